From an optimization exercise on the open Yosys and OpenROAD flow, aimed at small area, a short achievable clock period and few clock cycles per item; shortcuts taken in it are not production practice. RTL that was checked went through simulation tests only; none was proved equivalent to the original. Runs are listed by start time; runs that overlapped did not see each other's results, and the first one shown may already differ from the original design. Some runs may be left out. An edit can pass the tests and still lose a function that they never use. The RTL of runs 1 to 6, 8 to 10, 12, 13, 17 to 19, 27 to 29 and 31 was laid out without a check of its function.

### flow/run.sh
#!/bin/bash
# synth_recipe.tcl (not shown) runs the flow's synth.tcl, then flattens the netlist and writes it again
# the make line also repeats each setting of config.mk as NAME=value (left out here)
make -C /OpenROAD-flow-scripts/flow DESIGN_CONFIG=/design/flow/config.mk WORK_HOME=/design/flow/orfs CLKGATE_MAP_FILE= SYNTH_SCRIPT=/design/flow/synth_recipe.tcl finish
### flow/config.mk
export PLATFORM = sky130hd
export DESIGN_NAME = alu
export DESIGN_NICKNAME = alu
export VERILOG_FILES = /design/flow/design.v
export SDC_FILE = /design/flow/constraint.sdc
export NUM_CORES = 4
export LEC_CHECK = 0
export CAP_MARGIN = 20
export CORE_MARGIN = 2
export CORE_UTILIZATION = 40
export SLEW_MARGIN = 20
### flow/constraint.sdc
create_clock -name core_clock -period 5.0 [get_ports {clk}]
set_input_delay 1.0000 -clock core_clock [delete_from_list [all_inputs] [get_ports {clk}]]
set_output_delay 1.0000 -clock core_clock [all_outputs]
set_load 0.01 [all_outputs]
### flow/design.v
module alu(
	output reg[16 - 1:0] 		data_out,
	output reg 						  		valid_out,
	output reg							  		cmd_out,
	input [16 - 1:0] 			data_in,
	input 							  			valid_in,
	input 							  			cmd_in,
	output reg 									 	amm_read,
	output reg[8 - 1:0] 		amm_address,
	input [8 - 1:0] 			amm_readdata,
	input 									 			amm_waitrequest,
	input[1:0] 							 			amm_response,
	input clk,
	input rst_n
	);
	localparam ST_READ_HEAD = 3'h0, ST_READ_PAYLOAD = 3'h1, ST_DECODE = 3'h2, ST_OP_CODE = 3'h3,
	           ST_ERROR = 3'h4, ST_SEND = 3'h5, ST_SEND2 = 3'h6;
	reg[7:0] date[63:0];
	reg      is_addr[63:0];
	reg[5:0] numar_val;
	reg[5:0] i;
	reg[3:0] operatie;
	reg[2:0] state;
	reg[11:0] rez;
	reg       err;
	wire[5:0] last = numar_val - 6'd1;
	wire[7:0] cur  = date[i];
	reg[11:0] rez_next;
	reg       op_err;
	always @(*) begin
		rez_next = rez;
		op_err   = 1'b0;
		case(operatie)
			4'd0: rez_next = rez + {4'h0, cur};
			4'd1: rez_next = (i == 6'd0) ? {4'h0, cur} : (rez & {4'h0, cur});
			4'd2: rez_next = rez | {4'h0, cur};
			4'd3: rez_next = rez ^ {4'h0, cur};
			4'd4: if(numar_val == 6'd1) rez_next = {4'h0, ~cur}; else op_err = 1'b1;
			4'd5: if(numar_val == 6'd1) rez_next = {4'h0, cur} + 12'd1; else op_err = 1'b1;
			4'd6: if(numar_val == 6'd1) rez_next = {4'h0, cur} - 12'd1; else op_err = 1'b1;
			4'd7: if(numar_val == 6'd1) rez_next = {4'h0, 8'd0 - cur}; else op_err = 1'b1;
			4'd8: if(numar_val == 6'd2) rez_next = {4'h0, date[0] >> date[1]}; else op_err = 1'b1;
			4'd9: if(numar_val == 6'd2) rez_next = {4'h0, date[0] << date[1]}; else op_err = 1'b1;
			default: op_err = 1'b1;
		endcase
	end
	always @(posedge clk) begin
		if(!rst_n) begin
			state     <= ST_READ_HEAD;
			valid_out <= 1'b0;
			cmd_out   <= 1'b0;
			data_out  <= 0;
			amm_read  <= 1'b0;
			amm_address <= 0;
			i         <= 0;
			numar_val <= 0;
			operatie  <= 0;
			rez       <= 0;
			err       <= 1'b0;
		end
		else begin
			case(state)
				ST_READ_HEAD: begin
					valid_out <= 1'b0;
					cmd_out   <= 1'b0;
					i         <= 0;
					err       <= 1'b0;
					if(valid_in && cmd_in) begin
						numar_val <= data_in[5:0];
						operatie  <= data_in[11:8];
						if(data_in[5:0] == 6'd0)
							state <= ST_ERROR;
						else
							state <= ST_READ_PAYLOAD;
					end
				end
				ST_READ_PAYLOAD: begin
					if(valid_in) begin
						date[i]    <= data_in[7:0];
						is_addr[i] <= data_in[8];
						i <= i + 6'd1;
						if(i == last) begin
							i     <= 0;
							state <= ST_DECODE;
						end
					end
				end
				ST_DECODE: begin  
					if(is_addr[i]) begin
						if(!amm_read) begin
							amm_read    <= 1'b1;
							amm_address <= cur;
						end
						else if(!amm_waitrequest) begin
							amm_read <= 1'b0;
							if(amm_response != 2'b00)
								state <= ST_ERROR;
							else begin
								date[i]    <= amm_readdata;
								is_addr[i] <= 1'b0;
								i <= i + 6'd1;
								if(i == last) begin
									i     <= 0;
									rez   <= 0;
									state <= ST_OP_CODE;
								end
							end
						end
					end
					else begin
						i <= i + 6'd1;
						if(i == last) begin
							i     <= 0;
							rez   <= 0;
							state <= ST_OP_CODE;
						end
					end
				end
				ST_OP_CODE: begin  
					rez <= rez_next;
					i   <= i + 6'd1;
					if(op_err)
						state <= ST_ERROR;
					else if(i == last)
						state <= ST_SEND;
				end
				ST_ERROR: begin
					rez   <= 12'hbad;
					err   <= 1'b1;
					state <= ST_SEND;
				end
				ST_SEND: begin
					data_out  <= {11'h0, err, operatie};
					valid_out <= 1'b1;
					cmd_out   <= 1'b1;
					state     <= ST_SEND2;
				end
				ST_SEND2: begin
					data_out <= {4'h0, rez};
					cmd_out  <= 1'b0;
					state    <= ST_READ_HEAD;
				end
				default: state <= ST_READ_HEAD;
			endcase
		end
	end
endmodule
==> flow_summary.html, run 1 <==
<table>
<tr><th>Metric</th><th>Value</th></tr>
<tr><th colspan="2">Synthesis</th></tr>
<tr><td>Cell taking the most area after synthesis</td><td>sky130_fd_sc_hd__edfxtp_1</td></tr>
<tr><td>Register bit total from synthesis</td><td>637</td></tr>
<tr><td>Cell Area, Synth</td><td>27200 um^2</td></tr>
<tr><td>Sequential-to-total area share from yosys stat</td><td>68.2%</td></tr>
<tr><td>Cell types with the largest area share after synthesis</td><td>sky130_fd_sc_hd__edfxtp_1, sky130_fd_sc_hd__mux4_2, sky130_fd_sc_hd__dfxtp_1</td></tr>
<tr><td>Count of cell types in the netlist</td><td>78</td></tr>
<tr><td>Prevailing post-synth register cell</td><td>sky130_fd_sc_hd__edfxtp_1</td></tr>
<tr><td>Proportion of synthesized flip-flops having asynchronous set or reset</td><td>0%</td></tr>
<tr><td>Mean area per synthesized cell</td><td>16.8 um^2</td></tr>
<tr><td>Portion of synthesized cell area occupied by the leading cell type</td><td>63.7%</td></tr>
<tr><td>Post-Syn Instances</td><td>1612</td></tr>
<tr><td>EDFF count, synth</td><td>576</td></tr>
<tr><td>YS warnings</td><td>1</td></tr>
<tr><th colspan="2">Clocking</th></tr>
<tr><td>Latest clock arrival within the worst-skew pair</td><td>0.62 ns</td></tr>
<tr><td># Post-CTS Setup Buffers</td><td>0</td></tr>
<tr><td>Worst-path clk slew</td><td>0.06 ns</td></tr>
<tr><td>Maximum buffer depth of the clock tree</td><td>3</td></tr>
<tr><td>CTS H-Tree Depth</td><td>3</td></tr>
<tr><td>Post-CTS sizing</td><td>0</td></tr>
<tr><td>Clock tree from TritonCTS</td><td>done</td></tr>
<tr><td>Buffer type at the clock tree root</td><td>sky130_fd_sc_hd__clkbuf_16</td></tr>
<tr><td>Total clock buffers created by CTS</td><td>68</td></tr>
<tr><td>Quantity of hold-fixing buffers added after cts</td><td>0</td></tr>
<tr><td>Number of clock sinks seen by CTS</td><td>637</td></tr>
<tr><th colspan="2">STA</th></tr>
<tr><td>Clock period minus final worst setup slack</td><td>4.46 ns</td></tr>
<tr><td>RSZ-0062 raised after global routing</td><td>no</td></tr>
<tr><td>Final worst path period share</td><td>89.2%</td></tr>
<tr><td>Final number of setup-violating endpoints</td><td>0</td></tr>
<tr><td>Highest clock rate</td><td>224 MHz</td></tr>
<tr><td>Hold Violations, Final</td><td>0</td></tr>
<tr><td>Pins Over Slew Limit</td><td>0</td></tr>
<tr><td>Least-Margin Pin Slew</td><td>1.11 ns</td></tr>
<tr><td>Headroom to the max-slew limit</td><td>25.8%</td></tr>
<tr><td>Final total negative setup slack</td><td>0 ns</td></tr>
<tr><td>Skew final</td><td>0.0375 ns</td></tr>
<tr><th colspan="2">Floorplanning</th></tr>
<tr><td>Site row count</td><td>95</td></tr>
<tr><td>Die extent in y</td><td>265 um</td></tr>
<tr><td>Top-Level Pins</td><td>58</td></tr>
<tr><td>Horizontal die dimension</td><td>265 um</td></tr>
<tr><td>Total core area</td><td>67200 um^2</td></tr>
<tr><td>Die Footprint</td><td>70000 um^2</td></tr>
<tr><td>Initial core utilization</td><td>40.4%</td></tr>
<tr><th colspan="2">Routing</th></tr>
<tr><td>DRC violation total after the first TritonRoute iteration</td><td>1441</td></tr>
<tr><td>Final wirelength</td><td>69.7 mm</td></tr>
<tr><td>Count of vias placed by the detailed router</td><td>15500</td></tr>
<tr><td>Mean routed wirelength per cell</td><td>25.9 um</td></tr>
<tr><td>Number of design rule violations left after detail routing</td><td>0</td></tr>
<tr><td>Router iterations before antenna repair</td><td>5</td></tr>
<tr><td>Number of vias per cell after detailed routing</td><td>5.75</td></tr>
<tr><td>ANT nets after route</td><td>0</td></tr>
<tr><th colspan="2">Setup path</th></tr>
<tr><td>Critical Path Fanout Max</td><td>37</td></tr>
<tr><td>Startpoint-to-endpoint class of the critical path</td><td>reg2reg</td></tr>
<tr><td>WP data required</td><td>5.24 ns</td></tr>
<tr><td>Critical Path Source Type</td><td>flip-flop</td></tr>
<tr><td>Number of cells on the worst reg-to-reg path</td><td>13</td></tr>
<tr><td>Endpoint type of the worst setup path</td><td>flip-flop</td></tr>
<tr><td>CP arrival</td><td>4.70 ns</td></tr>
<tr><th colspan="2">Run status</th></tr>
<tr><td>Result of the run</td><td>no timing/DRC/antenna violations</td></tr>
<tr><th colspan="2">Global route</th></tr>
<tr><td>Maximum number of pins on one net before global-route repair</td><td>65</td></tr>
<tr><td>Combined global-route utilization of all metal layers</td><td>20.1%</td></tr>
<tr><td>Wire length of the first global-routing pass</td><td>104 mm</td></tr>
<tr><td>Overflow left after global routing</td><td>0</td></tr>
<tr><td>Number of antenna violations at the first check in global routing</td><td>0</td></tr>
<tr><td>Number of global-route vias before repair</td><td>15400</td></tr>
<tr><th colspan="2">Job</th></tr>
<tr><td>Number of max-capacitance violations reported</td><td>0</td></tr>
<tr><th colspan="2">Place</th></tr>
<tr><td>DP HPWL</td><td>44.8 mm</td></tr>
<tr><td>Count of buffers from port buffering</td><td>49</td></tr>
<tr><td>Weighted congestion reported at the end of routability-driven placement</td><td>0.868</td></tr>
<tr><th colspan="2">Layout</th></tr>
<tr><td>Diode count</td><td>0</td></tr>
<tr><td>Fraction of final layout cells with drive strength greater than 1</td><td>23.4%</td></tr>
<tr><td>Commonest cells after routing, fill and taps aside</td><td>sky130_fd_sc_hd__edfxtp_1, sky130_fd_sc_hd__mux4_2, sky130_fd_sc_hd__nor2_1, sky130_fd_sc_hd__buf_4</td></tr>
<tr><td>Final-layout fill cell count</td><td>5663</td></tr>
<tr><td>Final layout net count</td><td>1823</td></tr>
<tr><td>Leading cell type in the layout, fill and taps excluded</td><td>sky130_fd_sc_hd__edfxtp_1</td></tr>
<tr><td>Area growth, synth to finish</td><td>16.1%</td></tr>
<tr><th colspan="2">Worst hold path</th></tr>
<tr><td>Class of the tightest hold or removal check</td><td>reg2reg</td></tr>
<tr><td>Worst Hold Depth</td><td>2</td></tr>
</table>
[state kept, by name, indices dropped and copies added (netlist names), named ones only]
signal	count
date	512
is_addr	64
data_out	12
rez	12
amm_address	8
i	6
numar_val	6
operatie	4
state	3
amm_read	1
cmd_out	1
err	1
valid_out	1
[final cells by class]
type / count / area, um^2 / share of cell area [%]
sequential: 637 / 18500 / 58.8
multi-input combinational: 843 / 8000 / 25.4
clock buffer: 87 / 1840 / 5.82
timing repair buffer: 179 / 1620 / 5.13
tap: 873 / 1090 / 3.47
clock inverter: 33 / 307 / 0.972
inverter: 39 / 146 / 0.464
[worst max-delay path: stages, from the launching register on]
cell and delay [ns]:
sky130_fd_sc_hd__dfxtp_4 0.57, sky130_fd_sc_hd__buf_12 0.30, sky130_fd_sc_hd__buf_4 0.20, sky130_fd_sc_hd__mux4_2 0.20, sky130_fd_sc_hd__mux4_2 0.23, sky130_fd_sc_hd__mux2i_1 0.14, sky130_fd_sc_hd__mux2_2 0.39, sky130_fd_sc_hd__nor4_4 0.27
sky130_fd_sc_hd__a31oi_1 0.16, sky130_fd_sc_hd__nor2_1 0.35, sky130_fd_sc_hd__nand3_1 0.12, sky130_fd_sc_hd__buf_4 0.24, sky130_fd_sc_hd__buf_4 0.15, sky130_fd_sc_hd__nor2_1 0.68
[path summary, 6_finish.rpt]
| kind | startpoint | slack, ns | end |
|---|---|---|---|
| max | flip-flop | 0.54 | date[54][5]$_DFFE_PP_ |
| min | data_out[1]$_SDFFE_PN0P_ | 0.45 | data_out[1]$_SDFFE_PN0P_ |
| max reg2reg | flip-flop | 0.54 | date[54][5]$_DFFE_PP_ |
| min reg2reg | data_out[1]$_SDFFE_PN0P_ | 0.45 | data_out[1]$_SDFFE_PN0P_ |
[layer usage]
metal	GRT usage, %	wire length (um)
met1	28.2	30000
met2	32.6	33800
met3	3.31	4090
met4	5.74	1830
met5	0	0
[cells by family (layout without fill, tap and decap cells)]
logic type | after synthesis | count (layout) | share of synthesized area [%]
and+or+nand+nor | 337 | 337 | 5.82
adders and majority gates | 24 | 24 | 1.13
AOI/OAI and AO/OA | 230 | 230 | 6.11
muxes | 219 | 219 | 15.3
other | 1 | 4 | 0.0138
DFF | 637 | 637 | 68.2
xor gates and xnor gates | 29 | 29 | 0.935
buffers and inverters | 135 | 338 | 2.53
[stage by stage]
stage	hold WS (ns)	instance area [um^2]	cells	setup WS, ns	util (%)
after floorplan	0.454	27200	1615	0.760	-
after global routing	0.482	31500	2691	0.296	46.9
after CTS	0.456	31500	2691	0.479	46.9
final	0.452	31500	2691	0.538	46.9
after detailed placement	0.448	29400	2571	0.508	43.7
after global placement	0.444	29400	2571	0.590	43.7
[Yosys cell counts (all sizes together), types with 5 or more instances]
library cell  instances
xnor2                22
a2111oi               6
edfxtp              576
ha                   23
mux2                 11
a221oi               14
a21oi                34
nor3b                 5
nand3                25
o22ai                12
dfxtp                61
nand2                70
buf                  46
a31oi                13
nor2                141
nand4                 5
mux4                155
o31ai                 5
nand2b               13
clkbuf               50
mux2i                53
and3                  5
a211oi               16
a21boi                5
a32oi                 6
nand3b                5
nor2b                14
a21o                  5
o21ai                38
or3                   6
inv                  39
a22oi                29
o211ai                5
nor4                  8
nor3                 23
and2                 10
xor2                  7
Power of run 1 is not shown: the default activity estimate is doubtful for this run.
==> run 2: changes to the inputs <==
==> flow/design.v (replaced) <==
module alu(
	output reg[15:0] data_out,
	output reg       valid_out,
	output reg       cmd_out,
	input [15:0]     data_in,
	input            valid_in,
	input            cmd_in,
	output reg       amm_read,
	output reg[7:0]  amm_address,
	input [7:0]      amm_readdata,
	input            amm_waitrequest,
	input [1:0]      amm_response,
	input clk,
	input rst_n
	);
	localparam D = 62;               
	reg        busy;                 
	reg        rx;                   
	reg        last;                 
	reg [5:0]  rem;                  
	reg        idx0, idx1;           
	reg [3:0]  op;
	reg        ee;                   
	reg        err;                  
	reg        b_v;                  
	reg        b_mem;                
	reg        b_iss;                
	reg        b_i1;                 
	reg [7:0]  b_val;
	reg [7:0]  stk [0:D-1];
	reg [5:0]  cnt;
	reg        pop;                  
	reg        infl_i1;              
	reg        rd_v;                 
	reg        rd_i1;
	reg [7:0]  rd_q;
	reg [11:0] acc;
	reg [7:0]  s1;
	wire hdr_in  = !busy && !(valid_out && cmd_out) && valid_in && cmd_in;
	wire beat_in = busy && rx && valid_in;
	wire [3:0] h_op = data_in[11:8];
	wire [5:0] h_n  = data_in[5:0];
	wire h_ee = (h_n == 6'd0) || (h_op >= 4'd10) ||
	            (h_op[3:2] == 2'b01 && h_n != 6'd1) ||
	            (h_op[3:1] == 3'b100 && h_n != 6'd2);
	wire done_rd  = amm_read && !amm_waitrequest;
	wire rsp_err  = done_rd && (amm_response != 2'b00);
	wire err_n    = err || rsp_err;
	wire push     = b_mem && !b_iss && !err;
	wire head_ok  = (cnt != 6'd0) && !pop;
	wire new_mem  = beat_in && data_in[8] && !ee;
	wire port_free = !amm_read || !amm_waitrequest;
	wire can_iss   = busy && port_free && !err_n;
	wire src_b     = push;
	wire src_e     = !push && head_ok;
	wire src_d     = !push && !head_ok && new_mem;
	wire issue     = can_iss && (src_b || src_e || src_d);
	wire waiting   = push || head_ok || new_mem;
	wire reads_done = err_n || (!(amm_read && amm_waitrequest) && !waiting);
	wire beats_done = !rx || (last && valid_in);
	wire respond    = (busy && beats_done && reads_done) ||
	                  (hdr_in && h_n == 6'd0);
	wire [7:0] vb  = b_v  ? b_val : 8'h00;
	wire [7:0] vr  = rd_v ? rd_q  : 8'h00;
	wire [7:0] vb0 = (b_v  && !b_i1)  ? b_val : 8'h00;
	wire [7:0] vr0 = (rd_v && !rd_i1) ? rd_q  : 8'h00;
	wire [7:0] vb1 = (b_v  && b_i1)   ? b_val : 8'h00;
	wire [7:0] vr1 = (rd_v && rd_i1)  ? rd_q  : 8'h00;
	wire [7:0] ab  = b_v  ? b_val : 8'hff;
	wire [7:0] ar  = rd_v ? rd_q  : 8'hff;
	reg [11:0] acc_n;
	always @(*) begin
		case (op)
			4'd0:    acc_n = acc + {4'h0, vb} + {4'h0, vr};
			4'd1:    acc_n = {4'h0, acc[7:0] & ab & ar};
			4'd3:    acc_n = {4'h0, acc[7:0] ^ vb ^ vr};
			4'd2:    acc_n = {4'h0, acc[7:0] | vb | vr};
			default: acc_n = {4'h0, acc[7:0] | vb0 | vr0};
		endcase
	end
	wire [7:0] s1_n = s1 | vb1 | vr1;
	wire [7:0] a0 = acc_n[7:0];
	reg [11:0] res;
	always @(*) begin
		case (op)
			4'd4:    res = {4'h0, ~a0};
			4'd5:    res = {4'h0, a0} + 12'd1;
			4'd6:    res = {4'h0, a0} - 12'd1;
			4'd7:    res = {4'h0, 8'd0 - a0};
			4'd8:    res = {4'h0, a0 >> s1_n};
			4'd9:    res = {4'h0, a0 << s1_n};
			default: res = acc_n;
		endcase
	end
	integer k;
	always @(posedge clk) begin
		if (push) begin
			stk[0] <= b_val;
			if (!pop)
				for (k = 1; k < D; k = k + 1) stk[k] <= stk[k-1];
		end
		else if (pop) begin
			for (k = 0; k < D-1; k = k + 1) stk[k] <= stk[k+1];
		end
		b_val <= data_in[7:0];
		b_i1  <= idx1;
		rd_q  <= amm_readdata;
		rd_i1 <= infl_i1;
		data_out <= respond ? {11'h0, (hdr_in ? 1'b1 : err_n), (hdr_in ? h_op : op)}
		                    : (err ? 16'h0bad : {4'h0, res});
		if (issue) begin
			amm_address <= src_b ? b_val : (src_e ? stk[0] : data_in[7:0]);
			infl_i1     <= src_b ? b_i1 : (src_e ? 1'b1 : idx1);
		end
		if (!rst_n) begin
			busy      <= 1'b0;
			rx        <= 1'b0;
			last      <= 1'b0;
			rem       <= 6'd0;
			idx0      <= 1'b0;
			idx1      <= 1'b0;
			op        <= 4'd0;
			ee        <= 1'b0;
			err       <= 1'b0;
			b_v       <= 1'b0;
			b_mem     <= 1'b0;
			b_iss     <= 1'b0;
			cnt       <= 6'd0;
			pop       <= 1'b0;
			rd_v      <= 1'b0;
			acc       <= 12'd0;
			s1        <= 8'd0;
			amm_read  <= 1'b0;
			valid_out <= 1'b0;
			cmd_out   <= 1'b0;
		end
		else begin
			if (hdr_in) begin
				busy <= 1'b1;
				rx   <= (h_n != 6'd0);
				last <= (h_n == 6'd1);
				rem  <= h_n;
				idx0 <= 1'b1;
				idx1 <= 1'b0;
				op   <= h_op;
				ee   <= h_ee;
				err  <= h_ee;
				acc  <= (h_op == 4'd1) ? 12'h0ff : 12'h000;
				s1   <= 8'd0;
			end
			else begin
				acc <= acc_n;
				s1  <= s1_n;
				err <= err_n;
			end
			if (beat_in) begin
				rem  <= rem - 6'd1;
				last <= (rem == 6'd2);
				rx   <= !last;
				idx0 <= 1'b0;
				idx1 <= idx0;
			end
			b_v   <= beat_in && !(data_in[8] && !ee);
			b_mem <= new_mem;
			b_iss <= issue && src_d;
			cnt <= err ? 6'd0 : cnt + {5'd0, push} - {5'd0, pop};
			pop <= issue && !src_d;
			amm_read <= (amm_read && amm_waitrequest) || issue;
			rd_v     <= done_rd;
			if (respond) busy <= 1'b0;
			valid_out <= respond || (valid_out && cmd_out);
			cmd_out   <= respond;
		end
	end
endmodule
==> run 2 against run 1 <==
  * Still clean
  * Synthesized area fell by 2.2%
  * Wire length fell by 24%
  * Final cell count rose by 22%
  * Global-route usage fell by 4.7 points
  * Hold slack got worse by 0.11 ns
  * Setup slack improved by 0.18 ns
  * Fmax rose by 4.2%
==> flow_summary.html, run 2 <==
<table>
<tr><th>Metric</th><th>Value</th></tr>
<tr><th colspan="2">STA</th></tr>
<tr><td>Highest clock rate</td><td>234 MHz (was 224 MHz)</td></tr>
<tr><td>Clock period minus final worst setup slack</td><td>4.28 ns (was 4.46 ns)</td></tr>
<tr><td>Final worst path period share</td><td>85.6% (was 89.2%)</td></tr>
<tr><td>Final number of setup-violating endpoints</td><td>0 (unchanged)</td></tr>
<tr><td>Skew final</td><td>0.0177 ns (was 0.0375 ns)</td></tr>
<tr><td>RSZ-0062 raised after global routing</td><td>no (unchanged)</td></tr>
<tr><td>Headroom to the max-slew limit</td><td>26.0% (was 25.8%)</td></tr>
<tr><td>Pins Over Slew Limit</td><td>0 (unchanged)</td></tr>
<tr><td>Least-Margin Pin Slew</td><td>1.11 ns (about the same)</td></tr>
<tr><td>Final total negative setup slack</td><td>0 ns (unchanged)</td></tr>
<tr><td>Hold Violations, Final</td><td>0 (unchanged)</td></tr>
<tr><th colspan="2">Global route</th></tr>
<tr><td>Combined global-route utilization of all metal layers</td><td>15.4% (was 20.1%)</td></tr>
<tr><td>Most Used Layer, Global Route</td><td>met2 (unchanged)</td></tr>
<tr><td>Wire length of the first global-routing pass</td><td>87.2 mm (was 104 mm)</td></tr>
<tr><td>Number of global-route vias before repair</td><td>16900 (was 15400)</td></tr>
<tr><td>Maximum number of pins on one net before global-route repair</td><td>163 (was 65)</td></tr>
<tr><td>Met3 track utilization from global routing</td><td>3.23% (was 3.31%)</td></tr>
<tr><td>Overflow left after global routing</td><td>0 (unchanged)</td></tr>
<tr><td>Number of antenna violations at the first check in global routing</td><td>0 (unchanged)</td></tr>
<tr><td>Met2 Use GR</td><td>23.5% (was 32.6%)</td></tr>
<tr><td>Met1 Track Usage GR</td><td>21.7% (was 28.2%)</td></tr>
<tr><th colspan="2">Setup path</th></tr>
<tr><td>Critical Path Fanout Max</td><td>20 (was 37)</td></tr>
<tr><td>Startpoint-to-endpoint class of the critical path</td><td>reg2reg (unchanged)</td></tr>
<tr><td>R2R Path End</td><td>data_out[4]$_DFF_P_ (was date[54][5]$_DFFE_PP_)</td></tr>
<tr><td>WP data required</td><td>5.49 ns (was 5.24 ns)</td></tr>
<tr><td>Setup slack of the worst register-to-register path</td><td>0.72 ns (was 0.54 ns)</td></tr>
<tr><td>CP arrival</td><td>4.77 ns (was 4.70 ns)</td></tr>
<tr><td>Endpoint type of the worst setup path</td><td>flip-flop (unchanged)</td></tr>
<tr><td>Critical Path Source Type</td><td>flip-flop (unchanged)</td></tr>
<tr><td>Timing startpoint of the critical path</td><td>b_v$_SDFF_PN0_</td></tr>
<tr><td>Number of cells on the worst reg-to-reg path</td><td>14 (was 13)</td></tr>
<tr><td>Reg2reg start</td><td>b_v$_SDFF_PN0_</td></tr>
<tr><th colspan="2">Floorplanning</th></tr>
<tr><td>Site row count</td><td>94 (was 95)</td></tr>
<tr><td>Die extent in y</td><td>262 um (was 265 um)</td></tr>
<tr><td>Top-Level Pins</td><td>58 (unchanged)</td></tr>
<tr><td>Horizontal die dimension</td><td>262 um (was 265 um)</td></tr>
<tr><td>Total core area</td><td>65700 um^2 (was 67200 um^2)</td></tr>
<tr><td>Die Footprint</td><td>68500 um^2 (was 70000 um^2)</td></tr>
<tr><td>Initial core utilization</td><td>40.4% (about the same)</td></tr>
<tr><th colspan="2">Clocking</th></tr>
<tr><td>Quantity of hold-fixing buffers added after cts</td><td>0 (unchanged)</td></tr>
<tr><td>Maximum buffer depth of the clock tree</td><td>3 (unchanged)</td></tr>
<tr><td>Worst-path clk slew</td><td>0.06 ns (about the same)</td></tr>
<tr><td>Latest clock arrival within the worst-skew pair</td><td>0.61 ns (was 0.62 ns)</td></tr>
<tr><td>Buffer type at the clock tree root</td><td>sky130_fd_sc_hd__clkbuf_16 (unchanged)</td></tr>
<tr><td>Number of clock sinks seen by CTS</td><td>586 (was 637)</td></tr>
<tr><td>CTS H-Tree Depth</td><td>3 (unchanged)</td></tr>
<tr><td>Clock tree from TritonCTS</td><td>done (unchanged)</td></tr>
<tr><td>Total clock buffers created by CTS</td><td>68 (unchanged)</td></tr>
<tr><td>Post-CTS sizing</td><td>0 (unchanged)</td></tr>
<tr><td># Post-CTS Setup Buffers</td><td>0 (unchanged)</td></tr>
<tr><th colspan="2">Synthesis</th></tr>
<tr><td>Cell types with the largest area share after synthesis</td><td>sky130_fd_sc_hd__dfxtp_1, sky130_fd_sc_hd__mux2i_1, sky130_fd_sc_hd__edfxtp_1 (was sky130_fd_sc_hd__edfxtp_1, sky130_fd_sc_hd__mux4_2, sky130_fd_sc_hd__dfxtp_1)</td></tr>
<tr><td>Cell Area, Synth</td><td>26600 um^2 (was 27200 um^2)</td></tr>
<tr><td>Most frequent cell after synthesis</td><td>sky130_fd_sc_hd__mux2i_1 (was sky130_fd_sc_hd__edfxtp_1)</td></tr>
<tr><td>Cell taking the most area after synthesis</td><td>sky130_fd_sc_hd__dfxtp_1 (was sky130_fd_sc_hd__edfxtp_1)</td></tr>
<tr><td>Sequential-to-total area share from yosys stat</td><td>44.8% (was 68.2%)</td></tr>
<tr><td>Portion of synthesized cell area occupied by the leading cell type</td><td>42.9% (was 63.7%)</td></tr>
<tr><td>Most frequent cells after synthesis</td><td>sky130_fd_sc_hd__mux2i_1, sky130_fd_sc_hd__dfxtp_1, sky130_fd_sc_hd__clkbuf_1 (was sky130_fd_sc_hd__edfxtp_1, sky130_fd_sc_hd__mux4_2, sky130_fd_sc_hd__nor2_1)</td></tr>
<tr><td>EDFF count, synth</td><td>17 (was 576)</td></tr>
<tr><td>Mean area per synthesized cell</td><td>11.2 um^2 (was 16.8 um^2)</td></tr>
<tr><td>Prevailing post-synth register cell</td><td>sky130_fd_sc_hd__dfxtp_1 (was sky130_fd_sc_hd__edfxtp_1)</td></tr>
<tr><td>Register bit total from synthesis</td><td>586 (was 637)</td></tr>
<tr><td>YS warnings</td><td>2 (was 1)</td></tr>
<tr><td>Proportion of synthesized flip-flops having asynchronous set or reset</td><td>0% (unchanged)</td></tr>
<tr><td>Post-Syn Instances</td><td>2373 (was 1612)</td></tr>
<tr><td>Count of cell types in the netlist</td><td>92 (was 78)</td></tr>
<tr><th colspan="2">Routing</th></tr>
<tr><td>Number of vias per cell after detailed routing</td><td>5.26 (was 5.75)</td></tr>
<tr><td>DRC violation total after the first TritonRoute iteration</td><td>791 (was 1441)</td></tr>
<tr><td>Final wirelength</td><td>53.2 mm (was 69.7 mm)</td></tr>
<tr><td>Router iterations before antenna repair</td><td>5 (unchanged)</td></tr>
<tr><td>Count of vias placed by the detailed router</td><td>17300 (was 15500)</td></tr>
<tr><td>Number of design rule violations left after detail routing</td><td>0 (unchanged)</td></tr>
<tr><td>Mean routed wirelength per cell</td><td>16.2 um (was 25.9 um)</td></tr>
<tr><td>ANT nets after route</td><td>0 (unchanged)</td></tr>
<tr><th colspan="2">Worst hold path</th></tr>
<tr><td>Class of the tightest hold or removal check</td><td>reg2reg (unchanged)</td></tr>
<tr><td>Hold Path End</td><td>rd_i1$_DFF_P_ (was data_out[1]$_SDFFE_PN0P_)</td></tr>
<tr><td>Hold Crit Start</td><td>infl_i1$_DFFE_PP_ (was data_out[1]$_SDFFE_PN0P_)</td></tr>
<tr><td>Worst Hold Depth</td><td>0 (was 2)</td></tr>
<tr><th colspan="2">Place</th></tr>
<tr><td>Weighted congestion reported at the end of routability-driven placement</td><td>0.851 (was 0.868)</td></tr>
<tr><td>Instance area at placement</td><td>27800 um^2 (was 29400 um^2)</td></tr>
<tr><td>DP HPWL</td><td>35.2 mm (was 44.8 mm)</td></tr>
<tr><td>Count of buffers from port buffering</td><td>49 (unchanged)</td></tr>
<tr><th colspan="2">Layout</th></tr>
<tr><td>Final layout net count</td><td>2443 (was 1823)</td></tr>
<tr><td>Flip-flop count of the largest register after layout</td><td>496 (was 512)</td></tr>
<tr><td>Leading cell type in the layout, fill and taps excluded</td><td>sky130_fd_sc_hd__mux2i_1 (was sky130_fd_sc_hd__edfxtp_1)</td></tr>
<tr><td>Regs by FF count</td><td>stk (496), acc (12), data_out (12) (was date (512), is_addr (64))</td></tr>
<tr><td>Post-route cell area</td><td>30100 um^2 (was 31500 um^2)</td></tr>
<tr><td>Top register by number of flip-flops</td><td>stk (was date)</td></tr>
<tr><td>Fraction of final layout cells with drive strength greater than 1</td><td>7.96% (was 23.4%)</td></tr>
<tr><td>Diode count</td><td>0 (unchanged)</td></tr>
<tr><td>Commonest cells after routing, fill and taps aside</td><td>sky130_fd_sc_hd__mux2i_1, sky130_fd_sc_hd__dfxtp_1, sky130_fd_sc_hd__nor2_1, sky130_fd_sc_hd__a21oi_1, sky130_fd_sc_hd__nand2_1 (was sky130_fd_sc_hd__edfxtp_1, sky130_fd_sc_hd__mux4_2, sky130_fd_sc_hd__nor2_1, sky130_fd_sc_hd__buf_4)</td></tr>
<tr><td>Area growth, synth to finish</td><td>13.3% (was 16.1%)</td></tr>
<tr><th colspan="2">Job</th></tr>
<tr><td>Number of max-capacitance violations reported</td><td>0 (unchanged)</td></tr>
<tr><th colspan="2">Run status</th></tr>
<tr><td>Result of the run</td><td>no timing/DRC/antenna violations (unchanged)</td></tr>
</table>
-- run 2: worst max path at each step --
stage / endpoint / slack (ns)
CTS: data_out[4]$_DFF_P_ / 0.74
floorplan: data_out[4]$_DFF_P_ / 1.18
detailed placement: data_out[4]$_DFF_P_ / 0.77
finish: data_out[4]$_DFF_P_ / 0.72
global placement: data_out[7]$_SDFF_PP0_ / 0.70
global route: data_out[7]$_SDFF_PP0_ / 0.52
-- run 2: logic make-up after synthesis --
family / synth area share, %
mux: 36.8
flops: 44.8
simple gates: 6.06
compound gates: 6.34
buf+inv: 3.29
fa+ha+maj: 2.07
xor+xnor: 0.593
other cells: 0.0141
-- run 2: final cells by class --
cell class	count	area [um^2]
fillers	6047	35700
multi-input cells	1585	13800
flip-flops and latches	586	11900
clock buffers	97	1920
well taps	864	1080
repair buffers	87	846
clock inverters	23	352
inverters	46	175
-- run 2: worst max-delay path, stage by stage (launching register included) --
cell                       delay (ns)
sky130_fd_sc_hd__dfxtp_1         0.31
sky130_fd_sc_hd__buf_4           0.22
sky130_fd_sc_hd__nand2_1         0.13
sky130_fd_sc_hd__inv_1           0.11
sky130_fd_sc_hd__fa_1            0.37
sky130_fd_sc_hd__ha_1            0.28
sky130_fd_sc_hd__fa_1            0.49
sky130_fd_sc_hd__a211oi_2        0.38
sky130_fd_sc_hd__nor3_1          0.10
sky130_fd_sc_hd__or3_1           0.44
sky130_fd_sc_hd__o21ai_2         0.34
sky130_fd_sc_hd__inv_1           0.16
sky130_fd_sc_hd__a211oi_1        0.31
sky130_fd_sc_hd__o21ai_0         0.17
sky130_fd_sc_hd__a211o_1         0.32
-- run 2: per-layer routing --
layer | up-vias | share of wire [%]
li1 | 8662 | -
met1 | 8308 | 50
met2 | 250 | 43
met3 | 77 | 4.9
met4 | 0 | 2.3
met5 | - | 0
-- run 2: per-stage QoR --
step / utilization [%] / std cells / hold WS [ns] / setup slack [ns]
floorplan: - / 2376 / 0.323 / 1.18
global placement: 42.3 / 3167 / 0.330 / 0.699
detailed placement: 42.3 / 3167 / 0.338 / 0.770
CTS: 45.7 / 3287 / 0.351 / 0.735
global route: 45.8 / 3288 / 0.351 / 0.520
finish: 45.8 / 3288 / 0.347 / 0.719
Power of run 2 is not shown: the default activity estimate is doubtful for this run.
==> run 3: changes to the inputs <==
--- a/flow/config.mk
+++ b/flow/config.mk
@@ -5,7 +5,9 @@
 export SDC_FILE = /design/flow/constraint.sdc
 export NUM_CORES = 4
 export LEC_CHECK = 0
+export ABC_CLOCK_PERIOD_IN_PS = 1800
 export CAP_MARGIN = 20
 export CORE_MARGIN = 2
 export CORE_UTILIZATION = 40
+export SETUP_SLACK_MARGIN = 3.0
 export SLEW_MARGIN = 20
==> run 3 against run 2 <==
  * Final cell count up 2.7%
  * Still clean on timing, DRC and antenna
  * Synthesized area did not move
  * Count of clock-buffer cells in the layout rose by 5
  * Largest cell class unchanged
  * Global-route usage rose by 0.72 points
  * Critical endpoint is now data_out[8]$_SDFF_PP0_
==> flow_summary.html, run 3 <==
<table>
<tr><th>Metric</th><th>Value</th></tr>
<tr><th colspan="2">Routing</th></tr>
<tr><td>Count of vias placed by the detailed router</td><td>17900 (was 17300)</td></tr>
<tr><td>ANT nets after route</td><td>0 (unchanged)</td></tr>
<tr><td>DRC violation total after the first TritonRoute iteration</td><td>849 (was 791)</td></tr>
<tr><td>Final wirelength</td><td>58.8 mm (was 53.2 mm)</td></tr>
<tr><td>Number of design rule violations left after detail routing</td><td>0 (unchanged)</td></tr>
<tr><td>Router iterations before antenna repair</td><td>5 (unchanged)</td></tr>
<tr><td>Mean routed wirelength per cell</td><td>17.4 um (was 16.2 um)</td></tr>
<tr><td>Number of vias per cell after detailed routing</td><td>5.30 (was 5.26)</td></tr>
<tr><th colspan="2">Global route</th></tr>
<tr><td>Overflow left after global routing</td><td>0 (unchanged)</td></tr>
<tr><td>Combined global-route utilization of all metal layers</td><td>16.2% (was 15.4%)</td></tr>
<tr><td>Maximum number of pins on one net before global-route repair</td><td>123 (was 163)</td></tr>
<tr><td>Number of global-route vias before repair</td><td>17500 (was 16900)</td></tr>
<tr><td>Number of antenna violations at the first check in global routing</td><td>0 (unchanged)</td></tr>
<tr><td>Wire length of the first global-routing pass</td><td>90.4 mm (was 87.2 mm)</td></tr>
<tr><th colspan="2">Synthesis</th></tr>
<tr><td>Multiplexer area fraction after synthesis</td><td>36.8% (unchanged)</td></tr>
<tr><td>Register bit total from synthesis</td><td>586 (unchanged)</td></tr>
<tr><td>Portion of synthesized cell area occupied by the leading cell type</td><td>42.9% (unchanged)</td></tr>
<tr><td>Area fraction in and, or, nand and nor cells after synthesis</td><td>6.06% (unchanged)</td></tr>
<tr><td>Post-synthesis compound-gate area fraction</td><td>6.34% (unchanged)</td></tr>
<tr><td>Sequential-to-total area share from yosys stat</td><td>44.8% (unchanged)</td></tr>
<tr><td>Prevailing post-synth register cell</td><td>sky130_fd_sc_hd__dfxtp_1 (unchanged)</td></tr>
<tr><td>Cell types with the largest area share after synthesis</td><td>sky130_fd_sc_hd__dfxtp_1, sky130_fd_sc_hd__mux2i_1, sky130_fd_sc_hd__edfxtp_1 (unchanged)</td></tr>
<tr><td>Cell Area, Synth</td><td>26600 um^2 (unchanged)</td></tr>
<tr><td>YS warnings</td><td>2 (unchanged)</td></tr>
<tr><td>Adder-cell share of the synthesized area</td><td>2.07% (unchanged)</td></tr>
<tr><td>EDFF count, synth</td><td>17 (unchanged)</td></tr>
<tr><td>Most frequent cell after synthesis</td><td>sky130_fd_sc_hd__mux2i_1 (unchanged)</td></tr>
<tr><td>Dominant combinational cell family by area after synthesis</td><td>multiplexers (unchanged)</td></tr>
<tr><td>Post-Syn Instances</td><td>2373 (unchanged)</td></tr>
<tr><td>Cell taking the most area after synthesis</td><td>sky130_fd_sc_hd__dfxtp_1 (unchanged)</td></tr>
<tr><td>Mean area per synthesized cell</td><td>11.2 um^2 (unchanged)</td></tr>
<tr><td>Proportion of synthesized flip-flops having asynchronous set or reset</td><td>0% (unchanged)</td></tr>
<tr><td>XOR/XNOR Fraction of Synth Area</td><td>0.593% (unchanged)</td></tr>
<tr><td>Most frequent cells after synthesis</td><td>sky130_fd_sc_hd__mux2i_1, sky130_fd_sc_hd__dfxtp_1, sky130_fd_sc_hd__clkbuf_1 (unchanged)</td></tr>
<tr><td>Count of cell types in the netlist</td><td>92 (unchanged)</td></tr>
<tr><th colspan="2">Clocking</th></tr>
<tr><td>Latest clock arrival within the worst-skew pair</td><td>0.58 ns (was 0.61 ns)</td></tr>
<tr><td>Clock tree from TritonCTS</td><td>done (unchanged)</td></tr>
<tr><td>Total clock buffers created by CTS</td><td>66 (was 68)</td></tr>
<tr><td>Maximum buffer depth of the clock tree</td><td>3 (unchanged)</td></tr>
<tr><td>Number of clock sinks seen by CTS</td><td>586 (unchanged)</td></tr>
<tr><td>Buffer type at the clock tree root</td><td>sky130_fd_sc_hd__clkbuf_16 (unchanged)</td></tr>
<tr><td>Worst-path clk slew</td><td>0.06 ns (about the same)</td></tr>
<tr><td>CTS H-Tree Depth</td><td>3 (unchanged)</td></tr>
<tr><th colspan="2">Layout</th></tr>
<tr><td>Final layout net count</td><td>2539 (was 2443)</td></tr>
<tr><td>Fraction of final layout cells with drive strength greater than 1</td><td>17.2% (was 7.96%)</td></tr>
<tr><td>Commonest cells after routing, fill and taps aside</td><td>sky130_fd_sc_hd__mux2i_1, sky130_fd_sc_hd__dfxtp_1, sky130_fd_sc_hd__nor2_1, sky130_fd_sc_hd__clkbuf_16 (was sky130_fd_sc_hd__mux2i_1, sky130_fd_sc_hd__dfxtp_1, sky130_fd_sc_hd__nor2_1, sky130_fd_sc_hd__a21oi_1, sky130_fd_sc_hd__nand2_1)</td></tr>
<tr><td>Flip-flop count of the largest register after layout</td><td>496 (unchanged)</td></tr>
<tr><td>Top register by number of flip-flops</td><td>stk (unchanged)</td></tr>
<tr><td>Regs by FF count</td><td>stk (496), acc (12), data_out (12) (unchanged)</td></tr>
<tr><td>Diode count</td><td>0 (unchanged)</td></tr>
<tr><td>Area growth, synth to finish</td><td>20.2% (was 13.3%)</td></tr>
<tr><td>Leading cell type in the layout, fill and taps excluded</td><td>sky130_fd_sc_hd__mux2i_1 (unchanged)</td></tr>
<tr><td>Post-route cell area</td><td>31900 um^2 (was 30100 um^2)</td></tr>
<tr><th colspan="2">STA</th></tr>
<tr><td>Hold Violations, Final</td><td>0 (unchanged)</td></tr>
<tr><td>Skew final</td><td>0.0155 ns (was 0.0177 ns)</td></tr>
<tr><td>Headroom to the max-slew limit</td><td>10.7% (was 26.0%)</td></tr>
<tr><td>Final number of setup-violating endpoints</td><td>0 (unchanged)</td></tr>
<tr><td>Post-Route Hold Slack</td><td>0.344 ns (was 0.347 ns)</td></tr>
<tr><td>Final total negative setup slack</td><td>0 ns (unchanged)</td></tr>
<tr><td>Final worst path period share</td><td>72.8% (was 85.6%)</td></tr>
<tr><td>Least-Margin Pin Slew</td><td>1.33 ns (was 1.11 ns)</td></tr>
<tr><td>Clock period minus final worst setup slack</td><td>3.64 ns (was 4.28 ns)</td></tr>
<tr><td>Pins Over Slew Limit</td><td>0 (unchanged)</td></tr>
<tr><td>RSZ-0062 raised after global routing</td><td>yes (was no)</td></tr>
<tr><td>Highest clock rate</td><td>275 MHz (was 234 MHz)</td></tr>
<tr><th colspan="2">Run status</th></tr>
<tr><td>Result of the run</td><td>no timing/DRC/antenna violations (unchanged)</td></tr>
<tr><th colspan="2">Setup path</th></tr>
<tr><td>Buffer and inverter count on the worst path</td><td>3 (unchanged)</td></tr>
<tr><td>Critical Path Fanout Max</td><td>5 (was 20)</td></tr>
<tr><td>Endpoint type of the worst setup path</td><td>flip-flop (unchanged)</td></tr>
<tr><td>WP data required</td><td>5.51 ns (was 5.49 ns)</td></tr>
<tr><td>Cell-by-cell trace of the critical path</td><td>buf_4 &gt; and2_4 &gt; fa_2 &gt; fa_2 &gt; a211oi_4 &gt; buf_4 &gt; buf_6 &gt; o2111a_1 &gt; or3_4 &gt; o21ai_4 &gt; nand2_1 &gt; or4_4 &gt; nor2b_4 &gt; a31oi_1 (was buf_4 &gt; nand2_1 &gt; inv_1 &gt; fa_1 &gt; ha_1 &gt; fa_1 &gt; a211oi_2 &gt; nor3_1 &gt; or3_1 &gt; o21ai_2 &gt; inv_1 &gt; a211oi_1 &gt; o21ai_0 &gt; a211o_1)</td></tr>
<tr><td>CP arrival</td><td>4.15 ns (was 4.77 ns)</td></tr>
<tr><td>Number of cells on the worst reg-to-reg path</td><td>14 (unchanged)</td></tr>
<tr><td>Timing startpoint of the critical path</td><td>rd_v$_SDFF_PN0_ (was b_v$_SDFF_PN0_)</td></tr>
<tr><td>Critical Path Source Type</td><td>flip-flop (unchanged)</td></tr>
<tr><td>Reg2reg start</td><td>rd_v$_SDFF_PN0_ (was b_v$_SDFF_PN0_)</td></tr>
<tr><td>CP max stage delay</td><td>0.58 ns (was 0.49 ns)</td></tr>
<tr><td>Cell with the largest stage delay on the worst path</td><td>sky130_fd_sc_hd__fa_2 (was sky130_fd_sc_hd__fa_1)</td></tr>
<tr><td>Startpoint-to-endpoint class of the critical path</td><td>reg2reg (unchanged)</td></tr>
<tr><td>Logic depth of the worst setup path including buffers</td><td>14 (unchanged)</td></tr>
<tr><td>Top Family by Delay on Critical Path</td><td>simple AND/OR/NAND/NOR gates (was compound AO/OA/AOI/OAI gates)</td></tr>
<tr><th colspan="2">Floorplanning</th></tr>
<tr><td>Horizontal die dimension</td><td>262 um (unchanged)</td></tr>
<tr><td>Initial core utilization</td><td>40.4% (unchanged)</td></tr>
<tr><td>Total core area</td><td>65700 um^2 (unchanged)</td></tr>
<tr><td>Die extent in y</td><td>262 um (unchanged)</td></tr>
<tr><td>Top-Level Pins</td><td>58 (unchanged)</td></tr>
<tr><td>Site row count</td><td>94 (unchanged)</td></tr>
<tr><td>Die Footprint</td><td>68500 um^2 (unchanged)</td></tr>
<tr><th colspan="2">Place</th></tr>
<tr><td>DP HPWL</td><td>34.9 mm (was 35.2 mm)</td></tr>
<tr><td>Instance area at placement</td><td>27900 um^2 (was 27800 um^2)</td></tr>
<tr><td>Count of buffers from port buffering</td><td>49 (unchanged)</td></tr>
<tr><td>Weighted congestion reported at the end of routability-driven placement</td><td>0.849 (was 0.851)</td></tr>
<tr><th colspan="2">Worst hold path</th></tr>
<tr><td>Worst Hold Depth</td><td>0 (unchanged)</td></tr>
<tr><td>Hold Crit Start</td><td>infl_i1$_DFFE_PP_ (unchanged)</td></tr>
<tr><td>Class of the tightest hold or removal check</td><td>reg2reg (unchanged)</td></tr>
<tr><th colspan="2">Job</th></tr>
<tr><td>Number of max-capacitance violations reported</td><td>0 (unchanged)</td></tr>
</table>
[run 3: cell types whose count changed in the layout (fill, tap and decap cells not counted), moves of 10 or more]
| cell | delta |
|---|---|
| sky130_fd_sc_hd__clkdlybuf4s50_1 | -34 |
| sky130_fd_sc_hd__dfxtp_2 | +15 |
| sky130_fd_sc_hd__buf_4 | +33 |
| sky130_fd_sc_hd__clkbuf_16 | +10 |
| sky130_fd_sc_hd__o21ai_0 | -15 |
| sky130_fd_sc_hd__buf_2 | +14 |
| sky130_fd_sc_hd__buf_6 | +40 |
| sky130_fd_sc_hd__buf_16 | +11 |
| sky130_fd_sc_hd__inv_1 | -12 |
| sky130_fd_sc_hd__dfxtp_1 | -19 |
[run 3: kinds of logic (layout without fill, tap and decap cells)]
| logic type | after synthesis | count (layout) |
|---|---|---|
| mux | 976 | 976 |
| flops | 586 | 586 |
| simple gates | 304 | 307 |
| compound gates | 245 | 245 |
| buf+inv | 205 | 340 |
| fa+ha+maj | 38 | 38 |
| xor+xnor | 18 | 18 |
| other cells | 1 | 4 |
[run 3: path summary, 6_finish.rpt]
check	end	slack, ns
setup / recovery	data_out[8]$_SDFF_PP0_	1.36
hold / removal	rd_i1$_DFF_P_	0.34
setup reg to reg	data_out[8]$_SDFF_PP0_	1.36
hold reg to reg	rd_i1$_DFF_P_	0.34
[run 3: worst reg2reg max path, delay by kind of cell (launching register included)]
kind	cells	cell delay, ns
buf+inv	3	0.41
simple gates	5	1.23
fa+ha+maj	2	0.85
compound gates	4	0.72
flops	1	0.37
[run 3: metrics by stage]
stage                     cells  worst slack (ns)  utilization [%]
after floorplan            2376              1.53                -
after global routing       3378              1.24             48.6
after global placement     3163             0.907             42.5
after CTS                  3338              1.43             47.2
final                      3378              1.36             48.6
after detailed placement   3163             0.959             42.5
[run 3: what timing repair did]
action / CTS / global route
gates resized for setup: 266 / 91
buffers inserted: 55 / 23
hold buffers: 0 / 0
pin swaps: 44 / 50
endpoints found under the hold margin: 0 / 0
setup endpoints to repair: 539 / 274
gates cloned: 8 / 17
[run 3: layout make-up]
| type | instances | area (um^2) |
|---|---|---|
| Inverter | 46 | 205 |
| Timing Repair inverter | 2 | 16.3 |
| Clock buffer | 102 | 1960 |
| Tap cell | 864 | 1080 |
| Sequential cell | 586 | 11900 |
| Timing Repair Buffer | 180 | 2140 |
| Multi-Input combinational cell | 1588 | 14500 |
| Fill cell | 5836 | 33800 |
| Clock inverter | 10 | 98.8 |
[run 3: metal layers]
metal / vias to the layer above / global-route usage, % / routed length (um)
li1: 8864 / - / -
met1: 8662 / 21.0 / 27300
met2: 287 / 25.8 / 27000
met3: 99 / 3.70 / 2870
met4: 0 / 6.87 / 1640
met5: - / 0 / 0
Power of run 3 is not shown: the default activity estimate is doubtful for this run.
==> run 4: changes to the inputs <==
--- a/flow/design.v
+++ b/flow/design.v
@@ -58,8 +58,7 @@
 	wire waiting   = push || head_ok || new_mem;
 	wire reads_done = err_n || (!(amm_read && amm_waitrequest) && !waiting);
 	wire beats_done = !rx || (last && valid_in);
-	wire respond    = (busy && beats_done && reads_done) ||
-	                  (hdr_in && h_n == 6'd0);
+	wire respond    = busy && beats_done && reads_done;
 	wire [7:0] vb  = b_v  ? b_val : 8'h00;
 	wire [7:0] vr  = rd_v ? rd_q  : 8'h00;
 	wire [7:0] vb0 = (b_v  && !b_i1)  ? b_val : 8'h00;
@@ -80,13 +79,14 @@
 	end
 	wire [7:0] s1_n = s1 | vb1 | vr1;
 	wire [7:0] a0 = acc_n[7:0];
+	wire [7:0] u0 = b_v ? b_val : rd_q;    
 	reg [11:0] res;
 	always @(*) begin
 		case (op)
-			4'd4:    res = {4'h0, ~a0};
-			4'd5:    res = {4'h0, a0} + 12'd1;
-			4'd6:    res = {4'h0, a0} - 12'd1;
-			4'd7:    res = {4'h0, 8'd0 - a0};
+			4'd4:    res = {4'h0, ~u0};
+			4'd5:    res = {4'h0, u0} + 12'd1;
+			4'd6:    res = {4'h0, u0} - 12'd1;
+			4'd7:    res = {4'h0, 8'd0 - u0};
 			4'd8:    res = {4'h0, a0 >> s1_n};
 			4'd9:    res = {4'h0, a0 << s1_n};
 			default: res = acc_n;
@@ -106,9 +106,9 @@
 		b_i1  <= idx1;
 		rd_q  <= amm_readdata;
 		rd_i1 <= infl_i1;
-		data_out <= respond ? {11'h0, (hdr_in ? 1'b1 : err_n), (hdr_in ? h_op : op)}
-		                    : (err ? 16'h0bad : {4'h0, res});
-		if (issue) begin
+		data_out <= (valid_out && cmd_out) ? (err ? 16'h0bad : {4'h0, res})
+		                                   : {11'h0, err_n, op};
+		if (!(amm_read && amm_waitrequest)) begin
 			amm_address <= src_b ? b_val : (src_e ? stk[0] : data_in[7:0]);
 			infl_i1     <= src_b ? b_i1 : (src_e ? 1'b1 : idx1);
 		end
==> run 4 against run 3 <==
  * Still clean on timing, DRC and antenna
  * Die area decreased by 0.31%
  * First-iteration DRC count is 14% lower
  * Synthesized cell count fell by 0.59%
  * Critical path type unchanged
  * Largest cell class unchanged
==> flow_summary.html, run 4 <==
<table>
<tr><th>Metric</th><th>Value</th></tr>
<tr><th colspan="2">Run status</th></tr>
<tr><td>Result of the run</td><td>no timing/DRC/antenna violations (unchanged)</td></tr>
<tr><th colspan="2">Floorplanning</th></tr>
<tr><td>Die extent in y</td><td>261 um (was 262 um)</td></tr>
<tr><td>Top-Level Pins</td><td>58 (unchanged)</td></tr>
<tr><td>Site row count</td><td>94 (unchanged)</td></tr>
<tr><td>Die Footprint</td><td>68300 um^2 (was 68500 um^2)</td></tr>
<tr><td>Horizontal die dimension</td><td>261 um (was 262 um)</td></tr>
<tr><td>Initial core utilization</td><td>40.3% (was 40.4%)</td></tr>
<tr><td>Total core area</td><td>65600 um^2 (was 65700 um^2)</td></tr>
<tr><th colspan="2">Global route</th></tr>
<tr><td>Number of antenna violations at the first check in global routing</td><td>0 (unchanged)</td></tr>
<tr><td>Number of global-route vias before repair</td><td>17700 (was 17500)</td></tr>
<tr><td>Wire length of the first global-routing pass</td><td>87.3 mm (was 90.4 mm)</td></tr>
<tr><td>Overflow left after global routing</td><td>0 (unchanged)</td></tr>
<tr><td>Combined global-route utilization of all metal layers</td><td>15.3% (was 16.2%)</td></tr>
<tr><td>Maximum number of pins on one net before global-route repair</td><td>119 (was 123)</td></tr>
<tr><th colspan="2">Synthesis</th></tr>
<tr><td>Post-synthesis compound-gate area fraction</td><td>6.14% (was 6.34%)</td></tr>
<tr><td>Portion of synthesized cell area occupied by the leading cell type</td><td>43.0% (was 42.9%)</td></tr>
<tr><td>Cell types with the largest area share after synthesis</td><td>sky130_fd_sc_hd__dfxtp_1, sky130_fd_sc_hd__mux2i_1, sky130_fd_sc_hd__edfxtp_1 (unchanged)</td></tr>
<tr><td>Sequential-to-total area share from yosys stat</td><td>44.9% (was 44.8%)</td></tr>
<tr><td>Prevailing post-synth register cell</td><td>sky130_fd_sc_hd__dfxtp_1 (unchanged)</td></tr>
<tr><td>XOR/XNOR Fraction of Synth Area</td><td>0.761% (was 0.593%)</td></tr>
<tr><td>YS warnings</td><td>2 (unchanged)</td></tr>
<tr><td>Register bit total from synthesis</td><td>586 (unchanged)</td></tr>
<tr><td>Most frequent cell after synthesis</td><td>sky130_fd_sc_hd__mux2i_1 (unchanged)</td></tr>
<tr><td>Post-Syn Instances</td><td>2359 (was 2373)</td></tr>
<tr><td>Most frequent cells after synthesis</td><td>sky130_fd_sc_hd__mux2i_1, sky130_fd_sc_hd__dfxtp_1, sky130_fd_sc_hd__nand2_1 (was sky130_fd_sc_hd__mux2i_1, sky130_fd_sc_hd__dfxtp_1, sky130_fd_sc_hd__clkbuf_1)</td></tr>
<tr><td>Dominant combinational cell family by area after synthesis</td><td>multiplexers (unchanged)</td></tr>
<tr><td>Proportion of synthesized flip-flops having asynchronous set or reset</td><td>0% (unchanged)</td></tr>
<tr><td>Cell Area, Synth</td><td>26500 um^2 (was 26600 um^2)</td></tr>
<tr><td>Multiplexer area fraction after synthesis</td><td>37.2% (was 36.8%)</td></tr>
<tr><td>Adder-cell share of the synthesized area</td><td>2.08% (was 2.07%)</td></tr>
<tr><td>Area fraction in and, or, nand and nor cells after synthesis</td><td>5.57% (was 6.06%)</td></tr>
<tr><td>Cell taking the most area after synthesis</td><td>sky130_fd_sc_hd__dfxtp_1 (unchanged)</td></tr>
<tr><td>Mean area per synthesized cell</td><td>11.2 um^2 (about the same)</td></tr>
<tr><td>EDFF count, synth</td><td>17 (unchanged)</td></tr>
<tr><td>Count of cell types in the netlist</td><td>86 (was 92)</td></tr>
<tr><th colspan="2">Worst hold path</th></tr>
<tr><td>Worst Hold Depth</td><td>0 (unchanged)</td></tr>
<tr><td>Hold Path End</td><td>rd_i1$_DFF_P_ (unchanged)</td></tr>
<tr><td>Hold Crit Start</td><td>infl_i1$_DFFE_PN_ (was infl_i1$_DFFE_PP_)</td></tr>
<tr><td>Class of the tightest hold or removal check</td><td>reg2reg (unchanged)</td></tr>
<tr><th colspan="2">Place</th></tr>
<tr><td>Count of buffers from port buffering</td><td>49 (unchanged)</td></tr>
<tr><td>Instance area at placement</td><td>27800 um^2 (was 27900 um^2)</td></tr>
<tr><td>DP HPWL</td><td>32.2 mm (was 34.9 mm)</td></tr>
<tr><td>Weighted congestion reported at the end of routability-driven placement</td><td>0.863 (was 0.849)</td></tr>
<tr><th colspan="2">STA</th></tr>
<tr><td>Highest clock rate</td><td>286 MHz (was 275 MHz)</td></tr>
<tr><td>Pins Over Slew Limit</td><td>0 (unchanged)</td></tr>
<tr><td>Hold Violations, Final</td><td>0 (unchanged)</td></tr>
<tr><td>Final number of setup-violating endpoints</td><td>0 (unchanged)</td></tr>
<tr><td>Clock period minus final worst setup slack</td><td>3.50 ns (was 3.64 ns)</td></tr>
<tr><td>RSZ-0062 raised after global routing</td><td>yes (unchanged)</td></tr>
<tr><td>Final total negative setup slack</td><td>0 ns (unchanged)</td></tr>
<tr><td>Least-Margin Pin Slew</td><td>1.03 ns (was 1.33 ns)</td></tr>
<tr><td>Final worst path period share</td><td>70.0% (was 72.8%)</td></tr>
<tr><td>Skew final</td><td>0.0201 ns (was 0.0155 ns)</td></tr>
<tr><td>Headroom to the max-slew limit</td><td>31.3% (was 10.7%)</td></tr>
<tr><th colspan="2">Clocking</th></tr>
<tr><td>Number of clock sinks seen by CTS</td><td>586 (unchanged)</td></tr>
<tr><td>Latest clock arrival within the worst-skew pair</td><td>0.59 ns (was 0.58 ns)</td></tr>
<tr><td>Maximum buffer depth of the clock tree</td><td>3 (unchanged)</td></tr>
<tr><td>Worst-path clk slew</td><td>0.06 ns (about the same)</td></tr>
<tr><td>CTS H-Tree Depth</td><td>3 (unchanged)</td></tr>
<tr><td>Clock tree from TritonCTS</td><td>done (unchanged)</td></tr>
<tr><td>Buffer type at the clock tree root</td><td>sky130_fd_sc_hd__clkbuf_16 (unchanged)</td></tr>
<tr><td>Total clock buffers created by CTS</td><td>66 (unchanged)</td></tr>
<tr><td>Quantity of hold-fixing buffers added after cts</td><td>0 (unchanged)</td></tr>
<tr><th colspan="2">Layout</th></tr>
<tr><td>Commonest cells after routing, fill and taps aside</td><td>sky130_fd_sc_hd__mux2i_1, sky130_fd_sc_hd__dfxtp_1, sky130_fd_sc_hd__nor2_1, sky130_fd_sc_hd__nand2_1, sky130_fd_sc_hd__clkbuf_16 (was sky130_fd_sc_hd__mux2i_1, sky130_fd_sc_hd__dfxtp_1, sky130_fd_sc_hd__nor2_1, sky130_fd_sc_hd__clkbuf_16)</td></tr>
<tr><td>Diode count</td><td>0 (unchanged)</td></tr>
<tr><td>Top register by number of flip-flops</td><td>stk (unchanged)</td></tr>
<tr><td>Final layout net count</td><td>2489 (was 2539)</td></tr>
<tr><td>Area growth, synth to finish</td><td>17.4% (was 20.2%)</td></tr>
<tr><td>Regs by FF count</td><td>stk (496), acc (12), data_out (12) (unchanged)</td></tr>
<tr><td>Leading cell type in the layout, fill and taps excluded</td><td>sky130_fd_sc_hd__mux2i_1 (unchanged)</td></tr>
<tr><td>Fraction of final layout cells with drive strength greater than 1</td><td>14.8% (was 17.2%)</td></tr>
<tr><td>Post-route cell area</td><td>31100 um^2 (was 31900 um^2)</td></tr>
<tr><td>Flip-flop count of the largest register after layout</td><td>496 (unchanged)</td></tr>
<tr><th colspan="2">Setup path</th></tr>
<tr><td>WP data required</td><td>5.47 ns (was 5.51 ns)</td></tr>
<tr><td>Startpoint-to-endpoint class of the critical path</td><td>reg2reg (unchanged)</td></tr>
<tr><td>Critical Path Source Type</td><td>flip-flop (unchanged)</td></tr>
<tr><td>CP arrival</td><td>3.97 ns (was 4.15 ns)</td></tr>
<tr><td>Number of cells on the worst reg-to-reg path</td><td>13 (was 14)</td></tr>
<tr><td>Critical Path Fanout Max</td><td>7 (was 5)</td></tr>
<tr><td>R2R Path End</td><td>data_out[4]$_DFF_P_ (was data_out[8]$_SDFF_PP0_)</td></tr>
<tr><td>Endpoint type of the worst setup path</td><td>flip-flop (unchanged)</td></tr>
<tr><td>Setup slack of the worst register-to-register path</td><td>1.50 ns (was 1.36 ns)</td></tr>
<tr><td>Reg2reg start</td><td>b_v$_SDFF_PN0_ (was rd_v$_SDFF_PN0_)</td></tr>
<tr><th colspan="2">Routing</th></tr>
<tr><td>ANT nets after route</td><td>0 (unchanged)</td></tr>
<tr><td>Mean routed wirelength per cell</td><td>15.8 um (was 17.4 um)</td></tr>
<tr><td>Number of design rule violations left after detail routing</td><td>0 (unchanged)</td></tr>
<tr><td>Router iterations before antenna repair</td><td>5 (unchanged)</td></tr>
<tr><td>Final wirelength</td><td>52.8 mm (was 58.8 mm)</td></tr>
<tr><td>Count of vias placed by the detailed router</td><td>17700 (was 17900)</td></tr>
<tr><td>DRC violation total after the first TritonRoute iteration</td><td>726 (was 849)</td></tr>
<tr><td>Number of vias per cell after detailed routing</td><td>5.31 (was 5.30)</td></tr>
<tr><th colspan="2">Job</th></tr>
<tr><td>Number of max-capacitance violations reported</td><td>0 (unchanged)</td></tr>
</table>
-- run 4: changes by cell type in the layout (fill, tap and decap cells not counted), sizes merged, moves of 7 or more --
cell    delta
a211oi     -7
a21oi      -7
buf       -32
clkbuf    -14
nand2     +12
nand3     +10
nor2      -11
nor3      -10
nor4       -7
o21ai     -10
o22ai     +14
xnor2     +10
-- run 4: cells by family after synthesis --
| group | count (synthesis) |
|---|---|
| multiplexers | 982 |
| buffers and inverters | 202 |
| AND/OR/NAND/NOR | 290 |
| other | 1 |
| XOR/XNOR | 23 |
| adder cells (fa/ha/maj) | 38 |
| AO/OA/AOI/OAI | 237 |
| flip-flops | 586 |
-- run 4: worst max path at each step --
stage / from / endpoint / slack (ns)
2_1_floorplan: b_v$_SDFF_PN0_ / data_out[4]$_DFF_P_ / 1.61
3_3_place_gp: b_v$_SDFF_PN0_ / data_out[4]$_DFF_P_ / 0.89
3_5_place_dp: b_v$_SDFF_PN0_ / data_out[4]$_DFF_P_ / 0.81
4_1_cts: b_v$_SDFF_PN0_ / data_out[4]$_DFF_P_ / 1.55
5_1_grt: b_v$_SDFF_PN0_ / data_out[4]$_DFF_P_ / 1.43
6_report: b_v$_SDFF_PN0_ / data_out[4]$_DFF_P_ / 1.50
-- run 4: through the flow --
| stage | setup slack [ns] | utilization [%] | std cells | hold slack (ns) |
|---|---|---|---|---|
| final | 1.50 | 47.4 | 3331 | 0.344 |
| after global routing | 1.43 | 47.4 | 3331 | 0.346 |
| after global placement | 0.892 | 42.3 | 3142 | 0.325 |
| after detailed placement | 0.806 | 42.3 | 3142 | 0.333 |
| after floorplan | 1.61 | - | 2362 | 0.323 |
| after CTS | 1.55 | 46.8 | 3311 | 0.345 |
-- run 4: routing by layer --
metal	part of all wire, %	vias up	GRT usage (%)
met1	44	8480	18.9
met4	3.0	0	6.39
met3	4.5	111	2.60
li1	-	8747	-
met2	48	345	26.4
met5	0	-	0
-- run 4: final cells by class --
class / count / area [um^2]
tap: 864 / 1080
timing repair inverter: 1 / 8.76
inverter: 47 / 204
timing repair buffer: 141 / 1370
fill: 5962 / 34500
clock buffer: 99 / 1990
clock inverter: 16 / 188
sequential: 586 / 11900
multi-input combinational: 1577 / 14300
-- run 4: worst max-delay path, stage by stage, from the launching register on --
cell	delay, ns
sky130_fd_sc_hd__dfxtp_4	0.44
sky130_fd_sc_hd__nand2_4	0.08
sky130_fd_sc_hd__inv_4	0.06
sky130_fd_sc_hd__fa_2	0.46
sky130_fd_sc_hd__ha_4	0.19
sky130_fd_sc_hd__fa_2	0.37
sky130_fd_sc_hd__a211oi_4	0.29
sky130_fd_sc_hd__nor4b_2	0.08
sky130_fd_sc_hd__o31a_1	0.32
sky130_fd_sc_hd__nor3_4	0.26
sky130_fd_sc_hd__mux2_4	0.20
sky130_fd_sc_hd__o31a_1	0.21
sky130_fd_sc_hd__nand3_2	0.10
sky130_fd_sc_hd__a221o_1	0.32
-- run 4: timing repair --
action                     in CTS  in global routing
cloned                          4                  1
buffers inserted               50                 19
setup endpoints to repair     522                206
pin swaps                      55                 36
resized for setup             201                 45
Power of run 4 is not shown: the default activity estimate is doubtful for this run.
==> run 5: changes to the inputs <==
--- a/flow/design.v
+++ b/flow/design.v
@@ -67,10 +67,33 @@
 	wire [7:0] vr1 = (rd_v && rd_i1)  ? rd_q  : 8'h00;
 	wire [7:0] ab  = b_v  ? b_val : 8'hff;
 	wire [7:0] ar  = rd_v ? rd_q  : 8'hff;
+	function [11:0] ks_add;
+		input [11:0] x, y;
+		reg [11:0] g, p, gn, pn;
+		integer i, d;
+		begin
+			g = x & y;
+			p = x ^ y;
+			for (d = 1; d < 12; d = d * 2) begin
+				gn = g;
+				pn = p;
+				for (i = d; i < 12; i = i + 1) begin
+					gn[i] = g[i] | (p[i] & g[i-d]);
+					pn[i] = p[i] & p[i-d];
+				end
+				g = gn;
+				p = pn;
+			end
+			ks_add = x ^ y ^ {g[10:0], 1'b0};
+		end
+	endfunction
+	wire [11:0] cs_s = acc ^ {4'h0, vb ^ vr};
+	wire [11:0] cs_c = {acc[10:0] & {3'h0, vb | vr} | {3'h0, vb & vr}, 1'b0};
+	wire [11:0] sum  = ks_add(cs_s, cs_c);
 	reg [11:0] acc_n;
 	always @(*) begin
 		case (op)
-			4'd0:    acc_n = acc + {4'h0, vb} + {4'h0, vr};
+			4'd0:    acc_n = sum;
 			4'd1:    acc_n = {4'h0, acc[7:0] & ab & ar};
 			4'd3:    acc_n = {4'h0, acc[7:0] ^ vb ^ vr};
 			4'd2:    acc_n = {4'h0, acc[7:0] | vb | vr};
@@ -80,13 +103,26 @@
 	wire [7:0] s1_n = s1 | vb1 | vr1;
 	wire [7:0] a0 = acc_n[7:0];
 	wire [7:0] u0 = b_v ? b_val : rd_q;    
+	reg  [7:0] u_all1, u_any1;             
+	integer j;
+	always @(*) begin
+		u_all1[0] = 1'b1;
+		u_any1[0] = 1'b0;
+		for (j = 1; j < 8; j = j + 1) begin
+			u_all1[j] = u_all1[j-1] & u0[j-1];
+			u_any1[j] = u_any1[j-1] | u0[j-1];
+		end
+	end
+	wire [11:0] u_inc = {3'h0, u_all1[7] & u0[7], u0 ^ u_all1};
+	wire [11:0] u_dec = {{4{!(u_any1[7] | u0[7])}}, u0 ^ ~u_any1};
+	wire [7:0]  u_neg = u0 ^ u_any1;
 	reg [11:0] res;
 	always @(*) begin
 		case (op)
 			4'd4:    res = {4'h0, ~u0};
-			4'd5:    res = {4'h0, u0} + 12'd1;
-			4'd6:    res = {4'h0, u0} - 12'd1;
-			4'd7:    res = {4'h0, 8'd0 - u0};
+			4'd5:    res = u_inc;
+			4'd6:    res = u_dec;
+			4'd7:    res = {4'h0, u_neg};
 			4'd8:    res = {4'h0, a0 >> s1_n};
 			4'd9:    res = {4'h0, a0 << s1_n};
 			default: res = acc_n;
==> run 5 against run 4 <==
  * Clock skew rose by 0.0058 ns
  * Sequential share of layout area down 0.30 points
  * Critical path depth rose by 2
  * Utilization is 0.46 points higher
  * Count of clock-buffer cells in the layout fell by 2
  * Global-route usage is 1.7 points higher
  * Flip-flop and latch count unchanged
==> flow_summary.html, run 5 <==
<table>
<tr><th>Metric</th><th>Value</th></tr>
<tr><th colspan="2">Synthesis</th></tr>
<tr><td>Proportion of synthesized flip-flops having asynchronous set or reset</td><td>0% (unchanged)</td></tr>
<tr><td>Cell types with the largest area share after synthesis</td><td>sky130_fd_sc_hd__dfxtp_1, sky130_fd_sc_hd__mux2i_1, sky130_fd_sc_hd__edfxtp_1 (unchanged)</td></tr>
<tr><td>Prevailing post-synth register cell</td><td>sky130_fd_sc_hd__dfxtp_1 (unchanged)</td></tr>
<tr><td>Count of cell types in the netlist</td><td>85 (was 86)</td></tr>
<tr><td>Cell taking the most area after synthesis</td><td>sky130_fd_sc_hd__dfxtp_1 (unchanged)</td></tr>
<tr><td>EDFF count, synth</td><td>17 (unchanged)</td></tr>
<tr><td>Portion of synthesized cell area occupied by the leading cell type</td><td>43.1% (was 43.0%)</td></tr>
<tr><td>Register bit total from synthesis</td><td>586 (unchanged)</td></tr>
<tr><td>Cell Area, Synth</td><td>26400 um^2 (was 26500 um^2)</td></tr>
<tr><td>Most frequent cells after synthesis</td><td>sky130_fd_sc_hd__mux2i_1, sky130_fd_sc_hd__dfxtp_1, sky130_fd_sc_hd__nand2_1 (unchanged)</td></tr>
<tr><td>Post-Syn Instances</td><td>2401 (was 2359)</td></tr>
<tr><td>Most frequent cell after synthesis</td><td>sky130_fd_sc_hd__mux2i_1 (unchanged)</td></tr>
<tr><td>Mean area per synthesized cell</td><td>11.0 um^2 (was 11.2 um^2)</td></tr>
<tr><td>YS warnings</td><td>2 (unchanged)</td></tr>
<tr><td>Sequential-to-total area share from yosys stat</td><td>45.0% (was 44.9%)</td></tr>
<tr><th colspan="2">Routing</th></tr>
<tr><td>Mean routed wirelength per cell</td><td>17.6 um (was 15.8 um)</td></tr>
<tr><td>DRC violation total after the first TritonRoute iteration</td><td>927 (was 726)</td></tr>
<tr><td>Final wirelength</td><td>59.3 mm (was 52.8 mm)</td></tr>
<tr><td>Number of design rule violations left after detail routing</td><td>0 (unchanged)</td></tr>
<tr><td>Routed met2 length</td><td>26.3 mm (was 25.5 mm)</td></tr>
<tr><td>Router iterations before antenna repair</td><td>5 (unchanged)</td></tr>
<tr><td>Count of vias placed by the detailed router</td><td>18000 (was 17700)</td></tr>
<tr><td>Number of vias per cell after detailed routing</td><td>5.35 (was 5.31)</td></tr>
<tr><td>ANT nets after route</td><td>0 (unchanged)</td></tr>
<tr><td>Met3 routed WL</td><td>2.35 mm (was 2.37 mm)</td></tr>
<tr><td>Highest metal used</td><td>met4 (unchanged)</td></tr>
<tr><td>Met1 Wirelength</td><td>29.6 mm (was 23.3 mm)</td></tr>
<tr><th colspan="2">Layout</th></tr>
<tr><td>Fraction of final layout cells with drive strength greater than 1</td><td>15.1% (was 14.8%)</td></tr>
<tr><td>Top register by number of flip-flops</td><td>stk (unchanged)</td></tr>
<tr><td>Commonest cells after routing, fill and taps aside</td><td>sky130_fd_sc_hd__mux2i_1, sky130_fd_sc_hd__dfxtp_1, sky130_fd_sc_hd__nand2_1, sky130_fd_sc_hd__nor2_1, sky130_fd_sc_hd__clkbuf_16 (was sky130_fd_sc_hd__mux2i_1, sky130_fd_sc_hd__dfxtp_1, sky130_fd_sc_hd__nor2_1, sky130_fd_sc_hd__nand2_1, sky130_fd_sc_hd__clkbuf_16)</td></tr>
<tr><td>Final core utilization</td><td>47.8% (was 47.4%)</td></tr>
<tr><td>Diode count</td><td>0 (unchanged)</td></tr>
<tr><td>Final-layout fill cell count</td><td>6032 (was 5962)</td></tr>
<tr><td>Leading cell type in the layout, fill and taps excluded</td><td>sky130_fd_sc_hd__mux2i_1 (unchanged)</td></tr>
<tr><td>Final layout net count</td><td>2517 (was 2489)</td></tr>
<tr><td>Flip-flop count of the largest register after layout</td><td>496 (unchanged)</td></tr>
<tr><td>Regs by FF count</td><td>stk (496), acc (12), data_out (12) (unchanged)</td></tr>
<tr><td>Area growth, synth to finish</td><td>18.7% (was 17.4%)</td></tr>
<tr><th colspan="2">STA</th></tr>
<tr><td>Final total negative setup slack</td><td>0 ns (unchanged)</td></tr>
<tr><td>Highest clock rate</td><td>291 MHz (was 286 MHz)</td></tr>
<tr><td>Final number of setup-violating endpoints</td><td>0 (unchanged)</td></tr>
<tr><td>Final worst path period share</td><td>68.6% (was 70.0%)</td></tr>
<tr><td>Skew final</td><td>0.0260 ns (was 0.0201 ns)</td></tr>
<tr><td>Hold Violations, Final</td><td>0 (unchanged)</td></tr>
<tr><td>Clock period minus final worst setup slack</td><td>3.43 ns (was 3.50 ns)</td></tr>
<tr><td>Least-Margin Pin Slew</td><td>0.997 ns (was 1.03 ns)</td></tr>
<tr><td>RSZ-0062 raised after global routing</td><td>yes (unchanged)</td></tr>
<tr><td>Pins Over Slew Limit</td><td>0 (unchanged)</td></tr>
<tr><td>Headroom to the max-slew limit</td><td>33.1% (was 31.3%)</td></tr>
<tr><th colspan="2">Global route</th></tr>
<tr><td>Overflow left after global routing</td><td>0 (unchanged)</td></tr>
<tr><td>Number of antenna violations at the first check in global routing</td><td>0 (unchanged)</td></tr>
<tr><td>Maximum number of pins on one net before global-route repair</td><td>132 (was 119)</td></tr>
<tr><td>Number of global-route vias before repair</td><td>17600 (was 17700)</td></tr>
<tr><td>Wire length of the first global-routing pass</td><td>94.1 mm (was 87.3 mm)</td></tr>
<tr><td>Combined global-route utilization of all metal layers</td><td>17.0% (was 15.3%)</td></tr>
<tr><th colspan="2">Clocking</th></tr>
<tr><td>Quantity of hold-fixing buffers added after cts</td><td>0 (unchanged)</td></tr>
<tr><td>Number of clock sinks seen by CTS</td><td>586 (unchanged)</td></tr>
<tr><td>Buffer type at the clock tree root</td><td>sky130_fd_sc_hd__clkbuf_16 (unchanged)</td></tr>
<tr><td>Maximum buffer depth of the clock tree</td><td>3 (unchanged)</td></tr>
<tr><td>Total clock buffers created by CTS</td><td>66 (unchanged)</td></tr>
<tr><td>Latest clock arrival within the worst-skew pair</td><td>0.59 ns (about the same)</td></tr>
<tr><td>Worst-path clk slew</td><td>0.06 ns (about the same)</td></tr>
<tr><td>CTS H-Tree Depth</td><td>3 (unchanged)</td></tr>
<tr><td>Clock tree from TritonCTS</td><td>done (unchanged)</td></tr>
<tr><th colspan="2">Job</th></tr>
<tr><td>Number of max-capacitance violations reported</td><td>0 (unchanged)</td></tr>
<tr><th colspan="2">Floorplanning</th></tr>
<tr><td>Die extent in y</td><td>261 um (about the same)</td></tr>
<tr><td>Site row count</td><td>94 (unchanged)</td></tr>
<tr><td>Horizontal die dimension</td><td>261 um (about the same)</td></tr>
<tr><td>Initial core utilization</td><td>40.3% (about the same)</td></tr>
<tr><td>Top-Level Pins</td><td>58 (unchanged)</td></tr>
<tr><td>Die Footprint</td><td>68200 um^2 (was 68300 um^2)</td></tr>
<tr><td>Total core area</td><td>65600 um^2 (unchanged)</td></tr>
<tr><th colspan="2">Setup path</th></tr>
<tr><td>Critical Path Source Type</td><td>flip-flop (unchanged)</td></tr>
<tr><td>CP arrival</td><td>3.94 ns (was 3.97 ns)</td></tr>
<tr><td>Endpoint type of the worst setup path</td><td>flip-flop (unchanged)</td></tr>
<tr><td>Critical Path Fanout Max</td><td>5 (was 7)</td></tr>
<tr><td>Startpoint-to-endpoint class of the critical path</td><td>reg2reg (unchanged)</td></tr>
<tr><td>WP data required</td><td>5.50 ns (was 5.47 ns)</td></tr>
<tr><th colspan="2">Place</th></tr>
<tr><td>Count of buffers from port buffering</td><td>49 (unchanged)</td></tr>
<tr><td>DP HPWL</td><td>36.2 mm (was 32.2 mm)</td></tr>
<tr><td>Weighted congestion reported at the end of routability-driven placement</td><td>0.842 (was 0.863)</td></tr>
<tr><th colspan="2">Worst hold path</th></tr>
<tr><td>Class of the tightest hold or removal check</td><td>reg2reg (unchanged)</td></tr>
<tr><th colspan="2">Run status</th></tr>
<tr><td>Result of the run</td><td>no timing/DRC/antenna violations (unchanged)</td></tr>
</table>
## run 5: changes by cell type in the layout (fill, tap and decap cells not counted), sizes merged, moves of 7 or more
cell	previous run	this run
o31ai	1	10
o22ai	19	12
o21ai	37	53
nand2	88	103
buf	114	107
o2111ai	3	11
mux2i	971	959
## run 5: worst paths after layout
check	from	to	slack (ns)	cells after the start
max	rd_v$_SDFF_PN0_	data_out[7]$_SDFF_PN0_	1.57	15
min reg2reg	infl_i1$_DFFE_PN_	rd_i1$_DFF_P_	0.34	0
max reg2reg	rd_v$_SDFF_PN0_	data_out[7]$_SDFF_PN0_	1.57	15
min	infl_i1$_DFFE_PN_	rd_i1$_DFF_P_	0.34	0
## run 5: area by class of cell
type                            count  area, um^2  share of cell area (%)
Timing Repair inverter              1        8.76                  0.0279
Inverter                           52         234                   0.745
Multi-Input combinational cell   1607       14400                    46.0
Sequential cell                   586       12000                    38.1
Clock inverter                     18         226                   0.722
Clock buffer                       97        1920                    6.12
Tap cell                          864        1080                    3.44
Timing Repair Buffer              136        1520                    4.84
## run 5: cell families (layout without fill, tap and decap cells)
kind of cell,count (synthesis),count (layout),synth area share [%]
adders and majority gates,36,36,1.90
xor gates and xnor gates,20,20,0.663
muxes,968,968,36.7
other,1,4,0.0142
and+or+nand+nor,298,301,5.38
DFF,586,586,45.0
buffers and inverters,214,304,3.20
AOI/OAI and AO/OA,278,278,7.12
## run 5: metal layers
layer	up-vias	GRT usage, %
met5	-	0
met4	0	4.45
met3	79	3.18
met2	318	26.6
met1	8680	24.1
li1	8903	-
## run 5: critical path, cell delays in order, from the launching register on
cell and delay (ns):
sky130_fd_sc_hd__dfxtp_4 0.39, sky130_fd_sc_hd__and2_4 0.17, sky130_fd_sc_hd__inv_4 0.04, sky130_fd_sc_hd__ha_4 0.28
sky130_fd_sc_hd__xor2_4 0.17, sky130_fd_sc_hd__ha_4 0.17, sky130_fd_sc_hd__inv_2 0.04, sky130_fd_sc_hd__fa_2 0.41
sky130_fd_sc_hd__o21ba_4 0.20, sky130_fd_sc_hd__a32o_1 0.19, sky130_fd_sc_hd__o31a_1 0.37, sky130_fd_sc_hd__mux2i_2 0.21
sky130_fd_sc_hd__nand2_1 0.07, sky130_fd_sc_hd__a21o_1 0.22, sky130_fd_sc_hd__a211o_1 0.28, sky130_fd_sc_hd__o22ai_2 0.12
## run 5: what timing repair did
action | in CTS | in global routing
resized for setup | 237 | 79
endpoints found under the setup margin | 594 | 323
gates cloned | 9 | 2
pin swaps | 30 | 43
setup buffers | 40 | 15
## run 5: stage by stage
stage / hold slack [ns] / std cells / setup WS, ns / area [um^2]
after global placement: 0.326 / 3180 / 1.05 / 27800
after global routing: 0.349 / 3361 / 1.44 / 31400
after CTS: 0.343 / 3344 / 1.54 / 30900
final: 0.342 / 3361 / 1.57 / 31400
after detailed placement: 0.328 / 3180 / 1.06 / 27800
after floorplan: 0.323 / 2404 / 1.76 / 26700
Power of run 5 is not shown: the default activity estimate is doubtful for this run.
==> run 6: changes to the inputs <==
--- a/flow/design.v
+++ b/flow/design.v
@@ -34,6 +34,7 @@
 	reg        rd_v;                 
 	reg        rd_i1;
 	reg [7:0]  rd_q;
+	reg [8:0]  bsum;                 
 	reg [11:0] acc;
 	reg [7:0]  s1;
 	wire hdr_in  = !busy && !(valid_out && cmd_out) && valid_in && cmd_in;
@@ -67,41 +68,48 @@
 	wire [7:0] vr1 = (rd_v && rd_i1)  ? rd_q  : 8'h00;
 	wire [7:0] ab  = b_v  ? b_val : 8'hff;
 	wire [7:0] ar  = rd_v ? rd_q  : 8'hff;
-	function [11:0] ks_add;
+	function [11:0] pf_add;
 		input [11:0] x, y;
-		reg [11:0] g, p, gn, pn;
+		reg [11:0] g, t, gn, tn;
 		integer i, d;
 		begin
 			g = x & y;
-			p = x ^ y;
+			t = x | y;
 			for (d = 1; d < 12; d = d * 2) begin
 				gn = g;
-				pn = p;
+				tn = t;
 				for (i = d; i < 12; i = i + 1) begin
-					gn[i] = g[i] | (p[i] & g[i-d]);
-					pn[i] = p[i] & p[i-d];
+					gn[i] = g[i] | (t[i] & g[i-d]);
+					tn[i] = t[i] & t[i-d];
 				end
 				g = gn;
-				p = pn;
-			end
-			ks_add = x ^ y ^ {g[10:0], 1'b0};
+				t = tn;
+			end
+			pf_add = (x ^ {g[10:0], 1'b0}) ^ y;
 		end
 	endfunction
-	wire [11:0] cs_s = acc ^ {4'h0, vb ^ vr};
-	wire [11:0] cs_c = {acc[10:0] & {3'h0, vb | vr} | {3'h0, vb & vr}, 1'b0};
-	wire [11:0] sum  = ks_add(cs_s, cs_c);
-	reg [11:0] acc_n;
-	always @(*) begin
-		case (op)
-			4'd0:    acc_n = sum;
-			4'd1:    acc_n = {4'h0, acc[7:0] & ab & ar};
-			4'd3:    acc_n = {4'h0, acc[7:0] ^ vb ^ vr};
-			4'd2:    acc_n = {4'h0, acc[7:0] | vb | vr};
-			default: acc_n = {4'h0, acc[7:0] | vb0 | vr0};
-		endcase
-	end
-	wire [7:0] s1_n = s1 | vb1 | vr1;
-	wire [7:0] a0 = acc_n[7:0];
+	wire [11:0] bsum_n = pf_add({4'h0, (beat_in && !new_mem) ? data_in[7:0] : 8'h00},
+	                            {4'h0, done_rd ? amm_readdata : 8'h00});
+	wire [11:0] sum = pf_add(acc, {3'h0, bsum});
+	wire o_add = (op == 4'd0);
+	wire o_and = (op == 4'd1);
+	wire o_or  = (op == 4'd2);
+	wire o_xor = (op == 4'd3);
+	wire o_not = (op == 4'd4);
+	wire o_inc = (op == 4'd5);
+	wire o_dec = (op == 4'd6);
+	wire o_neg = (op == 4'd7);
+	wire o_shr = (op == 4'd8);
+	wire o_shl = (op == 4'd9);
+	wire [7:0] a_and = acc[7:0] & ab & ar;
+	wire [7:0] a_or  = acc[7:0] | vb | vr;
+	wire [7:0] a_xor = acc[7:0] ^ vb ^ vr;
+	wire [7:0] a0    = acc[7:0] | vb0 | vr0;     
+	wire [7:0] s1_n  = s1 | vb1 | vr1;           
+	wire [11:0] acc_n = o_add ? sum :
+	                    {4'h0, ({8{o_and}} & a_and) | ({8{o_or}} & a_or) |
+	                           ({8{o_xor}} & a_xor) | ({8{!op[3] && op[2]}} & a0) |
+	                           ({8{op[3]}} & a0)};
 	wire [7:0] u0 = b_v ? b_val : rd_q;    
 	reg  [7:0] u_all1, u_any1;             
 	integer j;
@@ -116,18 +124,13 @@
 	wire [11:0] u_inc = {3'h0, u_all1[7] & u0[7], u0 ^ u_all1};
 	wire [11:0] u_dec = {{4{!(u_any1[7] | u0[7])}}, u0 ^ ~u_any1};
 	wire [7:0]  u_neg = u0 ^ u_any1;
-	reg [11:0] res;
-	always @(*) begin
-		case (op)
-			4'd4:    res = {4'h0, ~u0};
-			4'd5:    res = u_inc;
-			4'd6:    res = u_dec;
-			4'd7:    res = {4'h0, u_neg};
-			4'd8:    res = {4'h0, a0 >> s1_n};
-			4'd9:    res = {4'h0, a0 << s1_n};
-			default: res = acc_n;
-		endcase
-	end
+	wire [7:0]  u_shr = a0 >> s1_n;
+	wire [7:0]  u_shl = a0 << s1_n;
+	wire [11:0] res = ({12{o_add}} & sum) |
+	                  {4'h0, ({8{o_and}} & a_and) | ({8{o_or}} & a_or) | ({8{o_xor}} & a_xor) |
+	                         ({8{o_not}} & ~u0) | ({8{o_neg}} & u_neg) |
+	                         ({8{o_shr}} & u_shr) | ({8{o_shl}} & u_shl)} |
+	                  ({12{o_inc}} & u_inc) | ({12{o_dec}} & u_dec);
 	integer k;
 	always @(posedge clk) begin
 		if (push) begin
@@ -141,6 +144,7 @@
 		b_val <= data_in[7:0];
 		b_i1  <= idx1;
 		rd_q  <= amm_readdata;
+		bsum  <= bsum_n[8:0];
 		rd_i1 <= infl_i1;
 		data_out <= (valid_out && cmd_out) ? (err ? 16'h0bad : {4'h0, res})
 		                                   : {11'h0, err_n, op};
==> run 6 against run 5 <==
  * Via count is 1.6% higher
  * Count of clock-buffer cells in the layout stayed put
  * Hold slack worse by 0.0041 ns
  * Critical path type is now in2reg
  * Fmax is 23% higher
  * Synthesized area is 1.7% higher
  * Register-to-register slack better by 0.70 ns
  * Critical endpoint is now bsum[6]$_DFF_P_
  * Global-route usage is 1.3 points lower
  * Highest routed layer unchanged
==> flow_summary.html, run 6 <==
<table>
<tr><th>Metric</th><th>Value</th></tr>
<tr><th colspan="2">Setup path</th></tr>
<tr><td>Number of cells on the worst reg-to-reg path</td><td>14 (was 15)</td></tr>
<tr><td>Capturing element of the worst setup path</td><td>bsum[6]$_DFF_P_ (was data_out[7]$_SDFF_PN0_)</td></tr>
<tr><td>Setup slack of the worst register-to-register path</td><td>2.27 ns (was 1.57 ns)</td></tr>
<tr><td>R2R Path End</td><td>bsum[6]$_DFF_P_ (was data_out[7]$_SDFF_PN0_)</td></tr>
<tr><td>Critical Path Fanout Max</td><td>4 (was 5)</td></tr>
<tr><td>CP arrival</td><td>3.26 ns (was 3.94 ns)</td></tr>
<tr><td>Startpoint-to-endpoint class of the critical path</td><td>in2reg (was reg2reg)</td></tr>
<tr><td>Timing startpoint of the critical path</td><td>data_in[8] (was rd_v$_SDFF_PN0_)</td></tr>
<tr><td>Reg2reg start</td><td>busy$_SDFFE_PP0P_ (was rd_v$_SDFF_PN0_)</td></tr>
<tr><td>Critical Path Source Type</td><td>input pin (was flip-flop)</td></tr>
<tr><td>WP data required</td><td>5.47 ns (was 5.50 ns)</td></tr>
<tr><td>Endpoint type of the worst setup path</td><td>flip-flop (unchanged)</td></tr>
<tr><th colspan="2">Floorplanning</th></tr>
<tr><td>Initial core utilization</td><td>40.2% (was 40.3%)</td></tr>
<tr><td>Die extent in y</td><td>263 um (was 261 um)</td></tr>
<tr><td>Total core area</td><td>66900 um^2 (was 65600 um^2)</td></tr>
<tr><td>Top-Level Pins</td><td>58 (unchanged)</td></tr>
<tr><td>Horizontal die dimension</td><td>263 um (was 261 um)</td></tr>
<tr><td>Site row count</td><td>95 (was 94)</td></tr>
<tr><td>Die Footprint</td><td>69300 um^2 (was 68200 um^2)</td></tr>
<tr><th colspan="2">Clocking</th></tr>
<tr><td>Maximum buffer depth of the clock tree</td><td>3 (unchanged)</td></tr>
<tr><td>Worst-path clk slew</td><td>0.06 ns (about the same)</td></tr>
<tr><td>Buffer type at the clock tree root</td><td>sky130_fd_sc_hd__clkbuf_16 (unchanged)</td></tr>
<tr><td>Clock tree from TritonCTS</td><td>done (unchanged)</td></tr>
<tr><td>Quantity of hold-fixing buffers added after cts</td><td>0 (unchanged)</td></tr>
<tr><td>Latest clock arrival within the worst-skew pair</td><td>0.60 ns (was 0.59 ns)</td></tr>
<tr><td>CTS H-Tree Depth</td><td>3 (unchanged)</td></tr>
<tr><td>Total clock buffers created by CTS</td><td>66 (unchanged)</td></tr>
<tr><td>Number of clock sinks seen by CTS</td><td>595 (was 586)</td></tr>
<tr><th colspan="2">Synthesis</th></tr>
<tr><td>Prevailing post-synth register cell</td><td>sky130_fd_sc_hd__dfxtp_1 (unchanged)</td></tr>
<tr><td>Most frequent cell after synthesis</td><td>sky130_fd_sc_hd__mux2i_1 (unchanged)</td></tr>
<tr><td>Cell Area, Synth</td><td>26900 um^2 (was 26400 um^2)</td></tr>
<tr><td>EDFF count, synth</td><td>17 (unchanged)</td></tr>
<tr><td>Post-Syn Instances</td><td>2454 (was 2401)</td></tr>
<tr><td>Cell taking the most area after synthesis</td><td>sky130_fd_sc_hd__dfxtp_1 (unchanged)</td></tr>
<tr><td>Mean area per synthesized cell</td><td>11.0 um^2 (about the same)</td></tr>
<tr><td>Proportion of synthesized flip-flops having asynchronous set or reset</td><td>0% (unchanged)</td></tr>
<tr><td>YS warnings</td><td>2 (unchanged)</td></tr>
<tr><td>Register bit total from synthesis</td><td>595 (was 586)</td></tr>
<tr><td>Cell types with the largest area share after synthesis</td><td>sky130_fd_sc_hd__dfxtp_1, sky130_fd_sc_hd__mux2i_1, sky130_fd_sc_hd__edfxtp_1 (unchanged)</td></tr>
<tr><td>Count of cell types in the netlist</td><td>80 (was 85)</td></tr>
<tr><td>Sequential-to-total area share from yosys stat</td><td>44.9% (was 45.0%)</td></tr>
<tr><td>Most frequent cells after synthesis</td><td>sky130_fd_sc_hd__mux2i_1, sky130_fd_sc_hd__dfxtp_1, sky130_fd_sc_hd__nand2_1 (unchanged)</td></tr>
<tr><td>Portion of synthesized cell area occupied by the leading cell type</td><td>43.0% (was 43.1%)</td></tr>
<tr><th colspan="2">Place</th></tr>
<tr><td>Count of buffers from port buffering</td><td>49 (unchanged)</td></tr>
<tr><td>DP HPWL</td><td>33.6 mm (was 36.2 mm)</td></tr>
<tr><td>Total instance count after detailed placement</td><td>3230 (was 3180)</td></tr>
<tr><td>Weighted congestion reported at the end of routability-driven placement</td><td>0.827 (was 0.842)</td></tr>
<tr><th colspan="2">Routing</th></tr>
<tr><td>DRC violation total after the first TritonRoute iteration</td><td>961 (was 927)</td></tr>
<tr><td>Final wirelength</td><td>55.4 mm (was 59.3 mm)</td></tr>
<tr><td>Mean routed wirelength per cell</td><td>16.2 um (was 17.6 um)</td></tr>
<tr><td>Number of vias per cell after detailed routing</td><td>5.32 (was 5.35)</td></tr>
<tr><td>Router iterations before antenna repair</td><td>7 (was 5)</td></tr>
<tr><td>Number of design rule violations left after detail routing</td><td>0 (unchanged)</td></tr>
<tr><td>Count of vias placed by the detailed router</td><td>18300 (was 18000)</td></tr>
<tr><td>ANT nets after route</td><td>0 (unchanged)</td></tr>
<tr><th colspan="2">STA</th></tr>
<tr><td>Final total negative setup slack</td><td>0 ns (unchanged)</td></tr>
<tr><td>Final worst path period share</td><td>55.8% (was 68.6%)</td></tr>
<tr><td>RSZ-0062 raised after global routing</td><td>yes (unchanged)</td></tr>
<tr><td>Clock period minus final worst setup slack</td><td>2.79 ns (was 3.43 ns)</td></tr>
<tr><td>Headroom to the max-slew limit</td><td>36.6% (was 33.1%)</td></tr>
<tr><td>Highest clock rate</td><td>359 MHz (was 291 MHz)</td></tr>
<tr><td>Pins Over Slew Limit</td><td>0 (unchanged)</td></tr>
<tr><td>Hold Violations, Final</td><td>0 (unchanged)</td></tr>
<tr><td>Skew final</td><td>0.0198 ns (was 0.0260 ns)</td></tr>
<tr><td>Final number of setup-violating endpoints</td><td>0 (unchanged)</td></tr>
<tr><td>Least-Margin Pin Slew</td><td>0.951 ns (was 0.997 ns)</td></tr>
<tr><th colspan="2">Layout</th></tr>
<tr><td>Flip-flop count of the largest register after layout</td><td>496 (unchanged)</td></tr>
<tr><td>Area growth, synth to finish</td><td>18.6% (was 18.7%)</td></tr>
<tr><td>Top register by number of flip-flops</td><td>stk (unchanged)</td></tr>
<tr><td>Diode count</td><td>0 (unchanged)</td></tr>
<tr><td>Fraction of final layout cells with drive strength greater than 1</td><td>16.5% (was 15.1%)</td></tr>
<tr><td>Commonest cells after routing, fill and taps aside</td><td>sky130_fd_sc_hd__mux2i_1, sky130_fd_sc_hd__dfxtp_1, sky130_fd_sc_hd__nand2_1, sky130_fd_sc_hd__nor2_1, sky130_fd_sc_hd__a21oi_1 (was sky130_fd_sc_hd__mux2i_1, sky130_fd_sc_hd__dfxtp_1, sky130_fd_sc_hd__nand2_1, sky130_fd_sc_hd__nor2_1, sky130_fd_sc_hd__clkbuf_16)</td></tr>
<tr><td>Regs by FF count</td><td>stk (496), acc (12), data_out (12) (unchanged)</td></tr>
<tr><td>Final layout net count</td><td>2578 (was 2517)</td></tr>
<tr><td>Leading cell type in the layout, fill and taps excluded</td><td>sky130_fd_sc_hd__mux2i_1 (unchanged)</td></tr>
<tr><td>Number of non-filler instances in the completed layout</td><td>3430 (was 3361)</td></tr>
<tr><th colspan="2">Global route</th></tr>
<tr><td>Combined global-route utilization of all metal layers</td><td>15.7% (was 17.0%)</td></tr>
<tr><td>Number of antenna violations at the first check in global routing</td><td>1 (was 0)</td></tr>
<tr><td>Wire length of the first global-routing pass</td><td>91.4 mm (was 94.1 mm)</td></tr>
<tr><td>Overflow left after global routing</td><td>0 (unchanged)</td></tr>
<tr><td>Maximum number of pins on one net before global-route repair</td><td>125 (was 132)</td></tr>
<tr><td>Number of global-route vias before repair</td><td>18500 (was 17600)</td></tr>
<tr><th colspan="2">Worst hold path</th></tr>
<tr><td>Worst Hold Depth</td><td>0 (unchanged)</td></tr>
<tr><td>Class of the tightest hold or removal check</td><td>reg2reg (unchanged)</td></tr>
<tr><th colspan="2">Job</th></tr>
<tr><td>Number of max-capacitance violations reported</td><td>0 (unchanged)</td></tr>
<tr><th colspan="2">Run status</th></tr>
<tr><td>Result of the run</td><td>no timing/DRC/antenna violations (unchanged)</td></tr>
</table>
==> run 6: changes by cell type after synthesis, sizes merged, moves of 10 or more <==
| cell | previous run | this run |
|---|---|---|
| buf | 64 | 88 |
| nand3 | 23 | 37 |
| a21boi | 2 | 12 |
| xnor2 | 12 | 24 |
| clkbuf | 98 | 80 |
| mux2i | 959 | 977 |
==> run 6: metal layers <==
metal  global-route usage (%)  wire length [um]  vias up
met1                     19.5             25000     8858
met5                        0                 0        -
met4                     5.54              1280        0
li1                         -                 -     9043
met3                     2.53              2070       80
met2                     27.3             27000      281
==> run 6: layout make-up <==
cell class | instances | area, um^2
inverter | 47 | 186
clock inverter | 18 | 180
sequential | 595 | 12100
timing repair buffer | 150 | 1570
fill | 6130 | 35000
multi-input combinational | 1650 | 14800
tap | 873 | 1090
clock buffer | 97 | 1890
==> run 6: timing repair <==
action / 4_1_cts / 5_1_grt
setup buffers: 60 / 18
pin swaps: 71 / 54
hold endpoints to repair: 0 / 0
cloned: 5 / 2
setup endpoints to repair: 573 / 116
resized for setup: 283 / 78
==> run 6: worst max-delay path: stages <==
cell and delay [ns]:
sky130_fd_sc_hd__buf_8 0.10, sky130_fd_sc_hd__nor2b_4 0.13, sky130_fd_sc_hd__nor2_4 0.12, sky130_fd_sc_hd__and2_4 0.16
sky130_fd_sc_hd__ha_4 0.13, sky130_fd_sc_hd__inv_2 0.04, sky130_fd_sc_hd__fa_2 0.38, sky130_fd_sc_hd__a21oi_2 0.16
sky130_fd_sc_hd__o21ai_1 0.10, sky130_fd_sc_hd__a21oi_2 0.21, sky130_fd_sc_hd__nor4_2 0.08, sky130_fd_sc_hd__nor4_2 0.28
sky130_fd_sc_hd__buf_4 0.18, sky130_fd_sc_hd__a21o_1 0.08, sky130_fd_sc_hd__nand3_1 0.09
==> run 6: kinds of logic after synthesis <==
| group | after synthesis | synth area share [%] |
|---|---|---|
| AO/OA/AOI/OAI | 252 | 6.05 |
| XOR/XNOR | 40 | 1.30 |
| adder cells (fa/ha/maj) | 40 | 1.93 |
| buffers and inverters | 215 | 3.16 |
| flip-flops | 595 | 44.9 |
| multiplexers | 989 | 36.9 |
| other | 1 | 0.0139 |
| AND/OR/NAND/NOR | 322 | 5.72 |
==> run 6: through the flow <==
step	area, um^2	util [%]	setup slack, ns	hold slack (ns)
floorplan	27300	-	1.59	0.323
global placement	28400	42.4	0.601	0.327
detailed placement	28400	42.4	0.607	0.327
CTS	31500	47.0	2.24	0.339
global route	31900	47.7	2.10	0.360
finish	31900	47.7	2.21	0.338
==> run 6: worst min-delay path by stage <==
| stage | startpoint | end | slack, ns |
|---|---|---|---|
| 3_5_place_dp | infl_i1$_DFFE_PN_ | rd_i1$_DFF_P_ | 0.33 |
| 2_1_floorplan | infl_i1$_DFFE_PN_ | rd_i1$_DFF_P_ | 0.32 |
| 6_report | infl_i1$_DFFE_PN_ | rd_i1$_DFF_P_ | 0.34 |
| 4_1_cts | infl_i1$_DFFE_PN_ | rd_i1$_DFF_P_ | 0.34 |
| 5_1_grt | infl_i1$_DFFE_PN_ | rd_i1$_DFF_P_ | 0.36 |
| 3_3_place_gp | infl_i1$_DFFE_PN_ | rd_i1$_DFF_P_ | 0.33 |
Power of run 6 is not shown: the default activity estimate is doubtful for this run.
==> run 7: changes to the inputs <==
--- a/flow/design.v
+++ b/flow/design.v
@@ -22,6 +22,7 @@
 	reg [3:0]  op;
 	reg        ee;                   
 	reg        err;                  
+	reg        dly;                  
 	reg        b_v;                  
 	reg        b_mem;                
 	reg        b_iss;                
@@ -37,7 +38,7 @@
 	reg [8:0]  bsum;                 
 	reg [11:0] acc;
 	reg [7:0]  s1;
-	wire hdr_in  = !busy && !(valid_out && cmd_out) && valid_in && cmd_in;
+	wire hdr_in  = !busy && !dly && !(valid_out && cmd_out) && valid_in && cmd_in;
 	wire beat_in = busy && rx && valid_in;
 	wire [3:0] h_op = data_in[11:8];
 	wire [5:0] h_n  = data_in[5:0];
@@ -60,6 +61,7 @@
 	wire reads_done = err_n || (!(amm_read && amm_waitrequest) && !waiting);
 	wire beats_done = !rx || (last && valid_in);
 	wire respond    = busy && beats_done && reads_done;
+	wire hdr_go     = (respond && !o_add) || dly;
 	wire [7:0] vb  = b_v  ? b_val : 8'h00;
 	wire [7:0] vr  = rd_v ? rd_q  : 8'h00;
 	wire [7:0] vb0 = (b_v  && !b_i1)  ? b_val : 8'h00;
@@ -126,7 +128,7 @@
 	wire [7:0]  u_neg = u0 ^ u_any1;
 	wire [7:0]  u_shr = a0 >> s1_n;
 	wire [7:0]  u_shl = a0 << s1_n;
-	wire [11:0] res = ({12{o_add}} & sum) |
+	wire [11:0] res = ({12{o_add}} & acc) |
 	                  {4'h0, ({8{o_and}} & a_and) | ({8{o_or}} & a_or) | ({8{o_xor}} & a_xor) |
 	                         ({8{o_not}} & ~u0) | ({8{o_neg}} & u_neg) |
 	                         ({8{o_shr}} & u_shr) | ({8{o_shl}} & u_shl)} |
@@ -173,6 +175,7 @@
 			amm_read  <= 1'b0;
 			valid_out <= 1'b0;
 			cmd_out   <= 1'b0;
+			dly       <= 1'b0;
 		end
 		else begin
 			if (hdr_in) begin
@@ -208,8 +211,9 @@
 			amm_read <= (amm_read && amm_waitrequest) || issue;
 			rd_v     <= done_rd;
 			if (respond) busy <= 1'b0;
-			valid_out <= respond || (valid_out && cmd_out);
-			cmd_out   <= respond;
+			dly       <= respond && o_add;
+			valid_out <= hdr_go || (valid_out && cmd_out);
+			cmd_out   <= hdr_go;
 		end
 	end
 endmodule
==> run 7 against run 6 <==
  * Synthesized area grew 1.0%
  * Final cell count increased by 1.9%
  * Synthesized cell count grew 0.33%
  * Hold slack gained 0.019 ns
==> flow_summary.html, run 7 <==
<table>
<tr><th>Metric</th><th>Value</th></tr>
<tr><th colspan="2">Layout</th></tr>
<tr><td>Area growth, synth to finish</td><td>21.1% (was 18.6%)</td></tr>
<tr><td>Regs by FF count</td><td>stk (496), acc (12), data_out (12) (unchanged)</td></tr>
<tr><td>Leading cell type in the layout, fill and taps excluded</td><td>sky130_fd_sc_hd__mux2i_1 (unchanged)</td></tr>
<tr><td>Fraction of final layout cells with drive strength greater than 1</td><td>20.0% (was 16.5%)</td></tr>
<tr><td>Commonest cells after routing, fill and taps aside</td><td>sky130_fd_sc_hd__mux2i_1, sky130_fd_sc_hd__dfxtp_1, sky130_fd_sc_hd__buf_4, sky130_fd_sc_hd__nand2_1, sky130_fd_sc_hd__nor2_1 (was sky130_fd_sc_hd__mux2i_1, sky130_fd_sc_hd__dfxtp_1, sky130_fd_sc_hd__nand2_1, sky130_fd_sc_hd__nor2_1, sky130_fd_sc_hd__a21oi_1)</td></tr>
<tr><td>Final layout net count</td><td>2637 (was 2578)</td></tr>
<tr><td>Top register by number of flip-flops</td><td>stk (unchanged)</td></tr>
<tr><td>Flip-flop count of the largest register after layout</td><td>496 (unchanged)</td></tr>
<tr><th colspan="2">STA</th></tr>
<tr><td>Highest clock rate</td><td>370 MHz (was 359 MHz)</td></tr>
<tr><td>RSZ-0062 raised after global routing</td><td>yes (unchanged)</td></tr>
<tr><td>Final worst path period share</td><td>54.0% (was 55.8%)</td></tr>
<tr><td>Pins Over Slew Limit</td><td>0 (unchanged)</td></tr>
<tr><td>Clock period minus final worst setup slack</td><td>2.70 ns (was 2.79 ns)</td></tr>
<tr><td>Headroom to the max-slew limit</td><td>34.0% (was 36.6%)</td></tr>
<tr><td>Skew final</td><td>0.0231 ns (was 0.0198 ns)</td></tr>
<tr><td>Final total negative setup slack</td><td>0 ns (unchanged)</td></tr>
<tr><td>Final number of setup-violating endpoints</td><td>0 (unchanged)</td></tr>
<tr><td>Hold Violations, Final</td><td>0 (unchanged)</td></tr>
<tr><td>Least-Margin Pin Slew</td><td>0.989 ns (was 0.951 ns)</td></tr>
<tr><th colspan="2">Worst hold path</th></tr>
<tr><td>Hold Crit Start</td><td>infl_i1$_DFFE_PN_ (unchanged)</td></tr>
<tr><td>Class of the tightest hold or removal check</td><td>reg2reg (unchanged)</td></tr>
<tr><th colspan="2">Routing</th></tr>
<tr><td>Final wirelength</td><td>58.1 mm (was 55.4 mm)</td></tr>
<tr><td>Number of design rule violations left after detail routing</td><td>0 (unchanged)</td></tr>
<tr><td>DRC violation total after the first TritonRoute iteration</td><td>785 (was 961)</td></tr>
<tr><td>ANT nets after route</td><td>0 (unchanged)</td></tr>
<tr><td>Router iterations before antenna repair</td><td>5 (was 7)</td></tr>
<tr><td>Mean routed wirelength per cell</td><td>16.6 um (was 16.2 um)</td></tr>
<tr><td>Number of vias per cell after detailed routing</td><td>5.29 (was 5.32)</td></tr>
<tr><td>Count of vias placed by the detailed router</td><td>18500 (was 18300)</td></tr>
<tr><th colspan="2">Floorplanning</th></tr>
<tr><td>Top-Level Pins</td><td>58 (unchanged)</td></tr>
<tr><td>Die extent in y</td><td>265 um (was 263 um)</td></tr>
<tr><td>Total core area</td><td>67200 um^2 (was 66900 um^2)</td></tr>
<tr><td>Initial core utilization</td><td>40.5% (was 40.2%)</td></tr>
<tr><td>Site row count</td><td>95 (unchanged)</td></tr>
<tr><td>Die Footprint</td><td>70000 um^2 (was 69300 um^2)</td></tr>
<tr><td>Horizontal die dimension</td><td>265 um (was 263 um)</td></tr>
<tr><th colspan="2">Clocking</th></tr>
<tr><td>Quantity of hold-fixing buffers added after cts</td><td>0 (unchanged)</td></tr>
<tr><td>Number of clock sinks seen by CTS</td><td>596 (was 595)</td></tr>
<tr><td>Latest clock arrival within the worst-skew pair</td><td>0.60 ns (about the same)</td></tr>
<tr><td>Total clock buffers created by CTS</td><td>68 (was 66)</td></tr>
<tr><td>Worst-path clk slew</td><td>0.07 ns (was 0.06 ns)</td></tr>
<tr><td>Clock tree from TritonCTS</td><td>done (unchanged)</td></tr>
<tr><td>CTS H-Tree Depth</td><td>3 (unchanged)</td></tr>
<tr><td>Buffer type at the clock tree root</td><td>sky130_fd_sc_hd__clkbuf_16 (unchanged)</td></tr>
<tr><td>Maximum buffer depth of the clock tree</td><td>3 (unchanged)</td></tr>
<tr><th colspan="2">Global route</th></tr>
<tr><td>Met3 track utilization from global routing</td><td>2.96% (was 2.53%)</td></tr>
<tr><td>Wire length of the first global-routing pass</td><td>92.6 mm (was 91.4 mm)</td></tr>
<tr><td>Number of global-route vias before repair</td><td>18200 (was 18500)</td></tr>
<tr><td>Met2 Use GR</td><td>26.3% (was 27.3%)</td></tr>
<tr><td>Met1 Track Usage GR</td><td>21.1% (was 19.5%)</td></tr>
<tr><td>Overflow left after global routing</td><td>0 (unchanged)</td></tr>
<tr><td>Number of antenna violations at the first check in global routing</td><td>0 (was 1)</td></tr>
<tr><td>Most Used Layer, Global Route</td><td>met2 (unchanged)</td></tr>
<tr><td>Combined global-route utilization of all metal layers</td><td>16.0% (was 15.7%)</td></tr>
<tr><td>Maximum number of pins on one net before global-route repair</td><td>146 (was 125)</td></tr>
<tr><th colspan="2">Run status</th></tr>
<tr><td>Result of the run</td><td>no timing/DRC/antenna violations (unchanged)</td></tr>
<tr><th colspan="2">Synthesis</th></tr>
<tr><td>Sequential-to-total area share from yosys stat</td><td>44.5% (was 44.9%)</td></tr>
<tr><td>Cell taking the most area after synthesis</td><td>sky130_fd_sc_hd__dfxtp_1 (unchanged)</td></tr>
<tr><td>Proportion of synthesized flip-flops having asynchronous set or reset</td><td>0% (unchanged)</td></tr>
<tr><td>Post-Syn Instances</td><td>2462 (was 2454)</td></tr>
<tr><td>Cell Area, Synth</td><td>27200 um^2 (was 26900 um^2)</td></tr>
<tr><td>Cell types with the largest area share after synthesis</td><td>sky130_fd_sc_hd__dfxtp_1, sky130_fd_sc_hd__mux2i_1, sky130_fd_sc_hd__edfxtp_1 (unchanged)</td></tr>
<tr><td>Mean area per synthesized cell</td><td>11.0 um^2 (about the same)</td></tr>
<tr><td>Most frequent cells after synthesis</td><td>sky130_fd_sc_hd__mux2i_1, sky130_fd_sc_hd__dfxtp_1, sky130_fd_sc_hd__nand2_1 (unchanged)</td></tr>
<tr><td>Prevailing post-synth register cell</td><td>sky130_fd_sc_hd__dfxtp_1 (unchanged)</td></tr>
<tr><td>Most frequent cell after synthesis</td><td>sky130_fd_sc_hd__mux2i_1 (unchanged)</td></tr>
<tr><td>YS warnings</td><td>2 (unchanged)</td></tr>
<tr><td>Register bit total from synthesis</td><td>596 (was 595)</td></tr>
<tr><td>EDFF count, synth</td><td>17 (unchanged)</td></tr>
<tr><td>Portion of synthesized cell area occupied by the leading cell type</td><td>42.7% (was 43.0%)</td></tr>
<tr><td>Count of cell types in the netlist</td><td>89 (was 80)</td></tr>
<tr><th colspan="2">Setup path</th></tr>
<tr><td>CP arrival</td><td>3.22 ns (was 3.26 ns)</td></tr>
<tr><td>WP data required</td><td>5.52 ns (was 5.47 ns)</td></tr>
<tr><td>Critical Path Source Type</td><td>input pin (unchanged)</td></tr>
<tr><td>Reg2reg start</td><td>busy$_SDFFE_PP0P_ (unchanged)</td></tr>
<tr><td>Endpoint type of the worst setup path</td><td>flip-flop (unchanged)</td></tr>
<tr><td>Critical Path Fanout Max</td><td>4 (unchanged)</td></tr>
<tr><td>Startpoint-to-endpoint class of the critical path</td><td>in2reg (unchanged)</td></tr>
<tr><td>Timing startpoint of the critical path</td><td>valid_in (was data_in[8])</td></tr>
<tr><th colspan="2">Place</th></tr>
<tr><td>DP HPWL</td><td>35.4 mm (was 33.6 mm)</td></tr>
<tr><td>Weighted congestion reported at the end of routability-driven placement</td><td>0.885 (was 0.827)</td></tr>
<tr><td>Count of buffers from port buffering</td><td>49 (unchanged)</td></tr>
<tr><th colspan="2">Job</th></tr>
<tr><td>Number of max-capacitance violations reported</td><td>0 (unchanged)</td></tr>
</table>
[run 7: final cells by class]
class	instances	area [um^2]
well taps	873	1090
clock inverters	28	322
diodes	1	2.50
inverters	54	219
fillers	6071	34300
clock buffers	94	1960
repair buffers	194	1900
flip-flops and latches	596	12200
multi-input cells	1655	15200
[run 7: cell families (layout without fill, tap and decap cells)]
| logic type | Yosys count | count (layout) | synth area share, % |
|---|---|---|---|
| other | 1 | 5 | 0.0138 |
| AO/OA/AOI/OAI | 261 | 263 | 6.62 |
| adder cells (fa/ha/maj) | 41 | 41 | 1.94 |
| buffers and inverters | 220 | 370 | 3.53 |
| XOR/XNOR | 40 | 40 | 1.29 |
| multiplexers | 982 | 982 | 36.2 |
| AND/OR/NAND/NOR | 321 | 325 | 5.84 |
| flip-flops | 596 | 596 | 44.5 |
[run 7: path summary, 6_finish.rpt]
check / end / slack (ns) / depth (start not counted)
setup / recovery: bsum[8]$_DFF_P_ / 2.30 / 15
hold / removal: rd_i1$_DFF_P_ / 0.36 / 0
setup reg to reg: bsum[8]$_DFF_P_ / 2.36 / 14
hold reg to reg: rd_i1$_DFF_P_ / 0.36 / 0
[run 7: metrics by stage]
stage | setup WS [ns] | instance area, um^2 | instances | hold slack, ns | utilization (%)
2_1_floorplan | 1.90 | 27600 | 2465 | 0.323 | -
4_1_cts | 2.26 | 32200 | 3457 | 0.348 | 48.0
3_3_place_gp | 0.837 | 28600 | 3240 | 0.338 | 42.6
6_report | 2.30 | 32900 | 3495 | 0.357 | 49.0
3_5_place_dp | 0.837 | 28600 | 3240 | 0.335 | 42.6
5_1_grt | 2.25 | 32900 | 3494 | 0.378 | 49.0
[run 7: worst max-delay path: stages]
cell and delay, ns:
sky130_fd_sc_hd__buf_8 0.07, sky130_fd_sc_hd__and3_4 0.18, sky130_fd_sc_hd__and3_4 0.19, sky130_fd_sc_hd__ha_4 0.15
sky130_fd_sc_hd__inv_4 0.03, sky130_fd_sc_hd__fa_2 0.38, sky130_fd_sc_hd__nor3_4 0.27, sky130_fd_sc_hd__nor3_2 0.06
sky130_fd_sc_hd__o22ai_1 0.13, sky130_fd_sc_hd__o211ai_1 0.11, sky130_fd_sc_hd__buf_4 0.16, sky130_fd_sc_hd__buf_6 0.11
sky130_fd_sc_hd__a211oi_2 0.20, sky130_fd_sc_hd__o21ai_1 0.10, sky130_fd_sc_hd__o31ai_1 0.07
[run 7: what timing repair did]
item | 4_1_cts | 5_1_grt
endpoints found under the hold margin | 0 | 0
gates cloned | 7 | 4
setup endpoints to repair | 600 | 342
setup buffers | 88 | 33
pin swaps | 88 | 70
gates resized for setup | 313 | 79
[run 7: metal layers]
layer	share of wire, %	vias up
met5	0	-
met4	2.9	0
met3	3.7	120
met2	46	258
met1	47	8901
li1	-	9194
Testbench counts for the RTL of run 7, summed over its fixed seeds: cycles 33,362, items 2,000.
Power of run 7 is not shown: the default activity estimate is doubtful for this run.
==> run 8: changes to the inputs <==
--- a/flow/design.v
+++ b/flow/design.v
@@ -33,11 +33,11 @@
 	reg        pop;                  
 	reg        infl_i1;              
 	reg        rd_v;                 
-	reg        rd_i1;
 	reg [7:0]  rd_q;
 	reg [8:0]  bsum;                 
+	reg [7:0]  v0r, v1r;             
+	reg [11:0] ures;                 
 	reg [11:0] acc;
-	reg [7:0]  s1;
 	wire hdr_in  = !busy && !dly && !(valid_out && cmd_out) && valid_in && cmd_in;
 	wire beat_in = busy && rx && valid_in;
 	wire [3:0] h_op = data_in[11:8];
@@ -62,14 +62,9 @@
 	wire beats_done = !rx || (last && valid_in);
 	wire respond    = busy && beats_done && reads_done;
 	wire hdr_go     = (respond && !o_add) || dly;
-	wire [7:0] vb  = b_v  ? b_val : 8'h00;
-	wire [7:0] vr  = rd_v ? rd_q  : 8'h00;
-	wire [7:0] vb0 = (b_v  && !b_i1)  ? b_val : 8'h00;
-	wire [7:0] vr0 = (rd_v && !rd_i1) ? rd_q  : 8'h00;
-	wire [7:0] vb1 = (b_v  && b_i1)   ? b_val : 8'h00;
-	wire [7:0] vr1 = (rd_v && rd_i1)  ? rd_q  : 8'h00;
-	wire [7:0] ab  = b_v  ? b_val : 8'hff;
-	wire [7:0] ar  = rd_v ? rd_q  : 8'hff;
+	wire       imm_now = beat_in && !new_mem;
+	wire [7:0] d_in    = data_in[7:0];
+	wire [7:0] r_in    = amm_readdata;
 	function [11:0] pf_add;
 		input [11:0] x, y;
 		reg [11:0] g, t, gn, tn;
@@ -90,9 +85,11 @@
 			pf_add = (x ^ {g[10:0], 1'b0}) ^ y;
 		end
 	endfunction
-	wire [11:0] bsum_n = pf_add({4'h0, (beat_in && !new_mem) ? data_in[7:0] : 8'h00},
-	                            {4'h0, done_rd ? amm_readdata : 8'h00});
-	wire [11:0] sum = pf_add(acc, {3'h0, bsum});
+	wire [11:0] dr_sum = pf_add({4'h0, d_in}, {4'h0, r_in});
+	wire [8:0]  bsum_n = (imm_now && done_rd) ? dr_sum[8:0] :
+	                     imm_now ? {1'b0, d_in} : done_rd ? {1'b0, r_in} : 9'd0;
+	wire [7:0] x0 = (done_rd && !infl_i1) ? r_in : (imm_now && idx0) ? d_in : v0r;
+	wire [7:0] x1 = (done_rd &&  infl_i1) ? r_in : (imm_now && idx1) ? d_in : v1r;
 	wire o_add = (op == 4'd0);
 	wire o_and = (op == 4'd1);
 	wire o_or  = (op == 4'd2);
@@ -103,36 +100,37 @@
 	wire o_neg = (op == 4'd7);
 	wire o_shr = (op == 4'd8);
 	wire o_shl = (op == 4'd9);
-	wire [7:0] a_and = acc[7:0] & ab & ar;
-	wire [7:0] a_or  = acc[7:0] | vb | vr;
-	wire [7:0] a_xor = acc[7:0] ^ vb ^ vr;
-	wire [7:0] a0    = acc[7:0] | vb0 | vr0;     
-	wire [7:0] s1_n  = s1 | vb1 | vr1;           
-	wire [11:0] acc_n = o_add ? sum :
-	                    {4'h0, ({8{o_and}} & a_and) | ({8{o_or}} & a_or) |
-	                           ({8{o_xor}} & a_xor) | ({8{!op[3] && op[2]}} & a0) |
-	                           ({8{op[3]}} & a0)};
-	wire [7:0] u0 = b_v ? b_val : rd_q;    
-	reg  [7:0] u_all1, u_any1;             
+	reg  [7:0] x_all1, x_any1;             
 	integer j;
 	always @(*) begin
-		u_all1[0] = 1'b1;
-		u_any1[0] = 1'b0;
+		x_all1[0] = 1'b1;
+		x_any1[0] = 1'b0;
 		for (j = 1; j < 8; j = j + 1) begin
-			u_all1[j] = u_all1[j-1] & u0[j-1];
-			u_any1[j] = u_any1[j-1] | u0[j-1];
+			x_all1[j] = x_all1[j-1] & x0[j-1];
+			x_any1[j] = x_any1[j-1] | x0[j-1];
 		end
 	end
-	wire [11:0] u_inc = {3'h0, u_all1[7] & u0[7], u0 ^ u_all1};
-	wire [11:0] u_dec = {{4{!(u_any1[7] | u0[7])}}, u0 ^ ~u_any1};
-	wire [7:0]  u_neg = u0 ^ u_any1;
-	wire [7:0]  u_shr = a0 >> s1_n;
-	wire [7:0]  u_shl = a0 << s1_n;
+	wire [11:0] x_inc = {3'h0, x_all1[7] & x0[7], x0 ^ x_all1};
+	wire [11:0] x_dec = {{4{!(x_any1[7] | x0[7])}}, x0 ^ ~x_any1};
+	wire [7:0]  x_neg = x0 ^ x_any1;
+	wire [7:0]  x_shr = x0 >> x1;
+	wire [7:0]  x_shl = x0 << x1;
+	wire [11:0] ures_n = {4'h0, ({8{o_not}} & ~x0) | ({8{o_neg}} & x_neg) |
+	                            ({8{o_shr}} & x_shr) | ({8{o_shl}} & x_shl)} |
+	                     ({12{o_inc}} & x_inc) | ({12{o_dec}} & x_dec);
+	wire [7:0] vb  = b_v  ? b_val : 8'h00;
+	wire [7:0] vr  = rd_v ? rd_q  : 8'h00;
+	wire [7:0] ab  = b_v  ? b_val : 8'hff;
+	wire [7:0] ar  = rd_v ? rd_q  : 8'hff;
+	wire [11:0] sum   = pf_add(acc, {3'h0, bsum});
+	wire [7:0]  a_and = acc[7:0] & ab & ar;
+	wire [7:0]  a_or  = acc[7:0] | vb | vr;
+	wire [7:0]  a_xor = acc[7:0] ^ vb ^ vr;
+	wire [11:0] acc_n = o_add ? sum :
+	                    {4'h0, ({8{o_and}} & a_and) | ({8{o_or}} & a_or) | ({8{o_xor}} & a_xor)};
 	wire [11:0] res = ({12{o_add}} & acc) |
-	                  {4'h0, ({8{o_and}} & a_and) | ({8{o_or}} & a_or) | ({8{o_xor}} & a_xor) |
-	                         ({8{o_not}} & ~u0) | ({8{o_neg}} & u_neg) |
-	                         ({8{o_shr}} & u_shr) | ({8{o_shl}} & u_shl)} |
-	                  ({12{o_inc}} & u_inc) | ({12{o_dec}} & u_dec);
+	                  {4'h0, ({8{o_and}} & a_and) | ({8{o_or}} & a_or) | ({8{o_xor}} & a_xor)} |
+	                  ({12{op[3] || op[2]}} & ures);
 	integer k;
 	always @(posedge clk) begin
 		if (push) begin
@@ -146,8 +144,10 @@
 		b_val <= data_in[7:0];
 		b_i1  <= idx1;
 		rd_q  <= amm_readdata;
-		bsum  <= bsum_n[8:0];
-		rd_i1 <= infl_i1;
+		bsum  <= bsum_n;
+		v0r   <= x0;
+		v1r   <= x1;
+		ures  <= ures_n;
 		data_out <= (valid_out && cmd_out) ? (err ? 16'h0bad : {4'h0, res})
 		                                   : {11'h0, err_n, op};
 		if (!(amm_read && amm_waitrequest)) begin
@@ -171,7 +171,6 @@
 			pop       <= 1'b0;
 			rd_v      <= 1'b0;
 			acc       <= 12'd0;
-			s1        <= 8'd0;
 			amm_read  <= 1'b0;
 			valid_out <= 1'b0;
 			cmd_out   <= 1'b0;
@@ -189,11 +188,9 @@
 				ee   <= h_ee;
 				err  <= h_ee;
 				acc  <= (h_op == 4'd1) ? 12'h0ff : 12'h000;
-				s1   <= 8'd0;
 			end
 			else begin
 				acc <= acc_n;
-				s1  <= s1_n;
 				err <= err_n;
 			end
 			if (beat_in) begin
==> flow/flow/run.sh (new file) <==
#!/bin/bash
# The standard layout (standard.sh), with synthesis changed in two ways:
# adders are left to ABC as plain logic (no full/half-adder cells, ADDER_MAP_FILE
# empty), and ABC maps with a delay target (flow/synth.tcl). Registers and their
# names are those of the standard synthesis.
set -euo pipefail
here=$(pwd)
export MY_ABC_D=1200
bash standard.sh synth SYNTH_SCRIPT="$here/flow/synth.tcl" ADDER_MAP_FILE= > "$here/synth.log" 2>&1
bash standard.sh finish SYNTH_SCRIPT="$here/flow/synth.tcl" ADDER_MAP_FILE= > "$here/layout.log" 2>&1
test -f "$here/out/final.def"
==> flow/flow/synth.tcl (new file) <==
# The standard flow's synthesis script (synth_recipe.tcl), with one change: ABC maps with a
# delay target (the flow's speed script, -D on the mapper and the sizers).
proc synth {args} { yosys synth -nofsm -noshare {*}$args }
if {![info exists ::env(MY_ABC_D)]} { set ::env(MY_ABC_D) 1200 }
proc abc {args} {
  set i [lsearch -exact $args -script]
  if {$i >= 0} {
    set d $::env(MY_ABC_D)
    set s "+&get -n;&st;&dch;&nf -D $d;&st;&syn2;&if -g -K 6;&synch2;&nf -D $d;&st;&syn2;&if -g -K 6;&synch2;&nf -D $d;&put;buffer -c;topo;stime -c;upsize -c -D $d;dnsize -c -D $d"
    set args [lreplace $args $i [expr {$i + 1}] -script $s]
  }
  yosys abc {*}$args
}
source $::env(SCRIPTS_DIR)/synth.tcl
# left out here: clear keep_hierarchy, flatten, clean up, hide names made inside functions, write 1_2_yosys.v
==> flow/standard.sh (new file) <==
#!/bin/bash
# synth_recipe.tcl (not shown) runs the flow's synth.tcl, then flattens the netlist and writes it again
# the make line also repeats each setting of config.mk as NAME=value (left out here)
make -C /OpenROAD-flow-scripts/flow DESIGN_CONFIG=/design/flow/config.mk WORK_HOME=/design/flow/orfs CLKGATE_MAP_FILE= SYNTH_SCRIPT=/design/flow/synth_recipe.tcl "${@:-finish}"
removed: flow/run.sh
==> run 8 against run 7 <==
  * Synthesized cell count is 2.6% higher
  * Synthesized area is 1.2% higher
  * Clock skew hardly changed
  * Fmax is 0.47% higher
  * Die area is 1.2% higher
  * Wire length is 4.7% higher
  * Count of clock-buffer cells in the layout stayed put
  * Flip-flop and latch count is 17 higher
  * First-iteration DRC count is 31% higher
  * Setup slack better by 0.013 ns
  * Register-to-register slack better by 0.05 ns
  * Critical endpoint is now ures[6]$_DFF_P_
  * Largest cell class unchanged
==> flow_summary.html, run 8 <==
<table>
<tr><th>Metric</th><th>Value</th></tr>
<tr><th colspan="2">Run status</th></tr>
<tr><td>Result of the run</td><td>no timing/DRC/antenna violations (unchanged)</td></tr>
<tr><th colspan="2">Global route</th></tr>
<tr><td>Overflow left after global routing</td><td>0 (unchanged)</td></tr>
<tr><td>Number of antenna violations at the first check in global routing</td><td>1 (was 0)</td></tr>
<tr><td>Combined global-route utilization of all metal layers</td><td>16.6% (was 16.0%)</td></tr>
<tr><td>Wire length of the first global-routing pass</td><td>97.3 mm (was 92.6 mm)</td></tr>
<tr><td>Number of global-route vias before repair</td><td>19000 (was 18200)</td></tr>
<tr><td>Maximum number of pins on one net before global-route repair</td><td>68 (was 146)</td></tr>
<tr><th colspan="2">STA</th></tr>
<tr><td>Final worst path period share</td><td>53.8% (was 54.0%)</td></tr>
<tr><td>Clock period minus final worst setup slack</td><td>2.69 ns (was 2.70 ns)</td></tr>
<tr><td>Pins Over Slew Limit</td><td>0 (unchanged)</td></tr>
<tr><td>RSZ-0062 raised after global routing</td><td>yes (unchanged)</td></tr>
<tr><td>Final number of setup-violating endpoints</td><td>0 (unchanged)</td></tr>
<tr><td>Post-Route Hold Slack</td><td>0.466 ns (was 0.357 ns)</td></tr>
<tr><td>Skew final</td><td>0.0233 ns (was 0.0231 ns)</td></tr>
<tr><td>Hold Violations, Final</td><td>0 (unchanged)</td></tr>
<tr><td>Highest clock rate</td><td>372 MHz (was 370 MHz)</td></tr>
<tr><td>Post-route setup slack</td><td>2.31 ns (was 2.30 ns)</td></tr>
<tr><td>Least-Margin Pin Slew</td><td>0.799 ns (was 0.989 ns)</td></tr>
<tr><td>Headroom to the max-slew limit</td><td>46.7% (was 34.0%)</td></tr>
<tr><td>Final total negative setup slack</td><td>0 ns (unchanged)</td></tr>
<tr><th colspan="2">Synthesis</th></tr>
<tr><td>Cell taking the most area after synthesis</td><td>sky130_fd_sc_hd__dfxtp_1 (unchanged)</td></tr>
<tr><td>Cell types with the largest area share after synthesis</td><td>sky130_fd_sc_hd__dfxtp_1, sky130_fd_sc_hd__mux2i_1, sky130_fd_sc_hd__edfxtp_1 (unchanged)</td></tr>
<tr><td>Portion of synthesized cell area occupied by the leading cell type</td><td>43.4% (was 42.7%)</td></tr>
<tr><td>EDFF count, synth</td><td>17 (unchanged)</td></tr>
<tr><td>Sequential-to-total area share from yosys stat</td><td>45.2% (was 44.5%)</td></tr>
<tr><td>Proportion of synthesized flip-flops having asynchronous set or reset</td><td>0% (unchanged)</td></tr>
<tr><td>Most frequent cells after synthesis</td><td>sky130_fd_sc_hd__mux2i_1, sky130_fd_sc_hd__dfxtp_1, sky130_fd_sc_hd__clkbuf_1 (was sky130_fd_sc_hd__mux2i_1, sky130_fd_sc_hd__dfxtp_1, sky130_fd_sc_hd__nand2_1)</td></tr>
<tr><td>Prevailing post-synth register cell</td><td>sky130_fd_sc_hd__dfxtp_1 (unchanged)</td></tr>
<tr><td>Count of cell types in the netlist</td><td>87 (was 89)</td></tr>
<tr><td>Cell Area, Synth</td><td>27500 um^2 (was 27200 um^2)</td></tr>
<tr><td>YS warnings</td><td>2 (unchanged)</td></tr>
<tr><td>Post-Syn Instances</td><td>2527 (was 2462)</td></tr>
<tr><td>Mean area per synthesized cell</td><td>10.9 um^2 (was 11.0 um^2)</td></tr>
<tr><td>Most frequent cell after synthesis</td><td>sky130_fd_sc_hd__mux2i_1 (unchanged)</td></tr>
<tr><td>Register bit total from synthesis</td><td>613 (was 596)</td></tr>
<tr><th colspan="2">Layout</th></tr>
<tr><td>Reg area</td><td>12500 um^2 (was 12200 um^2)</td></tr>
<tr><td>Fraction of final layout cells with drive strength greater than 1</td><td>17.9% (was 20.0%)</td></tr>
<tr><td>Combined area of the multi-input logic cells</td><td>15200 um^2 (about the same)</td></tr>
<tr><td>Number of non-filler instances in the completed layout</td><td>3524 (was 3495)</td></tr>
<tr><td>Commonest cells after routing, fill and taps aside</td><td>sky130_fd_sc_hd__mux2i_1, sky130_fd_sc_hd__dfxtp_1, sky130_fd_sc_hd__nor2_1, sky130_fd_sc_hd__nand2_1 (was sky130_fd_sc_hd__mux2i_1, sky130_fd_sc_hd__dfxtp_1, sky130_fd_sc_hd__buf_4, sky130_fd_sc_hd__nand2_1, sky130_fd_sc_hd__nor2_1)</td></tr>
<tr><td>Area growth, synth to finish</td><td>20.8% (was 21.1%)</td></tr>
<tr><td>Final layout net count</td><td>2622 (was 2637)</td></tr>
<tr><td>Top register by number of flip-flops</td><td>stk (unchanged)</td></tr>
<tr><td>Regs by FF count</td><td>stk (496), acc (12), data_out (12) (unchanged)</td></tr>
<tr><td>Leading cell type in the layout, fill and taps excluded</td><td>sky130_fd_sc_hd__mux2i_1 (unchanged)</td></tr>
<tr><td>Flip-flop count of the largest register after layout</td><td>496 (unchanged)</td></tr>
<tr><td>Final-layout fill cell count</td><td>6089 (was 6071)</td></tr>
<tr><th colspan="2">Setup path</th></tr>
<tr><td>WP data required</td><td>5.45 ns (was 5.52 ns)</td></tr>
<tr><td>Startpoint-to-endpoint class of the critical path</td><td>in2reg (unchanged)</td></tr>
<tr><td>CP max stage delay</td><td>0.46 ns (was 0.38 ns)</td></tr>
<tr><td>Critical Path Fanout Max</td><td>6 (was 4)</td></tr>
<tr><td>CP arrival</td><td>3.14 ns (was 3.22 ns)</td></tr>
<tr><td>Buffer and inverter count on the worst path</td><td>5 (was 4)</td></tr>
<tr><td>Endpoint type of the worst setup path</td><td>flip-flop (unchanged)</td></tr>
<tr><td>Critical Path Source Type</td><td>input pin (unchanged)</td></tr>
<tr><td>Cell with the largest stage delay on the worst path</td><td>sky130_fd_sc_hd__or3b_4 (was sky130_fd_sc_hd__fa_2)</td></tr>
<tr><td>Cell-by-cell trace of the critical path</td><td>buf_8 &gt; or3b_4 &gt; buf_4 &gt; buf_4 &gt; nor2_4 &gt; a31oi_4 &gt; buf_6 &gt; buf_4 &gt; mux2i_1 &gt; o22ai_1 &gt; and3_1 &gt; o22ai_1 &gt; o22ai_1 (was buf_8 &gt; and3_4 &gt; and3_4 &gt; ha_4 &gt; inv_4 &gt; fa_2 &gt; nor3_4 &gt; nor3_2 &gt; o22ai_1 &gt; o211ai_1 &gt; buf_4 &gt; buf_6 &gt; a211oi_2 &gt; o21ai_1 &gt; o31ai_1)</td></tr>
<tr><td>Top Family by Delay on Critical Path</td><td>simple AND/OR/NAND/NOR gates (unchanged)</td></tr>
<tr><th colspan="2">Routing</th></tr>
<tr><td>Mean routed wirelength per cell</td><td>17.3 um (was 16.6 um)</td></tr>
<tr><td>Count of vias placed by the detailed router</td><td>19300 (was 18500)</td></tr>
<tr><td>Final wirelength</td><td>60.9 mm (was 58.1 mm)</td></tr>
<tr><td>Number of vias per cell after detailed routing</td><td>5.46 (was 5.29)</td></tr>
<tr><td>ANT nets after route</td><td>0 (unchanged)</td></tr>
<tr><td>Router iterations before antenna repair</td><td>5 (unchanged)</td></tr>
<tr><td>DRC violation total after the first TritonRoute iteration</td><td>1029 (was 785)</td></tr>
<tr><td>Number of design rule violations left after detail routing</td><td>0 (unchanged)</td></tr>
<tr><th colspan="2">Floorplanning</th></tr>
<tr><td>Horizontal die dimension</td><td>266 um (was 265 um)</td></tr>
<tr><td>Die extent in y</td><td>266 um (was 265 um)</td></tr>
<tr><td>Initial core utilization</td><td>40.2% (was 40.5%)</td></tr>
<tr><td>Total core area</td><td>68300 um^2 (was 67200 um^2)</td></tr>
<tr><td>Die Footprint</td><td>70900 um^2 (was 70000 um^2)</td></tr>
<tr><td>Site row count</td><td>96 (was 95)</td></tr>
<tr><td>Top-Level Pins</td><td>58 (unchanged)</td></tr>
<tr><th colspan="2">Clocking</th></tr>
<tr><td>Latest clock arrival within the worst-skew pair</td><td>0.60 ns (about the same)</td></tr>
<tr><td>Total clock buffers created by CTS</td><td>68 (unchanged)</td></tr>
<tr><td>Buffer type at the clock tree root</td><td>sky130_fd_sc_hd__clkbuf_16 (unchanged)</td></tr>
<tr><td>Clock tree from TritonCTS</td><td>done (unchanged)</td></tr>
<tr><td>Worst-path clk slew</td><td>0.06 ns (was 0.07 ns)</td></tr>
<tr><td>Number of clock sinks seen by CTS</td><td>613 (was 596)</td></tr>
<tr><td>Quantity of hold-fixing buffers added after cts</td><td>0 (unchanged)</td></tr>
<tr><td>CTS H-Tree Depth</td><td>3 (unchanged)</td></tr>
<tr><td>Maximum buffer depth of the clock tree</td><td>3 (unchanged)</td></tr>
<tr><th colspan="2">Worst hold path</th></tr>
<tr><td>Class of the tightest hold or removal check</td><td>reg2reg (unchanged)</td></tr>
<tr><th colspan="2">Place</th></tr>
<tr><td>DP HPWL</td><td>36.0 mm (was 35.4 mm)</td></tr>
<tr><td>Count of buffers from port buffering</td><td>49 (unchanged)</td></tr>
<tr><td>Placement Setup Slack</td><td>0.813 ns (was 0.837 ns)</td></tr>
<tr><td>Weighted congestion reported at the end of routability-driven placement</td><td>0.859 (was 0.885)</td></tr>
<tr><td>Total instance count after detailed placement</td><td>3296 (was 3240)</td></tr>
<tr><th colspan="2">Job</th></tr>
<tr><td>Number of max-capacitance violations reported</td><td>0 (unchanged)</td></tr>
</table>
run 8: changes by cell type after synthesis, sizes merged, moves of 10 or more:
cell    change
clkbuf     +55
inv        -37
ha         -34
nor2       +25
buf        -24
dfxtp      +17
nand4      +17
o31ai      +17
o21ai      +11
a21oi      +10
run 8: final timing paths:
check	end	cells past startpoint	startpoint	slack [ns]
max	ures[6]$_DFF_P_	13	amm_waitrequest	2.31
min	b_i1$_DFF_P_	0	idx1$_SDFFE_PN0P_	0.47
max reg2reg	ures[6]$_DFF_P_	11	idx1$_SDFFE_PN0P_	2.41
min reg2reg	b_i1$_DFF_P_	0	idx1$_SDFFE_PN0P_	0.47
run 8: cell type report:
type,count,area share [%]
Multi-Input combinational cell,1709,45.6
Sequential cell,613,37.6
Timing Repair Buffer,180,6.39
Clock buffer,94,5.88
Tap cell,882,3.32
Clock inverter,26,0.851
Inverter,17,0.264
Timing Repair inverter,2,0.0527
Antenna cell,1,0.00753
run 8: per-stage QoR:
| step | area [um^2] | utilization (%) |
|---|---|---|
| 6_report | 33200 | 48.6 |
| 5_1_grt | 33200 | 48.6 |
| 4_1_cts | 32500 | 47.6 |
| 3_5_place_dp | 28800 | 42.1 |
| 3_3_place_gp | 28800 | 42.1 |
| 2_1_floorplan | 27800 | - |
run 8: repair_timing:
action,4_1_cts,5_1_grt
pin swaps,50,42
resized for setup,348,99
endpoints found under the hold margin,0,0
buffers inserted,59,25
cloned,20,3
endpoints found under the setup margin,568,216
run 8: worst register-to-register path, cell delays in order, from the launching register on:
cell and delay, ns:
sky130_fd_sc_hd__dfxtp_2 0.46, sky130_fd_sc_hd__inv_1 0.24, sky130_fd_sc_hd__o31ai_4 0.35, sky130_fd_sc_hd__a31oi_4 0.13, sky130_fd_sc_hd__nor4_4 0.27, sky130_fd_sc_hd__buf_4 0.19, sky130_fd_sc_hd__buf_6 0.13, sky130_fd_sc_hd__bufbuf_16 0.26
sky130_fd_sc_hd__nand3_1 0.08, sky130_fd_sc_hd__o21ai_0 0.10, sky130_fd_sc_hd__o22ai_1 0.14, sky130_fd_sc_hd__o22ai_1 0.18
run 8: routing by layer:
layer | wire, um | global-route usage [%]
met2 | 28100 | 27.5
met5 | 0 | 0
met3 | 2830 | 3.28
met1 | 28400 | 21.5
met4 | 1550 | 5.92
run 8: logic make-up after synthesis:
kind of cell,Yosys count,synth area share [%]
other,1,0.0136
muxes,982,35.8
DFF,613,45.2
xor gates and xnor gates,41,1.31
and+or+nand+nor,362,6.56
adders and majority gates,2,0.0728
AOI/OAI and AO/OA,313,7.84
buffers and inverters,213,3.16
Power of run 8 is not shown: the default activity estimate is doubtful for this run.
==> run 9: changes to the inputs <==
--- a/flow/config.mk
+++ b/flow/config.mk
@@ -9,5 +9,7 @@
 export CAP_MARGIN = 20
 export CORE_MARGIN = 2
 export CORE_UTILIZATION = 40
+export CTS_CLUSTER_DIAMETER = 60
+export CTS_CLUSTER_SIZE = 24
 export SETUP_SLACK_MARGIN = 3.0
 export SLEW_MARGIN = 20
==> run 9 against run 8 <==
  * Critical path depth is the same
  * Global-route usage down 0.20 points
  * Count of clock-buffer cells in the layout shrank 45
  * Design area fell by 2.0%
  * Sequential share of layout area grew 0.77 points
  * Setup slack gained 0.054 ns
  * Non-clock buffer count decreased by 9
  * Die area unchanged
  * Utilization down 0.98 points
  * Clock skew grew 0.020 ns
  * Final cell count fell by 1.1%
  * Synthesized area is the same
==> flow_summary.html, run 9 <==
<table>
<tr><th>Metric</th><th>Value</th></tr>
<tr><th colspan="2">Floorplanning</th></tr>
<tr><td>Die Footprint</td><td>70900 um^2 (unchanged)</td></tr>
<tr><td>Die extent in y</td><td>266 um (unchanged)</td></tr>
<tr><td>Total core area</td><td>68300 um^2 (unchanged)</td></tr>
<tr><td>Top-Level Pins</td><td>58 (unchanged)</td></tr>
<tr><td>Horizontal die dimension</td><td>266 um (unchanged)</td></tr>
<tr><td>Site row count</td><td>96 (unchanged)</td></tr>
<tr><td>Initial core utilization</td><td>40.2% (unchanged)</td></tr>
<tr><th colspan="2">Setup path</th></tr>
<tr><td>R2R Path End</td><td>ures[6]$_DFF_P_ (unchanged)</td></tr>
<tr><td>CP max stage delay</td><td>0.29 ns (was 0.46 ns)</td></tr>
<tr><td>Cell-by-cell trace of the critical path</td><td>buf_8 &gt; and2b_4 &gt; buf_8 &gt; o31ai_4 &gt; a31oi_4 &gt; nor4_4 &gt; buf_4 &gt; buf_6 &gt; bufbuf_16 &gt; nand3_1 &gt; o21ai_0 &gt; o22ai_1 &gt; o22ai_1 (was buf_8 &gt; or3b_4 &gt; buf_4 &gt; buf_4 &gt; nor2_4 &gt; a31oi_4 &gt; buf_6 &gt; buf_4 &gt; mux2i_1 &gt; o22ai_1 &gt; and3_1 &gt; o22ai_1 &gt; o22ai_1)</td></tr>
<tr><td>Startpoint-to-endpoint class of the critical path</td><td>in2reg (unchanged)</td></tr>
<tr><td>Critical Path Fanout Max</td><td>7 (was 6)</td></tr>
<tr><td>Cell with the largest stage delay on the worst path</td><td>sky130_fd_sc_hd__nor4_4 (was sky130_fd_sc_hd__or3b_4)</td></tr>
<tr><td>Number of cells on the worst reg-to-reg path</td><td>10 (was 11)</td></tr>
<tr><td>Critical Path Source Type</td><td>input pin (unchanged)</td></tr>
<tr><td>CP arrival</td><td>3.17 ns (was 3.14 ns)</td></tr>
<tr><td>WP data required</td><td>5.53 ns (was 5.45 ns)</td></tr>
<tr><td>Reg2reg start</td><td>infl_i1$_DFFE_PN_ (was idx1$_SDFFE_PN0P_)</td></tr>
<tr><td>Endpoint type of the worst setup path</td><td>flip-flop (unchanged)</td></tr>
<tr><td>Setup slack of the worst register-to-register path</td><td>2.43 ns (was 2.41 ns)</td></tr>
<tr><th colspan="2">Clocking</th></tr>
<tr><td>Clock tree from TritonCTS</td><td>done (unchanged)</td></tr>
<tr><td>CTS H-Tree Depth</td><td>2 (was 3)</td></tr>
<tr><td>Number of clock sinks seen by CTS</td><td>613 (unchanged)</td></tr>
<tr><td>Latest clock arrival within the worst-skew pair</td><td>0.63 ns (was 0.60 ns)</td></tr>
<tr><td>Buffer type at the clock tree root</td><td>sky130_fd_sc_hd__clkbuf_16 (unchanged)</td></tr>
<tr><td>Quantity of hold-fixing buffers added after cts</td><td>0 (unchanged)</td></tr>
<tr><td>Maximum buffer depth of the clock tree</td><td>3 (unchanged)</td></tr>
<tr><td>Total clock buffers created by CTS</td><td>48 (was 68)</td></tr>
<tr><td>Worst-path clk slew</td><td>0.08 ns (was 0.06 ns)</td></tr>
<tr><th colspan="2">Worst hold path</th></tr>
<tr><td>Hold Path End</td><td>data_out[11]$_SDFF_PN0_ (was b_i1$_DFF_P_)</td></tr>
<tr><td>Class of the tightest hold or removal check</td><td>reg2reg (unchanged)</td></tr>
<tr><td>Worst Hold Depth</td><td>2 (was 0)</td></tr>
<tr><td>Hold Crit Start</td><td>acc[11]$_SDFF_PP0_ (was idx1$_SDFFE_PN0P_)</td></tr>
<tr><th colspan="2">Synthesis</th></tr>
<tr><td>Portion of synthesized cell area occupied by the leading cell type</td><td>43.4% (unchanged)</td></tr>
<tr><td>Cell taking the most area after synthesis</td><td>sky130_fd_sc_hd__dfxtp_1 (unchanged)</td></tr>
<tr><td>YS warnings</td><td>2 (unchanged)</td></tr>
<tr><td>Count of cell types in the netlist</td><td>87 (unchanged)</td></tr>
<tr><td>Prevailing post-synth register cell</td><td>sky130_fd_sc_hd__dfxtp_1 (unchanged)</td></tr>
<tr><td>Sequential-to-total area share from yosys stat</td><td>45.2% (unchanged)</td></tr>
<tr><td>Cell types with the largest area share after synthesis</td><td>sky130_fd_sc_hd__dfxtp_1, sky130_fd_sc_hd__mux2i_1, sky130_fd_sc_hd__edfxtp_1 (unchanged)</td></tr>
<tr><td>Proportion of synthesized flip-flops having asynchronous set or reset</td><td>0% (unchanged)</td></tr>
<tr><td>Post-Syn Instances</td><td>2527 (unchanged)</td></tr>
<tr><td>Most frequent cells after synthesis</td><td>sky130_fd_sc_hd__mux2i_1, sky130_fd_sc_hd__dfxtp_1, sky130_fd_sc_hd__clkbuf_1 (unchanged)</td></tr>
<tr><td>Mean area per synthesized cell</td><td>10.9 um^2 (unchanged)</td></tr>
<tr><td>Most frequent cell after synthesis</td><td>sky130_fd_sc_hd__mux2i_1 (unchanged)</td></tr>
<tr><td>EDFF count, synth</td><td>17 (unchanged)</td></tr>
<tr><td>Register bit total from synthesis</td><td>613 (unchanged)</td></tr>
<tr><td>Cell Area, Synth</td><td>27500 um^2 (unchanged)</td></tr>
<tr><th colspan="2">Routing</th></tr>
<tr><td>Mean routed wirelength per cell</td><td>17.0 um (was 17.3 um)</td></tr>
<tr><td>DRC violation total after the first TritonRoute iteration</td><td>1101 (was 1029)</td></tr>
<tr><td>Number of vias per cell after detailed routing</td><td>5.45 (was 5.46)</td></tr>
<tr><td>ANT nets after route</td><td>0 (unchanged)</td></tr>
<tr><td>Router iterations before antenna repair</td><td>5 (unchanged)</td></tr>
<tr><td>Met3 routed WL</td><td>2.27 mm (was 2.83 mm)</td></tr>
<tr><td>Met1 Wirelength</td><td>28.2 mm (was 28.4 mm)</td></tr>
<tr><td>Count of vias placed by the detailed router</td><td>19000 (was 19300)</td></tr>
<tr><td>Routed met2 length</td><td>27.5 mm (was 28.1 mm)</td></tr>
<tr><td>Number of design rule violations left after detail routing</td><td>0 (unchanged)</td></tr>
<tr><td>Final wirelength</td><td>59.3 mm (was 60.9 mm)</td></tr>
<tr><td>Highest metal used</td><td>met4 (unchanged)</td></tr>
<tr><th colspan="2">STA</th></tr>
<tr><td>Headroom to the max-slew limit</td><td>46.8% (was 46.7%)</td></tr>
<tr><td>Final total negative setup slack</td><td>0 ns (unchanged)</td></tr>
<tr><td>Clock period minus final worst setup slack</td><td>2.64 ns (was 2.69 ns)</td></tr>
<tr><td>Final worst path period share</td><td>52.7% (was 53.8%)</td></tr>
<tr><td>Pins Over Slew Limit</td><td>0 (unchanged)</td></tr>
<tr><td>Least-Margin Pin Slew</td><td>0.799 ns (about the same)</td></tr>
<tr><td>RSZ-0062 raised after global routing</td><td>yes (unchanged)</td></tr>
<tr><td>Highest clock rate</td><td>379 MHz (was 372 MHz)</td></tr>
<tr><td>Skew final</td><td>0.0430 ns (was 0.0233 ns)</td></tr>
<tr><td>Hold Violations, Final</td><td>0 (unchanged)</td></tr>
<tr><td>Final number of setup-violating endpoints</td><td>0 (unchanged)</td></tr>
<tr><th colspan="2">Layout</th></tr>
<tr><td>Fraction of final layout cells with drive strength greater than 1</td><td>16.8% (was 17.9%)</td></tr>
<tr><td>Flip-flop count of the largest register after layout</td><td>496 (unchanged)</td></tr>
<tr><td>Commonest cells after routing, fill and taps aside</td><td>sky130_fd_sc_hd__mux2i_1, sky130_fd_sc_hd__dfxtp_1, sky130_fd_sc_hd__nor2_1, sky130_fd_sc_hd__nand2_1, sky130_fd_sc_hd__buf_4 (was sky130_fd_sc_hd__mux2i_1, sky130_fd_sc_hd__dfxtp_1, sky130_fd_sc_hd__nor2_1, sky130_fd_sc_hd__nand2_1)</td></tr>
<tr><td>Area growth, synth to finish</td><td>18.4% (was 20.8%)</td></tr>
<tr><td>Leading cell type in the layout, fill and taps excluded</td><td>sky130_fd_sc_hd__mux2i_1 (unchanged)</td></tr>
<tr><td>Top register by number of flip-flops</td><td>stk (unchanged)</td></tr>
<tr><td>Final core utilization</td><td>47.6% (was 48.6%)</td></tr>
<tr><td>Regs by FF count</td><td>stk (496), acc (12), data_out (12) (unchanged)</td></tr>
<tr><td>Final-layout fill cell count</td><td>6131 (was 6089)</td></tr>
<tr><td>Final layout net count</td><td>2594 (was 2622)</td></tr>
<tr><th colspan="2">Global route</th></tr>
<tr><td>Wire length of the first global-routing pass</td><td>96.8 mm (was 97.3 mm)</td></tr>
<tr><td>Maximum number of pins on one net before global-route repair</td><td>81 (was 68)</td></tr>
<tr><td>Overflow left after global routing</td><td>0 (unchanged)</td></tr>
<tr><td>Number of antenna violations at the first check in global routing</td><td>0 (was 1)</td></tr>
<tr><td>Number of global-route vias before repair</td><td>18800 (was 19000)</td></tr>
<tr><td>Combined global-route utilization of all metal layers</td><td>16.4% (was 16.6%)</td></tr>
<tr><th colspan="2">Place</th></tr>
<tr><td>DP HPWL</td><td>36.0 mm (unchanged)</td></tr>
<tr><td>Weighted congestion reported at the end of routability-driven placement</td><td>0.859 (unchanged)</td></tr>
<tr><td>Count of buffers from port buffering</td><td>49 (unchanged)</td></tr>
<tr><th colspan="2">Job</th></tr>
<tr><td>Number of max-capacitance violations reported</td><td>0 (unchanged)</td></tr>
<tr><th colspan="2">Run status</th></tr>
<tr><td>Result of the run</td><td>no timing/DRC/antenna violations (unchanged)</td></tr>
</table>
-- run 9: cell counts after synthesis --
Identical to the previous run, type by type.
-- run 9: cell type report --
type,instances,area (um^2),area share (%)
multi-input cells,1710,15100,46.4
flip-flops and latches,613,12500,38.4
repair buffers,171,1960,6.02
clock buffers,49,1210,3.73
well taps,882,1100,3.39
clock inverters,41,563,1.73
inverters,17,91.3,0.281
repair inverters,2,17.5,0.0538
diodes,1,2.50,0.00769
-- run 9: kinds of logic (layout without fill, tap and decap cells) --
kind of cell	after synthesis	after routing	share of synthesized area, %
buf+inv	213	280	3.16
mux	982	982	35.8
other cells	1	5	0.0136
fa+ha+maj	2	2	0.0728
compound gates	313	314	7.84
flops	613	613	45.2
xor+xnor	41	41	1.31
simple gates	362	367	6.56
-- run 9: worst max-delay path by stage --
stage | from | to | slack, ns | cells after the start
floorplan | amm_waitrequest | ures[5]$_DFF_P_ | 2.06 | 9
global placement | data_in[8] | ures[5]$_DFF_P_ | 0.87 | 11
detailed placement | amm_waitrequest | ures[1]$_DFF_P_ | 0.81 | 9
CTS | data_in[0] | bsum[7]$_DFF_P_ | 2.43 | 10
global route | data_in[8] | ures[0]$_DFF_P_ | 2.32 | 13
finish | data_in[8] | ures[6]$_DFF_P_ | 2.36 | 13
-- run 9: per-layer routing --
| metal | up-vias | GRT usage (%) |
|---|---|---|
| met1 | 9253 | 21.8 |
| li1 | 9366 | - |
| met2 | 270 | 27.4 |
| met5 | - | 0 |
| met3 | 96 | 2.92 |
| met4 | 0 | 4.46 |
-- run 9: worst max-delay path: cells and delay by family --
kind | cells | cell delay, ns
buf+inv | 5 | 0.85
simple gates | 3 | 0.55
compound gates | 5 | 0.76
-- run 9: stage by stage --
stage                     cell area [um^2]  hold slack (ns)  instances  setup slack [ns]
after global routing                 32500            0.473       3485              2.32
final                                32500            0.484       3486              2.36
after CTS                            32100            0.450       3467              2.43
after global placement               28800            0.468       3296             0.869
after floorplan                      27800            0.326       2530              2.06
after detailed placement             28800            0.476       3296             0.813
-- run 9: timing repair --
action / 4_1_cts / 5_1_grt
buffers inserted: 59 / 18
resized for setup: 354 / 68
setup endpoints to repair: 568 / 201
pin swaps: 49 / 37
cloned: 22 / 0
Power of run 9 is not shown: the default activity estimate is doubtful for this run.
==> run 10: changes to the inputs <==
--- a/flow/design.v
+++ b/flow/design.v
@@ -34,7 +34,7 @@
 	reg        infl_i1;              
 	reg        rd_v;                 
 	reg [7:0]  rd_q;
-	reg [8:0]  bsum;                 
+	reg        rd_i1;                
 	reg [7:0]  v0r, v1r;             
 	reg [11:0] ures;                 
 	reg [11:0] acc;
@@ -61,45 +61,30 @@
 	wire reads_done = err_n || (!(amm_read && amm_waitrequest) && !waiting);
 	wire beats_done = !rx || (last && valid_in);
 	wire respond    = busy && beats_done && reads_done;
-	wire hdr_go     = (respond && !o_add) || dly;
-	wire       imm_now = beat_in && !new_mem;
-	wire [7:0] d_in    = data_in[7:0];
-	wire [7:0] r_in    = amm_readdata;
-	function [11:0] pf_add;
-		input [11:0] x, y;
-		reg [11:0] g, t, gn, tn;
-		integer i, d;
-		begin
-			g = x & y;
-			t = x | y;
-			for (d = 1; d < 12; d = d * 2) begin
-				gn = g;
-				tn = t;
-				for (i = d; i < 12; i = i + 1) begin
-					gn[i] = g[i] | (t[i] & g[i-d]);
-					tn[i] = t[i] & t[i-d];
-				end
-				g = gn;
-				t = tn;
-			end
-			pf_add = (x ^ {g[10:0], 1'b0}) ^ y;
-		end
-	endfunction
-	wire [11:0] dr_sum = pf_add({4'h0, d_in}, {4'h0, r_in});
-	wire [8:0]  bsum_n = (imm_now && done_rd) ? dr_sum[8:0] :
-	                     imm_now ? {1'b0, d_in} : done_rd ? {1'b0, r_in} : 9'd0;
-	wire [7:0] x0 = (done_rd && !infl_i1) ? r_in : (imm_now && idx0) ? d_in : v0r;
-	wire [7:0] x1 = (done_rd &&  infl_i1) ? r_in : (imm_now && idx1) ? d_in : v1r;
-	wire o_add = (op == 4'd0);
+	wire hdr_go     = (respond && o_log) || dly;
 	wire o_and = (op == 4'd1);
 	wire o_or  = (op == 4'd2);
 	wire o_xor = (op == 4'd3);
+	wire o_log = o_and || o_or || o_xor;
 	wire o_not = (op == 4'd4);
 	wire o_inc = (op == 4'd5);
 	wire o_dec = (op == 4'd6);
 	wire o_neg = (op == 4'd7);
 	wire o_shr = (op == 4'd8);
 	wire o_shl = (op == 4'd9);
+	wire [7:0] vb  = b_v  ? b_val : 8'h00;
+	wire [7:0] vr  = rd_v ? rd_q  : 8'h00;
+	wire [7:0] ab  = b_v  ? b_val : 8'hff;
+	wire [7:0] ar  = rd_v ? rd_q  : 8'hff;
+	wire [11:0] sum   = acc + {4'h0, vb} + {4'h0, vr};
+	wire [7:0]  a_and = acc[7:0] & ab & ar;
+	wire [7:0]  a_or  = acc[7:0] | vb | vr;
+	wire [7:0]  a_xor = acc[7:0] ^ vb ^ vr;
+	wire [11:0] acc_n = o_log ? {4'h0, ({8{o_and}} & a_and) | ({8{o_or}} & a_or) |
+	                                  ({8{o_xor}} & a_xor)}
+	                          : sum;
+	wire [7:0] x0 = (b_v && !b_i1) ? b_val : (rd_v && !rd_i1) ? rd_q : v0r;
+	wire [7:0] x1 = (b_v &&  b_i1) ? b_val : (rd_v &&  rd_i1) ? rd_q : v1r;
 	reg  [7:0] x_all1, x_any1;             
 	integer j;
 	always @(*) begin
@@ -118,19 +103,7 @@
 	wire [11:0] ures_n = {4'h0, ({8{o_not}} & ~x0) | ({8{o_neg}} & x_neg) |
 	                            ({8{o_shr}} & x_shr) | ({8{o_shl}} & x_shl)} |
 	                     ({12{o_inc}} & x_inc) | ({12{o_dec}} & x_dec);
-	wire [7:0] vb  = b_v  ? b_val : 8'h00;
-	wire [7:0] vr  = rd_v ? rd_q  : 8'h00;
-	wire [7:0] ab  = b_v  ? b_val : 8'hff;
-	wire [7:0] ar  = rd_v ? rd_q  : 8'hff;
-	wire [11:0] sum   = pf_add(acc, {3'h0, bsum});
-	wire [7:0]  a_and = acc[7:0] & ab & ar;
-	wire [7:0]  a_or  = acc[7:0] | vb | vr;
-	wire [7:0]  a_xor = acc[7:0] ^ vb ^ vr;
-	wire [11:0] acc_n = o_add ? sum :
-	                    {4'h0, ({8{o_and}} & a_and) | ({8{o_or}} & a_or) | ({8{o_xor}} & a_xor)};
-	wire [11:0] res = ({12{o_add}} & acc) |
-	                  {4'h0, ({8{o_and}} & a_and) | ({8{o_or}} & a_or) | ({8{o_xor}} & a_xor)} |
-	                  ({12{op[3] || op[2]}} & ures);
+	wire [11:0] res = o_log ? acc_n : (op[3] || op[2]) ? ures : acc;
 	integer k;
 	always @(posedge clk) begin
 		if (push) begin
@@ -144,7 +117,7 @@
 		b_val <= data_in[7:0];
 		b_i1  <= idx1;
 		rd_q  <= amm_readdata;
-		bsum  <= bsum_n;
+		rd_i1 <= infl_i1;
 		v0r   <= x0;
 		v1r   <= x1;
 		ures  <= ures_n;
@@ -208,7 +181,7 @@
 			amm_read <= (amm_read && amm_waitrequest) || issue;
 			rd_v     <= done_rd;
 			if (respond) busy <= 1'b0;
-			dly       <= respond && o_add;
+			dly       <= respond && !o_log;
 			valid_out <= hdr_go || (valid_out && cmd_out);
 			cmd_out   <= hdr_go;
 		end
==> flow/flow/run.sh (replaced) <==
#!/bin/bash
# The standard layout (standard.sh), with synthesis changed in two ways:
# adders are left to ABC as plain logic (no full/half-adder cells, ADDER_MAP_FILE
# empty), and ABC maps for delay with light area recovery (flow/synth.tcl). Registers and their
# names are those of the standard synthesis.
set -euo pipefail
here=$(pwd)

bash standard.sh synth SYNTH_SCRIPT="$here/flow/synth.tcl" ADDER_MAP_FILE= > "$here/synth.log" 2>&1
bash standard.sh finish SYNTH_SCRIPT="$here/flow/synth.tcl" ADDER_MAP_FILE= > "$here/layout.log" 2>&1
test -f "$here/out/final.def"
==> flow/flow/synth.tcl (replaced) <==
# The standard flow's synthesis script (synth_recipe.tcl), with one change: ABC maps with a
# script that maps for delay with a single light area-recovery pass.
proc synth {args} { yosys synth -nofsm -noshare {*}$args }
proc abc {args} {
  set i [lsearch -exact $args -script]
  if {$i >= 0} {
    set s "+&get -n;&st;&syn2;&if -g -K 6;&synch2;&dch;&nf -R 0 -F 1;&put;buffer -c;topo;stime -c;upsize -c;dnsize -c"
    set args [lreplace $args $i [expr {$i + 1}] -script $s]
  }
  yosys abc {*}$args
}
source $::env(SCRIPTS_DIR)/synth.tcl
# left out here: clear keep_hierarchy, flatten, clean up, hide names made inside functions, write 1_2_yosys.v
==> run 10 against run 9 <==
  * Still clean
  * Synthesized cell count decreased by 4.2%
  * Critical path depth shrank 3
  * Final cell count shrank 2.8%
  * Sequential share of layout area grew 0.69 points
  * Hold slack worse by 0.12 ns
==> flow_summary.html, run 10 <==
<table>
<tr><th>Metric</th><th>Value</th></tr>
<tr><th colspan="2">Global route</th></tr>
<tr><td>Number of global-route vias before repair</td><td>18100 (was 18800)</td></tr>
<tr><td>Wire length of the first global-routing pass</td><td>93.0 mm (was 96.8 mm)</td></tr>
<tr><td>Maximum number of pins on one net before global-route repair</td><td>71 (was 81)</td></tr>
<tr><td>Overflow left after global routing</td><td>0 (unchanged)</td></tr>
<tr><td>Combined global-route utilization of all metal layers</td><td>16.5% (was 16.4%)</td></tr>
<tr><td>Number of antenna violations at the first check in global routing</td><td>0 (unchanged)</td></tr>
<tr><th colspan="2">Layout</th></tr>
<tr><td>Fraction of final layout cells with drive strength greater than 1</td><td>17.6% (was 16.8%)</td></tr>
<tr><td>Commonest cells after routing, fill and taps aside</td><td>sky130_fd_sc_hd__mux2i_1, sky130_fd_sc_hd__dfxtp_1, sky130_fd_sc_hd__nor2_1, sky130_fd_sc_hd__nand2_1, sky130_fd_sc_hd__a21oi_1 (was sky130_fd_sc_hd__mux2i_1, sky130_fd_sc_hd__dfxtp_1, sky130_fd_sc_hd__nor2_1, sky130_fd_sc_hd__nand2_1, sky130_fd_sc_hd__buf_4)</td></tr>
<tr><td>Diode count</td><td>0 (was 1)</td></tr>
<tr><td>Regs by FF count</td><td>stk (496), acc (12), data_out (12) (unchanged)</td></tr>
<tr><td>Number of non-filler instances in the completed layout</td><td>3388 (was 3486)</td></tr>
<tr><td>Area growth, synth to finish</td><td>18.7% (was 18.4%)</td></tr>
<tr><td>Leading cell type in the layout, fill and taps excluded</td><td>sky130_fd_sc_hd__mux2i_1 (unchanged)</td></tr>
<tr><td>Final layout net count</td><td>2516 (was 2594)</td></tr>
<tr><td>Top register by number of flip-flops</td><td>stk (unchanged)</td></tr>
<tr><td>Final-layout fill cell count</td><td>6032 (was 6131)</td></tr>
<tr><td>Flip-flop count of the largest register after layout</td><td>496 (unchanged)</td></tr>
<tr><th colspan="2">Setup path</th></tr>
<tr><td>Reg2reg start</td><td>rd_v$_SDFF_PN0_ (was infl_i1$_DFFE_PN_)</td></tr>
<tr><td>Endpoint type of the worst setup path</td><td>flip-flop (unchanged)</td></tr>
<tr><td>Critical Path Source Type</td><td>flip-flop (was input pin)</td></tr>
<tr><td>Buffer and inverter count on the worst path</td><td>2 (was 5)</td></tr>
<tr><td>Cell with the largest stage delay on the worst path</td><td>sky130_fd_sc_hd__or4_4 (was sky130_fd_sc_hd__nor4_4)</td></tr>
<tr><td>Top Family by Delay on Critical Path</td><td>compound AO/OA/AOI/OAI gates (was buffers and inverters)</td></tr>
<tr><td>Startpoint-to-endpoint class of the critical path</td><td>reg2reg (was in2reg)</td></tr>
<tr><td>Critical Path Fanout Max</td><td>8 (was 7)</td></tr>
<tr><td>CP max stage delay</td><td>0.55 ns (was 0.29 ns)</td></tr>
<tr><td>Cell-by-cell trace of the critical path</td><td>buf_4 &gt; nand2b_4 &gt; a21oi_2 &gt; a21o_2 &gt; inv_4 &gt; or4_4 &gt; a21boi_2 &gt; o21ai_2 &gt; o32ai_2 &gt; nand2_1 (was buf_8 &gt; and2b_4 &gt; buf_8 &gt; o31ai_4 &gt; a31oi_4 &gt; nor4_4 &gt; buf_4 &gt; buf_6 &gt; bufbuf_16 &gt; nand3_1 &gt; o21ai_0 &gt; o22ai_1 &gt; o22ai_1)</td></tr>
<tr><td>WP data required</td><td>5.46 ns (was 5.53 ns)</td></tr>
<tr><td>CP arrival</td><td>2.97 ns (was 3.17 ns)</td></tr>
<tr><td>Timing startpoint of the critical path</td><td>rd_v$_SDFF_PN0_ (was data_in[8])</td></tr>
<tr><th colspan="2">Synthesis</th></tr>
<tr><td>Portion of synthesized cell area occupied by the leading cell type</td><td>44.2% (was 43.4%)</td></tr>
<tr><td>YS warnings</td><td>2 (unchanged)</td></tr>
<tr><td>Prevailing post-synth register cell</td><td>sky130_fd_sc_hd__dfxtp_1 (unchanged)</td></tr>
<tr><td>Cell taking the most area after synthesis</td><td>sky130_fd_sc_hd__dfxtp_1 (unchanged)</td></tr>
<tr><td>Cell Area, Synth</td><td>26600 um^2 (was 27500 um^2)</td></tr>
<tr><td>EDFF count, synth</td><td>17 (unchanged)</td></tr>
<tr><td>Sequential-to-total area share from yosys stat</td><td>46.1% (was 45.2%)</td></tr>
<tr><td>Most frequent cell after synthesis</td><td>sky130_fd_sc_hd__mux2i_1 (unchanged)</td></tr>
<tr><td>Most frequent cells after synthesis</td><td>sky130_fd_sc_hd__mux2i_1, sky130_fd_sc_hd__dfxtp_1, sky130_fd_sc_hd__nor2_1 (was sky130_fd_sc_hd__mux2i_1, sky130_fd_sc_hd__dfxtp_1, sky130_fd_sc_hd__clkbuf_1)</td></tr>
<tr><td>Mean area per synthesized cell</td><td>11.0 um^2 (was 10.9 um^2)</td></tr>
<tr><td>Cell types with the largest area share after synthesis</td><td>sky130_fd_sc_hd__dfxtp_1, sky130_fd_sc_hd__mux2i_1, sky130_fd_sc_hd__edfxtp_1 (unchanged)</td></tr>
<tr><td>Register bit total from synthesis</td><td>605 (was 613)</td></tr>
<tr><td>Count of cell types in the netlist</td><td>91 (was 87)</td></tr>
<tr><td>Proportion of synthesized flip-flops having asynchronous set or reset</td><td>0% (unchanged)</td></tr>
<tr><td>Post-Syn Instances</td><td>2421 (was 2527)</td></tr>
<tr><th colspan="2">Clocking</th></tr>
<tr><td>Number of clock sinks seen by CTS</td><td>605 (was 613)</td></tr>
<tr><td>Clock tree from TritonCTS</td><td>done (unchanged)</td></tr>
<tr><td>CTS H-Tree Depth</td><td>2 (unchanged)</td></tr>
<tr><td>Buffer type at the clock tree root</td><td>sky130_fd_sc_hd__clkbuf_16 (unchanged)</td></tr>
<tr><td>Latest clock arrival within the worst-skew pair</td><td>0.62 ns (was 0.63 ns)</td></tr>
<tr><td>Maximum buffer depth of the clock tree</td><td>3 (unchanged)</td></tr>
<tr><td>Total clock buffers created by CTS</td><td>47 (was 48)</td></tr>
<tr><td>Quantity of hold-fixing buffers added after cts</td><td>0 (unchanged)</td></tr>
<tr><td>Worst-path clk slew</td><td>0.06 ns (was 0.08 ns)</td></tr>
<tr><th colspan="2">Routing</th></tr>
<tr><td>Mean routed wirelength per cell</td><td>17.2 um (was 17.0 um)</td></tr>
<tr><td>Count of vias placed by the detailed router</td><td>18100 (was 19000)</td></tr>
<tr><td>Number of design rule violations left after detail routing</td><td>0 (unchanged)</td></tr>
<tr><td>DRC violation total after the first TritonRoute iteration</td><td>832 (was 1101)</td></tr>
<tr><td>Router iterations before antenna repair</td><td>5 (unchanged)</td></tr>
<tr><td>ANT nets after route</td><td>0 (unchanged)</td></tr>
<tr><td>Final wirelength</td><td>58.3 mm (was 59.3 mm)</td></tr>
<tr><td>Number of vias per cell after detailed routing</td><td>5.35 (was 5.45)</td></tr>
<tr><th colspan="2">Place</th></tr>
<tr><td>Count of buffers from port buffering</td><td>49 (unchanged)</td></tr>
<tr><td>Total instance count after detailed placement</td><td>3201 (was 3296)</td></tr>
<tr><td>DP HPWL</td><td>35.6 mm (was 36.0 mm)</td></tr>
<tr><td>Weighted congestion reported at the end of routability-driven placement</td><td>0.902 (was 0.859)</td></tr>
<tr><th colspan="2">STA</th></tr>
<tr><td>Final number of setup-violating endpoints</td><td>0 (unchanged)</td></tr>
<tr><td>Skew final</td><td>0.0265 ns (was 0.0430 ns)</td></tr>
<tr><td>Pins Over Slew Limit</td><td>0 (unchanged)</td></tr>
<tr><td>RSZ-0062 raised after global routing</td><td>yes (unchanged)</td></tr>
<tr><td>Least-Margin Pin Slew</td><td>0.744 ns (was 0.799 ns)</td></tr>
<tr><td>Highest clock rate</td><td>397 MHz (was 379 MHz)</td></tr>
<tr><td>Final total negative setup slack</td><td>0 ns (unchanged)</td></tr>
<tr><td>Clock period minus final worst setup slack</td><td>2.52 ns (was 2.64 ns)</td></tr>
<tr><td>Final worst path period share</td><td>50.3% (was 52.7%)</td></tr>
<tr><td>Hold Violations, Final</td><td>0 (unchanged)</td></tr>
<tr><td>Headroom to the max-slew limit</td><td>50.4% (was 46.8%)</td></tr>
<tr><th colspan="2">Floorplanning</th></tr>
<tr><td>Site row count</td><td>94 (was 96)</td></tr>
<tr><td>Top-Level Pins</td><td>58 (unchanged)</td></tr>
<tr><td>Horizontal die dimension</td><td>262 um (was 266 um)</td></tr>
<tr><td>Die extent in y</td><td>262 um (was 266 um)</td></tr>
<tr><td>Initial core utilization</td><td>40.4% (was 40.2%)</td></tr>
<tr><td>Total core area</td><td>65900 um^2 (was 68300 um^2)</td></tr>
<tr><td>Die Footprint</td><td>68600 um^2 (was 70900 um^2)</td></tr>
<tr><th colspan="2">Run status</th></tr>
<tr><td>Result of the run</td><td>no timing/DRC/antenna violations (unchanged)</td></tr>
<tr><th colspan="2">Worst hold path</th></tr>
<tr><td>Hold Crit Start</td><td>infl_i1$_DFFE_PN_ (was acc[11]$_SDFF_PP0_)</td></tr>
<tr><td>Class of the tightest hold or removal check</td><td>reg2reg (unchanged)</td></tr>
<tr><th colspan="2">Job</th></tr>
<tr><td>Number of max-capacitance violations reported</td><td>0 (unchanged)</td></tr>
</table>
==> run 10: cell count changes after synthesis, moves of 12 or more <==
cell,delta
sky130_fd_sc_hd__clkbuf_1,-47
sky130_fd_sc_hd__nand2_1,+17
sky130_fd_sc_hd__buf_1,+16
sky130_fd_sc_hd__a21boi_0,-15
sky130_fd_sc_hd__a21oi_1,+15
sky130_fd_sc_hd__o31ai_1,-15
sky130_fd_sc_hd__nand4_1,-13
sky130_fd_sc_hd__a31oi_1,-12
sky130_fd_sc_hd__xor2_1,-12
==> run 10: repair_timing <==
item	in CTS	in global routing
gates cloned	11	7
setup endpoints to repair	574	446
pin swaps	43	49
gates resized for setup	279	103
buffers inserted	45	36
==> run 10: path summary, 6_finish.rpt <==
kind | endpoint | slack, ns | cells after the start
worst max-delay path | ures[7]$_DFF_P_ | 2.48 | 10
worst min-delay path | rd_i1$_DFF_P_ | 0.36 | 0
worst max register to register | ures[7]$_DFF_P_ | 2.48 | 10
worst min register to register | rd_i1$_DFF_P_ | 0.36 | 0
==> run 10: routing by layer <==
metal | global-route usage [%] | routed length, um
met1 | 21.3 | 26700
met2 | 28.2 | 28000
met3 | 2.79 | 2050
met4 | 4.90 | 1530
met5 | 0 | 0
==> run 10: final cells by class <==
cell class | count | area [um^2] | share of cell area, %
clock inverters | 37 | 459 | 1.45
repair inverters | 3 | 22.5 | 0.0713
well taps | 864 | 1080 | 3.42
clock buffers | 51 | 1230 | 3.91
repair buffers | 163 | 1890 | 5.99
flip-flops and latches | 605 | 12300 | 39.1
inverters | 24 | 143 | 0.452
multi-input cells | 1641 | 14400 | 45.6
==> run 10: logic make-up after synthesis <==
family                    count (synthesis)  share of synthesized area [%]
buffers and inverters                   178                           2.75
xor gates and xnor gates                 29                           1.40
and+or+nand+nor                         364                           6.47
muxes                                   974                           36.7
DFF                                     605                           46.1
AOI/OAI and AO/OA                       270                           6.56
other                                     1                         0.0141
==> run 10: stage by stage <==
step	util (%)	area [um^2]	hold WS [ns]	setup WS, ns
floorplan	-	26800	0.323	2.77
global placement	42.4	27900	0.326	1.85
detailed placement	42.4	27900	0.340	1.88
CTS	46.7	30800	0.366	2.54
global route	48.0	31600	0.370	2.38
finish	48.0	31600	0.363	2.48
Power of run 10 is not shown: the default activity estimate is doubtful for this run.
==> run 11: changes to the inputs <==
==> flow/design.v: back to that of run 7 <==
==> flow/flow/run.sh (replaced) <==
#!/bin/bash
# The standard layout (standard.sh), with synthesis changed in two ways:
# adders are left to ABC as plain logic (no full/half-adder cells, ADDER_MAP_FILE
# empty), and ABC maps with a delay target (flow/synth.tcl). Registers and their
# names are those of the standard synthesis.
set -euo pipefail
here=$(pwd)
export MY_ABC_D=1200
bash standard.sh synth SYNTH_SCRIPT="$here/flow/synth.tcl" ADDER_MAP_FILE= > "$here/synth.log" 2>&1
bash standard.sh finish SYNTH_SCRIPT="$here/flow/synth.tcl" ADDER_MAP_FILE= > "$here/layout.log" 2>&1
test -f "$here/out/final.def"
==> flow/flow/synth.tcl (replaced) <==
# The standard flow's synthesis script (synth_recipe.tcl), with one change: ABC maps with a
# delay target (the flow's speed script, -D on the mapper and the sizers).
proc synth {args} { yosys synth -nofsm -noshare {*}$args }
if {![info exists ::env(MY_ABC_D)]} { set ::env(MY_ABC_D) 1200 }
proc abc {args} {
  set i [lsearch -exact $args -script]
  if {$i >= 0} {
    set d $::env(MY_ABC_D)
    set s "+&get -n;&st;&dch;&nf -D $d;&st;&syn2;&if -g -K 6;&synch2;&nf -D $d;&st;&syn2;&if -g -K 6;&synch2;&nf -D $d;&put;buffer -c;topo;stime -c;upsize -c -D $d;dnsize -c -D $d"
    set args [lreplace $args $i [expr {$i + 1}] -script $s]
  }
  yosys abc {*}$args
}
source $::env(SCRIPTS_DIR)/synth.tcl
# left out here: clear keep_hierarchy, flatten, clean up, hide names made inside functions, write 1_2_yosys.v
--- a/flow/config.mk
+++ b/flow/config.mk
@@ -9,7 +9,5 @@
 export CAP_MARGIN = 20
 export CORE_MARGIN = 2
 export CORE_UTILIZATION = 40
-export CTS_CLUSTER_DIAMETER = 60
-export CTS_CLUSTER_SIZE = 24
 export SETUP_SLACK_MARGIN = 3.0
 export SLEW_MARGIN = 20
==> run 11 against run 10 <==
  * Non-clock buffer count rose by 28
  * Count of clock-buffer cells in the layout up 46
  * Fmax is 1.8% lower
  * Utilization up 0.70 points
  * Final cell count up 0.65%
==> flow_summary.html, run 11 <==
<table>
<tr><th>Metric</th><th>Value</th></tr>
<tr><th colspan="2">Synthesis</th></tr>
<tr><td>Mean area per synthesized cell</td><td>11.1 um^2 (was 11.0 um^2)</td></tr>
<tr><td>Cell taking the most area after synthesis</td><td>sky130_fd_sc_hd__dfxtp_1 (unchanged)</td></tr>
<tr><td>Cell Area, Synth</td><td>26500 um^2 (was 26600 um^2)</td></tr>
<tr><td>Most frequent cell after synthesis</td><td>sky130_fd_sc_hd__mux2i_1 (unchanged)</td></tr>
<tr><td>Register bit total from synthesis</td><td>596 (was 605)</td></tr>
<tr><td>Post-Syn Instances</td><td>2393 (was 2421)</td></tr>
<tr><td>EDFF count, synth</td><td>17 (unchanged)</td></tr>
<tr><td>Proportion of synthesized flip-flops having asynchronous set or reset</td><td>0% (unchanged)</td></tr>
<tr><td>Count of cell types in the netlist</td><td>85 (was 91)</td></tr>
<tr><td>Sequential-to-total area share from yosys stat</td><td>45.6% (was 46.1%)</td></tr>
<tr><td>Cell types with the largest area share after synthesis</td><td>sky130_fd_sc_hd__dfxtp_1, sky130_fd_sc_hd__mux2i_1, sky130_fd_sc_hd__edfxtp_1 (unchanged)</td></tr>
<tr><td>Most frequent cells after synthesis</td><td>sky130_fd_sc_hd__mux2i_1, sky130_fd_sc_hd__dfxtp_1, sky130_fd_sc_hd__nand2_1 (was sky130_fd_sc_hd__mux2i_1, sky130_fd_sc_hd__dfxtp_1, sky130_fd_sc_hd__nor2_1)</td></tr>
<tr><td>Portion of synthesized cell area occupied by the leading cell type</td><td>43.7% (was 44.2%)</td></tr>
<tr><td>Prevailing post-synth register cell</td><td>sky130_fd_sc_hd__dfxtp_1 (unchanged)</td></tr>
<tr><td>YS warnings</td><td>2 (unchanged)</td></tr>
<tr><th colspan="2">Floorplanning</th></tr>
<tr><td>Total core area</td><td>65700 um^2 (was 65900 um^2)</td></tr>
<tr><td>Top-Level Pins</td><td>58 (unchanged)</td></tr>
<tr><td>Horizontal die dimension</td><td>262 um (about the same)</td></tr>
<tr><td>Die extent in y</td><td>262 um (about the same)</td></tr>
<tr><td>Initial core utilization</td><td>40.4% (about the same)</td></tr>
<tr><td>Site row count</td><td>94 (unchanged)</td></tr>
<tr><td>Die Footprint</td><td>68400 um^2 (was 68600 um^2)</td></tr>
<tr><th colspan="2">Layout</th></tr>
<tr><td>Regs by FF count</td><td>stk (496), acc (12), data_out (12) (unchanged)</td></tr>
<tr><td>Flip-flop count of the largest register after layout</td><td>496 (unchanged)</td></tr>
<tr><td>Top register by number of flip-flops</td><td>stk (unchanged)</td></tr>
<tr><td>Post-route cell area</td><td>32000 um^2 (was 31600 um^2)</td></tr>
<tr><td>Commonest cells after routing, fill and taps aside</td><td>sky130_fd_sc_hd__mux2i_1, sky130_fd_sc_hd__dfxtp_1, sky130_fd_sc_hd__buf_4, sky130_fd_sc_hd__nand2_1, sky130_fd_sc_hd__clkbuf_16 (was sky130_fd_sc_hd__mux2i_1, sky130_fd_sc_hd__dfxtp_1, sky130_fd_sc_hd__nor2_1, sky130_fd_sc_hd__nand2_1, sky130_fd_sc_hd__a21oi_1)</td></tr>
<tr><td>Area growth, synth to finish</td><td>20.5% (was 18.7%)</td></tr>
<tr><td>Diode count</td><td>0 (unchanged)</td></tr>
<tr><td>Number of non-filler instances in the completed layout</td><td>3410 (was 3388)</td></tr>
<tr><td>Final layout net count</td><td>2525 (was 2516)</td></tr>
<tr><td>Fraction of final layout cells with drive strength greater than 1</td><td>18.2% (was 17.6%)</td></tr>
<tr><td>Leading cell type in the layout, fill and taps excluded</td><td>sky130_fd_sc_hd__mux2i_1 (unchanged)</td></tr>
<tr><th colspan="2">Setup path</th></tr>
<tr><td>Reg2reg start</td><td>b_val[6]$_DFF_P_ (was rd_v$_SDFF_PN0_)</td></tr>
<tr><td>Endpoint type of the worst setup path</td><td>flip-flop (unchanged)</td></tr>
<tr><td>WP data required</td><td>5.49 ns (was 5.46 ns)</td></tr>
<tr><td>Critical Path Source Type</td><td>flip-flop (unchanged)</td></tr>
<tr><td>Critical Path Fanout Max</td><td>4 (was 8)</td></tr>
<tr><td>CP arrival</td><td>3.05 ns (was 2.97 ns)</td></tr>
<tr><td>Startpoint-to-endpoint class of the critical path</td><td>reg2reg (unchanged)</td></tr>
<tr><td>Timing startpoint of the critical path</td><td>b_val[6]$_DFF_P_ (was rd_v$_SDFF_PN0_)</td></tr>
<tr><th colspan="2">Global route</th></tr>
<tr><td>Number of global-route vias before repair</td><td>17900 (was 18100)</td></tr>
<tr><td>Overflow left after global routing</td><td>0 (unchanged)</td></tr>
<tr><td>Maximum number of pins on one net before global-route repair</td><td>139 (was 71)</td></tr>
<tr><td>Number of antenna violations at the first check in global routing</td><td>0 (unchanged)</td></tr>
<tr><td>Wire length of the first global-routing pass</td><td>93.0 mm (about the same)</td></tr>
<tr><td>Combined global-route utilization of all metal layers</td><td>16.6% (was 16.5%)</td></tr>
<tr><th colspan="2">Run status</th></tr>
<tr><td>Result of the run</td><td>no timing/DRC/antenna violations (unchanged)</td></tr>
<tr><th colspan="2">Place</th></tr>
<tr><td>Total instance count after detailed placement</td><td>3167 (was 3201)</td></tr>
<tr><td>Count of buffers from port buffering</td><td>49 (unchanged)</td></tr>
<tr><td>Instance area at placement</td><td>27900 um^2 (about the same)</td></tr>
<tr><td>Weighted congestion reported at the end of routability-driven placement</td><td>0.893 (was 0.902)</td></tr>
<tr><td>DP HPWL</td><td>35.1 mm (was 35.6 mm)</td></tr>
<tr><th colspan="2">Clocking</th></tr>
<tr><td>Buffer type at the clock tree root</td><td>sky130_fd_sc_hd__clkbuf_16 (unchanged)</td></tr>
<tr><td>CTS H-Tree Depth</td><td>3 (was 2)</td></tr>
<tr><td>Latest clock arrival within the worst-skew pair</td><td>0.60 ns (was 0.62 ns)</td></tr>
<tr><td>Quantity of hold-fixing buffers added after cts</td><td>0 (unchanged)</td></tr>
<tr><td>Worst-path clk slew</td><td>0.06 ns (about the same)</td></tr>
<tr><td>Maximum buffer depth of the clock tree</td><td>3 (unchanged)</td></tr>
<tr><td>Number of clock sinks seen by CTS</td><td>596 (was 605)</td></tr>
<tr><td>Total clock buffers created by CTS</td><td>68 (was 47)</td></tr>
<tr><td>Clock tree from TritonCTS</td><td>done (unchanged)</td></tr>
<tr><th colspan="2">STA</th></tr>
<tr><td>Headroom to the max-slew limit</td><td>18.8% (was 50.4%)</td></tr>
<tr><td>Final number of setup-violating endpoints</td><td>0 (unchanged)</td></tr>
<tr><td>Highest clock rate</td><td>390 MHz (was 397 MHz)</td></tr>
<tr><td>Hold Violations, Final</td><td>0 (unchanged)</td></tr>
<tr><td>Clock period minus final worst setup slack</td><td>2.56 ns (was 2.52 ns)</td></tr>
<tr><td>Skew final</td><td>0.0276 ns (was 0.0265 ns)</td></tr>
<tr><td>Pins Over Slew Limit</td><td>0 (unchanged)</td></tr>
<tr><td>Final worst path period share</td><td>51.3% (was 50.3%)</td></tr>
<tr><td>RSZ-0062 raised after global routing</td><td>yes (unchanged)</td></tr>
<tr><td>Final total negative setup slack</td><td>0 ns (unchanged)</td></tr>
<tr><td>Least-Margin Pin Slew</td><td>1.20 ns (was 0.744 ns)</td></tr>
<tr><th colspan="2">Routing</th></tr>
<tr><td>Number of design rule violations left after detail routing</td><td>0 (unchanged)</td></tr>
<tr><td>DRC violation total after the first TritonRoute iteration</td><td>1016 (was 832)</td></tr>
<tr><td>Number of vias per cell after detailed routing</td><td>5.38 (was 5.35)</td></tr>
<tr><td>Count of vias placed by the detailed router</td><td>18400 (was 18100)</td></tr>
<tr><td>Mean routed wirelength per cell</td><td>16.9 um (was 17.2 um)</td></tr>
<tr><td>Final wirelength</td><td>57.8 mm (was 58.3 mm)</td></tr>
<tr><td>ANT nets after route</td><td>0 (unchanged)</td></tr>
<tr><td>Router iterations before antenna repair</td><td>5 (unchanged)</td></tr>
<tr><th colspan="2">Worst hold path</th></tr>
<tr><td>Hold Crit Start</td><td>infl_i1$_DFFE_PN_ (unchanged)</td></tr>
<tr><td>Class of the tightest hold or removal check</td><td>reg2reg (unchanged)</td></tr>
<tr><th colspan="2">Job</th></tr>
<tr><td>Number of max-capacitance violations reported</td><td>0 (unchanged)</td></tr>
</table>
## run 11: cell types whose count changed in the layout (fill, tap and decap cells not counted), moves of 11 or more
cell / before / now
sky130_fd_sc_hd__clkdlybuf4s50_1: 20 / 9
sky130_fd_sc_hd__o21ai_0: 33 / 21
sky130_fd_sc_hd__xnor2_1: 11 / 40
sky130_fd_sc_hd__nor2_1: 105 / 69
sky130_fd_sc_hd__a21oi_1: 77 / 66
sky130_fd_sc_hd__clkbuf_8: 0 / 17
sky130_fd_sc_hd__dfxtp_1: 557 / 543
sky130_fd_sc_hd__clkbuf_16: 56 / 70
sky130_fd_sc_hd__o31ai_1: 0 / 16
sky130_fd_sc_hd__buf_4: 64 / 104
sky130_fd_sc_hd__clkinv_2: 4 / 15
sky130_fd_sc_hd__xor2_1: 7 / 21
## run 11: what timing repair did
action,CTS,global route
cloned,8,1
resized for setup,322,72
endpoints found under the setup margin,516,229
pin swaps,56,46
buffers inserted,83,29
## run 11: kinds of logic after synthesis
logic type | share of synthesized area (%)
simple gates | 5.27
xor+xnor | 2.15
mux | 36.8
flops | 45.6
compound gates | 7.20
other cells | 0.0141
buf+inv | 2.83
fa+ha+maj | 0.156
## run 11: through the flow
step | worst slack [ns] | hold WS, ns | utilization [%]
detailed placement | 1.35 | 0.327 | 42.4
floorplan | 2.37 | 0.323 | -
global placement | 1.37 | 0.329 | 42.4
finish | 2.44 | 0.342 | 48.7
CTS | 2.39 | 0.326 | 47.9
global route | 2.37 | 0.358 | 48.7
## run 11: critical path: stages (launching register included)
cell	delay [ns]
sky130_fd_sc_hd__dfxtp_4	0.34
sky130_fd_sc_hd__or4_4	0.53
sky130_fd_sc_hd__a31o_4	0.26
sky130_fd_sc_hd__or4b_4	0.52
sky130_fd_sc_hd__buf_6	0.16
sky130_fd_sc_hd__o22ai_4	0.11
sky130_fd_sc_hd__a21oi_2	0.04
sky130_fd_sc_hd__a211o_1	0.30
sky130_fd_sc_hd__a31oi_1	0.18
## run 11: final timing paths
kind / to / slack [ns] / cells past startpoint
hold / removal: rd_i1$_DFF_P_ / 0.34 / 0
setup / recovery: data_out[5]$_SDFF_PN0_ / 2.44 / 8
setup reg to reg: data_out[5]$_SDFF_PN0_ / 2.44 / 8
hold reg to reg: rd_i1$_DFF_P_ / 0.34 / 0
## run 11: cell type report
| type | instances | area [um^2] |
|---|---|---|
| clock buffer | 97 | 1990 |
| clock inverter | 25 | 274 |
| fill | 5924 | 33800 |
| inverter | 13 | 72.6 |
| multi-input combinational | 1621 | 14400 |
| sequential | 596 | 12200 |
| tap | 864 | 1080 |
| timing repair buffer | 191 | 1920 |
| timing repair inverter | 3 | 28.8 |
## run 11: routing by layer
metal / up-vias / track usage, % / wire [um]
li1: 9019 / - / -
met1: 8881 / 22.6 / 27700
met2: 354 / 25.9 / 25700
met3: 101 / 3.44 / 2980
met4: 0 / 5.98 / 1450
met5: - / 0 / 0
Testbench counts for the RTL of run 11, summed over its fixed seeds: cycles 33,362, items 2,000.
Power of run 11 is not shown: the default activity estimate is doubtful for this run.
==> run 12: changes to the inputs <==
==> flow/design.v (replaced) <==
module alu(
	output reg[15:0] data_out,
	output reg       valid_out,
	output reg       cmd_out,
	input [15:0]     data_in,
	input            valid_in,
	input            cmd_in,
	output reg       amm_read,
	output reg[7:0]  amm_address,
	input [7:0]      amm_readdata,
	input            amm_waitrequest,
	input [1:0]      amm_response,
	input clk,
	input rst_n
	);
	localparam D = 62;               
	reg        busy;                 
	reg        rx;                   
	reg        last;                 
	reg [5:0]  rem;                  
	reg        idx0, idx1;           
	reg [3:0]  op;
	reg        ee;                   
	reg        err;                  
	reg        dly;                  
	reg        b_v;                  
	reg        b_mem;                
	reg        b_iss;                
	reg        b_i1;                 
	reg [7:0]  b_val;
	reg [7:0]  stk [0:D-1];
	reg        pol;                  
	reg [5:0]  cnt;
	reg        pop;                  
	reg        infl_i1;              
	reg        rd_v;                 
	reg [7:0]  rd_q;
	reg        rd_i1;                
	reg [7:0]  v0r, v1r;             
	reg [11:0] ures;                 
	reg [11:0] acc;
	wire hdr_in  = !busy && !dly && !(valid_out && cmd_out) && valid_in && cmd_in;
	wire beat_in = busy && rx && valid_in;
	wire [3:0] h_op = data_in[11:8];
	wire [5:0] h_n  = data_in[5:0];
	wire h_ee = (h_n == 6'd0) || (h_op >= 4'd10) ||
	            (h_op[3:2] == 2'b01 && h_n != 6'd1) ||
	            (h_op[3:1] == 3'b100 && h_n != 6'd2);
	wire done_rd  = amm_read && !amm_waitrequest;
	wire rsp_err  = done_rd && (amm_response != 2'b00);
	wire err_n    = err || rsp_err;
	wire push     = b_mem && !b_iss && !err;
	wire head_ok  = (cnt != 6'd0) && !pop;
	wire s_up     = pop && !push;    
	wire s_dn     = push && !pop;    
	wire s_hd     = push == pop;     
	wire s_hd0    = !push && !pop;
	wire new_mem  = beat_in && data_in[8] && !ee;
	wire port_free = !amm_read || !amm_waitrequest;
	wire can_iss   = busy && port_free && !err_n;
	wire src_b     = push;
	wire src_e     = !push && head_ok;
	wire src_d     = !push && !head_ok && new_mem;
	wire issue     = can_iss && (src_b || src_e || src_d);
	wire waiting   = push || head_ok || new_mem;
	wire reads_done = err_n || (!(amm_read && amm_waitrequest) && !waiting);
	wire beats_done = !rx || (last && valid_in);
	wire respond    = busy && beats_done && reads_done;
	wire hdr_go     = (respond && o_log) || dly;
	wire o_and = (op == 4'd1);
	wire o_or  = (op == 4'd2);
	wire o_xor = (op == 4'd3);
	wire o_log = o_and || o_or || o_xor;
	wire o_not = (op == 4'd4);
	wire o_inc = (op == 4'd5);
	wire o_dec = (op == 4'd6);
	wire o_neg = (op == 4'd7);
	wire o_shr = (op == 4'd8);
	wire o_shl = (op == 4'd9);
	wire [7:0] vb  = b_v  ? b_val : 8'h00;
	wire [7:0] vr  = rd_v ? rd_q  : 8'h00;
	wire [7:0] ab  = b_v  ? b_val : 8'hff;
	wire [7:0] ar  = rd_v ? rd_q  : 8'hff;
	wire [11:0] sum   = acc + {4'h0, vb} + {4'h0, vr};
	wire [7:0]  a_and = acc[7:0] & ab & ar;
	wire [7:0]  a_or  = acc[7:0] | vb | vr;
	wire [7:0]  a_xor = acc[7:0] ^ vb ^ vr;
	wire [11:0] acc_n = o_log ? {4'h0, ({8{o_and}} & a_and) | ({8{o_or}} & a_or) |
	                                  ({8{o_xor}} & a_xor)}
	                          : sum;
	wire [7:0] x0 = (b_v && !b_i1) ? b_val : (rd_v && !rd_i1) ? rd_q : v0r;
	wire [7:0] x1 = (b_v &&  b_i1) ? b_val : (rd_v &&  rd_i1) ? rd_q : v1r;
	reg  [7:0] x_all1, x_any1;             
	integer j;
	always @(*) begin
		x_all1[0] = 1'b1;
		x_any1[0] = 1'b0;
		for (j = 1; j < 8; j = j + 1) begin
			x_all1[j] = x_all1[j-1] & x0[j-1];
			x_any1[j] = x_any1[j-1] | x0[j-1];
		end
	end
	wire [11:0] x_inc = {3'h0, x_all1[7] & x0[7], x0 ^ x_all1};
	wire [11:0] x_dec = {{4{!(x_any1[7] | x0[7])}}, x0 ^ ~x_any1};
	wire [7:0]  x_neg = x0 ^ x_any1;
	wire [7:0]  x_shr = x0 >> x1;
	wire [7:0]  x_shl = x0 << x1;
	wire [11:0] ures_n = {4'h0, ({8{o_not}} & ~x0) | ({8{o_neg}} & x_neg) |
	                            ({8{o_shr}} & x_shr) | ({8{o_shl}} & x_shl)} |
	                     ({12{o_inc}} & x_inc) | ({12{o_dec}} & x_dec);
	wire [11:0] res = o_log ? acc_n : (op[3] || op[2]) ? ures : acc;
	integer k;
	always @(posedge clk) begin
		stk[0] <= ~(({8{s_up}} & stk[1]) | ({8{push}} & (b_val ^ {8{pol}})) |
		            ({8{s_hd0}} & stk[0]));
		for (k = 1; k < D-1; k = k + 1)
			stk[k] <= ~(({8{s_up}} & stk[k+1]) | ({8{s_dn}} & stk[k-1]) |
			            ({8{s_hd}} & stk[k]));
		stk[D-1] <= ~(({8{s_dn}} & stk[D-2]) | ({8{s_hd}} & stk[D-1]));
		b_val <= data_in[7:0];
		b_i1  <= idx1;
		rd_q  <= amm_readdata;
		rd_i1 <= infl_i1;
		v0r   <= x0;
		v1r   <= x1;
		ures  <= ures_n;
		data_out <= (valid_out && cmd_out) ? (err ? 16'h0bad : {4'h0, res})
		                                   : {11'h0, err_n, op};
		if (!(amm_read && amm_waitrequest)) begin
			amm_address <= src_b ? b_val : (src_e ? (stk[0] ^ {8{pol}}) : data_in[7:0]);
			infl_i1     <= src_b ? b_i1 : (src_e ? 1'b1 : idx1);
		end
		if (!rst_n) begin
			busy      <= 1'b0;
			rx        <= 1'b0;
			last      <= 1'b0;
			rem       <= 6'd0;
			idx0      <= 1'b0;
			idx1      <= 1'b0;
			op        <= 4'd0;
			ee        <= 1'b0;
			err       <= 1'b0;
			b_v       <= 1'b0;
			b_mem     <= 1'b0;
			b_iss     <= 1'b0;
			cnt       <= 6'd0;
			pop       <= 1'b0;
			pol       <= 1'b0;
			rd_v      <= 1'b0;
			acc       <= 12'd0;
			amm_read  <= 1'b0;
			valid_out <= 1'b0;
			cmd_out   <= 1'b0;
			dly       <= 1'b0;
		end
		else begin
			if (hdr_in) begin
				busy <= 1'b1;
				rx   <= (h_n != 6'd0);
				last <= (h_n == 6'd1);
				rem  <= h_n;
				idx0 <= 1'b1;
				idx1 <= 1'b0;
				op   <= h_op;
				ee   <= h_ee;
				err  <= h_ee;
				acc  <= (h_op == 4'd1) ? 12'h0ff : 12'h000;
			end
			else begin
				acc <= acc_n;
				err <= err_n;
			end
			if (beat_in) begin
				rem  <= rem - 6'd1;
				last <= (rem == 6'd2);
				rx   <= !last;
				idx0 <= 1'b0;
				idx1 <= idx0;
			end
			b_v   <= beat_in && !(data_in[8] && !ee);
			b_mem <= new_mem;
			b_iss <= issue && src_d;
			cnt <= err ? 6'd0 : cnt + {5'd0, push} - {5'd0, pop};
			pop <= issue && !src_d;
			pol <= !pol;
			amm_read <= (amm_read && amm_waitrequest) || issue;
			rd_v     <= done_rd;
			if (respond) busy <= 1'b0;
			dly       <= respond && !o_log;
			valid_out <= hdr_go || (valid_out && cmd_out);
			cmd_out   <= hdr_go;
		end
	end
endmodule
==> flow/flow/run.sh (replaced) <==
#!/bin/bash
# The standard layout (standard.sh), with synthesis changed in two ways:
# adders are left to ABC as plain logic (no full/half-adder cells, ADDER_MAP_FILE
# empty), and ABC maps with its own script (flow/synth.tcl). Registers and their
# names are those of the standard synthesis.
set -euo pipefail
here=$(pwd)

bash standard.sh synth SYNTH_SCRIPT="$here/flow/synth.tcl" ADDER_MAP_FILE= > "$here/synth.log" 2>&1
bash standard.sh finish SYNTH_SCRIPT="$here/flow/synth.tcl" ADDER_MAP_FILE= > "$here/layout.log" 2>&1
test -f "$here/out/final.def"
==> flow/flow/synth.tcl (replaced) <==
# The standard flow's synthesis script (synth_recipe.tcl), with one change: ABC maps with a
# script that maps with SAT-based area-oriented matching (&nf -a) and pin permutation.
proc synth {args} { yosys synth -nofsm -noshare {*}$args }
proc abc {args} {
  set i [lsearch -exact $args -script]
  if {$i >= 0} {
    set s "+&get -n;&st;&dch;&nf -a -p;&put;buffer -c;topo;stime -c;upsize -c;dnsize -c"
    set args [lreplace $args $i [expr {$i + 1}] -script $s]
  }
  yosys abc {*}$args
}
source $::env(SCRIPTS_DIR)/synth.tcl
# left out here: clear keep_hierarchy, flatten, clean up, hide names made inside functions, write 1_2_yosys.v
--- a/flow/config.mk
+++ b/flow/config.mk
@@ -9,5 +9,7 @@
 export CAP_MARGIN = 20
 export CORE_MARGIN = 2
 export CORE_UTILIZATION = 40
+export CTS_CLUSTER_DIAMETER = 60
+export CTS_CLUSTER_SIZE = 24
 export SETUP_SLACK_MARGIN = 3.0
 export SLEW_MARGIN = 20
==> run 12 against run 11 <==
  * Still clean on timing, DRC and antenna
  * Flip-flop and latch count increased by 10
  * Via count increased by 11%
  * Global-route usage increased by 2.6 points
  * Synthesized cell count increased by 1.5%
  * Die area decreased by 10%
  * Critical path type unchanged
  * Critical endpoint is now ures[7]$_DFF_P_
  * Highest routed layer is now met5
==> flow_summary.html, run 12 <==
<table>
<tr><th>Metric</th><th>Value</th></tr>
<tr><th colspan="2">Run status</th></tr>
<tr><td>Result of the run</td><td>no timing/DRC/antenna violations (unchanged)</td></tr>
<tr><th colspan="2">Synthesis</th></tr>
<tr><td>Adder-cell share of the synthesized area</td><td>0.0473% (was 0.156%)</td></tr>
<tr><td>Proportion of synthesized flip-flops having asynchronous set or reset</td><td>0% (unchanged)</td></tr>
<tr><td>Most frequent cells after synthesis</td><td>sky130_fd_sc_hd__dfxtp_1, sky130_fd_sc_hd__a21oi_1, sky130_fd_sc_hd__a22o_1 (was sky130_fd_sc_hd__mux2i_1, sky130_fd_sc_hd__dfxtp_1, sky130_fd_sc_hd__nand2_1)</td></tr>
<tr><td>Post-synthesis compound-gate area fraction</td><td>34.7% (was 7.20%)</td></tr>
<tr><td>XOR/XNOR Fraction of Synth Area</td><td>2.62% (was 2.15%)</td></tr>
<tr><td>Dominant combinational cell family by area after synthesis</td><td>compound AO/OA/AOI/OAI gates (was multiplexers)</td></tr>
<tr><td>Prevailing post-synth register cell</td><td>sky130_fd_sc_hd__dfxtp_1 (unchanged)</td></tr>
<tr><td>Register bit total from synthesis</td><td>606 (was 596)</td></tr>
<tr><td>YS warnings</td><td>2 (unchanged)</td></tr>
<tr><td>Mean area per synthesized cell</td><td>9.81 um^2 (was 11.1 um^2)</td></tr>
<tr><td>Cell types with the largest area share after synthesis</td><td>sky130_fd_sc_hd__dfxtp_1, sky130_fd_sc_hd__a22o_1, sky130_fd_sc_hd__a21oi_1 (was sky130_fd_sc_hd__dfxtp_1, sky130_fd_sc_hd__mux2i_1, sky130_fd_sc_hd__edfxtp_1)</td></tr>
<tr><td>Portion of synthesized cell area occupied by the leading cell type</td><td>50.2% (was 43.7%)</td></tr>
<tr><td>Post-Syn Instances</td><td>2428 (was 2393)</td></tr>
<tr><td>Count of cell types in the netlist</td><td>82 (was 85)</td></tr>
<tr><td>Multiplexer area fraction after synthesis</td><td>0.231% (was 36.8%)</td></tr>
<tr><td>Cell taking the most area after synthesis</td><td>sky130_fd_sc_hd__dfxtp_1 (unchanged)</td></tr>
<tr><td>EDFF count, synth</td><td>9 (was 17)</td></tr>
<tr><td>Cell Area, Synth</td><td>23800 um^2 (was 26500 um^2)</td></tr>
<tr><td>Sequential-to-total area share from yosys stat</td><td>51.3% (was 45.6%)</td></tr>
<tr><td>Most frequent cell after synthesis</td><td>sky130_fd_sc_hd__dfxtp_1 (was sky130_fd_sc_hd__mux2i_1)</td></tr>
<tr><td>Area fraction in and, or, nand and nor cells after synthesis</td><td>6.72% (was 5.27%)</td></tr>
<tr><th colspan="2">Layout</th></tr>
<tr><td>Leading cell type in the layout, fill and taps excluded</td><td>sky130_fd_sc_hd__dfxtp_1 (was sky130_fd_sc_hd__mux2i_1)</td></tr>
<tr><td>Fraction of final layout cells with drive strength greater than 1</td><td>28.1% (was 18.2%)</td></tr>
<tr><td>Final layout net count</td><td>2540 (was 2525)</td></tr>
<tr><td>Regs by FF count</td><td>stk (496), acc (12), data_out (12) (unchanged)</td></tr>
<tr><td>Combined area of the multi-input logic cells</td><td>12300 um^2 (was 14400 um^2)</td></tr>
<tr><td>Final-layout fill cell count</td><td>5025 (was 5924)</td></tr>
<tr><td>Commonest cells after routing, fill and taps aside</td><td>sky130_fd_sc_hd__dfxtp_1, sky130_fd_sc_hd__a22o_1, sky130_fd_sc_hd__a21oi_1, sky130_fd_sc_hd__a21oi_2, sky130_fd_sc_hd__nand2_1 (was sky130_fd_sc_hd__mux2i_1, sky130_fd_sc_hd__dfxtp_1, sky130_fd_sc_hd__buf_4, sky130_fd_sc_hd__nand2_1, sky130_fd_sc_hd__clkbuf_16)</td></tr>
<tr><td>Reg area</td><td>12300 um^2 (was 12200 um^2)</td></tr>
<tr><td>Diode count</td><td>0 (unchanged)</td></tr>
<tr><td>Flip-flop count of the largest register after layout</td><td>496 (unchanged)</td></tr>
<tr><td>Area growth, synth to finish</td><td>30.2% (was 20.5%)</td></tr>
<tr><td>Top register by number of flip-flops</td><td>stk (unchanged)</td></tr>
<tr><th colspan="2">STA</th></tr>
<tr><td>RSZ-0062 raised after global routing</td><td>yes (unchanged)</td></tr>
<tr><td>Clock period minus final worst setup slack</td><td>2.50 ns (was 2.56 ns)</td></tr>
<tr><td>Final total negative setup slack</td><td>0 ns (unchanged)</td></tr>
<tr><td>Highest clock rate</td><td>400 MHz (was 390 MHz)</td></tr>
<tr><td>Hold Violations, Final</td><td>0 (unchanged)</td></tr>
<tr><td>Pins Over Slew Limit</td><td>0 (unchanged)</td></tr>
<tr><td>Final worst path period share</td><td>50.1% (was 51.3%)</td></tr>
<tr><td>Final number of setup-violating endpoints</td><td>0 (unchanged)</td></tr>
<tr><td>Headroom to the max-slew limit</td><td>37.0% (was 18.8%)</td></tr>
<tr><td>Least-Margin Pin Slew</td><td>0.938 ns (was 1.20 ns)</td></tr>
<tr><td>Skew final</td><td>0.0316 ns (was 0.0276 ns)</td></tr>
<tr><th colspan="2">Floorplanning</th></tr>
<tr><td>Die Footprint</td><td>61500 um^2 (was 68400 um^2)</td></tr>
<tr><td>Site row count</td><td>89 (was 94)</td></tr>
<tr><td>Initial core utilization</td><td>40.4% (about the same)</td></tr>
<tr><td>Top-Level Pins</td><td>58 (unchanged)</td></tr>
<tr><td>Horizontal die dimension</td><td>248 um (was 262 um)</td></tr>
<tr><td>Total core area</td><td>58900 um^2 (was 65700 um^2)</td></tr>
<tr><td>Die extent in y</td><td>248 um (was 262 um)</td></tr>
<tr><th colspan="2">Setup path</th></tr>
<tr><td>Capturing element of the worst setup path</td><td>ures[7]$_DFF_P_ (was data_out[5]$_SDFF_PN0_)</td></tr>
<tr><td>Reg2reg start</td><td>rd_v$_SDFF_PN0_ (was b_val[6]$_DFF_P_)</td></tr>
<tr><td>Endpoint type of the worst setup path</td><td>flip-flop (unchanged)</td></tr>
<tr><td>Startpoint-to-endpoint class of the critical path</td><td>reg2reg (unchanged)</td></tr>
<tr><td>Critical Path Source Type</td><td>flip-flop (unchanged)</td></tr>
<tr><td>Timing startpoint of the critical path</td><td>rd_v$_SDFF_PN0_ (was b_val[6]$_DFF_P_)</td></tr>
<tr><td>Number of cells on the worst reg-to-reg path</td><td>11 (was 8)</td></tr>
<tr><td>Setup slack of the worst register-to-register path</td><td>2.50 ns (was 2.44 ns)</td></tr>
<tr><td>WP data required</td><td>5.46 ns (was 5.49 ns)</td></tr>
<tr><td>R2R Path End</td><td>ures[7]$_DFF_P_ (was data_out[5]$_SDFF_PN0_)</td></tr>
<tr><td>CP arrival</td><td>2.96 ns (was 3.05 ns)</td></tr>
<tr><td>Critical Path Fanout Max</td><td>7 (was 4)</td></tr>
<tr><th colspan="2">Clocking</th></tr>
<tr><td>Total clock buffers created by CTS</td><td>43 (was 68)</td></tr>
<tr><td>Maximum buffer depth of the clock tree</td><td>3 (unchanged)</td></tr>
<tr><td>CTS H-Tree Depth</td><td>2 (was 3)</td></tr>
<tr><td>Worst-path clk slew</td><td>0.09 ns (was 0.06 ns)</td></tr>
<tr><td>Latest clock arrival within the worst-skew pair</td><td>0.63 ns (was 0.60 ns)</td></tr>
<tr><td>Clock tree from TritonCTS</td><td>done (unchanged)</td></tr>
<tr><td>Quantity of hold-fixing buffers added after cts</td><td>0 (unchanged)</td></tr>
<tr><td>Number of clock sinks seen by CTS</td><td>606 (was 596)</td></tr>
<tr><td>Buffer type at the clock tree root</td><td>sky130_fd_sc_hd__clkbuf_16 (unchanged)</td></tr>
<tr><th colspan="2">Routing</th></tr>
<tr><td>Count of vias placed by the detailed router</td><td>20400 (was 18400)</td></tr>
<tr><td>Number of design rule violations left after detail routing</td><td>0 (unchanged)</td></tr>
<tr><td>DRC violation total after the first TritonRoute iteration</td><td>1769 (was 1016)</td></tr>
<tr><td>Number of vias per cell after detailed routing</td><td>6.16 (was 5.38)</td></tr>
<tr><td>Router iterations before antenna repair</td><td>5 (unchanged)</td></tr>
<tr><td>Mean routed wirelength per cell</td><td>22.5 um (was 16.9 um)</td></tr>
<tr><td>Final wirelength</td><td>74.6 mm (was 57.8 mm)</td></tr>
<tr><td>ANT nets after route</td><td>0 (unchanged)</td></tr>
<tr><th colspan="2">Global route</th></tr>
<tr><td>Wire length of the first global-routing pass</td><td>97.2 mm (was 93.0 mm)</td></tr>
<tr><td>Overflow left after global routing</td><td>0 (unchanged)</td></tr>
<tr><td>Maximum number of pins on one net before global-route repair</td><td>117 (was 139)</td></tr>
<tr><td>Number of global-route vias before repair</td><td>18600 (was 17900)</td></tr>
<tr><td>Combined global-route utilization of all metal layers</td><td>19.2% (was 16.6%)</td></tr>
<tr><td>Number of antenna violations at the first check in global routing</td><td>1 (was 0)</td></tr>
<tr><th colspan="2">Worst hold path</th></tr>
<tr><td>Class of the tightest hold or removal check</td><td>reg2reg (unchanged)</td></tr>
<tr><th colspan="2">Place</th></tr>
<tr><td>Count of buffers from port buffering</td><td>49 (unchanged)</td></tr>
<tr><td>Weighted congestion reported at the end of routability-driven placement</td><td>0.882 (was 0.893)</td></tr>
<tr><td>DP HPWL</td><td>30.5 mm (was 35.1 mm)</td></tr>
<tr><th colspan="2">Job</th></tr>
<tr><td>Number of max-capacitance violations reported</td><td>0 (unchanged)</td></tr>
</table>
==> run 12: cell count changes in the layout (fill, tap and decap cells not counted), sizes merged, moves of 10 or more <==
| cell | change |
|---|---|
| o22ai | -17 |
| a22oi | +19 |
| a22o | +482 |
| nand3 | +11 |
| mux2i | -961 |
| clkdlybuf4s50 | +11 |
| dfxtp | +18 |
| inv | +10 |
| o31ai | -11 |
| a21oi | +467 |
| xnor2 | -18 |
==> run 12: through the flow <==
stage | utilization (%) | cells | setup WS (ns) | hold WS [ns] | instance area (um^2)
after detailed placement | 41.9 | 3053 | 1.59 | 0.334 | 24700
after floorplan | - | 2431 | 2.75 | 0.323 | 24500
after global placement | 41.9 | 3053 | 1.63 | 0.332 | 24700
after global routing | 52.6 | 3313 | 2.43 | 0.356 | 31000
after CTS | 47.3 | 3219 | 2.50 | 0.352 | 27900
final | 52.6 | 3313 | 2.50 | 0.350 | 31000
==> run 12: kinds of logic (layout without fill, tap and decap cells) <==
kind of cell / after synthesis / after routing
adder cells (fa/ha/maj): 1 / 1
flip-flops: 606 / 606
buffers and inverters: 229 / 335
AND/OR/NAND/NOR: 323 / 326
AO/OA/AOI/OAI: 1203 / 1203
multiplexers: 5 / 5
XOR/XNOR: 60 / 60
other: 1 / 4
==> run 12: routing by layer <==
layer	vias up	wire length (um)	track usage [%]
met5	-	13	0
met1	10200	33000	25.5
met2	652	35000	31.5
met4	2	2290	6.87
met3	143	4350	3.29
li1	9368	-	-
==> run 12: how the worst min path moves through the flow <==
| stage | from | cells after the start | endpoint |
|---|---|---|---|
| 3_5_place_dp | infl_i1$_DFFE_PN_ | 0 | rd_i1$_DFF_P_ |
| 4_1_cts | infl_i1$_DFFE_PN_ | 0 | rd_i1$_DFF_P_ |
| 3_3_place_gp | infl_i1$_DFFE_PN_ | 0 | rd_i1$_DFF_P_ |
| 6_report | infl_i1$_DFFE_PN_ | 0 | rd_i1$_DFF_P_ |
| 5_1_grt | infl_i1$_DFFE_PN_ | 0 | rd_i1$_DFF_P_ |
| 2_1_floorplan | infl_i1$_DFFE_PN_ | 0 | rd_i1$_DFF_P_ |
==> run 12: cell type report <==
type	count	share of cell area (%)
Multi-Input combinational cell	1599	39.8
Sequential cell	606	39.6
Timing Repair Buffer	244	12.4
Clock buffer	45	3.56
Tap cell	773	3.12
Clock inverter	31	1.36
Inverter	15	0.194
==> run 12: worst max-delay path: stages, from the launching register on <==
cell and delay, ns:
sky130_fd_sc_hd__dfxtp_4 0.38, sky130_fd_sc_hd__buf_6 0.14, sky130_fd_sc_hd__and3b_2 0.22, sky130_fd_sc_hd__o31ai_4 0.30, sky130_fd_sc_hd__nor4_4 0.09, sky130_fd_sc_hd__buf_6 0.15, sky130_fd_sc_hd__buf_8 0.13, sky130_fd_sc_hd__and3_4 0.20
sky130_fd_sc_hd__a31oi_2 0.20, sky130_fd_sc_hd__o2111ai_2 0.16, sky130_fd_sc_hd__a31oi_2 0.26, sky130_fd_sc_hd__o211ai_2 0.12
==> run 12: what timing repair did <==
item	CTS	global route
setup endpoints to repair	582	539
resized for setup	241	376
gates cloned	24	67
buffers inserted	66	27
pin swaps	39	242
Power of run 12 is not shown: the default activity estimate is doubtful for this run.
==> run 13: changes to the inputs <==
--- a/flow/design.v
+++ b/flow/design.v
@@ -23,7 +23,6 @@
 	reg        ee;                   
 	reg        err;                  
 	reg        dly;                  
-	reg        b_v;                  
 	reg        b_mem;                
 	reg        b_iss;                
 	reg        b_i1;                 
@@ -33,14 +32,14 @@
 	reg [5:0]  cnt;
 	reg        pop;                  
 	reg        infl_i1;              
-	reg        rd_v;                 
-	reg [7:0]  rd_q;
-	reg        rd_i1;                
 	reg [7:0]  v0r, v1r;             
+	reg [7:0]  vbg, vrg;             
 	reg [11:0] ures;                 
 	reg [11:0] acc;
-	wire hdr_in  = !busy && !dly && !(valid_out && cmd_out) && valid_in && cmd_in;
+	wire hdr_in  = idle && valid_in && cmd_in;
 	wire beat_in = busy && rx && valid_in;
+	wire idle    = !busy && !dly && !(valid_out && cmd_out);
+	wire imm_now = beat_in && !(data_in[8] && !ee);    
 	wire [3:0] h_op = data_in[11:8];
 	wire [5:0] h_n  = data_in[5:0];
 	wire h_ee = (h_n == 6'd0) || (h_op >= 4'd10) ||
@@ -77,19 +76,13 @@
 	wire o_neg = (op == 4'd7);
 	wire o_shr = (op == 4'd8);
 	wire o_shl = (op == 4'd9);
-	wire [7:0] vb  = b_v  ? b_val : 8'h00;
-	wire [7:0] vr  = rd_v ? rd_q  : 8'h00;
-	wire [7:0] ab  = b_v  ? b_val : 8'hff;
-	wire [7:0] ar  = rd_v ? rd_q  : 8'hff;
-	wire [11:0] sum   = acc + {4'h0, vb} + {4'h0, vr};
-	wire [7:0]  a_and = acc[7:0] & ab & ar;
-	wire [7:0]  a_or  = acc[7:0] | vb | vr;
-	wire [7:0]  a_xor = acc[7:0] ^ vb ^ vr;
-	wire [11:0] acc_n = o_log ? {4'h0, ({8{o_and}} & a_and) | ({8{o_or}} & a_or) |
-	                                  ({8{o_xor}} & a_xor)}
-	                          : sum;
-	wire [7:0] x0 = (b_v && !b_i1) ? b_val : (rd_v && !rd_i1) ? rd_q : v0r;
-	wire [7:0] x1 = (b_v &&  b_i1) ? b_val : (rd_v &&  rd_i1) ? rd_q : v1r;
+	wire [11:0] sum   = acc + {4'h0, vbg} + {4'h0, vrg};
+	wire [7:0]  a_or  = acc[7:0] | vbg | vrg;
+	wire [7:0]  a_xor = acc[7:0] ^ vbg ^ vrg;
+	wire [7:0]  a_log = o_xor ? a_xor : a_or;
+	wire [11:0] acc_n = o_log ? {4'h0, a_log} : sum;
+	wire [7:0] x0 = v0r;
+	wire [7:0] x1 = v1r;
 	reg  [7:0] x_all1, x_any1;             
 	integer j;
 	always @(*) begin
@@ -108,7 +101,7 @@
 	wire [11:0] ures_n = {4'h0, ({8{o_not}} & ~x0) | ({8{o_neg}} & x_neg) |
 	                            ({8{o_shr}} & x_shr) | ({8{o_shl}} & x_shl)} |
 	                     ({12{o_inc}} & x_inc) | ({12{o_dec}} & x_dec);
-	wire [11:0] res = o_log ? acc_n : (op[3] || op[2]) ? ures : acc;
+	wire [11:0] res = o_log ? {4'h0, a_log ^ {8{o_and}}} : (op[3] || op[2]) ? ures : acc;
 	integer k;
 	always @(posedge clk) begin
 		stk[0] <= ~(({8{s_up}} & stk[1]) | ({8{push}} & (b_val ^ {8{pol}})) |
@@ -119,10 +112,10 @@
 		stk[D-1] <= ~(({8{s_dn}} & stk[D-2]) | ({8{s_hd}} & stk[D-1]));
 		b_val <= data_in[7:0];
 		b_i1  <= idx1;
-		rd_q  <= amm_readdata;
-		rd_i1 <= infl_i1;
-		v0r   <= x0;
-		v1r   <= x1;
+		v0r   <= (imm_now && idx0) ? data_in[7:0] : (done_rd && !infl_i1) ? amm_readdata : v0r;
+		v1r   <= (imm_now && idx1) ? data_in[7:0] : (done_rd &&  infl_i1) ? amm_readdata : v1r;
+		vbg   <= imm_now ? data_in[7:0] ^ {8{o_and}} : 8'h00;
+		vrg   <= done_rd ? amm_readdata ^ {8{o_and}} : 8'h00;
 		ures  <= ures_n;
 		data_out <= (valid_out && cmd_out) ? (err ? 16'h0bad : {4'h0, res})
 		                                   : {11'h0, err_n, op};
@@ -140,13 +133,11 @@
 			op        <= 4'd0;
 			ee        <= 1'b0;
 			err       <= 1'b0;
-			b_v       <= 1'b0;
 			b_mem     <= 1'b0;
 			b_iss     <= 1'b0;
 			cnt       <= 6'd0;
 			pop       <= 1'b0;
 			pol       <= 1'b0;
-			rd_v      <= 1'b0;
 			acc       <= 12'd0;
 			amm_read  <= 1'b0;
 			valid_out <= 1'b0;
@@ -164,12 +155,10 @@
 				op   <= h_op;
 				ee   <= h_ee;
 				err  <= h_ee;
-				acc  <= (h_op == 4'd1) ? 12'h0ff : 12'h000;
 			end
-			else begin
-				acc <= acc_n;
+			else
 				err <= err_n;
-			end
+			acc <= idle ? 12'h000 : acc_n;
 			if (beat_in) begin
 				rem  <= rem - 6'd1;
 				last <= (rem == 6'd2);
@@ -177,14 +166,12 @@
 				idx0 <= 1'b0;
 				idx1 <= idx0;
 			end
-			b_v   <= beat_in && !(data_in[8] && !ee);
 			b_mem <= new_mem;
 			b_iss <= issue && src_d;
 			cnt <= err ? 6'd0 : cnt + {5'd0, push} - {5'd0, pop};
 			pop <= issue && !src_d;
 			pol <= !pol;
 			amm_read <= (amm_read && amm_waitrequest) || issue;
-			rd_v     <= done_rd;
 			if (respond) busy <= 1'b0;
 			dly       <= respond && !o_log;
 			valid_out <= hdr_go || (valid_out && cmd_out);
==> run 13 against run 12 <==
  * Still clean
  * First-iteration DRC count increased by 15%
  * Die area increased by 0.44%
  * Utilization increased by 1.1 points
  * Critical path type unchanged
  * Critical endpoint is now stk[43][7]$_DFF_P_
  * Largest cell class is now registers
  * Highest routed layer is now met4
==> flow_summary.html, run 13 <==
<table>
<tr><th>Metric</th><th>Value</th></tr>
<tr><th colspan="2">Run status</th></tr>
<tr><td>Result of the run</td><td>no timing/DRC/antenna violations (unchanged)</td></tr>
<tr><th colspan="2">Setup path</th></tr>
<tr><td>Critical Path Fanout Max</td><td>10 (was 7)</td></tr>
<tr><td>CP arrival</td><td>2.68 ns (was 2.96 ns)</td></tr>
<tr><td>Startpoint-to-endpoint class of the critical path</td><td>reg2reg (unchanged)</td></tr>
<tr><td>Critical Path Source Type</td><td>flip-flop (unchanged)</td></tr>
<tr><td>WP data required</td><td>5.50 ns (was 5.46 ns)</td></tr>
<tr><td>Endpoint type of the worst setup path</td><td>flip-flop (unchanged)</td></tr>
<tr><th colspan="2">Routing</th></tr>
<tr><td>Count of vias placed by the detailed router</td><td>20700 (was 20400)</td></tr>
<tr><td>Number of vias per cell after detailed routing</td><td>6.23 (was 6.16)</td></tr>
<tr><td>Number of design rule violations left after detail routing</td><td>0 (unchanged)</td></tr>
<tr><td>Router iterations before antenna repair</td><td>7 (was 5)</td></tr>
<tr><td>DRC violation total after the first TritonRoute iteration</td><td>2026 (was 1769)</td></tr>
<tr><td>Final wirelength</td><td>80.4 mm (was 74.6 mm)</td></tr>
<tr><td>Mean routed wirelength per cell</td><td>24.2 um (was 22.5 um)</td></tr>
<tr><td>ANT nets after route</td><td>0 (unchanged)</td></tr>
<tr><th colspan="2">Clocking</th></tr>
<tr><td>Latest clock arrival within the worst-skew pair</td><td>0.62 ns (was 0.63 ns)</td></tr>
<tr><td>Maximum buffer depth of the clock tree</td><td>3 (unchanged)</td></tr>
<tr><td>CTS H-Tree Depth</td><td>2 (unchanged)</td></tr>
<tr><td>Total clock buffers created by CTS</td><td>41 (was 43)</td></tr>
<tr><td>Worst-path clk slew</td><td>0.09 ns (about the same)</td></tr>
<tr><td>Clock tree from TritonCTS</td><td>done (unchanged)</td></tr>
<tr><td>Number of clock sinks seen by CTS</td><td>611 (was 606)</td></tr>
<tr><td>Buffer type at the clock tree root</td><td>sky130_fd_sc_hd__clkbuf_16 (unchanged)</td></tr>
<tr><td>Quantity of hold-fixing buffers added after cts</td><td>0 (unchanged)</td></tr>
<tr><th colspan="2">Floorplanning</th></tr>
<tr><td>Total core area</td><td>59100 um^2 (was 58900 um^2)</td></tr>
<tr><td>Horizontal die dimension</td><td>249 um (was 248 um)</td></tr>
<tr><td>Die extent in y</td><td>249 um (was 248 um)</td></tr>
<tr><td>Die Footprint</td><td>61800 um^2 (was 61500 um^2)</td></tr>
<tr><td>Top-Level Pins</td><td>58 (unchanged)</td></tr>
<tr><td>Initial core utilization</td><td>40.5% (was 40.4%)</td></tr>
<tr><td>Site row count</td><td>89 (unchanged)</td></tr>
<tr><th colspan="2">Synthesis</th></tr>
<tr><td>EDFF count, synth</td><td>25 (was 9)</td></tr>
<tr><td>Portion of synthesized cell area occupied by the leading cell type</td><td>49.0% (was 50.2%)</td></tr>
<tr><td>Cell Area, Synth</td><td>23900 um^2 (was 23800 um^2)</td></tr>
<tr><td>Sequential-to-total area share from yosys stat</td><td>52.2% (was 51.3%)</td></tr>
<tr><td>Mean area per synthesized cell</td><td>10.1 um^2 (was 9.81 um^2)</td></tr>
<tr><td>Prevailing post-synth register cell</td><td>sky130_fd_sc_hd__dfxtp_1 (unchanged)</td></tr>
<tr><td>Cell taking the most area after synthesis</td><td>sky130_fd_sc_hd__dfxtp_1 (unchanged)</td></tr>
<tr><td>Most frequent cells after synthesis</td><td>sky130_fd_sc_hd__dfxtp_1, sky130_fd_sc_hd__a21oi_1, sky130_fd_sc_hd__a22o_1 (unchanged)</td></tr>
<tr><td>Most frequent cell after synthesis</td><td>sky130_fd_sc_hd__dfxtp_1 (unchanged)</td></tr>
<tr><td>YS warnings</td><td>2 (unchanged)</td></tr>
<tr><td>Register bit total from synthesis</td><td>611 (was 606)</td></tr>
<tr><td>Count of cell types in the netlist</td><td>69 (was 82)</td></tr>
<tr><td>Proportion of synthesized flip-flops having asynchronous set or reset</td><td>0% (unchanged)</td></tr>
<tr><td>Post-Syn Instances</td><td>2360 (was 2428)</td></tr>
<tr><td>Cell types with the largest area share after synthesis</td><td>sky130_fd_sc_hd__dfxtp_1, sky130_fd_sc_hd__a22o_1, sky130_fd_sc_hd__a21oi_1 (unchanged)</td></tr>
<tr><th colspan="2">Place</th></tr>
<tr><td>Count of buffers from port buffering</td><td>49 (unchanged)</td></tr>
<tr><td>Placement Setup Slack</td><td>1.68 ns (was 1.59 ns)</td></tr>
<tr><td>DP HPWL</td><td>27.7 mm (was 30.5 mm)</td></tr>
<tr><td>Weighted congestion reported at the end of routability-driven placement</td><td>0.851 (was 0.882)</td></tr>
<tr><th colspan="2">STA</th></tr>
<tr><td>Highest clock rate</td><td>460 MHz (was 400 MHz)</td></tr>
<tr><td>Post-Route Hold Slack</td><td>0.451 ns (was 0.350 ns)</td></tr>
<tr><td>Post-route setup slack</td><td>2.82 ns (was 2.50 ns)</td></tr>
<tr><td>RSZ-0062 raised after global routing</td><td>yes (unchanged)</td></tr>
<tr><td>Final total negative setup slack</td><td>0 ns (unchanged)</td></tr>
<tr><td>Pins Over Slew Limit</td><td>0 (unchanged)</td></tr>
<tr><td>Final worst path period share</td><td>43.5% (was 50.1%)</td></tr>
<tr><td>Headroom to the max-slew limit</td><td>42.5% (was 37.0%)</td></tr>
<tr><td>Skew final</td><td>0.0227 ns (was 0.0316 ns)</td></tr>
<tr><td>Clock period minus final worst setup slack</td><td>2.18 ns (was 2.50 ns)</td></tr>
<tr><td>Least-Margin Pin Slew</td><td>0.862 ns (was 0.938 ns)</td></tr>
<tr><td>Final number of setup-violating endpoints</td><td>0 (unchanged)</td></tr>
<tr><td>Hold Violations, Final</td><td>0 (unchanged)</td></tr>
<tr><th colspan="2">Worst hold path</th></tr>
<tr><td>Class of the tightest hold or removal check</td><td>reg2reg (unchanged)</td></tr>
<tr><th colspan="2">Global route</th></tr>
<tr><td>Overflow left after global routing</td><td>0 (unchanged)</td></tr>
<tr><td>Number of global-route vias before repair</td><td>17500 (was 18600)</td></tr>
<tr><td>Wire length of the first global-routing pass</td><td>92.3 mm (was 97.2 mm)</td></tr>
<tr><td>Number of antenna violations at the first check in global routing</td><td>0 (was 1)</td></tr>
<tr><td>Combined global-route utilization of all metal layers</td><td>17.6% (was 19.2%)</td></tr>
<tr><td>Maximum number of pins on one net before global-route repair</td><td>118 (was 117)</td></tr>
<tr><th colspan="2">Layout</th></tr>
<tr><td>Top register by number of flip-flops</td><td>stk (unchanged)</td></tr>
<tr><td>Final-layout fill cell count</td><td>4810 (was 5025)</td></tr>
<tr><td>Area growth, synth to finish</td><td>32.9% (was 30.2%)</td></tr>
<tr><td>Leading cell type in the layout, fill and taps excluded</td><td>sky130_fd_sc_hd__dfxtp_1 (unchanged)</td></tr>
<tr><td>Final layout net count</td><td>2558 (was 2540)</td></tr>
<tr><td>Flip-flop count of the largest register after layout</td><td>496 (unchanged)</td></tr>
<tr><td>Fraction of final layout cells with drive strength greater than 1</td><td>25.8% (was 28.1%)</td></tr>
<tr><td>Diode count</td><td>0 (unchanged)</td></tr>
<tr><td>Commonest cells after routing, fill and taps aside</td><td>sky130_fd_sc_hd__dfxtp_1, sky130_fd_sc_hd__a22o_1, sky130_fd_sc_hd__a21oi_1, sky130_fd_sc_hd__a21oi_2, sky130_fd_sc_hd__clkbuf_16 (was sky130_fd_sc_hd__dfxtp_1, sky130_fd_sc_hd__a22o_1, sky130_fd_sc_hd__a21oi_1, sky130_fd_sc_hd__a21oi_2, sky130_fd_sc_hd__nand2_1)</td></tr>
<tr><td>Regs by FF count</td><td>stk (496), acc (12), data_out (12) (unchanged)</td></tr>
<tr><th colspan="2">Job</th></tr>
<tr><td>Number of max-capacitance violations reported</td><td>0 (unchanged)</td></tr>
</table>
run 13: cell types whose count changed in the layout (fill, tap and decap cells not counted), moves of 16 or more:
cell	change
sky130_fd_sc_hd__a21oi_1	+100
sky130_fd_sc_hd__a21oi_2	-104
sky130_fd_sc_hd__buf_6	+29
sky130_fd_sc_hd__clkbuf_16	+31
sky130_fd_sc_hd__edfxtp_1	+16
sky130_fd_sc_hd__nand2_1	-51
sky130_fd_sc_hd__nand3_1	-19
sky130_fd_sc_hd__nor2_1	+24
sky130_fd_sc_hd__xnor2_1	+17
run 13: critical path, stage by stage, from the launching register on:
cell and delay (ns):
sky130_fd_sc_hd__dfxtp_4 0.36, sky130_fd_sc_hd__or3b_4 0.43, sky130_fd_sc_hd__and2_4 0.22, sky130_fd_sc_hd__nor2_4 0.34, sky130_fd_sc_hd__buf_12 0.18, sky130_fd_sc_hd__buf_16 0.17
sky130_fd_sc_hd__buf_8 0.13, sky130_fd_sc_hd__clkbuf_16 0.14, sky130_fd_sc_hd__a21oi_1 0.07
run 13: logic make-up (layout without fill, tap and decap cells):
kind of cell | count (synthesis) | in the layout | synth area share [%]
AND/OR/NAND/NOR | 269 | 273 | 5.34
AO/OA/AOI/OAI | 1162 | 1162 | 33.0
buffers and inverters | 211 | 400 | 4.86
XOR/XNOR | 77 | 77 | 3.32
other | 1 | 4 | 0.0157
multiplexers | 21 | 21 | 0.967
flip-flops | 611 | 611 | 52.2
adder cells (fa/ha/maj) | 8 | 8 | 0.335
run 13: routing by layer:
layer	share of wire, %	global-route usage, %	vias to the layer above	wire length, um
met5	0	0	-	0
met4	3.6	5.77	0	2930
met3	6.8	2.40	214	5490
met2	46	28.9	836	37200
met1	43	23.9	10400	34800
li1	-	-	9293	-
run 13: area by class of cell:
type	count	area (um^2)	share of cell area (%)
flip-flops and latches	611	12500	39.4
multi-input cells	1545	11500	36.1
inverters	4	15.0	0.0472
well taps	773	967	3.04
clock inverters	25	358	1.13
clock buffers	47	1120	3.53
repair buffers	324	5350	16.8
run 13: through the flow:
stage / instance area, um^2 / cells / utilization [%]
after CTS: 27500 / 3145 / 46.5
after floorplan: 24000 / 2363 / -
after global placement: 24500 / 2988 / 41.5
after detailed placement: 24500 / 2988 / 41.5
after global routing: 31800 / 3329 / 53.8
final: 31800 / 3329 / 53.8
run 13: path summary, 6_finish.rpt:
check,startpoint,end,slack [ns],depth (start not counted)
worst max-delay path,err$_SDFF_PN0_,stk[43][7]$_DFF_P_,2.82,8
worst max register to register,err$_SDFF_PN0_,stk[43][7]$_DFF_P_,2.82,8
worst min-delay path,stk[61][4]$_DFF_P_,stk[61][4]$_DFF_P_,0.45,1
worst min register to register,stk[61][4]$_DFF_P_,stk[61][4]$_DFF_P_,0.45,1
run 13: what timing repair did:
action,CTS,global route
gates cloned,28,135
pin swaps,35,177
resized for setup,250,324
setup buffers,57,49
endpoints found under the setup margin,617,588
Power of run 13 is not shown: the default activity estimate is doubtful for this run.
==> run 14: changes to the inputs <==
--- a/flow/design.v
+++ b/flow/design.v
@@ -28,7 +28,6 @@
 	reg        b_i1;                 
 	reg [7:0]  b_val;
 	reg [7:0]  stk [0:D-1];
-	reg        pol;                  
 	reg [5:0]  cnt;
 	reg        pop;                  
 	reg        infl_i1;              
@@ -50,10 +49,6 @@
 	wire err_n    = err || rsp_err;
 	wire push     = b_mem && !b_iss && !err;
 	wire head_ok  = (cnt != 6'd0) && !pop;
-	wire s_up     = pop && !push;    
-	wire s_dn     = push && !pop;    
-	wire s_hd     = push == pop;     
-	wire s_hd0    = !push && !pop;
 	wire new_mem  = beat_in && data_in[8] && !ee;
 	wire port_free = !amm_read || !amm_waitrequest;
 	wire can_iss   = busy && port_free && !err_n;
@@ -104,12 +99,14 @@
 	wire [11:0] res = o_log ? {4'h0, a_log ^ {8{o_and}}} : (op[3] || op[2]) ? ures : acc;
 	integer k;
 	always @(posedge clk) begin
-		stk[0] <= ~(({8{s_up}} & stk[1]) | ({8{push}} & (b_val ^ {8{pol}})) |
-		            ({8{s_hd0}} & stk[0]));
-		for (k = 1; k < D-1; k = k + 1)
-			stk[k] <= ~(({8{s_up}} & stk[k+1]) | ({8{s_dn}} & stk[k-1]) |
-			            ({8{s_hd}} & stk[k]));
-		stk[D-1] <= ~(({8{s_dn}} & stk[D-2]) | ({8{s_hd}} & stk[D-1]));
+		if (push) begin
+			stk[0] <= b_val;
+			if (!pop)
+				for (k = 1; k < D; k = k + 1) stk[k] <= stk[k-1];
+		end
+		else if (pop) begin
+			for (k = 0; k < D-1; k = k + 1) stk[k] <= stk[k+1];
+		end
 		b_val <= data_in[7:0];
 		b_i1  <= idx1;
 		v0r   <= (imm_now && idx0) ? data_in[7:0] : (done_rd && !infl_i1) ? amm_readdata : v0r;
@@ -120,7 +117,7 @@
 		data_out <= (valid_out && cmd_out) ? (err ? 16'h0bad : {4'h0, res})
 		                                   : {11'h0, err_n, op};
 		if (!(amm_read && amm_waitrequest)) begin
-			amm_address <= src_b ? b_val : (src_e ? (stk[0] ^ {8{pol}}) : data_in[7:0]);
+			amm_address <= src_b ? b_val : (src_e ? stk[0] : data_in[7:0]);
 			infl_i1     <= src_b ? b_i1 : (src_e ? 1'b1 : idx1);
 		end
 		if (!rst_n) begin
@@ -137,7 +134,6 @@
 			b_iss     <= 1'b0;
 			cnt       <= 6'd0;
 			pop       <= 1'b0;
-			pol       <= 1'b0;
 			acc       <= 12'd0;
 			amm_read  <= 1'b0;
 			valid_out <= 1'b0;
@@ -170,7 +166,6 @@
 			b_iss <= issue && src_d;
 			cnt <= err ? 6'd0 : cnt + {5'd0, push} - {5'd0, pop};
 			pop <= issue && !src_d;
-			pol <= !pol;
 			amm_read <= (amm_read && amm_waitrequest) || issue;
 			if (respond) busy <= 1'b0;
 			dly       <= respond && !o_log;
==> run 14 against run 13 <==
  * Register-to-register slack improved by 0.09 ns
  * Global-route usage fell by 3.3 points
  * Final cell count fell by 0.84%
  * Synthesized cell count rose by 1.5%
  * Critical endpoint is now amm_address[0]
  * Clock skew rose by 0.0040 ns
  * Largest cell class is now multi-input gates
  * Utilization fell by 7.6 points
  * Hold slack improved by 0.00072 ns
  * Still clean on timing, DRC and antenna
  * Setup slack improved by 0.0052 ns
==> flow_summary.html, run 14 <==
<table>
<tr><th>Metric</th><th>Value</th></tr>
<tr><th colspan="2">Run status</th></tr>
<tr><td>Result of the run</td><td>no timing/DRC/antenna violations (unchanged)</td></tr>
<tr><th colspan="2">Clocking</th></tr>
<tr><td>Total clock buffers created by CTS</td><td>43 (was 41)</td></tr>
<tr><td>Maximum buffer depth of the clock tree</td><td>3 (unchanged)</td></tr>
<tr><td>Clock tree from TritonCTS</td><td>done (unchanged)</td></tr>
<tr><td>Number of clock sinks seen by CTS</td><td>610 (was 611)</td></tr>
<tr><td>Buffer type at the clock tree root</td><td>sky130_fd_sc_hd__clkbuf_16 (unchanged)</td></tr>
<tr><td>Quantity of hold-fixing buffers added after cts</td><td>0 (unchanged)</td></tr>
<tr><td>Latest clock arrival within the worst-skew pair</td><td>0.60 ns (was 0.62 ns)</td></tr>
<tr><td>CTS H-Tree Depth</td><td>2 (unchanged)</td></tr>
<tr><td>Worst-path clk slew</td><td>0.09 ns (about the same)</td></tr>
<tr><th colspan="2">Layout</th></tr>
<tr><td>Final core utilization</td><td>46.1% (was 53.8%)</td></tr>
<tr><td>Final-layout fill cell count</td><td>5981 (was 4810)</td></tr>
<tr><td>Diode count</td><td>0 (unchanged)</td></tr>
<tr><td>Fraction of final layout cells with drive strength greater than 1</td><td>14.9% (was 25.8%)</td></tr>
<tr><td>Area growth, synth to finish</td><td>14.6% (was 32.9%)</td></tr>
<tr><td>Final layout net count</td><td>2433 (was 2558)</td></tr>
<tr><td>Flip-flop count of the largest register after layout</td><td>496 (unchanged)</td></tr>
<tr><td>Commonest cells after routing, fill and taps aside</td><td>sky130_fd_sc_hd__mux2i_1, sky130_fd_sc_hd__dfxtp_1, sky130_fd_sc_hd__o21ai_0, sky130_fd_sc_hd__nor2_1, sky130_fd_sc_hd__nand2_1 (was sky130_fd_sc_hd__dfxtp_1, sky130_fd_sc_hd__a22o_1, sky130_fd_sc_hd__a21oi_1, sky130_fd_sc_hd__a21oi_2, sky130_fd_sc_hd__clkbuf_16)</td></tr>
<tr><td>Leading cell type in the layout, fill and taps excluded</td><td>sky130_fd_sc_hd__mux2i_1 (was sky130_fd_sc_hd__dfxtp_1)</td></tr>
<tr><td>Regs by FF count</td><td>stk (496), acc (12), data_out (12) (unchanged)</td></tr>
<tr><td>Top register by number of flip-flops</td><td>stk (unchanged)</td></tr>
<tr><th colspan="2">Routing</th></tr>
<tr><td>Number of vias per cell after detailed routing</td><td>5.24 (was 6.23)</td></tr>
<tr><td>Number of design rule violations left after detail routing</td><td>0 (unchanged)</td></tr>
<tr><td>Mean routed wirelength per cell</td><td>15.3 um (was 24.2 um)</td></tr>
<tr><td>Final wirelength</td><td>50.4 mm (was 80.4 mm)</td></tr>
<tr><td>Router iterations before antenna repair</td><td>5 (was 7)</td></tr>
<tr><td>ANT nets after route</td><td>0 (unchanged)</td></tr>
<tr><td>DRC violation total after the first TritonRoute iteration</td><td>909 (was 2026)</td></tr>
<tr><td>Count of vias placed by the detailed router</td><td>17300 (was 20700)</td></tr>
<tr><th colspan="2">Setup path</th></tr>
<tr><td>Startpoint-to-endpoint class of the critical path</td><td>reg2out (was reg2reg)</td></tr>
<tr><td>Reg2reg start</td><td>vrg[7]$_SDFF_PN0_ (was err$_SDFF_PN0_)</td></tr>
<tr><td>Buffer and inverter count on the worst path</td><td>1 (was 4)</td></tr>
<tr><td>CP arrival</td><td>1.17 ns (was 2.68 ns)</td></tr>
<tr><td>Timing startpoint of the critical path</td><td>amm_address[0]$_DFFE_PN_ (was err$_SDFF_PN0_)</td></tr>
<tr><td>Critical Path Fanout Max</td><td>1 (was 10)</td></tr>
<tr><td>Cell-by-cell trace of the critical path</td><td>buf_2 (was or3b_4 &gt; and2_4 &gt; nor2_4 &gt; buf_12 &gt; buf_16 &gt; buf_8 &gt; clkbuf_16 &gt; a21oi_1)</td></tr>
<tr><td>Capturing element of the worst setup path</td><td>amm_address[0] (was stk[43][7]$_DFF_P_)</td></tr>
<tr><td>Critical Path Source Type</td><td>flip-flop (unchanged)</td></tr>
<tr><td>Logic depth of the worst setup path including buffers</td><td>1 (was 8)</td></tr>
<tr><td>Setup slack of the worst register-to-register path</td><td>2.91 ns (was 2.82 ns)</td></tr>
<tr><td>Top Family by Delay on Critical Path</td><td>flip-flops (was simple AND/OR/NAND/NOR gates)</td></tr>
<tr><td>Cell with the largest stage delay on the worst path</td><td>sky130_fd_sc_hd__edfxtp_1 (was sky130_fd_sc_hd__or3b_4)</td></tr>
<tr><td>WP data required</td><td>4.00 ns (was 5.50 ns)</td></tr>
<tr><td>Number of cells on the worst reg-to-reg path</td><td>7 (was 8)</td></tr>
<tr><td>CP max stage delay</td><td>0.42 ns (was 0.43 ns)</td></tr>
<tr><td>Endpoint type of the worst setup path</td><td>output pin (was flip-flop)</td></tr>
<tr><td>R2R Path End</td><td>acc[11]$_SDFF_PP0_ (was stk[43][7]$_DFF_P_)</td></tr>
<tr><th colspan="2">STA</th></tr>
<tr><td>Hold Violations, Final</td><td>0 (unchanged)</td></tr>
<tr><td>Least-Margin Pin Slew</td><td>0.715 ns (was 0.862 ns)</td></tr>
<tr><td>Headroom to the max-slew limit</td><td>52.3% (was 42.5%)</td></tr>
<tr><td>Highest clock rate</td><td>461 MHz (was 460 MHz)</td></tr>
<tr><td>Post-Route Hold Slack</td><td>0.452 ns (was 0.451 ns)</td></tr>
<tr><td>Final worst path period share</td><td>43.4% (was 43.5%)</td></tr>
<tr><td>RSZ-0062 raised after global routing</td><td>yes (unchanged)</td></tr>
<tr><td>Skew final</td><td>0.0267 ns (was 0.0227 ns)</td></tr>
<tr><td>Clock period minus final worst setup slack</td><td>2.17 ns (was 2.18 ns)</td></tr>
<tr><td>Final total negative setup slack</td><td>0 ns (unchanged)</td></tr>
<tr><td>Post-route setup slack</td><td>2.83 ns (was 2.82 ns)</td></tr>
<tr><td>Pins Over Slew Limit</td><td>0 (unchanged)</td></tr>
<tr><td>Final number of setup-violating endpoints</td><td>0 (unchanged)</td></tr>
<tr><th colspan="2">Synthesis</th></tr>
<tr><td>Cell Area, Synth</td><td>26400 um^2 (was 23900 um^2)</td></tr>
<tr><td>Mean area per synthesized cell</td><td>11.0 um^2 (was 10.1 um^2)</td></tr>
<tr><td>EDFF count, synth</td><td>33 (was 25)</td></tr>
<tr><td>Register bit total from synthesis</td><td>610 (was 611)</td></tr>
<tr><td>Portion of synthesized cell area occupied by the leading cell type</td><td>43.8% (was 49.0%)</td></tr>
<tr><td>Proportion of synthesized flip-flops having asynchronous set or reset</td><td>0% (unchanged)</td></tr>
<tr><td>YS warnings</td><td>2 (unchanged)</td></tr>
<tr><td>Count of cell types in the netlist</td><td>69 (unchanged)</td></tr>
<tr><td>Most frequent cells after synthesis</td><td>sky130_fd_sc_hd__mux2i_1, sky130_fd_sc_hd__dfxtp_1, sky130_fd_sc_hd__o21ai_0 (was sky130_fd_sc_hd__dfxtp_1, sky130_fd_sc_hd__a21oi_1, sky130_fd_sc_hd__a22o_1)</td></tr>
<tr><td>Post-Syn Instances</td><td>2395 (was 2360)</td></tr>
<tr><td>Most frequent cell after synthesis</td><td>sky130_fd_sc_hd__mux2i_1 (was sky130_fd_sc_hd__dfxtp_1)</td></tr>
<tr><td>Cell types with the largest area share after synthesis</td><td>sky130_fd_sc_hd__dfxtp_1, sky130_fd_sc_hd__mux2i_1, sky130_fd_sc_hd__edfxtp_1 (was sky130_fd_sc_hd__dfxtp_1, sky130_fd_sc_hd__a22o_1, sky130_fd_sc_hd__a21oi_1)</td></tr>
<tr><td>Sequential-to-total area share from yosys stat</td><td>47.5% (was 52.2%)</td></tr>
<tr><td>Prevailing post-synth register cell</td><td>sky130_fd_sc_hd__dfxtp_1 (unchanged)</td></tr>
<tr><td>Cell taking the most area after synthesis</td><td>sky130_fd_sc_hd__dfxtp_1 (unchanged)</td></tr>
<tr><th colspan="2">Floorplanning</th></tr>
<tr><td>Horizontal die dimension</td><td>261 um (was 249 um)</td></tr>
<tr><td>Site row count</td><td>94 (was 89)</td></tr>
<tr><td>Initial core utilization</td><td>40.3% (was 40.5%)</td></tr>
<tr><td>Top-Level Pins</td><td>58 (unchanged)</td></tr>
<tr><td>Die extent in y</td><td>261 um (was 249 um)</td></tr>
<tr><td>Total core area</td><td>65500 um^2 (was 59100 um^2)</td></tr>
<tr><td>Die Footprint</td><td>68000 um^2 (was 61800 um^2)</td></tr>
<tr><th colspan="2">Global route</th></tr>
<tr><td>Maximum number of pins on one net before global-route repair</td><td>144 (was 118)</td></tr>
<tr><td>Overflow left after global routing</td><td>0 (unchanged)</td></tr>
<tr><td>Combined global-route utilization of all metal layers</td><td>14.4% (was 17.6%)</td></tr>
<tr><td>Number of antenna violations at the first check in global routing</td><td>0 (unchanged)</td></tr>
<tr><td>Wire length of the first global-routing pass</td><td>82.5 mm (was 92.3 mm)</td></tr>
<tr><td>Number of global-route vias before repair</td><td>16900 (was 17500)</td></tr>
<tr><th colspan="2">Place</th></tr>
<tr><td>DP HPWL</td><td>29.9 mm (was 27.7 mm)</td></tr>
<tr><td>Weighted congestion reported at the end of routability-driven placement</td><td>0.843 (was 0.851)</td></tr>
<tr><td>Placement Setup Slack</td><td>1.88 ns (was 1.68 ns)</td></tr>
<tr><td>Count of buffers from port buffering</td><td>49 (unchanged)</td></tr>
<tr><th colspan="2">Worst hold path</th></tr>
<tr><td>Class of the tightest hold or removal check</td><td>reg2reg (unchanged)</td></tr>
<tr><th colspan="2">Job</th></tr>
<tr><td>Number of max-capacitance violations reported</td><td>0 (unchanged)</td></tr>
</table>
run 14: cell count changes after synthesis, moves of 16 or more:
cell	before	now
sky130_fd_sc_hd__a21oi_1	530	38
sky130_fd_sc_hd__a22o_1	480	0
sky130_fd_sc_hd__a22oi_1	20	2
sky130_fd_sc_hd__buf_2	77	52
sky130_fd_sc_hd__buf_6	34	0
sky130_fd_sc_hd__mux2_2	17	33
sky130_fd_sc_hd__mux2i_1	4	845
sky130_fd_sc_hd__nand2_1	59	87
sky130_fd_sc_hd__nand2b_1	11	40
sky130_fd_sc_hd__nand3_1	12	80
sky130_fd_sc_hd__o21ai_0	51	130
sky130_fd_sc_hd__or2_2	2	31
run 14: area by class of cell:
cell class | count | area [um^2] | share of cell area (%)
repair buffers | 111 | 1180 | 3.90
multi-input cells | 1631 | 13800 | 45.8
clock buffers | 51 | 1170 | 3.86
well taps | 864 | 1080 | 3.58
inverters | 5 | 18.8 | 0.0621
flip-flops and latches | 610 | 12600 | 41.6
clock inverters | 29 | 354 | 1.17
run 14: worst min path at each step:
stage                                  from  depth (start not counted)  slack [ns]            to
final                     idx1$_SDFFE_PN0P_                          0        0.45  b_i1$_DFF_P_
after global routing      idx1$_SDFFE_PN0P_                          0        0.47  b_i1$_DFF_P_
after CTS                 idx1$_SDFFE_PN0P_                          0        0.45  b_i1$_DFF_P_
after detailed placement  idx1$_SDFFE_PN0P_                          0        0.43  b_i1$_DFF_P_
after global placement    idx1$_SDFFE_PN0P_                          0        0.41  b_i1$_DFF_P_
after floorplan           idx1$_SDFFE_PN0P_                          0        0.40  b_i1$_DFF_P_
run 14: cell families after synthesis:
logic type               Yosys count  synth area share [%]
flip-flops                       610                  47.5
AO/OA/AOI/OAI                    259                  5.80
buffers and inverters            161                  2.59
other                              1                0.0142
adder cells (fa/ha/maj)           10                 0.384
XOR/XNOR                          59                  2.40
multiplexers                     878                  33.5
AND/OR/NAND/NOR                  417                  7.81
run 14: through the flow:
step,instance area (um^2),instances
floorplan,26500,2398
global placement,27600,3167
detailed placement,27600,3167
CTS,29800,3282
global route,30200,3301
finish,30200,3301
run 14: layer usage:
| layer | track usage (%) | wire length (um) |
|---|---|---|
| met1 | 18.7 | 23700 |
| met2 | 24.4 | 23700 |
| met3 | 2.11 | 1820 |
| met4 | 4.62 | 1100 |
| met5 | 0 | 0 |
run 14: repair_timing:
item	CTS	global route
gates resized for setup	216	77
gates cloned	6	3
setup endpoints to repair	624	361
buffers inserted	29	16
pin swaps	35	32
Testbench counts for the RTL of run 14, summed over its fixed seeds: cycles 34,567, items 2,000.
Power of run 14 is not shown: the default activity estimate is doubtful for this run.
==> run 15: changes to the inputs <==
--- a/flow/design.v
+++ b/flow/design.v
@@ -31,6 +31,7 @@
 	reg [5:0]  cnt;
 	reg        pop;                  
 	reg        infl_i1;              
+	reg [7:0]  addr_n;               
 	reg [7:0]  v0r, v1r;             
 	reg [7:0]  vbg, vrg;             
 	reg [11:0] ures;                 
@@ -56,15 +57,18 @@
 	wire src_e     = !push && head_ok;
 	wire src_d     = !push && !head_ok && new_mem;
 	wire issue     = can_iss && (src_b || src_e || src_d);
+	wire hold_a    = amm_read && amm_waitrequest;
+	wire [7:0] addr_next = src_b ? b_val : (src_e ? stk[0] : data_in[7:0]);
 	wire waiting   = push || head_ok || new_mem;
 	wire reads_done = err_n || (!(amm_read && amm_waitrequest) && !waiting);
 	wire beats_done = !rx || (last && valid_in);
 	wire respond    = busy && beats_done && reads_done;
-	wire hdr_go     = (respond && o_log) || dly;
+	wire hdr_go     = (respond && o_fast) || dly;
 	wire o_and = (op == 4'd1);
 	wire o_or  = (op == 4'd2);
 	wire o_xor = (op == 4'd3);
 	wire o_log = o_and || o_or || o_xor;
+	wire o_fast = o_log || o_not;        
 	wire o_not = (op == 4'd4);
 	wire o_inc = (op == 4'd5);
 	wire o_dec = (op == 4'd6);
@@ -96,7 +100,8 @@
 	wire [11:0] ures_n = {4'h0, ({8{o_not}} & ~x0) | ({8{o_neg}} & x_neg) |
 	                            ({8{o_shr}} & x_shr) | ({8{o_shl}} & x_shl)} |
 	                     ({12{o_inc}} & x_inc) | ({12{o_dec}} & x_dec);
-	wire [11:0] res = o_log ? {4'h0, a_log ^ {8{o_and}}} : (op[3] || op[2]) ? ures : acc;
+	wire [11:0] res = o_log ? {4'h0, a_log ^ {8{o_and}}} : o_not ? {4'h0, ~v0r} :
+	                  (op[3] || op[2]) ? ures : acc;
 	integer k;
 	always @(posedge clk) begin
 		if (push) begin
@@ -116,10 +121,10 @@
 		ures  <= ures_n;
 		data_out <= (valid_out && cmd_out) ? (err ? 16'h0bad : {4'h0, res})
 		                                   : {11'h0, err_n, op};
-		if (!(amm_read && amm_waitrequest)) begin
-			amm_address <= src_b ? b_val : (src_e ? stk[0] : data_in[7:0]);
-			infl_i1     <= src_b ? b_i1 : (src_e ? 1'b1 : idx1);
-		end
+		amm_address <= hold_a ? ~addr_n : addr_next;
+		addr_n      <= hold_a ? addr_n : ~addr_next;
+		if (!hold_a)
+			infl_i1 <= src_b ? b_i1 : (src_e ? 1'b1 : idx1);
 		if (!rst_n) begin
 			busy      <= 1'b0;
 			rx        <= 1'b0;
@@ -168,7 +173,7 @@
 			pop <= issue && !src_d;
 			amm_read <= (amm_read && amm_waitrequest) || issue;
 			if (respond) busy <= 1'b0;
-			dly       <= respond && !o_log;
+			dly       <= respond && !o_fast;
 			valid_out <= hdr_go || (valid_out && cmd_out);
 			cmd_out   <= hdr_go;
 		end
==> flow/flow/run.sh (replaced) <==
#!/bin/bash
# The standard layout (standard.sh), with synthesis changed in two ways:
# adders are left to ABC as plain logic (no full/half-adder cells, ADDER_MAP_FILE
# empty), and ABC maps with its own script (flow/synth.tcl). Registers and their
# names are those of the standard synthesis. Ports are buffered, as in the
# standard flow, but with buf_4 cells rather than the delay buffer that
# buffer_ports picks by default.
set -euo pipefail
here=$(pwd)

ports="BUFFER_PORTS_ARGS=-buffer_cell sky130_fd_sc_hd__buf_4"
bash standard.sh synth SYNTH_SCRIPT="$here/flow/synth.tcl" ADDER_MAP_FILE= "$ports" > "$here/synth.log" 2>&1
bash standard.sh finish SYNTH_SCRIPT="$here/flow/synth.tcl" ADDER_MAP_FILE= "$ports" > "$here/layout.log" 2>&1
test -f "$here/out/final.def"
==> run 15 against run 14 <==
  * Fmax is 4.0% higher
  * Flip-flop and latch count grew 8
  * Non-clock buffer count up 3
  * Final cell count rose by 0.97%
  * Sequential share of layout area is 0.095 points higher
  * Die area is 1.2% higher
  * Critical path type is now reg2reg
  * Clock skew grew 0.0036 ns
  * Utilization up 0.30 points
  * Synthesized area up 1.2%
  * Count of clock-buffer cells in the layout up 1
  * Highest routed layer unchanged
  * Via count grew 1.5%
==> flow_summary.html, run 15 <==
<table>
<tr><th>Metric</th><th>Value</th></tr>
<tr><th colspan="2">Run status</th></tr>
<tr><td>Result of the run</td><td>no timing/DRC/antenna violations (unchanged)</td></tr>
<tr><th colspan="2">Synthesis</th></tr>
<tr><td>Count of cell types in the netlist</td><td>62 (was 69)</td></tr>
<tr><td>Mean area per synthesized cell</td><td>11.0 um^2 (about the same)</td></tr>
<tr><td>Most frequent cells after synthesis</td><td>sky130_fd_sc_hd__mux2i_1, sky130_fd_sc_hd__dfxtp_1, sky130_fd_sc_hd__o21ai_0 (unchanged)</td></tr>
<tr><td>Most frequent cell after synthesis</td><td>sky130_fd_sc_hd__mux2i_1 (unchanged)</td></tr>
<tr><td>Cell taking the most area after synthesis</td><td>sky130_fd_sc_hd__dfxtp_1 (unchanged)</td></tr>
<tr><td>Sequential-to-total area share from yosys stat</td><td>47.6% (was 47.5%)</td></tr>
<tr><td>Cell types with the largest area share after synthesis</td><td>sky130_fd_sc_hd__dfxtp_1, sky130_fd_sc_hd__mux2i_1, sky130_fd_sc_hd__edfxtp_1 (unchanged)</td></tr>
<tr><td>Cell Area, Synth</td><td>26700 um^2 (was 26400 um^2)</td></tr>
<tr><td>Proportion of synthesized flip-flops having asynchronous set or reset</td><td>0% (unchanged)</td></tr>
<tr><td>YS warnings</td><td>2 (unchanged)</td></tr>
<tr><td>Register bit total from synthesis</td><td>618 (was 610)</td></tr>
<tr><td>EDFF count, synth</td><td>33 (unchanged)</td></tr>
<tr><td>Post-Syn Instances</td><td>2427 (was 2395)</td></tr>
<tr><td>Prevailing post-synth register cell</td><td>sky130_fd_sc_hd__dfxtp_1 (unchanged)</td></tr>
<tr><td>Portion of synthesized cell area occupied by the leading cell type</td><td>43.9% (was 43.8%)</td></tr>
<tr><th colspan="2">Global route</th></tr>
<tr><td>Overflow left after global routing</td><td>0 (unchanged)</td></tr>
<tr><td>Maximum number of pins on one net before global-route repair</td><td>147 (was 144)</td></tr>
<tr><td>Combined global-route utilization of all metal layers</td><td>14.2% (was 14.4%)</td></tr>
<tr><td>Number of antenna violations at the first check in global routing</td><td>0 (unchanged)</td></tr>
<tr><td>Number of global-route vias before repair</td><td>17100 (was 16900)</td></tr>
<tr><td>Wire length of the first global-routing pass</td><td>84.2 mm (was 82.5 mm)</td></tr>
<tr><th colspan="2">Clocking</th></tr>
<tr><td>Clock tree from TritonCTS</td><td>done (unchanged)</td></tr>
<tr><td>Total clock buffers created by CTS</td><td>46 (was 43)</td></tr>
<tr><td>Latest clock arrival within the worst-skew pair</td><td>0.60 ns (about the same)</td></tr>
<tr><td>Buffer type at the clock tree root</td><td>sky130_fd_sc_hd__clkbuf_16 (unchanged)</td></tr>
<tr><td>Worst-path clk slew</td><td>0.09 ns (about the same)</td></tr>
<tr><td>Number of clock sinks seen by CTS</td><td>618 (was 610)</td></tr>
<tr><td>Maximum buffer depth of the clock tree</td><td>3 (unchanged)</td></tr>
<tr><td>CTS H-Tree Depth</td><td>2 (unchanged)</td></tr>
<tr><th colspan="2">Floorplanning</th></tr>
<tr><td>Horizontal die dimension</td><td>262 um (was 261 um)</td></tr>
<tr><td>Total core area</td><td>65900 um^2 (was 65500 um^2)</td></tr>
<tr><td>Die Footprint</td><td>68800 um^2 (was 68000 um^2)</td></tr>
<tr><td>Top-Level Pins</td><td>58 (unchanged)</td></tr>
<tr><td>Die extent in y</td><td>262 um (was 261 um)</td></tr>
<tr><td>Initial core utilization</td><td>40.5% (was 40.3%)</td></tr>
<tr><td>Site row count</td><td>94 (unchanged)</td></tr>
<tr><th colspan="2">Layout</th></tr>
<tr><td>Leading cell type in the layout, fill and taps excluded</td><td>sky130_fd_sc_hd__mux2i_1 (unchanged)</td></tr>
<tr><td>Top register by number of flip-flops</td><td>stk (unchanged)</td></tr>
<tr><td>Fraction of final layout cells with drive strength greater than 1</td><td>15.6% (was 14.9%)</td></tr>
<tr><td>Final-layout fill cell count</td><td>6148 (was 5981)</td></tr>
<tr><td>Flip-flop count of the largest register after layout</td><td>496 (unchanged)</td></tr>
<tr><td>Diode count</td><td>0 (unchanged)</td></tr>
<tr><td>Regs by FF count</td><td>stk (496), acc (12), data_out (12) (unchanged)</td></tr>
<tr><td>Final layout net count</td><td>2463 (was 2433)</td></tr>
<tr><td>Combined area of the multi-input logic cells</td><td>13800 um^2 (about the same)</td></tr>
<tr><td>Area growth, synth to finish</td><td>14.6% (about the same)</td></tr>
<tr><td>Commonest cells after routing, fill and taps aside</td><td>sky130_fd_sc_hd__mux2i_1, sky130_fd_sc_hd__dfxtp_1, sky130_fd_sc_hd__o21ai_0, sky130_fd_sc_hd__nor2_1, sky130_fd_sc_hd__nand2_1 (unchanged)</td></tr>
<tr><td>Reg area</td><td>12800 um^2 (was 12600 um^2)</td></tr>
<tr><th colspan="2">Place</th></tr>
<tr><td>Weighted congestion reported at the end of routability-driven placement</td><td>0.818 (was 0.843)</td></tr>
<tr><td>Count of buffers from port buffering</td><td>49 (unchanged)</td></tr>
<tr><td>DP HPWL</td><td>31.0 mm (was 29.9 mm)</td></tr>
<tr><th colspan="2">Setup path</th></tr>
<tr><td>Cell-by-cell trace of the critical path</td><td>xor3_2 &gt; xnor2_4 &gt; or4_4 &gt; o21ai_2 &gt; xor2_1 &gt; nor2_1 (was buf_2)</td></tr>
<tr><td>Endpoint type of the worst setup path</td><td>flip-flop (was output pin)</td></tr>
<tr><td>WP data required</td><td>5.45 ns (was 4.00 ns)</td></tr>
<tr><td>Critical Path Fanout Max</td><td>5 (was 1)</td></tr>
<tr><td>Startpoint-to-endpoint class of the critical path</td><td>reg2reg (was reg2out)</td></tr>
<tr><td>Cell with the largest stage delay on the worst path</td><td>sky130_fd_sc_hd__xor3_2 (was sky130_fd_sc_hd__edfxtp_1)</td></tr>
<tr><td>Critical Path Source Type</td><td>flip-flop (unchanged)</td></tr>
<tr><td>CP max stage delay</td><td>0.51 ns (was 0.42 ns)</td></tr>
<tr><td>CP arrival</td><td>2.54 ns (was 1.17 ns)</td></tr>
<tr><th colspan="2">Job</th></tr>
<tr><td>Number of max-capacitance violations reported</td><td>0 (unchanged)</td></tr>
<tr><th colspan="2">STA</th></tr>
<tr><td>Final number of setup-violating endpoints</td><td>0 (unchanged)</td></tr>
<tr><td>Final total negative setup slack</td><td>0 ns (unchanged)</td></tr>
<tr><td>Clock period minus final worst setup slack</td><td>2.09 ns (was 2.17 ns)</td></tr>
<tr><td>Hold Violations, Final</td><td>0 (unchanged)</td></tr>
<tr><td>Skew final</td><td>0.0303 ns (was 0.0267 ns)</td></tr>
<tr><td>Pins Over Slew Limit</td><td>0 (unchanged)</td></tr>
<tr><td>Final worst path period share</td><td>41.7% (was 43.4%)</td></tr>
<tr><td>RSZ-0062 raised after global routing</td><td>yes (unchanged)</td></tr>
<tr><td>Least-Margin Pin Slew</td><td>0.770 ns (was 0.715 ns)</td></tr>
<tr><td>Highest clock rate</td><td>479 MHz (was 461 MHz)</td></tr>
<tr><td>Headroom to the max-slew limit</td><td>48.7% (was 52.3%)</td></tr>
<tr><th colspan="2">Routing</th></tr>
<tr><td>Mean routed wirelength per cell</td><td>15.9 um (was 15.3 um)</td></tr>
<tr><td>DRC violation total after the first TritonRoute iteration</td><td>896 (was 909)</td></tr>
<tr><td>ANT nets after route</td><td>0 (unchanged)</td></tr>
<tr><td>Number of design rule violations left after detail routing</td><td>0 (unchanged)</td></tr>
<tr><td>Router iterations before antenna repair</td><td>4 (was 5)</td></tr>
<tr><td>Count of vias placed by the detailed router</td><td>17600 (was 17300)</td></tr>
<tr><td>Number of vias per cell after detailed routing</td><td>5.27 (was 5.24)</td></tr>
<tr><td>Final wirelength</td><td>53.1 mm (was 50.4 mm)</td></tr>
<tr><th colspan="2">Worst hold path</th></tr>
<tr><td>Class of the tightest hold or removal check</td><td>reg2reg (unchanged)</td></tr>
</table>
[run 15: changes by cell type after synthesis, moves of 6 or more]
cell	before	now
sky130_fd_sc_hd__nor2_1	108	98
sky130_fd_sc_hd__o21ai_0	130	149
sky130_fd_sc_hd__a21oi_1	38	56
sky130_fd_sc_hd__dfxtp_1	577	585
sky130_fd_sc_hd__nor3_1	14	20
sky130_fd_sc_hd__mux2_2	33	27
sky130_fd_sc_hd__buf_2	52	64
sky130_fd_sc_hd__mux2i_1	845	861
sky130_fd_sc_hd__or3_1	0	6
sky130_fd_sc_hd__xnor2_1	32	26
sky130_fd_sc_hd__nand3_1	80	69
[run 15: layer usage]
metal,up-vias,routed length (um),global-route usage (%)
met4,0,1280,4.45
met1,8487,25200,18.8
met3,76,1990,2.35
li1,8761,-,-
met2,243,24600,23.7
met5,-,0,0
[run 15: logic make-up (layout without fill, tap and decap cells)]
kind of cell / Yosys count / after routing / share of synthesized area [%]
compound gates: 287 / 287 / 6.17
buf+inv: 168 / 205 / 2.72
other cells: 1 / 4 / 0.0140
mux: 888 / 888 / 33.4
fa+ha+maj: 8 / 8 / 0.300
simple gates: 399 / 401 / 7.35
xor+xnor: 58 / 58 / 2.45
flops: 618 / 618 / 47.6
[run 15: area by class of cell]
type                            instances  share of cell area [%]
Sequential cell                       618                    41.7
Tap cell                              864                    3.53
Timing Repair Buffer                  114                    4.20
Clock buffer                           52                    4.08
Inverter                                6                  0.0736
Clock inverter                         33                    1.36
Multi-Input combinational cell       1646                    45.0
[run 15: path summary, 6_finish.rpt]
path | startpoint | slack, ns | end | depth (start not counted)
hold / removal | addr_n[7]$_DFFE_PN_ | 0.43 | amm_address[7]$_DFF_P_ | 1
hold reg to reg | addr_n[7]$_DFFE_PN_ | 0.43 | amm_address[7]$_DFF_P_ | 1
setup reg to reg | vrg[6]$_SDFF_PN0_ | 2.91 | acc[8]$_SDFF_PP0_ | 6
setup / recovery | vrg[6]$_SDFF_PN0_ | 2.91 | acc[8]$_SDFF_PP0_ | 6
[run 15: repair_timing]
item,in CTS,in global routing
cloned,4,5
buffers inserted,22,24
gates resized for setup,102,74
pin swaps,13,38
hold buffers,0,0
setup endpoints to repair,571,368
[run 15: metrics by stage]
step                      setup WS [ns]  hold WS (ns)  utilization (%)  std cells  instance area [um^2]
final                              2.91         0.426             46.4       3333                 30600
after global routing               2.83         0.439             46.4       3333                 30600
after CTS                          2.90         0.428             45.5       3304                 30000
after detailed placement           2.15         0.414             42.1       3193                 27700
after global placement             2.21         0.418             42.1       3193                 27700
after floorplan                    2.90         0.397                -       2430                 26800
[run 15: worst max-delay path: cells and delay by family, from the launching register on]
family           cells  cell delay, ns
XOR/XNOR             3            0.86
AO/OA/AOI/OAI        1            0.14
flip-flops           1            0.40
AND/OR/NAND/NOR      2            0.54
Testbench counts for the RTL of run 15, summed over its fixed seeds: cycles 34,374, items 2,000.
Power of run 15 is not shown: the default activity estimate is doubtful for this run.
==> run 16: changes to the inputs <==
--- a/flow/config.mk
+++ b/flow/config.mk
@@ -11,5 +11,5 @@
 export CORE_UTILIZATION = 40
 export CTS_CLUSTER_DIAMETER = 60
 export CTS_CLUSTER_SIZE = 24
-export SETUP_SLACK_MARGIN = 3.0
+export SETUP_SLACK_MARGIN = 2.85
 export SLEW_MARGIN = 20
==> run 16 against run 15 <==
  * Via count fell by 1.3%
  * First-iteration DRC count down 7.7%
  * Count of clock-buffer cells in the layout is 6 lower
  * Non-clock buffer count decreased by 15
  * Critical path depth unchanged
  * Hold slack lost 0.022 ns
  * Utilization is 1.2 points lower
  * Setup slack worse by 0.023 ns
  * Register-to-register slack got worse by 0.02 ns
  * Synthesized cell count unchanged
  * Critical path type unchanged
  * Highest routed layer unchanged
==> flow_summary.html, run 16 <==
<table>
<tr><th>Metric</th><th>Value</th></tr>
<tr><th colspan="2">Floorplanning</th></tr>
<tr><td>Site row count</td><td>94 (unchanged)</td></tr>
<tr><td>Total core area</td><td>65900 um^2 (unchanged)</td></tr>
<tr><td>Die extent in y</td><td>262 um (unchanged)</td></tr>
<tr><td>Initial core utilization</td><td>40.5% (unchanged)</td></tr>
<tr><td>Top-Level Pins</td><td>58 (unchanged)</td></tr>
<tr><td>Horizontal die dimension</td><td>262 um (unchanged)</td></tr>
<tr><td>Die Footprint</td><td>68800 um^2 (unchanged)</td></tr>
<tr><th colspan="2">Synthesis</th></tr>
<tr><td>Proportion of synthesized flip-flops having asynchronous set or reset</td><td>0% (unchanged)</td></tr>
<tr><td>Sequential-to-total area share from yosys stat</td><td>47.6% (unchanged)</td></tr>
<tr><td>Cell taking the most area after synthesis</td><td>sky130_fd_sc_hd__dfxtp_1 (unchanged)</td></tr>
<tr><td>Most frequent cell after synthesis</td><td>sky130_fd_sc_hd__mux2i_1 (unchanged)</td></tr>
<tr><td>Post-Syn Instances</td><td>2427 (unchanged)</td></tr>
<tr><td>YS warnings</td><td>2 (unchanged)</td></tr>
<tr><td>Register bit total from synthesis</td><td>618 (unchanged)</td></tr>
<tr><td>Most frequent cells after synthesis</td><td>sky130_fd_sc_hd__mux2i_1, sky130_fd_sc_hd__dfxtp_1, sky130_fd_sc_hd__o21ai_0 (unchanged)</td></tr>
<tr><td>Portion of synthesized cell area occupied by the leading cell type</td><td>43.9% (unchanged)</td></tr>
<tr><td>Count of cell types in the netlist</td><td>62 (unchanged)</td></tr>
<tr><td>Prevailing post-synth register cell</td><td>sky130_fd_sc_hd__dfxtp_1 (unchanged)</td></tr>
<tr><td>Mean area per synthesized cell</td><td>11.0 um^2 (unchanged)</td></tr>
<tr><td>EDFF count, synth</td><td>33 (unchanged)</td></tr>
<tr><td>Cell Area, Synth</td><td>26700 um^2 (unchanged)</td></tr>
<tr><td>Cell types with the largest area share after synthesis</td><td>sky130_fd_sc_hd__dfxtp_1, sky130_fd_sc_hd__mux2i_1, sky130_fd_sc_hd__edfxtp_1 (unchanged)</td></tr>
<tr><th colspan="2">Setup path</th></tr>
<tr><td>Reg2reg start</td><td>acc[5]$_SDFF_PP0_ (was vrg[6]$_SDFF_PN0_)</td></tr>
<tr><td>CP max stage delay</td><td>0.54 ns (was 0.51 ns)</td></tr>
<tr><td>Critical Path Fanout Max</td><td>6 (was 5)</td></tr>
<tr><td>Timing startpoint of the critical path</td><td>acc[5]$_SDFF_PP0_ (was vrg[6]$_SDFF_PN0_)</td></tr>
<tr><td>Capturing element of the worst setup path</td><td>acc[8]$_SDFF_PP0_ (unchanged)</td></tr>
<tr><td>Number of cells on the worst reg-to-reg path</td><td>6 (unchanged)</td></tr>
<tr><td>WP data required</td><td>5.48 ns (was 5.45 ns)</td></tr>
<tr><td>Cell with the largest stage delay on the worst path</td><td>sky130_fd_sc_hd__or4_4 (was sky130_fd_sc_hd__xor3_2)</td></tr>
<tr><td>Startpoint-to-endpoint class of the critical path</td><td>reg2reg (unchanged)</td></tr>
<tr><td>Cell-by-cell trace of the critical path</td><td>xor3_2 &gt; xnor2_4 &gt; or4_4 &gt; o21ai_2 &gt; xor2_1 &gt; nor2_1 (unchanged)</td></tr>
<tr><td>CP arrival</td><td>2.59 ns (was 2.54 ns)</td></tr>
<tr><td>Critical Path Source Type</td><td>flip-flop (unchanged)</td></tr>
<tr><td>R2R Path End</td><td>acc[8]$_SDFF_PP0_ (unchanged)</td></tr>
<tr><td>Setup slack of the worst register-to-register path</td><td>2.89 ns (was 2.91 ns)</td></tr>
<tr><td>Endpoint type of the worst setup path</td><td>flip-flop (unchanged)</td></tr>
<tr><th colspan="2">STA</th></tr>
<tr><td>Hold Violations, Final</td><td>0 (unchanged)</td></tr>
<tr><td>Final total negative setup slack</td><td>0 ns (unchanged)</td></tr>
<tr><td>Skew final</td><td>0.0191 ns (was 0.0303 ns)</td></tr>
<tr><td>Final number of setup-violating endpoints</td><td>0 (unchanged)</td></tr>
<tr><td>Highest clock rate</td><td>474 MHz (was 479 MHz)</td></tr>
<tr><td>Pins Over Slew Limit</td><td>0 (unchanged)</td></tr>
<tr><td>Headroom to the max-slew limit</td><td>47.1% (was 48.7%)</td></tr>
<tr><td>Clock period minus final worst setup slack</td><td>2.11 ns (was 2.09 ns)</td></tr>
<tr><td>Least-Margin Pin Slew</td><td>0.787 ns (was 0.770 ns)</td></tr>
<tr><td>RSZ-0062 raised after global routing</td><td>yes (unchanged)</td></tr>
<tr><td>Final worst path period share</td><td>42.2% (was 41.7%)</td></tr>
<tr><th colspan="2">Layout</th></tr>
<tr><td>Flip-flop count of the largest register after layout</td><td>496 (unchanged)</td></tr>
<tr><td>Combined area of the multi-input logic cells</td><td>13400 um^2 (was 13800 um^2)</td></tr>
<tr><td>Area growth, synth to finish</td><td>11.7% (was 14.6%)</td></tr>
<tr><td>Final-layout fill cell count</td><td>6075 (was 6148)</td></tr>
<tr><td>Diode count</td><td>0 (unchanged)</td></tr>
<tr><td>Reg area</td><td>12700 um^2 (was 12800 um^2)</td></tr>
<tr><td>Fraction of final layout cells with drive strength greater than 1</td><td>11.5% (was 15.6%)</td></tr>
<tr><td>Top register by number of flip-flops</td><td>stk (unchanged)</td></tr>
<tr><td>Final layout net count</td><td>2444 (was 2463)</td></tr>
<tr><td>Commonest cells after routing, fill and taps aside</td><td>sky130_fd_sc_hd__mux2i_1, sky130_fd_sc_hd__dfxtp_1, sky130_fd_sc_hd__o21ai_0, sky130_fd_sc_hd__nor2_1, sky130_fd_sc_hd__nand2_1 (unchanged)</td></tr>
<tr><td>Regs by FF count</td><td>stk (496), acc (12), data_out (12) (unchanged)</td></tr>
<tr><td>Leading cell type in the layout, fill and taps excluded</td><td>sky130_fd_sc_hd__mux2i_1 (unchanged)</td></tr>
<tr><th colspan="2">Clocking</th></tr>
<tr><td>Worst-path clk slew</td><td>0.08 ns (was 0.09 ns)</td></tr>
<tr><td>Clock tree from TritonCTS</td><td>done (unchanged)</td></tr>
<tr><td>Maximum buffer depth of the clock tree</td><td>3 (unchanged)</td></tr>
<tr><td>Buffer type at the clock tree root</td><td>sky130_fd_sc_hd__clkbuf_16 (unchanged)</td></tr>
<tr><td>Number of clock sinks seen by CTS</td><td>618 (unchanged)</td></tr>
<tr><td>CTS H-Tree Depth</td><td>2 (unchanged)</td></tr>
<tr><td>Latest clock arrival within the worst-skew pair</td><td>0.59 ns (was 0.60 ns)</td></tr>
<tr><td>Total clock buffers created by CTS</td><td>43 (was 46)</td></tr>
<tr><th colspan="2">Routing</th></tr>
<tr><td>Number of vias per cell after detailed routing</td><td>5.24 (was 5.27)</td></tr>
<tr><td>Number of design rule violations left after detail routing</td><td>0 (unchanged)</td></tr>
<tr><td>DRC violation total after the first TritonRoute iteration</td><td>827 (was 896)</td></tr>
<tr><td>Final wirelength</td><td>50.5 mm (was 53.1 mm)</td></tr>
<tr><td>Count of vias placed by the detailed router</td><td>17300 (was 17600)</td></tr>
<tr><td>Mean routed wirelength per cell</td><td>15.3 um (was 15.9 um)</td></tr>
<tr><td>ANT nets after route</td><td>0 (unchanged)</td></tr>
<tr><td>Router iterations before antenna repair</td><td>5 (was 4)</td></tr>
<tr><th colspan="2">Global route</th></tr>
<tr><td>Wire length of the first global-routing pass</td><td>85.0 mm (was 84.2 mm)</td></tr>
<tr><td>Number of antenna violations at the first check in global routing</td><td>0 (unchanged)</td></tr>
<tr><td>Overflow left after global routing</td><td>0 (unchanged)</td></tr>
<tr><td>Combined global-route utilization of all metal layers</td><td>14.4% (was 14.2%)</td></tr>
<tr><td>Number of global-route vias before repair</td><td>17100 (about the same)</td></tr>
<tr><td>Maximum number of pins on one net before global-route repair</td><td>132 (was 147)</td></tr>
<tr><th colspan="2">Job</th></tr>
<tr><td>Number of max-capacitance violations reported</td><td>0 (unchanged)</td></tr>
<tr><th colspan="2">Place</th></tr>
<tr><td>Weighted congestion reported at the end of routability-driven placement</td><td>0.866 (was 0.818)</td></tr>
<tr><td>Count of buffers from port buffering</td><td>49 (unchanged)</td></tr>
<tr><td>DP HPWL</td><td>31.5 mm (was 31.0 mm)</td></tr>
<tr><th colspan="2">Run status</th></tr>
<tr><td>Result of the run</td><td>no timing/DRC/antenna violations (unchanged)</td></tr>
<tr><th colspan="2">Worst hold path</th></tr>
<tr><td>Class of the tightest hold or removal check</td><td>reg2reg (unchanged)</td></tr>
</table>
==> run 16: per-stage QoR <==
stage / hold WS (ns) / setup slack (ns) / instances / cell area [um^2] / utilization (%)
2_1_floorplan: 0.364 / 2.82 / 2430 / 26700 / -
3_3_place_gp: 0.383 / 1.75 / 3197 / 27600 / 42.0
3_5_place_dp: 0.389 / 1.71 / 3197 / 27600 / 42.0
4_1_cts: 0.401 / 2.86 / 3295 / 29600 / 44.9
5_1_grt: 0.417 / 2.73 / 3311 / 29800 / 45.3
6_report: 0.404 / 2.89 / 3311 / 29800 / 45.3
==> run 16: worst min path at each step <==
stage	startpoint	end	slack (ns)	depth (start not counted)
after floorplan	idx1$_SDFFE_PN0P_	b_i1$_DFF_P_	0.36	0
after detailed placement	idx1$_SDFFE_PN0P_	b_i1$_DFF_P_	0.39	0
after CTS	idx1$_SDFFE_PN0P_	b_i1$_DFF_P_	0.40	0
after global routing	idx1$_SDFFE_PN0P_	b_i1$_DFF_P_	0.42	0
after global placement	idx1$_SDFFE_PN0P_	b_i1$_DFF_P_	0.38	0
final	idx1$_SDFFE_PN0P_	b_i1$_DFF_P_	0.40	0
==> run 16: metal layers <==
| layer | global-route usage, % | wire length [um] | vias to the layer above |
|---|---|---|---|
| met5 | 0 | 0 | - |
| met4 | 3.81 | 1090 | 0 |
| met3 | 2.48 | 2010 | 71 |
| met2 | 23.6 | 23000 | 237 |
| met1 | 19.6 | 24400 | 8314 |
| li1 | - | - | 8724 |
==> run 16: cell families after synthesis <==
logic type	count (synthesis)	share of synthesized area, %
multiplexers	888	33.4
AO/OA/AOI/OAI	287	6.17
adder cells (fa/ha/maj)	8	0.300
other	1	0.0140
flip-flops	618	47.6
AND/OR/NAND/NOR	399	7.35
buffers and inverters	168	2.72
XOR/XNOR	58	2.45
==> run 16: layout make-up <==
type	count	share of cell area [%]
multi-input combinational	1645	45.0
sequential	618	42.7
clock buffer	46	3.75
tap	864	3.63
timing repair buffer	99	3.60
clock inverter	33	1.28
inverter	6	0.0923
==> run 16: timing repair <==
action                                  in CTS  in global routing
hold endpoints to repair                     0                  0
pin swaps                                    4                  9
endpoints found under the setup margin     512                 51
gates cloned                                 4                  2
hold buffers                                 0                  0
gates resized for setup                     44                 24
setup buffers                               15                 14
==> run 16: critical path, delay by kind of cell (launching register included) <==
| kind | cells | cell delay, ns |
|---|---|---|
| xor+xnor | 3 | 0.87 |
| compound gates | 1 | 0.16 |
| simple gates | 2 | 0.59 |
| flops | 1 | 0.37 |
Power of run 16 is not shown: the default activity estimate is doubtful for this run.
==> run 17: changes to the inputs <==
--- a/flow/design.v
+++ b/flow/design.v
@@ -33,12 +33,24 @@
 	reg        infl_i1;              
 	reg [7:0]  addr_n;               
 	reg [7:0]  v0r, v1r;             
+	reg        v1big;                
 	reg [7:0]  vbg, vrg;             
 	reg [11:0] ures;                 
 	reg [11:0] acc;
+	wire o_and = (op == 4'd1);
+	wire o_or  = (op == 4'd2);
+	wire o_xor = (op == 4'd3);
+	wire o_log = o_and || o_or || o_xor;
+	wire o_not = (op == 4'd4);
+	wire o_inc = (op == 4'd5);
+	wire o_dec = (op == 4'd6);
+	wire o_neg = (op == 4'd7);
+	wire o_shr = (op == 4'd8);
+	wire o_shl = (op == 4'd9);
+	wire o_fast = o_log || o_not;        
+	wire idle    = !busy && !dly && !(valid_out && cmd_out);
 	wire hdr_in  = idle && valid_in && cmd_in;
 	wire beat_in = busy && rx && valid_in;
-	wire idle    = !busy && !dly && !(valid_out && cmd_out);
 	wire imm_now = beat_in && !(data_in[8] && !ee);    
 	wire [3:0] h_op = data_in[11:8];
 	wire [5:0] h_n  = data_in[5:0];
@@ -64,17 +76,6 @@
 	wire beats_done = !rx || (last && valid_in);
 	wire respond    = busy && beats_done && reads_done;
 	wire hdr_go     = (respond && o_fast) || dly;
-	wire o_and = (op == 4'd1);
-	wire o_or  = (op == 4'd2);
-	wire o_xor = (op == 4'd3);
-	wire o_log = o_and || o_or || o_xor;
-	wire o_fast = o_log || o_not;        
-	wire o_not = (op == 4'd4);
-	wire o_inc = (op == 4'd5);
-	wire o_dec = (op == 4'd6);
-	wire o_neg = (op == 4'd7);
-	wire o_shr = (op == 4'd8);
-	wire o_shl = (op == 4'd9);
 	wire [11:0] sum   = acc + {4'h0, vbg} + {4'h0, vrg};
 	wire [7:0]  a_or  = acc[7:0] | vbg | vrg;
 	wire [7:0]  a_xor = acc[7:0] ^ vbg ^ vrg;
@@ -95,8 +96,8 @@
 	wire [11:0] x_inc = {3'h0, x_all1[7] & x0[7], x0 ^ x_all1};
 	wire [11:0] x_dec = {{4{!(x_any1[7] | x0[7])}}, x0 ^ ~x_any1};
 	wire [7:0]  x_neg = x0 ^ x_any1;
-	wire [7:0]  x_shr = x0 >> x1;
-	wire [7:0]  x_shl = x0 << x1;
+	wire [7:0]  x_shr = v1big ? 8'h00 : x0 >> x1[2:0];
+	wire [7:0]  x_shl = v1big ? 8'h00 : x0 << x1[2:0];
 	wire [11:0] ures_n = {4'h0, ({8{o_not}} & ~x0) | ({8{o_neg}} & x_neg) |
 	                            ({8{o_shr}} & x_shr) | ({8{o_shl}} & x_shl)} |
 	                     ({12{o_inc}} & x_inc) | ({12{o_dec}} & x_dec);
@@ -116,6 +117,7 @@
 		b_i1  <= idx1;
 		v0r   <= (imm_now && idx0) ? data_in[7:0] : (done_rd && !infl_i1) ? amm_readdata : v0r;
 		v1r   <= (imm_now && idx1) ? data_in[7:0] : (done_rd &&  infl_i1) ? amm_readdata : v1r;
+		v1big <= (imm_now && idx1) ? |data_in[7:3] : (done_rd &&  infl_i1) ? |amm_readdata[7:3] : v1big;
 		vbg   <= imm_now ? data_in[7:0] ^ {8{o_and}} : 8'h00;
 		vrg   <= done_rd ? amm_readdata ^ {8{o_and}} : 8'h00;
 		ures  <= ures_n;
==> run 17 against run 16 <==
  * Wire length rose by 0.55%
  * Fmax fell by 4.6%
  * Register-to-register slack got worse by 0.10 ns
  * Die area fell by 0.12%
  * Utilization rose by 0.26 points
  * Critical endpoint is now ures[6]$_DFF_P_
  * Highest routed layer unchanged
==> flow_summary.html, run 17 <==
<table>
<tr><th>Metric</th><th>Value</th></tr>
<tr><th colspan="2">Run status</th></tr>
<tr><td>Result of the run</td><td>no timing/DRC/antenna violations (unchanged)</td></tr>
<tr><th colspan="2">Synthesis</th></tr>
<tr><td>Post-Syn Instances</td><td>2429 (was 2427)</td></tr>
<tr><td>Cell Area, Synth</td><td>26700 um^2 (about the same)</td></tr>
<tr><td>Cell types with the largest area share after synthesis</td><td>sky130_fd_sc_hd__dfxtp_1, sky130_fd_sc_hd__mux2i_1, sky130_fd_sc_hd__edfxtp_1 (unchanged)</td></tr>
<tr><td>Most frequent cells after synthesis</td><td>sky130_fd_sc_hd__mux2i_1, sky130_fd_sc_hd__dfxtp_1, sky130_fd_sc_hd__o21ai_0 (unchanged)</td></tr>
<tr><td>Portion of synthesized cell area occupied by the leading cell type</td><td>43.9% (about the same)</td></tr>
<tr><td>Cell taking the most area after synthesis</td><td>sky130_fd_sc_hd__dfxtp_1 (unchanged)</td></tr>
<tr><td>Mean area per synthesized cell</td><td>11.0 um^2 (about the same)</td></tr>
<tr><td>Sequential-to-total area share from yosys stat</td><td>47.2% (was 47.6%)</td></tr>
<tr><td>Prevailing post-synth register cell</td><td>sky130_fd_sc_hd__dfxtp_1 (unchanged)</td></tr>
<tr><td>Most frequent cell after synthesis</td><td>sky130_fd_sc_hd__mux2i_1 (unchanged)</td></tr>
<tr><td>Proportion of synthesized flip-flops having asynchronous set or reset</td><td>0% (unchanged)</td></tr>
<tr><td>EDFF count, synth</td><td>29 (was 33)</td></tr>
<tr><td>Count of cell types in the netlist</td><td>69 (was 62)</td></tr>
<tr><td>YS warnings</td><td>2 (unchanged)</td></tr>
<tr><td>Register bit total from synthesis</td><td>614 (was 618)</td></tr>
<tr><th colspan="2">Floorplanning</th></tr>
<tr><td>Die extent in y</td><td>262 um (about the same)</td></tr>
<tr><td>Horizontal die dimension</td><td>262 um (about the same)</td></tr>
<tr><td>Top-Level Pins</td><td>58 (unchanged)</td></tr>
<tr><td>Total core area</td><td>65900 um^2 (unchanged)</td></tr>
<tr><td>Site row count</td><td>94 (unchanged)</td></tr>
<tr><td>Die Footprint</td><td>68700 um^2 (was 68800 um^2)</td></tr>
<tr><td>Initial core utilization</td><td>40.5% (about the same)</td></tr>
<tr><th colspan="2">Setup path</th></tr>
<tr><td>Reg2reg start</td><td>v0r[2]$_DFFE_PP_ (was acc[5]$_SDFF_PP0_)</td></tr>
<tr><td>Setup slack of the worst register-to-register path</td><td>2.79 ns (was 2.89 ns)</td></tr>
<tr><td>CP arrival</td><td>2.66 ns (was 2.59 ns)</td></tr>
<tr><td>WP data required</td><td>5.45 ns (was 5.48 ns)</td></tr>
<tr><td>Critical Path Fanout Max</td><td>3 (was 6)</td></tr>
<tr><td>Critical Path Source Type</td><td>flip-flop (unchanged)</td></tr>
<tr><td>Endpoint type of the worst setup path</td><td>flip-flop (unchanged)</td></tr>
<tr><td>R2R Path End</td><td>ures[6]$_DFF_P_ (was acc[8]$_SDFF_PP0_)</td></tr>
<tr><td>Startpoint-to-endpoint class of the critical path</td><td>reg2reg (unchanged)</td></tr>
<tr><td>Number of cells on the worst reg-to-reg path</td><td>6 (unchanged)</td></tr>
<tr><th colspan="2">Routing</th></tr>
<tr><td>Number of vias per cell after detailed routing</td><td>5.26 (was 5.24)</td></tr>
<tr><td>Router iterations before antenna repair</td><td>5 (unchanged)</td></tr>
<tr><td>Mean routed wirelength per cell</td><td>15.3 um (about the same)</td></tr>
<tr><td>Final wirelength</td><td>50.8 mm (was 50.5 mm)</td></tr>
<tr><td>DRC violation total after the first TritonRoute iteration</td><td>922 (was 827)</td></tr>
<tr><td>ANT nets after route</td><td>0 (unchanged)</td></tr>
<tr><td>Number of design rule violations left after detail routing</td><td>0 (unchanged)</td></tr>
<tr><td>Count of vias placed by the detailed router</td><td>17400 (was 17300)</td></tr>
<tr><th colspan="2">STA</th></tr>
<tr><td>Skew final</td><td>0.0405 ns (was 0.0191 ns)</td></tr>
<tr><td>Pins Over Slew Limit</td><td>0 (unchanged)</td></tr>
<tr><td>Final total negative setup slack</td><td>0 ns (unchanged)</td></tr>
<tr><td>Clock period minus final worst setup slack</td><td>2.21 ns (was 2.11 ns)</td></tr>
<tr><td>Headroom to the max-slew limit</td><td>53.6% (was 47.1%)</td></tr>
<tr><td>Final worst path period share</td><td>44.2% (was 42.2%)</td></tr>
<tr><td>Highest clock rate</td><td>452 MHz (was 474 MHz)</td></tr>
<tr><td>RSZ-0062 raised after global routing</td><td>yes (unchanged)</td></tr>
<tr><td>Hold Violations, Final</td><td>0 (unchanged)</td></tr>
<tr><td>Final number of setup-violating endpoints</td><td>0 (unchanged)</td></tr>
<tr><td>Least-Margin Pin Slew</td><td>0.695 ns (was 0.787 ns)</td></tr>
<tr><th colspan="2">Layout</th></tr>
<tr><td>Commonest cells after routing, fill and taps aside</td><td>sky130_fd_sc_hd__mux2i_1, sky130_fd_sc_hd__dfxtp_1, sky130_fd_sc_hd__o21ai_0, sky130_fd_sc_hd__nor2_1 (was sky130_fd_sc_hd__mux2i_1, sky130_fd_sc_hd__dfxtp_1, sky130_fd_sc_hd__o21ai_0, sky130_fd_sc_hd__nor2_1, sky130_fd_sc_hd__nand2_1)</td></tr>
<tr><td>Top register by number of flip-flops</td><td>stk (unchanged)</td></tr>
<tr><td>Final layout net count</td><td>2444 (unchanged)</td></tr>
<tr><td>Number of non-filler instances in the completed layout</td><td>3310 (was 3311)</td></tr>
<tr><td>Diode count</td><td>0 (unchanged)</td></tr>
<tr><td>Leading cell type in the layout, fill and taps excluded</td><td>sky130_fd_sc_hd__mux2i_1 (unchanged)</td></tr>
<tr><td>Flip-flop count of the largest register after layout</td><td>496 (unchanged)</td></tr>
<tr><td>Area growth, synth to finish</td><td>12.4% (was 11.7%)</td></tr>
<tr><td>Regs by FF count</td><td>stk (496), acc (12), data_out (12) (unchanged)</td></tr>
<tr><td>Fraction of final layout cells with drive strength greater than 1</td><td>12.4% (was 11.5%)</td></tr>
<tr><th colspan="2">Place</th></tr>
<tr><td>DP HPWL</td><td>30.2 mm (was 31.5 mm)</td></tr>
<tr><td>Weighted congestion reported at the end of routability-driven placement</td><td>0.848 (was 0.866)</td></tr>
<tr><td>Count of buffers from port buffering</td><td>49 (unchanged)</td></tr>
<tr><td>Total instance count after detailed placement</td><td>3191 (was 3197)</td></tr>
<tr><th colspan="2">Global route</th></tr>
<tr><td>Wire length of the first global-routing pass</td><td>84.2 mm (was 85.0 mm)</td></tr>
<tr><td>Number of antenna violations at the first check in global routing</td><td>0 (unchanged)</td></tr>
<tr><td>Combined global-route utilization of all metal layers</td><td>14.6% (was 14.4%)</td></tr>
<tr><td>Number of global-route vias before repair</td><td>17100 (about the same)</td></tr>
<tr><td>Overflow left after global routing</td><td>0 (unchanged)</td></tr>
<tr><td>Maximum number of pins on one net before global-route repair</td><td>118 (was 132)</td></tr>
<tr><th colspan="2">Worst hold path</th></tr>
<tr><td>Hold Crit Start</td><td>idx1$_SDFFE_PN0P_ (unchanged)</td></tr>
<tr><td>Worst Hold Depth</td><td>0 (unchanged)</td></tr>
<tr><td>Hold Path End</td><td>b_i1$_DFF_P_ (unchanged)</td></tr>
<tr><td>Class of the tightest hold or removal check</td><td>reg2reg (unchanged)</td></tr>
<tr><th colspan="2">Clocking</th></tr>
<tr><td>Maximum buffer depth of the clock tree</td><td>3 (unchanged)</td></tr>
<tr><td>Clock tree from TritonCTS</td><td>done (unchanged)</td></tr>
<tr><td>CTS H-Tree Depth</td><td>2 (unchanged)</td></tr>
<tr><td>Total clock buffers created by CTS</td><td>44 (was 43)</td></tr>
<tr><td>Number of clock sinks seen by CTS</td><td>614 (was 618)</td></tr>
<tr><td>Worst-path clk slew</td><td>0.09 ns (was 0.08 ns)</td></tr>
<tr><td>Buffer type at the clock tree root</td><td>sky130_fd_sc_hd__clkbuf_16 (unchanged)</td></tr>
<tr><td>Latest clock arrival within the worst-skew pair</td><td>0.61 ns (was 0.59 ns)</td></tr>
<tr><th colspan="2">Job</th></tr>
<tr><td>Number of max-capacitance violations reported</td><td>0 (unchanged)</td></tr>
</table>
[run 17: cell types whose count changed in the layout (fill, tap and decap cells not counted), moves of 7 or more]
cell	previous run	this run
sky130_fd_sc_hd__and3_1	7	14
sky130_fd_sc_hd__a21oi_1	55	44
sky130_fd_sc_hd__nor4_1	2	9
sky130_fd_sc_hd__dfxtp_1	577	570
sky130_fd_sc_hd__nor3_1	18	9
sky130_fd_sc_hd__buf_4	74	81
[run 17: cells by family after synthesis]
logic type                 after synthesis  share of synthesized area, %
muxes                                  893                          33.7
DFF                                    614                          47.2
and+or+nand+nor                        410                          7.69
AOI/OAI and AO/OA                      271                          5.99
buffers and inverters                  178                          2.81
xor gates and xnor gates                54                          2.31
adders and majority gates                8                         0.300
other                                    1                        0.0141
[run 17: cell type report]
type,instances,area (um^2)
fillers,6084,35900
multi-input cells,1642,13600
flip-flops and latches,614,12600
clock buffers,47,1140
repair buffers,101,1100
well taps,864,1080
clock inverters,32,399
inverters,10,42.5
[run 17: timing repair]
item                                    4_1_cts  5_1_grt
gates resized for setup                      46       38
gates cloned                                  6        1
endpoints found under the setup margin      504      148
hold buffers                                  0        0
pin swaps                                     8       17
setup buffers                                15       17
[run 17: worst max path at each step]
stage,to,from,depth (start not counted)
2_1_floorplan,ures[6]$_DFF_P_,v0r[3]$_DFFE_PP_,7
3_3_place_gp,valid_out$_SDFF_PN0_,amm_waitrequest,7
3_5_place_dp,valid_out$_SDFF_PN0_,amm_waitrequest,7
4_1_cts,acc[11]$_SDFF_PP0_,vrg[4]$_SDFF_PN0_,7
5_1_grt,ures[6]$_DFF_P_,v0r[2]$_DFFE_PP_,6
6_report,ures[6]$_DFF_P_,v0r[2]$_DFFE_PP_,6
[run 17: stage by stage]
stage          utilization [%]  area [um^2]  setup slack, ns  hold slack [ns]
5_1_grt                   45.5        30000             2.71            0.397
4_1_cts                   45.0        29600             2.78            0.395
3_3_place_gp              41.9        27600             2.02            0.383
2_1_floorplan                -        26700             2.86            0.364
3_5_place_dp              41.9        27600             1.97            0.389
6_report                  45.5        30000             2.79            0.404
[run 17: worst max-delay path, stage by stage, from the launching register on]
cell and delay [ns]:
sky130_fd_sc_hd__edfxtp_1 0.40, sky130_fd_sc_hd__buf_4 0.17, sky130_fd_sc_hd__or4_4 0.55, sky130_fd_sc_hd__nor3_4 0.20, sky130_fd_sc_hd__xnor2_2 0.15, sky130_fd_sc_hd__nor2_1 0.06, sky130_fd_sc_hd__or4_1 0.52
[run 17: per-layer routing]
layer	global-route usage [%]	wire, um	vias to the layer above
met4	3.52	876	0
met1	18.9	23800	8384
met3	2.82	2130	60
met5	0	0	-
met2	24.9	24000	247
li1	-	-	8724
Power of run 17 is not shown: the default activity estimate is doubtful for this run.
==> run 18: changes to the inputs <==
--- a/flow/config.mk
+++ b/flow/config.mk
@@ -8,8 +8,8 @@
 export ABC_CLOCK_PERIOD_IN_PS = 1800
 export CAP_MARGIN = 20
 export CORE_MARGIN = 2
-export CORE_UTILIZATION = 40
+export CORE_UTILIZATION = 60
 export CTS_CLUSTER_DIAMETER = 60
 export CTS_CLUSTER_SIZE = 24
-export SETUP_SLACK_MARGIN = 2.85
+export SETUP_SLACK_MARGIN = 3.0
 export SLEW_MARGIN = 20
==> run 18 against run 17 <==
  * Fmax up 6.1%
  * Global-route usage is 5.5 points higher
  * Critical path type unchanged
  * Critical path depth fell by 1
  * Sequential share of layout area is 0.099 points higher
  * Still clean on timing, DRC and antenna
  * Setup slack improved by 0.13 ns
==> flow_summary.html, run 18 <==
<table>
<tr><th>Metric</th><th>Value</th></tr>
<tr><th colspan="2">STA</th></tr>
<tr><td>Skew final</td><td>0.0176 ns (was 0.0405 ns)</td></tr>
<tr><td>RSZ-0062 raised after global routing</td><td>yes (unchanged)</td></tr>
<tr><td>Headroom to the max-slew limit</td><td>49.7% (was 53.6%)</td></tr>
<tr><td>Pins Over Slew Limit</td><td>0 (unchanged)</td></tr>
<tr><td>Post-route setup slack</td><td>2.92 ns (was 2.79 ns)</td></tr>
<tr><td>Post-Route Hold Slack</td><td>0.420 ns (was 0.404 ns)</td></tr>
<tr><td>Least-Margin Pin Slew</td><td>0.754 ns (was 0.695 ns)</td></tr>
<tr><td>Highest clock rate</td><td>480 MHz (was 452 MHz)</td></tr>
<tr><td>Final total negative setup slack</td><td>0 ns (unchanged)</td></tr>
<tr><td>Clock period minus final worst setup slack</td><td>2.08 ns (was 2.21 ns)</td></tr>
<tr><td>Final number of setup-violating endpoints</td><td>0 (unchanged)</td></tr>
<tr><td>Hold Violations, Final</td><td>0 (unchanged)</td></tr>
<tr><td>Final worst path period share</td><td>41.7% (was 44.2%)</td></tr>
<tr><th colspan="2">Setup path</th></tr>
<tr><td>Startpoint-to-endpoint class of the critical path</td><td>reg2reg (unchanged)</td></tr>
<tr><td>Critical Path Source Type</td><td>flip-flop (unchanged)</td></tr>
<tr><td>CP arrival</td><td>2.53 ns (was 2.66 ns)</td></tr>
<tr><td>Critical Path Fanout Max</td><td>2 (was 3)</td></tr>
<tr><td>WP data required</td><td>5.45 ns (about the same)</td></tr>
<tr><td>Endpoint type of the worst setup path</td><td>flip-flop (unchanged)</td></tr>
<tr><th colspan="2">Synthesis</th></tr>
<tr><td>XOR/XNOR Fraction of Synth Area</td><td>2.31% (unchanged)</td></tr>
<tr><td>Count of cell types in the netlist</td><td>69 (unchanged)</td></tr>
<tr><td>Sequential-to-total area share from yosys stat</td><td>47.2% (unchanged)</td></tr>
<tr><td>Proportion of synthesized flip-flops having asynchronous set or reset</td><td>0% (unchanged)</td></tr>
<tr><td>Mean area per synthesized cell</td><td>11.0 um^2 (unchanged)</td></tr>
<tr><td>Cell Area, Synth</td><td>26700 um^2 (unchanged)</td></tr>
<tr><td>Dominant combinational cell family by area after synthesis</td><td>multiplexers (unchanged)</td></tr>
<tr><td>YS warnings</td><td>2 (unchanged)</td></tr>
<tr><td>Cell taking the most area after synthesis</td><td>sky130_fd_sc_hd__dfxtp_1 (unchanged)</td></tr>
<tr><td>EDFF count, synth</td><td>29 (unchanged)</td></tr>
<tr><td>Cell types with the largest area share after synthesis</td><td>sky130_fd_sc_hd__dfxtp_1, sky130_fd_sc_hd__mux2i_1, sky130_fd_sc_hd__edfxtp_1 (unchanged)</td></tr>
<tr><td>Multiplexer area fraction after synthesis</td><td>33.7% (unchanged)</td></tr>
<tr><td>Register bit total from synthesis</td><td>614 (unchanged)</td></tr>
<tr><td>Prevailing post-synth register cell</td><td>sky130_fd_sc_hd__dfxtp_1 (unchanged)</td></tr>
<tr><td>Portion of synthesized cell area occupied by the leading cell type</td><td>43.9% (unchanged)</td></tr>
<tr><td>Most frequent cells after synthesis</td><td>sky130_fd_sc_hd__mux2i_1, sky130_fd_sc_hd__dfxtp_1, sky130_fd_sc_hd__o21ai_0 (unchanged)</td></tr>
<tr><td>Most frequent cell after synthesis</td><td>sky130_fd_sc_hd__mux2i_1 (unchanged)</td></tr>
<tr><td>Post-synthesis compound-gate area fraction</td><td>5.99% (unchanged)</td></tr>
<tr><td>Post-Syn Instances</td><td>2429 (unchanged)</td></tr>
<tr><td>Area fraction in and, or, nand and nor cells after synthesis</td><td>7.69% (unchanged)</td></tr>
<tr><td>Adder-cell share of the synthesized area</td><td>0.300% (unchanged)</td></tr>
<tr><th colspan="2">Layout</th></tr>
<tr><td>Combined area of the multi-input logic cells</td><td>13800 um^2 (was 13600 um^2)</td></tr>
<tr><td>Top register by number of flip-flops</td><td>stk (unchanged)</td></tr>
<tr><td>Commonest cells after routing, fill and taps aside</td><td>sky130_fd_sc_hd__mux2i_1, sky130_fd_sc_hd__dfxtp_1, sky130_fd_sc_hd__o21ai_0, sky130_fd_sc_hd__nor2_1, sky130_fd_sc_hd__nand2_1 (was sky130_fd_sc_hd__mux2i_1, sky130_fd_sc_hd__dfxtp_1, sky130_fd_sc_hd__o21ai_0, sky130_fd_sc_hd__nor2_1)</td></tr>
<tr><td>Reg area</td><td>12600 um^2 (about the same)</td></tr>
<tr><td>Final-layout fill cell count</td><td>3462 (was 6084)</td></tr>
<tr><td>Diode count</td><td>0 (unchanged)</td></tr>
<tr><td>Final layout net count</td><td>2461 (was 2444)</td></tr>
<tr><td>Post-route cell area</td><td>30000 um^2 (about the same)</td></tr>
<tr><td>Leading cell type in the layout, fill and taps excluded</td><td>sky130_fd_sc_hd__mux2i_1 (unchanged)</td></tr>
<tr><td>Flip-flop count of the largest register after layout</td><td>496 (unchanged)</td></tr>
<tr><td>Fraction of final layout cells with drive strength greater than 1</td><td>14.6% (was 12.4%)</td></tr>
<tr><td>Regs by FF count</td><td>stk (496), acc (12), data_out (12) (unchanged)</td></tr>
<tr><td>Area growth, synth to finish</td><td>12.4% (about the same)</td></tr>
<tr><th colspan="2">Global route</th></tr>
<tr><td>Number of global-route vias before repair</td><td>16800 (was 17100)</td></tr>
<tr><td>Number of antenna violations at the first check in global routing</td><td>0 (unchanged)</td></tr>
<tr><td>Overflow left after global routing</td><td>0 (unchanged)</td></tr>
<tr><td>Maximum number of pins on one net before global-route repair</td><td>136 (was 118)</td></tr>
<tr><td>Combined global-route utilization of all metal layers</td><td>20.0% (was 14.6%)</td></tr>
<tr><td>Wire length of the first global-routing pass</td><td>79.3 mm (was 84.2 mm)</td></tr>
<tr><th colspan="2">Place</th></tr>
<tr><td>Placement Setup Slack</td><td>1.94 ns (was 1.97 ns)</td></tr>
<tr><td>Instance area at placement</td><td>27400 um^2 (was 27600 um^2)</td></tr>
<tr><td>Weighted congestion reported at the end of routability-driven placement</td><td>0.847 (was 0.848)</td></tr>
<tr><td>DP HPWL</td><td>28.4 mm (was 30.2 mm)</td></tr>
<tr><td>Count of buffers from port buffering</td><td>49 (unchanged)</td></tr>
<tr><th colspan="2">Clocking</th></tr>
<tr><td>Number of clock sinks seen by CTS</td><td>614 (unchanged)</td></tr>
<tr><td>Maximum buffer depth of the clock tree</td><td>3 (unchanged)</td></tr>
<tr><td>Buffer type at the clock tree root</td><td>sky130_fd_sc_hd__clkbuf_16 (unchanged)</td></tr>
<tr><td>CTS H-Tree Depth</td><td>2 (unchanged)</td></tr>
<tr><td>Latest clock arrival within the worst-skew pair</td><td>0.59 ns (was 0.61 ns)</td></tr>
<tr><td>Total clock buffers created by CTS</td><td>42 (was 44)</td></tr>
<tr><td>Clock tree from TritonCTS</td><td>done (unchanged)</td></tr>
<tr><td>Worst-path clk slew</td><td>0.08 ns (was 0.09 ns)</td></tr>
<tr><th colspan="2">Floorplanning</th></tr>
<tr><td>Top-Level Pins</td><td>58 (unchanged)</td></tr>
<tr><td>Site row count</td><td>77 (was 94)</td></tr>
<tr><td>Total core area</td><td>44000 um^2 (was 65900 um^2)</td></tr>
<tr><td>Die Footprint</td><td>46100 um^2 (was 68700 um^2)</td></tr>
<tr><td>Horizontal die dimension</td><td>215 um (was 262 um)</td></tr>
<tr><td>Initial core utilization</td><td>60.6% (was 40.5%)</td></tr>
<tr><td>Die extent in y</td><td>215 um (was 262 um)</td></tr>
<tr><th colspan="2">Routing</th></tr>
<tr><td>ANT nets after route</td><td>0 (unchanged)</td></tr>
<tr><td>Number of design rule violations left after detail routing</td><td>0 (unchanged)</td></tr>
<tr><td>Number of vias per cell after detailed routing</td><td>5.75 (was 5.26)</td></tr>
<tr><td>Count of vias placed by the detailed router</td><td>17600 (was 17400)</td></tr>
<tr><td>Mean routed wirelength per cell</td><td>15.9 um (was 15.3 um)</td></tr>
<tr><td>DRC violation total after the first TritonRoute iteration</td><td>940 (was 922)</td></tr>
<tr><td>Final wirelength</td><td>48.5 mm (was 50.8 mm)</td></tr>
<tr><td>Router iterations before antenna repair</td><td>5 (unchanged)</td></tr>
<tr><th colspan="2">Job</th></tr>
<tr><td>Number of max-capacitance violations reported</td><td>0 (unchanged)</td></tr>
<tr><th colspan="2">Worst hold path</th></tr>
<tr><td>Class of the tightest hold or removal check</td><td>reg2reg (unchanged)</td></tr>
<tr><th colspan="2">Run status</th></tr>
<tr><td>Result of the run</td><td>no timing/DRC/antenna violations (unchanged)</td></tr>
</table>
run 18: cell count changes in the layout (fill, tap and decap cells not counted), sizes merged:
| cell | delta |
|---|---|
| clkinv | -5 |
| inv | -2 |
| or3b | +1 |
| buf | +17 |
| clkinvlp | +2 |
| clkbuf | +2 |
| bufbuf | -2 |
| bufinv | +4 |
run 18: repair_timing:
item | 4_1_cts | 5_1_grt
gates cloned | 4 | 4
endpoints found under the hold margin | 0 | 0
setup endpoints to repair | 587 | 237
pin swaps | 21 | 12
resized for setup | 105 | 48
buffers inserted | 39 | 8
hold buffers | 0 | 0
run 18: worst max-delay path, stage by stage (launching register included):
cell and delay (ns):
sky130_fd_sc_hd__edfxtp_1 0.46, sky130_fd_sc_hd__or4_4 0.59, sky130_fd_sc_hd__nor3_4 0.18, sky130_fd_sc_hd__xnor2_2 0.15
sky130_fd_sc_hd__nor2_1 0.05, sky130_fd_sc_hd__or4_1 0.53
run 18: path summary, 6_finish.rpt:
check	from	endpoint	slack [ns]	cells after the start
worst max-delay path	v0r[1]$_DFFE_PP_	ures[6]$_DFF_P_	2.92	5
worst min-delay path	addr_n[3]$_DFFE_PN_	amm_address[3]$_DFF_P_	0.42	1
worst max register to register	v0r[1]$_DFFE_PP_	ures[6]$_DFF_P_	2.92	5
worst min register to register	addr_n[3]$_DFFE_PN_	amm_address[3]$_DFF_P_	0.42	1
run 18: cells by family (layout without fill, tap and decap cells):
logic type,count (synthesis),in the layout
flops,614,614
other cells,1,4
simple gates,410,413
fa+ha+maj,8,8
buf+inv,178,206
mux,893,893
compound gates,271,271
xor+xnor,54,54
run 18: layer usage:
metal  GRT usage [%]  vias up  wire [um]
li1                -     8758          -
met1            26.1     8475      22400
met2            34.4      260      23200
met3            3.35       62       1930
met4            5.39        0        940
met5               0        -          0
run 18: final cells by class:
type | count | area share (%)
inverter | 10 | 0.142
sequential | 614 | 42.2
multi-input combinational | 1643 | 46.0
clock buffer | 46 | 3.66
tap | 592 | 2.47
timing repair buffer | 119 | 4.16
clock inverter | 31 | 1.35
run 18: stage by stage:
stage	instances	util, %
6_report	3055	68.1
5_1_grt	3055	68.1
4_1_cts	3043	67.3
3_5_place_dp	2923	62.2
3_3_place_gp	2923	62.2
2_1_floorplan	2432	-
Power of run 18 is not shown: the default activity estimate is doubtful for this run.
==> run 19: changes to the inputs <==
--- a/flow/config.mk
+++ b/flow/config.mk
@@ -8,7 +8,7 @@
 export ABC_CLOCK_PERIOD_IN_PS = 1800
 export CAP_MARGIN = 20
 export CORE_MARGIN = 2
-export CORE_UTILIZATION = 60
+export CORE_UTILIZATION = 75
 export CTS_CLUSTER_DIAMETER = 60
 export CTS_CLUSTER_SIZE = 24
 export SETUP_SLACK_MARGIN = 3.0
==> run 19 against run 18 <==
  * Still clean
  * Synthesized cell count stayed put
  * Hold slack better by 0.012 ns
  * Fmax is 7.3% lower
  * Critical endpoint is now acc[6]$_SDFF_PP0_
==> flow_summary.html, run 19 <==
<table>
<tr><th>Metric</th><th>Value</th></tr>
<tr><th colspan="2">Clocking</th></tr>
<tr><td>Maximum buffer depth of the clock tree</td><td>3 (unchanged)</td></tr>
<tr><td>Latest clock arrival within the worst-skew pair</td><td>0.57 ns (was 0.59 ns)</td></tr>
<tr><td>Buffer type at the clock tree root</td><td>sky130_fd_sc_hd__clkbuf_16 (unchanged)</td></tr>
<tr><td>Worst-path clk slew</td><td>0.09 ns (was 0.08 ns)</td></tr>
<tr><td>Number of clock sinks seen by CTS</td><td>614 (unchanged)</td></tr>
<tr><td>Total clock buffers created by CTS</td><td>38 (was 42)</td></tr>
<tr><td>CTS H-Tree Depth</td><td>2 (unchanged)</td></tr>
<tr><td>Quantity of hold-fixing buffers added after cts</td><td>0 (unchanged)</td></tr>
<tr><td>Clock tree from TritonCTS</td><td>done (unchanged)</td></tr>
<tr><th colspan="2">Synthesis</th></tr>
<tr><td>Cell types with the largest area share after synthesis</td><td>sky130_fd_sc_hd__dfxtp_1, sky130_fd_sc_hd__mux2i_1, sky130_fd_sc_hd__edfxtp_1 (unchanged)</td></tr>
<tr><td>Most frequent cell after synthesis</td><td>sky130_fd_sc_hd__mux2i_1 (unchanged)</td></tr>
<tr><td>YS warnings</td><td>2 (unchanged)</td></tr>
<tr><td>Cell taking the most area after synthesis</td><td>sky130_fd_sc_hd__dfxtp_1 (unchanged)</td></tr>
<tr><td>Prevailing post-synth register cell</td><td>sky130_fd_sc_hd__dfxtp_1 (unchanged)</td></tr>
<tr><td>Mean area per synthesized cell</td><td>11.0 um^2 (unchanged)</td></tr>
<tr><td>EDFF count, synth</td><td>29 (unchanged)</td></tr>
<tr><td>Cell Area, Synth</td><td>26700 um^2 (unchanged)</td></tr>
<tr><td>Register bit total from synthesis</td><td>614 (unchanged)</td></tr>
<tr><td>Count of cell types in the netlist</td><td>69 (unchanged)</td></tr>
<tr><td>Portion of synthesized cell area occupied by the leading cell type</td><td>43.9% (unchanged)</td></tr>
<tr><td>Post-Syn Instances</td><td>2429 (unchanged)</td></tr>
<tr><td>Most frequent cells after synthesis</td><td>sky130_fd_sc_hd__mux2i_1, sky130_fd_sc_hd__dfxtp_1, sky130_fd_sc_hd__o21ai_0 (unchanged)</td></tr>
<tr><td>Proportion of synthesized flip-flops having asynchronous set or reset</td><td>0% (unchanged)</td></tr>
<tr><td>Sequential-to-total area share from yosys stat</td><td>47.2% (unchanged)</td></tr>
<tr><th colspan="2">Place</th></tr>
<tr><td>Instance area at placement</td><td>27200 um^2 (was 27400 um^2)</td></tr>
<tr><td>DP HPWL</td><td>28.5 mm (was 28.4 mm)</td></tr>
<tr><td>Weighted congestion reported at the end of routability-driven placement</td><td>0.877 (was 0.847)</td></tr>
<tr><td>Placement Setup Slack</td><td>1.78 ns (was 1.94 ns)</td></tr>
<tr><td>Count of buffers from port buffering</td><td>49 (unchanged)</td></tr>
<tr><th colspan="2">Floorplanning</th></tr>
<tr><td>Top-Level Pins</td><td>58 (unchanged)</td></tr>
<tr><td>Horizontal die dimension</td><td>193 um (was 215 um)</td></tr>
<tr><td>Die Footprint</td><td>37100 um^2 (was 46100 um^2)</td></tr>
<tr><td>Initial core utilization</td><td>75.5% (was 60.6%)</td></tr>
<tr><td>Site row count</td><td>69 (was 77)</td></tr>
<tr><td>Die extent in y</td><td>193 um (was 215 um)</td></tr>
<tr><td>Total core area</td><td>35300 um^2 (was 44000 um^2)</td></tr>
<tr><th colspan="2">STA</th></tr>
<tr><td>Final total negative setup slack</td><td>0 ns (unchanged)</td></tr>
<tr><td>Clock period minus final worst setup slack</td><td>2.25 ns (was 2.08 ns)</td></tr>
<tr><td>Final number of setup-violating endpoints</td><td>0 (unchanged)</td></tr>
<tr><td>RSZ-0062 raised after global routing</td><td>yes (unchanged)</td></tr>
<tr><td>Final worst path period share</td><td>45.0% (was 41.7%)</td></tr>
<tr><td>Skew final</td><td>0.0210 ns (was 0.0176 ns)</td></tr>
<tr><td>Post-Route Hold Slack</td><td>0.432 ns (was 0.420 ns)</td></tr>
<tr><td>Highest clock rate</td><td>445 MHz (was 480 MHz)</td></tr>
<tr><td>Least-Margin Pin Slew</td><td>1.05 ns (was 0.754 ns)</td></tr>
<tr><td>Headroom to the max-slew limit</td><td>29.8% (was 49.7%)</td></tr>
<tr><td>Pins Over Slew Limit</td><td>0 (unchanged)</td></tr>
<tr><td>Hold Violations, Final</td><td>0 (unchanged)</td></tr>
<tr><td>Post-route setup slack</td><td>2.75 ns (was 2.92 ns)</td></tr>
<tr><th colspan="2">Routing</th></tr>
<tr><td>Mean routed wirelength per cell</td><td>17.3 um (was 15.9 um)</td></tr>
<tr><td>Number of vias per cell after detailed routing</td><td>6.13 (was 5.75)</td></tr>
<tr><td>Count of vias placed by the detailed router</td><td>17900 (was 17600)</td></tr>
<tr><td>ANT nets after route</td><td>0 (unchanged)</td></tr>
<tr><td>DRC violation total after the first TritonRoute iteration</td><td>1241 (was 940)</td></tr>
<tr><td>Router iterations before antenna repair</td><td>7 (was 5)</td></tr>
<tr><td>Number of design rule violations left after detail routing</td><td>0 (unchanged)</td></tr>
<tr><td>Final wirelength</td><td>50.5 mm (was 48.5 mm)</td></tr>
<tr><th colspan="2">Worst hold path</th></tr>
<tr><td>Class of the tightest hold or removal check</td><td>reg2reg (unchanged)</td></tr>
<tr><td>Hold Path End</td><td>amm_address[5]$_DFF_P_ (was amm_address[3]$_DFF_P_)</td></tr>
<tr><td>Worst Hold Depth</td><td>1 (unchanged)</td></tr>
<tr><td>Hold Crit Start</td><td>addr_n[5]$_DFFE_PN_ (was addr_n[3]$_DFFE_PN_)</td></tr>
<tr><th colspan="2">Layout</th></tr>
<tr><td>Reg area</td><td>12600 um^2 (about the same)</td></tr>
<tr><td>Leading cell type in the layout, fill and taps excluded</td><td>sky130_fd_sc_hd__mux2i_1 (unchanged)</td></tr>
<tr><td>Diode count</td><td>0 (unchanged)</td></tr>
<tr><td>Regs by FF count</td><td>stk (496), acc (12), data_out (12) (unchanged)</td></tr>
<tr><td>Combined area of the multi-input logic cells</td><td>13800 um^2 (about the same)</td></tr>
<tr><td>Top register by number of flip-flops</td><td>stk (unchanged)</td></tr>
<tr><td>Final-layout fill cell count</td><td>2019 (was 3462)</td></tr>
<tr><td>Final layout net count</td><td>2469 (was 2461)</td></tr>
<tr><td>Post-route cell area</td><td>29700 um^2 (was 30000 um^2)</td></tr>
<tr><td>Fraction of final layout cells with drive strength greater than 1</td><td>14.5% (was 14.6%)</td></tr>
<tr><td>Flip-flop count of the largest register after layout</td><td>496 (unchanged)</td></tr>
<tr><td>Commonest cells after routing, fill and taps aside</td><td>sky130_fd_sc_hd__mux2i_1, sky130_fd_sc_hd__dfxtp_1, sky130_fd_sc_hd__o21ai_0, sky130_fd_sc_hd__nor2_1, sky130_fd_sc_hd__buf_4 (was sky130_fd_sc_hd__mux2i_1, sky130_fd_sc_hd__dfxtp_1, sky130_fd_sc_hd__o21ai_0, sky130_fd_sc_hd__nor2_1, sky130_fd_sc_hd__nand2_1)</td></tr>
<tr><td>Area growth, synth to finish</td><td>11.3% (was 12.4%)</td></tr>
<tr><th colspan="2">Global route</th></tr>
<tr><td>Maximum number of pins on one net before global-route repair</td><td>167 (was 136)</td></tr>
<tr><td>Combined global-route utilization of all metal layers</td><td>26.0% (was 20.0%)</td></tr>
<tr><td>Number of global-route vias before repair</td><td>17000 (was 16800)</td></tr>
<tr><td>Wire length of the first global-routing pass</td><td>80.4 mm (was 79.3 mm)</td></tr>
<tr><td>Overflow left after global routing</td><td>0 (unchanged)</td></tr>
<tr><td>Number of antenna violations at the first check in global routing</td><td>0 (unchanged)</td></tr>
<tr><th colspan="2">Setup path</th></tr>
<tr><td>Startpoint-to-endpoint class of the critical path</td><td>reg2reg (unchanged)</td></tr>
<tr><td>Number of cells on the worst reg-to-reg path</td><td>8 (was 5)</td></tr>
<tr><td>Reg2reg start</td><td>vrg[4]$_SDFF_PN0_ (was v0r[1]$_DFFE_PP_)</td></tr>
<tr><td>WP data required</td><td>5.49 ns (was 5.45 ns)</td></tr>
<tr><td>Endpoint type of the worst setup path</td><td>flip-flop (unchanged)</td></tr>
<tr><td>Critical Path Source Type</td><td>flip-flop (unchanged)</td></tr>
<tr><td>R2R Path End</td><td>acc[6]$_SDFF_PP0_ (was ures[6]$_DFF_P_)</td></tr>
<tr><td>CP arrival</td><td>2.73 ns (was 2.53 ns)</td></tr>
<tr><td>Setup slack of the worst register-to-register path</td><td>2.75 ns (was 2.92 ns)</td></tr>
<tr><td>Critical Path Fanout Max</td><td>5 (was 2)</td></tr>
<tr><th colspan="2">Job</th></tr>
<tr><td>Number of max-capacitance violations reported</td><td>0 (unchanged)</td></tr>
<tr><th colspan="2">Run status</th></tr>
<tr><td>Result of the run</td><td>no timing/DRC/antenna violations (unchanged)</td></tr>
</table>
run 19: changes by cell type in the layout (fill, tap and decap cells not counted), moves of 4 or more:
cell / before / now
sky130_fd_sc_hd__clkbuf_1: 2 / 8
sky130_fd_sc_hd__inv_6: 11 / 2
sky130_fd_sc_hd__clkinv_2: 5 / 0
sky130_fd_sc_hd__clkbuf_16: 47 / 43
sky130_fd_sc_hd__buf_12: 5 / 9
sky130_fd_sc_hd__buf_4: 73 / 87
sky130_fd_sc_hd__bufinv_16: 6 / 1
sky130_fd_sc_hd__o21ai_1: 4 / 8
run 19: metrics by stage:
step / util [%] / cells
2_1_floorplan: - / 2432
3_3_place_gp: 77.0 / 2788
3_5_place_dp: 77.0 / 2788
4_1_cts: 82.8 / 2900
5_1_grt: 84.1 / 2926
6_report: 84.1 / 2926
run 19: cells by family after synthesis:
| logic type | count (synthesis) | share of synthesized area, % |
|---|---|---|
| AO/OA/AOI/OAI | 271 | 5.99 |
| XOR/XNOR | 54 | 2.31 |
| adder cells (fa/ha/maj) | 8 | 0.300 |
| buffers and inverters | 178 | 2.81 |
| flip-flops | 614 | 47.2 |
| multiplexers | 893 | 33.7 |
| other | 1 | 0.0141 |
| AND/OR/NAND/NOR | 410 | 7.69 |
run 19: layout make-up:
type                    count  area share [%]
clock buffers              55            3.91
clock inverters            12           0.510
inverters                  10           0.169
multi-input cells        1643            46.5
flip-flops and latches    614            42.6
well taps                 461            1.94
repair buffers            130            4.34
repair inverters            1          0.0295
run 19: metal layers:
layer	global-route usage, %	up-vias	wire, um
met3	3.09	132	2540
li1	-	8788	-
met1	33.3	8512	21400
met4	10.2	0	1560
met5	0	-	0
met2	44.8	496	25000
run 19: repair_timing:
action,4_1_cts,5_1_grt
gates resized for setup,92,62
buffers inserted,41,25
gates cloned,4,1
pin swaps,21,28
endpoints found under the setup margin,582,218
endpoints found under the hold margin,0,0
run 19: how the worst max path moves through the flow:
stage / startpoint / endpoint / slack (ns)
after global placement: err$_SDFF_PN0_ / stk[60][6]$_DFF_P_ / 1.85
after CTS: acc[4]$_SDFF_PP0_ / acc[11]$_SDFF_PP0_ / 2.90
after global routing: vrg[4]$_SDFF_PN0_ / acc[7]$_SDFF_PP0_ / 2.73
final: vrg[4]$_SDFF_PN0_ / acc[6]$_SDFF_PP0_ / 2.75
after detailed placement: err$_SDFF_PN0_ / stk[43][0]$_DFF_P_ / 1.78
after floorplan: v0r[3]$_DFFE_PP_ / ures[6]$_DFF_P_ / 2.94
run 19: critical path, cell delays in order (launching register included):
cell and delay, ns:
sky130_fd_sc_hd__dfxtp_2 0.35, sky130_fd_sc_hd__xor3_2 0.53, sky130_fd_sc_hd__xnor2_4 0.29, sky130_fd_sc_hd__buf_6 0.15, sky130_fd_sc_hd__a211oi_2 0.03, sky130_fd_sc_hd__a211o_1 0.33, sky130_fd_sc_hd__buf_4 0.16, sky130_fd_sc_hd__xor2_2 0.15
sky130_fd_sc_hd__o22ai_1 0.18
Power of run 19 is not shown: the default activity estimate is doubtful for this run.
==> run 20: changes to the inputs <==
--- a/flow/design.v
+++ b/flow/design.v
@@ -23,6 +23,7 @@
 	reg        ee;                   
 	reg        err;                  
 	reg        dly;                  
+	reg        pay;                  
 	reg        b_mem;                
 	reg        b_iss;                
 	reg        b_i1;                 
@@ -118,8 +119,6 @@
 		v0r   <= (imm_now && idx0) ? data_in[7:0] : (done_rd && !infl_i1) ? amm_readdata : v0r;
 		v1r   <= (imm_now && idx1) ? data_in[7:0] : (done_rd &&  infl_i1) ? amm_readdata : v1r;
 		v1big <= (imm_now && idx1) ? |data_in[7:3] : (done_rd &&  infl_i1) ? |amm_readdata[7:3] : v1big;
-		vbg   <= imm_now ? data_in[7:0] ^ {8{o_and}} : 8'h00;
-		vrg   <= done_rd ? amm_readdata ^ {8{o_and}} : 8'h00;
 		ures  <= ures_n;
 		data_out <= (valid_out && cmd_out) ? (err ? 16'h0bad : {4'h0, res})
 		                                   : {11'h0, err_n, op};
@@ -146,6 +145,9 @@
 			valid_out <= 1'b0;
 			cmd_out   <= 1'b0;
 			dly       <= 1'b0;
+			pay       <= 1'b0;
+			vbg       <= 8'h00;
+			vrg       <= 8'h00;
 		end
 		else begin
 			if (hdr_in) begin
@@ -161,7 +163,10 @@
 			end
 			else
 				err <= err_n;
-			acc <= idle ? 12'h000 : acc_n;
+			acc <= pay ? 12'h000 : acc_n;
+			pay <= cmd_out;
+			vbg <= imm_now ? data_in[7:0] ^ {8{o_and}} : 8'h00;
+			vrg <= done_rd ? amm_readdata ^ {8{o_and}} : 8'h00;
 			if (beat_in) begin
 				rem  <= rem - 6'd1;
 				last <= (rem == 6'd2);
--- a/flow/config.mk
+++ b/flow/config.mk
@@ -8,7 +8,7 @@
 export ABC_CLOCK_PERIOD_IN_PS = 1800
 export CAP_MARGIN = 20
 export CORE_MARGIN = 2
-export CORE_UTILIZATION = 75
+export CORE_UTILIZATION = 60
 export CTS_CLUSTER_DIAMETER = 60
 export CTS_CLUSTER_SIZE = 24
 export SETUP_SLACK_MARGIN = 3.0
==> run 20 against run 19 <==
  * Count of clock-buffer cells in the layout decreased by 8
  * Setup slack improved by 0.14 ns
  * First-iteration DRC count decreased by 10%
  * Fmax increased by 6.9%
  * Synthesized cell count about the same
  * Hold slack got worse by 0.038 ns
  * Global-route usage decreased by 4.6 points
  * Flip-flop and latch count increased by 1
  * Critical path depth decreased by 1
  * Wire length decreased by 1.0%
==> flow_summary.html, run 20 <==
<table>
<tr><th>Metric</th><th>Value</th></tr>
<tr><th colspan="2">Place</th></tr>
<tr><td>Total instance count after detailed placement</td><td>2924 (was 2788)</td></tr>
<tr><td>Count of buffers from port buffering</td><td>49 (unchanged)</td></tr>
<tr><td>Weighted congestion reported at the end of routability-driven placement</td><td>0.867 (was 0.877)</td></tr>
<tr><td>DP HPWL</td><td>28.4 mm (was 28.5 mm)</td></tr>
<tr><th colspan="2">Setup path</th></tr>
<tr><td>Most common cell on crit path</td><td>sky130_fd_sc_hd__nor3b_2</td></tr>
<tr><td>CP max stage delay</td><td>0.45 ns (was 0.53 ns)</td></tr>
<tr><td>Critical Path Fanout Max</td><td>4 (was 5)</td></tr>
<tr><td>Cell with the largest stage delay on the worst path</td><td>sky130_fd_sc_hd__maj3_1 (was sky130_fd_sc_hd__xor3_2)</td></tr>
<tr><td>CP arrival</td><td>2.55 ns (was 2.73 ns)</td></tr>
<tr><td>Startpoint-to-endpoint class of the critical path</td><td>reg2reg (unchanged)</td></tr>
<tr><td>Critical Path Source Type</td><td>flip-flop (unchanged)</td></tr>
<tr><td>WP data required</td><td>5.45 ns (was 5.49 ns)</td></tr>
<tr><td>Setup slack of the worst register-to-register path</td><td>2.90 ns (was 2.75 ns)</td></tr>
<tr><td>Endpoint type of the worst setup path</td><td>flip-flop (unchanged)</td></tr>
<tr><td>Cell-by-cell trace of the critical path</td><td>maj3_1 &gt; xnor2_4 &gt; nor3b_2 &gt; nor3b_2 &gt; o21bai_1 &gt; xor2_1 &gt; a21oi_1 (was xor3_2 &gt; xnor2_4 &gt; buf_6 &gt; a211oi_2 &gt; a211o_1 &gt; buf_4 &gt; xor2_2 &gt; o22ai_1)</td></tr>
<tr><th colspan="2">Layout</th></tr>
<tr><td>Flip-flop count of the largest register after layout</td><td>496 (unchanged)</td></tr>
<tr><td>Final layout net count</td><td>2477 (was 2469)</td></tr>
<tr><td>Fraction of final layout cells with drive strength greater than 1</td><td>14.9% (was 14.5%)</td></tr>
<tr><td>Diode count</td><td>0 (unchanged)</td></tr>
<tr><td>Leading cell type in the layout, fill and taps excluded</td><td>sky130_fd_sc_hd__mux2i_1 (unchanged)</td></tr>
<tr><td>Regs by FF count</td><td>stk (496), acc (12), data_out (12) (unchanged)</td></tr>
<tr><td>Number of non-filler instances in the completed layout</td><td>3073 (was 2926)</td></tr>
<tr><td>Commonest cells after routing, fill and taps aside</td><td>sky130_fd_sc_hd__mux2i_1, sky130_fd_sc_hd__dfxtp_1, sky130_fd_sc_hd__o21ai_0, sky130_fd_sc_hd__nor2_1, sky130_fd_sc_hd__nand2_1 (was sky130_fd_sc_hd__mux2i_1, sky130_fd_sc_hd__dfxtp_1, sky130_fd_sc_hd__o21ai_0, sky130_fd_sc_hd__nor2_1, sky130_fd_sc_hd__buf_4)</td></tr>
<tr><td>Final core utilization</td><td>68.3% (was 84.1%)</td></tr>
<tr><td>Final-layout fill cell count</td><td>3407 (was 2019)</td></tr>
<tr><td>Top register by number of flip-flops</td><td>stk (unchanged)</td></tr>
<tr><td>Area growth, synth to finish</td><td>12.9% (was 11.3%)</td></tr>
<tr><th colspan="2">Synthesis</th></tr>
<tr><td>YS warnings</td><td>2 (unchanged)</td></tr>
<tr><td>Most frequent cells after synthesis</td><td>sky130_fd_sc_hd__mux2i_1, sky130_fd_sc_hd__dfxtp_1, sky130_fd_sc_hd__o21ai_0 (unchanged)</td></tr>
<tr><td>EDFF count, synth</td><td>29 (unchanged)</td></tr>
<tr><td>Register bit total from synthesis</td><td>615 (was 614)</td></tr>
<tr><td>Prevailing post-synth register cell</td><td>sky130_fd_sc_hd__dfxtp_1 (unchanged)</td></tr>
<tr><td>Sequential-to-total area share from yosys stat</td><td>47.4% (was 47.2%)</td></tr>
<tr><td>Portion of synthesized cell area occupied by the leading cell type</td><td>44.1% (was 43.9%)</td></tr>
<tr><td>Post-Syn Instances</td><td>2427 (was 2429)</td></tr>
<tr><td>Cell types with the largest area share after synthesis</td><td>sky130_fd_sc_hd__dfxtp_1, sky130_fd_sc_hd__mux2i_1, sky130_fd_sc_hd__edfxtp_1 (unchanged)</td></tr>
<tr><td>Cell Area, Synth</td><td>26600 um^2 (was 26700 um^2)</td></tr>
<tr><td>Cell taking the most area after synthesis</td><td>sky130_fd_sc_hd__dfxtp_1 (unchanged)</td></tr>
<tr><td>Most frequent cell after synthesis</td><td>sky130_fd_sc_hd__mux2i_1 (unchanged)</td></tr>
<tr><td>Count of cell types in the netlist</td><td>70 (was 69)</td></tr>
<tr><td>Mean area per synthesized cell</td><td>11.0 um^2 (about the same)</td></tr>
<tr><td>Proportion of synthesized flip-flops having asynchronous set or reset</td><td>0% (unchanged)</td></tr>
<tr><th colspan="2">Floorplanning</th></tr>
<tr><td>Die Footprint</td><td>46000 um^2 (was 37100 um^2)</td></tr>
<tr><td>Total core area</td><td>43900 um^2 (was 35300 um^2)</td></tr>
<tr><td>Top-Level Pins</td><td>58 (unchanged)</td></tr>
<tr><td>Site row count</td><td>77 (was 69)</td></tr>
<tr><td>Horizontal die dimension</td><td>214 um (was 193 um)</td></tr>
<tr><td>Die extent in y</td><td>214 um (was 193 um)</td></tr>
<tr><td>Initial core utilization</td><td>60.5% (was 75.5%)</td></tr>
<tr><th colspan="2">Routing</th></tr>
<tr><td>DRC violation total after the first TritonRoute iteration</td><td>1111 (was 1241)</td></tr>
<tr><td>Number of vias per cell after detailed routing</td><td>5.69 (was 6.13)</td></tr>
<tr><td>ANT nets after route</td><td>0 (unchanged)</td></tr>
<tr><td>Count of vias placed by the detailed router</td><td>17500 (was 17900)</td></tr>
<tr><td>Router iterations before antenna repair</td><td>5 (was 7)</td></tr>
<tr><td>Number of design rule violations left after detail routing</td><td>0 (unchanged)</td></tr>
<tr><td>Final wirelength</td><td>50.0 mm (was 50.5 mm)</td></tr>
<tr><td>Mean routed wirelength per cell</td><td>16.3 um (was 17.3 um)</td></tr>
<tr><th colspan="2">STA</th></tr>
<tr><td>Headroom to the max-slew limit</td><td>48.3% (was 29.8%)</td></tr>
<tr><td>Skew final</td><td>0.0238 ns (was 0.0210 ns)</td></tr>
<tr><td>Clock period minus final worst setup slack</td><td>2.10 ns (was 2.25 ns)</td></tr>
<tr><td>Pins Over Slew Limit</td><td>0 (unchanged)</td></tr>
<tr><td>Final number of setup-violating endpoints</td><td>0 (unchanged)</td></tr>
<tr><td>Hold Violations, Final</td><td>0 (unchanged)</td></tr>
<tr><td>Highest clock rate</td><td>475 MHz (was 445 MHz)</td></tr>
<tr><td>RSZ-0062 raised after global routing</td><td>yes (unchanged)</td></tr>
<tr><td>Least-Margin Pin Slew</td><td>0.776 ns (was 1.05 ns)</td></tr>
<tr><td>Final total negative setup slack</td><td>0 ns (unchanged)</td></tr>
<tr><td>Final worst path period share</td><td>42.1% (was 45.0%)</td></tr>
<tr><th colspan="2">Clocking</th></tr>
<tr><td>CTS H-Tree Depth</td><td>2 (unchanged)</td></tr>
<tr><td>Maximum buffer depth of the clock tree</td><td>3 (unchanged)</td></tr>
<tr><td>Buffer type at the clock tree root</td><td>sky130_fd_sc_hd__clkbuf_16 (unchanged)</td></tr>
<tr><td>Worst-path clk slew</td><td>0.08 ns (was 0.09 ns)</td></tr>
<tr><td>Total clock buffers created by CTS</td><td>44 (was 38)</td></tr>
<tr><td>Latest clock arrival within the worst-skew pair</td><td>0.59 ns (was 0.57 ns)</td></tr>
<tr><td>Number of clock sinks seen by CTS</td><td>615 (was 614)</td></tr>
<tr><td>Clock tree from TritonCTS</td><td>done (unchanged)</td></tr>
<tr><th colspan="2">Global route</th></tr>
<tr><td>Overflow left after global routing</td><td>0 (unchanged)</td></tr>
<tr><td>Number of antenna violations at the first check in global routing</td><td>0 (unchanged)</td></tr>
<tr><td>Wire length of the first global-routing pass</td><td>83.6 mm (was 80.4 mm)</td></tr>
<tr><td>Number of global-route vias before repair</td><td>17500 (was 17000)</td></tr>
<tr><td>Combined global-route utilization of all metal layers</td><td>21.4% (was 26.0%)</td></tr>
<tr><td>Maximum number of pins on one net before global-route repair</td><td>124 (was 167)</td></tr>
<tr><th colspan="2">Worst hold path</th></tr>
<tr><td>Class of the tightest hold or removal check</td><td>reg2reg (unchanged)</td></tr>
<tr><th colspan="2">Job</th></tr>
<tr><td>Number of max-capacitance violations reported</td><td>0 (unchanged)</td></tr>
<tr><th colspan="2">Run status</th></tr>
<tr><td>Result of the run</td><td>no timing/DRC/antenna violations (unchanged)</td></tr>
</table>
-- run 20: layer usage --
metal | vias up | global-route usage, % | wire (um)
met3 | 97 | 3.56 | 1900
li1 | 8725 | - | -
met2 | 276 | 37.3 | 24200
met5 | - | 0 | 0
met4 | 0 | 6.64 | 1310
met1 | 8389 | 27.2 | 22600
-- run 20: critical path, delay by kind of cell, from the launching register on --
family                   cells  cell delay (ns)
XOR/XNOR                     2             0.49
adder cells (fa/ha/maj)      1             0.45
AND/OR/NAND/NOR              2             0.39
flip-flops                   1             0.35
AO/OA/AOI/OAI                2             0.27
-- run 20: area by class of cell --
| class | count | area [um^2] | area share (%) |
|---|---|---|---|
| clock inverters | 34 | 374 | 1.25 |
| inverters | 6 | 30.0 | 0.100 |
| well taps | 592 | 741 | 2.47 |
| repair buffers | 131 | 1500 | 5.01 |
| flip-flops and latches | 615 | 12700 | 42.2 |
| multi-input cells | 1648 | 13600 | 45.2 |
| clock buffers | 47 | 1120 | 3.74 |
-- run 20: per-stage QoR --
| stage | hold slack [ns] | setup slack (ns) | area (um^2) |
|---|---|---|---|
| finish | 0.394 | 2.90 | 30000 |
| global route | 0.408 | 2.81 | 30000 |
| CTS | 0.390 | 2.88 | 29600 |
| detailed placement | 0.380 | 2.11 | 27200 |
| global placement | 0.385 | 2.14 | 27200 |
| floorplan | 0.364 | 2.59 | 26700 |
-- run 20: kinds of logic (layout without fill, tap and decap cells) --
family / after synthesis / after routing / share of synthesized area (%)
buffers and inverters: 167 / 218 / 2.70
adders and majority gates: 8 / 8 / 0.301
xor gates and xnor gates: 64 / 64 / 2.66
DFF: 615 / 615 / 47.4
muxes: 885 / 885 / 33.4
other: 1 / 4 / 0.0141
AOI/OAI and AO/OA: 269 / 269 / 5.81
and+or+nand+nor: 418 / 418 / 7.64
-- run 20: path summary, 6_finish.rpt --
path / start / to / cells past startpoint
max: acc[2]$_SDFF_PP0_ / acc[6]$_SDFF_PP0_ / 7
max reg2reg: acc[2]$_SDFF_PP0_ / acc[6]$_SDFF_PP0_ / 7
min reg2reg: idx1$_SDFFE_PN0P_ / b_i1$_DFF_P_ / 0
min: idx1$_SDFFE_PN0P_ / b_i1$_DFF_P_ / 0
-- run 20: timing repair --
item                                    CTS  global route
resized for setup                       105            47
hold buffers                              0             0
buffers inserted                         31            28
pin swaps                                24            23
endpoints found under the hold margin     0             0
endpoints found under the setup margin  553           203
cloned                                    9             0
Testbench counts for the RTL of run 20, summed over its fixed seeds: cycles 34,374, items 2,000.
Power of run 20 is not shown: the default activity estimate is doubtful for this run.
==> run 21: changes to the inputs <==
--- a/flow/config.mk
+++ b/flow/config.mk
@@ -9,7 +9,7 @@
 export CAP_MARGIN = 20
 export CORE_MARGIN = 2
 export CORE_UTILIZATION = 60
-export CTS_CLUSTER_DIAMETER = 60
-export CTS_CLUSTER_SIZE = 24
+export CTS_CLUSTER_DIAMETER = 50
+export CTS_CLUSTER_SIZE = 32
 export SETUP_SLACK_MARGIN = 3.0
 export SLEW_MARGIN = 20
==> run 21 against run 20 <==
  * Design area up 0.90%
  * First-iteration DRC count up 10%
  * Critical path depth down 6
  * Synthesized cell count unchanged
  * Setup slack better by 0.015 ns
  * Clock skew down 0.0055 ns
  * Still clean on timing, DRC and antenna
  * Via count up 0.23%
  * Fmax up 0.71%
  * Critical endpoint is now amm_read
==> flow_summary.html, run 21 <==
<table>
<tr><th>Metric</th><th>Value</th></tr>
<tr><th colspan="2">Clocking</th></tr>
<tr><td>CTS H-Tree Depth</td><td>2 (unchanged)</td></tr>
<tr><td>Buffer type at the clock tree root</td><td>sky130_fd_sc_hd__clkbuf_16 (unchanged)</td></tr>
<tr><td>Worst-path clk slew</td><td>0.08 ns (about the same)</td></tr>
<tr><td>Maximum buffer depth of the clock tree</td><td>3 (unchanged)</td></tr>
<tr><td>Total clock buffers created by CTS</td><td>49 (was 44)</td></tr>
<tr><td>Latest clock arrival within the worst-skew pair</td><td>0.61 ns (was 0.59 ns)</td></tr>
<tr><td>Clock tree from TritonCTS</td><td>done (unchanged)</td></tr>
<tr><td>Quantity of hold-fixing buffers added after cts</td><td>0 (unchanged)</td></tr>
<tr><td>Number of clock sinks seen by CTS</td><td>615 (unchanged)</td></tr>
<tr><th colspan="2">Layout</th></tr>
<tr><td>Area growth, synth to finish</td><td>13.9% (was 12.9%)</td></tr>
<tr><td>Leading cell type in the layout, fill and taps excluded</td><td>sky130_fd_sc_hd__mux2i_1 (unchanged)</td></tr>
<tr><td>Regs by FF count</td><td>stk (496), acc (12), data_out (12) (unchanged)</td></tr>
<tr><td>Commonest cells after routing, fill and taps aside</td><td>sky130_fd_sc_hd__mux2i_1, sky130_fd_sc_hd__dfxtp_1, sky130_fd_sc_hd__o21ai_0, sky130_fd_sc_hd__nand2_1, sky130_fd_sc_hd__nor2_1 (was sky130_fd_sc_hd__mux2i_1, sky130_fd_sc_hd__dfxtp_1, sky130_fd_sc_hd__o21ai_0, sky130_fd_sc_hd__nor2_1, sky130_fd_sc_hd__nand2_1)</td></tr>
<tr><td>Diode count</td><td>0 (unchanged)</td></tr>
<tr><td>Fraction of final layout cells with drive strength greater than 1</td><td>15.2% (was 14.9%)</td></tr>
<tr><td>Final layout net count</td><td>2482 (was 2477)</td></tr>
<tr><td>Flip-flop count of the largest register after layout</td><td>496 (unchanged)</td></tr>
<tr><td>Top register by number of flip-flops</td><td>stk (unchanged)</td></tr>
<tr><th colspan="2">Global route</th></tr>
<tr><td>Maximum number of pins on one net before global-route repair</td><td>124 (unchanged)</td></tr>
<tr><td>Number of antenna violations at the first check in global routing</td><td>0 (unchanged)</td></tr>
<tr><td>Number of global-route vias before repair</td><td>17400 (was 17500)</td></tr>
<tr><td>Combined global-route utilization of all metal layers</td><td>21.2% (was 21.4%)</td></tr>
<tr><td>Overflow left after global routing</td><td>0 (unchanged)</td></tr>
<tr><td>Wire length of the first global-routing pass</td><td>83.0 mm (was 83.6 mm)</td></tr>
<tr><th colspan="2">Floorplanning</th></tr>
<tr><td>Die Footprint</td><td>46000 um^2 (unchanged)</td></tr>
<tr><td>Top-Level Pins</td><td>58 (unchanged)</td></tr>
<tr><td>Initial core utilization</td><td>60.5% (unchanged)</td></tr>
<tr><td>Horizontal die dimension</td><td>214 um (unchanged)</td></tr>
<tr><td>Total core area</td><td>43900 um^2 (unchanged)</td></tr>
<tr><td>Site row count</td><td>77 (unchanged)</td></tr>
<tr><td>Die extent in y</td><td>214 um (unchanged)</td></tr>
<tr><th colspan="2">Routing</th></tr>
<tr><td>Number of design rule violations left after detail routing</td><td>0 (unchanged)</td></tr>
<tr><td>Router iterations before antenna repair</td><td>5 (unchanged)</td></tr>
<tr><td>Number of vias per cell after detailed routing</td><td>5.68 (was 5.69)</td></tr>
<tr><td>Final wirelength</td><td>49.7 mm (was 50.0 mm)</td></tr>
<tr><td>DRC violation total after the first TritonRoute iteration</td><td>1224 (was 1111)</td></tr>
<tr><td>Mean routed wirelength per cell</td><td>16.1 um (was 16.3 um)</td></tr>
<tr><td>ANT nets after route</td><td>0 (unchanged)</td></tr>
<tr><td>Count of vias placed by the detailed router</td><td>17500 (about the same)</td></tr>
<tr><th colspan="2">Setup path</th></tr>
<tr><td>CP arrival</td><td>1.09 ns (was 2.55 ns)</td></tr>
<tr><td>CP max stage delay</td><td>0.37 ns (was 0.45 ns)</td></tr>
<tr><td>Setup slack of the worst register-to-register path</td><td>2.94 ns (was 2.90 ns)</td></tr>
<tr><td>Startpoint-to-endpoint class of the critical path</td><td>reg2out (was reg2reg)</td></tr>
<tr><td>Endpoint type of the worst setup path</td><td>output pin (was flip-flop)</td></tr>
<tr><td>Cell-by-cell trace of the critical path</td><td>buf_6 (was maj3_1 &gt; xnor2_4 &gt; nor3b_2 &gt; nor3b_2 &gt; o21bai_1 &gt; xor2_1 &gt; a21oi_1)</td></tr>
<tr><td>Critical Path Fanout Max</td><td>2 (was 4)</td></tr>
<tr><td>Buffer and inverter count on the worst path</td><td>1 (was 0)</td></tr>
<tr><td>WP data required</td><td>4.00 ns (was 5.45 ns)</td></tr>
<tr><td>Cell with the largest stage delay on the worst path</td><td>sky130_fd_sc_hd__dfxtp_4 (was sky130_fd_sc_hd__maj3_1)</td></tr>
<tr><td>Critical Path Source Type</td><td>flip-flop (unchanged)</td></tr>
<tr><td>Top Family by Delay on Critical Path</td><td>flip-flops (was XOR/XNOR gates)</td></tr>
<tr><th colspan="2">Synthesis</th></tr>
<tr><td>Most frequent cells after synthesis</td><td>sky130_fd_sc_hd__mux2i_1, sky130_fd_sc_hd__dfxtp_1, sky130_fd_sc_hd__o21ai_0 (unchanged)</td></tr>
<tr><td>Post-Syn Instances</td><td>2427 (unchanged)</td></tr>
<tr><td>Cell Area, Synth</td><td>26600 um^2 (unchanged)</td></tr>
<tr><td>Prevailing post-synth register cell</td><td>sky130_fd_sc_hd__dfxtp_1 (unchanged)</td></tr>
<tr><td>Portion of synthesized cell area occupied by the leading cell type</td><td>44.1% (unchanged)</td></tr>
<tr><td>Sequential-to-total area share from yosys stat</td><td>47.4% (unchanged)</td></tr>
<tr><td>Cell types with the largest area share after synthesis</td><td>sky130_fd_sc_hd__dfxtp_1, sky130_fd_sc_hd__mux2i_1, sky130_fd_sc_hd__edfxtp_1 (unchanged)</td></tr>
<tr><td>Proportion of synthesized flip-flops having asynchronous set or reset</td><td>0% (unchanged)</td></tr>
<tr><td>Cell taking the most area after synthesis</td><td>sky130_fd_sc_hd__dfxtp_1 (unchanged)</td></tr>
<tr><td>Register bit total from synthesis</td><td>615 (unchanged)</td></tr>
<tr><td>EDFF count, synth</td><td>29 (unchanged)</td></tr>
<tr><td>Mean area per synthesized cell</td><td>11.0 um^2 (unchanged)</td></tr>
<tr><td>YS warnings</td><td>2 (unchanged)</td></tr>
<tr><td>Most frequent cell after synthesis</td><td>sky130_fd_sc_hd__mux2i_1 (unchanged)</td></tr>
<tr><td>Count of cell types in the netlist</td><td>70 (unchanged)</td></tr>
<tr><th colspan="2">STA</th></tr>
<tr><td>Final total negative setup slack</td><td>0 ns (unchanged)</td></tr>
<tr><td>Hold Violations, Final</td><td>0 (unchanged)</td></tr>
<tr><td>Clock period minus final worst setup slack</td><td>2.09 ns (was 2.10 ns)</td></tr>
<tr><td>RSZ-0062 raised after global routing</td><td>yes (unchanged)</td></tr>
<tr><td>Highest clock rate</td><td>479 MHz (was 475 MHz)</td></tr>
<tr><td>Pins Over Slew Limit</td><td>0 (unchanged)</td></tr>
<tr><td>Final number of setup-violating endpoints</td><td>0 (unchanged)</td></tr>
<tr><td>Final worst path period share</td><td>41.8% (was 42.1%)</td></tr>
<tr><td>Skew final</td><td>0.0182 ns (was 0.0238 ns)</td></tr>
<tr><td>Least-Margin Pin Slew</td><td>0.804 ns (was 0.776 ns)</td></tr>
<tr><td>Headroom to the max-slew limit</td><td>46.4% (was 48.3%)</td></tr>
<tr><th colspan="2">Job</th></tr>
<tr><td>Number of max-capacitance violations reported</td><td>0 (unchanged)</td></tr>
<tr><th colspan="2">Place</th></tr>
<tr><td>Weighted congestion reported at the end of routability-driven placement</td><td>0.867 (unchanged)</td></tr>
<tr><td>Count of buffers from port buffering</td><td>49 (unchanged)</td></tr>
<tr><td>DP HPWL</td><td>28.4 mm (unchanged)</td></tr>
<tr><th colspan="2">Worst hold path</th></tr>
<tr><td>Class of the tightest hold or removal check</td><td>reg2reg (unchanged)</td></tr>
<tr><th colspan="2">Run status</th></tr>
<tr><td>Result of the run</td><td>no timing/DRC/antenna violations (unchanged)</td></tr>
</table>
## run 21: changes by cell type in the layout (fill, tap and decap cells not counted), sizes merged
cell / change
clkinvlp: -1
buf: -1
clkinv: -5
bufinv: +1
bufbuf: -1
inv: +9
clkbuf: +9
## run 21: per-stage QoR
stage / cells / util [%] / worst slack [ns] / hold WS, ns / cell area (um^2)
3_5_place_dp: 2924 / 62.0 / 2.11 / 0.380 / 27200
2_1_floorplan: 2430 / - / 2.59 / 0.364 / 26700
6_report: 3084 / 68.9 / 2.91 / 0.390 / 30300
4_1_cts: 3058 / 68.0 / 2.88 / 0.391 / 29900
3_3_place_gp: 2924 / 62.0 / 2.14 / 0.385 / 27200
5_1_grt: 3084 / 68.9 / 2.84 / 0.409 / 30300
## run 21: logic make-up (layout without fill, tap and decap cells)
kind of cell / count (synthesis) / after routing / share of synthesized area [%]
other cells: 1 / 4 / 0.0141
compound gates: 269 / 269 / 5.81
fa+ha+maj: 8 / 8 / 0.301
simple gates: 418 / 418 / 7.64
mux: 885 / 885 / 33.4
flops: 615 / 615 / 47.4
xor+xnor: 64 / 64 / 2.66
buf+inv: 167 / 229 / 2.70
## run 21: layer usage
layer,vias to the layer above,routed length [um],global-route usage (%)
met5,-,0,0
met4,0,1270,7.36
met3,97,1970,3.42
met2,288,23600,36.6
met1,8388,22800,27.0
li1,8755,-,-
## run 21: worst paths after layout
path,cells after the start,from,end
min,0,idx1$_SDFFE_PN0P_,b_i1$_DFF_P_
max reg2reg,7,acc[2]$_SDFF_PP0_,acc[11]$_SDFF_PP0_
min reg2reg,0,idx1$_SDFFE_PN0P_,b_i1$_DFF_P_
max,1,amm_read$_SDFF_PN0_,amm_read
## run 21: repair_timing
item                                    CTS  global route
buffers inserted                         34            24
endpoints found under the setup margin  556           138
gates cloned                              8             2
pin swaps                                25            26
gates resized for setup                  98            47
## run 21: layout make-up
cell class	instances	area [um^2]
clock buffer	54	1320
fill	3421	13700
timing repair buffer	131	1510
tap	592	741
multi-input combinational	1648	13600
inverter	6	27.5
clock inverter	38	469
sequential	615	12700
Power of run 21 is not shown: the default activity estimate is doubtful for this run.
==> run 22: changes to the inputs <==
==> flow/design.v: back to that of run 15 <==
--- a/flow/config.mk
+++ b/flow/config.mk
@@ -9,7 +9,7 @@
 export CAP_MARGIN = 20
 export CORE_MARGIN = 2
 export CORE_UTILIZATION = 60
-export CTS_CLUSTER_DIAMETER = 50
-export CTS_CLUSTER_SIZE = 32
+export CTS_CLUSTER_DIAMETER = 60
+export CTS_CLUSTER_SIZE = 24
 export SETUP_SLACK_MARGIN = 3.0
 export SLEW_MARGIN = 20
==> run 22 against run 21 <==
  * Register-to-register slack better by 0.02 ns
  * Utilization shrank 0.65 points
  * Synthesized cell count is the same
  * Critical endpoint is now amm_address[2]
  * Critical path type unchanged
==> flow_summary.html, run 22 <==
<table>
<tr><th>Metric</th><th>Value</th></tr>
<tr><th colspan="2">STA</th></tr>
<tr><td>Headroom to the max-slew limit</td><td>46.8% (was 46.4%)</td></tr>
<tr><td>Final number of setup-violating endpoints</td><td>0 (unchanged)</td></tr>
<tr><td>Hold Violations, Final</td><td>0 (unchanged)</td></tr>
<tr><td>Post-Route Hold Slack</td><td>0.424 ns (was 0.390 ns)</td></tr>
<tr><td>RSZ-0062 raised after global routing</td><td>yes (unchanged)</td></tr>
<tr><td>Least-Margin Pin Slew</td><td>0.799 ns (was 0.804 ns)</td></tr>
<tr><td>Highest clock rate</td><td>485 MHz (was 479 MHz)</td></tr>
<tr><td>Final worst path period share</td><td>41.2% (was 41.8%)</td></tr>
<tr><td>Clock period minus final worst setup slack</td><td>2.06 ns (was 2.09 ns)</td></tr>
<tr><td>Final total negative setup slack</td><td>0 ns (unchanged)</td></tr>
<tr><td>Pins Over Slew Limit</td><td>0 (unchanged)</td></tr>
<tr><td>Skew final</td><td>0.0182 ns (about the same)</td></tr>
<tr><th colspan="2">Setup path</th></tr>
<tr><td>Cell with the largest stage delay on the worst path</td><td>sky130_fd_sc_hd__dfxtp_4 (unchanged)</td></tr>
<tr><td>WP data required</td><td>4.00 ns (about the same)</td></tr>
<tr><td>Critical Path Source Type</td><td>flip-flop (unchanged)</td></tr>
<tr><td>Buffer and inverter count on the worst path</td><td>1 (unchanged)</td></tr>
<tr><td>Top Family by Delay on Critical Path</td><td>flip-flops (unchanged)</td></tr>
<tr><td>Critical Path Fanout Max</td><td>1 (was 2)</td></tr>
<tr><td>CP arrival</td><td>1.06 ns (was 1.09 ns)</td></tr>
<tr><td>Endpoint type of the worst setup path</td><td>output pin (unchanged)</td></tr>
<tr><td>Startpoint-to-endpoint class of the critical path</td><td>reg2out (unchanged)</td></tr>
<tr><td>Cell-by-cell trace of the critical path</td><td>buf_6 (unchanged)</td></tr>
<tr><td>CP max stage delay</td><td>0.37 ns (about the same)</td></tr>
<tr><th colspan="2">Global route</th></tr>
<tr><td>Number of antenna violations at the first check in global routing</td><td>0 (unchanged)</td></tr>
<tr><td>Combined global-route utilization of all metal layers</td><td>21.2% (about the same)</td></tr>
<tr><td>Met2 Use GR</td><td>36.7% (was 36.6%)</td></tr>
<tr><td>Met1 Track Usage GR</td><td>28.1% (was 27.0%)</td></tr>
<tr><td>Number of global-route vias before repair</td><td>16900 (was 17400)</td></tr>
<tr><td>Maximum number of pins on one net before global-route repair</td><td>115 (was 124)</td></tr>
<tr><td>Overflow left after global routing</td><td>0 (unchanged)</td></tr>
<tr><td>Most Used Layer, Global Route</td><td>met2 (unchanged)</td></tr>
<tr><td>Met3 track utilization from global routing</td><td>2.63% (was 3.42%)</td></tr>
<tr><td>Wire length of the first global-routing pass</td><td>82.6 mm (was 83.0 mm)</td></tr>
<tr><th colspan="2">Place</th></tr>
<tr><td>Weighted congestion reported at the end of routability-driven placement</td><td>0.840 (was 0.867)</td></tr>
<tr><td>Instance area at placement</td><td>27400 um^2 (was 27200 um^2)</td></tr>
<tr><td>Count of buffers from port buffering</td><td>49 (unchanged)</td></tr>
<tr><td>DP HPWL</td><td>29.6 mm (was 28.4 mm)</td></tr>
<tr><th colspan="2">Run status</th></tr>
<tr><td>Result of the run</td><td>no timing/DRC/antenna violations (unchanged)</td></tr>
<tr><th colspan="2">Synthesis</th></tr>
<tr><td>Most frequent cell after synthesis</td><td>sky130_fd_sc_hd__mux2i_1 (unchanged)</td></tr>
<tr><td>Cell taking the most area after synthesis</td><td>sky130_fd_sc_hd__dfxtp_1 (unchanged)</td></tr>
<tr><td>Cell Area, Synth</td><td>26700 um^2 (was 26600 um^2)</td></tr>
<tr><td>Register bit total from synthesis</td><td>618 (was 615)</td></tr>
<tr><td>Cell types with the largest area share after synthesis</td><td>sky130_fd_sc_hd__dfxtp_1, sky130_fd_sc_hd__mux2i_1, sky130_fd_sc_hd__edfxtp_1 (unchanged)</td></tr>
<tr><td>Portion of synthesized cell area occupied by the leading cell type</td><td>43.9% (was 44.1%)</td></tr>
<tr><td>Sequential-to-total area share from yosys stat</td><td>47.6% (was 47.4%)</td></tr>
<tr><td>Prevailing post-synth register cell</td><td>sky130_fd_sc_hd__dfxtp_1 (unchanged)</td></tr>
<tr><td>Mean area per synthesized cell</td><td>11.0 um^2 (about the same)</td></tr>
<tr><td>Post-Syn Instances</td><td>2427 (unchanged)</td></tr>
<tr><td>EDFF count, synth</td><td>33 (was 29)</td></tr>
<tr><td>YS warnings</td><td>2 (unchanged)</td></tr>
<tr><td>Proportion of synthesized flip-flops having asynchronous set or reset</td><td>0% (unchanged)</td></tr>
<tr><td>Most frequent cells after synthesis</td><td>sky130_fd_sc_hd__mux2i_1, sky130_fd_sc_hd__dfxtp_1, sky130_fd_sc_hd__o21ai_0 (unchanged)</td></tr>
<tr><td>Count of cell types in the netlist</td><td>62 (was 70)</td></tr>
<tr><th colspan="2">Clocking</th></tr>
<tr><td>Clock tree from TritonCTS</td><td>done (unchanged)</td></tr>
<tr><td>Maximum buffer depth of the clock tree</td><td>3 (unchanged)</td></tr>
<tr><td>CTS H-Tree Depth</td><td>2 (unchanged)</td></tr>
<tr><td>Buffer type at the clock tree root</td><td>sky130_fd_sc_hd__clkbuf_16 (unchanged)</td></tr>
<tr><td>Total clock buffers created by CTS</td><td>40 (was 49)</td></tr>
<tr><td>Latest clock arrival within the worst-skew pair</td><td>0.56 ns (was 0.61 ns)</td></tr>
<tr><td>Quantity of hold-fixing buffers added after cts</td><td>0 (unchanged)</td></tr>
<tr><td>Number of clock sinks seen by CTS</td><td>618 (was 615)</td></tr>
<tr><td>Worst-path clk slew</td><td>0.07 ns (was 0.08 ns)</td></tr>
<tr><th colspan="2">Layout</th></tr>
<tr><td>Leading cell type in the layout, fill and taps excluded</td><td>sky130_fd_sc_hd__mux2i_1 (unchanged)</td></tr>
<tr><td>Top register by number of flip-flops</td><td>stk (unchanged)</td></tr>
<tr><td>Commonest cells after routing, fill and taps aside</td><td>sky130_fd_sc_hd__mux2i_1, sky130_fd_sc_hd__dfxtp_1, sky130_fd_sc_hd__o21ai_0, sky130_fd_sc_hd__nor2_1, sky130_fd_sc_hd__nand2_1 (was sky130_fd_sc_hd__mux2i_1, sky130_fd_sc_hd__dfxtp_1, sky130_fd_sc_hd__o21ai_0, sky130_fd_sc_hd__nand2_1, sky130_fd_sc_hd__nor2_1)</td></tr>
<tr><td>Final-layout fill cell count</td><td>3427 (was 3421)</td></tr>
<tr><td>Final layout net count</td><td>2465 (was 2482)</td></tr>
<tr><td>Flip-flop count of the largest register after layout</td><td>496 (unchanged)</td></tr>
<tr><td>Diode count</td><td>0 (unchanged)</td></tr>
<tr><td>Post-route cell area</td><td>30100 um^2 (was 30300 um^2)</td></tr>
<tr><td>Area growth, synth to finish</td><td>12.6% (was 13.9%)</td></tr>
<tr><td>Regs by FF count</td><td>stk (496), acc (12), data_out (12) (unchanged)</td></tr>
<tr><td>Final core utilization</td><td>68.3% (was 68.9%)</td></tr>
<tr><td>Fraction of final layout cells with drive strength greater than 1</td><td>15.8% (was 15.2%)</td></tr>
<tr><th colspan="2">Routing</th></tr>
<tr><td>Final wirelength</td><td>50.4 mm (was 49.7 mm)</td></tr>
<tr><td>Number of vias per cell after detailed routing</td><td>5.68 (about the same)</td></tr>
<tr><td>Mean routed wirelength per cell</td><td>16.5 um (was 16.1 um)</td></tr>
<tr><td>Number of design rule violations left after detail routing</td><td>0 (unchanged)</td></tr>
<tr><td>Count of vias placed by the detailed router</td><td>17400 (was 17500)</td></tr>
<tr><td>Router iterations before antenna repair</td><td>7 (was 5)</td></tr>
<tr><td>DRC violation total after the first TritonRoute iteration</td><td>997 (was 1224)</td></tr>
<tr><td>ANT nets after route</td><td>0 (unchanged)</td></tr>
<tr><th colspan="2">Floorplanning</th></tr>
<tr><td>Horizontal die dimension</td><td>215 um (was 214 um)</td></tr>
<tr><td>Initial core utilization</td><td>60.6% (was 60.5%)</td></tr>
<tr><td>Total core area</td><td>44000 um^2 (was 43900 um^2)</td></tr>
<tr><td>Site row count</td><td>77 (unchanged)</td></tr>
<tr><td>Die extent in y</td><td>215 um (was 214 um)</td></tr>
<tr><td>Die Footprint</td><td>46200 um^2 (was 46000 um^2)</td></tr>
<tr><td>Top-Level Pins</td><td>58 (unchanged)</td></tr>
<tr><th colspan="2">Job</th></tr>
<tr><td>Number of max-capacitance violations reported</td><td>0 (unchanged)</td></tr>
<tr><th colspan="2">Worst hold path</th></tr>
<tr><td>Class of the tightest hold or removal check</td><td>reg2reg (unchanged)</td></tr>
</table>
-- run 22: changes by cell type in the layout (fill, tap and decap cells not counted), moves of 6 or more --
cell,delta
sky130_fd_sc_hd__a31oi_1,+6
sky130_fd_sc_hd__nor2_1,-8
sky130_fd_sc_hd__o21ai_1,+10
sky130_fd_sc_hd__mux2_4,+6
sky130_fd_sc_hd__dfxtp_1,-7
sky130_fd_sc_hd__xnor2_1,-12
sky130_fd_sc_hd__dfxtp_4,+8
sky130_fd_sc_hd__a21oi_1,-18
sky130_fd_sc_hd__nand2_1,-19
sky130_fd_sc_hd__clkbuf_16,-12
sky130_fd_sc_hd__inv_8,-9
-- run 22: path summary, 6_finish.rpt --
kind	to	start	slack [ns]	cells after the start
hold / removal	amm_address[1]$_DFF_P_	addr_n[1]$_DFFE_PN_	0.42	1
setup reg to reg	ures[1]$_DFF_P_	v1r[6]$_DFFE_PP_	2.96	8
hold reg to reg	amm_address[1]$_DFF_P_	addr_n[1]$_DFFE_PN_	0.42	1
setup / recovery	amm_address[2]	amm_address[2]$_DFF_P_	2.94	1
-- run 22: what timing repair did --
item | 4_1_cts | 5_1_grt
setup endpoints to repair | 594 | 131
gates resized for setup | 105 | 106
setup buffers | 32 | 20
pin swaps | 16 | 40
cloned | 7 | 2
-- run 22: layout make-up --
class                   instances  area (um^2)  area share (%)
flip-flops and latches        618        12800            42.5
repair buffers                122         1300            4.34
clock inverters                23          256           0.853
clock buffers                  48         1090            3.63
multi-input cells            1646        13800            46.1
inverters                       6         35.0           0.117
well taps                     592          741            2.46
-- run 22: logic make-up after synthesis --
group | Yosys count | synth area share (%)
XOR/XNOR | 58 | 2.45
multiplexers | 888 | 33.4
flip-flops | 618 | 47.6
adder cells (fa/ha/maj) | 8 | 0.300
AO/OA/AOI/OAI | 287 | 6.17
other | 1 | 0.0140
AND/OR/NAND/NOR | 399 | 7.35
buffers and inverters | 168 | 2.72
-- run 22: metrics by stage --
step / instances / worst slack (ns)
after global placement: 2923 / 1.53
after detailed placement: 2923 / 1.51
after CTS: 3033 / 2.91
after global routing: 3055 / 2.84
final: 3055 / 2.94
after floorplan: 2430 / 2.90
-- run 22: worst register-to-register path, stage by stage, from the launching register on --
cell                       delay, ns
sky130_fd_sc_hd__edfxtp_1       0.42
sky130_fd_sc_hd__nor4_4         0.37
sky130_fd_sc_hd__buf_6          0.20
sky130_fd_sc_hd__a21oi_2        0.10
sky130_fd_sc_hd__a21oi_2        0.13
sky130_fd_sc_hd__nand2b_4       0.13
sky130_fd_sc_hd__o211ai_1       0.10
sky130_fd_sc_hd__a311o_1        0.42
sky130_fd_sc_hd__o211ai_1       0.09
-- run 22: metal layers --
layer	vias to the layer above	wire length, um	part of all wire (%)
met5	-	0	0
met4	0	817	1.6
met3	60	2060	4.1
met2	270	24100	48
met1	8282	23300	46
li1	8753	-	-
Testbench counts for the RTL of run 22, summed over its fixed seeds: cycles 34,374, items 2,000.
Power of run 22 is not shown: the default activity estimate is doubtful for this run.
==> run 23: changes to the inputs <==
==> flow/design.v: back to that of run 20 <==
--- a/flow/config.mk
+++ b/flow/config.mk
@@ -9,7 +9,8 @@
 export CAP_MARGIN = 20
 export CORE_MARGIN = 2
 export CORE_UTILIZATION = 60
-export CTS_CLUSTER_DIAMETER = 60
-export CTS_CLUSTER_SIZE = 24
-export SETUP_SLACK_MARGIN = 3.0
+export CTS_BUF_LIST = sky130_fd_sc_hd__clkbuf_8
+export CTS_CLUSTER_DIAMETER = 40
+export CTS_CLUSTER_SIZE = 16
+export SETUP_SLACK_MARGIN = 2.9
 export SLEW_MARGIN = 20
==> run 23 against run 22 <==
  * Via count shrank 0.58%
  * Synthesized cell count is the same
  * Utilization shrank 0.27 points
  * Sequential share of layout area shrank 0.20 points
  * Fmax shrank 4.4%
  * Clock skew grew 0.030 ns
==> flow_summary.html, run 23 <==
<table>
<tr><th>Metric</th><th>Value</th></tr>
<tr><th colspan="2">Run status</th></tr>
<tr><td>Result of the run</td><td>no timing/DRC/antenna violations (unchanged)</td></tr>
<tr><th colspan="2">Routing</th></tr>
<tr><td>DRC violation total after the first TritonRoute iteration</td><td>938 (was 997)</td></tr>
<tr><td>Final wirelength</td><td>46.4 mm (was 50.4 mm)</td></tr>
<tr><td>Number of vias per cell after detailed routing</td><td>5.54 (was 5.68)</td></tr>
<tr><td>Router iterations before antenna repair</td><td>5 (was 7)</td></tr>
<tr><td>Count of vias placed by the detailed router</td><td>17300 (was 17400)</td></tr>
<tr><td>ANT nets after route</td><td>0 (unchanged)</td></tr>
<tr><td>Mean routed wirelength per cell</td><td>14.9 um (was 16.5 um)</td></tr>
<tr><td>Number of design rule violations left after detail routing</td><td>0 (unchanged)</td></tr>
<tr><th colspan="2">STA</th></tr>
<tr><td>Highest clock rate</td><td>464 MHz (was 485 MHz)</td></tr>
<tr><td>Headroom to the max-slew limit</td><td>31.1% (was 46.8%)</td></tr>
<tr><td>Final worst path period share</td><td>43.1% (was 41.2%)</td></tr>
<tr><td>Final total negative setup slack</td><td>0 ns (unchanged)</td></tr>
<tr><td>Least-Margin Pin Slew</td><td>1.03 ns (was 0.799 ns)</td></tr>
<tr><td>Skew final</td><td>0.0479 ns (was 0.0182 ns)</td></tr>
<tr><td>Final number of setup-violating endpoints</td><td>0 (unchanged)</td></tr>
<tr><td>Clock period minus final worst setup slack</td><td>2.16 ns (was 2.06 ns)</td></tr>
<tr><td>Pins Over Slew Limit</td><td>0 (unchanged)</td></tr>
<tr><td>Hold Violations, Final</td><td>0 (unchanged)</td></tr>
<tr><td>RSZ-0062 raised after global routing</td><td>yes (unchanged)</td></tr>
<tr><td>Post-route setup slack</td><td>2.84 ns (was 2.94 ns)</td></tr>
<tr><th colspan="2">Floorplanning</th></tr>
<tr><td>Initial core utilization</td><td>60.5% (was 60.6%)</td></tr>
<tr><td>Horizontal die dimension</td><td>214 um (was 215 um)</td></tr>
<tr><td>Site row count</td><td>77 (unchanged)</td></tr>
<tr><td>Die extent in y</td><td>214 um (was 215 um)</td></tr>
<tr><td>Die Footprint</td><td>46000 um^2 (was 46200 um^2)</td></tr>
<tr><td>Top-Level Pins</td><td>58 (unchanged)</td></tr>
<tr><td>Total core area</td><td>43900 um^2 (was 44000 um^2)</td></tr>
<tr><th colspan="2">Layout</th></tr>
<tr><td>Number of non-filler instances in the completed layout</td><td>3117 (was 3055)</td></tr>
<tr><td>Regs by FF count</td><td>stk (496), acc (12), data_out (12) (unchanged)</td></tr>
<tr><td>Final layout net count</td><td>2488 (was 2465)</td></tr>
<tr><td>Commonest cells after routing, fill and taps aside</td><td>sky130_fd_sc_hd__mux2i_1, sky130_fd_sc_hd__dfxtp_1, sky130_fd_sc_hd__o21ai_0, sky130_fd_sc_hd__nor2_1, sky130_fd_sc_hd__nand2_1 (unchanged)</td></tr>
<tr><td>Flip-flop count of the largest register after layout</td><td>496 (unchanged)</td></tr>
<tr><td>Top register by number of flip-flops</td><td>stk (unchanged)</td></tr>
<tr><td>Diode count</td><td>0 (unchanged)</td></tr>
<tr><td>Leading cell type in the layout, fill and taps excluded</td><td>sky130_fd_sc_hd__mux2i_1 (unchanged)</td></tr>
<tr><td>Fraction of final layout cells with drive strength greater than 1</td><td>15.0% (was 15.8%)</td></tr>
<tr><td>Area growth, synth to finish</td><td>12.4% (was 12.6%)</td></tr>
<tr><th colspan="2">Setup path</th></tr>
<tr><td>Top Family by Delay on Critical Path</td><td>flip-flops (unchanged)</td></tr>
<tr><td>Cell with the largest stage delay on the worst path</td><td>sky130_fd_sc_hd__dfxtp_4 (unchanged)</td></tr>
<tr><td>R2R Path End</td><td>stk[60][2]$_DFF_P_ (was ures[1]$_DFF_P_)</td></tr>
<tr><td>Capturing element of the worst setup path</td><td>amm_read (was amm_address[2])</td></tr>
<tr><td>Critical Path Fanout Max</td><td>2 (was 1)</td></tr>
<tr><td>Buffer and inverter count on the worst path</td><td>1 (unchanged)</td></tr>
<tr><td>WP data required</td><td>4.00 ns (about the same)</td></tr>
<tr><td>Critical Path Source Type</td><td>flip-flop (unchanged)</td></tr>
<tr><td>Endpoint type of the worst setup path</td><td>output pin (unchanged)</td></tr>
<tr><td>Reg2reg start</td><td>pop$_SDFF_PN0_ (was v1r[6]$_DFFE_PP_)</td></tr>
<tr><td>Startpoint-to-endpoint class of the critical path</td><td>reg2out (unchanged)</td></tr>
<tr><td>Timing startpoint of the critical path</td><td>amm_read$_SDFF_PN0_ (was amm_address[2]$_DFF_P_)</td></tr>
<tr><td>Setup slack of the worst register-to-register path</td><td>2.90 ns (was 2.96 ns)</td></tr>
<tr><td>Cell-by-cell trace of the critical path</td><td>buf_6 (unchanged)</td></tr>
<tr><td>CP max stage delay</td><td>0.37 ns (about the same)</td></tr>
<tr><td>CP arrival</td><td>1.16 ns (was 1.06 ns)</td></tr>
<tr><td>Number of cells on the worst reg-to-reg path</td><td>4 (was 8)</td></tr>
<tr><td>Logic depth of the worst setup path including buffers</td><td>1 (unchanged)</td></tr>
<tr><th colspan="2">Synthesis</th></tr>
<tr><td>EDFF count, synth</td><td>29 (was 33)</td></tr>
<tr><td>YS warnings</td><td>2 (unchanged)</td></tr>
<tr><td>Sequential-to-total area share from yosys stat</td><td>47.4% (was 47.6%)</td></tr>
<tr><td>Cell Area, Synth</td><td>26600 um^2 (was 26700 um^2)</td></tr>
<tr><td>Most frequent cells after synthesis</td><td>sky130_fd_sc_hd__mux2i_1, sky130_fd_sc_hd__dfxtp_1, sky130_fd_sc_hd__o21ai_0 (unchanged)</td></tr>
<tr><td>Cell taking the most area after synthesis</td><td>sky130_fd_sc_hd__dfxtp_1 (unchanged)</td></tr>
<tr><td>Cell types with the largest area share after synthesis</td><td>sky130_fd_sc_hd__dfxtp_1, sky130_fd_sc_hd__mux2i_1, sky130_fd_sc_hd__edfxtp_1 (unchanged)</td></tr>
<tr><td>Prevailing post-synth register cell</td><td>sky130_fd_sc_hd__dfxtp_1 (unchanged)</td></tr>
<tr><td>Post-Syn Instances</td><td>2427 (unchanged)</td></tr>
<tr><td>Proportion of synthesized flip-flops having asynchronous set or reset</td><td>0% (unchanged)</td></tr>
<tr><td>Register bit total from synthesis</td><td>615 (was 618)</td></tr>
<tr><td>Mean area per synthesized cell</td><td>11.0 um^2 (about the same)</td></tr>
<tr><td>Portion of synthesized cell area occupied by the leading cell type</td><td>44.1% (was 43.9%)</td></tr>
<tr><td>Most frequent cell after synthesis</td><td>sky130_fd_sc_hd__mux2i_1 (unchanged)</td></tr>
<tr><td>Count of cell types in the netlist</td><td>70 (was 62)</td></tr>
<tr><th colspan="2">Global route</th></tr>
<tr><td>Number of antenna violations at the first check in global routing</td><td>0 (unchanged)</td></tr>
<tr><td>Wire length of the first global-routing pass</td><td>78.7 mm (was 82.6 mm)</td></tr>
<tr><td>Overflow left after global routing</td><td>0 (unchanged)</td></tr>
<tr><td>Number of global-route vias before repair</td><td>17100 (was 16900)</td></tr>
<tr><td>Maximum number of pins on one net before global-route repair</td><td>158 (was 115)</td></tr>
<tr><td>Combined global-route utilization of all metal layers</td><td>19.9% (was 21.2%)</td></tr>
<tr><th colspan="2">Clocking</th></tr>
<tr><td>Latest clock arrival within the worst-skew pair</td><td>0.67 ns (was 0.56 ns)</td></tr>
<tr><td>Worst-path clk slew</td><td>0.08 ns (was 0.07 ns)</td></tr>
<tr><td>Buffer type at the clock tree root</td><td>sky130_fd_sc_hd__clkbuf_8 (was sky130_fd_sc_hd__clkbuf_16)</td></tr>
<tr><td>CTS H-Tree Depth</td><td>3 (was 2)</td></tr>
<tr><td>Maximum buffer depth of the clock tree</td><td>3 (unchanged)</td></tr>
<tr><td>Total clock buffers created by CTS</td><td>84 (was 40)</td></tr>
<tr><td>Clock tree from TritonCTS</td><td>done (unchanged)</td></tr>
<tr><td>Number of clock sinks seen by CTS</td><td>615 (was 618)</td></tr>
<tr><th colspan="2">Place</th></tr>
<tr><td>DP HPWL</td><td>28.2 mm (was 29.6 mm)</td></tr>
<tr><td>Count of buffers from port buffering</td><td>49 (unchanged)</td></tr>
<tr><td>Total instance count after detailed placement</td><td>2925 (was 2923)</td></tr>
<tr><td>Placement Setup Slack</td><td>2.05 ns (was 1.51 ns)</td></tr>
<tr><td>Weighted congestion reported at the end of routability-driven placement</td><td>0.889 (was 0.840)</td></tr>
<tr><th colspan="2">Job</th></tr>
<tr><td>Number of max-capacitance violations reported</td><td>0 (unchanged)</td></tr>
<tr><th colspan="2">Worst hold path</th></tr>
<tr><td>Class of the tightest hold or removal check</td><td>reg2reg (unchanged)</td></tr>
</table>
==> run 23: cell count changes after synthesis, sizes merged, moves of 5 or more <==
cell,change
xnor2,+10
o21ai,-10
nor2,+7
a211oi,-6
nand2,+14
nor3,-8
or3,+5
a21oi,+11
==> run 23: worst min path at each step <==
stage / from / to / slack, ns / cells past startpoint
6_report: idx1$_SDFFE_PN0P_ / b_i1$_DFF_P_ / 0.41 / 0
5_1_grt: data_in[7] / b_val[7]$_DFF_P_ / 0.43 / 1
4_1_cts: idx1$_SDFFE_PN0P_ / b_i1$_DFF_P_ / 0.41 / 0
3_5_place_dp: idx1$_SDFFE_PN0P_ / b_i1$_DFF_P_ / 0.38 / 0
3_3_place_gp: idx1$_SDFFE_PN0P_ / b_i1$_DFF_P_ / 0.38 / 0
2_1_floorplan: idx1$_SDFFE_PN0P_ / b_i1$_DFF_P_ / 0.36 / 0
==> run 23: final cells by class <==
class / count / area (um^2)
inverters: 6 / 22.5
well taps: 592 / 741
fillers: 3545 / 14100
clock buffers: 96 / 1320
repair buffers: 101 / 1030
multi-input cells: 1649 / 13400
flip-flops and latches: 615 / 12600
clock inverters: 58 / 678
==> run 23: cells by family (layout without fill, tap and decap cells) <==
kind of cell | count (synthesis) | count (layout) | share of synthesized area [%]
DFF | 615 | 615 | 47.4
adders and majority gates | 8 | 8 | 0.301
muxes | 885 | 885 | 33.4
AOI/OAI and AO/OA | 269 | 269 | 5.81
xor gates and xnor gates | 64 | 64 | 2.66
other | 1 | 4 | 0.0141
and+or+nand+nor | 418 | 419 | 7.64
buffers and inverters | 167 | 261 | 2.70
==> run 23: what timing repair did <==
action | 4_1_cts | 5_1_grt
hold buffers | 0 | 0
gates cloned | 2 | 1
pin swaps | 5 | 14
buffers inserted | 10 | 25
endpoints found under the setup margin | 509 | 89
resized for setup | 56 | 37
==> run 23: layer usage <==
layer	vias to the layer above	track usage (%)	wire [um]	share of wire (%)
li1	8769	-	-	-
met4	0	6.83	1130	2.4
met3	91	4.18	1790	3.9
met5	-	0	0	0
met2	240	33.9	21700	47
met1	8165	25.3	21800	47
==> run 23: per-stage QoR <==
| step | hold slack, ns | util, % | instance area [um^2] |
|---|---|---|---|
| after global placement | 0.380 | 61.9 | 27200 |
| after global routing | 0.425 | 68.0 | 29900 |
| after CTS | 0.408 | 67.2 | 29500 |
| final | 0.406 | 68.0 | 29900 |
| after floorplan | 0.364 | - | 26600 |
| after detailed placement | 0.378 | 61.9 | 27200 |
Testbench counts for the RTL of run 23, summed over its fixed seeds: cycles 34,374, items 2,000.
Power of run 23 is not shown: the default activity estimate is doubtful for this run.
==> run 24: changes to the inputs <==
--- a/flow/config.mk
+++ b/flow/config.mk
@@ -9,8 +9,8 @@
 export CAP_MARGIN = 20
 export CORE_MARGIN = 2
 export CORE_UTILIZATION = 60
-export CTS_BUF_LIST = sky130_fd_sc_hd__clkbuf_8
-export CTS_CLUSTER_DIAMETER = 40
-export CTS_CLUSTER_SIZE = 16
+export CTS_BUF_LIST = sky130_fd_sc_hd__clkbuf_4 sky130_fd_sc_hd__clkbuf_8 sky130_fd_sc_hd__clkbuf_16
+export CTS_CLUSTER_DIAMETER = 60
+export CTS_CLUSTER_SIZE = 24
 export SETUP_SLACK_MARGIN = 2.9
 export SLEW_MARGIN = 20
==> run 24 against run 23 <==
  * Non-clock buffer count shrank 16
  * Largest cell class unchanged
  * Flip-flop and latch count unchanged
  * Critical path depth is 7 higher
  * Highest routed layer unchanged
  * Synthesized cell count did not move
  * Via count decreased by 1.6%
  * Wire length is 2.5% lower
  * Global-route usage decreased by 0.33 points
  * Still clean on timing, DRC and antenna
  * Hold slack worse by 0.012 ns
  * Fmax is 3.6% higher
  * Utilization shrank 1.6 points
  * Sequential share of layout area rose by 0.93 points
  * Count of clock-buffer cells in the layout down 47
==> flow_summary.html, run 24 <==
<table>
<tr><th>Metric</th><th>Value</th></tr>
<tr><th colspan="2">Run status</th></tr>
<tr><td>Result of the run</td><td>no timing/DRC/antenna violations (unchanged)</td></tr>
<tr><th colspan="2">Floorplanning</th></tr>
<tr><td>Top-Level Pins</td><td>58 (unchanged)</td></tr>
<tr><td>Die extent in y</td><td>214 um (unchanged)</td></tr>
<tr><td>Initial core utilization</td><td>60.5% (unchanged)</td></tr>
<tr><td>Site row count</td><td>77 (unchanged)</td></tr>
<tr><td>Total core area</td><td>43900 um^2 (unchanged)</td></tr>
<tr><td>Die Footprint</td><td>46000 um^2 (unchanged)</td></tr>
<tr><td>Horizontal die dimension</td><td>214 um (unchanged)</td></tr>
<tr><th colspan="2">Setup path</th></tr>
<tr><td>Buffer and inverter count on the worst path</td><td>1 (unchanged)</td></tr>
<tr><td>Cell with the largest stage delay on the worst path</td><td>sky130_fd_sc_hd__or3_4 (was sky130_fd_sc_hd__dfxtp_4)</td></tr>
<tr><td>Most common cell on crit path</td><td>sky130_fd_sc_hd__or3_4</td></tr>
<tr><td>Critical Path Source Type</td><td>input pin (was flip-flop)</td></tr>
<tr><td>Critical Path Fanout Max</td><td>6 (was 2)</td></tr>
<tr><td>Setup slack of the worst register-to-register path</td><td>2.95 ns (was 2.90 ns)</td></tr>
<tr><td>R2R Path End</td><td>acc[11]$_SDFF_PP0_ (was stk[60][2]$_DFF_P_)</td></tr>
<tr><td>WP data required</td><td>5.47 ns (was 4.00 ns)</td></tr>
<tr><td>Endpoint type of the worst setup path</td><td>flip-flop (was output pin)</td></tr>
<tr><td>Timing startpoint of the critical path</td><td>data_in[4] (was amm_read$_SDFF_PN0_)</td></tr>
<tr><td>Number of cells on the worst reg-to-reg path</td><td>7 (was 4)</td></tr>
<tr><td>Capturing element of the worst setup path</td><td>ee$_SDFFE_PN0P_ (was amm_read)</td></tr>
<tr><td>CP max stage delay</td><td>0.38 ns (was 0.37 ns)</td></tr>
<tr><td>Cell-by-cell trace of the critical path</td><td>buf_6 &gt; or3_4 &gt; or2_4 &gt; or3_4 &gt; o21ai_2 &gt; a31oi_2 &gt; a21oi_2 &gt; nor2b_1 (was buf_6)</td></tr>
<tr><td>Startpoint-to-endpoint class of the critical path</td><td>in2reg (was reg2out)</td></tr>
<tr><td>CP arrival</td><td>2.55 ns (was 1.16 ns)</td></tr>
<tr><td>Top Family by Delay on Critical Path</td><td>simple AND/OR/NAND/NOR gates (was flip-flops)</td></tr>
<tr><td>Reg2reg start</td><td>acc[4]$_SDFF_PP0_ (was pop$_SDFF_PN0_)</td></tr>
<tr><td>Logic depth of the worst setup path including buffers</td><td>8 (was 1)</td></tr>
<tr><th colspan="2">Worst hold path</th></tr>
<tr><td>Hold Crit Start</td><td>idx1$_SDFFE_PN0P_ (unchanged)</td></tr>
<tr><td>Class of the tightest hold or removal check</td><td>reg2reg (unchanged)</td></tr>
<tr><th colspan="2">Synthesis</th></tr>
<tr><td>XOR/XNOR Fraction of Synth Area</td><td>2.66% (unchanged)</td></tr>
<tr><td>Portion of synthesized cell area occupied by the leading cell type</td><td>44.1% (unchanged)</td></tr>
<tr><td>Post-synthesis compound-gate area fraction</td><td>5.81% (unchanged)</td></tr>
<tr><td>Most frequent cell after synthesis</td><td>sky130_fd_sc_hd__mux2i_1 (unchanged)</td></tr>
<tr><td>Most frequent cells after synthesis</td><td>sky130_fd_sc_hd__mux2i_1, sky130_fd_sc_hd__dfxtp_1, sky130_fd_sc_hd__o21ai_0 (unchanged)</td></tr>
<tr><td>Count of cell types in the netlist</td><td>70 (unchanged)</td></tr>
<tr><td>Register bit total from synthesis</td><td>615 (unchanged)</td></tr>
<tr><td>EDFF count, synth</td><td>29 (unchanged)</td></tr>
<tr><td>Proportion of synthesized flip-flops having asynchronous set or reset</td><td>0% (unchanged)</td></tr>
<tr><td>Mean area per synthesized cell</td><td>11.0 um^2 (unchanged)</td></tr>
<tr><td>Adder-cell share of the synthesized area</td><td>0.301% (unchanged)</td></tr>
<tr><td>Prevailing post-synth register cell</td><td>sky130_fd_sc_hd__dfxtp_1 (unchanged)</td></tr>
<tr><td>Multiplexer area fraction after synthesis</td><td>33.4% (unchanged)</td></tr>
<tr><td>Cell taking the most area after synthesis</td><td>sky130_fd_sc_hd__dfxtp_1 (unchanged)</td></tr>
<tr><td>Dominant combinational cell family by area after synthesis</td><td>multiplexers (unchanged)</td></tr>
<tr><td>YS warnings</td><td>2 (unchanged)</td></tr>
<tr><td>Cell Area, Synth</td><td>26600 um^2 (unchanged)</td></tr>
<tr><td>Sequential-to-total area share from yosys stat</td><td>47.4% (unchanged)</td></tr>
<tr><td>Post-Syn Instances</td><td>2427 (unchanged)</td></tr>
<tr><td>Area fraction in and, or, nand and nor cells after synthesis</td><td>7.64% (unchanged)</td></tr>
<tr><td>Cell types with the largest area share after synthesis</td><td>sky130_fd_sc_hd__dfxtp_1, sky130_fd_sc_hd__mux2i_1, sky130_fd_sc_hd__edfxtp_1 (unchanged)</td></tr>
<tr><th colspan="2">Layout</th></tr>
<tr><td>Number of non-filler instances in the completed layout</td><td>3028 (was 3117)</td></tr>
<tr><td>Final-layout fill cell count</td><td>3603 (was 3545)</td></tr>
<tr><td>Diode count</td><td>0 (unchanged)</td></tr>
<tr><td>Combined area of the multi-input logic cells</td><td>13400 um^2 (about the same)</td></tr>
<tr><td>Fraction of final layout cells with drive strength greater than 1</td><td>11.7% (was 15.0%)</td></tr>
<tr><td>Flip-flop count of the largest register after layout</td><td>496 (unchanged)</td></tr>
<tr><td>Leading cell type in the layout, fill and taps excluded</td><td>sky130_fd_sc_hd__mux2i_1 (unchanged)</td></tr>
<tr><td>Regs by FF count</td><td>stk (496), acc (12), data_out (12) (unchanged)</td></tr>
<tr><td>Reg area</td><td>12600 um^2 (about the same)</td></tr>
<tr><td>Final layout net count</td><td>2432 (was 2488)</td></tr>
<tr><td>Top register by number of flip-flops</td><td>stk (unchanged)</td></tr>
<tr><td>Area growth, synth to finish</td><td>9.83% (was 12.4%)</td></tr>
<tr><td>Commonest cells after routing, fill and taps aside</td><td>sky130_fd_sc_hd__mux2i_1, sky130_fd_sc_hd__dfxtp_1, sky130_fd_sc_hd__o21ai_0, sky130_fd_sc_hd__nor2_1, sky130_fd_sc_hd__nand2_1 (unchanged)</td></tr>
<tr><th colspan="2">Place</th></tr>
<tr><td>DP HPWL</td><td>28.2 mm (unchanged)</td></tr>
<tr><td>Count of buffers from port buffering</td><td>49 (unchanged)</td></tr>
<tr><td>Total instance count after detailed placement</td><td>2925 (unchanged)</td></tr>
<tr><td>Weighted congestion reported at the end of routability-driven placement</td><td>0.889 (unchanged)</td></tr>
<tr><td>Placement Setup Slack</td><td>2.05 ns (unchanged)</td></tr>
<tr><th colspan="2">Routing</th></tr>
<tr><td>Router iterations before antenna repair</td><td>5 (unchanged)</td></tr>
<tr><td>Final wirelength</td><td>45.3 mm (was 46.4 mm)</td></tr>
<tr><td>Count of vias placed by the detailed router</td><td>17000 (was 17300)</td></tr>
<tr><td>Number of design rule violations left after detail routing</td><td>0 (unchanged)</td></tr>
<tr><td>DRC violation total after the first TritonRoute iteration</td><td>990 (was 938)</td></tr>
<tr><td>Number of vias per cell after detailed routing</td><td>5.61 (was 5.54)</td></tr>
<tr><td>ANT nets after route</td><td>0 (unchanged)</td></tr>
<tr><td>Mean routed wirelength per cell</td><td>14.9 um (about the same)</td></tr>
<tr><th colspan="2">Clocking</th></tr>
<tr><td>Clock tree from TritonCTS</td><td>done (unchanged)</td></tr>
<tr><td>Buffer type at the clock tree root</td><td>sky130_fd_sc_hd__clkbuf_16 (was sky130_fd_sc_hd__clkbuf_8)</td></tr>
<tr><td>Total clock buffers created by CTS</td><td>44 (was 84)</td></tr>
<tr><td>Latest clock arrival within the worst-skew pair</td><td>0.58 ns (was 0.67 ns)</td></tr>
<tr><td>Maximum buffer depth of the clock tree</td><td>3 (unchanged)</td></tr>
<tr><td>CTS H-Tree Depth</td><td>2 (was 3)</td></tr>
<tr><td>Number of clock sinks seen by CTS</td><td>615 (unchanged)</td></tr>
<tr><td>Worst-path clk slew</td><td>0.07 ns (was 0.08 ns)</td></tr>
<tr><th colspan="2">STA</th></tr>
<tr><td>Final number of setup-violating endpoints</td><td>0 (unchanged)</td></tr>
<tr><td>Skew final</td><td>0.0160 ns (was 0.0479 ns)</td></tr>
<tr><td>Post-Route Hold Slack</td><td>0.394 ns (was 0.406 ns)</td></tr>
<tr><td>RSZ-0062 raised after global routing</td><td>yes (unchanged)</td></tr>
<tr><td>Highest clock rate</td><td>480 MHz (was 464 MHz)</td></tr>
<tr><td>Hold Violations, Final</td><td>0 (unchanged)</td></tr>
<tr><td>Pins Over Slew Limit</td><td>0 (unchanged)</td></tr>
<tr><td>Headroom to the max-slew limit</td><td>28.8% (was 31.1%)</td></tr>
<tr><td>Final total negative setup slack</td><td>0 ns (unchanged)</td></tr>
<tr><td>Least-Margin Pin Slew</td><td>1.07 ns (was 1.03 ns)</td></tr>
<tr><td>Final worst path period share</td><td>41.7% (was 43.1%)</td></tr>
<tr><td>Clock period minus final worst setup slack</td><td>2.08 ns (was 2.16 ns)</td></tr>
<tr><td>Post-route setup slack</td><td>2.92 ns (was 2.84 ns)</td></tr>
<tr><th colspan="2">Global route</th></tr>
<tr><td>Wire length of the first global-routing pass</td><td>77.9 mm (was 78.7 mm)</td></tr>
<tr><td>Number of global-route vias before repair</td><td>16600 (was 17100)</td></tr>
<tr><td>Overflow left after global routing</td><td>0 (unchanged)</td></tr>
<tr><td>Number of antenna violations at the first check in global routing</td><td>0 (unchanged)</td></tr>
<tr><td>Combined global-route utilization of all metal layers</td><td>19.6% (was 19.9%)</td></tr>
<tr><td>Maximum number of pins on one net before global-route repair</td><td>158 (unchanged)</td></tr>
<tr><th colspan="2">Job</th></tr>
<tr><td>Number of max-capacitance violations reported</td><td>0 (unchanged)</td></tr>
</table>
==> run 24: cell counts after synthesis <==
Identical to the previous run, type by type.
==> run 24: layout make-up <==
type,instances,area share (%)
multi-input combinational,1649,46.1
sequential,615,43.3
clock buffer,49,4.03
timing repair buffer,85,2.72
tap,592,2.54
clock inverter,32,1.30
inverter,6,0.0772
==> run 24: cell families after synthesis <==
family | after synthesis
fa+ha+maj | 8
compound gates | 269
xor+xnor | 64
buf+inv | 167
other cells | 1
mux | 885
simple gates | 418
flops | 615
==> run 24: per-stage QoR <==
stage | util, % | area, um^2
global placement | 61.9 | 27200
detailed placement | 61.9 | 27200
global route | 66.4 | 29200
floorplan | - | 26600
finish | 66.4 | 29200
CTS | 66.0 | 29000
==> run 24: worst min-delay path by stage <==
stage / cells past startpoint / end
2_1_floorplan: 0 / b_i1$_DFF_P_
3_3_place_gp: 0 / b_i1$_DFF_P_
4_1_cts: 0 / b_i1$_DFF_P_
5_1_grt: 0 / b_i1$_DFF_P_
3_5_place_dp: 0 / b_i1$_DFF_P_
6_report: 0 / b_i1$_DFF_P_
==> run 24: layer usage <==
| metal | vias to the layer above | share of wire, % | track usage [%] | wire length, um |
|---|---|---|---|---|
| met5 | - | 0 | 0 | 0 |
| met4 | 0 | 2.7 | 6.67 | 1200 |
| met3 | 85 | 3.7 | 2.88 | 1670 |
| met2 | 217 | 46 | 33.2 | 21000 |
| met1 | 8050 | 47 | 25.8 | 21400 |
| li1 | 8637 | - | - | - |
==> run 24: timing repair <==
| item | 4_1_cts | 5_1_grt |
|---|---|---|
| resized for setup | 23 | 39 |
| gates cloned | 3 | 0 |
| endpoints found under the setup margin | 493 | 47 |
| pin swaps | 4 | 17 |
| setup buffers | 9 | 10 |
| hold buffers | 0 | 0 |
Power of run 24 is not shown: the default activity estimate is doubtful for this run.
==> run 25: changes to the inputs <==
--- a/flow/config.mk
+++ b/flow/config.mk
@@ -9,7 +9,6 @@
 export CAP_MARGIN = 20
 export CORE_MARGIN = 2
 export CORE_UTILIZATION = 60
-export CTS_BUF_LIST = sky130_fd_sc_hd__clkbuf_4 sky130_fd_sc_hd__clkbuf_8 sky130_fd_sc_hd__clkbuf_16
 export CTS_CLUSTER_DIAMETER = 60
 export CTS_CLUSTER_SIZE = 24
 export SETUP_SLACK_MARGIN = 2.9
==> run 25 against run 24 <==
  * Flip-flop and latch count is the same
  * Still clean on timing, DRC and antenna
  * Highest routed layer unchanged
  * Clock skew down 0.0026 ns
  * Register-to-register slack barely moved
  * Fmax barely moved
==> flow_summary.html, run 25 <==
<table>
<tr><th>Metric</th><th>Value</th></tr>
<tr><th colspan="2">Routing</th></tr>
<tr><td>DRC violation total after the first TritonRoute iteration</td><td>991 (was 990)</td></tr>
<tr><td>Number of vias per cell after detailed routing</td><td>5.61 (about the same)</td></tr>
<tr><td>ANT nets after route</td><td>0 (unchanged)</td></tr>
<tr><td>Mean routed wirelength per cell</td><td>15.0 um (was 14.9 um)</td></tr>
<tr><td>Number of design rule violations left after detail routing</td><td>0 (unchanged)</td></tr>
<tr><td>Router iterations before antenna repair</td><td>5 (unchanged)</td></tr>
<tr><td>Final wirelength</td><td>45.3 mm (about the same)</td></tr>
<tr><td>Count of vias placed by the detailed router</td><td>17000 (about the same)</td></tr>
<tr><th colspan="2">Layout</th></tr>
<tr><td>Regs by FF count</td><td>stk (496), acc (12), data_out (12) (unchanged)</td></tr>
<tr><td>Fraction of final layout cells with drive strength greater than 1</td><td>11.7% (about the same)</td></tr>
<tr><td>Flip-flop count of the largest register after layout</td><td>496 (unchanged)</td></tr>
<tr><td>Top register by number of flip-flops</td><td>stk (unchanged)</td></tr>
<tr><td>Post-route cell area</td><td>29200 um^2 (about the same)</td></tr>
<tr><td>Diode count</td><td>0 (unchanged)</td></tr>
<tr><td>Commonest cells after routing, fill and taps aside</td><td>sky130_fd_sc_hd__mux2i_1, sky130_fd_sc_hd__dfxtp_1, sky130_fd_sc_hd__o21ai_0, sky130_fd_sc_hd__nor2_1, sky130_fd_sc_hd__nand2_1 (unchanged)</td></tr>
<tr><td>Final layout net count</td><td>2432 (unchanged)</td></tr>
<tr><td>Final-layout fill cell count</td><td>3603 (unchanged)</td></tr>
<tr><td>Leading cell type in the layout, fill and taps excluded</td><td>sky130_fd_sc_hd__mux2i_1 (unchanged)</td></tr>
<tr><td>Final core utilization</td><td>66.4% (about the same)</td></tr>
<tr><td>Area growth, synth to finish</td><td>9.82% (was 9.83%)</td></tr>
<tr><th colspan="2">Setup path</th></tr>
<tr><td>Number of cells on the worst reg-to-reg path</td><td>7 (unchanged)</td></tr>
<tr><td>Reg2reg start</td><td>acc[4]$_SDFF_PP0_ (unchanged)</td></tr>
<tr><td>Cell-by-cell trace of the critical path</td><td>buf_6 &gt; or3_4 &gt; or2_4 &gt; or3_4 &gt; o21ai_2 &gt; a31oi_2 &gt; a21oi_2 &gt; nor2b_1 (unchanged)</td></tr>
<tr><td>CP max stage delay</td><td>0.38 ns (about the same)</td></tr>
<tr><td>Endpoint type of the worst setup path</td><td>flip-flop (unchanged)</td></tr>
<tr><td>Setup slack of the worst register-to-register path</td><td>2.95 ns (about the same)</td></tr>
<tr><td>R2R Path End</td><td>acc[11]$_SDFF_PP0_ (unchanged)</td></tr>
<tr><td>Critical Path Source Type</td><td>input pin (unchanged)</td></tr>
<tr><td>Cell with the largest stage delay on the worst path</td><td>sky130_fd_sc_hd__or3_4 (unchanged)</td></tr>
<tr><td>WP data required</td><td>5.47 ns (about the same)</td></tr>
<tr><td>Startpoint-to-endpoint class of the critical path</td><td>in2reg (unchanged)</td></tr>
<tr><td>CP arrival</td><td>2.55 ns (about the same)</td></tr>
<tr><td>Most common cell on crit path</td><td>sky130_fd_sc_hd__or3_4 (unchanged)</td></tr>
<tr><td>Critical Path Fanout Max</td><td>6 (unchanged)</td></tr>
<tr><th colspan="2">STA</th></tr>
<tr><td>Final number of setup-violating endpoints</td><td>0 (unchanged)</td></tr>
<tr><td>Least-Margin Pin Slew</td><td>1.06 ns (was 1.07 ns)</td></tr>
<tr><td>Clock period minus final worst setup slack</td><td>2.08 ns (about the same)</td></tr>
<tr><td>Skew final</td><td>0.0134 ns (was 0.0160 ns)</td></tr>
<tr><td>Pins Over Slew Limit</td><td>0 (unchanged)</td></tr>
<tr><td>Hold Violations, Final</td><td>0 (unchanged)</td></tr>
<tr><td>RSZ-0062 raised after global routing</td><td>yes (unchanged)</td></tr>
<tr><td>Post-route setup slack</td><td>2.92 ns (about the same)</td></tr>
<tr><td>Final worst path period share</td><td>41.6% (was 41.7%)</td></tr>
<tr><td>Highest clock rate</td><td>480 MHz (about the same)</td></tr>
<tr><td>Headroom to the max-slew limit</td><td>29.1% (was 28.8%)</td></tr>
<tr><td>Final total negative setup slack</td><td>0 ns (unchanged)</td></tr>
<tr><th colspan="2">Place</th></tr>
<tr><td>Weighted congestion reported at the end of routability-driven placement</td><td>0.889 (unchanged)</td></tr>
<tr><td>Count of buffers from port buffering</td><td>49 (unchanged)</td></tr>
<tr><td>Instance area at placement</td><td>27200 um^2 (unchanged)</td></tr>
<tr><td>Placement Setup Slack</td><td>2.05 ns (unchanged)</td></tr>
<tr><td>DP HPWL</td><td>28.2 mm (unchanged)</td></tr>
<tr><th colspan="2">Worst hold path</th></tr>
<tr><td>Hold Crit Start</td><td>idx1$_SDFFE_PN0P_ (unchanged)</td></tr>
<tr><td>Worst Hold Depth</td><td>0 (unchanged)</td></tr>
<tr><td>Hold Path End</td><td>b_i1$_DFF_P_ (unchanged)</td></tr>
<tr><td>Class of the tightest hold or removal check</td><td>reg2reg (unchanged)</td></tr>
<tr><th colspan="2">Global route</th></tr>
<tr><td>Number of global-route vias before repair</td><td>16600 (about the same)</td></tr>
<tr><td>Overflow left after global routing</td><td>0 (unchanged)</td></tr>
<tr><td>Met1 Track Usage GR</td><td>25.8% (about the same)</td></tr>
<tr><td>Maximum number of pins on one net before global-route repair</td><td>158 (unchanged)</td></tr>
<tr><td>Number of antenna violations at the first check in global routing</td><td>0 (unchanged)</td></tr>
<tr><td>Met2 Use GR</td><td>33.2% (about the same)</td></tr>
<tr><td>Combined global-route utilization of all metal layers</td><td>19.6% (about the same)</td></tr>
<tr><td>Most Used Layer, Global Route</td><td>met2 (unchanged)</td></tr>
<tr><td>Met3 track utilization from global routing</td><td>2.88% (unchanged)</td></tr>
<tr><td>Wire length of the first global-routing pass</td><td>77.9 mm (about the same)</td></tr>
<tr><th colspan="2">Synthesis</th></tr>
<tr><td>Sequential-to-total area share from yosys stat</td><td>47.4% (unchanged)</td></tr>
<tr><td>Post-Syn Instances</td><td>2427 (unchanged)</td></tr>
<tr><td>Most frequent cells after synthesis</td><td>sky130_fd_sc_hd__mux2i_1, sky130_fd_sc_hd__dfxtp_1, sky130_fd_sc_hd__o21ai_0 (unchanged)</td></tr>
<tr><td>Most frequent cell after synthesis</td><td>sky130_fd_sc_hd__mux2i_1 (unchanged)</td></tr>
<tr><td>Portion of synthesized cell area occupied by the leading cell type</td><td>44.1% (unchanged)</td></tr>
<tr><td>Register bit total from synthesis</td><td>615 (unchanged)</td></tr>
<tr><td>Prevailing post-synth register cell</td><td>sky130_fd_sc_hd__dfxtp_1 (unchanged)</td></tr>
<tr><td>Proportion of synthesized flip-flops having asynchronous set or reset</td><td>0% (unchanged)</td></tr>
<tr><td>YS warnings</td><td>2 (unchanged)</td></tr>
<tr><td>Cell types with the largest area share after synthesis</td><td>sky130_fd_sc_hd__dfxtp_1, sky130_fd_sc_hd__mux2i_1, sky130_fd_sc_hd__edfxtp_1 (unchanged)</td></tr>
<tr><td>Cell taking the most area after synthesis</td><td>sky130_fd_sc_hd__dfxtp_1 (unchanged)</td></tr>
<tr><td>EDFF count, synth</td><td>29 (unchanged)</td></tr>
<tr><td>Cell Area, Synth</td><td>26600 um^2 (unchanged)</td></tr>
<tr><td>Mean area per synthesized cell</td><td>11.0 um^2 (unchanged)</td></tr>
<tr><td>Count of cell types in the netlist</td><td>70 (unchanged)</td></tr>
<tr><th colspan="2">Clocking</th></tr>
<tr><td>CTS H-Tree Depth</td><td>2 (unchanged)</td></tr>
<tr><td>Number of clock sinks seen by CTS</td><td>615 (unchanged)</td></tr>
<tr><td>Worst-path clk slew</td><td>0.07 ns (about the same)</td></tr>
<tr><td>Total clock buffers created by CTS</td><td>44 (unchanged)</td></tr>
<tr><td>Latest clock arrival within the worst-skew pair</td><td>0.58 ns (about the same)</td></tr>
<tr><td>Buffer type at the clock tree root</td><td>sky130_fd_sc_hd__clkbuf_16 (unchanged)</td></tr>
<tr><td>Clock tree from TritonCTS</td><td>done (unchanged)</td></tr>
<tr><td>Maximum buffer depth of the clock tree</td><td>3 (unchanged)</td></tr>
<tr><th colspan="2">Floorplanning</th></tr>
<tr><td>Horizontal die dimension</td><td>214 um (unchanged)</td></tr>
<tr><td>Die extent in y</td><td>214 um (unchanged)</td></tr>
<tr><td>Initial core utilization</td><td>60.5% (unchanged)</td></tr>
<tr><td>Site row count</td><td>77 (unchanged)</td></tr>
<tr><td>Top-Level Pins</td><td>58 (unchanged)</td></tr>
<tr><td>Die Footprint</td><td>46000 um^2 (unchanged)</td></tr>
<tr><td>Total core area</td><td>43900 um^2 (unchanged)</td></tr>
<tr><th colspan="2">Job</th></tr>
<tr><td>Number of max-capacitance violations reported</td><td>0 (unchanged)</td></tr>
<tr><th colspan="2">Run status</th></tr>
<tr><td>Result of the run</td><td>no timing/DRC/antenna violations (unchanged)</td></tr>
</table>
run 25: repair_timing:
| action | in CTS | in global routing |
|---|---|---|
| cloned | 3 | 0 |
| setup endpoints to repair | 493 | 47 |
| pin swaps | 4 | 17 |
| gates resized for setup | 23 | 39 |
| setup buffers | 9 | 10 |
| hold buffers | 0 | 0 |
run 25: layout make-up:
class,instances,area (um^2),share of cell area (%)
timing repair buffer,85,795,2.72
inverter,6,22.5,0.0772
clock inverter,32,379,1.30
sequential,615,12600,43.3
tap,592,741,2.54
clock buffer,49,1170,4.01
multi-input combinational,1649,13400,46.1
run 25: how the worst max path moves through the flow:
stage	cells past startpoint	from	slack (ns)	to
finish	8	data_in[4]	2.92	ee$_SDFFE_PN0P_
global route	4	pop$_SDFF_PN0_	2.83	stk[60][1]$_DFF_P_
CTS	6	amm_waitrequest	2.90	valid_out$_SDFF_PN0_
detailed placement	4	err$_SDFF_PN0_	2.05	stk[39][0]$_DFF_P_
global placement	4	err$_SDFF_PN0_	2.07	stk[60][5]$_DFF_P_
floorplan	6	data_in[4]	2.59	err$_SDFF_PN0_
run 25: worst max-delay path, delay by kind of cell:
| family | cells | cell delay, ns |
|---|---|---|
| buf+inv | 1 | 0.12 |
| compound gates | 3 | 0.39 |
| simple gates | 4 | 1.04 |
run 25: cell families after synthesis:
logic type / Yosys count / share of synthesized area, %
buffers and inverters: 167 / 2.70
adder cells (fa/ha/maj): 8 / 0.301
other: 1 / 0.0141
XOR/XNOR: 64 / 2.66
multiplexers: 885 / 33.4
flip-flops: 615 / 47.4
AND/OR/NAND/NOR: 418 / 7.64
AO/OA/AOI/OAI: 269 / 5.81
run 25: per-stage QoR:
stage               cells  hold WS (ns)
detailed placement   2925         0.378
CTS                  3018         0.391
global placement     2924         0.380
finish               3028         0.394
global route         3028         0.410
floorplan            2430         0.364
run 25: per-layer routing:
metal,up-vias,share of wire [%]
met3,82,3.7
li1,8637,-
met2,239,46
met1,8043,47
met4,0,2.6
met5,-,0
Power of run 25 is not shown: the default activity estimate is doubtful for this run.
==> run 26: changes to the inputs <==
--- a/flow/config.mk
+++ b/flow/config.mk
@@ -11,5 +11,5 @@
 export CORE_UTILIZATION = 60
 export CTS_CLUSTER_DIAMETER = 60
 export CTS_CLUSTER_SIZE = 24
-export SETUP_SLACK_MARGIN = 2.9
+export SETUP_SLACK_MARGIN = 2.8
 export SLEW_MARGIN = 20
==> run 26 against run 25 <==
  * Still clean
  * Setup slack got worse by 0.073 ns
  * Synthesized area stayed put
  * Utilization shrank 0.32 points
  * Die area did not move
  * Flip-flop and latch count stayed put
  * First-iteration DRC count up 8.6%
  * Non-clock buffer count grew 2
  * Clock skew rose by 0.0054 ns
  * Global-route usage increased by 0.14 points
  * Hold slack better by 0.0026 ns
  * Highest routed layer unchanged
==> flow_summary.html, run 26 <==
<table>
<tr><th>Metric</th><th>Value</th></tr>
<tr><th colspan="2">Setup path</th></tr>
<tr><td>Cell-by-cell trace of the critical path</td><td>buf_4 &gt; nor2b_1 &gt; nand2_1 &gt; o21ai_0 (was buf_6 &gt; or3_4 &gt; or2_4 &gt; or3_4 &gt; o21ai_2 &gt; a31oi_2 &gt; a21oi_2 &gt; nor2b_1)</td></tr>
<tr><td>Endpoint type of the worst setup path</td><td>flip-flop (unchanged)</td></tr>
<tr><td>Buffer and inverter count on the worst path</td><td>1 (unchanged)</td></tr>
<tr><td>Startpoint-to-endpoint class of the critical path</td><td>in2reg (unchanged)</td></tr>
<tr><td>CP arrival</td><td>2.64 ns (was 2.55 ns)</td></tr>
<tr><td>Cell with the largest stage delay on the worst path</td><td>sky130_fd_sc_hd__nor2b_1 (was sky130_fd_sc_hd__or3_4)</td></tr>
<tr><td>WP data required</td><td>5.49 ns (was 5.47 ns)</td></tr>
<tr><td>CP max stage delay</td><td>0.75 ns (was 0.38 ns)</td></tr>
<tr><td>Critical Path Source Type</td><td>input pin (unchanged)</td></tr>
<tr><td>Top Family by Delay on Critical Path</td><td>simple AND/OR/NAND/NOR gates (unchanged)</td></tr>
<tr><td>Critical Path Fanout Max</td><td>28 (was 6)</td></tr>
<tr><th colspan="2">Clocking</th></tr>
<tr><td>Maximum buffer depth of the clock tree</td><td>3 (unchanged)</td></tr>
<tr><td>Total clock buffers created by CTS</td><td>42 (was 44)</td></tr>
<tr><td>Latest clock arrival within the worst-skew pair</td><td>0.59 ns (was 0.58 ns)</td></tr>
<tr><td>Buffer type at the clock tree root</td><td>sky130_fd_sc_hd__clkbuf_16 (unchanged)</td></tr>
<tr><td>Quantity of hold-fixing buffers added after cts</td><td>0 (unchanged)</td></tr>
<tr><td>CTS H-Tree Depth</td><td>2 (unchanged)</td></tr>
<tr><td>Worst-path clk slew</td><td>0.08 ns (was 0.07 ns)</td></tr>
<tr><td>Number of clock sinks seen by CTS</td><td>615 (unchanged)</td></tr>
<tr><td>Clock tree from TritonCTS</td><td>done (unchanged)</td></tr>
<tr><th colspan="2">STA</th></tr>
<tr><td>Final number of setup-violating endpoints</td><td>0 (unchanged)</td></tr>
<tr><td>Least-Margin Pin Slew</td><td>1.04 ns (was 1.06 ns)</td></tr>
<tr><td>RSZ-0062 raised after global routing</td><td>yes (unchanged)</td></tr>
<tr><td>Final total negative setup slack</td><td>0 ns (unchanged)</td></tr>
<tr><td>Headroom to the max-slew limit</td><td>30.7% (was 29.1%)</td></tr>
<tr><td>Skew final</td><td>0.0188 ns (was 0.0134 ns)</td></tr>
<tr><td>Clock period minus final worst setup slack</td><td>2.16 ns (was 2.08 ns)</td></tr>
<tr><td>Final worst path period share</td><td>43.1% (was 41.6%)</td></tr>
<tr><td>Hold Violations, Final</td><td>0 (unchanged)</td></tr>
<tr><td>Highest clock rate</td><td>464 MHz (was 480 MHz)</td></tr>
<tr><td>Pins Over Slew Limit</td><td>0 (unchanged)</td></tr>
<tr><th colspan="2">Floorplanning</th></tr>
<tr><td>Die extent in y</td><td>214 um (unchanged)</td></tr>
<tr><td>Initial core utilization</td><td>60.5% (unchanged)</td></tr>
<tr><td>Top-Level Pins</td><td>58 (unchanged)</td></tr>
<tr><td>Total core area</td><td>43900 um^2 (unchanged)</td></tr>
<tr><td>Site row count</td><td>77 (unchanged)</td></tr>
<tr><td>Die Footprint</td><td>46000 um^2 (unchanged)</td></tr>
<tr><td>Horizontal die dimension</td><td>214 um (unchanged)</td></tr>
<tr><th colspan="2">Routing</th></tr>
<tr><td>Count of vias placed by the detailed router</td><td>16900 (was 17000)</td></tr>
<tr><td>Router iterations before antenna repair</td><td>5 (unchanged)</td></tr>
<tr><td>Final wirelength</td><td>45.4 mm (was 45.3 mm)</td></tr>
<tr><td>ANT nets after route</td><td>0 (unchanged)</td></tr>
<tr><td>DRC violation total after the first TritonRoute iteration</td><td>1076 (was 991)</td></tr>
<tr><td>Number of vias per cell after detailed routing</td><td>5.59 (was 5.61)</td></tr>
<tr><td>Number of design rule violations left after detail routing</td><td>0 (unchanged)</td></tr>
<tr><td>Mean routed wirelength per cell</td><td>15.0 um (about the same)</td></tr>
<tr><th colspan="2">Synthesis</th></tr>
<tr><td>Most frequent cells after synthesis</td><td>sky130_fd_sc_hd__mux2i_1, sky130_fd_sc_hd__dfxtp_1, sky130_fd_sc_hd__o21ai_0 (unchanged)</td></tr>
<tr><td>Cell types with the largest area share after synthesis</td><td>sky130_fd_sc_hd__dfxtp_1, sky130_fd_sc_hd__mux2i_1, sky130_fd_sc_hd__edfxtp_1 (unchanged)</td></tr>
<tr><td>Cell taking the most area after synthesis</td><td>sky130_fd_sc_hd__dfxtp_1 (unchanged)</td></tr>
<tr><td>EDFF count, synth</td><td>29 (unchanged)</td></tr>
<tr><td>Cell Area, Synth</td><td>26600 um^2 (unchanged)</td></tr>
<tr><td>Portion of synthesized cell area occupied by the leading cell type</td><td>44.1% (unchanged)</td></tr>
<tr><td>Most frequent cell after synthesis</td><td>sky130_fd_sc_hd__mux2i_1 (unchanged)</td></tr>
<tr><td>Prevailing post-synth register cell</td><td>sky130_fd_sc_hd__dfxtp_1 (unchanged)</td></tr>
<tr><td>Mean area per synthesized cell</td><td>11.0 um^2 (unchanged)</td></tr>
<tr><td>Count of cell types in the netlist</td><td>70 (unchanged)</td></tr>
<tr><td>Sequential-to-total area share from yosys stat</td><td>47.4% (unchanged)</td></tr>
<tr><td>Register bit total from synthesis</td><td>615 (unchanged)</td></tr>
<tr><td>Proportion of synthesized flip-flops having asynchronous set or reset</td><td>0% (unchanged)</td></tr>
<tr><td>Post-Syn Instances</td><td>2427 (unchanged)</td></tr>
<tr><td>YS warnings</td><td>2 (unchanged)</td></tr>
<tr><th colspan="2">Layout</th></tr>
<tr><td>Area growth, synth to finish</td><td>9.29% (was 9.82%)</td></tr>
<tr><td>Leading cell type in the layout, fill and taps excluded</td><td>sky130_fd_sc_hd__mux2i_1 (unchanged)</td></tr>
<tr><td>Final layout net count</td><td>2432 (unchanged)</td></tr>
<tr><td>Fraction of final layout cells with drive strength greater than 1</td><td>10.3% (was 11.7%)</td></tr>
<tr><td>Diode count</td><td>0 (unchanged)</td></tr>
<tr><td>Final-layout fill cell count</td><td>3505 (was 3603)</td></tr>
<tr><td>Combined area of the multi-input logic cells</td><td>13400 um^2 (about the same)</td></tr>
<tr><td>Commonest cells after routing, fill and taps aside</td><td>sky130_fd_sc_hd__mux2i_1, sky130_fd_sc_hd__dfxtp_1, sky130_fd_sc_hd__o21ai_0, sky130_fd_sc_hd__nor2_1, sky130_fd_sc_hd__nand2_1 (unchanged)</td></tr>
<tr><td>Top register by number of flip-flops</td><td>stk (unchanged)</td></tr>
<tr><td>Regs by FF count</td><td>stk (496), acc (12), data_out (12) (unchanged)</td></tr>
<tr><td>Reg area</td><td>12600 um^2 (about the same)</td></tr>
<tr><td>Flip-flop count of the largest register after layout</td><td>496 (unchanged)</td></tr>
<tr><th colspan="2">Worst hold path</th></tr>
<tr><td>Class of the tightest hold or removal check</td><td>reg2reg (unchanged)</td></tr>
<tr><th colspan="2">Job</th></tr>
<tr><td>Number of max-capacitance violations reported</td><td>0 (unchanged)</td></tr>
<tr><th colspan="2">Global route</th></tr>
<tr><td>Number of global-route vias before repair</td><td>16400 (was 16600)</td></tr>
<tr><td>Combined global-route utilization of all metal layers</td><td>19.8% (was 19.6%)</td></tr>
<tr><td>Overflow left after global routing</td><td>0 (unchanged)</td></tr>
<tr><td>Wire length of the first global-routing pass</td><td>78.2 mm (was 77.9 mm)</td></tr>
<tr><td>Maximum number of pins on one net before global-route repair</td><td>181 (was 158)</td></tr>
<tr><td>Number of antenna violations at the first check in global routing</td><td>0 (unchanged)</td></tr>
<tr><th colspan="2">Run status</th></tr>
<tr><td>Result of the run</td><td>no timing/DRC/antenna violations (unchanged)</td></tr>
<tr><th colspan="2">Place</th></tr>
<tr><td>DP HPWL</td><td>28.7 mm (was 28.2 mm)</td></tr>
<tr><td>Count of buffers from port buffering</td><td>49 (unchanged)</td></tr>
<tr><td>Weighted congestion reported at the end of routability-driven placement</td><td>0.860 (was 0.889)</td></tr>
</table>
-- run 26: cell counts after synthesis --
Identical to the previous run, type by type.
-- run 26: worst paths after layout --
check             cells past startpoint  slack, ns                 end               from
hold reg to reg                       0       0.40        b_i1$_DFF_P_  idx1$_SDFFE_PN0P_
setup reg to reg                      7       2.87  acc[11]$_SDFF_PP0_  acc[6]$_SDFF_PP0_
hold / removal                        0       0.40        b_i1$_DFF_P_  idx1$_SDFFE_PN0P_
setup / recovery                      4       2.84   acc[0]$_SDFF_PP0_              rst_n
-- run 26: layout make-up --
cell class / count / area share (%)
inverter: 6 / 0.0862
tap: 592 / 2.55
timing repair buffer: 87 / 2.86
sequential: 615 / 43.4
multi-input combinational: 1649 / 46.1
clock buffer: 48 / 3.88
clock inverter: 29 / 1.14
-- run 26: repair_timing --
action                                  in CTS  in global routing
cloned                                       3                  0
buffers inserted                             5                 15
endpoints found under the setup margin     441                189
gates resized for setup                     22                 18
pin swaps                                    1                  6
-- run 26: logic make-up (layout without fill, tap and decap cells) --
logic type	after synthesis	after routing	share of synthesized area, %
XOR/XNOR	64	64	2.66
multiplexers	885	885	33.4
adder cells (fa/ha/maj)	8	8	0.301
AND/OR/NAND/NOR	418	419	7.64
other	1	4	0.0141
flip-flops	615	615	47.4
buffers and inverters	167	170	2.70
AO/OA/AOI/OAI	269	269	5.81
-- run 26: through the flow --
step	setup slack (ns)	cells	utilization (%)	instance area, um^2	hold WS, ns
CTS	2.76	3011	65.7	28900	0.381
global route	2.79	3026	66.1	29000	0.393
detailed placement	1.85	2926	61.9	27200	0.380
global placement	1.92	2926	61.9	27200	0.378
finish	2.84	3026	66.1	29000	0.397
floorplan	2.59	2430	-	26600	0.364
-- run 26: metal layers --
metal  global-route usage, %  up-vias  wire, um
met1                    26.6     7992     21600
met2                    33.1      209     21000
met5                       0        -         0
met4                    5.00        0       853
li1                        -     8642         -
met3                    3.36       63      1870
Power of run 26 is not shown: the default activity estimate is doubtful for this run.
==> run 27: changes to the inputs <==
--- a/flow/design.v
+++ b/flow/design.v
@@ -36,7 +36,6 @@
 	reg [7:0]  v0r, v1r;             
 	reg        v1big;                
 	reg [7:0]  vbg, vrg;             
-	reg [11:0] ures;                 
 	reg [11:0] acc;
 	wire o_and = (op == 4'd1);
 	wire o_or  = (op == 4'd2);
@@ -81,7 +80,6 @@
 	wire [7:0]  a_or  = acc[7:0] | vbg | vrg;
 	wire [7:0]  a_xor = acc[7:0] ^ vbg ^ vrg;
 	wire [7:0]  a_log = o_xor ? a_xor : a_or;
-	wire [11:0] acc_n = o_log ? {4'h0, a_log} : sum;
 	wire [7:0] x0 = v0r;
 	wire [7:0] x1 = v1r;
 	reg  [7:0] x_all1, x_any1;             
@@ -102,8 +100,8 @@
 	wire [11:0] ures_n = {4'h0, ({8{o_not}} & ~x0) | ({8{o_neg}} & x_neg) |
 	                            ({8{o_shr}} & x_shr) | ({8{o_shl}} & x_shl)} |
 	                     ({12{o_inc}} & x_inc) | ({12{o_dec}} & x_dec);
-	wire [11:0] res = o_log ? {4'h0, a_log ^ {8{o_and}}} : o_not ? {4'h0, ~v0r} :
-	                  (op[3] || op[2]) ? ures : acc;
+	wire [11:0] acc_n = o_log ? {4'h0, a_log} : (op[3] || op[2]) ? ures_n : sum;
+	wire [11:0] res = o_log ? {4'h0, a_log ^ {8{o_and}}} : o_not ? {4'h0, ~v0r} : acc;
 	integer k;
 	always @(posedge clk) begin
 		if (push) begin
@@ -119,7 +117,6 @@
 		v0r   <= (imm_now && idx0) ? data_in[7:0] : (done_rd && !infl_i1) ? amm_readdata : v0r;
 		v1r   <= (imm_now && idx1) ? data_in[7:0] : (done_rd &&  infl_i1) ? amm_readdata : v1r;
 		v1big <= (imm_now && idx1) ? |data_in[7:3] : (done_rd &&  infl_i1) ? |amm_readdata[7:3] : v1big;
-		ures  <= ures_n;
 		data_out <= (valid_out && cmd_out) ? (err ? 16'h0bad : {4'h0, res})
 		                                   : {11'h0, err_n, op};
 		amm_address <= hold_a ? ~addr_n : addr_next;
@@ -150,6 +147,7 @@
 			vrg       <= 8'h00;
 		end
 		else begin
+			if (pay) op <= 4'd0;
 			if (hdr_in) begin
 				busy <= 1'b1;
 				rx   <= (h_n != 6'd0);
--- a/flow/config.mk
+++ b/flow/config.mk
@@ -11,5 +11,5 @@
 export CORE_UTILIZATION = 60
 export CTS_CLUSTER_DIAMETER = 60
 export CTS_CLUSTER_SIZE = 24
-export SETUP_SLACK_MARGIN = 2.8
+export SETUP_SLACK_MARGIN = 2.9
 export SLEW_MARGIN = 20
==> run 27 against run 26 <==
  * Design area up 0.37%
  * Final cell count is 0.23% lower
  * Utilization rose by 1.6 points
  * Non-clock buffer count rose by 29
  * Hold slack gained 0.021 ns
  * Critical path depth is 4 higher
  * Sequential share of layout area shrank 0.77 points
  * Critical path type is now reg2reg
==> flow_summary.html, run 27 <==
<table>
<tr><th>Metric</th><th>Value</th></tr>
<tr><th colspan="2">Run status</th></tr>
<tr><td>Result of the run</td><td>no timing/DRC/antenna violations (unchanged)</td></tr>
<tr><th colspan="2">Routing</th></tr>
<tr><td>Mean routed wirelength per cell</td><td>16.2 um (was 15.0 um)</td></tr>
<tr><td>Final wirelength</td><td>49.0 mm (was 45.4 mm)</td></tr>
<tr><td>DRC violation total after the first TritonRoute iteration</td><td>837 (was 1076)</td></tr>
<tr><td>ANT nets after route</td><td>0 (unchanged)</td></tr>
<tr><td>Count of vias placed by the detailed router</td><td>17200 (was 16900)</td></tr>
<tr><td>Number of vias per cell after detailed routing</td><td>5.70 (was 5.59)</td></tr>
<tr><td>Number of design rule violations left after detail routing</td><td>0 (unchanged)</td></tr>
<tr><td>Router iterations before antenna repair</td><td>5 (unchanged)</td></tr>
<tr><th colspan="2">Setup path</th></tr>
<tr><td>Top Family by Delay on Critical Path</td><td>XOR/XNOR gates (was simple AND/OR/NAND/NOR gates)</td></tr>
<tr><td>CP max stage delay</td><td>0.52 ns (was 0.75 ns)</td></tr>
<tr><td>Cell with the largest stage delay on the worst path</td><td>sky130_fd_sc_hd__or4_4 (was sky130_fd_sc_hd__nor2b_1)</td></tr>
<tr><td>Cell-by-cell trace of the critical path</td><td>xor3_2 &gt; xnor2_4 &gt; or4_4 &gt; o211ai_4 &gt; a21oi_2 &gt; o21bai_1 &gt; a31oi_1 &gt; nor2_1 (was buf_4 &gt; nor2b_1 &gt; nand2_1 &gt; o21ai_0)</td></tr>
<tr><td>Critical Path Fanout Max</td><td>3 (was 28)</td></tr>
<tr><td>Buffer and inverter count on the worst path</td><td>0 (was 1)</td></tr>
<tr><td>CP arrival</td><td>2.83 ns (was 2.64 ns)</td></tr>
<tr><td>Critical Path Source Type</td><td>flip-flop (was input pin)</td></tr>
<tr><td>Startpoint-to-endpoint class of the critical path</td><td>reg2reg (was in2reg)</td></tr>
<tr><td>WP data required</td><td>5.51 ns (was 5.49 ns)</td></tr>
<tr><td>Endpoint type of the worst setup path</td><td>flip-flop (unchanged)</td></tr>
<tr><td>Setup slack of the worst register-to-register path</td><td>2.68 ns (was 2.87 ns)</td></tr>
<tr><th colspan="2">STA</th></tr>
<tr><td>Post-route setup slack</td><td>2.68 ns (was 2.84 ns)</td></tr>
<tr><td>Highest clock rate</td><td>431 MHz (was 464 MHz)</td></tr>
<tr><td>Headroom to the max-slew limit</td><td>34.0% (was 30.7%)</td></tr>
<tr><td>Clock period minus final worst setup slack</td><td>2.32 ns (was 2.16 ns)</td></tr>
<tr><td>Final number of setup-violating endpoints</td><td>0 (unchanged)</td></tr>
<tr><td>Least-Margin Pin Slew</td><td>0.990 ns (was 1.04 ns)</td></tr>
<tr><td>RSZ-0062 raised after global routing</td><td>yes (unchanged)</td></tr>
<tr><td>Final worst path period share</td><td>46.4% (was 43.1%)</td></tr>
<tr><td>Pins Over Slew Limit</td><td>0 (unchanged)</td></tr>
<tr><td>Final total negative setup slack</td><td>0 ns (unchanged)</td></tr>
<tr><td>Skew final</td><td>0.0220 ns (was 0.0188 ns)</td></tr>
<tr><td>Post-Route Hold Slack</td><td>0.418 ns (was 0.397 ns)</td></tr>
<tr><td>Hold Violations, Final</td><td>0 (unchanged)</td></tr>
<tr><th colspan="2">Place</th></tr>
<tr><td>Count of buffers from port buffering</td><td>49 (unchanged)</td></tr>
<tr><td>DP HPWL</td><td>29.5 mm (was 28.7 mm)</td></tr>
<tr><td>Total instance count after detailed placement</td><td>2886 (was 2926)</td></tr>
<tr><td>Placement Setup Slack</td><td>1.51 ns (was 1.85 ns)</td></tr>
<tr><td>Weighted congestion reported at the end of routability-driven placement</td><td>0.890 (was 0.860)</td></tr>
<tr><th colspan="2">Clocking</th></tr>
<tr><td>Worst-path clk slew</td><td>0.08 ns (about the same)</td></tr>
<tr><td>Maximum buffer depth of the clock tree</td><td>3 (unchanged)</td></tr>
<tr><td>Number of clock sinks seen by CTS</td><td>605 (was 615)</td></tr>
<tr><td>Quantity of hold-fixing buffers added after cts</td><td>0 (unchanged)</td></tr>
<tr><td>Clock tree from TritonCTS</td><td>done (unchanged)</td></tr>
<tr><td>Total clock buffers created by CTS</td><td>40 (was 42)</td></tr>
<tr><td>CTS H-Tree Depth</td><td>2 (unchanged)</td></tr>
<tr><td>Buffer type at the clock tree root</td><td>sky130_fd_sc_hd__clkbuf_16 (unchanged)</td></tr>
<tr><td>Latest clock arrival within the worst-skew pair</td><td>0.59 ns (about the same)</td></tr>
<tr><th colspan="2">Synthesis</th></tr>
<tr><td>Count of cell types in the netlist</td><td>66 (was 70)</td></tr>
<tr><td>Cell types with the largest area share after synthesis</td><td>sky130_fd_sc_hd__dfxtp_1, sky130_fd_sc_hd__mux2i_1, sky130_fd_sc_hd__edfxtp_1 (unchanged)</td></tr>
<tr><td>Most frequent cell after synthesis</td><td>sky130_fd_sc_hd__mux2i_1 (unchanged)</td></tr>
<tr><td>Proportion of synthesized flip-flops having asynchronous set or reset</td><td>0% (unchanged)</td></tr>
<tr><td>Most frequent cells after synthesis</td><td>sky130_fd_sc_hd__mux2i_1, sky130_fd_sc_hd__dfxtp_1, sky130_fd_sc_hd__o21ai_0 (unchanged)</td></tr>
<tr><td>Cell taking the most area after synthesis</td><td>sky130_fd_sc_hd__dfxtp_1 (unchanged)</td></tr>
<tr><td>Sequential-to-total area share from yosys stat</td><td>47.3% (was 47.4%)</td></tr>
<tr><td>Register bit total from synthesis</td><td>605 (was 615)</td></tr>
<tr><td>EDFF count, synth</td><td>29 (unchanged)</td></tr>
<tr><td>YS warnings</td><td>2 (unchanged)</td></tr>
<tr><td>Portion of synthesized cell area occupied by the leading cell type</td><td>44.0% (was 44.1%)</td></tr>
<tr><td>Mean area per synthesized cell</td><td>10.9 um^2 (was 11.0 um^2)</td></tr>
<tr><td>Prevailing post-synth register cell</td><td>sky130_fd_sc_hd__dfxtp_1 (unchanged)</td></tr>
<tr><td>Cell Area, Synth</td><td>26200 um^2 (was 26600 um^2)</td></tr>
<tr><td>Post-Syn Instances</td><td>2399 (was 2427)</td></tr>
<tr><th colspan="2">Layout</th></tr>
<tr><td>Final layout net count</td><td>2433 (was 2432)</td></tr>
<tr><td>Combined area of the multi-input logic cells</td><td>13400 um^2 (about the same)</td></tr>
<tr><td>Fraction of final layout cells with drive strength greater than 1</td><td>12.5% (was 10.3%)</td></tr>
<tr><td>Leading cell type in the layout, fill and taps excluded</td><td>sky130_fd_sc_hd__mux2i_1 (unchanged)</td></tr>
<tr><td>Diode count</td><td>0 (unchanged)</td></tr>
<tr><td>Area growth, synth to finish</td><td>11.2% (was 9.29%)</td></tr>
<tr><td>Regs by FF count</td><td>stk (496), acc (12), data_out (12) (unchanged)</td></tr>
<tr><td>Commonest cells after routing, fill and taps aside</td><td>sky130_fd_sc_hd__mux2i_1, sky130_fd_sc_hd__dfxtp_1, sky130_fd_sc_hd__o21ai_0, sky130_fd_sc_hd__buf_4, sky130_fd_sc_hd__nand2_1 (was sky130_fd_sc_hd__mux2i_1, sky130_fd_sc_hd__dfxtp_1, sky130_fd_sc_hd__o21ai_0, sky130_fd_sc_hd__nor2_1, sky130_fd_sc_hd__nand2_1)</td></tr>
<tr><td>Reg area</td><td>12400 um^2 (was 12600 um^2)</td></tr>
<tr><td>Number of non-filler instances in the completed layout</td><td>3019 (was 3026)</td></tr>
<tr><td>Final-layout fill cell count</td><td>3371 (was 3505)</td></tr>
<tr><td>Top register by number of flip-flops</td><td>stk (unchanged)</td></tr>
<tr><td>Flip-flop count of the largest register after layout</td><td>496 (unchanged)</td></tr>
<tr><th colspan="2">Floorplanning</th></tr>
<tr><td>Site row count</td><td>76 (was 77)</td></tr>
<tr><td>Total core area</td><td>43100 um^2 (was 43900 um^2)</td></tr>
<tr><td>Die Footprint</td><td>45400 um^2 (was 46000 um^2)</td></tr>
<tr><td>Initial core utilization</td><td>60.9% (was 60.5%)</td></tr>
<tr><td>Horizontal die dimension</td><td>213 um (was 214 um)</td></tr>
<tr><td>Die extent in y</td><td>213 um (was 214 um)</td></tr>
<tr><td>Top-Level Pins</td><td>58 (unchanged)</td></tr>
<tr><th colspan="2">Global route</th></tr>
<tr><td>Wire length of the first global-routing pass</td><td>81.6 mm (was 78.2 mm)</td></tr>
<tr><td>Overflow left after global routing</td><td>0 (unchanged)</td></tr>
<tr><td>Number of antenna violations at the first check in global routing</td><td>0 (unchanged)</td></tr>
<tr><td>Maximum number of pins on one net before global-route repair</td><td>162 (was 181)</td></tr>
<tr><td>Combined global-route utilization of all metal layers</td><td>21.7% (was 19.8%)</td></tr>
<tr><td>Number of global-route vias before repair</td><td>16800 (was 16400)</td></tr>
<tr><th colspan="2">Worst hold path</th></tr>
<tr><td>Class of the tightest hold or removal check</td><td>reg2reg (unchanged)</td></tr>
<tr><th colspan="2">Job</th></tr>
<tr><td>Number of max-capacitance violations reported</td><td>0 (unchanged)</td></tr>
</table>
## run 27: cell count changes after synthesis, sizes merged, moves of 4 or more
cell,delta
nor2,-13
and2,-4
nor3b,-4
or3,-7
inv,+8
o21ai,-14
nor4,+4
dfxtp,-10
a31oi,+7
buf,-8
a22oi,+4
clkbuf,+9
nand2,-9
## run 27: metrics by stage
step	utilization [%]	cell area [um^2]
after floorplan	-	26300
after global placement	62.4	26900
after detailed placement	62.4	26900
after CTS	67.1	28900
after global routing	67.7	29200
final	67.7	29200
## run 27: metal layers
layer | track usage (%) | vias up | wire (um)
li1 | - | 8634 | -
met4 | 7.91 | 0 | 1430
met3 | 3.21 | 84 | 1830
met1 | 28.0 | 8248 | 22700
met5 | 0 | - | 0
met2 | 37.0 | 241 | 23000
## run 27: logic make-up after synthesis
kind of cell               Yosys count  synth area share [%]
and+or+nand+nor                    387                  7.22
adders and majority gates           10                 0.382
buffers and inverters              176                  2.72
other                                1                0.0143
DFF                                605                  47.3
xor gates and xnor gates            65                  2.54
muxes                              887                  34.0
AOI/OAI and AO/OA                  268                  5.82
## run 27: what timing repair did
item,4_1_cts,5_1_grt
cloned,8,1
resized for setup,55,25
pin swaps,17,17
setup buffers,39,11
endpoints found under the setup margin,515,248
## run 27: cell type report
class,count,share of cell area [%]
sequential,605,42.7
multi-input combinational,1623,46.0
timing repair inverter,2,0.0601
clock buffer,49,3.80
timing repair buffer,116,3.88
tap,585,2.51
clock inverter,25,0.901
inverter,14,0.236
## run 27: worst paths after layout
check	startpoint	endpoint	cells after the start
setup / recovery	vrg[6]$_SDFF_PN0_	acc[10]$_SDFF_PP0_	8
hold / removal	idx1$_SDFFE_PN0P_	b_i1$_DFF_P_	0
setup reg to reg	vrg[6]$_SDFF_PN0_	acc[10]$_SDFF_PP0_	8
hold reg to reg	idx1$_SDFFE_PN0P_	b_i1$_DFF_P_	0
## run 27: worst reg2reg max path: cells and delay by family (launching register included)
family	cells	cell delay [ns]
compound gates	4	0.60
xor+xnor	2	0.68
flops	1	0.36
simple gates	2	0.63
Power of run 27 is not shown: the default activity estimate is doubtful for this run.
==> run 28: changes to the inputs <==
--- a/flow/design.v
+++ b/flow/design.v
@@ -33,9 +33,8 @@
 	reg        pop;                  
 	reg        infl_i1;              
 	reg [7:0]  addr_n;               
-	reg [7:0]  v0r, v1r;             
+	reg [7:0]  opa, opb;
 	reg        v1big;                
-	reg [7:0]  vbg, vrg;             
 	reg [11:0] acc;
 	wire o_and = (op == 4'd1);
 	wire o_or  = (op == 4'd2);
@@ -48,6 +47,7 @@
 	wire o_shr = (op == 4'd8);
 	wire o_shl = (op == 4'd9);
 	wire o_fast = o_log || o_not;        
+	wire o_fold = !(op[3] || op[2]);     
 	wire idle    = !busy && !dly && !(valid_out && cmd_out);
 	wire hdr_in  = idle && valid_in && cmd_in;
 	wire beat_in = busy && rx && valid_in;
@@ -76,12 +76,12 @@
 	wire beats_done = !rx || (last && valid_in);
 	wire respond    = busy && beats_done && reads_done;
 	wire hdr_go     = (respond && o_fast) || dly;
-	wire [11:0] sum   = acc + {4'h0, vbg} + {4'h0, vrg};
-	wire [7:0]  a_or  = acc[7:0] | vbg | vrg;
-	wire [7:0]  a_xor = acc[7:0] ^ vbg ^ vrg;
+	wire [11:0] sum   = acc + {4'h0, opa} + {4'h0, opb};
+	wire [7:0]  a_or  = acc[7:0] | opa | opb;
+	wire [7:0]  a_xor = acc[7:0] ^ opa ^ opb;
 	wire [7:0]  a_log = o_xor ? a_xor : a_or;
-	wire [7:0] x0 = v0r;
-	wire [7:0] x1 = v1r;
+	wire [7:0] x0 = opa;
+	wire [7:0] x1 = opb;
 	reg  [7:0] x_all1, x_any1;             
 	integer j;
 	always @(*) begin
@@ -101,7 +101,7 @@
 	                            ({8{o_shr}} & x_shr) | ({8{o_shl}} & x_shl)} |
 	                     ({12{o_inc}} & x_inc) | ({12{o_dec}} & x_dec);
 	wire [11:0] acc_n = o_log ? {4'h0, a_log} : (op[3] || op[2]) ? ures_n : sum;
-	wire [11:0] res = o_log ? {4'h0, a_log ^ {8{o_and}}} : o_not ? {4'h0, ~v0r} : acc;
+	wire [11:0] res = o_log ? {4'h0, a_log ^ {8{o_and}}} : o_not ? {4'h0, ~opa} : acc;
 	integer k;
 	always @(posedge clk) begin
 		if (push) begin
@@ -114,8 +114,6 @@
 		end
 		b_val <= data_in[7:0];
 		b_i1  <= idx1;
-		v0r   <= (imm_now && idx0) ? data_in[7:0] : (done_rd && !infl_i1) ? amm_readdata : v0r;
-		v1r   <= (imm_now && idx1) ? data_in[7:0] : (done_rd &&  infl_i1) ? amm_readdata : v1r;
 		v1big <= (imm_now && idx1) ? |data_in[7:3] : (done_rd &&  infl_i1) ? |amm_readdata[7:3] : v1big;
 		data_out <= (valid_out && cmd_out) ? (err ? 16'h0bad : {4'h0, res})
 		                                   : {11'h0, err_n, op};
@@ -143,8 +141,8 @@
 			cmd_out   <= 1'b0;
 			dly       <= 1'b0;
 			pay       <= 1'b0;
-			vbg       <= 8'h00;
-			vrg       <= 8'h00;
+			opa       <= 8'h00;
+			opb       <= 8'h00;
 		end
 		else begin
 			if (pay) op <= 4'd0;
@@ -163,8 +161,18 @@
 				err <= err_n;
 			acc <= pay ? 12'h000 : acc_n;
 			pay <= cmd_out;
-			vbg <= imm_now ? data_in[7:0] ^ {8{o_and}} : 8'h00;
-			vrg <= done_rd ? amm_readdata ^ {8{o_and}} : 8'h00;
+			if (o_fold) begin
+				opa <= imm_now ? data_in[7:0] ^ {8{o_and}} : 8'h00;
+				opb <= done_rd ? amm_readdata ^ {8{o_and}} : 8'h00;
+			end
+			else begin
+				opa <= (imm_now && idx0) ? data_in[7:0] : (done_rd && !infl_i1) ? amm_readdata : opa;
+				opb <= (imm_now && idx1) ? data_in[7:0] : (done_rd &&  infl_i1) ? amm_readdata : opb;
+			end
+			if (pay) begin
+				opa <= 8'h00;
+				opb <= 8'h00;
+			end
 			if (beat_in) begin
 				rem  <= rem - 6'd1;
 				last <= (rem == 6'd2);
==> run 28 against run 27 <==
  * Count of clock-buffer cells in the layout shrank 3
  * Flip-flop and latch count shrank 11
  * Via count grew 3.4%
  * Register-to-register slack lost 0.09 ns
  * Critical endpoint unchanged
  * Design area grew 1.9%
  * Fmax shrank 3.6%
  * Critical path depth grew 2
  * Setup slack lost 0.086 ns
  * Hold slack lost 0.00079 ns
  * Die area is essentially flat
  * Sequential share of layout area shrank 1.7 points
==> flow_summary.html, run 28 <==
<table>
<tr><th>Metric</th><th>Value</th></tr>
<tr><th colspan="2">Run status</th></tr>
<tr><td>Result of the run</td><td>no timing/DRC/antenna violations (unchanged)</td></tr>
<tr><th colspan="2">Routing</th></tr>
<tr><td>Mean routed wirelength per cell</td><td>16.5 um (was 16.2 um)</td></tr>
<tr><td>Router iterations before antenna repair</td><td>5 (unchanged)</td></tr>
<tr><td>Number of design rule violations left after detail routing</td><td>0 (unchanged)</td></tr>
<tr><td>Final wirelength</td><td>51.5 mm (was 49.0 mm)</td></tr>
<tr><td>Count of vias placed by the detailed router</td><td>17800 (was 17200)</td></tr>
<tr><td>DRC violation total after the first TritonRoute iteration</td><td>1137 (was 837)</td></tr>
<tr><td>ANT nets after route</td><td>0 (unchanged)</td></tr>
<tr><td>Number of vias per cell after detailed routing</td><td>5.72 (was 5.70)</td></tr>
<tr><th colspan="2">Job</th></tr>
<tr><td>Number of max-capacitance violations reported</td><td>0 (unchanged)</td></tr>
<tr><th colspan="2">Synthesis</th></tr>
<tr><td>Cell types with the largest area share after synthesis</td><td>sky130_fd_sc_hd__dfxtp_1, sky130_fd_sc_hd__mux2i_1, sky130_fd_sc_hd__o21ai_0 (was sky130_fd_sc_hd__dfxtp_1, sky130_fd_sc_hd__mux2i_1, sky130_fd_sc_hd__edfxtp_1)</td></tr>
<tr><td>YS warnings</td><td>2 (unchanged)</td></tr>
<tr><td>Sequential-to-total area share from yosys stat</td><td>46.0% (was 47.3%)</td></tr>
<tr><td>Cell Area, Synth</td><td>26200 um^2 (about the same)</td></tr>
<tr><td>Most frequent cell after synthesis</td><td>sky130_fd_sc_hd__mux2i_1 (unchanged)</td></tr>
<tr><td>Count of cell types in the netlist</td><td>69 (was 66)</td></tr>
<tr><td>Post-Syn Instances</td><td>2470 (was 2399)</td></tr>
<tr><td>Portion of synthesized cell area occupied by the leading cell type</td><td>44.0% (about the same)</td></tr>
<tr><td>Proportion of synthesized flip-flops having asynchronous set or reset</td><td>0% (unchanged)</td></tr>
<tr><td>Register bit total from synthesis</td><td>594 (was 605)</td></tr>
<tr><td>Most frequent cells after synthesis</td><td>sky130_fd_sc_hd__mux2i_1, sky130_fd_sc_hd__dfxtp_1, sky130_fd_sc_hd__o21ai_0 (unchanged)</td></tr>
<tr><td>Mean area per synthesized cell</td><td>10.6 um^2 (was 10.9 um^2)</td></tr>
<tr><td>Prevailing post-synth register cell</td><td>sky130_fd_sc_hd__dfxtp_1 (unchanged)</td></tr>
<tr><td>EDFF count, synth</td><td>18 (was 29)</td></tr>
<tr><td>Cell taking the most area after synthesis</td><td>sky130_fd_sc_hd__dfxtp_1 (unchanged)</td></tr>
<tr><th colspan="2">Floorplanning</th></tr>
<tr><td>Initial core utilization</td><td>60.9% (about the same)</td></tr>
<tr><td>Total core area</td><td>43100 um^2 (unchanged)</td></tr>
<tr><td>Die Footprint</td><td>45400 um^2 (about the same)</td></tr>
<tr><td>Site row count</td><td>76 (unchanged)</td></tr>
<tr><td>Die extent in y</td><td>213 um (about the same)</td></tr>
<tr><td>Horizontal die dimension</td><td>213 um (about the same)</td></tr>
<tr><td>Top-Level Pins</td><td>58 (unchanged)</td></tr>
<tr><th colspan="2">Clocking</th></tr>
<tr><td>Latest clock arrival within the worst-skew pair</td><td>0.59 ns (about the same)</td></tr>
<tr><td>Number of clock sinks seen by CTS</td><td>594 (was 605)</td></tr>
<tr><td>Maximum buffer depth of the clock tree</td><td>3 (unchanged)</td></tr>
<tr><td>CTS H-Tree Depth</td><td>2 (unchanged)</td></tr>
<tr><td>Buffer type at the clock tree root</td><td>sky130_fd_sc_hd__clkbuf_16 (unchanged)</td></tr>
<tr><td>Total clock buffers created by CTS</td><td>41 (was 40)</td></tr>
<tr><td>Worst-path clk slew</td><td>0.09 ns (was 0.08 ns)</td></tr>
<tr><td>Clock tree from TritonCTS</td><td>done (unchanged)</td></tr>
<tr><th colspan="2">Layout</th></tr>
<tr><td>Fraction of final layout cells with drive strength greater than 1</td><td>15.1% (was 12.5%)</td></tr>
<tr><td>Flip-flop count of the largest register after layout</td><td>496 (unchanged)</td></tr>
<tr><td>Regs by FF count</td><td>stk (496), acc (12), data_out (12) (unchanged)</td></tr>
<tr><td>Final-layout fill cell count</td><td>3302 (was 3371)</td></tr>
<tr><td>Final layout net count</td><td>2521 (was 2433)</td></tr>
<tr><td>Leading cell type in the layout, fill and taps excluded</td><td>sky130_fd_sc_hd__mux2i_1 (unchanged)</td></tr>
<tr><td>Area growth, synth to finish</td><td>13.2% (was 11.2%)</td></tr>
<tr><td>Top register by number of flip-flops</td><td>stk (unchanged)</td></tr>
<tr><td>Commonest cells after routing, fill and taps aside</td><td>sky130_fd_sc_hd__mux2i_1, sky130_fd_sc_hd__dfxtp_1, sky130_fd_sc_hd__o21ai_0, sky130_fd_sc_hd__buf_4, sky130_fd_sc_hd__nand2_1 (unchanged)</td></tr>
<tr><th colspan="2">STA</th></tr>
<tr><td>RSZ-0062 raised after global routing</td><td>yes (unchanged)</td></tr>
<tr><td>Clock period minus final worst setup slack</td><td>2.40 ns (was 2.32 ns)</td></tr>
<tr><td>Headroom to the max-slew limit</td><td>47.6% (was 34.0%)</td></tr>
<tr><td>Highest clock rate</td><td>416 MHz (was 431 MHz)</td></tr>
<tr><td>Post-Route Hold Slack</td><td>0.417 ns (was 0.418 ns)</td></tr>
<tr><td>Hold Violations, Final</td><td>0 (unchanged)</td></tr>
<tr><td>Final worst path period share</td><td>48.1% (was 46.4%)</td></tr>
<tr><td>Least-Margin Pin Slew</td><td>0.786 ns (was 0.990 ns)</td></tr>
<tr><td>Pins Over Slew Limit</td><td>0 (unchanged)</td></tr>
<tr><td>Final total negative setup slack</td><td>0 ns (unchanged)</td></tr>
<tr><td>Skew final</td><td>0.0220 ns (about the same)</td></tr>
<tr><td>Final number of setup-violating endpoints</td><td>0 (unchanged)</td></tr>
<tr><th colspan="2">Setup path</th></tr>
<tr><td>CP arrival</td><td>2.92 ns (was 2.83 ns)</td></tr>
<tr><td>Critical Path Fanout Max</td><td>3 (unchanged)</td></tr>
<tr><td>Timing startpoint of the critical path</td><td>opa[5]$_SDFFE_PP0P_ (was vrg[6]$_SDFF_PN0_)</td></tr>
<tr><td>Critical Path Source Type</td><td>flip-flop (unchanged)</td></tr>
<tr><td>CP max stage delay</td><td>0.53 ns (was 0.52 ns)</td></tr>
<tr><td>Cell-by-cell trace of the critical path</td><td>buf_4 &gt; maj3_2 &gt; xnor2_4 &gt; or4_4 &gt; o211ai_4 &gt; buf_4 &gt; a21oi_4 &gt; o21bai_1 &gt; a31oi_1 &gt; nor2_1 (was xor3_2 &gt; xnor2_4 &gt; or4_4 &gt; o211ai_4 &gt; a21oi_2 &gt; o21bai_1 &gt; a31oi_1 &gt; nor2_1)</td></tr>
<tr><td>WP data required</td><td>5.52 ns (was 5.51 ns)</td></tr>
<tr><td>Most common cell on crit path</td><td>sky130_fd_sc_hd__buf_4</td></tr>
<tr><td>Reg2reg start</td><td>opa[5]$_SDFFE_PP0P_ (was vrg[6]$_SDFF_PN0_)</td></tr>
<tr><td>Buffer and inverter count on the worst path</td><td>2 (was 0)</td></tr>
<tr><td>Endpoint type of the worst setup path</td><td>flip-flop (unchanged)</td></tr>
<tr><td>Top Family by Delay on Critical Path</td><td>simple AND/OR/NAND/NOR gates (was XOR/XNOR gates)</td></tr>
<tr><td>Startpoint-to-endpoint class of the critical path</td><td>reg2reg (unchanged)</td></tr>
<tr><td>Setup slack of the worst register-to-register path</td><td>2.60 ns (was 2.68 ns)</td></tr>
<tr><td>Cell with the largest stage delay on the worst path</td><td>sky130_fd_sc_hd__or4_4 (unchanged)</td></tr>
<tr><th colspan="2">Global route</th></tr>
<tr><td>Number of global-route vias before repair</td><td>17500 (was 16800)</td></tr>
<tr><td>Overflow left after global routing</td><td>0 (unchanged)</td></tr>
<tr><td>Wire length of the first global-routing pass</td><td>85.4 mm (was 81.6 mm)</td></tr>
<tr><td>Maximum number of pins on one net before global-route repair</td><td>120 (was 162)</td></tr>
<tr><td>Combined global-route utilization of all metal layers</td><td>22.9% (was 21.7%)</td></tr>
<tr><td>Number of antenna violations at the first check in global routing</td><td>3 (was 0)</td></tr>
<tr><th colspan="2">Place</th></tr>
<tr><td>Weighted congestion reported at the end of routability-driven placement</td><td>0.855 (was 0.890)</td></tr>
<tr><td>DP HPWL</td><td>30.5 mm (was 29.5 mm)</td></tr>
<tr><td>Count of buffers from port buffering</td><td>49 (unchanged)</td></tr>
<tr><th colspan="2">Worst hold path</th></tr>
<tr><td>Class of the tightest hold or removal check</td><td>reg2reg (unchanged)</td></tr>
<tr><td>Hold Crit Start</td><td>addr_n[0]$_DFFE_PN_ (was idx1$_SDFFE_PN0P_)</td></tr>
</table>
run 28: changes by cell type after synthesis, sizes merged, moves of 9 or more:
cell	before	now
nor2	92	101
clkbuf	96	109
o21ai	132	171
edfxtp	29	18
a21oi	68	77
nand2	93	104
run 28: final cells by class:
class / instances / area, um^2 / share of cell area [%]
Clock buffer: 46 / 1120 / 3.76
Inverter: 12 / 57.6 / 0.194
Tap cell: 585 / 732 / 2.46
Sequential cell: 594 / 12200 / 40.9
Clock inverter: 30 / 380 / 1.28
Timing Repair Buffer: 142 / 1380 / 4.66
Timing Repair inverter: 1 / 8.76 / 0.0295
Multi-Input combinational cell: 1698 / 13900 / 46.7
Antenna cell: 2 / 5.00 / 0.0169
run 28: logic make-up after synthesis:
group / Yosys count / share of synthesized area, %
flops: 594 / 46.0
xor+xnor: 64 / 2.60
fa+ha+maj: 9 / 0.343
compound gates: 332 / 7.23
buf+inv: 183 / 2.73
simple gates: 413 / 7.61
other cells: 1 / 0.0143
mux: 874 / 33.4
run 28: final timing paths:
| path | to | depth (start not counted) |
|---|---|---|
| hold / removal | amm_address[0]$_DFF_P_ | 1 |
| setup / recovery | acc[10]$_SDFF_PP0_ | 10 |
| hold reg to reg | amm_address[0]$_DFF_P_ | 1 |
| setup reg to reg | acc[10]$_SDFF_PP0_ | 10 |
run 28: stage by stage:
stage / setup WS [ns] / util, % / area [um^2] / cells
after floorplan: 2.76 / - / 26300 / 2473
after global placement: 1.75 / 62.5 / 26900 / 2951
after detailed placement: 1.68 / 62.5 / 26900 / 2951
after CTS: 2.69 / 68.4 / 29500 / 3097
after global routing: 2.48 / 68.9 / 29700 / 3109
final: 2.60 / 68.9 / 29700 / 3110
run 28: metal layers:
metal | up-vias | GRT usage, % | wire (um)
li1 | 8916 | - | -
met1 | 8501 | 29.6 | 23600
met2 | 284 | 38.5 | 23900
met3 | 85 | 4.41 | 2460
met4 | 2 | 7.76 | 1440
met5 | - | 0 | 12
run 28: repair_timing:
action	in CTS	in global routing
setup buffers	62	11
resized for setup	105	46
hold buffers	0	0
gates cloned	8	0
hold endpoints to repair	0	0
endpoints found under the setup margin	540	66
pin swaps	31	17
Power of run 28 is not shown: the default activity estimate is doubtful for this run.
==> run 29: changes to the inputs <==
--- a/flow/design.v
+++ b/flow/design.v
@@ -35,6 +35,7 @@
 	reg [7:0]  addr_n;               
 	reg [7:0]  opa, opb;
 	reg        v1big;                
+	reg [11:0] ures;                 
 	reg [11:0] acc;
 	wire o_and = (op == 4'd1);
 	wire o_or  = (op == 4'd2);
@@ -80,6 +81,7 @@
 	wire [7:0]  a_or  = acc[7:0] | opa | opb;
 	wire [7:0]  a_xor = acc[7:0] ^ opa ^ opb;
 	wire [7:0]  a_log = o_xor ? a_xor : a_or;
+	wire [11:0] acc_n = o_log ? {4'h0, a_log} : sum;
 	wire [7:0] x0 = opa;
 	wire [7:0] x1 = opb;
 	reg  [7:0] x_all1, x_any1;             
@@ -100,8 +102,8 @@
 	wire [11:0] ures_n = {4'h0, ({8{o_not}} & ~x0) | ({8{o_neg}} & x_neg) |
 	                            ({8{o_shr}} & x_shr) | ({8{o_shl}} & x_shl)} |
 	                     ({12{o_inc}} & x_inc) | ({12{o_dec}} & x_dec);
-	wire [11:0] acc_n = o_log ? {4'h0, a_log} : (op[3] || op[2]) ? ures_n : sum;
-	wire [11:0] res = o_log ? {4'h0, a_log ^ {8{o_and}}} : o_not ? {4'h0, ~opa} : acc;
+	wire [11:0] res = o_log ? {4'h0, a_log ^ {8{o_and}}} : o_not ? {4'h0, ~opa} :
+	                  (op[3] || op[2]) ? ures : acc;
 	integer k;
 	always @(posedge clk) begin
 		if (push) begin
@@ -115,6 +117,7 @@
 		b_val <= data_in[7:0];
 		b_i1  <= idx1;
 		v1big <= (imm_now && idx1) ? |data_in[7:3] : (done_rd &&  infl_i1) ? |amm_readdata[7:3] : v1big;
+		ures  <= ures_n;
 		data_out <= (valid_out && cmd_out) ? (err ? 16'h0bad : {4'h0, res})
 		                                   : {11'h0, err_n, op};
 		amm_address <= hold_a ? ~addr_n : addr_next;
@@ -145,7 +148,6 @@
 			opb       <= 8'h00;
 		end
 		else begin
-			if (pay) op <= 4'd0;
 			if (hdr_in) begin
 				busy <= 1'b1;
 				rx   <= (h_n != 6'd0);
@@ -161,17 +163,17 @@
 				err <= err_n;
 			acc <= pay ? 12'h000 : acc_n;
 			pay <= cmd_out;
-			if (o_fold) begin
+			if (pay) begin
+				opa <= 8'h00;
+				opb <= 8'h00;
+			end
+			else if (o_fold) begin
 				opa <= imm_now ? data_in[7:0] ^ {8{o_and}} : 8'h00;
 				opb <= done_rd ? amm_readdata ^ {8{o_and}} : 8'h00;
 			end
 			else begin
 				opa <= (imm_now && idx0) ? data_in[7:0] : (done_rd && !infl_i1) ? amm_readdata : opa;
 				opb <= (imm_now && idx1) ? data_in[7:0] : (done_rd &&  infl_i1) ? amm_readdata : opb;
-			end
-			if (pay) begin
-				opa <= 8'h00;
-				opb <= 8'h00;
 			end
 			if (beat_in) begin
 				rem  <= rem - 6'd1;
==> run 29 against run 28 <==
  * Count of clock-buffer cells in the layout is 3 higher
  * Synthesized area is 1.8% higher
  * Register-to-register slack better by 0.32 ns
  * Flip-flop and latch count is 10 higher
  * First-iteration DRC count is 13% lower
  * Hold slack worse by 0.011 ns
  * Wire length is 2.8% higher
  * Fmax is 15% higher
  * Synthesized cell count is 2.1% higher
  * Clock skew is 0.0071 ns higher
  * Critical endpoint is now amm_address[0]
  * Highest routed layer is now met4
==> flow_summary.html, run 29 <==
<table>
<tr><th>Metric</th><th>Value</th></tr>
<tr><th colspan="2">Synthesis</th></tr>
<tr><td>Mean area per synthesized cell</td><td>10.6 um^2 (about the same)</td></tr>
<tr><td>Post-synthesis compound-gate area fraction</td><td>6.85% (was 7.23%)</td></tr>
<tr><td>Most frequent cells after synthesis</td><td>sky130_fd_sc_hd__mux2i_1, sky130_fd_sc_hd__dfxtp_1, sky130_fd_sc_hd__o21ai_0 (unchanged)</td></tr>
<tr><td>Adder-cell share of the synthesized area</td><td>0.300% (was 0.343%)</td></tr>
<tr><td>Area fraction in and, or, nand and nor cells after synthesis</td><td>8.45% (was 7.61%)</td></tr>
<tr><td>Dominant combinational cell family by area after synthesis</td><td>multiplexers (unchanged)</td></tr>
<tr><td>Register bit total from synthesis</td><td>604 (was 594)</td></tr>
<tr><td>Post-Syn Instances</td><td>2522 (was 2470)</td></tr>
<tr><td>Prevailing post-synth register cell</td><td>sky130_fd_sc_hd__dfxtp_1 (unchanged)</td></tr>
<tr><td>YS warnings</td><td>2 (unchanged)</td></tr>
<tr><td>Portion of synthesized cell area occupied by the leading cell type</td><td>43.9% (was 44.0%)</td></tr>
<tr><td>Most frequent cell after synthesis</td><td>sky130_fd_sc_hd__mux2i_1 (unchanged)</td></tr>
<tr><td>Cell Area, Synth</td><td>26700 um^2 (was 26200 um^2)</td></tr>
<tr><td>Sequential-to-total area share from yosys stat</td><td>46.0% (about the same)</td></tr>
<tr><td>XOR/XNOR Fraction of Synth Area</td><td>2.36% (was 2.60%)</td></tr>
<tr><td>Proportion of synthesized flip-flops having asynchronous set or reset</td><td>0% (unchanged)</td></tr>
<tr><td>Count of cell types in the netlist</td><td>72 (was 69)</td></tr>
<tr><td>Cell types with the largest area share after synthesis</td><td>sky130_fd_sc_hd__dfxtp_1, sky130_fd_sc_hd__mux2i_1, sky130_fd_sc_hd__o21ai_0 (unchanged)</td></tr>
<tr><td>Cell taking the most area after synthesis</td><td>sky130_fd_sc_hd__dfxtp_1 (unchanged)</td></tr>
<tr><td>EDFF count, synth</td><td>18 (unchanged)</td></tr>
<tr><td>Multiplexer area fraction after synthesis</td><td>33.1% (was 33.4%)</td></tr>
<tr><th colspan="2">Global route</th></tr>
<tr><td>Wire length of the first global-routing pass</td><td>86.0 mm (was 85.4 mm)</td></tr>
<tr><td>Maximum number of pins on one net before global-route repair</td><td>148 (was 120)</td></tr>
<tr><td>Number of global-route vias before repair</td><td>17500 (about the same)</td></tr>
<tr><td>Overflow left after global routing</td><td>0 (unchanged)</td></tr>
<tr><td>Combined global-route utilization of all metal layers</td><td>22.3% (was 22.9%)</td></tr>
<tr><td>Number of antenna violations at the first check in global routing</td><td>1 (was 3)</td></tr>
<tr><th colspan="2">Layout</th></tr>
<tr><td>Area growth, synth to finish</td><td>11.1% (was 13.2%)</td></tr>
<tr><td>Regs by FF count</td><td>stk (496), acc (12), data_out (12) (unchanged)</td></tr>
<tr><td>Commonest cells after routing, fill and taps aside</td><td>sky130_fd_sc_hd__mux2i_1, sky130_fd_sc_hd__dfxtp_1, sky130_fd_sc_hd__o21ai_0, sky130_fd_sc_hd__nor2_1, sky130_fd_sc_hd__nand2_1 (was sky130_fd_sc_hd__mux2i_1, sky130_fd_sc_hd__dfxtp_1, sky130_fd_sc_hd__o21ai_0, sky130_fd_sc_hd__buf_4, sky130_fd_sc_hd__nand2_1)</td></tr>
<tr><td>Flip-flop count of the largest register after layout</td><td>496 (unchanged)</td></tr>
<tr><td>Fraction of final layout cells with drive strength greater than 1</td><td>12.1% (was 15.1%)</td></tr>
<tr><td>Leading cell type in the layout, fill and taps excluded</td><td>sky130_fd_sc_hd__mux2i_1 (unchanged)</td></tr>
<tr><td>Diode count</td><td>0 (was 2)</td></tr>
<tr><td>Final layout net count</td><td>2527 (was 2521)</td></tr>
<tr><td>Top register by number of flip-flops</td><td>stk (unchanged)</td></tr>
<tr><th colspan="2">Clocking</th></tr>
<tr><td>Total clock buffers created by CTS</td><td>43 (was 41)</td></tr>
<tr><td>Worst-path clk slew</td><td>0.09 ns (about the same)</td></tr>
<tr><td>Latest clock arrival within the worst-skew pair</td><td>0.60 ns (was 0.59 ns)</td></tr>
<tr><td>CTS H-Tree Depth</td><td>2 (unchanged)</td></tr>
<tr><td>Number of clock sinks seen by CTS</td><td>604 (was 594)</td></tr>
<tr><td>Quantity of hold-fixing buffers added after cts</td><td>0 (unchanged)</td></tr>
<tr><td>Maximum buffer depth of the clock tree</td><td>3 (unchanged)</td></tr>
<tr><td>Clock tree from TritonCTS</td><td>done (unchanged)</td></tr>
<tr><td>Buffer type at the clock tree root</td><td>sky130_fd_sc_hd__clkbuf_16 (unchanged)</td></tr>
<tr><th colspan="2">Routing</th></tr>
<tr><td>Mean routed wirelength per cell</td><td>16.9 um (was 16.5 um)</td></tr>
<tr><td>Number of design rule violations left after detail routing</td><td>0 (unchanged)</td></tr>
<tr><td>Final wirelength</td><td>52.9 mm (was 51.5 mm)</td></tr>
<tr><td>Count of vias placed by the detailed router</td><td>18100 (was 17800)</td></tr>
<tr><td>Number of vias per cell after detailed routing</td><td>5.80 (was 5.72)</td></tr>
<tr><td>DRC violation total after the first TritonRoute iteration</td><td>986 (was 1137)</td></tr>
<tr><td>Router iterations before antenna repair</td><td>5 (unchanged)</td></tr>
<tr><td>ANT nets after route</td><td>0 (unchanged)</td></tr>
<tr><th colspan="2">Floorplanning</th></tr>
<tr><td>Initial core utilization</td><td>60.6% (was 60.9%)</td></tr>
<tr><td>Die Footprint</td><td>46200 um^2 (was 45400 um^2)</td></tr>
<tr><td>Die extent in y</td><td>215 um (was 213 um)</td></tr>
<tr><td>Total core area</td><td>44000 um^2 (was 43100 um^2)</td></tr>
<tr><td>Top-Level Pins</td><td>58 (unchanged)</td></tr>
<tr><td>Horizontal die dimension</td><td>215 um (was 213 um)</td></tr>
<tr><td>Site row count</td><td>77 (was 76)</td></tr>
<tr><th colspan="2">STA</th></tr>
<tr><td>Hold Violations, Final</td><td>0 (unchanged)</td></tr>
<tr><td>Least-Margin Pin Slew</td><td>0.919 ns (was 0.786 ns)</td></tr>
<tr><td>Post-Route Hold Slack</td><td>0.406 ns (was 0.417 ns)</td></tr>
<tr><td>RSZ-0062 raised after global routing</td><td>yes (unchanged)</td></tr>
<tr><td>Final worst path period share</td><td>41.8% (was 48.1%)</td></tr>
<tr><td>Final total negative setup slack</td><td>0 ns (unchanged)</td></tr>
<tr><td>Skew final</td><td>0.0291 ns (was 0.0220 ns)</td></tr>
<tr><td>Clock period minus final worst setup slack</td><td>2.09 ns (was 2.40 ns)</td></tr>
<tr><td>Pins Over Slew Limit</td><td>0 (unchanged)</td></tr>
<tr><td>Final number of setup-violating endpoints</td><td>0 (unchanged)</td></tr>
<tr><td>Highest clock rate</td><td>479 MHz (was 416 MHz)</td></tr>
<tr><td>Post-route setup slack</td><td>2.91 ns (was 2.60 ns)</td></tr>
<tr><td>Headroom to the max-slew limit</td><td>38.7% (was 47.6%)</td></tr>
<tr><th colspan="2">Place</th></tr>
<tr><td>Weighted congestion reported at the end of routability-driven placement</td><td>0.918 (was 0.855)</td></tr>
<tr><td>Count of buffers from port buffering</td><td>49 (unchanged)</td></tr>
<tr><td>Placement Setup Slack</td><td>2.02 ns (was 1.68 ns)</td></tr>
<tr><td>DP HPWL</td><td>31.7 mm (was 30.5 mm)</td></tr>
<tr><th colspan="2">Setup path</th></tr>
<tr><td>Logic depth of the worst setup path including buffers</td><td>1 (was 10)</td></tr>
<tr><td>Number of cells on the worst reg-to-reg path</td><td>6 (was 10)</td></tr>
<tr><td>Buffer and inverter count on the worst path</td><td>1 (was 2)</td></tr>
<tr><td>Timing startpoint of the critical path</td><td>amm_address[0]$_DFF_P_ (was opa[5]$_SDFFE_PP0P_)</td></tr>
<tr><td>CP arrival</td><td>1.09 ns (was 2.92 ns)</td></tr>
<tr><td>Top Family by Delay on Critical Path</td><td>flip-flops (was simple AND/OR/NAND/NOR gates)</td></tr>
<tr><td>Startpoint-to-endpoint class of the critical path</td><td>reg2out (was reg2reg)</td></tr>
<tr><td>Cell-by-cell trace of the critical path</td><td>buf_6 (was buf_4 &gt; maj3_2 &gt; xnor2_4 &gt; or4_4 &gt; o211ai_4 &gt; buf_4 &gt; a21oi_4 &gt; o21bai_1 &gt; a31oi_1 &gt; nor2_1)</td></tr>
<tr><td>Critical Path Fanout Max</td><td>1 (was 3)</td></tr>
<tr><td>Critical Path Source Type</td><td>flip-flop (unchanged)</td></tr>
<tr><td>CP max stage delay</td><td>0.37 ns (was 0.53 ns)</td></tr>
<tr><td>WP data required</td><td>4.00 ns (was 5.52 ns)</td></tr>
<tr><td>Reg2reg start</td><td>opa[2]$_SDFFE_PP0P_ (was opa[5]$_SDFFE_PP0P_)</td></tr>
<tr><td>Cell with the largest stage delay on the worst path</td><td>sky130_fd_sc_hd__dfxtp_4 (was sky130_fd_sc_hd__or4_4)</td></tr>
<tr><td>Endpoint type of the worst setup path</td><td>output pin (was flip-flop)</td></tr>
<tr><th colspan="2">Worst hold path</th></tr>
<tr><td>Worst Hold Depth</td><td>1 (unchanged)</td></tr>
<tr><td>Class of the tightest hold or removal check</td><td>reg2reg (unchanged)</td></tr>
<tr><td>Hold Crit Start</td><td>addr_n[3]$_DFFE_PN_ (was addr_n[0]$_DFFE_PN_)</td></tr>
<tr><th colspan="2">Run status</th></tr>
<tr><td>Result of the run</td><td>no timing/DRC/antenna violations (unchanged)</td></tr>
<tr><th colspan="2">Job</th></tr>
<tr><td>Number of max-capacitance violations reported</td><td>0 (unchanged)</td></tr>
</table>
run 29: cell type report:
cell class              instances  area, um^2
inverters                      13        51.3
repair buffers                100        1110
clock inverters                29         350
multi-input cells            1734       13900
fillers                      3534       14400
well taps                     592         741
clock buffers                  49        1150
flip-flops and latches        604       12400
run 29: cells by family after synthesis:
logic type / after synthesis
xor+xnor: 54
mux: 881
simple gates: 466
flops: 604
buf+inv: 190
compound gates: 318
other cells: 1
fa+ha+maj: 8
run 29: per-stage QoR:
| step | cell area, um^2 | instances | util [%] |
|---|---|---|---|
| final | 29700 | 3121 | 67.4 |
| after CTS | 29400 | 3106 | 66.7 |
| after detailed placement | 27300 | 3007 | 62.1 |
| after floorplan | 26800 | 2525 | - |
| after global routing | 29700 | 3121 | 67.4 |
| after global placement | 27300 | 3007 | 62.1 |
run 29: path summary, 6_finish.rpt:
path	end	slack, ns
max	amm_address[0]	2.91
min	amm_address[3]$_DFF_P_	0.41
max reg2reg	acc[8]$_SDFF_PP0_	2.92
min reg2reg	amm_address[3]$_DFF_P_	0.41
run 29: repair_timing:
item | in CTS | in global routing
hold endpoints to repair | 0 | 0
setup endpoints to repair | 536 | 61
cloned | 7 | 2
pin swaps | 13 | 7
setup buffers | 14 | 13
resized for setup | 78 | 39
run 29: metal layers:
layer | global-route usage [%] | vias up | wire, um | part of all wire (%)
li1 | - | 9009 | - | -
met1 | 29.2 | 8665 | 24400 | 46
met2 | 37.2 | 313 | 24400 | 46
met3 | 4.23 | 105 | 2420 | 4.6
met4 | 7.57 | 0 | 1620 | 3.1
met5 | 0 | - | 0 | 0
Power of run 29 is not shown: the default activity estimate is doubtful for this run.
==> run 30: changes to the inputs <==
==> flow/design.v: back to that of run 20 <==
--- a/flow/flow/synth.tcl
+++ b/flow/flow/synth.tcl
@@ -4,7 +4,7 @@
 proc abc {args} {
   set i [lsearch -exact $args -script]
   if {$i >= 0} {
-    set s "+&get -n;&st;&dch;&nf -a -p;&put;buffer -c;topo;stime -c;upsize -c;dnsize -c"
+    set s "+&get -n;&st;&syn2;&if -g -K 6;&synch2;&dch;&nf -R 0 -F 1;&put;buffer -c;topo;stime -c;upsize -c;dnsize -c"
     set args [lreplace $args $i [expr {$i + 1}] -script $s]
   }
   yosys abc {*}$args
==> run 30 against run 29 <==
  * Design area fell by 0.46%
  * Flip-flop and latch count rose by 11
  * Clock skew fell by 0.0035 ns
  * Synthesized cell count fell by 5.0%
  * Count of clock-buffer cells in the layout fell by 1
  * Via count fell by 5.1%
  * Utilization fell by 0.45 points
  * Wire length fell by 7.3%
  * Hold slack barely moved
  * Setup slack got worse by 0.19 ns
  * Critical path type is now reg2reg
==> flow_summary.html, run 30 <==
<table>
<tr><th>Metric</th><th>Value</th></tr>
<tr><th colspan="2">Floorplanning</th></tr>
<tr><td>Horizontal die dimension</td><td>215 um (about the same)</td></tr>
<tr><td>Initial core utilization</td><td>60.6% (about the same)</td></tr>
<tr><td>Die Footprint</td><td>46200 um^2 (about the same)</td></tr>
<tr><td>Site row count</td><td>77 (unchanged)</td></tr>
<tr><td>Total core area</td><td>44100 um^2 (was 44000 um^2)</td></tr>
<tr><td>Top-Level Pins</td><td>58 (unchanged)</td></tr>
<tr><td>Die extent in y</td><td>215 um (about the same)</td></tr>
<tr><th colspan="2">Layout</th></tr>
<tr><td>Final layout net count</td><td>2417 (was 2527)</td></tr>
<tr><td>Diode count</td><td>0 (unchanged)</td></tr>
<tr><td>Combined area of the multi-input logic cells</td><td>13700 um^2 (was 13900 um^2)</td></tr>
<tr><td>Top register by number of flip-flops</td><td>stk (unchanged)</td></tr>
<tr><td>Flip-flop count of the largest register after layout</td><td>496 (unchanged)</td></tr>
<tr><td>Final-layout fill cell count</td><td>3529 (was 3534)</td></tr>
<tr><td>Commonest cells after routing, fill and taps aside</td><td>sky130_fd_sc_hd__mux2i_1, sky130_fd_sc_hd__dfxtp_1, sky130_fd_sc_hd__nand2_1, sky130_fd_sc_hd__nor2_1, sky130_fd_sc_hd__buf_4 (was sky130_fd_sc_hd__mux2i_1, sky130_fd_sc_hd__dfxtp_1, sky130_fd_sc_hd__o21ai_0, sky130_fd_sc_hd__nor2_1, sky130_fd_sc_hd__nand2_1)</td></tr>
<tr><td>Reg area</td><td>12600 um^2 (was 12400 um^2)</td></tr>
<tr><td>Regs by FF count</td><td>stk (496), acc (12), data_out (12) (unchanged)</td></tr>
<tr><td>Leading cell type in the layout, fill and taps excluded</td><td>sky130_fd_sc_hd__mux2i_1 (unchanged)</td></tr>
<tr><td>Fraction of final layout cells with drive strength greater than 1</td><td>10.6% (was 12.1%)</td></tr>
<tr><td>Area growth, synth to finish</td><td>10.5% (was 11.1%)</td></tr>
<tr><th colspan="2">STA</th></tr>
<tr><td>Final number of setup-violating endpoints</td><td>0 (unchanged)</td></tr>
<tr><td>Skew final</td><td>0.0256 ns (was 0.0291 ns)</td></tr>
<tr><td>Pins Over Slew Limit</td><td>0 (unchanged)</td></tr>
<tr><td>Least-Margin Pin Slew</td><td>0.721 ns (was 0.919 ns)</td></tr>
<tr><td>Highest clock rate</td><td>439 MHz (was 479 MHz)</td></tr>
<tr><td>RSZ-0062 raised after global routing</td><td>yes (unchanged)</td></tr>
<tr><td>Final worst path period share</td><td>45.5% (was 41.8%)</td></tr>
<tr><td>Hold Violations, Final</td><td>0 (unchanged)</td></tr>
<tr><td>Clock period minus final worst setup slack</td><td>2.28 ns (was 2.09 ns)</td></tr>
<tr><td>Headroom to the max-slew limit</td><td>51.9% (was 38.7%)</td></tr>
<tr><td>Final total negative setup slack</td><td>0 ns (unchanged)</td></tr>
<tr><th colspan="2">Routing</th></tr>
<tr><td>ANT nets after route</td><td>0 (unchanged)</td></tr>
<tr><td>DRC violation total after the first TritonRoute iteration</td><td>931 (was 986)</td></tr>
<tr><td>Count of vias placed by the detailed router</td><td>17200 (was 18100)</td></tr>
<tr><td>Mean routed wirelength per cell</td><td>16.3 um (was 16.9 um)</td></tr>
<tr><td>Final wirelength</td><td>49.0 mm (was 52.9 mm)</td></tr>
<tr><td>Router iterations before antenna repair</td><td>5 (unchanged)</td></tr>
<tr><td>Number of design rule violations left after detail routing</td><td>0 (unchanged)</td></tr>
<tr><td>Number of vias per cell after detailed routing</td><td>5.70 (was 5.80)</td></tr>
<tr><th colspan="2">Synthesis</th></tr>
<tr><td>Portion of synthesized cell area occupied by the leading cell type</td><td>43.9% (about the same)</td></tr>
<tr><td>Most frequent cell after synthesis</td><td>sky130_fd_sc_hd__mux2i_1 (unchanged)</td></tr>
<tr><td>Mean area per synthesized cell</td><td>11.2 um^2 (was 10.6 um^2)</td></tr>
<tr><td>Prevailing post-synth register cell</td><td>sky130_fd_sc_hd__dfxtp_1 (unchanged)</td></tr>
<tr><td>Cell types with the largest area share after synthesis</td><td>sky130_fd_sc_hd__dfxtp_1, sky130_fd_sc_hd__mux2i_1, sky130_fd_sc_hd__edfxtp_1 (was sky130_fd_sc_hd__dfxtp_1, sky130_fd_sc_hd__mux2i_1, sky130_fd_sc_hd__o21ai_0)</td></tr>
<tr><td>Cell Area, Synth</td><td>26700 um^2 (about the same)</td></tr>
<tr><td>Sequential-to-total area share from yosys stat</td><td>47.2% (was 46.0%)</td></tr>
<tr><td>EDFF count, synth</td><td>29 (was 18)</td></tr>
<tr><td>YS warnings</td><td>2 (unchanged)</td></tr>
<tr><td>Register bit total from synthesis</td><td>615 (was 604)</td></tr>
<tr><td>Count of cell types in the netlist</td><td>71 (was 72)</td></tr>
<tr><td>Post-Syn Instances</td><td>2396 (was 2522)</td></tr>
<tr><td>Proportion of synthesized flip-flops having asynchronous set or reset</td><td>0% (unchanged)</td></tr>
<tr><td>Most frequent cells after synthesis</td><td>sky130_fd_sc_hd__mux2i_1, sky130_fd_sc_hd__dfxtp_1, sky130_fd_sc_hd__nor2_1 (was sky130_fd_sc_hd__mux2i_1, sky130_fd_sc_hd__dfxtp_1, sky130_fd_sc_hd__o21ai_0)</td></tr>
<tr><td>Cell taking the most area after synthesis</td><td>sky130_fd_sc_hd__dfxtp_1 (unchanged)</td></tr>
<tr><th colspan="2">Clocking</th></tr>
<tr><td>Worst-path clk slew</td><td>0.09 ns (about the same)</td></tr>
<tr><td>Number of clock sinks seen by CTS</td><td>615 (was 604)</td></tr>
<tr><td>Quantity of hold-fixing buffers added after cts</td><td>0 (unchanged)</td></tr>
<tr><td>Buffer type at the clock tree root</td><td>sky130_fd_sc_hd__clkbuf_16 (unchanged)</td></tr>
<tr><td>Clock tree from TritonCTS</td><td>done (unchanged)</td></tr>
<tr><td>Maximum buffer depth of the clock tree</td><td>3 (unchanged)</td></tr>
<tr><td>CTS H-Tree Depth</td><td>2 (unchanged)</td></tr>
<tr><td>Latest clock arrival within the worst-skew pair</td><td>0.59 ns (was 0.60 ns)</td></tr>
<tr><td>Total clock buffers created by CTS</td><td>41 (was 43)</td></tr>
<tr><th colspan="2">Global route</th></tr>
<tr><td>Overflow left after global routing</td><td>0 (unchanged)</td></tr>
<tr><td>Number of global-route vias before repair</td><td>17100 (was 17500)</td></tr>
<tr><td>Number of antenna violations at the first check in global routing</td><td>0 (was 1)</td></tr>
<tr><td>Wire length of the first global-routing pass</td><td>82.0 mm (was 86.0 mm)</td></tr>
<tr><td>Maximum number of pins on one net before global-route repair</td><td>145 (was 148)</td></tr>
<tr><td>Combined global-route utilization of all metal layers</td><td>21.0% (was 22.3%)</td></tr>
<tr><th colspan="2">Place</th></tr>
<tr><td>DP HPWL</td><td>30.5 mm (was 31.7 mm)</td></tr>
<tr><td>Count of buffers from port buffering</td><td>49 (unchanged)</td></tr>
<tr><td>Weighted congestion reported at the end of routability-driven placement</td><td>0.887 (was 0.918)</td></tr>
<tr><th colspan="2">Setup path</th></tr>
<tr><td>Endpoint type of the worst setup path</td><td>flip-flop (was output pin)</td></tr>
<tr><td>Reg2reg start</td><td>acc[4]$_SDFF_PP0_ (was opa[2]$_SDFFE_PP0P_)</td></tr>
<tr><td>CP max stage delay</td><td>0.47 ns (was 0.37 ns)</td></tr>
<tr><td>Buffer and inverter count on the worst path</td><td>1 (unchanged)</td></tr>
<tr><td>Startpoint-to-endpoint class of the critical path</td><td>reg2reg (was reg2out)</td></tr>
<tr><td>Timing startpoint of the critical path</td><td>acc[4]$_SDFF_PP0_ (was amm_address[0]$_DFF_P_)</td></tr>
<tr><td>Cell with the largest stage delay on the worst path</td><td>sky130_fd_sc_hd__xor3_2 (was sky130_fd_sc_hd__dfxtp_4)</td></tr>
<tr><td>WP data required</td><td>5.50 ns (was 4.00 ns)</td></tr>
<tr><td>Top Family by Delay on Critical Path</td><td>XOR/XNOR gates (was flip-flops)</td></tr>
<tr><td>Cell-by-cell trace of the critical path</td><td>xor3_2 &gt; xnor2_2 &gt; or3_4 &gt; buf_4 &gt; o211ai_4 &gt; a31oi_1 &gt; xnor2_1 &gt; nand2_1 &gt; a21oi_2 (was buf_6)</td></tr>
<tr><td>Critical Path Source Type</td><td>flip-flop (unchanged)</td></tr>
<tr><td>Critical Path Fanout Max</td><td>3 (was 1)</td></tr>
<tr><td>CP arrival</td><td>2.77 ns (was 1.09 ns)</td></tr>
<tr><th colspan="2">Run status</th></tr>
<tr><td>Result of the run</td><td>no timing/DRC/antenna violations (unchanged)</td></tr>
<tr><th colspan="2">Job</th></tr>
<tr><td>Number of max-capacitance violations reported</td><td>0 (unchanged)</td></tr>
<tr><th colspan="2">Worst hold path</th></tr>
<tr><td>Class of the tightest hold or removal check</td><td>reg2reg (unchanged)</td></tr>
<tr><td>Hold Crit Start</td><td>idx1$_SDFFE_PN0P_ (was addr_n[3]$_DFFE_PN_)</td></tr>
</table>
[run 30: changes by cell type after synthesis, moves of 14 or more]
cell,before,now
sky130_fd_sc_hd__o21ai_0,175,53
sky130_fd_sc_hd__mux2i_1,863,966
sky130_fd_sc_hd__nand3_1,71,18
sky130_fd_sc_hd__clkbuf_1,106,71
sky130_fd_sc_hd__buf_1,31,64
sky130_fd_sc_hd__or2_2,32,6
sky130_fd_sc_hd__nand2b_1,44,19
sky130_fd_sc_hd__buf_2,34,11
sky130_fd_sc_hd__a21oi_1,52,72
sky130_fd_sc_hd__nand2_1,105,123
sky130_fd_sc_hd__xnor2_1,23,37
[run 30: cell type report]
cell class	count	share of cell area, %
multi-input cells	1626	46.4
clock inverters	27	1.04
well taps	592	2.51
repair inverters	1	0.0297
flip-flops and latches	615	42.8
repair buffers	93	3.27
clock buffers	48	3.74
inverters	8	0.157
[run 30: through the flow]
stage               utilization, %  cell area (um^2)  setup slack [ns]  hold WS, ns  instances
finish                        66.9             29500              2.72        0.406       3010
global route                  66.9             29500              2.62        0.414       3010
CTS                           66.3             29300              2.76        0.403       2995
detailed placement            62.3             27500              1.93        0.390       2902
global placement              62.3             27500              2.01        0.397       2902
floorplan                        -             26800              2.72        0.364       2399
[run 30: path summary, 6_finish.rpt]
path	to	slack [ns]	cells past startpoint
min reg2reg	b_i1$_DFF_P_	0.41	0
max	acc[7]$_SDFF_PP0_	2.72	9
max reg2reg	acc[7]$_SDFF_PP0_	2.72	9
min	b_i1$_DFF_P_	0.41	0
[run 30: cell families (layout without fill, tap and decap cells)]
group,Yosys count,in the layout,synth area share [%]
AO/OA/AOI/OAI,224,224,5.29
XOR/XNOR,53,53,2.21
adder cells (fa/ha/maj),6,6,0.225
buffers and inverters,160,177,2.40
flip-flops,615,615,47.2
multiplexers,978,978,36.7
other,1,4,0.0140
AND/OR/NAND/NOR,359,361,6.01
[run 30: timing repair]
item | 4_1_cts | 5_1_grt
setup buffers | 13 | 14
gates resized for setup | 56 | 30
pin swaps | 13 | 18
gates cloned | 5 | 1
setup endpoints to repair | 561 | 115
[run 30: layer usage]
layer | vias up | global-route usage, % | part of all wire, %
met5 | - | 0 | 0
met1 | 8206 | 27.1 | 46
met2 | 236 | 35.8 | 47
met3 | 98 | 3.06 | 3.5
met4 | 0 | 8.07 | 3.1
li1 | 8627 | - | -
[run 30: worst reg2reg max path: stages (launching register included)]
cell                       delay, ns
sky130_fd_sc_hd__dfxtp_4        0.36
sky130_fd_sc_hd__xor3_2         0.47
sky130_fd_sc_hd__xnor2_2        0.16
sky130_fd_sc_hd__or3_4          0.35
sky130_fd_sc_hd__buf_4          0.16
sky130_fd_sc_hd__o211ai_4       0.21
sky130_fd_sc_hd__a31oi_1        0.13
sky130_fd_sc_hd__xnor2_1        0.18
sky130_fd_sc_hd__nand2_1        0.08
sky130_fd_sc_hd__a21oi_2        0.11
Testbench counts for the RTL of run 30, summed over its fixed seeds: cycles 34,374, items 2,000.
Power of run 30 is not shown: the default activity estimate is doubtful for this run.
==> run 31: changes to the inputs <==
--- a/flow/design.v
+++ b/flow/design.v
@@ -31,6 +31,7 @@
 	reg [7:0]  stk [0:D-1];
 	reg [5:0]  cnt;
 	reg        pop;                  
+	reg        s_push, s_pop;        
 	reg        infl_i1;              
 	reg [7:0]  addr_n;               
 	reg [7:0]  v0r, v1r;             
@@ -106,12 +107,12 @@
 	                  (op[3] || op[2]) ? ures : acc;
 	integer k;
 	always @(posedge clk) begin
-		if (push) begin
+		if (s_push) begin
 			stk[0] <= b_val;
-			if (!pop)
+			if (!s_pop)
 				for (k = 1; k < D; k = k + 1) stk[k] <= stk[k-1];
 		end
-		else if (pop) begin
+		else if (s_pop) begin
 			for (k = 0; k < D-1; k = k + 1) stk[k] <= stk[k+1];
 		end
 		b_val <= data_in[7:0];
@@ -140,6 +141,8 @@
 			b_iss     <= 1'b0;
 			cnt       <= 6'd0;
 			pop       <= 1'b0;
+			s_push    <= 1'b0;
+			s_pop     <= 1'b0;
 			acc       <= 12'd0;
 			amm_read  <= 1'b0;
 			valid_out <= 1'b0;
@@ -178,6 +181,8 @@
 			b_iss <= issue && src_d;
 			cnt <= err ? 6'd0 : cnt + {5'd0, push} - {5'd0, pop};
 			pop <= issue && !src_d;
+			s_pop  <= issue && !src_d;
+			s_push <= new_mem && !(issue && src_d) && !err_n;
 			amm_read <= (amm_read && amm_waitrequest) || issue;
 			if (respond) busy <= 1'b0;
 			dly       <= respond && !o_fast;
--- a/flow/flow/synth.tcl
+++ b/flow/flow/synth.tcl
@@ -4,7 +4,7 @@
 proc abc {args} {
   set i [lsearch -exact $args -script]
   if {$i >= 0} {
-    set s "+&get -n;&st;&syn2;&if -g -K 6;&synch2;&dch;&nf -R 0 -F 1;&put;buffer -c;topo;stime -c;upsize -c;dnsize -c"
+    set s "+&get -n;&st;&dch;&nf -a -p;&put;buffer -c;topo;stime -c;upsize -c;dnsize -c"
     set args [lreplace $args $i [expr {$i + 1}] -script $s]
   }
   yosys abc {*}$args
==> run 31 against run 30 <==
  * Critical path depth down 3
  * Setup slack better by 0.17 ns
  * Global-route usage down 1.9 points
  * Critical path type unchanged
  * Critical endpoint is now acc[8]$_SDFF_PP0_
==> flow_summary.html, run 31 <==
<table>
<tr><th>Metric</th><th>Value</th></tr>
<tr><th colspan="2">Setup path</th></tr>
<tr><td>Endpoint type of the worst setup path</td><td>flip-flop (unchanged)</td></tr>
<tr><td>CP arrival</td><td>2.56 ns (was 2.77 ns)</td></tr>
<tr><td>WP data required</td><td>5.45 ns (was 5.50 ns)</td></tr>
<tr><td>Critical Path Fanout Max</td><td>4 (was 3)</td></tr>
<tr><td>Critical Path Source Type</td><td>flip-flop (unchanged)</td></tr>
<tr><td>Startpoint-to-endpoint class of the critical path</td><td>reg2reg (unchanged)</td></tr>
<tr><th colspan="2">Clocking</th></tr>
<tr><td>Number of clock sinks seen by CTS</td><td>616 (was 615)</td></tr>
<tr><td>Worst-path clk slew</td><td>0.08 ns (was 0.09 ns)</td></tr>
<tr><td>Latest clock arrival within the worst-skew pair</td><td>0.58 ns (was 0.59 ns)</td></tr>
<tr><td>Clock tree from TritonCTS</td><td>done (unchanged)</td></tr>
<tr><td>Total clock buffers created by CTS</td><td>41 (unchanged)</td></tr>
<tr><td>Quantity of hold-fixing buffers added after cts</td><td>0 (unchanged)</td></tr>
<tr><td>CTS H-Tree Depth</td><td>2 (unchanged)</td></tr>
<tr><td>Maximum buffer depth of the clock tree</td><td>3 (unchanged)</td></tr>
<tr><td>Buffer type at the clock tree root</td><td>sky130_fd_sc_hd__clkbuf_16 (unchanged)</td></tr>
<tr><th colspan="2">Synthesis</th></tr>
<tr><td>Post-Syn Instances</td><td>2401 (was 2396)</td></tr>
<tr><td>Cell types with the largest area share after synthesis</td><td>sky130_fd_sc_hd__dfxtp_1, sky130_fd_sc_hd__mux2i_1, sky130_fd_sc_hd__edfxtp_1 (unchanged)</td></tr>
<tr><td>Prevailing post-synth register cell</td><td>sky130_fd_sc_hd__dfxtp_1 (unchanged)</td></tr>
<tr><td>Most frequent cell after synthesis</td><td>sky130_fd_sc_hd__mux2i_1 (unchanged)</td></tr>
<tr><td>Most frequent cells after synthesis</td><td>sky130_fd_sc_hd__mux2i_1, sky130_fd_sc_hd__dfxtp_1, sky130_fd_sc_hd__a21oi_1 (was sky130_fd_sc_hd__mux2i_1, sky130_fd_sc_hd__dfxtp_1, sky130_fd_sc_hd__nor2_1)</td></tr>
<tr><td>Count of cell types in the netlist</td><td>64 (was 71)</td></tr>
<tr><td>EDFF count, synth</td><td>29 (unchanged)</td></tr>
<tr><td>YS warnings</td><td>2 (unchanged)</td></tr>
<tr><td>Sequential-to-total area share from yosys stat</td><td>47.5% (was 47.2%)</td></tr>
<tr><td>Portion of synthesized cell area occupied by the leading cell type</td><td>44.3% (was 43.9%)</td></tr>
<tr><td>Proportion of synthesized flip-flops having asynchronous set or reset</td><td>0% (unchanged)</td></tr>
<tr><td>Cell taking the most area after synthesis</td><td>sky130_fd_sc_hd__dfxtp_1 (unchanged)</td></tr>
<tr><td>Mean area per synthesized cell</td><td>11.1 um^2 (was 11.2 um^2)</td></tr>
<tr><td>Register bit total from synthesis</td><td>616 (was 615)</td></tr>
<tr><td>Cell Area, Synth</td><td>26500 um^2 (was 26700 um^2)</td></tr>
<tr><th colspan="2">Layout</th></tr>
<tr><td>Diode count</td><td>0 (unchanged)</td></tr>
<tr><td>Flip-flop count of the largest register after layout</td><td>496 (unchanged)</td></tr>
<tr><td>Commonest cells after routing, fill and taps aside</td><td>sky130_fd_sc_hd__mux2i_1, sky130_fd_sc_hd__dfxtp_1, sky130_fd_sc_hd__a21oi_1, sky130_fd_sc_hd__nor2_1, sky130_fd_sc_hd__o21ai_0 (was sky130_fd_sc_hd__mux2i_1, sky130_fd_sc_hd__dfxtp_1, sky130_fd_sc_hd__nand2_1, sky130_fd_sc_hd__nor2_1, sky130_fd_sc_hd__buf_4)</td></tr>
<tr><td>Leading cell type in the layout, fill and taps excluded</td><td>sky130_fd_sc_hd__mux2i_1 (unchanged)</td></tr>
<tr><td>Regs by FF count</td><td>stk (496), acc (12), data_out (12) (unchanged)</td></tr>
<tr><td>Fraction of final layout cells with drive strength greater than 1</td><td>11.8% (was 10.6%)</td></tr>
<tr><td>Top register by number of flip-flops</td><td>stk (unchanged)</td></tr>
<tr><td>Final-layout fill cell count</td><td>3599 (was 3529)</td></tr>
<tr><td>Final layout net count</td><td>2412 (was 2417)</td></tr>
<tr><td>Post-route cell area</td><td>29100 um^2 (was 29500 um^2)</td></tr>
<tr><td>Number of non-filler instances in the completed layout</td><td>3006 (was 3010)</td></tr>
<tr><td>Area growth, synth to finish</td><td>9.80% (was 10.5%)</td></tr>
<tr><th colspan="2">STA</th></tr>
<tr><td>Final total negative setup slack</td><td>0 ns (unchanged)</td></tr>
<tr><td>Highest clock rate</td><td>475 MHz (was 439 MHz)</td></tr>
<tr><td>Headroom to the max-slew limit</td><td>39.7% (was 51.9%)</td></tr>
<tr><td>Skew final</td><td>0.0158 ns (was 0.0256 ns)</td></tr>
<tr><td>Pins Over Slew Limit</td><td>0 (unchanged)</td></tr>
<tr><td>Least-Margin Pin Slew</td><td>0.905 ns (was 0.721 ns)</td></tr>
<tr><td>Final worst path period share</td><td>42.1% (was 45.5%)</td></tr>
<tr><td>Hold Violations, Final</td><td>0 (unchanged)</td></tr>
<tr><td>Final number of setup-violating endpoints</td><td>0 (unchanged)</td></tr>
<tr><td>RSZ-0062 raised after global routing</td><td>yes (unchanged)</td></tr>
<tr><td>Clock period minus final worst setup slack</td><td>2.10 ns (was 2.28 ns)</td></tr>
<tr><th colspan="2">Global route</th></tr>
<tr><td>Combined global-route utilization of all metal layers</td><td>19.1% (was 21.0%)</td></tr>
<tr><td>Maximum number of pins on one net before global-route repair</td><td>187 (was 145)</td></tr>
<tr><td>Overflow left after global routing</td><td>0 (unchanged)</td></tr>
<tr><td>Wire length of the first global-routing pass</td><td>75.9 mm (was 82.0 mm)</td></tr>
<tr><td>Number of antenna violations at the first check in global routing</td><td>0 (unchanged)</td></tr>
<tr><td>Number of global-route vias before repair</td><td>16400 (was 17100)</td></tr>
<tr><th colspan="2">Floorplanning</th></tr>
<tr><td>Top-Level Pins</td><td>58 (unchanged)</td></tr>
<tr><td>Initial core utilization</td><td>60.4% (was 60.6%)</td></tr>
<tr><td>Site row count</td><td>77 (unchanged)</td></tr>
<tr><td>Die Footprint</td><td>45900 um^2 (was 46200 um^2)</td></tr>
<tr><td>Total core area</td><td>43900 um^2 (was 44100 um^2)</td></tr>
<tr><td>Horizontal die dimension</td><td>214 um (was 215 um)</td></tr>
<tr><td>Die extent in y</td><td>214 um (was 215 um)</td></tr>
<tr><th colspan="2">Routing</th></tr>
<tr><td>Count of vias placed by the detailed router</td><td>16900 (was 17200)</td></tr>
<tr><td>Final wirelength</td><td>45.2 mm (was 49.0 mm)</td></tr>
<tr><td>DRC violation total after the first TritonRoute iteration</td><td>905 (was 931)</td></tr>
<tr><td>ANT nets after route</td><td>0 (unchanged)</td></tr>
<tr><td>Router iterations before antenna repair</td><td>5 (unchanged)</td></tr>
<tr><td>Number of vias per cell after detailed routing</td><td>5.61 (was 5.70)</td></tr>
<tr><td>Mean routed wirelength per cell</td><td>15.0 um (was 16.3 um)</td></tr>
<tr><td>Number of design rule violations left after detail routing</td><td>0 (unchanged)</td></tr>
<tr><th colspan="2">Place</th></tr>
<tr><td>Count of buffers from port buffering</td><td>49 (unchanged)</td></tr>
<tr><td>Weighted congestion reported at the end of routability-driven placement</td><td>0.858 (was 0.887)</td></tr>
<tr><td>DP HPWL</td><td>28.2 mm (was 30.5 mm)</td></tr>
<tr><td>Total instance count after detailed placement</td><td>2900 (was 2902)</td></tr>
<tr><td>Instance area at placement</td><td>27200 um^2 (was 27500 um^2)</td></tr>
<tr><th colspan="2">Run status</th></tr>
<tr><td>Result of the run</td><td>no timing/DRC/antenna violations (unchanged)</td></tr>
<tr><th colspan="2">Job</th></tr>
<tr><td>Number of max-capacitance violations reported</td><td>0 (unchanged)</td></tr>
<tr><th colspan="2">Worst hold path</th></tr>
<tr><td>Class of the tightest hold or removal check</td><td>reg2reg (unchanged)</td></tr>
</table>
==> run 31: final timing paths <==
kind	from	end	slack [ns]	cells after the start
worst max-delay path	acc[5]$_SDFF_PP0_	acc[8]$_SDFF_PP0_	2.90	6
worst min-delay path	idx1$_SDFFE_PN0P_	b_i1$_DFF_P_	0.41	0
worst max register to register	acc[5]$_SDFF_PP0_	acc[8]$_SDFF_PP0_	2.90	6
worst min register to register	idx1$_SDFFE_PN0P_	b_i1$_DFF_P_	0.41	0
==> run 31: cells by family (layout without fill, tap and decap cells) <==
logic type,after synthesis,after routing,share of synthesized area (%)
buffers and inverters,164,174,2.61
flip-flops,616,616,47.5
other,1,4,0.0141
AO/OA/AOI/OAI,285,285,6.10
AND/OR/NAND/NOR,361,361,6.81
XOR/XNOR,63,63,2.47
adder cells (fa/ha/maj),8,8,0.302
multiplexers,903,903,34.1
==> run 31: per-stage QoR <==
step,hold slack [ns],worst slack (ns),utilization (%)
after global routing,0.411,2.83,66.3
after detailed placement,0.395,2.29,61.9
after global placement,0.394,2.33,61.9
after floorplan,0.364,2.69,-
after CTS,0.405,2.87,65.7
final,0.413,2.90,66.3
==> run 31: metal layers <==
layer	vias to the layer above	global-route usage, %	part of all wire (%)
li1	8635	-	-
met1	7949	25.1	47
met2	214	32.5	47
met3	64	2.58	3.5
met4	0	6.32	2.3
met5	-	0	0
==> run 31: layout make-up <==
class / instances / area (um^2) / share of cell area [%]
clock inverters: 27 / 298 / 1.02
clock buffers: 49 / 1120 / 3.84
inverters: 7 / 26.3 / 0.0901
repair buffers: 91 / 850 / 2.91
multi-input cells: 1624 / 13500 / 46.1
flip-flops and latches: 616 / 12700 / 43.4
well taps: 592 / 741 / 2.54
==> run 31: repair_timing <==
| item | 4_1_cts | 5_1_grt |
|---|---|---|
| pin swaps | 6 | 14 |
| buffers inserted | 16 | 13 |
| endpoints found under the setup margin | 236 | 242 |
| gates resized for setup | 43 | 34 |
| gates cloned | 0 | 1 |
==> run 31: worst max-delay path: stages, from the launching register on <==
cell	delay, ns
sky130_fd_sc_hd__dfxtp_2	0.34
sky130_fd_sc_hd__xnor3_1	0.43
sky130_fd_sc_hd__xor2_1	0.20
sky130_fd_sc_hd__or2_1	0.26
sky130_fd_sc_hd__or4_4	0.55
sky130_fd_sc_hd__a21oi_2	0.16
sky130_fd_sc_hd__nor3b_2	0.05
Power of run 31 is not shown: the default activity estimate is doubtful for this run.
==> run 32: changes to the inputs <==
--- a/flow/design.v
+++ b/flow/design.v
@@ -31,7 +31,6 @@
 	reg [7:0]  stk [0:D-1];
 	reg [5:0]  cnt;
 	reg        pop;                  
-	reg        s_push, s_pop;        
 	reg        infl_i1;              
 	reg [7:0]  addr_n;               
 	reg [7:0]  v0r, v1r;             
@@ -107,12 +106,12 @@
 	                  (op[3] || op[2]) ? ures : acc;
 	integer k;
 	always @(posedge clk) begin
-		if (s_push) begin
+		if (push) begin
 			stk[0] <= b_val;
-			if (!s_pop)
+			if (!pop)
 				for (k = 1; k < D; k = k + 1) stk[k] <= stk[k-1];
 		end
-		else if (s_pop) begin
+		else if (pop) begin
 			for (k = 0; k < D-1; k = k + 1) stk[k] <= stk[k+1];
 		end
 		b_val <= data_in[7:0];
@@ -141,8 +140,6 @@
 			b_iss     <= 1'b0;
 			cnt       <= 6'd0;
 			pop       <= 1'b0;
-			s_push    <= 1'b0;
-			s_pop     <= 1'b0;
 			acc       <= 12'd0;
 			amm_read  <= 1'b0;
 			valid_out <= 1'b0;
@@ -181,8 +178,6 @@
 			b_iss <= issue && src_d;
 			cnt <= err ? 6'd0 : cnt + {5'd0, push} - {5'd0, pop};
 			pop <= issue && !src_d;
-			s_pop  <= issue && !src_d;
-			s_push <= new_mem && !(issue && src_d) && !err_n;
 			amm_read <= (amm_read && amm_waitrequest) || issue;
 			if (respond) busy <= 1'b0;
 			dly       <= respond && !o_fast;
--- a/flow/config.mk
+++ b/flow/config.mk
@@ -8,7 +8,7 @@
 export ABC_CLOCK_PERIOD_IN_PS = 1800
 export CAP_MARGIN = 20
 export CORE_MARGIN = 2
-export CORE_UTILIZATION = 60
+export CORE_UTILIZATION = 66
 export CTS_CLUSTER_DIAMETER = 60
 export CTS_CLUSTER_SIZE = 24
 export SETUP_SLACK_MARGIN = 2.9
==> run 32 against run 31 <==
  * Still clean
  * Fmax is 2.4% lower
  * Sequential share of layout area is 0.24 points lower
  * Flip-flop and latch count is 1 lower
  * Via count is 1.9% higher
  * Die area is 8.8% lower
  * Design area is 0.29% higher
  * Setup slack worse by 0.052 ns
  * Non-clock buffer count is 12 higher
  * Hold slack worse by 0.025 ns
  * Critical endpoint is now err$_SDFF_PN0_
  * Critical path depth is 2 higher
  * Synthesized area is 0.12% higher
  * Critical path type is now in2reg
==> flow_summary.html, run 32 <==
<table>
<tr><th>Metric</th><th>Value</th></tr>
<tr><th colspan="2">STA</th></tr>
<tr><td>RSZ-0062 raised after global routing</td><td>yes (unchanged)</td></tr>
<tr><td>Headroom to the max-slew limit</td><td>33.1% (was 39.7%)</td></tr>
<tr><td>Final number of setup-violating endpoints</td><td>0 (unchanged)</td></tr>
<tr><td>Clock period minus final worst setup slack</td><td>2.16 ns (was 2.10 ns)</td></tr>
<tr><td>Least-Margin Pin Slew</td><td>1.00 ns (was 0.905 ns)</td></tr>
<tr><td>Final worst path period share</td><td>43.1% (was 42.1%)</td></tr>
<tr><td>Hold Violations, Final</td><td>0 (unchanged)</td></tr>
<tr><td>Skew final</td><td>0.0148 ns (was 0.0158 ns)</td></tr>
<tr><td>Pins Over Slew Limit</td><td>0 (unchanged)</td></tr>
<tr><td>Highest clock rate</td><td>464 MHz (was 475 MHz)</td></tr>
<tr><td>Final total negative setup slack</td><td>0 ns (unchanged)</td></tr>
<tr><th colspan="2">Synthesis</th></tr>
<tr><td>EDFF count, synth</td><td>29 (unchanged)</td></tr>
<tr><td>YS warnings</td><td>2 (unchanged)</td></tr>
<tr><td>Most frequent cells after synthesis</td><td>sky130_fd_sc_hd__mux2i_1, sky130_fd_sc_hd__dfxtp_1, sky130_fd_sc_hd__o21ai_0 (was sky130_fd_sc_hd__mux2i_1, sky130_fd_sc_hd__dfxtp_1, sky130_fd_sc_hd__a21oi_1)</td></tr>
<tr><td>Cell types with the largest area share after synthesis</td><td>sky130_fd_sc_hd__dfxtp_1, sky130_fd_sc_hd__mux2i_1, sky130_fd_sc_hd__edfxtp_1 (unchanged)</td></tr>
<tr><td>Most frequent cell after synthesis</td><td>sky130_fd_sc_hd__mux2i_1 (unchanged)</td></tr>
<tr><td>Proportion of synthesized flip-flops having asynchronous set or reset</td><td>0% (unchanged)</td></tr>
<tr><td>Cell taking the most area after synthesis</td><td>sky130_fd_sc_hd__dfxtp_1 (unchanged)</td></tr>
<tr><td>Post-Syn Instances</td><td>2427 (was 2401)</td></tr>
<tr><td>Portion of synthesized cell area occupied by the leading cell type</td><td>44.1% (was 44.3%)</td></tr>
<tr><td>Cell Area, Synth</td><td>26600 um^2 (was 26500 um^2)</td></tr>
<tr><td>Prevailing post-synth register cell</td><td>sky130_fd_sc_hd__dfxtp_1 (unchanged)</td></tr>
<tr><td>Mean area per synthesized cell</td><td>11.0 um^2 (was 11.1 um^2)</td></tr>
<tr><td>Register bit total from synthesis</td><td>615 (was 616)</td></tr>
<tr><td>Count of cell types in the netlist</td><td>70 (was 64)</td></tr>
<tr><td>Sequential-to-total area share from yosys stat</td><td>47.4% (was 47.5%)</td></tr>
<tr><th colspan="2">Clocking</th></tr>
<tr><td>Maximum buffer depth of the clock tree</td><td>3 (unchanged)</td></tr>
<tr><td>Buffer type at the clock tree root</td><td>sky130_fd_sc_hd__clkbuf_16 (unchanged)</td></tr>
<tr><td>Total clock buffers created by CTS</td><td>39 (was 41)</td></tr>
<tr><td>Number of clock sinks seen by CTS</td><td>615 (was 616)</td></tr>
<tr><td>CTS H-Tree Depth</td><td>2 (unchanged)</td></tr>
<tr><td>Latest clock arrival within the worst-skew pair</td><td>0.57 ns (was 0.58 ns)</td></tr>
<tr><td>Clock tree from TritonCTS</td><td>done (unchanged)</td></tr>
<tr><td>Worst-path clk slew</td><td>0.08 ns (about the same)</td></tr>
<tr><th colspan="2">Layout</th></tr>
<tr><td>Area growth, synth to finish</td><td>9.99% (was 9.80%)</td></tr>
<tr><td>Final-layout fill cell count</td><td>2854 (was 3599)</td></tr>
<tr><td>Reg area</td><td>12600 um^2 (was 12700 um^2)</td></tr>
<tr><td>Commonest cells after routing, fill and taps aside</td><td>sky130_fd_sc_hd__mux2i_1, sky130_fd_sc_hd__dfxtp_1, sky130_fd_sc_hd__o21ai_0, sky130_fd_sc_hd__nor2_1, sky130_fd_sc_hd__nand2_1 (was sky130_fd_sc_hd__mux2i_1, sky130_fd_sc_hd__dfxtp_1, sky130_fd_sc_hd__a21oi_1, sky130_fd_sc_hd__nor2_1, sky130_fd_sc_hd__o21ai_0)</td></tr>
<tr><td>Flip-flop count of the largest register after layout</td><td>496 (unchanged)</td></tr>
<tr><td>Regs by FF count</td><td>stk (496), acc (12), data_out (12) (unchanged)</td></tr>
<tr><td>Leading cell type in the layout, fill and taps excluded</td><td>sky130_fd_sc_hd__mux2i_1 (unchanged)</td></tr>
<tr><td>Diode count</td><td>0 (unchanged)</td></tr>
<tr><td>Top register by number of flip-flops</td><td>stk (unchanged)</td></tr>
<tr><td>Combined area of the multi-input logic cells</td><td>13500 um^2 (about the same)</td></tr>
<tr><td>Final layout net count</td><td>2445 (was 2412)</td></tr>
<tr><td>Fraction of final layout cells with drive strength greater than 1</td><td>11.9% (was 11.8%)</td></tr>
<tr><td>Post-route cell area</td><td>29200 um^2 (was 29100 um^2)</td></tr>
<tr><th colspan="2">Global route</th></tr>
<tr><td>Combined global-route utilization of all metal layers</td><td>22.3% (was 19.1%)</td></tr>
<tr><td>Number of global-route vias before repair</td><td>16700 (was 16400)</td></tr>
<tr><td>Number of antenna violations at the first check in global routing</td><td>1 (was 0)</td></tr>
<tr><td>Overflow left after global routing</td><td>0 (unchanged)</td></tr>
<tr><td>Maximum number of pins on one net before global-route repair</td><td>125 (was 187)</td></tr>
<tr><td>Wire length of the first global-routing pass</td><td>78.6 mm (was 75.9 mm)</td></tr>
<tr><th colspan="2">Run status</th></tr>
<tr><td>Result of the run</td><td>no timing/DRC/antenna violations (unchanged)</td></tr>
<tr><th colspan="2">Floorplanning</th></tr>
<tr><td>Die extent in y</td><td>205 um (was 214 um)</td></tr>
<tr><td>Initial core utilization</td><td>66.9% (was 60.4%)</td></tr>
<tr><td>Total core area</td><td>39700 um^2 (was 43900 um^2)</td></tr>
<tr><td>Die Footprint</td><td>41900 um^2 (was 45900 um^2)</td></tr>
<tr><td>Horizontal die dimension</td><td>205 um (was 214 um)</td></tr>
<tr><td>Site row count</td><td>73 (was 77)</td></tr>
<tr><td>Top-Level Pins</td><td>58 (unchanged)</td></tr>
<tr><th colspan="2">Place</th></tr>
<tr><td>DP HPWL</td><td>28.6 mm (was 28.2 mm)</td></tr>
<tr><td>Count of buffers from port buffering</td><td>49 (unchanged)</td></tr>
<tr><td>Weighted congestion reported at the end of routability-driven placement</td><td>0.886 (was 0.858)</td></tr>
<tr><td>Instance area at placement</td><td>27100 um^2 (was 27200 um^2)</td></tr>
<tr><th colspan="2">Setup path</th></tr>
<tr><td>Reg2reg start</td><td>vrg[4]$_SDFF_PN0_ (was acc[5]$_SDFF_PP0_)</td></tr>
<tr><td>Capturing element of the worst setup path</td><td>err$_SDFF_PN0_ (was acc[8]$_SDFF_PP0_)</td></tr>
<tr><td>Logic depth of the worst setup path including buffers</td><td>8 (was 6)</td></tr>
<tr><td>Buffer and inverter count on the worst path</td><td>3 (was 0)</td></tr>
<tr><td>CP arrival</td><td>2.62 ns (was 2.56 ns)</td></tr>
<tr><td>CP max stage delay</td><td>0.38 ns (was 0.55 ns)</td></tr>
<tr><td>Startpoint-to-endpoint class of the critical path</td><td>in2reg (was reg2reg)</td></tr>
<tr><td>Top Family by Delay on Critical Path</td><td>simple AND/OR/NAND/NOR gates (unchanged)</td></tr>
<tr><td>Setup slack of the worst register-to-register path</td><td>2.93 ns (was 2.90 ns)</td></tr>
<tr><td>Endpoint type of the worst setup path</td><td>flip-flop (unchanged)</td></tr>
<tr><td>Critical Path Fanout Max</td><td>5 (was 4)</td></tr>
<tr><td>Timing startpoint of the critical path</td><td>data_in[3] (was acc[5]$_SDFF_PP0_)</td></tr>
<tr><td>Critical Path Source Type</td><td>input pin (was flip-flop)</td></tr>
<tr><td>Cell with the largest stage delay on the worst path</td><td>sky130_fd_sc_hd__or3_4 (was sky130_fd_sc_hd__or4_4)</td></tr>
<tr><td>R2R Path End</td><td>acc[11]$_SDFF_PP0_ (was acc[8]$_SDFF_PP0_)</td></tr>
<tr><td>Cell-by-cell trace of the critical path</td><td>buf_12 &gt; or3_4 &gt; or2_4 &gt; buf_4 &gt; buf_4 &gt; o31ai_2 &gt; a31oi_4 &gt; o21a_1 (was xnor3_1 &gt; xor2_1 &gt; or2_1 &gt; or4_4 &gt; a21oi_2 &gt; nor3b_2)</td></tr>
<tr><td>WP data required</td><td>5.46 ns (was 5.45 ns)</td></tr>
<tr><td>Most common cell on crit path</td><td>sky130_fd_sc_hd__buf_4</td></tr>
<tr><td>Number of cells on the worst reg-to-reg path</td><td>7 (was 6)</td></tr>
<tr><th colspan="2">Routing</th></tr>
<tr><td>ANT nets after route</td><td>0 (unchanged)</td></tr>
<tr><td>Final wirelength</td><td>47.3 mm (was 45.2 mm)</td></tr>
<tr><td>Number of vias per cell after detailed routing</td><td>5.78 (was 5.61)</td></tr>
<tr><td>Count of vias placed by the detailed router</td><td>17200 (was 16900)</td></tr>
<tr><td>Router iterations before antenna repair</td><td>5 (unchanged)</td></tr>
<tr><td>Number of design rule violations left after detail routing</td><td>0 (unchanged)</td></tr>
<tr><td>DRC violation total after the first TritonRoute iteration</td><td>813 (was 905)</td></tr>
<tr><td>Mean routed wirelength per cell</td><td>15.9 um (was 15.0 um)</td></tr>
<tr><th colspan="2">Job</th></tr>
<tr><td>Number of max-capacitance violations reported</td><td>0 (unchanged)</td></tr>
<tr><th colspan="2">Worst hold path</th></tr>
<tr><td>Hold Crit Start</td><td>idx1$_SDFFE_PN0P_ (unchanged)</td></tr>
<tr><td>Class of the tightest hold or removal check</td><td>reg2reg (unchanged)</td></tr>
<tr><td>Worst Hold Depth</td><td>0 (unchanged)</td></tr>
</table>
-- run 32: how the worst min path moves through the flow --
stage                    to  slack [ns]
2_1_floorplan  b_i1$_DFF_P_        0.36
3_3_place_gp   b_i1$_DFF_P_        0.38
3_5_place_dp   b_i1$_DFF_P_        0.38
4_1_cts        b_i1$_DFF_P_        0.39
5_1_grt        b_i1$_DFF_P_        0.40
6_report       b_i1$_DFF_P_        0.39
-- run 32: what timing repair did --
action	in CTS	in global routing
hold buffers	0	0
gates cloned	5	1
resized for setup	33	43
setup endpoints to repair	519	67
pin swaps	11	20
setup buffers	18	17
-- run 32: metal layers --
| metal | wire length (um) | vias up | track usage, % |
|---|---|---|---|
| li1 | - | 8661 | - |
| met1 | 21700 | 8201 | 28.6 |
| met2 | 22900 | 240 | 38.9 |
| met3 | 1710 | 72 | 3.67 |
| met4 | 1000 | 0 | 6.08 |
| met5 | 0 | - | 0 |
-- run 32: cell type report --
class / count / share of cell area, %
tap: 525 / 2.25
inverter: 6 / 0.0856
clock inverter: 24 / 1.01
timing repair buffer: 103 / 3.66
clock buffer: 47 / 3.69
sequential: 615 / 43.2
multi-input combinational: 1649 / 46.1
-- run 32: cells by family (layout without fill, tap and decap cells) --
kind of cell | Yosys count | in the layout | share of synthesized area [%]
mux | 885 | 885 | 33.4
simple gates | 418 | 419 | 7.64
buf+inv | 167 | 180 | 2.70
compound gates | 269 | 269 | 5.81
xor+xnor | 64 | 64 | 2.66
other cells | 1 | 4 | 0.0141
flops | 615 | 615 | 47.4
fa+ha+maj | 8 | 8 | 0.301
-- run 32: metrics by stage --
stage | utilization [%] | cells | setup WS, ns | hold slack (ns)
finish | 73.6 | 2969 | 2.84 | 0.388
global route | 73.6 | 2969 | 2.84 | 0.404
CTS | 72.8 | 2951 | 2.88 | 0.391
detailed placement | 68.3 | 2857 | 1.94 | 0.377
global placement | 68.3 | 2857 | 2.01 | 0.379
floorplan | - | 2430 | 2.59 | 0.364
Testbench counts for the RTL of run 32, summed over its fixed seeds: cycles 34,374, items 2,000.
Power of run 32 is not shown: the default activity estimate is doubtful for this run.
==> run 33: changes to the inputs <==
==> flow/flow/synth.tcl (replaced) <==
# The standard flow's synthesis script (synth_recipe.tcl), with one change: ABC maps with a
# script that maps with SAT-based area-oriented matching (&nf -a) and pin permutation,
# leaving buffering and sizing to the placement-aware repair steps.
proc synth {args} { yosys synth -nofsm -noshare {*}$args }
proc abc {args} {
  set i [lsearch -exact $args -script]
  if {$i >= 0} {
    set s "+&get -n;&st;&dch;&nf -a -p;&put;topo;stime -c"
    set args [lreplace $args $i [expr {$i + 1}] -script $s]
  }
  yosys abc {*}$args
}
source $::env(SCRIPTS_DIR)/synth.tcl
# left out here: clear keep_hierarchy, flatten, clean up, hide names made inside functions, write 1_2_yosys.v
--- a/flow/config.mk
+++ b/flow/config.mk
@@ -8,7 +8,7 @@
 export ABC_CLOCK_PERIOD_IN_PS = 1800
 export CAP_MARGIN = 20
 export CORE_MARGIN = 2
-export CORE_UTILIZATION = 66
+export CORE_UTILIZATION = 60
 export CTS_CLUSTER_DIAMETER = 60
 export CTS_CLUSTER_SIZE = 24
 export SETUP_SLACK_MARGIN = 2.9
==> run 33 against run 32 <==
  * Critical path type unchanged
  * Fmax up 2.0%
  * Critical endpoint is now ee$_SDFFE_PN0P_
  * Final cell count is 0.54% higher
  * Register-to-register slack about the same
  * Highest routed layer unchanged
==> flow_summary.html, run 33 <==
<table>
<tr><th>Metric</th><th>Value</th></tr>
<tr><th colspan="2">Clocking</th></tr>
<tr><td>Latest clock arrival within the worst-skew pair</td><td>0.59 ns (was 0.57 ns)</td></tr>
<tr><td>Maximum buffer depth of the clock tree</td><td>3 (unchanged)</td></tr>
<tr><td>CTS H-Tree Depth</td><td>2 (unchanged)</td></tr>
<tr><td>Total clock buffers created by CTS</td><td>40 (was 39)</td></tr>
<tr><td>Clock tree from TritonCTS</td><td>done (unchanged)</td></tr>
<tr><td>Buffer type at the clock tree root</td><td>sky130_fd_sc_hd__clkbuf_16 (unchanged)</td></tr>
<tr><td>Number of clock sinks seen by CTS</td><td>615 (unchanged)</td></tr>
<tr><td>Quantity of hold-fixing buffers added after cts</td><td>0 (unchanged)</td></tr>
<tr><td>Worst-path clk slew</td><td>0.10 ns (was 0.08 ns)</td></tr>
<tr><th colspan="2">Floorplanning</th></tr>
<tr><td>Top-Level Pins</td><td>58 (unchanged)</td></tr>
<tr><td>Horizontal die dimension</td><td>211 um (was 205 um)</td></tr>
<tr><td>Die Footprint</td><td>44700 um^2 (was 41900 um^2)</td></tr>
<tr><td>Site row count</td><td>75 (was 73)</td></tr>
<tr><td>Die extent in y</td><td>211 um (was 205 um)</td></tr>
<tr><td>Initial core utilization</td><td>61.1% (was 66.9%)</td></tr>
<tr><td>Total core area</td><td>42200 um^2 (was 39700 um^2)</td></tr>
<tr><th colspan="2">Global route</th></tr>
<tr><td>Combined global-route utilization of all metal layers</td><td>21.4% (was 22.3%)</td></tr>
<tr><td>Overflow left after global routing</td><td>0 (unchanged)</td></tr>
<tr><td>Number of global-route vias before repair</td><td>16800 (was 16700)</td></tr>
<tr><td>Wire length of the first global-routing pass</td><td>80.0 mm (was 78.6 mm)</td></tr>
<tr><td>Number of antenna violations at the first check in global routing</td><td>0 (was 1)</td></tr>
<tr><td>Maximum number of pins on one net before global-route repair</td><td>96 (was 125)</td></tr>
<tr><th colspan="2">Setup path</th></tr>
<tr><td>Critical Path Source Type</td><td>input pin (unchanged)</td></tr>
<tr><td>Timing startpoint of the critical path</td><td>data_in[4] (was data_in[3])</td></tr>
<tr><td>CP arrival</td><td>2.59 ns (was 2.62 ns)</td></tr>
<tr><td>WP data required</td><td>5.48 ns (was 5.46 ns)</td></tr>
<tr><td>Capturing element of the worst setup path</td><td>ee$_SDFFE_PN0P_ (was err$_SDFF_PN0_)</td></tr>
<tr><td>Top Family by Delay on Critical Path</td><td>simple AND/OR/NAND/NOR gates (unchanged)</td></tr>
<tr><td>Setup slack of the worst register-to-register path</td><td>2.92 ns (was 2.93 ns)</td></tr>
<tr><td>Startpoint-to-endpoint class of the critical path</td><td>in2reg (unchanged)</td></tr>
<tr><td>Most common cell on crit path</td><td>sky130_fd_sc_hd__or3_4 (was sky130_fd_sc_hd__buf_4)</td></tr>
<tr><td>Reg2reg start</td><td>vrg[4]$_SDFF_PN0_ (unchanged)</td></tr>
<tr><td>Endpoint type of the worst setup path</td><td>flip-flop (unchanged)</td></tr>
<tr><td>Cell-by-cell trace of the critical path</td><td>buf_4 &gt; or3_4 &gt; or2_4 &gt; or3_4 &gt; o21ai_2 &gt; a31oi_2 &gt; a21oi_1 &gt; nor2b_1 (was buf_12 &gt; or3_4 &gt; or2_4 &gt; buf_4 &gt; buf_4 &gt; o31ai_2 &gt; a31oi_4 &gt; o21a_1)</td></tr>
<tr><td>Logic depth of the worst setup path including buffers</td><td>8 (unchanged)</td></tr>
<tr><td>Cell with the largest stage delay on the worst path</td><td>sky130_fd_sc_hd__or3_4 (unchanged)</td></tr>
<tr><td>CP max stage delay</td><td>0.39 ns (was 0.38 ns)</td></tr>
<tr><td>Number of cells on the worst reg-to-reg path</td><td>7 (unchanged)</td></tr>
<tr><td>R2R Path End</td><td>acc[11]$_SDFF_PP0_ (unchanged)</td></tr>
<tr><td>Critical Path Fanout Max</td><td>6 (was 5)</td></tr>
<tr><td>Buffer and inverter count on the worst path</td><td>1 (was 3)</td></tr>
<tr><th colspan="2">Synthesis</th></tr>
<tr><td>YS warnings</td><td>2 (unchanged)</td></tr>
<tr><td>Post-Syn Instances</td><td>2270 (was 2427)</td></tr>
<tr><td>Most frequent cell after synthesis</td><td>sky130_fd_sc_hd__mux2i_1 (unchanged)</td></tr>
<tr><td>Sequential-to-total area share from yosys stat</td><td>48.8% (was 47.4%)</td></tr>
<tr><td>EDFF count, synth</td><td>29 (unchanged)</td></tr>
<tr><td>Register bit total from synthesis</td><td>615 (unchanged)</td></tr>
<tr><td>Portion of synthesized cell area occupied by the leading cell type</td><td>45.5% (was 44.1%)</td></tr>
<tr><td>Cell Area, Synth</td><td>25800 um^2 (was 26600 um^2)</td></tr>
<tr><td>Mean area per synthesized cell</td><td>11.4 um^2 (was 11.0 um^2)</td></tr>
<tr><td>Cell types with the largest area share after synthesis</td><td>sky130_fd_sc_hd__dfxtp_1, sky130_fd_sc_hd__mux2i_1, sky130_fd_sc_hd__edfxtp_1 (unchanged)</td></tr>
<tr><td>Prevailing post-synth register cell</td><td>sky130_fd_sc_hd__dfxtp_1 (unchanged)</td></tr>
<tr><td>Count of cell types in the netlist</td><td>52 (was 70)</td></tr>
<tr><td>Most frequent cells after synthesis</td><td>sky130_fd_sc_hd__mux2i_1, sky130_fd_sc_hd__dfxtp_1, sky130_fd_sc_hd__o21ai_0 (unchanged)</td></tr>
<tr><td>Cell taking the most area after synthesis</td><td>sky130_fd_sc_hd__dfxtp_1 (unchanged)</td></tr>
<tr><td>Proportion of synthesized flip-flops having asynchronous set or reset</td><td>0% (unchanged)</td></tr>
<tr><th colspan="2">STA</th></tr>
<tr><td>Least-Margin Pin Slew</td><td>0.900 ns (was 1.00 ns)</td></tr>
<tr><td>Skew final</td><td>0.0309 ns (was 0.0148 ns)</td></tr>
<tr><td>Highest clock rate</td><td>473 MHz (was 464 MHz)</td></tr>
<tr><td>RSZ-0062 raised after global routing</td><td>yes (unchanged)</td></tr>
<tr><td>Pins Over Slew Limit</td><td>0 (unchanged)</td></tr>
<tr><td>Final worst path period share</td><td>42.3% (was 43.1%)</td></tr>
<tr><td>Hold Violations, Final</td><td>0 (unchanged)</td></tr>
<tr><td>Clock period minus final worst setup slack</td><td>2.11 ns (was 2.16 ns)</td></tr>
<tr><td>Final number of setup-violating endpoints</td><td>0 (unchanged)</td></tr>
<tr><td>Headroom to the max-slew limit</td><td>39.8% (was 33.1%)</td></tr>
<tr><th colspan="2">Routing</th></tr>
<tr><td>Number of vias per cell after detailed routing</td><td>5.79 (was 5.78)</td></tr>
<tr><td>Mean routed wirelength per cell</td><td>16.2 um (was 15.9 um)</td></tr>
<tr><td>DRC violation total after the first TritonRoute iteration</td><td>837 (was 813)</td></tr>
<tr><td>Count of vias placed by the detailed router</td><td>17300 (was 17200)</td></tr>
<tr><td>Highest metal used</td><td>met4 (unchanged)</td></tr>
<tr><td>Final wirelength</td><td>48.2 mm (was 47.3 mm)</td></tr>
<tr><td>ANT nets after route</td><td>0 (unchanged)</td></tr>
<tr><td>Router iterations before antenna repair</td><td>5 (unchanged)</td></tr>
<tr><td>Routed met2 length</td><td>22.4 mm (was 22.9 mm)</td></tr>
<tr><td>Number of design rule violations left after detail routing</td><td>0 (unchanged)</td></tr>
<tr><td>Met3 routed WL</td><td>2.43 mm (was 1.71 mm)</td></tr>
<tr><td>Met1 Wirelength</td><td>22.3 mm (was 21.7 mm)</td></tr>
<tr><th colspan="2">Run status</th></tr>
<tr><td>Result of the run</td><td>no timing/DRC/antenna violations (unchanged)</td></tr>
<tr><th colspan="2">Layout</th></tr>
<tr><td>Final-layout fill cell count</td><td>3281 (was 2854)</td></tr>
<tr><td>Fraction of final layout cells with drive strength greater than 1</td><td>9.65% (was 11.9%)</td></tr>
<tr><td>Area growth, synth to finish</td><td>13.4% (was 9.99%)</td></tr>
<tr><td>Number of non-filler instances in the completed layout</td><td>2985 (was 2969)</td></tr>
<tr><td>Diode count</td><td>0 (unchanged)</td></tr>
<tr><td>Top register by number of flip-flops</td><td>stk (unchanged)</td></tr>
<tr><td>Flip-flop count of the largest register after layout</td><td>496 (unchanged)</td></tr>
<tr><td>Leading cell type in the layout, fill and taps excluded</td><td>sky130_fd_sc_hd__mux2i_1 (unchanged)</td></tr>
<tr><td>Regs by FF count</td><td>stk (496), acc (12), data_out (12) (unchanged)</td></tr>
<tr><td>Final layout net count</td><td>2447 (was 2445)</td></tr>
<tr><td>Commonest cells after routing, fill and taps aside</td><td>sky130_fd_sc_hd__mux2i_1, sky130_fd_sc_hd__dfxtp_1, sky130_fd_sc_hd__o21ai_0, sky130_fd_sc_hd__nor2_1, sky130_fd_sc_hd__nand2_1 (unchanged)</td></tr>
<tr><th colspan="2">Place</th></tr>
<tr><td>DP HPWL</td><td>28.7 mm (was 28.6 mm)</td></tr>
<tr><td>Count of buffers from port buffering</td><td>49 (unchanged)</td></tr>
<tr><td>Weighted congestion reported at the end of routability-driven placement</td><td>0.896 (was 0.886)</td></tr>
<tr><td>Total instance count after detailed placement</td><td>2874 (was 2857)</td></tr>
<tr><th colspan="2">Job</th></tr>
<tr><td>Number of max-capacitance violations reported</td><td>0 (unchanged)</td></tr>
<tr><th colspan="2">Worst hold path</th></tr>
<tr><td>Class of the tightest hold or removal check</td><td>reg2reg (unchanged)</td></tr>
</table>
run 33: how the worst min path moves through the flow:
stage                      start           end  slack [ns]  depth (start not counted)
3_3_place_gp   idx1$_SDFFE_PN0P_  b_i1$_DFF_P_        0.39                          0
3_5_place_dp   idx1$_SDFFE_PN0P_  b_i1$_DFF_P_        0.39                          0
6_report       idx1$_SDFFE_PN0P_  b_i1$_DFF_P_        0.41                          0
4_1_cts        idx1$_SDFFE_PN0P_  b_i1$_DFF_P_        0.41                          0
2_1_floorplan  idx1$_SDFFE_PN0P_  b_i1$_DFF_P_        0.36                          0
5_1_grt        idx1$_SDFFE_PN0P_  b_i1$_DFF_P_        0.42                          0
run 33: final cells by class:
type	count	area, um^2	area share (%)
Clock buffer	47	1060	3.62
Clock inverter	25	308	1.05
Inverter	6	30.0	0.103
Multi-Input combinational cell	1650	13500	46.0
Sequential cell	615	12600	43.2
Tap cell	539	674	2.30
Timing Repair Buffer	103	1110	3.80
run 33: repair_timing:
item / CTS / global route
gates resized for setup: 51 / 52
buffers inserted: 11 / 20
pin swaps: 9 / 11
endpoints found under the hold margin: 0 / 0
setup endpoints to repair: 536 / 299
gates cloned: 6 / 2
run 33: cells by family (layout without fill, tap and decap cells):
logic type	after synthesis	count (layout)	synth area share, %
and+or+nand+nor	418	420	7.82
other	1	4	0.0145
adders and majority gates	8	8	0.310
DFF	615	615	48.8
AOI/OAI and AO/OA	269	269	5.81
buffers and inverters	10	181	0.204
xor gates and xnor gates	64	64	2.57
muxes	885	885	34.4
run 33: metal layers:
metal  track usage (%)  up-vias
met3              3.84       77
met1              28.4     8277
met4              5.90        0
met5                 0        -
li1                  -     8648
met2              35.9      279
run 33: metrics by stage:
stage | setup TNS [ns] | utilization [%] | area [um^2] | setup WS (ns) | hold slack, ns
floorplan | -721.52 | - | 25900 | -5.52 | 0.364
global placement | 0 | 64.1 | 27000 | 2.07 | 0.391
detailed placement | 0 | 64.1 | 27000 | 2.01 | 0.390
CTS | 0 | 68.3 | 28900 | 2.89 | 0.406
global route | 0 | 69.3 | 29300 | 2.84 | 0.422
finish | 0 | 69.3 | 29300 | 2.89 | 0.408
Power of run 33 is not shown: the default activity estimate is doubtful for this run.
==> run 34: changes to the inputs <==
--- a/flow/config.mk
+++ b/flow/config.mk
@@ -11,5 +11,5 @@
 export CORE_UTILIZATION = 60
 export CTS_CLUSTER_DIAMETER = 60
 export CTS_CLUSTER_SIZE = 24
-export SETUP_SLACK_MARGIN = 2.9
+export SETUP_SLACK_MARGIN = 3.0
 export SLEW_MARGIN = 20
==> run 34 against run 33 <==
  * Wire length hardly changed
  * Largest cell class unchanged
  * Critical path type is now reg2out
  * Fmax is 1.6% higher
  * Still clean on timing, DRC and antenna
  * Critical path depth is 7 lower
==> flow_summary.html, run 34 <==
<table>
<tr><th>Metric</th><th>Value</th></tr>
<tr><th colspan="2">Worst hold path</th></tr>
<tr><td>Class of the tightest hold or removal check</td><td>reg2reg (unchanged)</td></tr>
<tr><td>Worst Hold Depth</td><td>1 (was 0)</td></tr>
<tr><td>Hold Crit Start</td><td>addr_n[0]$_DFFE_PN_ (was idx1$_SDFFE_PN0P_)</td></tr>
<tr><td>Hold Path End</td><td>amm_address[0]$_DFF_P_ (was b_i1$_DFF_P_)</td></tr>
<tr><th colspan="2">STA</th></tr>
<tr><td>Post-Route Hold Slack</td><td>0.425 ns (was 0.408 ns)</td></tr>
<tr><td>Final worst path period share</td><td>41.6% (was 42.3%)</td></tr>
<tr><td>Hold Violations, Final</td><td>0 (unchanged)</td></tr>
<tr><td>Highest clock rate</td><td>481 MHz (was 473 MHz)</td></tr>
<tr><td>RSZ-0062 raised after global routing</td><td>yes (unchanged)</td></tr>
<tr><td>Headroom to the max-slew limit</td><td>49.1% (was 39.8%)</td></tr>
<tr><td>Final number of setup-violating endpoints</td><td>0 (unchanged)</td></tr>
<tr><td>Skew final</td><td>0.0252 ns (was 0.0309 ns)</td></tr>
<tr><td>Clock period minus final worst setup slack</td><td>2.08 ns (was 2.11 ns)</td></tr>
<tr><td>Pins Over Slew Limit</td><td>0 (unchanged)</td></tr>
<tr><td>Least-Margin Pin Slew</td><td>0.764 ns (was 0.900 ns)</td></tr>
<tr><th colspan="2">Clocking</th></tr>
<tr><td>Maximum buffer depth of the clock tree</td><td>3 (unchanged)</td></tr>
<tr><td>Clock tree from TritonCTS</td><td>done (unchanged)</td></tr>
<tr><td>Total clock buffers created by CTS</td><td>40 (unchanged)</td></tr>
<tr><td>Number of clock sinks seen by CTS</td><td>615 (unchanged)</td></tr>
<tr><td>Buffer type at the clock tree root</td><td>sky130_fd_sc_hd__clkbuf_16 (unchanged)</td></tr>
<tr><td>Worst-path clk slew</td><td>0.09 ns (was 0.10 ns)</td></tr>
<tr><td>Quantity of hold-fixing buffers added after cts</td><td>0 (unchanged)</td></tr>
<tr><td>Latest clock arrival within the worst-skew pair</td><td>0.59 ns (about the same)</td></tr>
<tr><td>CTS H-Tree Depth</td><td>2 (unchanged)</td></tr>
<tr><th colspan="2">Place</th></tr>
<tr><td>DP HPWL</td><td>28.2 mm (was 28.7 mm)</td></tr>
<tr><td>Count of buffers from port buffering</td><td>49 (unchanged)</td></tr>
<tr><td>Weighted congestion reported at the end of routability-driven placement</td><td>0.855 (was 0.896)</td></tr>
<tr><th colspan="2">Setup path</th></tr>
<tr><td>Top Family by Delay on Critical Path</td><td>flip-flops (was simple AND/OR/NAND/NOR gates)</td></tr>
<tr><td>Buffer and inverter count on the worst path</td><td>1 (unchanged)</td></tr>
<tr><td>Startpoint-to-endpoint class of the critical path</td><td>reg2out (was in2reg)</td></tr>
<tr><td>Reg2reg start</td><td>vrg[6]$_SDFF_PN0_ (was vrg[4]$_SDFF_PN0_)</td></tr>
<tr><td>Critical Path Source Type</td><td>flip-flop (was input pin)</td></tr>
<tr><td>WP data required</td><td>4.00 ns (was 5.48 ns)</td></tr>
<tr><td>CP arrival</td><td>1.08 ns (was 2.59 ns)</td></tr>
<tr><td>Setup slack of the worst register-to-register path</td><td>2.93 ns (was 2.92 ns)</td></tr>
<tr><td>Cell-by-cell trace of the critical path</td><td>buf_6 (was buf_4 &gt; or3_4 &gt; or2_4 &gt; or3_4 &gt; o21ai_2 &gt; a31oi_2 &gt; a21oi_1 &gt; nor2b_1)</td></tr>
<tr><td>Endpoint type of the worst setup path</td><td>output pin (was flip-flop)</td></tr>
<tr><td>Number of cells on the worst reg-to-reg path</td><td>7 (unchanged)</td></tr>
<tr><td>R2R Path End</td><td>acc[11]$_SDFF_PP0_ (unchanged)</td></tr>
<tr><td>CP max stage delay</td><td>0.38 ns (was 0.39 ns)</td></tr>
<tr><td>Critical Path Fanout Max</td><td>4 (was 6)</td></tr>
<tr><td>Cell with the largest stage delay on the worst path</td><td>sky130_fd_sc_hd__dfxtp_4 (was sky130_fd_sc_hd__or3_4)</td></tr>
<tr><th colspan="2">Global route</th></tr>
<tr><td>Wire length of the first global-routing pass</td><td>80.2 mm (was 80.0 mm)</td></tr>
<tr><td>Overflow left after global routing</td><td>0 (unchanged)</td></tr>
<tr><td>Combined global-route utilization of all metal layers</td><td>21.4% (about the same)</td></tr>
<tr><td>Maximum number of pins on one net before global-route repair</td><td>92 (was 96)</td></tr>
<tr><td>Number of global-route vias before repair</td><td>17000 (was 16800)</td></tr>
<tr><td>Number of antenna violations at the first check in global routing</td><td>0 (unchanged)</td></tr>
<tr><th colspan="2">Layout</th></tr>
<tr><td>Final-layout fill cell count</td><td>3256 (was 3281)</td></tr>
<tr><td>Flip-flop count of the largest register after layout</td><td>496 (unchanged)</td></tr>
<tr><td>Commonest cells after routing, fill and taps aside</td><td>sky130_fd_sc_hd__mux2i_1, sky130_fd_sc_hd__dfxtp_1, sky130_fd_sc_hd__o21ai_0, sky130_fd_sc_hd__nor2_1, sky130_fd_sc_hd__nand2_1 (unchanged)</td></tr>
<tr><td>Regs by FF count</td><td>stk (496), acc (12), data_out (12) (unchanged)</td></tr>
<tr><td>Leading cell type in the layout, fill and taps excluded</td><td>sky130_fd_sc_hd__mux2i_1 (unchanged)</td></tr>
<tr><td>Area growth, synth to finish</td><td>15.3% (was 13.4%)</td></tr>
<tr><td>Final layout net count</td><td>2468 (was 2447)</td></tr>
<tr><td>Top register by number of flip-flops</td><td>stk (unchanged)</td></tr>
<tr><td>Fraction of final layout cells with drive strength greater than 1</td><td>12.4% (was 9.65%)</td></tr>
<tr><td>Combined area of the multi-input logic cells</td><td>13600 um^2 (was 13500 um^2)</td></tr>
<tr><td>Diode count</td><td>0 (unchanged)</td></tr>
<tr><td>Reg area</td><td>12700 um^2 (was 12600 um^2)</td></tr>
<tr><th colspan="2">Routing</th></tr>
<tr><td>Mean routed wirelength per cell</td><td>16.0 um (was 16.2 um)</td></tr>
<tr><td>Final wirelength</td><td>48.2 mm (about the same)</td></tr>
<tr><td>ANT nets after route</td><td>0 (unchanged)</td></tr>
<tr><td>Router iterations before antenna repair</td><td>5 (unchanged)</td></tr>
<tr><td>Number of vias per cell after detailed routing</td><td>5.79 (about the same)</td></tr>
<tr><td>Count of vias placed by the detailed router</td><td>17400 (was 17300)</td></tr>
<tr><td>DRC violation total after the first TritonRoute iteration</td><td>987 (was 837)</td></tr>
<tr><td>Number of design rule violations left after detail routing</td><td>0 (unchanged)</td></tr>
<tr><th colspan="2">Synthesis</th></tr>
<tr><td>Post-Syn Instances</td><td>2270 (unchanged)</td></tr>
<tr><td>Count of cell types in the netlist</td><td>52 (unchanged)</td></tr>
<tr><td>Portion of synthesized cell area occupied by the leading cell type</td><td>45.5% (unchanged)</td></tr>
<tr><td>Mean area per synthesized cell</td><td>11.4 um^2 (unchanged)</td></tr>
<tr><td>Cell types with the largest area share after synthesis</td><td>sky130_fd_sc_hd__dfxtp_1, sky130_fd_sc_hd__mux2i_1, sky130_fd_sc_hd__edfxtp_1 (unchanged)</td></tr>
<tr><td>Prevailing post-synth register cell</td><td>sky130_fd_sc_hd__dfxtp_1 (unchanged)</td></tr>
<tr><td>Cell Area, Synth</td><td>25800 um^2 (unchanged)</td></tr>
<tr><td>Most frequent cells after synthesis</td><td>sky130_fd_sc_hd__mux2i_1, sky130_fd_sc_hd__dfxtp_1, sky130_fd_sc_hd__o21ai_0 (unchanged)</td></tr>
<tr><td>Cell taking the most area after synthesis</td><td>sky130_fd_sc_hd__dfxtp_1 (unchanged)</td></tr>
<tr><td>Proportion of synthesized flip-flops having asynchronous set or reset</td><td>0% (unchanged)</td></tr>
<tr><td>Sequential-to-total area share from yosys stat</td><td>48.8% (unchanged)</td></tr>
<tr><td>Register bit total from synthesis</td><td>615 (unchanged)</td></tr>
<tr><td>Most frequent cell after synthesis</td><td>sky130_fd_sc_hd__mux2i_1 (unchanged)</td></tr>
<tr><td>YS warnings</td><td>2 (unchanged)</td></tr>
<tr><td>EDFF count, synth</td><td>29 (unchanged)</td></tr>
<tr><th colspan="2">Floorplanning</th></tr>
<tr><td>Horizontal die dimension</td><td>211 um (unchanged)</td></tr>
<tr><td>Die extent in y</td><td>211 um (unchanged)</td></tr>
<tr><td>Initial core utilization</td><td>61.1% (unchanged)</td></tr>
<tr><td>Total core area</td><td>42200 um^2 (unchanged)</td></tr>
<tr><td>Die Footprint</td><td>44700 um^2 (unchanged)</td></tr>
<tr><td>Top-Level Pins</td><td>58 (unchanged)</td></tr>
<tr><td>Site row count</td><td>75 (unchanged)</td></tr>
<tr><th colspan="2">Run status</th></tr>
<tr><td>Result of the run</td><td>no timing/DRC/antenna violations (unchanged)</td></tr>
<tr><th colspan="2">Job</th></tr>
<tr><td>Number of max-capacitance violations reported</td><td>0 (unchanged)</td></tr>
</table>
==> run 34: worst max-delay path by stage <==
stage	startpoint	end	slack (ns)	depth (start not counted)
after floorplan	b_mem$_SDFF_PN0_	valid_out$_SDFF_PN0_	-5.52	7
after global placement	err$_SDFF_PN0_	valid_out$_SDFF_PN0_	2.02	7
after detailed placement	err$_SDFF_PN0_	valid_out$_SDFF_PN0_	2.01	7
after CTS	cmd_out$_SDFF_PN0_	cmd_out	2.85	1
after global routing	cmd_out$_SDFF_PN0_	cmd_out	2.88	1
final	cmd_out$_SDFF_PN0_	cmd_out	2.92	1
==> run 34: final cells by class <==
class                           count  area share [%]
Sequential cell                   615            42.6
Multi-Input combinational cell   1652            45.8
Inverter                            6           0.118
Clock inverter                     25           0.950
Tap cell                          539            2.27
Timing Repair Buffer              122            4.52
Clock buffer                       49            3.79
==> run 34: logic make-up after synthesis <==
| logic type | share of synthesized area (%) |
|---|---|
| XOR/XNOR | 2.57 |
| multiplexers | 34.4 |
| buffers and inverters | 0.204 |
| AND/OR/NAND/NOR | 7.82 |
| flip-flops | 48.8 |
| other | 0.0145 |
| AO/OA/AOI/OAI | 5.81 |
| adder cells (fa/ha/maj) | 0.310 |
==> run 34: per-stage QoR <==
step | setup TNS, ns | cell area [um^2] | util (%) | worst slack, ns | instances
2_1_floorplan | -721.52 | 25900 | - | -5.52 | 2273
3_3_place_gp | 0 | 27100 | 64.2 | 2.02 | 2871
3_5_place_dp | 0 | 27100 | 64.2 | 2.01 | 2871
4_1_cts | 0 | 29300 | 69.3 | 2.85 | 2979
5_1_grt | 0 | 29800 | 70.5 | 2.88 | 3008
6_report | 0 | 29800 | 70.5 | 2.92 | 3008
==> run 34: metal layers <==
layer | wire length [um] | vias up | track usage (%)
met3 | 1990 | 61 | 3.10
met5 | 0 | - | 0
met4 | 902 | 0 | 4.81
li1 | - | 8717 | -
met1 | 22500 | 8365 | 29.1
met2 | 22800 | 279 | 36.3
==> run 34: what timing repair did <==
action | 4_1_cts | 5_1_grt
pin swaps | 24 | 26
setup buffers | 26 | 29
endpoints found under the hold margin | 0 | 0
resized for setup | 106 | 66
endpoints found under the setup margin | 569 | 69
cloned | 8 | 0
Power of run 34 is not shown: the default activity estimate is doubtful for this run.
==> run 35: changes to the inputs <==
==> flow/flow/synth.tcl (replaced) <==
# The standard flow's synthesis script (synth_recipe.tcl), with one change: ABC maps with a
# script that maps with SAT-based area-oriented matching (&nf -a) and pin permutation.
proc synth {args} { yosys synth -nofsm -noshare {*}$args }
proc abc {args} {
  set i [lsearch -exact $args -script]
  if {$i >= 0} {
    set s "+&get -n;&st;&dch;&nf -a -p;&put;buffer -c;topo;stime -c;upsize -c;dnsize -c"
    set args [lreplace $args $i [expr {$i + 1}] -script $s]
  }
  yosys abc {*}$args
}
source $::env(SCRIPTS_DIR)/synth.tcl
# left out here: clear keep_hierarchy, flatten, clean up, hide names made inside functions, write 1_2_yosys.v
--- a/flow/config.mk
+++ b/flow/config.mk
@@ -11,5 +11,5 @@
 export CORE_UTILIZATION = 60
 export CTS_CLUSTER_DIAMETER = 60
 export CTS_CLUSTER_SIZE = 24
-export SETUP_SLACK_MARGIN = 3.0
+export SETUP_SLACK_MARGIN = 2.95
 export SLEW_MARGIN = 20
==> run 35 against run 34 <==
  * Still clean on timing, DRC and antenna
  * Via count down 1.4%
  * Global-route usage down 1.4 points
  * Hold slack worse by 0.025 ns
  * Critical endpoint is now amm_read
  * Register-to-register slack better by 0.04 ns
  * Flip-flop and latch count unchanged
  * Non-clock buffer count down 7
  * Critical path depth unchanged
==> flow_summary.html, run 35 <==
<table>
<tr><th>Metric</th><th>Value</th></tr>
<tr><th colspan="2">Clocking</th></tr>
<tr><td>Maximum buffer depth of the clock tree</td><td>3 (unchanged)</td></tr>
<tr><td>Quantity of hold-fixing buffers added after cts</td><td>0 (unchanged)</td></tr>
<tr><td>Clock tree from TritonCTS</td><td>done (unchanged)</td></tr>
<tr><td>Buffer type at the clock tree root</td><td>sky130_fd_sc_hd__clkbuf_16 (unchanged)</td></tr>
<tr><td>Number of clock sinks seen by CTS</td><td>615 (unchanged)</td></tr>
<tr><td>Latest clock arrival within the worst-skew pair</td><td>0.59 ns (about the same)</td></tr>
<tr><td>CTS H-Tree Depth</td><td>2 (unchanged)</td></tr>
<tr><td>Total clock buffers created by CTS</td><td>42 (was 40)</td></tr>
<tr><td>Worst-path clk slew</td><td>0.08 ns (was 0.09 ns)</td></tr>
<tr><th colspan="2">Setup path</th></tr>
<tr><td>Startpoint-to-endpoint class of the critical path</td><td>reg2out (unchanged)</td></tr>
<tr><td>Cell-by-cell trace of the critical path</td><td>buf_6 (unchanged)</td></tr>
<tr><td>Top Family by Delay on Critical Path</td><td>flip-flops (unchanged)</td></tr>
<tr><td>Critical Path Source Type</td><td>flip-flop (unchanged)</td></tr>
<tr><td>Critical Path Fanout Max</td><td>3 (was 4)</td></tr>
<tr><td>WP data required</td><td>4.00 ns (about the same)</td></tr>
<tr><td>CP max stage delay</td><td>0.37 ns (was 0.38 ns)</td></tr>
<tr><td>Cell with the largest stage delay on the worst path</td><td>sky130_fd_sc_hd__dfxtp_4 (unchanged)</td></tr>
<tr><td>Endpoint type of the worst setup path</td><td>output pin (unchanged)</td></tr>
<tr><td>CP arrival</td><td>1.08 ns (about the same)</td></tr>
<tr><td>Buffer and inverter count on the worst path</td><td>1 (unchanged)</td></tr>
<tr><th colspan="2">Layout</th></tr>
<tr><td>Leading cell type in the layout, fill and taps excluded</td><td>sky130_fd_sc_hd__mux2i_1 (unchanged)</td></tr>
<tr><td>Flip-flop count of the largest register after layout</td><td>496 (unchanged)</td></tr>
<tr><td>Final layout net count</td><td>2460 (was 2468)</td></tr>
<tr><td>Combined area of the multi-input logic cells</td><td>13500 um^2 (was 13600 um^2)</td></tr>
<tr><td>Area growth, synth to finish</td><td>11.6% (was 15.3%)</td></tr>
<tr><td>Regs by FF count</td><td>stk (496), acc (12), data_out (12) (unchanged)</td></tr>
<tr><td>Diode count</td><td>0 (unchanged)</td></tr>
<tr><td>Commonest cells after routing, fill and taps aside</td><td>sky130_fd_sc_hd__mux2i_1, sky130_fd_sc_hd__dfxtp_1, sky130_fd_sc_hd__o21ai_0, sky130_fd_sc_hd__nor2_1, sky130_fd_sc_hd__nand2_1 (unchanged)</td></tr>
<tr><td>Top register by number of flip-flops</td><td>stk (unchanged)</td></tr>
<tr><td>Final-layout fill cell count</td><td>3479 (was 3256)</td></tr>
<tr><td>Fraction of final layout cells with drive strength greater than 1</td><td>13.6% (was 12.4%)</td></tr>
<tr><td>Reg area</td><td>12700 um^2 (about the same)</td></tr>
<tr><td>Final core utilization</td><td>67.5% (was 70.5%)</td></tr>
<tr><th colspan="2">Global route</th></tr>
<tr><td>Wire length of the first global-routing pass</td><td>79.2 mm (was 80.2 mm)</td></tr>
<tr><td>Number of antenna violations at the first check in global routing</td><td>0 (unchanged)</td></tr>
<tr><td>Number of global-route vias before repair</td><td>16700 (was 17000)</td></tr>
<tr><td>Overflow left after global routing</td><td>0 (unchanged)</td></tr>
<tr><td>Combined global-route utilization of all metal layers</td><td>20.0% (was 21.4%)</td></tr>
<tr><td>Maximum number of pins on one net before global-route repair</td><td>152 (was 92)</td></tr>
<tr><th colspan="2">Floorplanning</th></tr>
<tr><td>Die Footprint</td><td>46000 um^2 (was 44700 um^2)</td></tr>
<tr><td>Horizontal die dimension</td><td>214 um (was 211 um)</td></tr>
<tr><td>Top-Level Pins</td><td>58 (unchanged)</td></tr>
<tr><td>Site row count</td><td>77 (was 75)</td></tr>
<tr><td>Total core area</td><td>43900 um^2 (was 42200 um^2)</td></tr>
<tr><td>Initial core utilization</td><td>60.5% (was 61.1%)</td></tr>
<tr><td>Die extent in y</td><td>214 um (was 211 um)</td></tr>
<tr><th colspan="2">Synthesis</th></tr>
<tr><td>EDFF count, synth</td><td>29 (unchanged)</td></tr>
<tr><td>Count of cell types in the netlist</td><td>70 (was 52)</td></tr>
<tr><td>Most frequent cells after synthesis</td><td>sky130_fd_sc_hd__mux2i_1, sky130_fd_sc_hd__dfxtp_1, sky130_fd_sc_hd__o21ai_0 (unchanged)</td></tr>
<tr><td>Cell types with the largest area share after synthesis</td><td>sky130_fd_sc_hd__dfxtp_1, sky130_fd_sc_hd__mux2i_1, sky130_fd_sc_hd__edfxtp_1 (unchanged)</td></tr>
<tr><td>Portion of synthesized cell area occupied by the leading cell type</td><td>44.1% (was 45.5%)</td></tr>
<tr><td>Cell Area, Synth</td><td>26600 um^2 (was 25800 um^2)</td></tr>
<tr><td>Mean area per synthesized cell</td><td>11.0 um^2 (was 11.4 um^2)</td></tr>
<tr><td>Register bit total from synthesis</td><td>615 (unchanged)</td></tr>
<tr><td>Most frequent cell after synthesis</td><td>sky130_fd_sc_hd__mux2i_1 (unchanged)</td></tr>
<tr><td>Post-Syn Instances</td><td>2427 (was 2270)</td></tr>
<tr><td>Cell taking the most area after synthesis</td><td>sky130_fd_sc_hd__dfxtp_1 (unchanged)</td></tr>
<tr><td>Sequential-to-total area share from yosys stat</td><td>47.4% (was 48.8%)</td></tr>
<tr><td>Proportion of synthesized flip-flops having asynchronous set or reset</td><td>0% (unchanged)</td></tr>
<tr><td>Prevailing post-synth register cell</td><td>sky130_fd_sc_hd__dfxtp_1 (unchanged)</td></tr>
<tr><td>YS warnings</td><td>2 (unchanged)</td></tr>
<tr><th colspan="2">STA</th></tr>
<tr><td>Final worst path period share</td><td>41.6% (about the same)</td></tr>
<tr><td>Pins Over Slew Limit</td><td>0 (unchanged)</td></tr>
<tr><td>Hold Violations, Final</td><td>0 (unchanged)</td></tr>
<tr><td>Highest clock rate</td><td>481 MHz (about the same)</td></tr>
<tr><td>Final number of setup-violating endpoints</td><td>0 (unchanged)</td></tr>
<tr><td>Clock period minus final worst setup slack</td><td>2.08 ns (about the same)</td></tr>
<tr><td>Post-Route Hold Slack</td><td>0.400 ns (was 0.425 ns)</td></tr>
<tr><td>Final total negative setup slack</td><td>0 ns (unchanged)</td></tr>
<tr><td>Least-Margin Pin Slew</td><td>0.972 ns (was 0.764 ns)</td></tr>
<tr><td>RSZ-0062 raised after global routing</td><td>yes (unchanged)</td></tr>
<tr><td>Skew final</td><td>0.0196 ns (was 0.0252 ns)</td></tr>
<tr><td>Headroom to the max-slew limit</td><td>35.2% (was 49.1%)</td></tr>
<tr><th colspan="2">Place</th></tr>
<tr><td>Count of buffers from port buffering</td><td>49 (unchanged)</td></tr>
<tr><td>DP HPWL</td><td>28.8 mm (was 28.2 mm)</td></tr>
<tr><td>Weighted congestion reported at the end of routability-driven placement</td><td>0.905 (was 0.855)</td></tr>
<tr><th colspan="2">Routing</th></tr>
<tr><td>Met1 Wirelength</td><td>22.7 mm (was 22.5 mm)</td></tr>
<tr><td>DRC violation total after the first TritonRoute iteration</td><td>879 (was 987)</td></tr>
<tr><td>Highest metal used</td><td>met4 (unchanged)</td></tr>
<tr><td>Routed met2 length</td><td>22.2 mm (was 22.8 mm)</td></tr>
<tr><td>Mean routed wirelength per cell</td><td>15.5 um (was 16.0 um)</td></tr>
<tr><td>Number of vias per cell after detailed routing</td><td>5.62 (was 5.79)</td></tr>
<tr><td>Met3 routed WL</td><td>1.85 mm (was 1.99 mm)</td></tr>
<tr><td>ANT nets after route</td><td>0 (unchanged)</td></tr>
<tr><td>Count of vias placed by the detailed router</td><td>17200 (was 17400)</td></tr>
<tr><td>Final wirelength</td><td>47.5 mm (was 48.2 mm)</td></tr>
<tr><td>Router iterations before antenna repair</td><td>5 (unchanged)</td></tr>
<tr><td>Number of design rule violations left after detail routing</td><td>0 (unchanged)</td></tr>
<tr><th colspan="2">Job</th></tr>
<tr><td>Number of max-capacitance violations reported</td><td>0 (unchanged)</td></tr>
<tr><th colspan="2">Run status</th></tr>
<tr><td>Result of the run</td><td>no timing/DRC/antenna violations (unchanged)</td></tr>
<tr><th colspan="2">Worst hold path</th></tr>
<tr><td>Class of the tightest hold or removal check</td><td>reg2reg (unchanged)</td></tr>
</table>
==> run 35: changes by cell type after synthesis, moves of 9 or more <==
cell,previous run,this run
sky130_fd_sc_hd__buf_1,0,11
sky130_fd_sc_hd__or2_0,30,0
sky130_fd_sc_hd__mux2_1,25,0
sky130_fd_sc_hd__mux2_2,0,25
sky130_fd_sc_hd__and2_0,9,0
sky130_fd_sc_hd__clkbuf_1,0,87
sky130_fd_sc_hd__buf_2,0,58
sky130_fd_sc_hd__and2_1,0,9
sky130_fd_sc_hd__or2_2,0,28
==> run 35: path summary, 6_finish.rpt <==
path	startpoint	to	slack (ns)	cells after the start
setup / recovery	amm_read$_SDFF_PN0_	amm_read	2.92	1
hold / removal	idx1$_SDFFE_PN0P_	b_i1$_DFF_P_	0.40	0
setup reg to reg	err$_SDFF_PN0_	cnt[5]$_SDFF_PP0_	2.97	8
hold reg to reg	idx1$_SDFFE_PN0P_	b_i1$_DFF_P_	0.40	0
==> run 35: area by class of cell <==
cell class / instances / share of cell area [%]
inverters: 6 / 0.0928
repair buffers: 115 / 4.20
clock buffers: 51 / 3.94
well taps: 592 / 2.50
flip-flops and latches: 615 / 42.7
multi-input cells: 1649 / 45.5
clock inverters: 27 / 1.08
==> run 35: per-stage QoR <==
stage / setup slack (ns) / instances / instance area, um^2
floorplan: 2.59 / 2430 / 26700
global placement: 1.82 / 2924 / 27200
detailed placement: 1.78 / 2924 / 27200
CTS: 2.89 / 3024 / 29200
global route: 2.84 / 3055 / 29700
finish: 2.92 / 3055 / 29700
==> run 35: per-layer routing <==
metal | GRT usage (%) | vias to the layer above
met5 | 0 | -
met2 | 33.9 | 199
met1 | 26.3 | 8211
li1 | - | 8700
met3 | 3.66 | 64
met4 | 5.37 | 0
==> run 35: cell families after synthesis <==
| family | share of synthesized area (%) |
|---|---|
| xor+xnor | 2.66 |
| mux | 33.4 |
| buf+inv | 2.70 |
| simple gates | 7.64 |
| compound gates | 5.81 |
| fa+ha+maj | 0.301 |
| other cells | 0.0141 |
| flops | 47.4 |
==> run 35: repair_timing <==
action,CTS,global route
buffers inserted,19,29
setup endpoints to repair,566,120
gates resized for setup,69,52
endpoints found under the hold margin,0,0
pin swaps,12,24
gates cloned,3,2
Power of run 35 is not shown: the default activity estimate is doubtful for this run.

separate check: timing with driven ports:
Ports are ideal in the flow. The routed layouts listed here were re-timed in OpenROAD. Step 1 assumes that a clkbuf_16 drives the clock port and a buf_2 every other input. Step 2, shift: input delay + t, output delay - t, t = (earliest + latest rising clock arrival at the registers) / 2. This alone moves slack from input paths to output paths. a / b / c = ideal / step 1 / step 2; a / b = the first two.
run | shift t [ns] | setup WS [ns] | clock arrival spread, ns
run 1 | 0.660 | 0.538 / 0.538 / 0.538 | 0.038 / 0.038
run 2 | 0.659 | 0.719 / 0.719 / 0.719 | 0.019 / 0.019
run 3 | 0.643 | 1.359 / 1.359 / 1.359 | 0.021 / 0.021
run 4 | 0.639 | 1.498 / 1.498 / 1.498 | 0.021 / 0.020
run 5 | 0.641 | 1.568 / 1.568 / 1.568 | 0.031 / 0.031
run 6 | 0.655 | 2.212 / 2.232 / 1.577 | 0.021 / 0.021
run 7 | 0.651 | 2.298 / 2.307 / 1.656 | 0.024 / 0.024
run 8 | 0.644 | 2.311 / 2.329 / 1.685 | 0.028 / 0.028
run 9 | 0.670 | 2.365 / 2.387 / 1.716 | 0.043 / 0.043
run 10 | 0.656 | 2.483 / 2.483 / 2.377 | 0.033 / 0.032
run 11 | 0.647 | 2.437 / 2.437 / 2.218 | 0.029 / 0.029
run 12 | 0.672 | 2.497 / 2.497 / 2.432 | 0.054 / 0.054
run 13 | 0.668 | 2.825 / 2.805 / 2.333 | 0.034 / 0.034
run 14 | 0.649 | 2.830 / 2.766 / 2.374 | 0.029 / 0.028
run 15 | 0.647 | 2.913 / 2.878 / 2.490 | 0.037 / 0.037
run 16 | 0.647 | 2.890 / 2.855 / 2.329 | 0.034 / 0.033
run 17 | 0.649 | 2.788 / 2.788 / 2.502 | 0.044 / 0.045
run 18 | 0.633 | 2.915 / 2.905 / 2.396 | 0.022 / 0.022
run 19 | 0.617 | 2.752 / 2.752 / 2.434 | 0.028 / 0.028
run 20 | 0.638 | 2.897 / 2.867 / 2.337 | 0.030 / 0.030
run 21 | 0.651 | 2.911 / 2.855 / 2.364 | 0.021 / 0.021
run 22 | 0.615 | 2.938 / 2.884 / 2.410 | 0.030 / 0.029
run 23 | 0.704 | 2.843 / 2.790 / 2.333 | 0.057 / 0.058
run 24 | 0.627 | 2.917 / 2.884 / 2.311 | 0.020 / 0.020
run 25 | 0.627 | 2.918 / 2.884 / 2.312 | 0.020 / 0.020
run 26 | 0.637 | 2.844 / 2.810 / 2.234 | 0.028 / 0.028
run 27 | 0.631 | 2.681 / 2.681 / 2.397 | 0.028 / 0.027
run 28 | 0.634 | 2.595 / 2.595 / 2.456 | 0.026 / 0.026
run 29 | 0.642 | 2.911 / 2.856 / 2.414 | 0.031 / 0.032
run 30 | 0.630 | 2.724 / 2.724 / 2.398 | 0.030 / 0.030
run 31 | 0.628 | 2.896 / 2.867 / 2.393 | 0.019 / 0.018
run 32 | 0.622 | 2.844 / 2.850 / 2.228 | 0.021 / 0.022
run 33 | 0.628 | 2.886 / 2.876 / 2.290 | 0.031 / 0.032
run 34 | 0.629 | 2.919 / 2.865 / 2.350 | 0.030 / 0.030
run 35 | 0.633 | 2.919 / 2.863 / 2.347 | 0.021 / 0.021
After both steps setup and hold are still met in every run listed. The setup slack of run 9, which loses most, moves by +0.022 ns with the drivers and by -0.649 ns with both steps.
